Source: an optimization exercise on an open RTL-to-GDS flow (aim: small area and a short achievable clock period). Production flows keep margins and buffers that such runs may drop. RTL that was checked went through simulation tests only; none was proved equivalent to the original. Runs are listed by start time; runs that overlapped did not see each other's results, and the first one shown may already differ from the original design. The series may have gaps, and a smaller design here may also do less where the tests do not look. Function not checked in runs 1 to 5, 8, 12 to 21, 23, 26 to 28, 31 and 41 to 44: the RTL went through the layout flow alone. Power is estimated from default activity; no workload was simulated.

## flow/constraint.sdc

```tcl
create_clock -name core_clock -period 8.0 [get_ports {clk}]
set_input_delay 1.6000 -clock core_clock [delete_from_list [all_inputs] [get_ports {clk}]]
set_output_delay 1.6000 -clock core_clock [all_outputs]
set_load 0.01 [all_outputs]
```

## flow/config.mk

```make
export PLATFORM = sky130hd
export DESIGN_NAME = neurona_capa_1
export DESIGN_NICKNAME = neurona_capa_1
export VERILOG_FILES = /design/flow/design.v
export SDC_FILE = /design/flow/constraint.sdc
export NUM_CORES = 4
export LEC_CHECK = 0
export CAP_MARGIN = 20
export CORE_MARGIN = 2
export CORE_UTILIZATION = 40
export SLEW_MARGIN = 20
```

## flow/run.sh

```bash
#!/bin/bash
# synth_recipe.tcl (not shown) runs the flow's synth.tcl, then flattens the netlist and writes it again
# the make line also repeats each setting of config.mk as NAME=value (left out here)
make -C /OpenROAD-flow-scripts/flow DESIGN_CONFIG=/design/flow/config.mk WORK_HOME=/design/flow/orfs CLKGATE_MAP_FILE= SYNTH_SCRIPT=/design/flow/synth_recipe.tcl finish
```

## flow/design.v

```verilog
module neurona_capa_1(
    weight_0, weight_1, weight_2, weight_3, weight_4, weight_5, weight_6, weight_7,
    weight_8, weight_9, weight_10, weight_11, weight_12, weight_13, weight_14, weight_15,
    weight_16, weight_17, weight_18, weight_19, weight_20, weight_21, weight_22, weight_23,
    weight_24, weight_25, weight_26, weight_27, weight_28, weight_29, weight_30, weight_31, weight_32,
    weight_33, weight_34, weight_35, weight_36, weight_37, weight_38, weight_39, weight_40, weight_41,
    weight_42, weight_43, weight_44, weight_45, weight_46, weight_47, weight_48,
    pixel_0, pixel_1, pixel_2, pixel_3, pixel_4, pixel_5, pixel_6, pixel_7,
    pixel_8, pixel_9, pixel_10, pixel_11, pixel_12, pixel_13, pixel_14, pixel_15,
    pixel_16, pixel_17, pixel_18, pixel_19, pixel_20, pixel_21, pixel_22, pixel_23,
    pixel_24, pixel_25, pixel_26, pixel_27, pixel_28, pixel_29, pixel_30, pixel_31,
    pixel_32, pixel_33, pixel_34, pixel_35, pixel_36, pixel_37, pixel_38, pixel_39,
    pixel_40, pixel_41, pixel_42, pixel_43, pixel_44, pixel_45, pixel_46, pixel_47,
    pixel_48, 
    clk, out
);
    input wire pixel_0;
    input wire pixel_1;
    input wire pixel_2;
    input wire pixel_3;
    input wire pixel_4;
    input wire pixel_5;
    input wire pixel_6;
    input wire pixel_7;
    input wire pixel_8;
    input wire pixel_9;
    input wire pixel_10;
    input wire pixel_11;
    input wire pixel_12;
    input wire pixel_13;
    input wire pixel_14;
    input wire pixel_15;
    input wire pixel_16;
    input wire pixel_17;
    input wire pixel_18;
    input wire pixel_19;
    input wire pixel_20;
    input wire pixel_21;
    input wire pixel_22;
    input wire pixel_23;
    input wire pixel_24;
    input wire pixel_25;
    input wire pixel_26;
    input wire pixel_27;
    input wire pixel_28;
    input wire pixel_29;
    input wire pixel_30;
    input wire pixel_31;
    input wire pixel_32;
    input wire pixel_33;
    input wire pixel_34;
    input wire pixel_35;
    input wire pixel_36;
    input wire pixel_37;
    input wire pixel_38;
    input wire pixel_39;
    input wire pixel_40;
    input wire pixel_41;
    input wire pixel_42;
    input wire pixel_43;
    input wire pixel_44;
    input wire pixel_45;
    input wire pixel_46;
    input wire pixel_47;
    input wire pixel_48;
    input wire clk;
    input wire signed [7:0] weight_0;
    input wire signed [7:0] weight_1;
    input wire signed [7:0] weight_2;
    input wire signed [7:0] weight_3;
    input wire signed [7:0] weight_4;
    input wire signed [7:0] weight_5;
    input wire signed [7:0] weight_6;
    input wire signed [7:0] weight_7;
    input wire signed [7:0] weight_8;
    input wire signed [7:0] weight_9;
    input wire signed [7:0] weight_10;
    input wire signed [7:0] weight_11;
    input wire signed [7:0] weight_12;
    input wire signed [7:0] weight_13;
    input wire signed [7:0] weight_14;
    input wire signed [7:0] weight_15;
    input wire signed [7:0] weight_16;
    input wire signed [7:0] weight_17;
    input wire signed [7:0] weight_18;
    input wire signed [7:0] weight_19;
    input wire signed [7:0] weight_20;
    input wire signed [7:0] weight_21;
    input wire signed [7:0] weight_22;
    input wire signed [7:0] weight_23;
    input wire signed [7:0] weight_24;
    input wire signed [7:0] weight_25;
    input wire signed [7:0] weight_26;
    input wire signed [7:0] weight_27;
    input wire signed [7:0] weight_28;
    input wire signed [7:0] weight_29;
    input wire signed [7:0] weight_30;
    input wire signed [7:0] weight_31;
    input wire signed [7:0] weight_32;
    input wire signed [7:0] weight_33;
    input wire signed [7:0] weight_34;
    input wire signed [7:0] weight_35;
    input wire signed [7:0] weight_36;
    input wire signed [7:0] weight_37;
    input wire signed [7:0] weight_38;
    input wire signed [7:0] weight_39;
    input wire signed [7:0] weight_40;
    input wire signed [7:0] weight_41;
    input wire signed [7:0] weight_42;
    input wire signed [7:0] weight_43;
    input wire signed [7:0] weight_44;
    input wire signed [7:0] weight_45;
    input wire signed [7:0] weight_46;
    input wire signed [7:0] weight_47;
    input wire signed [7:0] weight_48;
    output reg signed [7:0] out;
    reg signed [7:0] mul_0;
    reg signed [7:0] mul_1;
    reg signed [7:0] mul_2;
    reg signed [7:0] mul_3;
    reg signed [7:0] mul_4;
    reg signed [7:0] mul_5;
    reg signed [7:0] mul_6;
    reg signed [7:0] mul_7;
    reg signed [7:0] mul_8;
    reg signed [7:0] mul_9;
    reg signed [7:0] mul_10;
    reg signed [7:0] mul_11;
    reg signed [7:0] mul_12;
    reg signed [7:0] mul_13;
    reg signed [7:0] mul_14;
    reg signed [7:0] mul_15;
    reg signed [7:0] mul_16;
    reg signed [7:0] mul_17;
    reg signed [7:0] mul_18;
    reg signed [7:0] mul_19;
    reg signed [7:0] mul_20;
    reg signed [7:0] mul_21;
    reg signed [7:0] mul_22;
    reg signed [7:0] mul_23;
    reg signed [7:0] mul_24;
    reg signed [7:0] mul_25;
    reg signed [7:0] mul_26;
    reg signed [7:0] mul_27;
    reg signed [7:0] mul_28;
    reg signed [7:0] mul_29;
    reg signed [7:0] mul_30;
    reg signed [7:0] mul_31;
    reg signed [7:0] mul_32;
    reg signed [7:0] mul_33;
    reg signed [7:0] mul_34;
    reg signed [7:0] mul_35;
    reg signed [7:0] mul_36;
    reg signed [7:0] mul_37;
    reg signed [7:0] mul_38;
    reg signed [7:0] mul_39;
    reg signed [7:0] mul_40;
    reg signed [7:0] mul_41;
    reg signed [7:0] mul_42;
    reg signed [7:0] mul_43;
    reg signed [7:0] mul_44;
    reg signed [7:0] mul_45;
    reg signed [7:0] mul_46;
    reg signed [7:0] mul_47;
    reg signed [7:0] mul_48;
    always @(posedge clk) begin
        mul_0 <= pixel_0 * weight_0;
        mul_1 <= pixel_1 * weight_1;
        mul_2 <= pixel_2 * weight_2;
        mul_3 <= pixel_3 * weight_3;
        mul_4 <= pixel_4 * weight_4;
        mul_5 <= pixel_5 * weight_5;
        mul_6 <= pixel_6 * weight_6;
        mul_7 <= pixel_7 * weight_7;
        mul_8 <= pixel_8 * weight_8;
        mul_9 <= pixel_9 * weight_9;
        mul_10 <= pixel_10 * weight_10;
        mul_11 <= pixel_11 * weight_11;
        mul_12 <= pixel_12 * weight_12;
        mul_13 <= pixel_13 * weight_13;
        mul_14 <= pixel_14 * weight_14;
        mul_15 <= pixel_15 * weight_15;
        mul_16 <= pixel_16 * weight_16;
        mul_17 <= pixel_17 * weight_17;
        mul_18 <= pixel_18 * weight_18;
        mul_19 <= pixel_19 * weight_19;
        mul_20 <= pixel_20 * weight_20;
        mul_21 <= pixel_21 * weight_21;
        mul_22 <= pixel_22 * weight_22;
        mul_23 <= pixel_23 * weight_23;
        mul_24 <= pixel_24 * weight_24;
        mul_25 <= pixel_25 * weight_25;
        mul_26 <= pixel_26 * weight_26;
        mul_27 <= pixel_27 * weight_27;
        mul_28 <= pixel_28 * weight_28;
        mul_29 <= pixel_29 * weight_29;
        mul_30 <= pixel_30 * weight_30;
        mul_31 <= pixel_31 * weight_31;
        mul_32 <= pixel_32 * weight_32;
        mul_33 <= pixel_33 * weight_33;
        mul_34 <= pixel_34 * weight_34;
        mul_35 <= pixel_35 * weight_35;
        mul_36 <= pixel_36 * weight_36;
        mul_37 <= pixel_37 * weight_37;
        mul_38 <= pixel_38 * weight_38;
        mul_39 <= pixel_39 * weight_39;
        mul_40 <= pixel_40 * weight_40;
        mul_41 <= pixel_41 * weight_41;
        mul_42 <= pixel_42 * weight_42;
        mul_43 <= pixel_43 * weight_43;
        mul_44 <= pixel_44 * weight_44;
        mul_45 <= pixel_45 * weight_45;
        mul_46 <= pixel_46 * weight_46;
        mul_47 <= pixel_47 * weight_47;
        mul_48 <= pixel_48 * weight_48;
        out <= mul_0 + mul_1 + mul_2 + mul_3 + mul_4 + mul_5 + mul_6 + mul_7 + mul_8 + mul_9 + mul_10 + mul_11 + mul_12 + mul_13 + mul_14 + mul_15 + mul_16 + mul_17 + mul_18 + mul_19 + mul_20 + mul_21 + mul_22 + mul_23 + mul_24 + mul_25 + mul_26 + mul_27 + mul_28 + mul_29 + mul_30 + mul_31 + mul_32 + mul_33 + mul_34 + mul_35 + mul_36 + mul_37 + mul_38 + mul_39 + mul_40 + mul_41 + mul_42 + mul_43 + mul_44 + mul_45 + mul_46 + mul_47 + mul_48;
    end
endmodule
```

==> results of run 1 <==
==> worst min path at each step <==
stage	slack, ns	endpoint	startpoint	cells after the start
final	0.89	out[0]	mul_48[0]	4
after global routing	0.96	out[0]	mul_48[0]	4
after CTS	0.90	out[0]	mul_48[0]	4
after detailed placement	0.88	out[0]	mul_48[0]	4
after global placement	0.89	out[0]	mul_48[0]	4
after floorplan	0.76	out[0]	mul_48[0]	4
==> through the flow <==
stage	util (%)	setup slack, ns	hold slack (ns)
after floorplan	-	1.238	0.7632
after global placement	51.91	1.011	0.8902
after detailed placement	51.91	0.9343	0.8769
after CTS	54.86	0.9447	0.8958
after global routing	54.87	0.6738	0.9560
final	54.87	0.9896	0.8868
==> worst register-to-register path, cell delays in order, from the launching register on <==
cell and delay (ns):
dfxtp_1 0.31, inv_1 0.06, fa_1 0.53, inv_1 0.05, fa_1 0.48, fa_1 0.57, inv_1 0.06, fa_1 0.55
inv_1 0.06, fa_1 0.49, fa_1 0.47, fa_1 0.49, fa_1 0.49, inv_1 0.05, fa_1 0.47, inv_1 0.04
ha_1 0.20, fa_1 0.47, a21o_1 0.17, a21oi_1 0.16, xnor2_1 0.14, xnor3_1 0.42, xnor3_1 0.18
==> cell families (layout without fill, tap and decap cells) <==
group	Yosys count	after routing	share of synthesized area, %
xor gates and xnor gates	96	96	4.605
other	0	2	0
adders and majority gates	318	318	32.21
AOI/OAI and AO/OA	4	4	0.1316
and+or+nand+nor	392	392	12.89
buffers and inverters	408	934	8.053
DFF	400	400	42.11
==> cell type report <==
type | instances | area (um2) | share of cell area (%)
multi-input combinational | 810 | 9479 | 36.95
sequential | 400 | 8008 | 31.21
timing repair buffer | 449 | 4494 | 17.52
inverter | 408 | 1531 | 5.970
clock buffer | 69 | 1296 | 5.053
tap | 607 | 759.5 | 2.960
clock inverter | 8 | 81.33 | 0.3170
antenna | 2 | 5.005 | 0.01951
==> Yosys cell counts (all sizes together) <==
| cell type | instances |
|---|---|
| xnor3 | 2 |
| ha | 32 |
| xnor2 | 82 |
| xor2 | 12 |
| a21o | 2 |
| dfxtp | 400 |
| inv | 408 |
| a21oi | 2 |
| fa | 286 |
| and2 | 392 |
==> routing by layer <==
metal | global-route usage, % | up-vias | wire, um | share of wire (%)
li1 | - | 5525 | - | -
met2 | 35.68 | 266 | 24090 | 49
met1 | 26.57 | 5494 | 21780 | 45
met4 | 5.929 | 4 | 1201 | 2.5
met3 | 3.326 | 78 | 1808 | 3.7
met5 | 0 | - | 22 | 0.045
==> flow_results.org, run 1 <==
** Die
- 450 I/O pins were placed.
- For this configuration, the core starts out at a cell density of 40.68%.
- Rows :: 79
- The floorplan step set the die width to 222.1 um.
- The floorplan step defined a die boundary enclosing 49310 um2.
- Area of the placeable core :: 46750 um2
- Y dimension of the die :: 222.1 um

** Route
- TritonRoute pass-1 iters :: 4
- Dividing the detail-routed via count by the number of cells gives 4.129.
- Routed wire per std cell :: 17.76 um
- Number of vias in the routed layout :: 11367
- In this run the remaining antenna-violating nets after routing total 0.
- Remaining design rule violation count :: 0
- For this block, the routed nets add up to 48.90 mm of wire.
- After the first detailed-routing iteration, the DRC count stood at 279.

** CTS
- No sink is reached through more buffers than the 3 on the longest clock path.
- In this run, CTS created clock tree buffers numbering 44.
- Clock-pin slew was measured on the worst setup and hold paths at 0.06 ns.
- Setup repair bufs after CTS :: 0
- Number of resized instances in the post-cts repair step :: 0
- H-tree depth :: 2
- The clock net in this run drives a total of 400 sinks.
- For the worst-skew pair, the clock arrives at the later sink with an insertion delay of 0.56 ns.
- In this run the clock root is driven by a clkbuf_16.
- CTS tree :: built
- For this design, the CTS-stage hold fixing added 0 buffers.

** STA
- Setup repair after global routing left no endpoint under its margin.
- Period utilization :: 87.63%
- Final setup fails :: 0
- The final number of hold-violating endpoints came to 0.
- Setup tns final :: 0 ns
- Between clock sinks in the finished design, the worst skew comes to 0.01182 ns.
- Maximum clock rate :: 142.6 MHz
- After layout, the minimum clock period comes to 7.010 ns.
- The final max-slew violation count came to 0.
- Headroom to the max-slew limit :: 57.45%
- Transition time at the pin with the least slew margin :: 0.6337 ns

** Critical path
- Worst R2R Setup Slack :: 0.99 ns
- For the worst setup path, the data arrival time is 7.45 ns.
- Cell breakdown of the critical path :: inv_1 -> fa_1 -> inv_1 -> fa_1 -> fa_1 -> inv_1 -> fa_1 -> inv_1 -> fa_1 -> fa_1 -> fa_1 -> fa_1 -> inv_1 -> fa_1 -> inv_1 -> ha_1 -> fa_1 -> a21o_1 -> a21oi_1 -> xnor2_1 -> xnor3_1 -> xnor3_1
- Cell family with most CP delay :: adder cells
- Type of the worst setup path :: reg -> reg
- The worst setup path is captured at a flop.
- Worst-case reg-to-reg path depth :: 22
- Along the worst path, the maximum fanout reaches 2.
- Together, buffers and inverters on the worst path number 6.
- Data required, critical path :: 8.44 ns
- The critical path runs through a total of 22 cells.
- Reg-to-reg startpoint :: mul_33[2]
- The largest single stage delay on the critical path is 0.56 ns.
- Following the worst setup path forward leads to its endpoint at out[7].
- Beginning of the critical path :: mul_33[2]
- The most numerous cell type found on the critical path is fa_1.
- The largest individual stage delay along the critical path comes from the cell fa_1.
- Startpoint Class :: flop
- RR Endpoint :: out[7]

** Logic synthesis
- The biggest area contributor in the post-synthesis netlist is dfxtp_1.
- Part of the Yosys area used for sequential elements :: 42.11%
- In this run, distinct cell masters in the synthesized netlist total 11.
- Avg Synthesized Cell Area :: 11.75 um2
- In this run the cell area of the synthesized design comes to 19020 um2.
- Warnings, synthesis :: 1
- Post-Syn Instances :: 1618
- Register bit count reported by yosys :: 400
- Ranked by total cell area, the synthesized netlist is headed by dfxtp_1 42%, fa_1 30%, and2_1 13%.
- Synthesis produced a netlist with a net count of 2378.
- The share of synthesized area in the top cell type comes to 42.11%.

** Placed design
- DP Area :: 24270 um2
- Port-buffer cells :: 449
- Cells after DPL :: 2674
- HPWL after DPL :: 42.51 mm
- At the end of routability-driven placement, the weighted congestion stood at 0.8095.

** Layout
- Leading cell type in the layout, fill and taps excluded :: clkdlybuf4s50_1
- Fraction of layout cells with a size suffix above 1 :: 2.892%
- Layout Nets :: 2873
- After the flow finishes, the layout carries non-filler instances totaling 2753.
- Design Area, Final :: 25650 um2
- In the layout the commonest cells are 449 x clkdlybuf4s50_1, 408 x inv_1, 400 x dfxtp_1, 392 x and2_1, 286 x fa_1.
- Syn-to-layout area delta :: 34.89%
- Filler cells :: 4139

** Min path
- The path class of the tightest hold or removal check is reg -> reg.

** Global routing
- Entering global routing, the biggest net connects 13 pins.
- Number of antenna violations at the first check in global routing :: 3
- The via count of the first global-routing pass was 13347.
- Wire length of the first global-routing pass :: 75.14 mm
- Combined global-route utilization of all metal layers :: 20.58%
- Global routing finished with a remaining overflow of 0.

** Status
- Run status :: finished clean

** Job
- Max_cap viols :: 0
Power of run 1 is not shown: default switching activity piles up to over one toggle a cycle in this logic, so the estimate is an artifact.
--- run 2: outline of the changes from run 1 ---
flow/design.v: 218 -> 1518 lines; modules unchanged: 0
  neurona_capa_1: edited, 218 -> 1518 lines, shown in part
==> module neurona_capa_1 as of run 2, first 12 of 1518 lines <==
module neurona_capa_1(
    weight_0, weight_1, weight_2, weight_3, weight_4, weight_5, weight_6, weight_7, weight_8, weight_9, weight_10, weight_11, weight_12, weight_13, weight_14, weight_15, weight_16, weight_17, weight_18, weight_19, weight_20, weight_21, weight_22, weight_23, weight_24, weight_25, weight_26, weight_27, weight_28, weight_29, weight_30, weight_31, weight_32, weight_33, weight_34, weight_35, weight_36, weight_37, weight_38, weight_39, weight_40, weight_41, weight_42, weight_43, weight_44, weight_45, weight_46, weight_47, weight_48,
    pixel_0, pixel_1, pixel_2, pixel_3, pixel_4, pixel_5, pixel_6, pixel_7, pixel_8, pixel_9, pixel_10, pixel_11, pixel_12, pixel_13, pixel_14, pixel_15, pixel_16, pixel_17, pixel_18, pixel_19, pixel_20, pixel_21, pixel_22, pixel_23, pixel_24, pixel_25, pixel_26, pixel_27, pixel_28, pixel_29, pixel_30, pixel_31, pixel_32, pixel_33, pixel_34, pixel_35, pixel_36, pixel_37, pixel_38, pixel_39, pixel_40, pixel_41, pixel_42, pixel_43, pixel_44, pixel_45, pixel_46, pixel_47, pixel_48,
    clk, out
);
    input wire clk;
    input wire pixel_0;
    input wire pixel_1;
    input wire pixel_2;
    input wire pixel_3;
    input wire pixel_4;
    input wire pixel_5;
==> run 2 against run 1 <==
Utilization increased by 3.6 points. Critical path type unchanged. Still clean. Cell count fell by 27%. Synthesized cell count is 30% lower. Largest cell class unchanged. Global-route usage is 9.2 points higher. Final area fell by 33%. Register-to-register slack improved by 2.2 ns.
==> flow_results.org, run 2 <==
** Route
- The detailed-router iteration count before antenna repair is 4 (unchanged).
- The count of antenna-violating nets left after detailed routing was 0 (unchanged).
- Count of routing violations after the opening detailed-route iteration :: 356 (+28%)
- The wire length reported by the detailed router is 44.53 mm (-8.9%).
- Via-per-instance ratio :: 4.497 (+8.9%)
- The wire length per cell after detailed routing came to 22.27 um (+25%).
- The vias after detailed routing is 8993 (-21%).
- Remaining design rule violation count :: 0 (unchanged)

** STA
- Unrepaired setup endpoints after global routing :: no
- Fin. Hold Viols :: 0 (unchanged)
- Setup tns final :: 0 ns (unchanged)
- Post-layout min period :: 4.848 ns (-2.163 ns)
- WHS :: 0.6452 ns (-0.2415 ns)
- The final worst setup slack is 3.152 ns (+2.163 ns).
- Headroom to the max-slew limit :: 53.92% (-3.5 points)
- The pin slew with the least headroom to its limit came to 0.6890 ns (+0.05532 ns).
- The highest clock frequency the design can meet is 206.3 MHz (+45%).
- The period utilization was 60.60% (-27 points).
- The count of endpoints failing setup in the final report is 0 (unchanged).
- The final max-slew violation count was 0 (unchanged).
- Final clock skew :: 0.009010 ns (-0.002813 ns)

** Logic synthesis
- The number of distinct standard cells referenced by the synthesized netlist is 12 (+1).
- Netlist Area Pre-Place :: 11870 um2 (-38%)
- The share of the yosys chip area belonging to registers came to 17.88% (-24 points).
- Sorting the synthesized cells by area gives the leading types as fa_1 49%, dfxtp_1 18%, and2_1 13%.
- The mean cell area of the mapped netlist was 10.44 um2 (-11%).
- Post-Syn Instances :: 1137 (-30%)
- Post-synth top area share :: 48.58% (+6.5 points)
- Most instantiated library cell after synthesis :: fa_1
- The register bit count reported by yosys came to 106 (-74%).
- The number of enable flip-flop cells after synthesis was 0 (unchanged).
- Top FF cell, synth :: dfxtp_1
- fa_1 takes more of the synthesized area than any other cell.
- Most frequent cells after synthesis :: 288 x fa_1, 255 x and2_1, 254 x inv_1
- The count of warnings emitted by yosys was 1 (unchanged).
- The share of flip-flops with an asynchronous set or reset came to 0% (unchanged).
- The net count after synthesis was 1869 (-21%).

** CTS
- Setup repair bufs after CTS :: 0 (unchanged)
- The count of hold buffers inserted by post-cts repair was 0 (unchanged).
- The worst-case clock buffer depth was 2 (-1).
- Buffer type at the clock tree root :: clkbuf_16
- Number of resized instances in the post-cts repair step :: 0 (unchanged)
- H-tree depth :: 3 (+1)
- CTS tree :: built
- CTS clock-pin slew for the worst setup and hold paths :: 0.08 ns (+0.02 ns)
- Clock tree sinks :: 106 (-74%)
- Worst-skew pair later-pin latency :: 0.36 ns (-0.20 ns)
- The number of CTS-inserted buffers is 9 (-80%).

** Layout
- Leaving out fill and tap cells, the most frequent cell in the layout is clkdlybuf4s50_1.
- From synthesis to final layout, the design area changed by 44.79%.
- Final cell count without fillers :: 2000 (-27%)
- The library cells used most frequently in the layout, excluding fill and tap cells, are 449 x clkdlybuf4s50_1, 288 x fa_1, 255 x and2_1, 254 x inv_1, 129 x nand2_1.
- Biggest regs :: r1 x98, r2a x8
- The register with the most flip-flops in the layout has 98 of them.
- Filler cells :: 2601 (-37%)
- Register with the highest flop count :: r1
- The count of nets after finishing was 2329 (-19%).
- The share of post-route cells with drive strength above 1 was 1.685% (-1.2 points).
- The utilization of the core after routing came to 58.44% (+3.6 points).

** Critical path
- The critical path goes through fa_1 -> inv_1 -> fa_1 -> fa_1 -> fa_1 -> inv_1 -> fa_1 -> fa_1 -> inv_1 -> fa_1 -> inv_1 -> fa_1 -> xor2_1 -> xnor2_1 -> xnor2_1 -> xnor2_1 -> xnor2_1.
- The worst path buffer plus inverter count is 4 (-2).
- Critical Path Most Common Cell :: fa_1
- Arrival time of data at the critical path endpoint :: 5.14 ns (-2.31 ns)
- The worst setup path is captured at a flop.
- The path length in cells of the critical path was 17 (-23%).
- The endpoint required time on the critical path came to 8.29 ns (-0.15 ns).
- Type of the worst setup path :: reg -> reg
- The kind of cell with the highest combined delay along the critical path is adder cells.
- The highest cell delay on the worst timing path came to 0.54 ns (-0.02 ns).
- Crit path max fanout :: 1 (-1)
- Startpoint Class :: flop
- Worst-case reg-to-reg path depth :: 17 (-23%)
- The slowest stage of the critical path belongs to the cell fa_1.

** Die
- The die boundary height came to 176.2 um (-21%).
- The horizontal die dimension is 176.2 um (-21%).
- The effective utilization at floorplan was 40.36% (-0.31 points).
- The placeable core region came to 29400 um2 (-37%).
- Top-Level Pins :: 450 (unchanged)
- The number of core rows was 63 (-20%).
- Die ar. :: 31060 um2 (-37%)

** Placed design
- The count of port buffers added during placement came to 449 (unchanged).
- The setup slack after placement was 3.163 ns (+2.229 ns).
- The weighted congestion at the end of routability-driven global placement was 0.9236 (+14%).
- HPWL after DPL :: 40.29 mm (-5.2%)
- The post-placement cell count was 1976 (-26%).

** Min path
- Number of cells on the worst hold path :: 3 (-1)
- The min-delay analysis places its worst path in the category reg -> reg.

** Global routing
- Largest net degree at the start of global routing :: 18 (+5)
- Remaining global-route overflow :: 0 (unchanged)
- Global-route track usage on met3 :: 5.534% (+2.2 points)
- The first-pass GRT wire length was 64.44 mm (-14%).
- Routing layer with the top usage in global route :: met2
- Global-route met2 utilization :: 56.37% (+21 points)
- Vias in the first global route :: 10582 (-21%)
- The met1 global-route usage is 33.88% (+7.3 points).
- The initial antenna violation count is 10 (+7).
- The total global routing track utilization came to 29.81% (+9.2 points).

** Status
- The run finished with no timing, DRC or antenna violations.

** Job
- Max_cap viols :: 0 (unchanged)

** Pwr
- Maximum vdd ir drop :: 0.001136 V
- PD cells :: 399.5 nW/um2
- For this design the static power due to leakage is 7.336 nW.
## run 2: changes by cell type after synthesis, sizes merged, moves of 30 or more
cell / change
nand2: +134
ha: -30
dfxtp: -294
inv: -154
and2: -134
## run 2: metrics by stage
step / total power [W] / area (um2)
2_1_floorplan: 0.004662 / 11870
3_3_place_gp: 0.006371 / 16850
3_5_place_dp: 0.006499 / 16850
4_1_cts: 0.006960 / 17160
5_1_grt: 0.007621 / 17180
6_report: 0.006864 / 17180
## run 2: area by class of cell
cell class	count	area, um2	area share, %
Clock inverter	5	60.06	0.3495
Multi-Input combinational cell	777	8792	51.17
Timing Repair Buffer	449	4494	26.16
Inverter	254	953.4	5.549
Antenna cell	8	20.02	0.1165
Tap cell	390	488.0	2.840
Clock buffer	11	252.7	1.471
Sequential cell	106	2122	12.35
## run 2: worst paths after layout
check        endpoint  startpoint  slack, ns
max            r2a[7]       r1[5]       3.15
min            r2a[0]       r1[2]       0.65
max reg2reg    r2a[7]       r1[5]       3.15
min reg2reg    r2a[0]       r1[2]       0.65
## run 2: worst reg2reg max path, delay by kind of cell, from the launching register on
family	cells	cell delay [ns]
xor+xnor	5	0.83
fa+ha+maj	8	3.34
buf+inv	4	0.30
flops	1	0.32
## run 2: kinds of logic (layout without fill, tap and decap cells)
logic type	count (synthesis)	in the layout	share of synthesized area (%)
buffers and inverters	254	719	8.034
xor gates and xnor gates	95	95	7.317
DFF	106	106	17.88
and+or+nand+nor	392	392	17.98
other	0	8	0
adders and majority gates	290	290	48.79
## run 2: layer usage
layer | vias to the layer above | share of wire [%]
met1 | 4506 | 36
met4 | 4 | 2.9
met5 | - | 0.056
met3 | 60 | 6.8
li1 | 4101 | -
met2 | 322 | 55
## run 2: report_power, final
group	switching, W	leakage [nW]	internal, W
registers	0.000107	0.889	0.000856
logic	0.00279	6.29	0.00264
clock network	0.000213	0.153	0.000262
total	0.00311	7.34	0.00375
## Run 3: large edit since run 2, in outline
flow/design.v: 1518 -> 1518 lines; modules unchanged: 0
  neurona_capa_1: edited, 1518 -> 1518 lines, shown in part
==> module neurona_capa_1, changes in run 3, first 76 of 1661 lines <==
@@ -602,60 +602,60 @@
     wire c448;
     wire s449;
     wire c450;
-    wire x451;
-    wire x452;
-    wire x453;
-    wire x454;
-    wire x455;
-    wire x456;
-    wire x457;
-    wire x458;
-    wire x459;
-    wire x460;
-    wire x461;
-    wire x462;
-    wire x463;
-    wire x464;
-    wire x465;
-    wire x466;
-    wire x467;
-    wire x468;
-    wire x469;
-    wire x470;
-    wire x471;
-    wire x472;
-    wire x473;
-    wire x474;
-    wire x475;
-    wire x476;
-    wire x477;
-    wire x478;
-    wire x479;
-    wire x480;
-    wire x481;
-    wire x482;
-    wire x483;
-    wire x484;
-    wire x485;
-    wire x486;
-    wire x487;
-    wire x488;
-    wire x489;
-    wire x490;
-    wire x491;
-    wire x492;
-    wire x493;
-    wire x494;
-    wire x495;
-    wire x496;
-    wire x497;
-    wire x498;
-    wire x499;
-    wire x500;
-    wire x501;
-    wire x502;
-    wire x503;
-    wire x504;
+    wire s451;
+    wire c452;
+    wire s453;
+    wire c454;
+    wire s455;
+    wire c456;
+    wire s457;
+    wire c458;
+    wire s459;
+    wire c460;
+    wire s461;
+    wire c462;
+    wire s463;
+    wire c464;
+    wire s465;
+    wire c466;
+    wire s467;
+    wire c468;
==> run 3 against run 2 <==
Total power down 25%. Synthesized cell count down 5.3%. Utilization up 2.1 points. Final area down 4.5%. Combinational power down 26%. Die area down 6.3%. Via count down 0.20%. Sequential cell count down 36. Clock skew up 0.0010 ns. Cell count down 3.4%. Sequential share of layout area down 3.8 points. Critical path type is now in -> reg. Critical endpoint is now r1[54].
==> flow_results.org, run 3 <==
** Logic synthesis
- The most common cell in the synthesized netlist is fa_1.
- The biggest area contributor in the post-synthesis netlist is fa_1.
- Netlist Area Pre-Place :: 11100 um2 (-6.5%)
- Top FF cell, synth :: dfxtp_1
- The number of enable flip-flop cells after synthesis was 0 (unchanged).
- The mean cell area of the mapped netlist is 10.30 um2 (-1.3%).
- Post-synthesis async set-or-reset flop share :: 0% (unchanged)
- The cell count after synthesis came to 1077 (-5.3%).
- Part of the Yosys area used for sequential elements :: 12.63% (-5.3 points)
- Synthesized netlist net count :: 1809 (-3.2%)
- The register bit count reported by yosys came to 70 (-34%).
- The number of distinct standard cells referenced by the synthesized netlist was 9 (-3).
- Top post-synthesis cells by area :: fa_1 52%, and2_1 16%, dfxtp_1 13%
- Warnings, synthesis :: 1 (unchanged)
- Post-synth top area share :: 51.95% (+3.4 points)
- Most frequent cells after synthesis :: 288 x fa_1, 276 x and2_1, 234 x inv_1

** Die
- Y dimension of the die :: 170.6 um (-3.2%)
- The number of core rows came to 60 (-4.8%).
- The placeable core region was 27100 um2 (-7.8%).
- Starting Density :: 40.95% (+0.59 points)
- Top-Level Pins :: 450 (unchanged)
- The die outline area was 29090 um2 (-6.3%).
- Width of the die :: 170.6 um (-3.2%)

** Layout
- Syn-to-layout area delta :: 47.90%
- Final cell count without fillers :: 1932 (-3.4%)
- Biggest regs :: r1 x62, r2a x8
- In the layout the commonest cells are 449 x clkdlybuf4s50_1, 288 x fa_1, 276 x and2_1, 234 x inv_1, 116 x nand2_1.
- The count of nets after finishing is 2269 (-2.6%).
- Counting flops per register, the top entry is r1.
- Flip-flop count of the largest register, all copies and words added :: 62 (-37%)
- Fraction of layout cells with a size suffix above 1 :: 1.038% (-0.65 points)
- Leading cell type in the layout, fill and taps excluded :: clkdlybuf4s50_1

** CTS
- CTS hold repair buffers :: 0 (unchanged)
- The worst-case clock buffer depth came to 2 (unchanged).
- The cell sitting at the root of the clock tree is a clkbuf_16.
- CTS tree :: built
- The post-CTS resize count was 0 (unchanged).
- Worst-skew pair later-pin latency :: 0.35 ns (about the same)
- The number of H-tree levels was 3 (unchanged).
- Number of buffers added by the clock tree synthesis step :: 9 (unchanged)
- The post-CTS setup buffer count is 0 (unchanged).
- CTS clock-pin slew for the worst setup and hold paths :: 0.06 ns (-0.02 ns)
- Clock tree sinks :: 70 (-34%)

** Critical path
- Startpoint Class :: input port
- The data arrival time of the worst path was 5.44 ns (+0.30 ns).
- The critical path is of the in -> reg type.
- Reg-to-reg startpoint :: r1[33]
- Kind of capture point of the worst setup path :: flop
- The most critical setup path has its startpoint at pixel_21.
- Crit path max fanout :: 8 (+7)
- Worst-case reg-to-reg path depth :: 13 (-4)
- The endpoint required time on the critical path came to 8.22 ns (-0.07 ns).

** STA
- The setup TNS after final layout was 0 ns (unchanged).
- Period utilization :: 65.25% (+4.7 points)
- The final max-slew violation count came to 0 (unchanged).
- The pin slew with the least headroom to its limit came to 0.8131 ns (+0.1241 ns).
- Unrepaired setup endpoints after global routing :: no
- Final setup fails :: 0 (unchanged)
- Post-layout min period :: 5.220 ns (+0.3724 ns)
- Fin. Hold Viols :: 0 (unchanged)
- The highest clock frequency the design can meet was 191.6 MHz (-7.1%).
- The tightest slew margin relative to the limit came to 45.62% (-8.3 points).
- The maximum clock skew at final layout was 0.01001 ns (+0.0009952 ns).

** Min path
- Worst Min Path Start :: r1[0]
- Classification of the worst-slack hold path :: reg -> reg
- Number of cells on the worst hold path :: 0 (-3)

** Status
- The run finished with no timing, DRC or antenna violations.

** Placed design
- Final estimated routing congestion in global placement :: 0.9296 (+0.65%)
- The post-placement cell count was 1898 (-3.9%).
- The count of port buffers added during placement was 449 (unchanged).
- HPWL after DPL :: 42.15 mm (+4.6%)

** Global routing
- In this run the most used layer during global routing was met2.
- The pin count of the biggest net entering global routing came to 16 (-2).
- Combined global-route utilization of all metal layers :: 34.29% (+4.5 points)
- The first-pass GRT wire length was 66.89 mm (+3.8%).
- Remaining global-route overflow :: 0 (unchanged)
- The fraction of met3 tracks used by global routing came to 6.870% (+1.3 points).
- The initial antenna violation count came to 21 (+11).
- The met1 global-route usage was 39.01% (+5.1 points).
- Vias in the first global route :: 10237 (-3.3%)
- The met2 routing resource usage after global routing is 61.08% (+4.7 points).

** Pwr
- The power density normalized to cell area is 313.4 nW/um2 (-22%).
- The share of total power in combinational logic came to 78.3% (-0.8 points).
- Switching power :: 0.002350 W (-24%)
- Int Pwr :: 0.002794 W (-26%)
- Share of total power consumed by net switching :: 45.69% (+0.39 points)
- Leakage power summed over all cells :: 7.138 nW (-2.7%)
- The portion of total power attributed to sequential cells was 13.3% (-0.7 points).
- The highest ir drop seen on vdd came to 0.0006738 V (-41%).
- The proportion of power drawn by the clock network was 8.4% (+1.5 points).

** Route
- Routed wire per std cell :: 24.89 um (+12%)
- Number of vias in the routed layout :: 8975 (-0.20%)
- The detailed-router iteration count before antenna repair is 8 (+4).
- Antenna-violating nets left :: 0 (unchanged)
- The wire length reported by the detailed router was 48.09 mm (+8.0%).
- Remaining design rule violation count :: 0 (unchanged)
- Via-per-instance ratio :: 4.645 (+3.3%)
- The number of violations reported at the end of detailed-routing iteration 0 was 453 (+27%).

** Job
- The max-cap check violation count is 0 (unchanged).
==> run 3: changes by cell type after synthesis, sizes merged <==
cell | before | now
dfxtp | 106 | 70
inv | 254 | 234
and2 | 258 | 276
nand2 | 134 | 116
xnor2 | 79 | 70
xnor3 | 1 | 5
xor2 | 15 | 16
==> run 3: path summary, 6_finish.rpt <==
path | end | slack, ns
min reg2reg | r2a[0] | 0.34
min | r2a[0] | 0.34
max | r1[54] | 2.78
max reg2reg | r2a[7] | 3.54
==> run 3: stage by stage <==
step                      power [W]  hold slack [ns]  utilization (%)  setup WS, ns  cell area [um2]
final                      0.005144           0.3354            60.57         2.780            16410
after global routing       0.005669           0.3437            60.52         2.647            16400
after CTS                  0.005211           0.3392            60.40         2.734            16370
after detailed placement   0.004753           0.3252            59.25         2.407            16060
after global placement     0.004660           0.3127            59.25         2.528            16060
after floorplan            0.003295           0.3096                -         3.471            11100
==> run 3: final cells by class <==
type / instances / area (um2)
Tap cell: 372 / 465.4
Sequential cell: 70 / 1401
Clock inverter: 7 / 86.33
Inverter: 234 / 878.3
Fill cell: 2427 / 10690
Clock buffer: 9 / 225.2
Timing Repair Buffer: 449 / 4494
Antenna cell: 18 / 45.04
Multi-Input combinational cell: 773 / 8818
==> run 3: cell families after synthesis <==
kind of cell	synth area share [%]
AND/OR/NAND/NOR	19.48
buffers and inverters	7.914
adder cells (fa/ha/maj)	52.18
XOR/XNOR	7.802
flip-flops	12.63
==> run 3: power by group through the flow <==
stage,Combinational (W),Clock (W),Sequential (W)
after global placement,0.00397,0,0.000694
after global routing,0.00451,0.000451,0.000704
after CTS,0.00409,0.000435,0.000688
after floorplan,0.00262,0,0.000676
final,0.00403,0.000431,0.000686
after detailed placement,0.00406,0,0.000695
==> run 3: critical path, cell delays in order <==
cell and delay [ns]:
clkdlybuf4s50_1 0.64, and2_1 0.28, fa_1 0.45, fa_1 0.48, xor2_1 0.25, xnor3_1 0.37, xnor3_1 0.39, xnor3_1 0.22
xnor3_1 0.38, xnor3_1 0.38
==> run 3: routing by layer <==
layer / part of all wire (%) / vias to the layer above / routed length, um
met5: 0.048 / - / 23
met4: 5.1 / 4 / 2448
met3: 5.9 / 97 / 2834
met2: 52 / 403 / 24880
met1: 37 / 4512 / 17910
li1: - / 3959 / -
## Run 4: large edit since run 3, in outline
flow/design.v: 1518 -> 1266 lines; modules unchanged: 0
  neurona_capa_1: edited, 1518 -> 1255 lines, shown in part
  nfa: new, 4 lines
  nha: new, 4 lines
  nx2: new, 3 lines
==> module neurona_capa_1, changes in run 4, first 30 of 1191 lines <==
@@ -152,10 +152,10 @@
     wire [7:0] nb_46 = ~({8{pixel_46}} & weight_46);
     wire [7:0] nb_47 = ~({8{pixel_47}} & weight_47);
     wire [7:0] nb_48 = ~({8{pixel_48}} & weight_48);
-    wire s1;
-    wire c2;
-    wire s3;
-    wire c4;
+    wire k1;
+    wire k2;
+    wire k3;
+    wire k4;
     wire s5;
     wire c6;
     wire s7;
@@ -738,16 +738,16 @@
     wire x584;
     wire s585;
     wire c586;
-    wire s587;
-    wire c588;
+    wire h587;
+    wire hc588;
     wire s589;
     wire c590;
     wire s591;
     wire c592;
     wire s593;
     wire c594;
-    wire s595;
==> module nfa as of run 4 <==
module nfa(input wire a, input wire b, input wire ci, output wire s, output wire co);
    assign s = a ^ b ^ ci;
    assign co = (a & b) | (a & ci) | (b & ci);
endmodule
==> module nha as of run 4 <==
module nha(input wire a, input wire b, output wire s, output wire co);
    assign s = a ^ b;
    assign co = a & b;
endmodule
==> module nx2 as of run 4 <==
module nx2(input wire a, input wire b, output wire y);
    assign y = a ^ b;
endmodule
--- a/flow/config.mk
+++ b/flow/config.mk
@@ -9,3 +9,5 @@
 export CORE_MARGIN = 2
 export CORE_UTILIZATION = 40
 export SLEW_MARGIN = 20
+export SYNTH_HIERARCHICAL = 1
+export SYNTH_MINIMUM_KEEP_SIZE = 0
==> run 4 against run 3 <==
Hold slack worse by 0.0097 ns. Worst setup slack better by 0.72 ns. First-iteration DRC count down 8.2%. Total power down 23%. Fmax up 16%. Synthesized cell count down 12%. Critical path type unchanged.
==> flow_results.org, run 4 <==
** CTS
- The root buffer cell chosen for the clock tree is clkbuf_16.
- CTS tree :: built
- CTS hold repair buffers :: 0 (unchanged)
- H-tree depth :: 3 (unchanged)
- The post-CTS setup buffer count is 0 (unchanged).
- CTS clock-pin slew for the worst setup and hold paths :: 0.06 ns (about the same)
- Clock tree sinks :: 76 (+8.6%)
- The worst-case clock buffer depth came to 2 (unchanged).
- Worst-skew pair later-pin latency :: 0.34 ns (about the same)
- The post-CTS resize count is 0 (unchanged).
- The number of CTS-inserted buffers is 9 (unchanged).

** Logic synthesis
- The proportion of netlist area held by the largest area contributor is 56.06% (+4.1 points).
- Adder-Cell Fraction of Synth Area :: 57.79% (+5.6 points)
- The count of warnings emitted by yosys came to 7 (+6).
- After synthesis, the largest family of logic cells by area is adder cells.
- Avg Synthesized Cell Area :: 10.69 um2 (+3.8%)
- Netlist Area Pre-Place :: 10110 um2 (-8.9%)
- Most instantiated library cell after synthesis :: nand2_1
- Xor-xnor portion of the synthesized cell area :: 8.493% (+0.69 points)
- Synthesized netlist net count :: 1684 (-6.9%)
- Register bit count reported by yosys :: 76 (+8.6%)
- Top FF cell, synth :: dfxtp_1
- The share of the yosys chip area belonging to registers was 15.06% (+2.4 points).
- Post-synth EDFFs :: 0 (unchanged)
- Top post-synthesis cells by area :: fa_1 56%, dfxtp_1 15%, nand2_1 14%
- The synthesized design spends more area on one cell type than any other, namely fa_1.
- The portion of netlist area occupied by mux cells came to 0% (unchanged).
- The number of distinct standard cells referenced by the synthesized netlist was 28 (+19).
- The area share of and/or/nand/nor cells after synthesis was 15.60% (-3.9 points).
- Post-Syn Instances :: 945 (-12%)
- After synthesis, the most frequently instantiated cells are 390 x nand2_1, 283 x fa_1, 98 x xor2_1.
- Share of the synthesized area in compound gates (AO/OA/AOI/OAI) :: 0.9781% (+0.98 points)
- The share of flip-flops with an asynchronous set or reset was 0% (unchanged).

** Critical path
- The data arrival time of the worst path is 4.72 ns (-0.72 ns).
- The critical path is of the in -> reg type.
- The worst setup path is launched from an input port.
- Kind of capture point of the worst setup path :: flop
- Data required, critical path :: 8.21 ns (about the same)
- The peak fanout along the critical path was 8 (unchanged).

** STA
- The count of endpoints failing setup in the final report is 0 (unchanged).
- The highest clock frequency the design can meet was 222.2 MHz (+16%).
- Headroom to the max-slew limit :: 55.59% (+10 points)
- Final count of pins violating max slew :: 0 (unchanged)
- Post-layout min period :: 4.501 ns (-0.7193 ns)
- Setup tns final :: 0 ns (unchanged)
- The final number of hold-violating endpoints was 0 (unchanged).
- The pin slew with the least headroom to its limit came to 0.6641 ns (-0.1491 ns).
- Period utilization :: 56.26% (-9.0 points)
- Unrepaired setup endpoints after global routing :: no
- Final clock skew :: 0.007287 ns (-0.002718 ns)
- WHS :: 0.3257 ns (-0.009668 ns)

** Route
- The final routed DRC violation total was 0 (unchanged).
- The number of violations reported at the end of detailed-routing iteration 0 is 416 (-8.2%).
- The count of antenna-violating nets left after detailed routing came to 0 (unchanged).
- The vias after detailed routing came to 8176 (-8.9%).
- Routed wire per std cell :: 24.32 um (-2.3%)
- TritonRoute pass-1 iters :: 5 (-3)
- Detailed Route WL :: 41.26 mm (-14%)
- Via-per-instance ratio :: 4.818 (+3.7%)

** Layout
- The library cell used most frequently in the layout, excluding fill and tap cells, is clkdlybuf4s50_1.
- Layout Nets :: 2097 (-7.6%)
- Relative to the synthesized area, the layout overhead comes to 50.04%.
- The utilization of the core after routing is 60.74% (+0.17 points).
- The share of post-route cells with drive strength above 1 was 1.541% (+0.50 points).
- Most used cells in the layout excluding fill and tap cells :: 449 x clkdlybuf4s50_1, 390 x nand2_1, 283 x fa_1, 98 x xor2_1, 76 x dfxtp_1
- Filler cells :: 2186 (-9.9%)
- Ranked by flip-flop count, first place goes to r1.
- The flip-flop count of the largest register after layout was 62 (unchanged).

** Global routing
- The initial antenna violation count came to 5 (-76%).
- The pin count of the biggest net entering global routing came to 15 (-1).
- The via count of the first global-routing pass is 9412 (-8.1%).
- Combined global-route utilization of all metal layers :: 31.70% (-2.6 points)
- Remaining global-route overflow :: 0 (unchanged)
- Wire length of the first global-routing pass :: 58.25 mm (-13%)

** Pwr
- The highest ir drop seen on vdd is 0.0003698 V (-45%).
- The leakage power summed over all cells is 5.572 nW (-22%).
- The power density normalized to cell area came to 262.3 nW/um2 (-16%).

** Placed design
- Port-buffer cells :: 449 (unchanged)
- The detailed-placement wirelength estimate was 38.08 mm (-9.7%).
- Final estimated routing congestion in global placement :: 1.009 (+8.5%)

** Die
- The die boundary height was 163.0 um (-4.5%).
- Rows :: 58 (-3.3%)
- The effective utilization at floorplan was 40.48% (-0.47 points).
- Die ar. :: 26550 um2 (-8.7%)
- The placeable core region is 24960 um2 (-7.9%).
- The horizontal die dimension was 163.0 um (-4.5%).
- The I/O pin count came to 450 (unchanged).

** Min path
- The path class of the tightest hold or removal check is reg -> reg.

** Job
- The max-cap check violation count was 0 (unchanged).

** Status
- The flow ran to the end and the layout has no timing, DRC or antenna violations.
[run 4: changes by cell type after synthesis, sizes merged, moves of 3 or more]
cell / before / now
nand2: 116 / 390
and2: 276 / 4
inv: 234 / 9
xor2: 16 / 98
xnor2: 70 / 0
clkbuf: 0 / 47
ha: 2 / 14
dfxtp: 70 / 76
fa: 288 / 283
xnor3: 5 / 0
o21ai: 0 / 3
[run 4: worst paths after layout]
path | slack, ns | cells after the start | to | start
max | 3.50 | 6 | r1[53] | pixel_39
min | 0.33 | 0 | r2_0_0 | r1[0]
max reg2reg | 5.16 | 6 | r2_0_7 | r1[25]
min reg2reg | 0.33 | 0 | r2_0_0 | r1[0]
[run 4: cell families after synthesis]
logic type,Yosys count
compound gates,13
xor+xnor,98
fa+ha+maj,297
buf+inv,56
flops,76
simple gates,405
[run 4: routing by layer]
| layer | routed length (um) | global-route usage, % | vias up |
|---|---|---|---|
| met4 | 1264 | 10.30 | 2 |
| met2 | 21970 | 57.45 | 357 |
| met1 | 15320 | 37.56 | 4105 |
| li1 | - | - | 3657 |
| met5 | 13 | 0 | - |
| met3 | 2695 | 6.595 | 55 |
[run 4: layout make-up]
cell class / count / area (um2) / area share (%)
sequential: 76 / 1521 / 10.03
timing repair buffer: 449 / 4494 / 29.64
clock inverter: 5 / 63.81 / 0.4208
clock buffer: 11 / 252.7 / 1.667
tap: 330 / 412.9 / 2.723
multi-input combinational: 813 / 8374 / 55.23
inverter: 9 / 33.78 / 0.2228
antenna: 4 / 10.01 / 0.06601
[run 4: modules after synthesis, one instance, submodules excluded]
| module | flip-flops and latches | cells |
|---|---|---|
| neurona_capa_1 | 76 | 561 |
| nfa | 0 | 1 |
| nha | 0 | 1 |
| nx2 | 0 | 1 |
[run 4: critical path, cell delays in order]
cell             delay [ns]
clkdlybuf4s50_1        0.82
nand2_1                0.16
fa_1                   0.53
fa_1                   0.56
fa_1                   0.61
fa_1                   0.43
[run 4: power by group]
group	total, W	internal (W)	switching, W
sequential	0.000742	0.000636	0.000107
combinational	0.00281	0.00140	0.00140
clock	0.000430	0.000262	0.000168
[run 4: stage by stage]
step | instances | total power [W] | setup slack [ns] | area, um2
floorplan | 945 | 0.002508 | 3.991 | 10110
global placement | 1677 | 0.003552 | 3.178 | 14840
detailed placement | 1677 | 0.003604 | 3.152 | 14840
CTS | 1693 | 0.004051 | 3.503 | 15150
global route | 1695 | 0.004358 | 3.423 | 15160
finish | 1697 | 0.003977 | 3.499 | 15160
==> inputs of run 5 (changes only) <==
--- a/flow/config.mk
+++ b/flow/config.mk
@@ -8,6 +8,7 @@
 export CAP_MARGIN = 20
 export CORE_MARGIN = 2
 export CORE_UTILIZATION = 40
+export SETUP_SLACK_MARGIN = 4.5
 export SLEW_MARGIN = 20
 export SYNTH_HIERARCHICAL = 1
 export SYNTH_MINIMUM_KEEP_SIZE = 0
==> run 5 against run 4 <==
Hold slack improved by 0.0013 ns. Sequential share of layout area down 0.64 points. Non-clock buffer count increased by 29. Cell count up 1.7%. Largest power group unchanged. Highest routed layer is now met4.
==> flow_results.org, run 5 <==
** Logic synthesis
- Unique cell type count in the Yosys netlist :: 28 (unchanged)
- Register bit count reported by yosys :: 76 (unchanged)
- Post-synth EDFFs :: 0 (unchanged)
- The share of flip-flops with an asynchronous set or reset is 0% (unchanged).
- Post-synth top area share :: 56.06% (unchanged)
- The mean cell area of the mapped netlist came to 10.69 um2 (unchanged).
- Most frequent cells after synthesis :: 390 x nand2_1, 283 x fa_1, 98 x xor2_1
- In the post-synthesis netlist, the cell with the most instances is nand2_1.
- Top FF cell, synth :: dfxtp_1
- The mapped cell area was 10110 um2 (unchanged).
- Post-Syn Instances :: 945 (unchanged)
- Of all cell types, the one taking the most synthesized area is fa_1.
- The count of warnings emitted by yosys is 7 (unchanged).
- By area the synthesized netlist is led by fa_1 56%, dfxtp_1 15%, nand2_1 14%.
- The share of the yosys chip area belonging to registers is 15.06% (unchanged).
- The net count after synthesis is 1684 (unchanged).

** Layout
- The utilization of the core after routing came to 64.99% (+4.3 points).
- Fraction of layout cells with a size suffix above 1 :: 53.49% (+52 points)
- Most used cells in the layout excluding fill and tap cells :: 189 x fa_2, 179 x nand2_2, 164 x nand2_1, 145 x buf_2, 94 x fa_1
- The count of nets after finishing came to 2126 (+1.4%).
- Filler cells :: 2117 (-3.2%)
- The post-layout instance count excluding filler cells came to 1726 (+1.7%).
- Compared with the post-synthesis result, the final layout area differs by 60.54%.
- The flip-flop count of the largest register after layout came to 62 (unchanged).
- The library cell used most frequently in the layout, excluding fill and tap cells, is fa_2.
- Register with the highest flop count :: r1

** Die
- Starting Density :: 40.48% (unchanged)
- The number of core rows came to 58 (unchanged).
- The placeable core region is 24960 um2 (unchanged).
- The die outline area came to 26550 um2 (unchanged).
- The horizontal die dimension came to 163.0 um (unchanged).
- Top-Level Pins :: 450 (unchanged)
- The die boundary height came to 163.0 um (unchanged).

** Placed design
- Final estimated routing congestion in global placement :: 0.9210 (-8.7%)
- The count of port buffers added during placement is 449 (unchanged).
- HPWL after DPL :: 36.76 mm (-3.5%)
- The post-placement cell count came to 1677 (unchanged).
- Pre-CTS setup slack :: 3.050 ns (-0.1014 ns)

** Route
- Detailed Route WL :: 41.26 mm (about the same)
- Antenna-violating nets left :: 0 (unchanged)
- TritonRoute pass-1 iters :: 4 (-1)
- Routed wire per std cell :: 23.91 um (-1.7%)
- Remaining design rule violation count :: 0 (unchanged)
- Count of routing violations after the opening detailed-route iteration :: 415 (-0.24%)
- Via-per-instance ratio :: 4.863 (+0.94%)
- Number of vias in the routed layout :: 8394 (+2.7%)

** STA
- The final period demand of the worst path came to 3.643 ns (-0.8579 ns).
- Final clock skew :: 0.003339 ns (-0.003948 ns)
- Period utilization :: 45.54% (-11 points)
- The final worst setup slack was 4.357 ns (+0.8579 ns).
- The final max-slew violation count was 0 (unchanged).
- Fin. Hold Viols :: 0 (unchanged)
- The tightest slew margin relative to the limit was 75.21% (+20 points).
- Final setup fails :: 0 (unchanged)
- Transition time at the pin with the least slew margin :: 0.3715 ns (-0.2926 ns)
- Setup tns final :: 0 ns (unchanged)
- Maximum clock rate :: 274.5 MHz (+24%)
- Unrepaired setup endpoints after global routing :: yes

** Pwr
- Maximum vdd ir drop :: 0.0003518 V (-4.9%)
- The total power draw was 0.004180 W (+5.1%).
- The leakage power summed over all cells came to 6.488 nW (+16%).
- PD cells :: 257.6 nW/um2 (-1.8%)

** Critical path
- Beginning of the critical path :: pixel_30
- In this run the critical register-to-register path is captured at r2_0_7.
- Type of the worst setup path :: in -> reg
- On the critical path, the stage with the largest delay is an instance of fa_2.
- Data required, critical path :: 8.22 ns (about the same)
- Startpoint Class :: input port
- Cell family with most CP delay :: adder cells
- Crit path max fanout :: 8 (unchanged)
- The number of cell instances on the worst register-to-register path was 6 (unchanged).
- The setup slack of the most critical reg-to-reg path came to 5.11 ns (-0.05 ns).
- Count of buffer and inverter cells on the critical path :: 1 (unchanged)
- Kind of capture point of the worst setup path :: flop
- Arrival time of data at the critical path endpoint :: 3.87 ns (-0.85 ns)
- Highest cell delay on the worst timing path :: 0.61 ns (-0.21 ns)
- The startpoint identified for the worst register-to-register timing path is r1[33].
- Cell breakdown of the critical path :: buf_12 -> nand2_2 -> fa_2 -> fa_2 -> fa_2 -> fa_2
- Critical Path Most Common Cell :: fa_2

** Global routing
- Largest net degree at the start of global routing :: 13 (-2)
- The global-route congestion overflow total is 0 (unchanged).
- The via count of the first global-routing pass is 9915 (+5.3%).
- The initial antenna violation count came to 3 (-2).
- The first-pass GRT wire length is 58.85 mm (+1.0%).
- The total global routing track utilization came to 31.74% (+0.042 points).

** CTS
- H-tree depth :: 3 (unchanged)
- Worst-skew pair later-pin latency :: 0.34 ns (about the same)
- CTS placed an instance of clkbuf_16 at the clock tree root.
- Number of buffers between clock root and the deepest sink :: 2 (unchanged)
- TritonCTS built the clock tree.
- CTS clock-pin slew for the worst setup and hold paths :: 0.06 ns (about the same)
- The clock net sink count came to 76 (unchanged).
- CTS hold repair buffers :: 0 (unchanged)
- The number of CTS-inserted buffers is 9 (unchanged).

** Min path
- For hold timing, the worst endpoint is r2_0_0.
- Number of cells on the worst hold path :: 0 (unchanged)
- In this run the most critical hold path is launched from r1[0].
- Classification of the worst-slack hold path :: reg -> reg

** Status
- The run finished with no timing, DRC or antenna violations.

** Job
- The max-cap check violation count came to 0 (unchanged).
-- run 5: cell counts after synthesis --
Identical to the previous run, type by type.
-- run 5: timing repair --
| item | 4_1_cts | 5_1_grt |
|---|---|---|
| endpoints found under the setup margin | 68 | 30 |
| setup buffers | 17 | 12 |
| gates resized for setup | 1483 | 180 |
| pin swaps | 406 | 204 |
| endpoints found under the hold margin | 0 | 0 |
-- run 5: layer usage --
layer | vias to the layer above | part of all wire [%] | global-route usage, %
li1 | 3721 | - | -
met4 | 0 | 3.2 | 10.06
met3 | 59 | 5.9 | 5.882
met2 | 337 | 54 | 57.84
met5 | - | 0 | 0
met1 | 4277 | 37 | 37.95
-- run 5: layout make-up --
class / instances / area (um2) / area share, %
timing repair buffer: 478 / 4103 / 25.29
inverter: 9 / 33.78 / 0.2082
antenna: 5 / 12.51 / 0.07712
multi-input combinational: 813 / 9813 / 60.48
tap: 330 / 412.9 / 2.545
clock buffer: 11 / 252.7 / 1.558
sequential: 76 / 1524 / 9.393
clock inverter: 4 / 72.57 / 0.4473
-- run 5: cells by family (layout without fill, tap and decap cells) --
logic type      after synthesis  in the layout  synth area share [%]
compound gates               13             13                0.9781
xor+xnor                     98             98                 8.493
fa+ha+maj                   297            297                 57.79
buf+inv                      56            502                 2.080
flops                        76             76                 15.06
other cells                   0              5                     0
simple gates                405            405                 15.60
-- run 5: per-stage QoR --
stage	hold slack, ns	instance area, um2
floorplan	0.3096	11390
global placement	0.3104	15430
detailed placement	0.3154	15430
CTS	0.3292	16060
global route	0.3319	16220
finish	0.3270	16220
-- run 5: worst max path at each step --
stage | cells past startpoint | endpoint
global route | 11 | r1[55]
floorplan | 6 | r1[53]
detailed placement | 6 | r1[0]
CTS | 6 | r1[0]
finish | 6 | r1[0]
global placement | 6 | r1[0]
-- run 5: worst reg2reg max path, delay by kind of cell, from the launching register on --
family     cells  cell delay, ns
xor+xnor       1            0.18
fa+ha+maj      5            2.26
flops          1            0.32
-- run 5: power by group --
group | switching [W] | internal, W
Clock | 0.000159 | 0.000288
Combinational | 0.00154 | 0.00145
Sequential | 0.000109 | 0.000637
Total | 0.00181 | 0.00237
-- run 5: modules after synthesis, one instance, submodules excluded --
module / flip-flops and latches / cells inside / copies in the design / area [um2]
neurona_capa_1: 76 / 561 / 1 / 3545
nha: 0 / 1 / 6 / 12.51
nx2: 0 / 1 / 96 / 8.758
nfa: 0 / 1 / 282 / 20.02
--- run 6: outline of the changes from run 5 ---
flow/design.v: 1266 -> 1376 lines; modules unchanged: 3
  neurona_capa_1: edited, 1255 -> 1362 lines, shown in part
  nxn2: new, 3 lines
==> module neurona_capa_1, changes in run 6, first 62 of 1232 lines <==
@@ -152,10 +152,10 @@
     wire [7:0] nb_46 = ~({8{pixel_46}} & weight_46);
     wire [7:0] nb_47 = ~({8{pixel_47}} & weight_47);
     wire [7:0] nb_48 = ~({8{pixel_48}} & weight_48);
-    wire k1;
-    wire k2;
-    wire k3;
-    wire k4;
+    wire x1;
+    wire p2;
+    wire x3;
+    wire p4;
     wire s5;
     wire c6;
     wire s7;
@@ -604,58 +604,58 @@
     wire c450;
     wire s451;
     wire c452;
-    wire s453;
-    wire c454;
-    wire s455;
-    wire c456;
-    wire s457;
-    wire c458;
-    wire s459;
-    wire c460;
-    wire s461;
-    wire c462;
-    wire s463;
-    wire c464;
-    wire s465;
-    wire c466;
-    wire s467;
-    wire c468;
-    wire s469;
-    wire c470;
-    wire s471;
-    wire c472;
-    wire s473;
-    wire c474;
-    wire s475;
-    wire c476;
-    wire s477;
-    wire c478;
-    wire s479;
-    wire c480;
-    wire s481;
-    wire c482;
-    wire s483;
-    wire c484;
-    wire s485;
-    wire c486;
-    wire s487;
-    wire c488;
-    wire s489;
-    wire c490;
-    wire s491;
-    wire c492;
-    wire s493;
-    wire c494;
-    wire s495;
==> module nxn2 as of run 6 <==
module nxn2(input wire a, input wire b, output wire y);
    assign y = ~(a ^ b);
endmodule
==> run 6 against run 5 <==
Register-to-register slack worse by 0.51 ns. Clock power up 4%. Clock-buffer cell count is 1 lower. Critical endpoint is now r1[89].
==> flow_results.org, run 6 <==
** Status
- The run finished with no timing, DRC or antenna violations.

** Global routing
- The global-route congestion overflow total is 0 (unchanged).
- The initial antenna violation count is 8 (+5).
- The total global routing track utilization was 31.24% (-0.50 points).
- The pin count of the biggest net entering global routing came to 20 (+7).
- The via count of the first global-routing pass is 9795 (-1.2%).
- The first-pass GRT wire length came to 61.62 mm (+4.7%).

** Route
- The via-per-instance ratio came to 4.850 (-0.28%).
- Count of routing violations after the opening detailed-route iteration :: 394 (-5.1%)
- TritonRoute pass-1 iters :: 5 (+1)
- Remaining design rule violation count :: 0 (unchanged)
- Antenna-violating nets left :: 0 (unchanged)
- The wire length reported by the detailed router came to 43.93 mm (+6.5%).
- The wire length per cell after detailed routing was 25.23 um (+5.5%).
- Number of vias in the routed layout :: 8443 (+0.58%)

** STA
- Final setup fails :: 0 (unchanged)
- Maximum clock rate :: 285.0 MHz (+3.8%)
- Period utilization :: 43.86% (-1.7 points)
- The setup TNS after final layout was 0 ns (unchanged).
- The final max-slew violation count is 0 (unchanged).
- Fin. Hold Viols :: 0 (unchanged)
- Unrepaired setup endpoints after global routing :: yes
- Headroom to the max-slew limit :: 71.87% (-3.3 points)
- Final clock skew :: 0.009888 ns (+0.006549 ns)
- Post-layout min period :: 3.509 ns (-0.1339 ns)
- The pin slew with the least headroom to its limit was 0.4220 ns (+0.05046 ns).

** Logic synthesis
- Register bit count reported by yosys :: 112 (+47%)
- Netlist Area Pre-Place :: 10880 um2 (+7.7%)
- The share of flip-flops with an asynchronous set or reset was 0% (unchanged).
- Xor-xnor portion of the synthesized cell area :: 8.450% (-0.043 points)
- The cell count after synthesis came to 985 (+4.2%).
- The mean cell area of the mapped netlist came to 11.05 um2 (+3.3%).
- The portion of netlist area occupied by mux cells was 0% (unchanged).
- Share of the synthesized area in compound gates (AO/OA/AOI/OAI) :: 0.8048% (-0.17 points)
- Largest area contributor in the synthesized netlist :: fa_1
- After synthesis, the largest family of logic cells by area is adder cells.
- Post-synth EDFFs :: 0 (unchanged)
- Part of the Yosys area used for sequential elements :: 20.60% (+5.5 points)
- The commonest cells after synthesis are 395 x nand2_1, 281 x fa_1, 112 x dfxtp_1.
- Warnings, synthesis :: 7 (unchanged)
- The most common cell in the synthesized netlist is nand2_1.
- The most used flip-flop cell after synthesis is dfxtp_1.
- The post-synthesis adder-cell area fraction is 53.30% (-4.5 points).
- Post-synth top area share :: 51.69% (-4.4 points)
- The area share of and/or/nand/nor cells after synthesis is 13.97% (-1.6 points).
- Unique cell type count in the Yosys netlist :: 17 (-39%)
- Top post-synthesis cells by area :: fa_1 52%, dfxtp_1 21%, nand2_1 14%
- Synthesized netlist net count :: 1722 (+2.3%)

** Critical path
- RR Endpoint :: r2_p698
- Arrival time of data at the critical path endpoint :: 3.80 ns (-0.07 ns)
- Startpoint Class :: input port
- The worst setup path is of the in -> reg kind.
- The peak fanout along the critical path was 1 (-7).
- The setup slack of the most critical reg-to-reg path was 4.60 ns (-0.51 ns).
- Reg-to-reg startpoint :: r1[30]
- Worst-case reg-to-reg path depth :: 7 (+1)
- The endpoint required time on the critical path came to 8.29 ns (+0.07 ns).
- Kind of capture point of the worst setup path :: flop

** Die
- Rows :: 60 (+3.4%)
- Width of the die :: 168.9 um (+3.7%)
- Area of the placeable core :: 26800 um2 (+7.4%)
- The I/O pin count was 450 (unchanged).
- The die boundary height was 168.9 um (+3.7%).
- Die ar. :: 28540 um2 (+7.5%)
- Starting Density :: 40.61% (+0.12 points)

** Placed design
- Port-buffer cells :: 449 (unchanged)
- Final estimated routing congestion in global placement :: 0.9574 (+4.0%)
- The post-placement cell count was 1718 (+2.4%).
- HPWL after DPL :: 39.70 mm (+8.0%)

** Pwr
- Portion of total power attributed to the clock network :: 7.1% (-3.6 points)
- Portion of total power attributed to combinational logic :: 76.2% (+4.7 points)
- Share of total power consumed by net switching :: 44.59% (+1.4 points)
- Sequential fraction of design power :: 16.7% (-1.1 points)
- Maximum vdd ir drop :: 0.0008357 V (+140%)
- Leakage power summed over all cells :: 6.581 nW (+1.4%)
- Int Pwr :: 0.003629 W (+53%)
- Switching power :: 0.002920 W (+62%)
- The power density normalized to cell area was 408.4 nW/um2 (+59%).

** CTS
- The number of H-tree levels was 3 (unchanged).
- The count of hold buffers inserted by post-cts repair came to 0 (unchanged).
- Worst-skew pair later-pin latency :: 0.35 ns (about the same)
- Number of buffers between clock root and the deepest sink :: 2 (unchanged)
- The number of CTS-inserted buffers is 9 (unchanged).
- Clock tree sinks :: 112 (+47%)
- CTS tree :: built
- Buffer type at the clock tree root :: clkbuf_16
- The clock-pin slew reported for the worst setup and hold paths after clock tree synthesis was 0.08 ns (+0.02 ns).
- Setup repair bufs after CTS :: 0 (-17)

** Layout
- The post-layout instance count excluding filler cells came to 1741 (+0.87%).
- Layout Nets :: 2125 (-0.047%)
- From synthesis to final layout, the design area changed by 47.36%.
- The library cell used most frequently in the layout, excluding fill and tap cells, is nand2_1.
- The top cell types in the final layout, fill and taps aside, are 375 x nand2_1, 311 x clkdlybuf4s50_1, 247 x fa_1, 112 x dfxtp_1, 84 x xor2_1.
- The flip-flop count of the largest register after layout is 90 (+45%).
- Fraction of layout cells with a size suffix above 1 :: 9.261% (-44 points)
- Register with the highest flop count :: r1

** Min path
- Worst Hold End :: r2_p718
- In this run the worst hold path is classified as reg -> reg.
- The number of cells on the worst hold path is 2 (+2).
- In this run the most critical hold path is launched from r1[2].

** Job
- Max_cap viols :: 0 (unchanged)
-- run 6: changes by cell type after synthesis, moves of 5 or more --
| cell | before | now |
|---|---|---|
| xnor2_1 | 0 | 9 |
| buf_4 | 0 | 8 |
| buf_2 | 0 | 49 |
| inv_1 | 9 | 2 |
| dfxtp_1 | 76 | 112 |
| nand2_1 | 390 | 395 |
| a21o_1 | 1 | 8 |
| clkbuf_1 | 47 | 0 |
-- run 6: power groups by stage --
| stage | Clock (W) | Sequential [W] | Combinational, W |
|---|---|---|---|
| CTS | 0.000473 | 0.00110 | 0.00504 |
| finish | 0.000463 | 0.00110 | 0.00499 |
| global route | 0.000492 | 0.00112 | 0.00556 |
| floorplan | 0 | 0.00107 | 0.00347 |
| global placement | 0 | 0.00111 | 0.00501 |
| detailed placement | 0 | 0.00112 | 0.00502 |
-- run 6: kinds of logic after synthesis --
group	after synthesis
buffers and inverters	59
flip-flops	112
AO/OA/AOI/OAI	13
AND/OR/NAND/NOR	401
XOR/XNOR	105
adder cells (fa/ha/maj)	295
-- run 6: stage by stage --
stage / instance area (um2) / power, W / setup slack [ns] / hold slack [ns] / util (%)
6_report: 16040 / 0.006549 / 4.491 / 0.5044 / 59.84
4_1_cts: 15870 / 0.006615 / 4.381 / 0.5060 / 59.21
5_1_grt: 16030 / 0.007172 / 4.438 / 0.5396 / 59.82
3_3_place_gp: 15500 / 0.006121 / 3.403 / 0.4951 / 57.84
2_1_floorplan: 10890 / 0.004533 / 4.512 / 0.4827 / -
3_5_place_dp: 15500 / 0.006134 / 3.417 / 0.4983 / 57.84
-- run 6: repair_timing --
action                     CTS  global route
setup endpoints to repair   84            22
pin swaps                   31           113
gates resized for setup    177           192
-- run 6: final cells by class --
type | count | area, um2
Fill cell | 2315 | 10760
Multi-Input combinational cell | 814 | 8553
Timing Repair Buffer | 449 | 4484
Sequential cell | 112 | 2242
Tap cell | 341 | 426.7
Clock buffer | 10 | 229.0
Clock inverter | 6 | 76.32
Antenna cell | 7 | 17.52
Inverter | 2 | 7.507
-- run 6: how the worst max path moves through the flow --
stage / startpoint / to
floorplan: pixel_23 / r1[88]
global placement: pixel_0 / r1[89]
detailed placement: pixel_0 / r1[89]
CTS: weight_47[5] / r1[89]
global route: pixel_4 / r1[89]
finish: weight_44[5] / r1[89]
-- run 6: critical path: stages --
cell             delay [ns]
clkdlybuf4s50_1        0.46
nand2_1                0.08
fa_1                   0.49
fa_2                   0.38
xor2_2                 0.23
xor2_1                 0.20
xor2_1                 0.21
xor2_1                 0.15
-- run 6: metal layers --
layer,vias to the layer above,track usage [%],routed length [um],part of all wire (%)
li1,3746,-,-,-
met1,4274,36.78,16420,37
met2,360,58.21,23610,54
met3,63,6.173,2667,6.1
met4,0,8.058,1229,2.8
met5,-,0,0,0
-- run 6: per-module statistics from Yosys (local to each module, per instance) --
module          times used  cells
nx2                     96      1
nxn2                     9      1
nfa                    281      1
neurona_capa_1           1    585
nha                     14      1
==> inputs of run 7 (changes only) <==
==> flow/flow/run.sh (new file) <==
#!/bin/bash
# Own layout flow: the standard flow (standard.sh, unchanged synthesis),
# except that the port buffers buffer_ports inserts are buf_1 cells rather
# than the default it picks; timing repair resizes them where needed.
set -euo pipefail
export BUFFER_PORTS_ARGS="-buffer_cell sky130_fd_sc_hd__buf_1"
bash standard.sh > standard.log 2>&1
==> flow/standard.sh (new file) <==
#!/bin/bash
# synth_recipe.tcl (not shown) runs the flow's synth.tcl, then flattens the netlist and writes it again
# the make line also repeats each setting of config.mk as NAME=value (left out here)
make -C /OpenROAD-flow-scripts/flow DESIGN_CONFIG=/design/flow/config.mk WORK_HOME=/design/flow/orfs CLKGATE_MAP_FILE= SYNTH_SCRIPT=/design/flow/synth_recipe.tcl "${@:-finish}"
--- a/flow/config.mk
+++ b/flow/config.mk
@@ -8,7 +8,7 @@
 export CAP_MARGIN = 20
 export CORE_MARGIN = 2
 export CORE_UTILIZATION = 40
-export SETUP_SLACK_MARGIN = 4.5
+export SETUP_SLACK_MARGIN = 5.0
 export SLEW_MARGIN = 20
 export SYNTH_HIERARCHICAL = 1
 export SYNTH_MINIMUM_KEEP_SIZE = 0
removed: flow/run.sh
==> run 7 against run 6 <==
Clock skew rose by 0.0025 ns. Die area did not move. Critical path depth fell by 1. Clock-buffer cell count rose by 1. Synthesized cell count did not move. Largest cell class unchanged. Largest power group unchanged.
==> flow_results.org, run 7 <==
** Logic synthesis
- For this run, the leading register cell type out of synthesis is dfxtp_1.
- Post-synthesis async set-or-reset flop share :: 0% (unchanged)
- The mapped cell area is 10880 um2 (unchanged).
- The proportion of netlist area held by the largest area contributor came to 51.69% (unchanged).
- After synthesis, the cell types taking the most area are fa_1 52%, dfxtp_1 21%, nand2_1 14%.
- Most frequent cells after synthesis :: 395 x nand2_1, 281 x fa_1, 112 x dfxtp_1
- Synthesized netlist net count :: 1722 (unchanged)
- The share of the yosys chip area belonging to registers came to 20.60% (unchanged).
- The register bit count reported by yosys was 112 (unchanged).
- The number of enable flip-flop cells after synthesis came to 0 (unchanged).
- Unique cell type count in the Yosys netlist :: 17 (unchanged)
- Post-Syn Instances :: 985 (unchanged)
- Avg Synthesized Cell Area :: 11.05 um2 (unchanged)
- The count of warnings emitted by yosys was 7 (unchanged).
- Largest area contributor in the synthesized netlist :: fa_1
- Most instantiated library cell after synthesis :: nand2_1

** STA
- Fin. Hold Viols :: 0 (unchanged)
- Post-layout min period :: 3.247 ns (-0.2616 ns)
- The count of endpoints failing setup in the final report is 0 (unchanged).
- The final max-slew violation count came to 0 (unchanged).
- Setup repair after global routing could not meet its margin everywhere.
- The tightest slew margin relative to the limit was 77.15% (+5.3 points).
- Final clock skew :: 0.01234 ns (+0.002451 ns)
- Setup tns final :: 0 ns (unchanged)
- The highest clock frequency the design can meet was 307.9 MHz (+8.1%).
- Transition time at the pin with the least slew margin :: 0.3416 ns (-0.08040 ns)
- The final worst setup slack is 4.753 ns (+0.2616 ns).
- Period utilization :: 40.59% (-3.3 points)

** Placed design
- Pre-CTS setup slack :: 3.736 ns (+0.3189 ns)
- The weighted congestion at the end of routability-driven global placement came to 0.9451 (-1.3%).
- Port-buffer cells :: 449 (unchanged)
- The detailed-placement wirelength estimate was 37.29 mm (-6.1%).

** CTS
- CTS hold repair buffers :: 0 (unchanged)
- The tree is rooted in a clkbuf_16.
- Worst-skew pair later-pin latency :: 0.36 ns (about the same)
- H-tree depth :: 3 (unchanged)
- Number of buffers between clock root and the deepest sink :: 2 (unchanged)
- CTS clock-pin slew for the worst setup and hold paths :: 0.08 ns (about the same)
- CTS tree :: built
- Number of buffers added by the clock tree synthesis step :: 9 (unchanged)
- Clock tree sinks :: 112 (unchanged)

** Layout
- The library cell used most frequently in the layout, excluding fill and tap cells, is buf_1.
- Register with the highest flop count :: r1
- Syn-to-layout area delta :: 47.34% (about the same)
- The share of post-route cells with drive strength above 1 is 45.09% (+36 points).
- Layout Nets :: 2158 (+1.6%)
- In the layout the commonest cells are 346 x buf_1, 217 x fa_2, 172 x nand2_1, 136 x nand2_2, 94 x dfxtp_1.
- The flip-flop count of the largest register after layout is 90 (unchanged).

** Critical path
- STA classifies the critical path startpoint as a flop.
- The setup slack of the most critical reg-to-reg path was 4.75 ns (+0.15 ns).
- Type of the worst setup path :: reg -> reg
- STA classifies the critical path endpoint as a flop.
- Crit path max fanout :: 3 (+2)
- Arrival time of data at the critical path endpoint :: 3.50 ns (-0.30 ns)
- The endpoint required time on the critical path is 8.25 ns (-0.04 ns).

** Global routing
- The initial antenna violation count came to 3 (-5).
- Vias in the first global route :: 9886 (+0.93%)
- The total global routing track utilization came to 29.54% (-1.7 points).
- The global-route congestion overflow total was 0 (unchanged).
- The pin count of the biggest net entering global routing came to 20 (unchanged).
- Wire length of the first global-routing pass :: 58.96 mm (-4.3%)

** Die
- The die boundary height came to 168.9 um (unchanged).
- Top-Level Pins :: 450 (unchanged)
- The effective utilization at floorplan is 40.61% (unchanged).
- Rows :: 60 (unchanged)
- Area of the placeable core :: 26800 um2 (unchanged)
- Die ar. :: 28540 um2 (unchanged)
- Width of the die :: 168.9 um (unchanged)

** Pwr
- The power density normalized to cell area came to 463.5 nW/um2 (+13%).
- Sequential fraction of design power :: 15.2% (-1.5 points)
- The switching power total is 0.003216 W (+10%).
- Portion of total power attributed to the clock network :: 6.0% (-1.1 points)
- Leakage power summed over all cells :: 5.859 nW (-11%)
- The internal power came to 0.004216 W (+16%).
- The share of total power in combinational logic was 78.8% (+2.6 points).
- Share of total power consumed by net switching :: 43.27% (-1.3 points)
- Maximum vdd ir drop :: 0.0008907 V (+6.6%)

** Min path
- The path class of the tightest hold or removal check is reg -> reg.

** Status
- Run status :: finished clean

** Job
- The max-cap check violation count was 0 (unchanged).

** Route
- The wire length per cell after detailed routing was 23.46 um (-7.0%).
- Number of vias in the routed layout :: 8520 (+0.91%)
- The wire length reported by the detailed router was 41.50 mm (-5.5%).
- Antenna-violating nets left :: 0 (unchanged)
- The final routed DRC violation total is 0 (unchanged).
- Count of routing violations after the opening detailed-route iteration :: 326 (-17%)
- The via-per-instance ratio is 4.816 (-0.69%).
- TritonRoute pass-1 iters :: 5 (unchanged)
[run 7: cell counts after synthesis]
Identical to the previous run, type by type.
[run 7: through the flow]
step	std cells	utilization, %	hold WS (ns)	area, um2	power (W)
after floorplan	985	-	0.4827	12350	0.004820
after global routing	1769	59.83	0.5612	16040	0.008158
after CTS	1751	57.76	0.5271	15480	0.007237
final	1769	59.83	0.5173	16040	0.007432
after global placement	1718	51.17	0.5066	13710	0.006087
after detailed placement	1718	51.17	0.5158	13710	0.006164
[run 7: layout make-up]
class,count,area [um2]
fillers,2234,10770
multi-input cells,814,10120
repair buffers,482,2904
flip-flops and latches,112,2272
well taps,341,426.7
clock buffers,11,252.7
clock inverters,5,43.79
inverters,2,7.507
diodes,2,5.005
[run 7: metal layers]
metal,global-route usage [%],share of wire (%),vias up
li1,-,-,3801
met2,55.70,56,278
met4,8.021,2.5,2
met3,3.671,4.1,55
met1,35.49,37,4384
met5,0,0.031,-
[run 7: power groups by stage]
stage / Sequential, W / Clock (W) / Combinational [W]
6_report: 0.00113 / 0.000448 / 0.00585
5_1_grt: 0.00115 / 0.000480 / 0.00652
4_1_cts: 0.00113 / 0.000459 / 0.00565
3_5_place_dp: 0.00113 / 0 / 0.00503
3_3_place_gp: 0.00113 / 0 / 0.00496
2_1_floorplan: 0.00107 / 0 / 0.00375
[run 7: modules after synthesis, one instance, submodules excluded]
module / copies in the design / flip-flops and latches
neurona_capa_1: 1 / 112
nfa: 281 / 0
nha: 14 / 0
nx2: 96 / 0
nxn2: 9 / 0
[run 7: path summary, 6_finish.rpt]
kind                            startpoint       to  cells past startpoint
worst min register to register       r1[2]  r2_p718                      2
worst max-delay path                r1[41]  r2_p699                      7
worst min-delay path                 r1[2]  r2_p718                      2
worst max register to register      r1[41]  r2_p699                      7
[run 7: timing repair]
item | CTS | global route
gates cloned | 1 | 0
resized for setup | 416 | 112
setup buffers | 16 | 16
setup endpoints to repair | 98 | 57
pin swaps | 170 | 130
[run 7: cells by family (layout without fill, tap and decap cells)]
logic type                 Yosys count  after routing  share of synthesized area [%]
DFF                                112            112                          20.60
adders and majority gates          295            295                          53.30
and+or+nand+nor                    401            401                          13.97
xor gates and xnor gates           105            105                          8.450
AOI/OAI and AO/OA                   13             13                         0.8047
buffers and inverters               59            500                          2.874
other                                0              2                              0
[run 7: worst max-delay path, cell delays in order, from the launching register on]
cell and delay, ns:
dfxtp_2 0.35, fa_2 0.40, fa_1 0.48, fa_1 0.55
fa_1 0.45, fa_1 0.55, ha_4 0.22, and2_1 0.14
--- run 8: outline of the changes from run 7 ---
flow/design.v: 1376 -> 1361 lines; modules unchanged: 4
  neurona_capa_1: edited, 1362 -> 1347 lines, shown in part
==> module neurona_capa_1, changes in run 8, first 76 of 1297 lines <==
@@ -604,58 +604,58 @@
     wire c450;
     wire s451;
     wire c452;
-    wire x453;
-    wire x454;
-    wire x455;
-    wire x456;
-    wire x457;
-    wire x458;
-    wire x459;
-    wire x460;
-    wire x461;
-    wire x462;
-    wire x463;
-    wire x464;
-    wire x465;
-    wire x466;
-    wire x467;
-    wire x468;
-    wire x469;
-    wire x470;
-    wire x471;
-    wire x472;
-    wire x473;
-    wire x474;
-    wire x475;
-    wire x476;
-    wire x477;
-    wire x478;
-    wire x479;
-    wire x480;
-    wire x481;
-    wire x482;
-    wire x483;
-    wire x484;
-    wire x485;
-    wire x486;
-    wire x487;
-    wire x488;
-    wire x489;
-    wire x490;
-    wire x491;
-    wire x492;
-    wire x493;
-    wire x494;
-    wire x495;
-    wire x496;
-    wire x497;
-    wire x498;
-    wire x499;
-    wire x500;
-    wire x501;
-    wire x502;
-    wire x503;
-    wire x504;
+    wire s453;
+    wire c454;
+    wire s455;
+    wire c456;
+    wire s457;
+    wire c458;
+    wire s459;
+    wire c460;
+    wire s461;
+    wire c462;
+    wire s463;
+    wire c464;
+    wire s465;
+    wire c466;
+    wire s467;
+    wire c468;
+    wire s469;
+    wire c470;
+    wire s471;
+    wire c472;
==> run 8 against run 7 <==
Wire length fell by 4.8%. Critical path depth fell by 1. Cell count fell by 3.4%. Clock-buffer cell count fell by 2. Sequential power fell by 29%. Utilization fell by 0.12 points. Highest routed layer is now met4. Clock power fell by 1%.
==> flow_results.org, run 8 <==
** Status
- The run finished with no timing, DRC or antenna violations.

** Route
- The number of violations reported at the end of detailed-routing iteration 0 is 331 (+1.5%).
- Routed wire per std cell :: 23.14 um (-1.4%)
- The final routed DRC violation total was 0 (unchanged).
- TritonRoute pass-1 iters :: 4 (-1)
- The via-per-instance ratio came to 4.856 (+0.82%).
- The count of antenna-violating nets left after detailed routing came to 0 (unchanged).
- Detailed Route WL :: 39.52 mm (-4.8%)
- The vias after detailed routing is 8294 (-2.7%).

** STA
- Post-layout min period :: 3.647 ns (+0.3995 ns)
- WHS :: 0.3701 ns (-0.1472 ns)
- The maximum clock skew at final layout was 0.008609 ns (-0.003730 ns).
- The setup TNS after final layout is 0 ns (unchanged).
- The final number of hold-violating endpoints came to 0 (unchanged).
- The highest clock frequency the design can meet was 274.2 MHz (-11%).
- Final count of pins violating max slew :: 0 (unchanged)
- Final setup fails :: 0 (unchanged)
- Transition time at the pin with the least slew margin :: 0.3945 ns (+0.05290 ns)
- Headroom to the max-slew limit :: 73.61% (-3.5 points)
- Period utilization :: 45.59% (+5.0 points)
- Setup repair after global routing could not meet its margin everywhere.

** Placed design
- Port-buffer cells :: 449 (unchanged)
- Final estimated routing congestion in global placement :: 0.9754 (+3.2%)
- The instance area at placement came to 12740 um2 (-7.1%).
- The detailed-placement wirelength estimate is 35.29 mm (-5.3%).

** Critical path
- The peak fanout along the critical path came to 8 (+5).
- The worst setup path is of the in -> reg kind.
- The endpoint required time on the critical path came to 8.22 ns (-0.03 ns).
- STA classifies the critical path startpoint as an input port.
- The data arrival time of the worst path was 3.87 ns (+0.37 ns).
- STA classifies the critical path endpoint as a flop.

** Global routing
- The total global routing track utilization was 30.11% (+0.57 points).
- Number of antenna violations at the first check in global routing :: 4 (+1)
- Routing layer with the top usage in global route :: met2
- The via count of the first global-routing pass is 9318 (-5.7%).
- The met2 routing resource usage after global routing was 55.85% (+0.15 points).
- Remaining global-route overflow :: 0 (unchanged)
- The fraction of met3 tracks used by global routing was 6.094% (+2.4 points).
- The first-pass GRT wire length is 55.84 mm (-5.3%).
- Largest net degree at the start of global routing :: 15 (-25%)
- Met1 usage in global routing :: 36.15% (+0.66 points)

** Logic synthesis
- Most frequent cells after synthesis :: 395 x nand2_1, 282 x fa_1, 96 x xor2_1
- The count of warnings emitted by yosys was 7 (unchanged).
- The share of flip-flops with an asynchronous set or reset is 0% (unchanged).
- Netlist Area Pre-Place :: 10160 um2 (-6.7%)
- Register bit count reported by yosys :: 78 (-30%)
- Post-synth top area share :: 55.58% (+3.9 points)
- fa_1 takes more of the synthesized area than any other cell.
- The most used flip-flop cell after synthesis is dfxtp_1.
- The number of enable flip-flop cells after synthesis came to 0 (unchanged).
- Most instantiated library cell after synthesis :: nand2_1
- Unique cell type count in the Yosys netlist :: 16 (-1)
- Post-Syn Instances :: 945 (-4.1%)
- The net count after synthesis is 1681 (-2.4%).
- Sorting the synthesized cells by area gives the leading types as fa_1 56%, dfxtp_1 15%, nand2_1 15%.
- Avg Synthesized Cell Area :: 10.75 um2 (-2.7%)
- The share of the yosys chip area belonging to registers was 15.37% (-5.2 points).

** CTS
- The clock latency of the later-clocked register in the worst-skew pair came to 0.34 ns (-0.02 ns).
- CTS tree :: built
- The number of H-tree levels was 3 (unchanged).
- The count of hold buffers inserted by post-cts repair came to 0 (unchanged).
- The clock net sink count is 78 (-30%).
- The root buffer cell chosen for the clock tree is clkbuf_16.
- Number of buffers between clock root and the deepest sink :: 2 (unchanged)
- The number of CTS-inserted buffers came to 9 (unchanged).
- CTS clock-pin slew for the worst setup and hold paths :: 0.07 ns (about the same)

** Layout
- Most used cells in the layout excluding fill and tap cells :: 325 x buf_1, 208 x fa_2, 162 x nand2_1, 157 x nand2_2, 84 x xor2_1
- The number of inserted filler cells in the final layout came to 2100 (-6.0%).
- Design Area, Final :: 14950 um2 (-6.8%)
- Leaving out fill and tap cells, the most frequent cell in the layout is buf_1.
- The flip-flop count of the largest register after layout was 61 (-32%).
- Syn-to-layout area delta :: 47.19%
- Layout Nets :: 2105 (-2.5%)
- The register with the most flip-flops in the final layout is r1.
- Fraction of layout cells with a size suffix above 1 :: 44.91% (-0.19 points)

** Pwr
- Leakage power summed over all cells :: 5.438 nW (-7.2%)
- Maximum vdd ir drop :: 0.0007750 V (-13%)
- PD cells :: 355.5 nW/um2 (-23%)

** Die
- The I/O pin count was 450 (unchanged).
- Width of the die :: 163.4 um (-3.3%)
- Die ar. :: 26680 um2 (-6.5%)
- Area of the placeable core :: 25040 um2 (-6.6%)
- The die boundary height was 163.4 um (-3.3%).
- The number of core rows is 58 (-3.3%).
- Starting Density :: 40.57% (about the same)

** Min path
- The worst hold path belongs to the class reg -> reg.

** Job
- Max_cap viols :: 0 (unchanged)
-- run 8: cell types whose count changed after synthesis --
| cell | delta |
|---|---|
| ha_1 | -2 |
| o21ai_0 | +1 |
| a21o_1 | -4 |
| and2_1 | -2 |
| a21oi_1 | +1 |
| xnor2_1 | -1 |
| o21bai_1 | -1 |
| fa_1 | +1 |
| dfxtp_1 | -34 |
| and2_4 | +1 |
-- run 8: stage by stage --
stage          total power, W  utilization [%]  worst slack (ns)  std cells
2_1_floorplan        0.003622                -             4.165        945
3_3_place_gp         0.004527            50.87             3.521       1667
4_1_cts              0.005336            57.81             4.369       1691
5_1_grt              0.005869            59.72             4.305       1708
3_5_place_dp         0.004613            50.87             3.485       1667
6_report             0.005315            59.72             4.353       1708
-- run 8: final timing paths --
| check | start | end | slack [ns] | cells after the start |
|---|---|---|---|---|
| hold reg to reg | r1[0] | r2_p713 | 0.37 | 1 |
| setup reg to reg | r1[33] | r2_p704 | 5.06 | 7 |
| setup / recovery | pixel_2 | r1[0] | 4.35 | 6 |
| hold / removal | r1[0] | r2_p713 | 0.37 | 1 |
-- run 8: timing repair --
item,CTS,global route
endpoints found under the hold margin,0,0
setup endpoints to repair,62,65
gates resized for setup,451,118
cloned,1,0
pin swaps,197,135
buffers inserted,7,13
-- run 8: power by group --
part           total [W]  internal (W)  switching (W)
Combinational    0.00407       0.00203        0.00204
Clock           0.000443      0.000274       0.000169
Sequential      0.000801      0.000703      0.0000987
Total            0.00531       0.00301        0.00231
-- run 8: logic make-up after synthesis --
logic type / synth area share [%]
xor gates and xnor gates: 8.968
DFF: 15.37
AOI/OAI and AO/OA: 0.5913
and+or+nand+nor: 14.93
adders and majority gates: 57.06
buffers and inverters: 3.080
-- run 8: metal layers --
layer	vias to the layer above	part of all wire, %
met3	57	6.0
li1	3661	-
met1	4234	38
met2	342	54
met5	-	0
met4	0	2.1
-- run 8: worst max-delay path: stages --
cell and delay (ns):
buf_12 0.11, nand2_2 0.06, fa_2 0.58, fa_2 0.51
fa_2 0.58, fa_1 0.42
-- run 8: cell type report --
type	count	area, um2	share of cell area, %
Timing Repair Buffer	470	2758	18.45
Inverter	2	7.507	0.05021
Clock buffer	9	225.2	1.506
Sequential cell	78	1562	10.44
Tap cell	330	412.9	2.762
Antenna cell	4	10.01	0.06695
Clock inverter	7	97.59	0.6528
Multi-Input combinational cell	808	9878	66.07
-- run 8: modules after synthesis, one instance, submodules excluded --
module	cell area [um2]	flops+latches
nfa	20.02	0
nha	12.51	0
nxn2	8.758	0
nx2	8.758	0
neurona_capa_1	3451	78
==> inputs of run 9 (changes only) <==
==> flow/design.v: back to that of run 6 <==
--- a/flow/config.mk
+++ b/flow/config.mk
@@ -8,7 +8,7 @@
 export CAP_MARGIN = 20
 export CORE_MARGIN = 2
 export CORE_UTILIZATION = 40
-export SETUP_SLACK_MARGIN = 5.0
+export SETUP_SLACK_MARGIN = 4.5
 export SLEW_MARGIN = 20
 export SYNTH_HIERARCHICAL = 1
 export SYNTH_MINIMUM_KEEP_SIZE = 0
==> run 9 against run 8 <==
Still clean on timing, DRC and antenna. Sequential cell count increased by 34. Clock power about the same. Sequential power increased by 36%. First-iteration DRC count increased by 35%. Critical endpoint is now r1[88].
==> flow_results.org, run 9 <==
** Status
- Run status :: finished clean

** Global routing
- Combined global-route utilization of all metal layers :: 29.06% (-1.0 points)
- Global-route met2 utilization :: 53.81% (-2.0 points)
- The pin count of the biggest net entering global routing was 22 (+7).
- The first-pass GRT wire length came to 57.59 mm (+3.1%).
- The initial antenna violation count is 6 (+2).
- Remaining global-route overflow :: 0 (unchanged)
- The fraction of met3 tracks used by global routing is 6.102% (+0.0079 points).
- Met1 usage in global routing :: 33.08% (-3.1 points)
- Routing layer with the top usage in global route :: met2
- The via count of the first global-routing pass came to 9569 (+2.7%).

** Logic synthesis
- The number of enable flip-flop cells after synthesis is 0 (unchanged).
- Post-synth top area share :: 51.69% (-3.9 points)
- Most frequent cells after synthesis :: 395 x nand2_1, 281 x fa_1, 112 x dfxtp_1
- Post-synthesis async set-or-reset flop share :: 0% (unchanged)
- The net count after synthesis came to 1722 (+2.4%).
- The cell count after synthesis is 985 (+4.2%).
- By area, the combinational part of the netlist is dominated by adder cells.
- By area the synthesized netlist is led by fa_1 52%, dfxtp_1 21%, nand2_1 14%.
- The area share of and/or/nand/nor cells after synthesis is 13.97% (-0.96 points).
- Xor-xnor portion of the synthesized cell area :: 8.450% (-0.52 points)
- Avg Synthesized Cell Area :: 11.05 um2 (+2.8%)
- Fraction of synthesized area in multiplexers :: 0% (unchanged)
- Most instantiated library cell after synthesis :: nand2_1
- Share of the synthesized area in compound gates (AO/OA/AOI/OAI) :: 0.8048% (+0.21 points)
- Part of the Yosys area used for sequential elements :: 20.60% (+5.2 points)
- Largest area contributor in the synthesized netlist :: fa_1
- The register bit count reported by yosys was 112 (+44%).
- Top FF cell, synth :: dfxtp_1
- The mapped cell area came to 10880 um2 (+7.1%).
- Warnings, synthesis :: 7 (unchanged)
- The post-synthesis adder-cell area fraction is 53.30% (-3.8 points).
- The number of distinct standard cells referenced by the synthesized netlist was 17 (+1).

** CTS
- Number of buffers between clock root and the deepest sink :: 2 (unchanged)
- The tree is rooted in a clkbuf_16.
- The clock latency of the later-clocked register in the worst-skew pair came to 0.35 ns (about the same).
- The clock-pin slew reported for the worst setup and hold paths after clock tree synthesis came to 0.08 ns (about the same).
- Number of buffers added by the clock tree synthesis step :: 9 (unchanged)
- The post-CTS setup buffer count came to 0 (-7).
- CTS hold repair buffers :: 0 (unchanged)
- CTS tree :: built
- Clock tree sinks :: 112 (+44%)
- H-tree depth :: 3 (unchanged)
- The post-CTS resize count came to 39 (-91%).

** Pwr
- The leakage power summed over all cells was 4.773 nW (-12%).
- PD cells :: 467.5 nW/um2 (+31%)
- The highest ir drop seen on vdd is 0.0007025 V (-9.4%).

** Die
- The number of core rows came to 60 (+3.4%).
- Die ar. :: 28540 um2 (+7.0%)
- The effective utilization at floorplan came to 40.61% (about the same).
- Area of the placeable core :: 26800 um2 (+7.0%)
- Y dimension of the die :: 168.9 um (+3.4%)
- Width of the die :: 168.9 um (+3.4%)
- The I/O pin count was 450 (unchanged).

** Route
- The count of antenna-violating nets left after detailed routing was 0 (unchanged).
- The vias after detailed routing was 8537 (+2.9%).
- The final routed DRC violation total is 0 (unchanged).
- Routed wire per std cell :: 23.41 um (+1.2%)
- The wire length reported by the detailed router is 40.73 mm (+3.0%).
- TritonRoute pass-1 iters :: 6 (+2)
- The via-per-instance ratio is 4.906 (+1.0%).
- The number of violations reported at the end of detailed-routing iteration 0 was 446 (+35%).

** Critical path
- The data arrival time of the worst path was 3.72 ns (-0.15 ns).
- Crit path max fanout :: 8 (unchanged)
- The endpoint required time on the critical path was 8.24 ns (+0.02 ns).
- The worst setup path is of the in -> reg kind.
- Startpoint Class :: input port
- Kind of capture point of the worst setup path :: flop

** STA
- Period utilization :: 43.47% (-2.1 points)
- The final number of hold-violating endpoints came to 0 (unchanged).
- The maximum clock skew at final layout is 0.01145 ns (+0.002837 ns).
- Maximum clock rate :: 287.5 MHz (+4.9%)
- The setup TNS after final layout is 0 ns (unchanged).
- The tightest slew margin relative to the limit is 67.04% (-6.6 points).
- The pin slew with the least headroom to its limit was 0.4944 ns (+0.09999 ns).
- Unrepaired setup endpoints after global routing :: no
- The final period demand of the worst path is 3.478 ns (-0.1690 ns).
- The count of endpoints failing setup in the final report is 0 (unchanged).
- The final max-slew violation count came to 0 (unchanged).

** Placed design
- The instance area at placement was 12690 um2 (-0.34%).
- The count of port buffers added during placement was 449 (unchanged).
- HPWL after DPL :: 37.16 mm (+5.3%)
- Final estimated routing congestion in global placement :: 0.9618 (-1.4%)
- The post-placement cell count is 1718 (+3.1%).

** Layout
- Filler cells :: 2557 (+22%)
- The library cell used most frequently in the layout, excluding fill and tap cells, is buf_1.
- In the layout the commonest cells are 401 x buf_1, 395 x nand2_1, 280 x fa_1, 112 x dfxtp_1, 94 x xor2_1.
- The flip-flop count of the largest register after layout is 90 (+48%).
- Fraction of layout cells with a size suffix above 1 :: 4.882% (-40 points)
- Syn-to-layout area delta :: 20.25%
- The final instance area is 13090 um2 (-12%).
- The post-layout instance count excluding filler cells was 1740 (+1.9%).
- The count of nets after finishing came to 2125 (+0.95%).
- Ranked by flip-flop count, first place goes to r1.
- Utilization after layout :: 48.83% (-11 points)

** Job
- Max_cap viols :: 0 (unchanged)

** Min path
- Classification of the worst-slack hold path :: reg -> reg
## run 9: kinds of logic after synthesis
family	after synthesis
AOI/OAI and AO/OA	13
xor gates and xnor gates	105
adders and majority gates	295
buffers and inverters	59
DFF	112
and+or+nand+nor	401
## run 9: worst paths after layout
path / cells after the start / start / slack, ns / endpoint
hold / removal: 2 / r1[2] / 0.52 / r2_p718
setup reg to reg: 7 / r1[40] / 4.66 / r2_p699
hold reg to reg: 2 / r1[2] / 0.52 / r2_p718
setup / recovery: 6 / pixel_28 / 4.52 / r1[88]
## run 9: layer usage
layer	part of all wire, %	wire, um
met1	35	14380
met2	55	22210
met3	6.7	2740
met4	3.4	1398
met5	0	0
## run 9: Yosys stat by module (local to each module, per instance)
module          copies in the design  cell area [um2]
neurona_capa_1                     1             4163
nfa                              281            20.02
nha                               14            12.51
nx2                               96            8.758
nxn2                               9            8.758
## run 9: stage by stage
step           hold WS [ns]  setup WS, ns  power, W
2_1_floorplan        0.4827         4.512  0.004533
3_3_place_gp         0.4969         3.774  0.005650
3_5_place_dp         0.4962         3.738  0.005692
4_1_cts              0.5109         4.386  0.006185
5_1_grt              0.5618         4.508  0.006746
6_report             0.5200         4.522  0.006118
## run 9: critical path, cell delays in order
cell,delay [ns]
buf_2,0.22
nand2_1,0.12
fa_1,0.56
fa_1,0.63
fa_2,0.42
xor2_1,0.16
## run 9: final cells by class
cell class	count	area [um2]	area share (%)
Antenna cell	6	15.01	0.1147
Clock inverter	7	71.32	0.5450
Timing Repair Buffer	449	1753	13.40
Clock buffer	9	225.2	1.721
Sequential cell	112	2242	17.13
Tap cell	341	426.7	3.260
Inverter	2	7.507	0.05737
Multi-Input combinational cell	814	8346	63.77
## run 9: where the power goes
group	switching (W)	internal, W
combinational	0.00239	0.00219
sequential	0.000128	0.000964
clock	0.000221	0.000222
total	0.00274	0.00338
==> inputs of run 10 (changes only) <==
--- a/flow/config.mk
+++ b/flow/config.mk
@@ -8,7 +8,7 @@
 export CAP_MARGIN = 20
 export CORE_MARGIN = 2
 export CORE_UTILIZATION = 40
-export SETUP_SLACK_MARGIN = 4.5
+export SETUP_SLACK_MARGIN = 4.7
 export SLEW_MARGIN = 20
 export SYNTH_HIERARCHICAL = 1
 export SYNTH_MINIMUM_KEEP_SIZE = 0
==> run 10 against run 9 <==
Fmax is 5.5% higher. First-iteration DRC count is 22% lower. Clock power is 16% higher. Sequential power hardly changed. Sequential cell count stayed put. Worst setup slack better by 0.18 ns. Wire length is 3.6% lower. Hold slack hardly changed. Clock-buffer cell count is 2 higher. Total power is 8.9% higher. Largest power group unchanged.
==> flow_results.org, run 10 <==
** Placed design
- Final estimated routing congestion in global placement :: 0.9307 (-3.2%)
- The setup slack after placement came to 3.780 ns (+0.04137 ns).
- The post-placement cell count was 1718 (unchanged).
- Port-buffer cells :: 449 (unchanged)
- The instance area at placement was 13000 um2 (+2.4%).
- The detailed-placement wirelength estimate was 35.58 mm (-4.3%).

** Route
- Antenna-violating nets left :: 0 (unchanged)
- The number of violations reported at the end of detailed-routing iteration 0 is 347 (-22%).
- TritonRoute pass-1 iters :: 4 (-2)
- Number of vias in the routed layout :: 8384 (-1.8%)
- Routed wire per std cell :: 22.61 um (-3.4%)
- The wire length reported by the detailed router was 39.26 mm (-3.6%).
- Via-per-instance ratio :: 4.829 (-1.6%)
- Total met3 wirelength after detailed routing :: 2.047 mm (-25%)
- The met2 layer wire length in the routed design came to 21.81 mm (-1.8%).
- The routed metal-1 wirelength was 14.52 mm (+0.97%).
- Remaining design rule violation count :: 0 (unchanged)
- Highest metal layer used by the detailed router :: met4

** Logic synthesis
- Yosys instantiated no cell more often than nand2_1.
- Avg Synthesized Cell Area :: 11.05 um2 (unchanged)
- Post-synth EDFFs :: 0 (unchanged)
- Netlist Area Pre-Place :: 10880 um2 (unchanged)
- The count of warnings emitted by yosys is 7 (unchanged).
- Counting instances in the post-synthesis netlist gives the leading cell types as 395 x nand2_1, 281 x fa_1, 112 x dfxtp_1.
- The cell count after synthesis was 985 (unchanged).
- After synthesis, the cell types taking the most area are fa_1 52%, dfxtp_1 21%, nand2_1 14%.
- The net count after synthesis was 1722 (unchanged).
- The register bit count reported by yosys was 112 (unchanged).
- Top FF cell, synth :: dfxtp_1
- The share of the yosys chip area belonging to registers was 20.60% (unchanged).
- Unique cell type count in the Yosys netlist :: 17 (unchanged)
- Post-synthesis async set-or-reset flop share :: 0% (unchanged)
- The largest total area in the synthesized netlist belongs to fa_1.
- Post-synth top area share :: 51.69% (unchanged)

** Critical path
- The endpoint required time on the critical path came to 8.28 ns (+0.04 ns).
- Cell depth of the worst setup path :: 10 (+4)
- Kind of capture point of the worst setup path :: flop
- In this design, the critical path's most frequently occurring cell is xor2_1.
- The data arrival time of the worst path was 3.58 ns (-0.14 ns).
- On the critical path, the stage with the largest delay is an instance of xor2_1.
- The number of cell instances on the worst register-to-register path came to 7 (unchanged).
- Cell family with most CP delay :: XOR/XNOR gates
- The worst path buffer plus inverter count is 1 (unchanged).
- Startpoint Class :: input port
- The critical path goes through buf_2 -> nand2_1 -> xor2_1 -> xor2_1 -> xor2_1 -> xor2_1 -> xor2_1 -> xor2_1 -> xor2_1 -> xor2_1.
- The peak fanout along the critical path came to 8 (unchanged).
- Type of the worst setup path :: in -> reg
- The highest cell delay on the worst timing path is 0.26 ns (-0.37 ns).

** CTS
- CTS tree :: built
- The worst-case clock buffer depth is 2 (unchanged).
- The clock latency of the later-clocked register in the worst-skew pair came to 0.34 ns (about the same).
- The clock-pin slew reported for the worst setup and hold paths after clock tree synthesis is 0.07 ns (about the same).
- The number of CTS-inserted buffers came to 9 (unchanged).
- The post-CTS setup buffer count was 0 (unchanged).
- H-tree depth :: 3 (unchanged)
- The count of hold buffers inserted by post-cts repair is 0 (unchanged).
- Clock tree sinks :: 112 (unchanged)
- The cell sitting at the root of the clock tree is a clkbuf_16.

** Die
- The die outline area came to 28540 um2 (unchanged).
- Top-Level Pins :: 450 (unchanged)
- The number of core rows is 60 (unchanged).
- The effective utilization at floorplan came to 40.61% (unchanged).
- Width of the die :: 168.9 um (unchanged)
- The die boundary height was 168.9 um (unchanged).
- Area of the placeable core :: 26800 um2 (unchanged)

** Layout
- Leading cell type in the layout, fill and taps excluded :: buf_1
- The final instance area is 13570 um2 (+3.7%).
- Final cell count without fillers :: 1736 (-0.23%)
- r1 holds more flip-flops than any other register.
- From synthesis to final layout, the design area changed by 24.67%.
- Filler cells :: 2527 (-1.2%)
- Most used cells in the layout excluding fill and tap cells :: 399 x buf_1, 329 x nand2_1, 225 x fa_1, 111 x dfxtp_1, 95 x xor2_1
- The flip-flop count of the largest register after layout was 90 (unchanged).
- Fraction of layout cells with a size suffix above 1 :: 13.78% (+8.9 points)
- The utilization of the core after routing came to 50.63% (+1.8 points).
- Layout Nets :: 2125 (unchanged)

** Global routing
- The pin count of the biggest net entering global routing came to 18 (-18%).
- The initial antenna violation count came to 2 (-4).
- The total global routing track utilization was 28.25% (-0.82 points).
- Wire length of the first global-routing pass :: 56.46 mm (-2.0%)
- Remaining global-route overflow :: 0 (unchanged)
- The via count of the first global-routing pass came to 9574 (+0.052%).

** STA
- Unrepaired setup endpoints after global routing :: yes
- The highest clock frequency the design can meet is 303.3 MHz (+5.5%).
- The tightest slew margin relative to the limit was 79.72% (+13 points).
- The final max-slew violation count came to 0 (unchanged).
- The maximum clock skew at final layout was 0.007787 ns (-0.003660 ns).
- The count of endpoints failing setup in the final report came to 0 (unchanged).
- The pin slew with the least headroom to its limit was 0.3032 ns (-0.1912 ns).
- Worst path setup slack after routing :: 4.702 ns (+0.1804 ns)
- Fin. Hold Viols :: 0 (unchanged)
- The final period demand of the worst path is 3.298 ns (-0.1804 ns).
- The period utilization is 41.22% (-2.3 points).
- Setup tns final :: 0 ns (unchanged)

** Min path
- In this run the worst hold path is classified as reg -> reg.
- The number of cells on the worst hold path came to 2 (unchanged).

** Pwr
- PD cells :: 491.1 nW/um2 (+5.0%)
- The highest ir drop seen on vdd was 0.0008744 V (+24%).
- The leakage power summed over all cells came to 4.864 nW (+1.9%).

** Status
- The run finished with no timing, DRC or antenna violations.

** Job
- The max-cap check violation count was 0 (unchanged).
run 10: worst register-to-register path: cells and delay by family, from the launching register on:
kind	cells	cell delay, ns
fa+ha+maj	6	2.67
flops	1	0.33
simple gates	1	0.15
run 10: where the power goes:
group	leakage, nW	internal, W	switching [W]	total (W)
Clock	0.170	0.000315	0.000199	0.000514
Combinational	3.76	0.00251	0.00254	0.00505
Sequential	0.939	0.000965	0.000135	0.00110
Total	4.86	0.00379	0.00287	0.00666
run 10: final cells by class:
cell class / count / area [um2] / share of cell area [%]
tap: 341 / 426.7 / 3.145
inverter: 2 / 7.507 / 0.05533
antenna: 2 / 5.005 / 0.03689
sequential: 112 / 2243 / 16.53
clock inverter: 5 / 103.9 / 0.7654
clock buffer: 11 / 242.7 / 1.789
timing repair buffer: 449 / 1838 / 13.55
multi-input combinational: 814 / 8701 / 64.13
run 10: through the flow:
step	hold slack (ns)	total power [W]
finish	0.5200	0.006663
floorplan	0.4827	0.004569
CTS	0.5270	0.006298
global placement	0.5093	0.005665
detailed placement	0.5166	0.005731
global route	0.5597	0.007389
run 10: path summary, 6_finish.rpt:
path	from	endpoint	slack, ns
max	pixel_47	r1[89]	4.70
min	r1[2]	r2_p718	0.52
max reg2reg	r1[41]	r2_p699	4.75
min reg2reg	r1[2]	r2_p718	0.52
run 10: Yosys stat by module (local to each module, per instance):
module / cells / cell area [um2] / flip-flops and latches / copies in the design
neurona_capa_1: 585 / 4163 / 112 / 1
nfa: 1 / 20.02 / 0 / 281
nha: 1 / 12.51 / 0 / 14
nx2: 1 / 8.758 / 0 / 96
nxn2: 1 / 8.758 / 0 / 9
run 10: logic make-up after synthesis:
family,synth area share [%]
flip-flops,20.60
AO/OA/AOI/OAI,0.8047
XOR/XNOR,8.450
buffers and inverters,2.874
AND/OR/NAND/NOR,13.97
adder cells (fa/ha/maj),53.30
run 10: repair_timing:
action	CTS	global route
cloned	0	0
hold endpoints to repair	0	0
resized for setup	83	27
endpoints found under the setup margin	85	22
pin swaps	4	12
run 10: per-layer routing:
metal  vias up  GRT usage, %
li1       3744             -
met1      4303         33.05
met2       295         53.30
met3        42         5.027
met4         0         7.196
met5         -             0
==> inputs of run 11 (changes only) <==
--- a/flow/config.mk
+++ b/flow/config.mk
@@ -7,7 +7,7 @@
 export LEC_CHECK = 0
 export CAP_MARGIN = 20
 export CORE_MARGIN = 2
-export CORE_UTILIZATION = 40
+export CORE_UTILIZATION = 60
 export SETUP_SLACK_MARGIN = 4.7
 export SLEW_MARGIN = 20
 export SYNTH_HIERARCHICAL = 1
==> run 11 against run 10 <==
Clock skew about the same. Wire length decreased by 2.8%. Cell count down 6.4%. Clock-buffer cell count unchanged. Non-clock buffer count is 2 higher. Sequential share of layout area about the same. Sequential power is essentially flat. Combinational power grew 9.9%. Hold slack improved by 0.012 ns. Via count rose by 5.2%. Highest routed layer is now met5.
==> flow_results.org, run 11 <==
** Status
- Run status :: finished clean

** Critical path
- Highest cell delay on the worst timing path :: 0.29 ns (+0.03 ns)
- STA classifies the critical path startpoint as an input port.
- Kind of capture point of the worst setup path :: flop
- The most numerous cell type found on the critical path is xor2_1.
- Worst R2R Setup Slack :: 4.74 ns (about the same)
- Cell family with most CP delay :: XOR/XNOR gates
- Count of buffer and inverter cells on the critical path :: 1 (unchanged)
- The signal on the critical path passes through buf_2 -> nand2_1 -> xor2_1 -> xor2_1 -> xor2_1 -> xor2_1 -> xor2_1 -> xor2_1 -> xor2_1 -> xor2_1.
- The worst setup path is of the in -> reg kind.
- Data required, critical path :: 8.29 ns (about the same)
- Crit path max fanout :: 8 (unchanged)
- Arrival time of data at the critical path endpoint :: 3.64 ns (+0.06 ns)
- Standard cell with the maximum stage delay on the critical path :: xor2_1

** CTS
- CTS hold repair buffers :: 0 (unchanged)
- The clock-pin slew reported for the worst setup and hold paths after clock tree synthesis is 0.07 ns (about the same).
- TritonCTS built the clock tree.
- Number of buffers added by the clock tree synthesis step :: 9 (unchanged)
- H-tree depth :: 3 (unchanged)
- The clock net sink count is 112 (unchanged).
- Worst-skew pair later-pin latency :: 0.36 ns (+0.02 ns)
- Buffer type at the clock tree root :: clkbuf_16
- Number of buffers between clock root and the deepest sink :: 2 (unchanged)

** Logic synthesis
- The mean cell area of the mapped netlist was 11.05 um2 (unchanged).
- Warnings, synthesis :: 7 (unchanged)
- Post-synthesis async set-or-reset flop share :: 0% (unchanged)
- Register bit count reported by yosys :: 112 (unchanged)
- Most instantiated library cell after synthesis :: nand2_1
- Netlist Area Pre-Place :: 10880 um2 (unchanged)
- The cell count after synthesis is 985 (unchanged).
- The number of distinct standard cells referenced by the synthesized netlist is 17 (unchanged).
- Largest area contributor in the synthesized netlist :: fa_1
- Sorting the synthesized cells by how often they occur yields 395 x nand2_1, 281 x fa_1, 112 x dfxtp_1.
- Top post-synthesis cells by area :: fa_1 52%, dfxtp_1 21%, nand2_1 14%
- Synthesized netlist net count :: 1722 (unchanged)
- Post-synth top area share :: 51.69% (unchanged)
- The number of enable flip-flop cells after synthesis is 0 (unchanged).
- Part of the Yosys area used for sequential elements :: 20.60% (unchanged)
- Top FF cell, synth :: dfxtp_1

** Global routing
- The global-route congestion overflow total was 0 (unchanged).
- The total global routing track utilization was 40.17% (+12 points).
- The pin count of the biggest net entering global routing came to 19 (+1).
- Vias in the first global route :: 9907 (+3.5%)
- The first-pass GRT wire length came to 55.42 mm (-1.8%).
- Number of antenna violations at the first check in global routing :: 2 (unchanged)

** Die
- The number of core rows was 49 (-18%).
- The die outline area was 19230 um2 (-33%).
- Y dimension of the die :: 138.7 um (-18%)
- Area of the placeable core :: 17900 um2 (-33%)
- Starting Density :: 60.79% (+20 points)
- Width of the die :: 138.7 um (-18%)
- The I/O pin count is 450 (unchanged).

** Layout
- Leaving out fill and tap cells, the most frequent cell in the layout is buf_1.
- Most used cells in the layout excluding fill and tap cells :: 399 x buf_1, 319 x nand2_1, 220 x fa_1, 105 x dfxtp_1, 85 x xor2_1
- Register with the highest flop count :: r1
- Flip-flop count of the largest register, all copies and words added :: 90 (unchanged)
- The final instance area came to 13650 um2 (+0.64%).
- Layout Nets :: 2127 (+0.094%)
- From synthesis to final layout, the design area changed by 25.47%.
- The share of post-route cells with drive strength above 1 was 16.20% (+2.4 points).
- Filler cells :: 1252 (-50%)

** STA
- Final setup fails :: 0 (unchanged)
- Final clock skew :: 0.007737 ns (-0.00004954 ns)
- The final number of hold-violating endpoints was 0 (unchanged).
- The highest clock frequency the design can meet came to 299.3 MHz (-1.3%).
- Period utilization :: 41.76% (+0.54 points)
- Setup tns final :: 0 ns (unchanged)
- Final count of pins violating max slew :: 0 (unchanged)
- The final period demand of the worst path is 3.341 ns (+0.04320 ns).
- Unrepaired setup endpoints after global routing :: yes
- The tightest slew margin relative to the limit was 74.31% (-5.4 points).
- Transition time at the pin with the least slew margin :: 0.3850 ns (+0.08180 ns)

** Placed design
- Port-buffer cells :: 449 (unchanged)
- DP Area :: 12860 um2 (-1.1%)
- The detailed-placement wirelength estimate was 32.75 mm (-8.0%).
- Final estimated routing congestion in global placement :: 1.009 (+8.5%)

** Route
- Number of vias in the routed layout :: 8817 (+5.2%)
- The wire length per cell after detailed routing is 23.47 um (+3.8%).
- Remaining design rule violation count :: 0 (unchanged)
- Count of routing violations after the opening detailed-route iteration :: 496 (+43%)
- The wire length reported by the detailed router came to 38.14 mm (-2.8%).
- TritonRoute pass-1 iters :: 5 (+1)
- Antenna-violating nets left :: 0 (unchanged)
- The via-per-instance ratio is 5.426 (+12%).

** Pwr
- Leakage power summed over all cells :: 4.919 nW (+1.1%)
- PD cells :: 519.8 nW/um2 (+5.8%)
- The highest ir drop seen on vdd was 0.001794 V (+110%).

** Min path
- Classification of the worst-slack hold path :: reg -> reg

** Job
- Max_cap viols :: 0 (unchanged)
[run 11: cell counts after synthesis]
No cell type changed its count.
[run 11: where the power goes]
part	internal (W)	total, W	leakage [nW]	switching, W
Sequential	0.000968	0.00111	0.939	0.000140
Clock	0.000230	0.000442	0.138	0.000212
Combinational	0.00264	0.00555	3.84	0.00291
[run 11: metal layers]
| metal | vias up | routed length, um | share of wire (%) | GRT usage (%) |
|---|---|---|---|---|
| met5 | - | 11 | 0.029 | 0 |
| met4 | 2 | 1878 | 4.9 | 15.79 |
| met3 | 109 | 2837 | 7.4 | 6.975 |
| met2 | 487 | 19960 | 52 | 71.44 |
| met1 | 4480 | 13450 | 35 | 49.36 |
| li1 | 3739 | - | - | - |
[run 11: final timing paths]
check             startpoint       to  cells after the start
setup / recovery    pixel_12   r1[89]                     10
hold / removal         r1[2]  r2_p718                      2
hold reg to reg        r1[2]  r2_p718                      2
setup reg to reg      r1[27]  r2_p698                      7
[run 11: through the flow]
step | hold WS (ns) | cells | util (%) | total power [W] | setup slack [ns]
3_3_place_gp | 0.5165 | 1606 | 71.85 | 0.005711 | 3.713
6_report | 0.5320 | 1625 | 76.27 | 0.007097 | 4.659
5_1_grt | 0.5571 | 1624 | 76.26 | 0.007581 | 4.581
2_1_floorplan | 0.4827 | 985 | - | 0.004569 | 4.610
4_1_cts | 0.5377 | 1622 | 74.34 | 0.006716 | 4.571
3_5_place_dp | 0.5273 | 1606 | 71.85 | 0.005871 | 3.693
[run 11: what timing repair did]
| item | in CTS | in global routing |
|---|---|---|
| gates resized for setup | 77 | 100 |
| pin swaps | 11 | 34 |
| setup endpoints to repair | 84 | 20 |
| hold endpoints to repair | 0 | 0 |
| buffers inserted | 0 | 2 |
[run 11: layout make-up]
cell class              count  area (um2)  area share (%)
diodes                      1       2.502         0.01833
inverters                   2       7.507         0.05498
clock buffers              11       252.7           1.851
clock inverters             5       41.29          0.3024
repair buffers            451        1984           14.53
multi-input cells         814        8828           64.66
flip-flops and latches    112        2251           16.48
well taps                 229       286.5           2.098
[run 11: cell families (layout without fill, tap and decap cells)]
kind of cell / count (synthesis) / count (layout) / share of synthesized area [%]
AOI/OAI and AO/OA: 13 / 13 / 0.8047
xor gates and xnor gates: 105 / 105 / 8.450
adders and majority gates: 295 / 295 / 53.30
buffers and inverters: 59 / 469 / 2.874
DFF: 112 / 112 / 20.60
other: 0 / 1 / 0
and+or+nand+nor: 401 / 401 / 13.97
[run 11: modules after synthesis (local to each module, per instance)]
module	cell area, um2	times used
nxn2	8.758	9
nx2	8.758	96
nfa	20.02	281
neurona_capa_1	4163	1
nha	12.51	14
[run 11: tightest hold or removal path, delay by kind of cell (launching register included)]
kind	cells	cell delay, ns
fa+ha+maj	1	0.14
flops	1	0.32
buf+inv	1	0.03
==> inputs of run 12 (changes only) <==
==> flow/design.v: back to that of run 8 <==
--- a/flow/config.mk
+++ b/flow/config.mk
@@ -7,8 +7,8 @@
 export LEC_CHECK = 0
 export CAP_MARGIN = 20
 export CORE_MARGIN = 2
-export CORE_UTILIZATION = 60
-export SETUP_SLACK_MARGIN = 4.7
+export CORE_UTILIZATION = 40
+export SETUP_SLACK_MARGIN = 4.5
 export SLEW_MARGIN = 20
 export SYNTH_HIERARCHICAL = 1
 export SYNTH_MINIMUM_KEEP_SIZE = 0
==> run 12 against run 11 <==
Clock-buffer cell count down 1. Utilization shrank 20 points. Critical path depth down 4. Via count fell by 7.3%. Sequential power decreased by 28%. Total power is 29% lower. Non-clock buffer count rose by 7. First-iteration DRC count shrank 26%. Fmax is 8.5% lower. Sequential share of layout area shrank 5.5 points. Largest cell class unchanged.
==> flow_results.org, run 12 <==
** Status
- Run status :: finished clean

** Pwr
- The proportion of power drawn by the clock network was 8.2% (+2.0 points).
- Share of total power consumed by net switching :: 44.15% (-1.8 points)
- The portion of total power attributed to sequential cells is 16.0% (+0.4 points).
- Power Total :: 0.005031 W (-29%)
- Leakage power summed over all cells :: 5.035 nW (+2.4%)
- Maximum vdd ir drop :: 0.0005607 V (-69%)
- The power density normalized to cell area was 355.2 nW/um2 (-32%).
- The internal power came to 0.002810 W (-27%).
- The share of total power in combinational logic came to 75.9% (-2.3 points).
- The switching power total was 0.002221 W (-32%).

** Logic synthesis
- Largest area contributor in the synthesized netlist :: fa_1
- The share of the yosys chip area belonging to registers came to 15.37% (-5.2 points).
- Post-Syn Instances :: 945 (-4.1%)
- The number of distinct standard cells referenced by the synthesized netlist came to 16 (-1).
- Post-synth top area share :: 55.58% (+3.9 points)
- For this run, the leading register cell type out of synthesis is dfxtp_1.
- Among all cell types in the netlist, the one instantiated most often is nand2_1.
- The mapped cell area came to 10160 um2 (-6.7%).
- Register bit count reported by yosys :: 78 (-30%)
- Most frequent cells after synthesis :: 395 x nand2_1, 282 x fa_1, 96 x xor2_1
- Post-synth EDFFs :: 0 (unchanged)
- The share of flip-flops with an asynchronous set or reset is 0% (unchanged).
- Synthesized netlist net count :: 1681 (-2.4%)
- Warnings, synthesis :: 7 (unchanged)
- By area the synthesized netlist is led by fa_1 56%, dfxtp_1 15%, nand2_1 15%.
- The mean cell area of the mapped netlist was 10.75 um2 (-2.7%).

** Die
- The I/O pin count came to 450 (unchanged).
- The effective utilization at floorplan is 40.57% (-20 points).
- Y dimension of the die :: 163.4 um (+18%)
- Rows :: 58 (+18%)
- The placeable core region came to 25040 um2 (+40%).
- The die outline area was 26680 um2 (+39%).
- The horizontal die dimension was 163.4 um (+18%).

** Layout
- Filler cells :: 2250 (+80%)
- Fraction of layout cells with a size suffix above 1 :: 33.99% (+18 points)
- Syn-to-layout area delta :: 39.47%
- Leading cell type in the layout, fill and taps excluded :: buf_1
- In the layout the commonest cells are 363 x buf_1, 220 x nand2_1, 173 x fa_2, 137 x nand2_2, 109 x fa_1.
- Layout Nets :: 2093 (-1.6%)
- The flip-flop count of the largest register after layout came to 61 (-32%).
- r1 holds more flip-flops than any other register.

** Placed design
- The setup slack after placement came to 3.346 ns (-0.3474 ns).
- HPWL after DPL :: 34.95 mm (+6.7%)
- Port-buffer cells :: 449 (unchanged)
- The weighted congestion at the end of routability-driven global placement was 0.9670 (-4.2%).

** Route
- The via-per-instance ratio is 4.826 (-11%).
- The wire length per cell after detailed routing was 22.78 um (-2.9%).
- Remaining design rule violation count :: 0 (unchanged)
- The number of violations reported at the end of detailed-routing iteration 0 came to 366 (-26%).
- TritonRoute pass-1 iters :: 5 (unchanged)
- The count of antenna-violating nets left after detailed routing was 0 (unchanged).
- Detailed Route WL :: 38.57 mm (+1.1%)
- The vias after detailed routing came to 8171 (-7.3%).

** CTS
- The clock latency of the later-clocked register in the worst-skew pair was 0.34 ns (-0.02 ns).
- The clock-pin slew reported for the worst setup and hold paths after clock tree synthesis came to 0.06 ns (about the same).
- CTS tree :: built
- Buffer type at the clock tree root :: clkbuf_16
- The clock net sink count was 78 (-30%).
- The number of H-tree levels is 3 (unchanged).
- Number of buffers between clock root and the deepest sink :: 2 (unchanged)
- The number of CTS-inserted buffers came to 9 (unchanged).

** STA
- Setup repair after global routing could not meet its margin everywhere.
- Period utilization :: 45.64% (+3.9 points)
- Fin. Hold Viols :: 0 (unchanged)
- The final max-slew violation count was 0 (unchanged).
- The count of endpoints failing setup in the final report is 0 (unchanged).
- The tightest slew margin relative to the limit is 77.58% (+3.3 points).
- Final clock skew :: 0.005074 ns (-0.002663 ns)
- The smallest hold slack came to 0.3607 ns (-0.1713 ns).
- Transition time at the pin with the least slew margin :: 0.3351 ns (-0.04992 ns)
- Maximum clock rate :: 273.9 MHz (-8.5%)
- The setup TNS after final layout came to 0 ns (unchanged).
- Worst path setup slack after routing :: 4.349 ns (-0.3101 ns)
- The final period demand of the worst path was 3.651 ns (+0.3101 ns).

** Global routing
- The global-route congestion overflow total was 0 (unchanged).
- The first-pass GRT wire length was 55.70 mm (+0.50%).
- Number of antenna violations at the first check in global routing :: 0 (-2)
- The pin count of the biggest net entering global routing was 14 (-5).
- The via count of the first global-routing pass is 9492 (-4.2%).
- Combined global-route utilization of all metal layers :: 29.93% (-10 points)

** Critical path
- STA classifies the critical path endpoint as a flop.
- The peak fanout along the critical path is 8 (unchanged).
- Arrival time of data at the critical path endpoint :: 3.87 ns (+0.23 ns)
- The worst setup path is of the in -> reg kind.
- Startpoint Class :: input port
- Data required, critical path :: 8.21 ns (-0.08 ns)

** Job
- Max_cap viols :: 0 (unchanged)

** Min path
- Classification of the worst-slack hold path :: reg -> reg
[run 12: cells by family (layout without fill, tap and decap cells)]
kind of cell,after synthesis,count (layout),share of synthesized area (%)
compound gates,10,10,0.5913
xor+xnor,104,104,8.968
fa+ha+maj,294,294,57.06
buf+inv,59,476,3.080
flops,78,78,15.37
other cells,0,1,0
simple gates,400,400,14.93
[run 12: through the flow]
step	util (%)	std cells	area (um2)
after floorplan	-	945	11230
after global placement	50.59	1667	12670
after detailed placement	50.59	1667	12670
after CTS	55.02	1685	13780
after global routing	56.57	1692	14160
final	56.58	1693	14170
[run 12: routing by layer]
| metal | part of all wire [%] | track usage (%) |
|---|---|---|
| met5 | 0 | 0 |
| met2 | 55 | 55.54 |
| met1 | 37 | 35.22 |
| met3 | 4.2 | 4.241 |
| met4 | 4.0 | 10.62 |
[run 12: critical path: stages]
cell and delay (ns):
buf_12 0.11, nand2_4 0.05, fa_2 0.58, fa_2 0.50, fa_2 0.59, fa_2 0.43
[run 12: power groups by stage]
| stage | Combinational, W | Sequential (W) | Clock (W) |
|---|---|---|---|
| after floorplan | 0.00283 | 0.000783 | 0 |
| after global placement | 0.00368 | 0.000813 | 0 |
| after detailed placement | 0.00373 | 0.000817 | 0 |
| after CTS | 0.00383 | 0.000808 | 0.000419 |
| after global routing | 0.00430 | 0.000825 | 0.000440 |
| final | 0.00382 | 0.000803 | 0.000412 |
[run 12: timing repair]
| action | CTS | global route |
|---|---|---|
| resized for setup | 287 | 113 |
| setup endpoints to repair | 61 | 22 |
| cloned | 0 | 0 |
| hold buffers | 0 | 0 |
| pin swaps | 89 | 112 |
| buffers inserted | 2 | 7 |
| hold endpoints to repair | 0 | 0 |
[run 12: area by class of cell]
cell class	instances	area, um2	area share [%]
clock buffer	10	239.0	1.687
timing repair buffer	458	2522	17.81
multi-input combinational	808	9359	66.07
inverter	2	7.507	0.05299
antenna	1	2.502	0.01766
sequential	78	1562	11.02
tap	330	412.9	2.915
clock inverter	6	61.31	0.4328
[run 12: worst paths after layout]
check / depth (start not counted) / end / start / slack (ns)
worst max-delay path: 6 / r1[21] / pixel_13 / 4.35
worst min register to register: 1 / r2_p713 / r1[0] / 0.36
worst min-delay path: 1 / r2_p713 / r1[0] / 0.36
worst max register to register: 7 / r2_p704 / r1[33] / 4.96
[run 12: modules after synthesis, one instance, submodules excluded]
module	cells inside	flip-flops and latches
nx2	1	0
nfa	1	0
nxn2	1	0
nha	1	0
neurona_capa_1	547	78
--- run 13: outline of the changes from run 12 ---
flow/design.v: 1361 -> 1519 lines; modules unchanged: 4
  neurona_capa_1: edited, 1347 -> 1502 lines, shown in part
  nmx: new, 3 lines
==> module neurona_capa_1, changes in run 13, first 50 of 1515 lines <==
@@ -604,58 +604,58 @@
     wire c450;
     wire s451;
     wire c452;
-    wire s453;
-    wire c454;
-    wire s455;
-    wire c456;
-    wire s457;
-    wire c458;
-    wire s459;
-    wire c460;
-    wire s461;
-    wire c462;
-    wire s463;
-    wire c464;
-    wire s465;
-    wire c466;
-    wire s467;
-    wire c468;
-    wire s469;
-    wire c470;
-    wire s471;
-    wire c472;
-    wire s473;
-    wire c474;
-    wire s475;
-    wire c476;
-    wire s477;
-    wire c478;
-    wire s479;
-    wire c480;
-    wire s481;
-    wire c482;
-    wire s483;
-    wire c484;
-    wire s485;
-    wire c486;
-    wire s487;
-    wire c488;
-    wire s489;
-    wire c490;
-    wire s491;
-    wire c492;
-    wire s493;
-    wire c494;
-    wire s495;
-    wire c496;
-    wire s497;
-    wire c498;
==> module nmx as of run 13 <==
module nmx(input wire s, input wire a, input wire b, output wire y);
    assign y = s ? b : a;
endmodule
--- a/flow/config.mk
+++ b/flow/config.mk
@@ -8,7 +8,7 @@
 export CAP_MARGIN = 20
 export CORE_MARGIN = 2
 export CORE_UTILIZATION = 40
-export SETUP_SLACK_MARGIN = 4.5
+export SETUP_SLACK_MARGIN = 4.7
 export SLEW_MARGIN = 20
 export SYNTH_HIERARCHICAL = 1
 export SYNTH_MINIMUM_KEEP_SIZE = 0
==> run 13 against run 12 <==
Critical endpoint is now r1[85]. Via count is 13% higher. Wire length is 16% higher. Still clean on timing, DRC and antenna. Non-clock buffer count is 8 higher. Fmax is 11% higher. Clock skew is 0.0087 ns higher. Highest routed layer unchanged. Global-route usage is 0.093 points higher. Critical path type unchanged. Register-to-register slack worse by 0.25 ns.
==> flow_results.org, run 13 <==
** Global routing
- Wire length of the first global-routing pass :: 61.02 mm (+9.6%)
- The initial antenna violation count came to 0 (unchanged).
- The pin count of the biggest net entering global routing came to 19 (+5).
- The global-route congestion overflow total was 0 (unchanged).
- Combined global-route utilization of all metal layers :: 30.03% (+0.093 points)
- Vias in the first global route :: 9936 (+4.7%)

** STA
- The final number of hold-violating endpoints came to 0 (unchanged).
- The final worst setup slack came to 4.706 ns (+0.3568 ns).
- Unrepaired setup endpoints after global routing :: yes
- Setup tns final :: 0 ns (unchanged)
- The maximum clock skew at final layout came to 0.01381 ns (+0.008735 ns).
- The final max-slew violation count came to 0 (unchanged).
- The pin slew with the least headroom to its limit is 0.3578 ns (+0.02272 ns).
- Post-layout min period :: 3.294 ns (-0.3568 ns)
- The count of endpoints failing setup in the final report was 0 (unchanged).
- Maximum clock rate :: 303.6 MHz (+11%)
- The period utilization is 41.18% (-4.5 points).
- The tightest slew margin relative to the limit was 76.06% (-1.5 points).

** Logic synthesis
- The cell count after synthesis was 1072 (+13%).
- The proportion of netlist area held by the largest area contributor came to 41.34% (-14 points).
- Register bit count reported by yosys :: 106 (+36%)
- The share of flip-flops with an asynchronous set or reset was 0% (unchanged).
- The number of distinct standard cells referenced by the synthesized netlist was 17 (+1).
- Part of the Yosys area used for sequential elements :: 18.81% (+3.4 points)
- The number of enable flip-flop cells after synthesis was 0 (unchanged).
- Among all cell types in the netlist, the one instantiated most often is nand2_1.
- The count of warnings emitted by yosys is 7 (unchanged).
- Avg Synthesized Cell Area :: 10.52 um2 (-2.1%)
- The synthesized design spends more area on one cell type than any other, namely fa_1.
- Most frequent cells after synthesis :: 394 x nand2_1, 233 x fa_1, 192 x xor2_1
- The net count after synthesis came to 1761 (+4.8%).
- Top post-synthesis cells by area :: fa_1 41%, dfxtp_1 19%, xor2_1 15%
- Netlist Area Pre-Place :: 11280 um2 (+11%)
- In the synthesized netlist the dominant register cell turns out to be dfxtp_1.

** Min path
- Worst Min Path Start :: r1[2]
- Classification of the worst-slack hold path :: reg -> reg

** Layout
- Most used cells in the layout excluding fill and tap cells :: 398 x buf_1, 343 x nand2_1, 167 x fa_1, 147 x xor2_1, 92 x dfxtp_1
- The area growth from synthesis to layout is 31.45%.
- Flip-flop count of the largest register, all copies and words added :: 90 (+48%)
- The register with the most flip-flops in the final layout is r1.
- The utilization of the core after routing was 53.38% (-3.2 points).
- The number of antenna repair diodes is 0 (-1).
- Leaving out fill and tap cells, the most frequent cell in the layout is buf_1.
- The count of nets after finishing was 2181 (+4.2%).
- The post-layout instance count excluding filler cells was 1875 (+11%).
- The number of inserted filler cells in the final layout came to 2623 (+17%).
- The share of post-route cells with drive strength above 1 came to 20.77% (-13 points).

** Route
- The final routed DRC violation total was 0 (unchanged).
- The vias after detailed routing was 9235 (+13%).
- The met2 layer wire length in the routed design is 24.09 mm (+14%).
- Met1 Routed Length :: 16.53 mm (+16%)
- Total met3 wirelength after detailed routing :: 2.746 mm (+68%)
- The highest layer touched by signal routing is met4.
- The via-per-instance ratio was 4.925 (+2.1%).
- TritonRoute pass-1 iters :: 5 (unchanged)
- Detailed Route WL :: 44.76 mm (+16%)
- Count of routing violations after the opening detailed-route iteration :: 492 (+34%)
- Routed wire per std cell :: 23.87 um (+4.8%)
- Antenna-violating nets left :: 0 (unchanged)

** Critical path
- The worst path buffer plus inverter count was 1 (unchanged).
- Broken down by cell family, the worst path's largest delay share belongs to adder cells.
- Crit path max fanout :: 8 (unchanged)
- Highest cell delay on the worst timing path :: 0.57 ns (-0.02 ns)
- Standard cell with the maximum stage delay on the critical path :: fa_1
- The data arrival time of the worst path came to 3.59 ns (-0.28 ns).
- Cell breakdown of the critical path :: buf_4 -> nand2_1 -> fa_1 -> fa_1 -> xor2_1 -> xor2_1 -> xor2_1
- Beginning of the critical path :: pixel_20
- The worst register-to-register path begins at r1[40].
- Critical Path Most Common Cell :: xor2_1
- Startpoint Class :: input port
- The setup slack of the most critical reg-to-reg path was 4.71 ns (-0.25 ns).
- The critical path is of the in -> reg type.
- STA classifies the critical path endpoint as a flop.
- Data required, critical path :: 8.29 ns (+0.08 ns)

** Die
- The horizontal die dimension came to 171.9 um (+5.3%).
- Starting Density :: 40.61% (about the same)
- Rows :: 61 (+5.2%)
- Area of the placeable core :: 27780 um2 (+11%)
- The die outline area is 29570 um2 (+11%).
- Y dimension of the die :: 171.9 um (+5.3%)
- The I/O pin count came to 450 (unchanged).

** CTS
- Worst-skew pair later-pin latency :: 0.36 ns (+0.02 ns)
- The worst-case clock buffer depth was 2 (unchanged).
- Clock tree sinks :: 106 (+36%)
- The number of CTS-inserted buffers was 9 (unchanged).
- CTS clock-pin slew for the worst setup and hold paths :: 0.07 ns (about the same)
- H-tree depth :: 3 (unchanged)
- TritonCTS built the clock tree.
- The tree is rooted in a clkbuf_16.

** Job
- Max_cap viols :: 0 (unchanged)

** Placed design
- The setup slack after placement came to 3.678 ns (+0.3320 ns).
- HPWL after DPL :: 38.55 mm (+10%)
- Final estimated routing congestion in global placement :: 0.9445 (-2.3%)
- The count of port buffers added during placement was 449 (unchanged).
- Cells after DPL :: 1842 (+10%)

** Status
- The flow ran to the end and the layout has no timing, DRC or antenna violations.
==> run 13: cell count changes in the layout (fill, tap and decap cells not counted), sizes merged, moves of 3 or more <==
cell,change
xor2,+96
fa,-49
mux2,+48
dfxtp,+28
buf,+24
clkbuf,-16
a21o,+3
==> run 13: path summary, 6_finish.rpt <==
| check | endpoint | depth (start not counted) |
|---|---|---|
| setup / recovery | r1[85] | 7 |
| hold / removal | r2_p766 | 2 |
| setup reg to reg | r2_p748 | 10 |
| hold reg to reg | r2_p766 | 2 |
==> run 13: per-layer routing <==
| layer | up-vias | global-route usage (%) |
|---|---|---|
| met2 | 406 | 55.54 |
| met1 | 4709 | 35.47 |
| met3 | 74 | 4.692 |
| li1 | 4046 | - |
| met4 | 0 | 10.05 |
| met5 | - | 0 |
==> run 13: modules after synthesis (local to each module, per instance) <==
module          flip-flops and latches  copies in the design  cells inside
nxn2                                 0                     9             1
nmx                                  0                    48             1
nfa                                  0                   233             1
neurona_capa_1                     106                     1           576
nx2                                  0                   192             1
nha                                  0                    14             1
==> run 13: worst min-delay path, cell delays in order (launching register included) <==
cell and delay (ns):
dfxtp_1 0.32, ha_1 0.13, inv_1 0.04
==> run 13: logic make-up (layout without fill, tap and decap cells) <==
kind of cell / Yosys count / in the layout / share of synthesized area [%]
fa+ha+maj: 247 / 247 / 42.90
flops: 106 / 106 / 18.81
xor+xnor: 201 / 201 / 15.60
compound gates: 11 / 11 / 0.6431
buf+inv: 59 / 484 / 2.229
simple gates: 400 / 400 / 13.43
mux: 48 / 48 / 6.388
==> run 13: repair_timing <==
item / CTS / global route
pin swaps: 25 / 56
gates resized for setup: 167 / 87
setup endpoints to repair: 91 / 16
cloned: 0 / 0
setup buffers: 10 / 7
hold buffers: 0 / 0
==> run 13: cell type report <==
class / instances / area [um2] / area share, %
Sequential cell: 106 / 2152 / 14.51
Clock inverter: 6 / 73.82 / 0.4978
Multi-Input combinational cell: 907 / 9806 / 66.12
Tap cell: 378 / 473.0 / 3.189
Clock buffer: 10 / 229.0 / 1.544
Inverter: 2 / 7.507 / 0.05062
Timing Repair Buffer: 466 / 2090 / 14.09
==> run 13: stage by stage <==
step | hold WS [ns] | cell area (um2)
after floorplan | 0.4827 | 12270
after global placement | 0.5137 | 13590
after detailed placement | 0.5129 | 13590
after CTS | 0.5280 | 14350
after global routing | 0.5305 | 14830
final | 0.5214 | 14830
Power of run 13 is not shown: the default activity estimate is doubtful for this run.
--- run 14: outline of the changes from run 13 ---
flow/design.v: 1519 -> 1405 lines; modules unchanged: 5
  neurona_capa_1: edited, 1502 -> 1388 lines, shown in part
==> module neurona_capa_1, changes in run 14, first 75 of 871 lines <==
@@ -684,93 +684,93 @@
     wire x530;
     wire h531;
     wire g532;
-    wire fp533;
-    wire s534;
-    wire c535;
-    wire fp536;
-    wire s537;
-    wire c538;
-    wire fp539;
-    wire s540;
-    wire c541;
-    wire h542;
-    wire g543;
-    wire fp544;
-    wire s545;
-    wire c546;
-    wire fp547;
+    wire s533;
+    wire c534;
+    wire s535;
+    wire c536;
+    wire fp537;
+    wire s538;
+    wire c539;
+    wire h540;
+    wire g541;
+    wire s542;
+    wire c543;
+    wire s544;
+    wire c545;
+    wire s546;
+    wire c547;
     wire s548;
     wire c549;
-    wire fp550;
-    wire s551;
-    wire c552;
-    wire fp553;
-    wire s554;
-    wire c555;
-    wire s556;
-    wire c557;
-    wire fp558;
+    wire s550;
+    wire c551;
+    wire s552;
+    wire c553;
+    wire fp554;
+    wire s555;
+    wire c556;
+    wire h557;
+    wire g558;
     wire s559;
     wire c560;
-    wire fp561;
-    wire s562;
-    wire c563;
-    wire h564;
-    wire g565;
-    wire fp566;
+    wire s561;
+    wire c562;
+    wire s563;
+    wire c564;
+    wire s565;
+    wire c566;
     wire s567;
     wire c568;
-    wire fp569;
-    wire s570;
-    wire c571;
-    wire fp572;
+    wire s569;
==> run 14 against run 13 <==
Sequential share of layout area grew 0.96 points. Worst setup slack gained 0.015 ns. Hold slack lost 0.013 ns. Die area shrank 3.9%. Clock skew shrank 0.0060 ns. Cell count shrank 6.6%. Area after synthesis shrank 4.0%. Critical endpoint is now r1[68]. Synthesized cell count shrank 7.0%. Fmax grew 0.46%. Clock-buffer cell count is the same.
==> flow_results.org, run 14 <==
** Logic synthesis
- The net count after synthesis came to 1724 (-2.1%).
- The share of flip-flops with an asynchronous set or reset is 0% (unchanged).
- Warnings, synthesis :: 7 (unchanged)
- The mapped cell area was 10830 um2 (-4.0%).
- Unique cell type count in the Yosys netlist :: 17 (unchanged)
- The mean cell area of the mapped netlist was 10.86 um2 (+3.2%).
- Post-Syn Instances :: 997 (-7.0%)
- Most instantiated library cell after synthesis :: nand2_1
- Among all flip-flop cells after synthesis, the most frequent one is dfxtp_1.
- Of all cell types, the one taking the most synthesized area is fa_1.
- Top post-synthesis cells by area :: fa_1 50%, dfxtp_1 20%, nand2_1 14%
- Most frequent cells after synthesis :: 394 x nand2_1, 271 x fa_1, 116 x xor2_1
- The number of enable flip-flop cells after synthesis is 0 (unchanged).
- The proportion of netlist area held by the largest area contributor came to 50.11% (+8.8 points).
- Part of the Yosys area used for sequential elements :: 19.79% (+0.98 points)
- The register bit count reported by yosys was 107 (+0.94%).

** Die
- The number of core rows is 60 (-1.6%).
- The die outline area was 28400 um2 (-3.9%).
- The die boundary height came to 168.5 um (-2.0%).
- The effective utilization at floorplan is 40.40% (-0.21 points).
- Area of the placeable core :: 26800 um2 (-3.5%)
- Top-Level Pins :: 450 (unchanged)
- The horizontal die dimension came to 168.5 um (-2.0%).

** STA
- The final max-slew violation count came to 0 (unchanged).
- Transition time at the pin with the least slew margin :: 0.3696 ns (+0.01178 ns)
- The highest clock frequency the design can meet is 305.0 MHz (+0.46%).
- The maximum clock skew at final layout is 0.007772 ns (-0.006038 ns).
- The tightest slew margin relative to the limit was 75.28% (-0.79 points).
- The count of endpoints failing setup in the final report was 0 (unchanged).
- Setup tns final :: 0 ns (unchanged)
- Post-layout min period :: 3.279 ns (-0.01523 ns)
- Setup repair after global routing could not meet its margin everywhere.
- Period utilization :: 40.99% (-0.19 points)
- The final number of hold-violating endpoints came to 0 (unchanged).

** Global routing
- Combined global-route utilization of all metal layers :: 28.76% (-1.3 points)
- The first-pass GRT wire length came to 57.33 mm (-6.0%).
- Largest net degree at the start of global routing :: 18 (-1)
- The via count of the first global-routing pass was 9803 (-1.3%).
- Number of antenna violations at the first check in global routing :: 1 (+1)
- Remaining global-route overflow :: 0 (unchanged)

** Route
- Number of vias in the routed layout :: 8534 (-7.6%)
- Via-per-instance ratio :: 4.871 (-1.1%)
- Remaining design rule violation count :: 0 (unchanged)
- Detailed Route WL :: 40.09 mm (-10%)
- The detailed-router iteration count before antenna repair was 5 (unchanged).
- The count of antenna-violating nets left after detailed routing is 0 (unchanged).
- Count of routing violations after the opening detailed-route iteration :: 418 (-15%)
- Routed wire per std cell :: 22.88 um (-4.1%)

** CTS
- The number of CTS-inserted buffers came to 9 (unchanged).
- The worst-case clock buffer depth is 2 (unchanged).
- Buffer type at the clock tree root :: clkbuf_16
- H-tree depth :: 3 (unchanged)
- Worst-skew pair later-pin latency :: 0.35 ns (about the same)
- CTS hold repair buffers :: 0 (unchanged)
- The clock-pin slew reported for the worst setup and hold paths after clock tree synthesis came to 0.07 ns (about the same).
- Clock tree sinks :: 107 (+0.94%)
- CTS tree :: built

** Placed design
- Final estimated routing congestion in global placement :: 0.9590 (+1.5%)
- HPWL after DPL :: 36.09 mm (-6.4%)
- The count of port buffers added during placement is 449 (unchanged).

** Critical path
- Arrival time of data at the critical path endpoint :: 3.50 ns (-0.09 ns)
- Type of the worst setup path :: in -> reg
- Crit path max fanout :: 8 (unchanged)
- Data required, critical path :: 8.23 ns (-0.06 ns)
- Kind of capture point of the worst setup path :: flop
- STA classifies the critical path startpoint as an input port.

** Layout
- Filler cells :: 2485 (-5.3%)
- Sequential cell area :: 2147 um2 (-0.23%)
- Layout Nets :: 2131 (-2.3%)
- Combined area of the multi-input logic cells :: 8982 um2 (-8.4%)
- In the layout the commonest cells are 399 x buf_1, 343 x nand2_1, 199 x fa_1, 103 x dfxtp_1, 102 x xor2_1.
- r1 holds more flip-flops than any other register.
- Flip-flop count of the largest register, all copies and words added :: 90 (unchanged)
- Syn-to-layout area delta :: 28.19%
- Leaving out fill and tap cells, the most frequent cell in the layout is buf_1.
- Fraction of layout cells with a size suffix above 1 :: 16.04% (-4.7 points)

** Min path
- In this run the worst hold path is classified as reg -> reg.

** Status
- The run finished with no timing, DRC or antenna violations.

** Job
- The max-cap check violation count came to 0 (unchanged).
==> run 14: cell types whose count changed after synthesis, sizes merged <==
cell	before	now
fa	233	271
mux2	48	10
dfxtp	106	107
xor2	192	116
==> run 14: area by class of cell <==
type                       count  share of cell area [%]
multi-input combinational    831                   64.72
sequential                   107                   15.47
timing repair buffer         453                   14.34
tap                          341                   3.074
clock buffer                  10                   1.650
clock inverter                 6                  0.6491
inverter                       2                 0.05409
antenna                        2                 0.03606
==> run 14: through the flow <==
step	worst slack, ns	util (%)	cell area [um2]	hold WS (ns)	std cells
after floorplan	4.586	-	11760	0.4827	997
after global placement	3.789	48.65	13040	0.5071	1730
after detailed placement	3.775	48.65	13040	0.5074	1730
after CTS	4.673	50.88	13640	0.5173	1749
after global routing	4.655	51.77	13880	0.5304	1751
final	4.721	51.78	13880	0.5085	1752
==> run 14: cell families (layout without fill, tap and decap cells) <==
logic type,count (synthesis),after routing,share of synthesized area (%)
and+or+nand+nor,400,400,14.00
buffers and inverters,59,471,2.323
AOI/OAI and AO/OA,11,11,0.6702
adders and majority gates,285,285,51.73
other,0,2,0
xor gates and xnor gates,125,125,10.11
DFF,107,107,19.79
muxes,10,10,1.387
==> run 14: worst max-delay path, stage by stage <==
cell and delay [ns]:
clkbuf_4 0.22, nand2_1 0.10, fa_1 0.49, fa_1 0.64
fa_2 0.45
==> run 14: metal layers <==
metal | track usage (%) | vias to the layer above | wire (um)
met5 | 0 | - | 0
met2 | 53.55 | 360 | 21780
li1 | - | 3785 | -
met4 | 11.06 | 0 | 1599
met3 | 5.027 | 77 | 2370
met1 | 32.90 | 4312 | 14340
==> run 14: worst paths after layout <==
check               start      end  slack, ns  cells after the start
hold / removal      r1[2]  r2_p728       0.51                      2
setup reg to reg   r1[55]  r2_p710       4.79                      8
hold reg to reg     r1[2]  r2_p728       0.51                      2
setup / recovery  pixel_9   r1[68]       4.72                      5
==> run 14: modules after synthesis, one instance, submodules excluded <==
| module | flip-flops and latches | cells | area [um2] | times used |
|---|---|---|---|---|
| nxn2 | 0 | 1 | 8.758 | 9 |
| nmx | 0 | 1 | 15.01 | 10 |
| neurona_capa_1 | 107 | 577 | 3981 | 1 |
| nfa | 0 | 1 | 20.02 | 271 |
| nx2 | 0 | 1 | 8.758 | 116 |
| nha | 0 | 1 | 12.51 | 14 |
==> run 14: timing repair <==
item,4_1_cts,5_1_grt
endpoints found under the setup margin,88,14
buffers inserted,3,1
pin swaps,13,22
resized for setup,118,59
Power of run 14 is not shown: the default activity estimate is doubtful for this run.
==> inputs of run 15 (changes only) <==
--- a/flow/config.mk
+++ b/flow/config.mk
@@ -8,7 +8,7 @@
 export CAP_MARGIN = 20
 export CORE_MARGIN = 2
 export CORE_UTILIZATION = 40
-export SETUP_SLACK_MARGIN = 4.7
+export SETUP_SLACK_MARGIN = 4.5
 export SLEW_MARGIN = 20
 export SYNTH_HIERARCHICAL = 1
 export SYNTH_MINIMUM_KEEP_SIZE = 0
==> run 15 against run 14 <==
Hold slack got worse by 0.0051 ns. Register-to-register slack lost 0.21 ns. Cell count about the same. Sequential cell count is the same.
==> flow_results.org, run 15 <==
** Global routing
- The first-pass GRT wire length is 58.47 mm (+2.0%).
- Remaining global-route overflow :: 0 (unchanged)
- Number of antenna violations at the first check in global routing :: 4 (+3)
- The via count of the first global-routing pass is 9635 (-1.7%).
- Largest net degree at the start of global routing :: 19 (+1)
- The total global routing track utilization was 29.54% (+0.79 points).

** Die
- The die outline area is 28400 um2 (unchanged).
- Rows :: 60 (unchanged)
- Area of the placeable core :: 26800 um2 (unchanged)
- Starting Density :: 40.40% (unchanged)
- Width of the die :: 168.5 um (unchanged)
- The I/O pin count was 450 (unchanged).
- The die boundary height came to 168.5 um (unchanged).

** Logic synthesis
- The share of the yosys chip area belonging to registers was 19.79% (unchanged).
- The register bit count reported by yosys was 107 (unchanged).
- The share of flip-flops with an asynchronous set or reset was 0% (unchanged).
- The mapped cell area was 10830 um2 (unchanged).
- The mean cell area of the mapped netlist was 10.86 um2 (unchanged).
- The number of enable flip-flop cells after synthesis is 0 (unchanged).
- The commonest cells after synthesis are 394 x nand2_1, 271 x fa_1, 116 x xor2_1.
- Most instantiated library cell after synthesis :: nand2_1
- The count of warnings emitted by yosys was 7 (unchanged).
- Of all cell types, the one taking the most synthesized area is fa_1.
- Top post-synthesis cells by area :: fa_1 50%, dfxtp_1 20%, nand2_1 14%
- Post-synth top area share :: 50.11% (unchanged)
- Unique cell type count in the Yosys netlist :: 17 (unchanged)
- The cell count after synthesis came to 997 (unchanged).
- The net count after synthesis was 1724 (unchanged).
- Top FF cell, synth :: dfxtp_1

** Critical path
- The worst setup path is captured at a flop.
- Type of the worst setup path :: in -> reg
- Arrival time of data at the critical path endpoint :: 3.71 ns (+0.21 ns)
- Crit path max fanout :: 8 (unchanged)
- The worst setup path is launched from an input port.
- The endpoint required time on the critical path is 8.28 ns (+0.05 ns).

** Layout
- The number of inserted filler cells in the final layout was 2605 (+4.8%).
- Final cell count without fillers :: 1751 (-0.057%)
- Layout Nets :: 2127 (-0.19%)
- Leading cell type in the layout, fill and taps excluded :: buf_1
- Syn-to-layout area delta :: 21.32%
- Most used cells in the layout excluding fill and tap cells :: 401 x buf_1, 394 x nand2_1, 270 x fa_1, 109 x xor2_1, 105 x dfxtp_1
- Register with the highest flop count :: r1
- The flip-flop count of the largest register after layout came to 90 (unchanged).
- The share of post-route cells with drive strength above 1 was 5.979% (-10 points).

** STA
- Headroom to the max-slew limit :: 69.75% (-5.5 points)
- The final max-slew violation count is 0 (unchanged).
- Maximum clock rate :: 291.1 MHz (-4.5%)
- The final period demand of the worst path was 3.435 ns (+0.1559 ns).
- The period utilization came to 42.93% (+1.9 points).
- Unrepaired setup endpoints after global routing :: no
- Fin. Hold Viols :: 0 (unchanged)
- The setup TNS after final layout was 0 ns (unchanged).
- Transition time at the pin with the least slew margin :: 0.4538 ns (+0.08422 ns)
- The maximum clock skew at final layout is 0.01021 ns (+0.002442 ns).
- The count of endpoints failing setup in the final report came to 0 (unchanged).

** Status
- Run status :: finished clean

** Route
- Count of routing violations after the opening detailed-route iteration :: 415 (-0.72%)
- Detailed Route WL :: 41.39 mm (+3.2%)
- The count of antenna-violating nets left after detailed routing came to 0 (unchanged).
- Via-per-instance ratio :: 4.898 (+0.55%)
- Routed wire per std cell :: 23.64 um (+3.3%)
- The detailed-router iteration count before antenna repair is 4 (-1).
- The vias after detailed routing was 8576 (+0.49%).
- Remaining design rule violation count :: 0 (unchanged)

** CTS
- CTS clock-pin slew for the worst setup and hold paths :: 0.08 ns (about the same)
- The worst-case clock buffer depth is 2 (unchanged).
- Clock tree sinks :: 107 (unchanged)
- Worst-skew pair later-pin latency :: 0.35 ns (about the same)
- TritonCTS built the clock tree.
- H-tree depth :: 3 (unchanged)
- Buffer type at the clock tree root :: clkbuf_16
- Setup repair bufs after CTS :: 0 (-3)
- Number of buffers added by the clock tree synthesis step :: 9 (unchanged)

** Placed design
- The detailed-placement wirelength estimate came to 37.22 mm (+3.1%).
- The post-placement cell count was 1730 (unchanged).
- The count of port buffers added during placement was 449 (unchanged).
- Final estimated routing congestion in global placement :: 0.9921 (+3.5%)

** Min path
- Classification of the worst-slack hold path :: reg -> reg

** Job
- Max_cap viols :: 0 (unchanged)
[run 15: layout make-up]
| type | count | area, um2 | area share, % |
|---|---|---|---|
| Timing Repair Buffer | 449 | 1780 | 13.55 |
| Antenna cell | 5 | 12.51 | 0.09526 |
| Clock buffer | 9 | 225.2 | 1.715 |
| Sequential cell | 107 | 2145 | 16.33 |
| Inverter | 2 | 7.507 | 0.05715 |
| Multi-Input combinational cell | 831 | 8488 | 64.62 |
| Tap cell | 341 | 426.7 | 3.248 |
| Clock inverter | 7 | 50.05 | 0.3810 |
[run 15: through the flow]
stage / hold WS (ns) / util, % / cell area (um2) / worst slack [ns]
after global placement: 0.4954 / 47.38 / 12700 / 3.777
after CTS: 0.5097 / 48.66 / 13040 / 4.482
after floorplan: 0.4827 / - / 10910 / 4.498
final: 0.5034 / 49.01 / 13140 / 4.565
after detailed placement: 0.4983 / 47.38 / 12700 / 3.748
after global routing: 0.5325 / 49.00 / 13130 / 4.490
[run 15: worst paths after layout]
path / end / slack [ns] / start / cells after the start
worst max-delay path: r1[89] / 4.57 / pixel_30 / 8
worst min-delay path: r2_p728 / 0.50 / r1[2] / 2
worst max register to register: r2_p710 / 4.58 / r1[61] / 9
worst min register to register: r2_p728 / 0.50 / r1[2] / 2
[run 15: critical path, stage by stage]
cell and delay, ns:
buf_2 0.22, nand2_1 0.11, fa_1 0.48, fa_1 0.44, xor2_1 0.31, xor2_1 0.20, xor2_1 0.18, xor2_1 0.15
[run 15: per-module statistics from Yosys, one instance, submodules excluded]
module / cell area [um2] / cells / flip-flops and latches / times used
neurona_capa_1: 3981 / 577 / 107 / 1
nxn2: 8.758 / 1 / 0 / 9
nfa: 20.02 / 1 / 0 / 271
nmx: 15.01 / 1 / 0 / 10
nha: 12.51 / 1 / 0 / 14
nx2: 8.758 / 1 / 0 / 116
[run 15: cells by family (layout without fill, tap and decap cells)]
| family | after synthesis | in the layout | synth area share, % |
|---|---|---|---|
| adders and majority gates | 285 | 285 | 51.73 |
| AOI/OAI and AO/OA | 11 | 11 | 0.6702 |
| xor gates and xnor gates | 125 | 125 | 10.11 |
| other | 0 | 5 | 0 |
| buffers and inverters | 59 | 467 | 2.323 |
| DFF | 107 | 107 | 19.79 |
| muxes | 10 | 10 | 1.387 |
| and+or+nand+nor | 400 | 400 | 14.00 |
[run 15: metal layers]
metal | wire (um) | track usage (%) | share of wire [%]
met2 | 22000 | 53.91 | 53
met5 | 0 | 0 | 0
met3 | 2268 | 5.307 | 5.5
met4 | 1493 | 11.06 | 3.6
met1 | 15640 | 34.76 | 38
[run 15: what timing repair did]
item                                    4_1_cts  5_1_grt
endpoints found under the setup margin       79       11
gates resized for setup                      55       29
hold buffers                                  0        0
pin swaps                                     0        6
Power of run 15 is not shown: the default activity estimate is doubtful for this run.
==> inputs of run 16 (changes only) <==
--- a/flow/config.mk
+++ b/flow/config.mk
@@ -8,7 +8,8 @@
 export CAP_MARGIN = 20
 export CORE_MARGIN = 2
 export CORE_UTILIZATION = 40
-export SETUP_SLACK_MARGIN = 4.5
+export CTS_BUF_LIST = sky130_fd_sc_hd__clkbuf_4 sky130_fd_sc_hd__clkbuf_8
+export SETUP_SLACK_MARGIN = 4.7
 export SLEW_MARGIN = 20
 export SYNTH_HIERARCHICAL = 1
 export SYNTH_MINIMUM_KEEP_SIZE = 0
==> run 16 against run 15 <==
Still clean on timing, DRC and antenna. Non-clock buffer count up 5. Fmax up 4.8%. Area after synthesis unchanged. Synthesized cell count unchanged. Clock skew up 0.0052 ns. Largest cell class unchanged. Highest routed layer unchanged.
==> flow_results.org, run 16 <==
** Critical path
- STA classifies the critical path endpoint as a flop.
- The data arrival time of the worst path was 3.61 ns (-0.10 ns).
- Standard cell with the maximum stage delay on the critical path :: fa_2
- The number of cell instances on the worst register-to-register path was 8 (-1).
- Critical Path Most Common Cell :: fa_2
- The endpoint required time on the critical path was 8.33 ns (+0.05 ns).
- Walking the worst path, the cells encountered are buf_2 -> nand2_2 -> fa_2 -> fa_2 -> fa_2.
- STA classifies the critical path startpoint as an input port.
- Reg-to-reg startpoint :: r1[55]
- The peak fanout along the critical path was 8 (unchanged).
- The highest cell delay on the worst timing path came to 0.65 ns (+0.17 ns).
- The critical path starts at pixel_47.
- The critical path in this run is classified as in -> reg.

** Route
- Remaining design rule violation count :: 0 (unchanged)
- The wire length reported by the detailed router is 39.93 mm (-3.5%).
- Antenna-violating nets left :: 0 (unchanged)
- The vias after detailed routing came to 8528 (-0.56%).
- Count of routing violations after the opening detailed-route iteration :: 357 (-14%)
- Routed wire per std cell :: 22.78 um (-3.6%)
- The via-per-instance ratio was 4.865 (-0.67%).
- TritonRoute pass-1 iters :: 5 (+1)

** STA
- Transition time at the pin with the least slew margin :: 0.3328 ns (-0.1210 ns)
- The count of endpoints failing setup in the final report was 0 (unchanged).
- The highest clock frequency the design can meet is 305.1 MHz (+4.8%).
- The final number of hold-violating endpoints came to 0 (unchanged).
- Final clock skew :: 0.01539 ns (+0.005174 ns)
- Post-layout min period :: 3.278 ns (-0.1572 ns)
- The setup TNS after final layout is 0 ns (unchanged).
- The period utilization was 40.97% (-2.0 points).
- The final max-slew violation count came to 0 (unchanged).
- Unrepaired setup endpoints after global routing :: yes
- The tightest slew margin relative to the limit came to 77.74% (+8.0 points).

** CTS
- The number of CTS-inserted buffers was 9 (unchanged).
- The worst-case clock buffer depth is 2 (unchanged).
- The clock net sink count was 107 (unchanged).
- TritonCTS built the clock tree.
- Worst-skew pair later-pin latency :: 0.39 ns (+0.04 ns)
- The number of H-tree levels came to 3 (unchanged).
- Buffer type at the clock tree root :: clkbuf_8
- The clock-pin slew reported for the worst setup and hold paths after clock tree synthesis came to 0.10 ns (+0.02 ns).

** Logic synthesis
- Unique cell type count in the Yosys netlist :: 17 (unchanged)
- Most instantiated library cell after synthesis :: nand2_1
- By count the netlist is led by 394 x nand2_1, 271 x fa_1, 116 x xor2_1.
- The cell count after synthesis was 997 (unchanged).
- Warnings, synthesis :: 7 (unchanged)
- Top post-synthesis cells by area :: fa_1 50%, dfxtp_1 20%, nand2_1 14%
- The share of the yosys chip area belonging to registers came to 19.79% (unchanged).
- Top FF cell, synth :: dfxtp_1
- The share of flip-flops with an asynchronous set or reset was 0% (unchanged).
- Netlist Area Pre-Place :: 10830 um2 (unchanged)
- The mean cell area of the mapped netlist is 10.86 um2 (unchanged).
- fa_1 takes more of the synthesized area than any other cell.
- Synthesized netlist net count :: 1724 (unchanged)
- The register bit count reported by yosys was 107 (unchanged).
- The number of enable flip-flop cells after synthesis was 0 (unchanged).
- The proportion of netlist area held by the largest area contributor came to 50.11% (unchanged).

** Layout
- Most used cells in the layout excluding fill and tap cells :: 400 x buf_1, 344 x nand2_1, 202 x fa_1, 104 x xor2_1, 100 x dfxtp_1
- Layout Nets :: 2132 (+0.24%)
- Flip-flop count of the largest register, all copies and words added :: 90 (unchanged)
- From synthesis to final layout, the design area changed by 26.27%.
- Leading cell type in the layout, fill and taps excluded :: buf_1
- Filler cells :: 2522 (-3.2%)
- Fraction of layout cells with a size suffix above 1 :: 15.89% (+9.9 points)
- More flip-flops sit in one register than any other, and that register is r1.

** Min path
- Classification of the worst-slack hold path :: reg -> reg
- Number of cells on the worst hold path :: 2 (unchanged)
- In this run the most critical hold path is launched from r1[2].

** Die
- Rows :: 60 (unchanged)
- The effective utilization at floorplan came to 40.40% (unchanged).
- Width of the die :: 168.5 um (unchanged)
- Area of the placeable core :: 26800 um2 (unchanged)
- Y dimension of the die :: 168.5 um (unchanged)
- The I/O pin count came to 450 (unchanged).
- The die outline area came to 28400 um2 (unchanged).

** Global routing
- The total global routing track utilization is 28.68% (-0.86 points).
- The initial antenna violation count is 1 (-3).
- The pin count of the biggest net entering global routing was 18 (-1).
- Remaining global-route overflow :: 0 (unchanged)
- The first-pass GRT wire length is 57.26 mm (-2.1%).
- Vias in the first global route :: 9672 (+0.38%)

** Status
- Run status :: finished clean

** Placed design
- Port-buffer cells :: 449 (unchanged)
- The weighted congestion at the end of routability-driven global placement is 0.9590 (-3.3%).
- HPWL after DPL :: 36.09 mm (-3.0%)

** Job
- Max_cap viols :: 0 (unchanged)
-- run 16: cell counts after synthesis --
No cell type changed its count.
-- run 16: area by class of cell --
| class | instances | area (um2) | share of cell area [%] |
|---|---|---|---|
| diodes | 2 | 5.005 | 0.03661 |
| clock buffers | 10 | 131.4 | 0.9610 |
| clock inverters | 6 | 90.09 | 0.6590 |
| inverters | 2 | 7.507 | 0.05491 |
| multi-input cells | 831 | 8949 | 65.46 |
| flip-flops and latches | 107 | 2151 | 15.73 |
| well taps | 341 | 426.7 | 3.121 |
| repair buffers | 454 | 1911 | 13.98 |
-- run 16: timing repair --
item                       4_1_cts  5_1_grt
buffers inserted                 2        3
setup endpoints to repair       87       14
resized for setup              101       55
pin swaps                       12       20
hold buffers                     0        0
-- run 16: Yosys stat by module (local to each module, per instance) --
module / times used / flip-flops and latches / cell area (um2)
nmx: 10 / 0 / 15.01
nxn2: 9 / 0 / 8.758
nx2: 116 / 0 / 8.758
neurona_capa_1: 1 / 107 / 3981
nha: 14 / 0 / 12.51
nfa: 271 / 0 / 20.02
-- run 16: path summary, 6_finish.rpt --
| kind | endpoint | slack, ns |
|---|---|---|
| setup / recovery | r1[2] | 4.72 |
| hold / removal | r2_p728 | 0.51 |
| setup reg to reg | r2_p710 | 4.78 |
| hold reg to reg | r2_p728 | 0.51 |
-- run 16: through the flow --
step	std cells	instance area [um2]	hold WS (ns)	setup slack, ns	utilization (%)
floorplan	997	11760	0.4827	4.586	-
global placement	1730	13040	0.5071	3.789	48.65
detailed placement	1730	13040	0.5074	3.775	48.65
CTS	1748	13480	0.5218	4.659	50.29
global route	1752	13670	0.5352	4.648	51.00
finish	1753	13670	0.5127	4.722	51.01
-- run 16: worst max-delay path, delay by kind of cell --
family | cells | cell delay, ns
AND/OR/NAND/NOR | 1 | 0.09
adder cells (fa/ha/maj) | 3 | 1.69
buffers and inverters | 1 | 0.23
-- run 16: cells by family (layout without fill, tap and decap cells) --
logic type | count (synthesis) | count (layout) | share of synthesized area (%)
AND/OR/NAND/NOR | 400 | 400 | 14.00
adder cells (fa/ha/maj) | 285 | 285 | 51.73
XOR/XNOR | 125 | 125 | 10.11
flip-flops | 107 | 107 | 19.79
buffers and inverters | 59 | 472 | 2.323
AO/OA/AOI/OAI | 11 | 11 | 0.6702
multiplexers | 10 | 10 | 1.387
other | 0 | 2 | 0
-- run 16: per-layer routing --
metal	routed length, um	part of all wire [%]	global-route usage (%)	vias up
li1	-	-	-	3788
met1	14720	37	33.69	4341
met2	22230	56	55.07	348
met3	1928	4.8	3.647	51
met4	1049	2.6	7.609	0
met5	0	0	0	-
Power of run 16 is not shown: the default activity estimate is doubtful for this run.
--- run 17: outline of the changes from run 16 ---
flow/design.v: 1405 -> 1550 lines; modules unchanged: 5
  neurona_capa_1: edited, 1388 -> 1530 lines, shown in part
  nmj: new, 3 lines
==> module neurona_capa_1, changes in run 17, first 48 of 1152 lines <==
@@ -602,8 +602,8 @@
     wire c448;
     wire s449;
     wire c450;
-    wire s451;
-    wire c452;
+    wire x451;
+    wire x452;
     wire x453;
     wire x454;
     wire x455;
@@ -674,35 +674,35 @@
     wire x520;
     wire x521;
     wire x522;
-    wire x523;
-    wire x524;
-    wire x525;
-    wire x526;
-    wire x527;
-    wire x528;
-    wire x529;
-    wire x530;
-    wire h531;
-    wire g532;
-    wire s533;
-    wire c534;
-    wire s535;
-    wire c536;
-    wire fp537;
-    wire s538;
-    wire c539;
-    wire h540;
-    wire g541;
-    wire s542;
-    wire c543;
-    wire s544;
-    wire c545;
+    wire h523;
+    wire g524;
+    wire fp525;
+    wire s526;
+    wire c527;
+    wire fp528;
+    wire s529;
+    wire c530;
+    wire fp531;
+    wire s532;
==> module nmj as of run 17 <==
module nmj(input wire a, input wire b, input wire c, output wire y);
    assign y = (a & b) | (a & c) | (b & c);
endmodule
--- a/flow/config.mk
+++ b/flow/config.mk
@@ -8,7 +8,6 @@
 export CAP_MARGIN = 20
 export CORE_MARGIN = 2
 export CORE_UTILIZATION = 40
-export CTS_BUF_LIST = sky130_fd_sc_hd__clkbuf_4 sky130_fd_sc_hd__clkbuf_8
 export SETUP_SLACK_MARGIN = 4.7
 export SLEW_MARGIN = 20
 export SYNTH_HIERARCHICAL = 1
==> run 17 against run 16 <==
Still clean on timing, DRC and antenna. Die area up 4.9%. Clock-buffer cell count up 7. Fmax down 2.0%. Via count up 11%. Synthesized cell count up 10%. Critical path depth unchanged. Register-to-register slack better by 0.10 ns. Non-clock buffer count down 4. Wire length up 13%. Area after synthesis up 5.0%. Critical path type unchanged.
==> flow_results.org, run 17 <==
** Status
- The flow ran to the end and the layout has no timing, DRC or antenna violations.

** Critical path
- On the critical path the largest part of the delay comes from adder cells.
- Highest cell delay on the worst timing path :: 0.65 ns (about the same)
- The data arrival time of the worst path came to 3.63 ns (+0.02 ns).
- Standard cell with the maximum stage delay on the critical path :: fa_1
- Startpoint Class :: input port
- Data required, critical path :: 8.29 ns (-0.04 ns)
- By instance count, the cell type seen most on the critical path is fa_1.
- Type of the worst setup path :: in -> reg
- The peak fanout along the critical path came to 8 (unchanged).
- Kind of capture point of the worst setup path :: flop
- The worst path buffer plus inverter count came to 1 (unchanged).
- Cell breakdown of the critical path :: buf_4 -> nand2_2 -> fa_1 -> fa_1 -> fa_1

** CTS
- The count of hold buffers inserted by post-cts repair is 0 (unchanged).
- CTS tree :: built
- Number of buffers between clock root and the deepest sink :: 2 (unchanged)
- Worst-skew pair later-pin latency :: 0.42 ns (+0.03 ns)
- The number of CTS-inserted buffers is 17 (+8).
- H-tree depth :: 4 (+1)
- CTS clock-pin slew for the worst setup and hold paths :: 0.06 ns (-0.04 ns)
- The clock net sink count was 114 (+6.5%).
- Buffer type at the clock tree root :: clkbuf_16

** Route
- Routed wire per std cell :: 23.64 um (+3.8%)
- Antenna-violating nets left :: 0 (unchanged)
- Total met3 wirelength after detailed routing :: 3.077 mm (+60%)
- Detailed Route WL :: 45.03 mm (+13%)
- The met2 layer wire length in the routed design is 23.15 mm (+4.1%).
- Remaining design rule violation count :: 0 (unchanged)
- The highest layer touched by signal routing is met4.
- The detailed-router iteration count before antenna repair came to 5 (unchanged).
- Via-per-instance ratio :: 4.973 (+2.2%)
- The vias after detailed routing was 9474 (+11%).
- Met1 Routed Length :: 16.78 mm (+14%)
- Count of routing violations after the opening detailed-route iteration :: 657 (+84%)

** Layout
- Most used cells in the layout excluding fill and tap cells :: 401 x buf_1, 357 x nand2_1, 208 x xor2_1, 198 x fa_1, 114 x dfxtp_1
- The area taken by multi-input logic gates came to 9059 um2 (+1.2%).
- The number of inserted filler cells in the final layout came to 2606 (+3.3%).
- Layout Nets :: 2191 (+2.8%)
- The library cell used most frequently in the layout, excluding fill and tap cells, is buf_1.
- Sequential cell area :: 2282 um2 (+6.1%)
- Flip-flop count of the largest register, all copies and words added :: 97 (+7.8%)
- Register with the highest flop count :: r1
- Relative to the synthesized area, the layout overhead comes to 25.10%.
- Fraction of layout cells with a size suffix above 1 :: 13.51% (-2.4 points)

** Die
- The die outline area is 29790 um2 (+4.9%).
- Area of the placeable core :: 27860 um2 (+3.9%)
- Y dimension of the die :: 172.6 um (+2.4%)
- The I/O pin count came to 450 (unchanged).
- Starting Density :: 40.81% (+0.42 points)
- The horizontal die dimension was 172.6 um (+2.4%).
- The number of core rows is 61 (+1.7%).

** Logic synthesis
- Netlist Area Pre-Place :: 11370 um2 (+5.0%)
- Largest area contributor in the synthesized netlist :: fa_1
- Top FF cell, synth :: dfxtp_1
- The cell count after synthesis came to 1100 (+10%).
- The proportion of netlist area held by the largest area contributor is 39.26% (-11 points).
- The register bit count reported by yosys came to 114 (+6.5%).
- Unique cell type count in the Yosys netlist :: 18 (+1)
- Most instantiated library cell after synthesis :: nand2_1
- Synthesized netlist net count :: 1779 (+3.2%)
- Warnings, synthesis :: 7 (unchanged)
- The share of the yosys chip area belonging to registers came to 20.07% (+0.29 points).
- Top post-synthesis cells by area :: fa_1 39%, dfxtp_1 20%, xor2_1 16%
- In the synthesized netlist, the cells that appear most often are 395 x nand2_1, 223 x fa_1, 212 x xor2_1.
- The number of enable flip-flop cells after synthesis is 0 (unchanged).
- Avg Synthesized Cell Area :: 10.34 um2 (-4.8%)
- Post-synthesis async set-or-reset flop share :: 0% (unchanged)

** Placed design
- HPWL after DPL :: 38.99 mm (+8.0%)
- Final estimated routing congestion in global placement :: 0.9479 (-1.2%)
- Pre-CTS setup slack :: 3.691 ns (-0.08411 ns)
- Port-buffer cells :: 449 (unchanged)

** Pwr
- Leakage power summed over all cells :: 5.212 nW
- IR analysis of the VDD net gives a maximum drop of 0.0006405 V.
- For this design the ratio of total power to cell area is 563.6 nW/um2.

** STA
- Unrepaired setup endpoints after global routing :: yes
- Transition time at the pin with the least slew margin :: 0.7337 ns (+0.4009 ns)
- Post-layout min period :: 3.344 ns (+0.06604 ns)
- The count of endpoints failing setup in the final report is 0 (unchanged).
- The setup TNS after final layout is 0 ns (unchanged).
- The highest clock frequency the design can meet was 299.1 MHz (-2.0%).
- Period utilization :: 41.79% (+0.83 points)
- The final max-slew violation count is 0 (unchanged).
- The tightest slew margin relative to the limit came to 51.09% (-27 points).
- Worst path setup slack after routing :: 4.656 ns (-0.06604 ns)
- Final clock skew :: 0.009443 ns (-0.005945 ns)
- Fin. Hold Viols :: 0 (unchanged)

** Global routing
- Remaining global-route overflow :: 0 (unchanged)
- The pin count of the biggest net entering global routing is 17 (-1).
- The total global routing track utilization came to 30.24% (+1.6 points).
- The via count of the first global-routing pass is 10291 (+6.4%).
- The first-pass GRT wire length is 63.58 mm (+11%).
- The initial antenna violation count was 1 (unchanged).

** Min path
- Classification of the worst-slack hold path :: reg -> reg

** Job
- Max_cap viols :: 0 (unchanged)
-- run 17: cell types whose count changed in the layout (fill, tap and decap cells not counted), sizes merged, moves of 2 or more --
cell    change
a21o        -3
a21oi       +2
buf         -6
clkbuf      +9
clkinv      +7
dfxtp       +7
fa         -48
inv         +3
maj3       +50
mux2        -2
xor2       +96
-- run 17: power breakdown --
| part | internal [W] | switching, W | total (W) |
|---|---|---|---|
| clock network | 0.000460 | 0.000287 | 0.000747 |
| logic | 0.00289 | 0.00325 | 0.00613 |
| registers | 0.000976 | 0.000161 | 0.00114 |
-- run 17: area by class of cell --
class	count	share of cell area, %
multi-input combinational	927	63.69
antenna	2	0.03519
clock buffer	17	2.991
tap	378	3.325
clock inverter	15	1.117
timing repair buffer	450	12.75
inverter	2	0.05278
sequential	114	16.05
-- run 17: per-layer routing --
layer	vias up	track usage (%)
met2	505	53.92
li1	4183	-
met3	93	5.321
met1	4693	35.95
met5	-	0
met4	0	12.71
-- run 17: stage by stage --
stage | utilization, % | hold WS (ns) | instances | power [W] | cell area, um2
CTS | 50.88 | 0.5238 | 1902 | 0.008037 | 14170
global placement | 48.37 | 0.5065 | 1870 | 0.007140 | 13470
floorplan | - | 0.4827 | 1100 | 0.006002 | 12090
global route | 51.04 | 0.5466 | 1903 | 0.008889 | 14220
finish | 51.06 | 0.5128 | 1905 | 0.008017 | 14220
detailed placement | 48.37 | 0.5142 | 1870 | 0.007230 | 13470
-- run 17: tightest hold or removal path, stage by stage (launching register included) --
cell and delay [ns]:
dfxtp_1 0.31, ha_1 0.13, inv_1 0.04
-- run 17: final timing paths --
kind	to	start	depth (start not counted)	slack, ns
setup / recovery	r1[37]	pixel_1	5	4.66
hold / removal	r2_p776	r1[2]	2	0.51
setup reg to reg	r2_h747	r1[42]	10	4.88
hold reg to reg	r2_p776	r1[2]	2	0.51
-- run 17: cells by family after synthesis --
group	share of synthesized area, %
AOI/OAI and AO/OA	0.5722
muxes	1.056
adders and majority gates	45.76
xor gates and xnor gates	17.02
DFF	20.07
and+or+nand+nor	13.30
buffers and inverters	2.212
-- run 17: Yosys stat by module, one instance, submodules excluded --
module | cells | flip-flops and latches
neurona_capa_1 | 584 | 114
nfa | 1 | 0
nmx | 1 | 0
nha | 1 | 0
nmj | 1 | 0
nx2 | 1 | 0
nxn2 | 1 | 0
-- run 17: timing repair --
| item | in CTS | in global routing |
|---|---|---|
| setup endpoints to repair | 86 | 11 |
| pin swaps | 0 | 2 |
| gates resized for setup | 108 | 11 |
| buffers inserted | 0 | 1 |
==> inputs of run 18 (changes only) <==
--- a/flow/design.v
+++ b/flow/design.v
@@ -1458,6 +1458,10 @@
     assign p755 = h743 & h741;
     assign p756 = g746 | (h745 & g744);
     assign p757 = h745 & h743;
+    assign p758 = g748 | (h747 & g746);
+    assign p759 = h747 & h745;
+    assign p760 = x734 & g748;
+    assign p761 = x734 & h747;
     assign p762 = p750 | (p751 & g736);
     assign p763 = p752 | (p753 & p749);
     assign p764 = p754 | (p755 & p750);
@@ -1465,68 +1469,62 @@
     assign p766 = p756 | (p757 & p752);
     assign p767 = p757 & p753;
     assign p772 = p764 | (p765 & g736);
+    assign p773 = p766 | (p767 & p749);
     assign p776 = ~h735;
     nxn2 u_x777 (.a(h737), .b(g736), .y(x777));
     nxn2 u_x778 (.a(h739), .b(p749), .y(x778));
     nxn2 u_x779 (.a(h741), .b(p762), .y(x779));
     nxn2 u_x780 (.a(h743), .b(p763), .y(x780));
-    reg r2_g748;
-    reg r2_h747;
-    reg r2_g746;
-    reg r2_h745;
-    reg r2_x734;
+    nxn2 u_x781 (.a(h745), .b(p772), .y(x781));
+    reg r2_p758;
+    reg r2_p759;
     reg r2_p754;
     reg r2_p755;
+    reg r2_p760;
+    reg r2_p761;
     reg r2_p756;
     reg r2_p757;
-    reg r2_p766;
-    reg r2_p767;
-    reg r2_p749;
     reg r2_p762;
     reg r2_p763;
-    reg r2_p772;
+    reg r2_h747;
+    reg r2_p773;
+    reg r2_x734;
     reg r2_p776;
     reg r2_x777;
     reg r2_x778;
     reg r2_x779;
     reg r2_x780;
+    reg r2_x781;
     always @(posedge clk) begin
-        r2_g748 <= g748;
-        r2_h747 <= h747;
-        r2_g746 <= g746;
-        r2_h745 <= h745;
-        r2_x734 <= x734;
+        r2_p758 <= p758;
+        r2_p759 <= p759;
         r2_p754 <= p754;
         r2_p755 <= p755;
+        r2_p760 <= p760;
+        r2_p761 <= p761;
         r2_p756 <= p756;
         r2_p757 <= p757;
-        r2_p766 <= p766;
-        r2_p767 <= p767;
-        r2_p749 <= p749;
         r2_p762 <= p762;
         r2_p763 <= p763;
-        r2_p772 <= p772;
+        r2_h747 <= h747;
+        r2_p773 <= p773;
+        r2_x734 <= x734;
         r2_p776 <= p776;
         r2_x777 <= x777;
         r2_x778 <= x778;
         r2_x779 <= x779;
         r2_x780 <= x780;
+        r2_x781 <= x781;
     end
-    assign p758 = r2_g748 | (r2_h747 & r2_g746);
-    assign p759 = r2_h747 & r2_h745;
-    assign p760 = r2_x734 & r2_g748;
-    assign p761 = r2_x734 & r2_h747;
-    assign p768 = p758 | (p759 & r2_p754);
-    assign p769 = p759 & r2_p755;
-    assign p770 = p760 | (p761 & r2_p756);
-    assign p771 = p761 & r2_p757;
-    assign p773 = r2_p766 | (r2_p767 & r2_p749);
+    assign p768 = r2_p758 | (r2_p759 & r2_p754);
+    assign p769 = r2_p759 & r2_p755;
+    assign p770 = r2_p760 | (r2_p761 & r2_p756);
+    assign p771 = r2_p761 & r2_p757;
     assign p774 = p768 | (p769 & r2_p762);
     assign p775 = p770 | (p771 & r2_p763);
-    nxn2 u_x781 (.a(r2_h745), .b(r2_p772), .y(x781));
-    nxn2 u_x782 (.a(r2_h747), .b(p773), .y(x782));
+    nxn2 u_x782 (.a(r2_h747), .b(r2_p773), .y(x782));
     nxn2 u_x783 (.a(r2_x734), .b(p774), .y(x783));
-    assign out = {x783, x782, x781, r2_x780, r2_x779, r2_x778, r2_x777, r2_p776};
+    assign out = {x783, x782, r2_x781, r2_x780, r2_x779, r2_x778, r2_x777, r2_p776};
 endmodule
 module nfa(input wire a, input wire b, input wire ci, output wire s, output wire co);
     assign s = a ^ b ^ ci;
==> run 18 against run 17 <==
Still clean on timing, DRC and antenna. Cell count is 1.0% lower. First-iteration DRC count decreased by 19%. Critical path depth is the same. Synthesized cell count fell by 0.45%. Utilization decreased by 0.77 points. Clock skew decreased by 0.0015 ns. Area after synthesis shrank 0.50%. Final area fell by 1.8%. Non-clock buffer count did not move. Global-route usage decreased by 0.16 points. Via count decreased by 1.3%.
==> flow_results.org, run 18 <==
** Global routing
- Routing layer with the top usage in global route :: met2
- The first-pass GRT wire length was 61.18 mm (-3.8%).
- Vias in the first global route :: 9885 (-3.9%)
- Largest net degree at the start of global routing :: 20 (+3)
- Combined global-route utilization of all metal layers :: 30.08% (-0.16 points)
- Global-route track usage on met3 :: 4.669% (-0.65 points)
- The met2 routing resource usage after global routing was 54.25% (+0.34 points).
- The met1 global-route usage is 35.51% (-0.44 points).
- The initial antenna violation count is 4 (+3).
- Remaining global-route overflow :: 0 (unchanged)

** Critical path
- The worst path buffer plus inverter count was 1 (unchanged).
- The data arrival time of the worst path was 3.53 ns (-0.10 ns).
- The worst setup path is launched from an input port.
- The largest individual stage delay along the critical path comes from the cell fa_1.
- The peak fanout along the critical path is 8 (unchanged).
- Walking the worst path, the cells encountered are buf_2 -> nand2_1 -> fa_1 -> fa_1 -> fa_1.
- Critical Path Most Common Cell :: fa_1
- Worst R2R Setup Slack :: 4.77 ns (-0.11 ns)
- RR Endpoint :: r2_p758
- Beginning of the critical path :: pixel_33
- The critical path in this run is classified as in -> reg.
- Data required, critical path :: 8.23 ns (-0.06 ns)
- Reg-to-reg startpoint :: r1[56]
- Cell family with most CP delay :: adder cells
- Highest cell delay on the worst timing path :: 0.54 ns (-0.11 ns)
- Kind of capture point of the worst setup path :: flop
- Worst-case reg-to-reg path depth :: 11 (+1)

** Logic synthesis
- Post-Syn Instances :: 1095 (-0.45%)
- Unique cell type count in the Yosys netlist :: 17 (-1)
- The mapped cell area came to 11310 um2 (-0.50%).
- The share of the yosys chip area belonging to registers came to 19.64% (-0.43 points).
- Warnings, synthesis :: 7 (unchanged)
- Register bit count reported by yosys :: 111 (-2.6%)
- By instance count, the leading cell after synthesis is nand2_1.
- Among all flip-flop cells after synthesis, the most frequent one is dfxtp_1.
- The share of flip-flops with an asynchronous set or reset was 0% (unchanged).
- Largest area contributor in the synthesized netlist :: fa_1
- Post-synth top area share :: 39.46% (+0.20 points)
- Top post-synthesis cells by area :: fa_1 39%, dfxtp_1 20%, xor2_1 16%
- Avg Synthesized Cell Area :: 10.33 um2 (about the same)
- The net count after synthesis came to 1774 (-0.28%).
- The number of enable flip-flop cells after synthesis was 0 (unchanged).
- By count the netlist is led by 393 x nand2_1, 223 x fa_1, 212 x xor2_1.

** CTS
- The clock net sink count came to 111 (-2.6%).
- Number of buffers added by the clock tree synthesis step :: 9 (-8)
- The number of H-tree levels came to 3 (-1).
- The worst-case clock buffer depth is 2 (unchanged).
- CTS clock-pin slew for the worst setup and hold paths :: 0.08 ns (+0.02 ns)
- TritonCTS built the clock tree.
- The clock latency of the later-clocked register in the worst-skew pair came to 0.36 ns (-0.06 ns).
- Buffer type at the clock tree root :: clkbuf_16

** Route
- The detailed-router iteration count before antenna repair is 5 (unchanged).
- The number of violations reported at the end of detailed-routing iteration 0 was 530 (-19%).
- Remaining design rule violation count :: 0 (unchanged)
- The vias after detailed routing was 9348 (-1.3%).
- The count of antenna-violating nets left after detailed routing was 0 (unchanged).
- Detailed Route WL :: 44.37 mm (-1.5%)
- The wire length per cell after detailed routing was 23.52 um (-0.49%).
- The via-per-instance ratio is 4.957 (-0.34%).

** Layout
- The flip-flop count of the largest register after layout is 97 (unchanged).
- Register with the highest flop count :: r1
- Layout Nets :: 2178 (-0.59%)
- The share of post-route cells with drive strength above 1 is 13.43% (-0.077 points).
- Compared with the post-synthesis result, the final layout area differs by 23.49%.
- The library cells used most frequently in the layout, excluding fill and tap cells, are 400 x buf_1, 355 x nand2_1, 204 x xor2_1, 195 x fa_1, 107 x dfxtp_1.
- Leading cell type in the layout, fill and taps excluded :: buf_1
- The post-layout instance count excluding filler cells was 1886 (-1.0%).

** STA
- The maximum clock skew at final layout came to 0.007982 ns (-0.001461 ns).
- Setup tns final :: 0 ns (unchanged)
- The period utilization came to 41.16% (-0.64 points).
- The tightest slew margin relative to the limit was 67.89% (+17 points).
- Final count of pins violating max slew :: 0 (unchanged)
- The final number of hold-violating endpoints came to 0 (unchanged).
- Transition time at the pin with the least slew margin :: 0.4800 ns (-0.2536 ns)
- The highest clock frequency the design can meet was 303.7 MHz (+1.5%).
- The count of endpoints failing setup in the final report was 0 (unchanged).
- Setup repair after global routing could not meet its margin everywhere.
- The final period demand of the worst path came to 3.293 ns (-0.05088 ns).

** Placed design
- Final estimated routing congestion in global placement :: 0.9517 (+0.40%)
- The post-placement cell count is 1865 (-0.27%).
- HPWL after DPL :: 38.98 mm (about the same)
- The count of port buffers added during placement was 449 (unchanged).

** Die
- The placeable core region was 27780 um2 (-0.27%).
- Top-Level Pins :: 450 (unchanged)
- Starting Density :: 40.72% (-0.091 points)
- Die ar. :: 29640 um2 (-0.49%)
- The horizontal die dimension is 172.2 um (-0.24%).
- The die boundary height was 172.2 um (-0.24%).
- The number of core rows was 61 (unchanged).

** Job
- Max_cap viols :: 0 (unchanged)

** Status
- Run status :: finished clean

** Min path
- The worst hold path begins at r1[2].
- The tightest min-delay check is of the reg -> reg type.
- The path with the worst hold slack has its endpoint at r2_p776.
- Number of cells on the worst hold path :: 2 (unchanged)
run 18: cell count changes after synthesis:
cell,before,now
a21boi_0,0,1
a21o_1,4,7
a21oi_1,5,2
and2_1,1,3
and3_1,1,0
dfxtp_1,114,111
nand2_1,395,393
nand3_1,1,0
o21ai_0,0,1
o21ai_1,2,0
run 18: per-module statistics from Yosys, one instance, submodules excluded:
module | cells inside | area (um2)
nx2 | 1 | 8.758
neurona_capa_1 | 579 | 4055
nfa | 1 | 20.02
nmj | 1 | 11.26
nxn2 | 1 | 8.758
nmx | 1 | 15.01
nha | 1 | 12.51
run 18: worst max-delay path by stage:
stage	end	slack, ns	cells past startpoint
finish	r1[38]	4.71	5
global route	r2_p758	4.67	11
CTS	r1[23]	4.67	5
detailed placement	r1[23]	3.74	5
global placement	r1[23]	3.80	5
floorplan	r1[23]	4.63	5
run 18: metrics by stage:
step                hold slack (ns)  area, um2  setup WS [ns]  utilization (%)
floorplan                    0.4827      12030          4.629                -
global placement             0.4972      13420          3.800            48.30
detailed placement           0.5091      13420          3.742            48.30
CTS                          0.5216      13840          4.675            49.82
global route                 0.5513      13970          4.670            50.29
finish                       0.5089      13970          4.707            50.29
run 18: cell type report:
type | instances | area [um2]
Inverter | 2 | 7.507
Sequential cell | 111 | 2227
Clock inverter | 6 | 51.30
Timing Repair Buffer | 450 | 1852
Multi-Input combinational cell | 925 | 9111
Antenna cell | 4 | 10.01
Fill cell | 2700 | 13810
Clock buffer | 10 | 239.0
Tap cell | 378 | 473.0
run 18: layer usage:
| metal | vias up | part of all wire [%] |
|---|---|---|
| li1 | 4146 | - |
| met1 | 4709 | 38 |
| met2 | 417 | 53 |
| met3 | 76 | 5.6 |
| met4 | 0 | 3.8 |
| met5 | - | 0 |
run 18: repair_timing:
item | CTS | global route
hold endpoints to repair | 0 | 0
gates resized for setup | 104 | 30
setup endpoints to repair | 92 | 21
pin swaps | 0 | 9
setup buffers | 0 | 1
hold buffers | 0 | 0
run 18: worst reg2reg max path, cell delays in order, from the launching register on:
cell and delay [ns]:
dfxtp_1 0.39, xor2_2 0.20, xor2_2 0.23, xor2_1 0.19, xor2_1 0.29, xor2_2 0.25
xor2_2 0.33, xor2_4 0.20, mux2_4 0.31, ha_1 0.27, ha_1 0.30, a21o_1 0.16
run 18: logic make-up (layout without fill, tap and decap cells):
family,count (synthesis),after routing,synth area share (%)
muxes,8,8,1.062
buffers and inverters,59,468,2.223
adders and majority gates,287,287,45.99
and+or+nand+nor,398,398,13.32
other,0,4,0
AOI/OAI and AO/OA,11,11,0.6636
xor gates and xnor gates,221,221,17.11
DFF,111,111,19.64
Power of run 18 is not shown: the default activity estimate is doubtful for this run.
## Run 19: large edit since run 18, in outline
flow/design.v: 1548 -> 1382 lines; modules unchanged: 6
  neurona_capa_1: edited, 1528 -> 1362 lines, shown in part
==> module neurona_capa_1, changes in run 19, first 61 of 1127 lines <==
@@ -602,8 +602,8 @@
     wire c448;
     wire s449;
     wire c450;
-    wire x451;
-    wire x452;
+    wire s451;
+    wire c452;
     wire x453;
     wire x454;
     wire x455;
@@ -674,202 +674,202 @@
     wire x520;
     wire x521;
     wire x522;
-    wire h523;
-    wire g524;
-    wire fp525;
-    wire s526;
-    wire c527;
-    wire fp528;
-    wire s529;
-    wire c530;
-    wire fp531;
-    wire s532;
-    wire c533;
-    wire h534;
-    wire g535;
-    wire fp536;
+    wire x523;
+    wire x524;
+    wire x525;
+    wire x526;
+    wire x527;
+    wire x528;
+    wire x529;
+    wire x530;
+    wire h531;
+    wire g532;
+    wire s533;
+    wire c534;
+    wire s535;
+    wire c536;
     wire s537;
     wire c538;
-    wire fp539;
-    wire s540;
-    wire c541;
-    wire fp542;
+    wire h539;
+    wire g540;
+    wire s541;
+    wire c542;
     wire s543;
     wire c544;
-    wire fp545;
-    wire s546;
-    wire c547;
-    wire fp548;
+    wire s545;
+    wire c546;
--- a/flow/config.mk
+++ b/flow/config.mk
@@ -5,6 +5,7 @@
 export SDC_FILE = /design/flow/constraint.sdc
 export NUM_CORES = 4
 export LEC_CHECK = 0
+export ABC_AREA = 1
 export CAP_MARGIN = 20
 export CORE_MARGIN = 2
 export CORE_UTILIZATION = 40
==> run 19 against run 18 <==
Still clean. Critical path depth is the same. Via count grew 12%. Clock-buffer cell count shrank 1. Wire length grew 1.4%. Sequential cell count grew 1. Non-clock buffer count shrank 1. Cell count grew 18%. Area after synthesis grew 5.8%. First-iteration DRC count shrank 6.0%. Critical endpoint is now r1[32].
==> flow_results.org, run 19 <==
** Status
- The flow ran to the end and the layout has no timing, DRC or antenna violations.

** Layout
- The share of post-route cells with drive strength above 1 was 9.623% (-3.8 points).
- The footprint of the flip-flops and latches is 2245 um2 (+0.79%).
- Filler cells :: 2928 (+8.4%)
- Syn-to-layout area delta :: 22.34%
- Leaving out fill and tap cells, the most frequent cell in the layout is nand2_1.
- The flip-flop count of the largest register after layout was 90 (-7.2%).
- Layout Nets :: 2561 (+18%)
- Counting flops per register, the top entry is r1.
- The library cells used most frequently in the layout, excluding fill and tap cells, are 656 x nand2_1, 400 x buf_1, 246 x fa_1, 218 x inv_1, 110 x dfxtp_1.
- The area taken by multi-input logic gates came to 8897 um2 (-2.3%).

** Logic synthesis
- The number of enable flip-flop cells after synthesis is 0 (unchanged).
- Largest area contributor in the synthesized netlist :: fa_1
- Yosys attributes the largest share of cell area to fa_1 47%, nand2_1 23%, dfxtp_1 19%.
- Most instantiated library cell after synthesis :: nand2_1
- Post-Syn Instances :: 1421 (+30%)
- The number of distinct standard cells referenced by the synthesized netlist is 14 (-3).
- Warnings, synthesis :: 7 (unchanged)
- Most frequent cells after synthesis :: 724 x nand2_1, 281 x fa_1, 218 x inv_1
- The share of the yosys chip area belonging to registers was 18.74% (-0.90 points).
- Avg Synthesized Cell Area :: 8.419 um2 (-19%)
- Top FF cell, synth :: dfxtp_1
- Synthesized netlist net count :: 2158 (+22%)
- The register bit count reported by yosys was 112 (+0.90%).
- Netlist Area Pre-Place :: 11960 um2 (+5.8%)
- The proportion of netlist area held by the largest area contributor came to 47.02% (+7.6 points).
- Post-synthesis async set-or-reset flop share :: 0% (unchanged)

** Pwr
- Dividing total power by cell area gives a power density of 456.3 nW/um2.
- In this run the power spent charging and discharging nets is 0.003273 W.
- Sequential fraction of design power :: 16.3%
- Portion of total power attributed to combinational logic :: 76.6%
- Of the total power, the share spent switching nets is 49.01%.
- Total power for the finished layout comes to 0.006679 W.
- Maximum vdd ir drop :: 0.0007233 V
- The clock network accounts for 7.1% of the total power.
- For this design the static power due to leakage is 6.638 nW.
- Int Pwr :: 0.003406 W

** Global routing
- Largest net degree at the start of global routing :: 21 (+5.0%)
- Wire length of the first global-routing pass :: 65.03 mm (+6.3%)
- The via count of the first global-routing pass is 11213 (+13%).
- The initial antenna violation count came to 5 (+1).
- The global-route congestion overflow total is 0 (unchanged).
- Combined global-route utilization of all metal layers :: 29.68% (-0.41 points)

** STA
- Final clock skew :: 0.008162 ns (+0.0001808 ns)
- Period utilization :: 41.69% (+0.53 points)
- The count of endpoints failing setup in the final report is 0 (unchanged).
- Setup tns final :: 0 ns (unchanged)
- The final period demand of the worst path came to 3.335 ns (+0.04223 ns).
- Unrepaired setup endpoints after global routing :: yes
- The pin slew with the least headroom to its limit came to 0.3265 ns (-0.1535 ns).
- Maximum clock rate :: 299.9 MHz (-1.3%)
- Fin. Hold Viols :: 0 (unchanged)
- The tightest slew margin relative to the limit was 78.23% (+10 points).
- The final max-slew violation count was 0 (unchanged).

** Route
- TritonRoute pass-1 iters :: 7 (+2)
- The number of violations reported at the end of detailed-routing iteration 0 came to 498 (-6.0%).
- Via-per-instance ratio :: 4.700 (-5.2%)
- The routed metal-1 wirelength was 16.41 mm (-1.8%).
- The wire length per cell after detailed routing was 20.23 um (-14%).
- The detailed router used layers up to and including met4.
- Remaining design rule violation count :: 0 (unchanged)
- Number of vias in the routed layout :: 10457 (+12%)
- Total met3 wirelength after detailed routing :: 2.986 mm (+19%)
- The wire length reported by the detailed router was 45.01 mm (+1.4%).
- Antenna-violating nets left :: 0 (unchanged)
- The met2 layer wire length in the routed design was 23.82 mm (+1.5%).

** Critical path
- Arrival time of data at the critical path endpoint :: 3.56 ns (+0.03 ns)
- Critical Path Most Common Cell :: fa_2
- Data required, critical path :: 8.23 ns (about the same)
- Kind of capture point of the worst setup path :: flop
- Highest cell delay on the worst timing path :: 0.67 ns (+0.13 ns)
- STA classifies the critical path startpoint as an input port.
- Crit path max fanout :: 8 (unchanged)
- Type of the worst setup path :: in -> reg
- For this design, the slowest cell found on the critical path is fa_2.
- Cell depth of the worst setup path :: 5 (unchanged)
- Cell family with most CP delay :: adder cells
- Count of buffer and inverter cells on the critical path :: 1 (unchanged)
- The critical path goes through buf_4 -> nand2_1 -> fa_2 -> fa_2 -> fa_1.
- The number of cell instances on the worst register-to-register path came to 7 (-4).

** CTS
- CTS tree :: built
- The clock latency of the later-clocked register in the worst-skew pair is 0.36 ns (about the same).
- CTS clock-pin slew for the worst setup and hold paths :: 0.08 ns (about the same)
- Number of buffers between clock root and the deepest sink :: 2 (unchanged)
- H-tree depth :: 3 (unchanged)
- Clock tree synthesis selected as its root buffer the cell clkbuf_16.
- The number of CTS-inserted buffers was 9 (unchanged).
- Setup repair bufs after CTS :: 0 (unchanged)
- The clock net sink count was 112 (+0.90%).

** Job
- The max-cap check violation count was 0 (unchanged).

** Die
- Width of the die :: 176.9 um (+2.8%)
- The die outline area is 31310 um2 (+5.6%).
- The placeable core region came to 29560 um2 (+6.4%).
- Top-Level Pins :: 450 (unchanged)
- The effective utilization at floorplan is 40.47% (-0.25 points).
- Y dimension of the die :: 176.9 um (+2.8%)
- Rows :: 63 (+3.3%)

** Min path
- The number of cells on the worst hold path came to 2 (unchanged).
- The tightest min-delay check is of the reg -> reg type.

** Placed design
- The count of port buffers added during placement came to 449 (unchanged).
- The detailed-placement wirelength estimate was 40.69 mm (+4.4%).
- Final estimated routing congestion in global placement :: 0.9626 (+1.1%)
## run 19: layer usage
metal | up-vias | track usage [%]
li1 | 4846 | -
met5 | - | 0
met4 | 0 | 11.43
met1 | 5134 | 33.87
met3 | 88 | 6.229
met2 | 389 | 54.13
## run 19: layout make-up
cell class	instances	share of cell area [%]
diodes	6	0.1026
clock buffers	9	1.539
clock inverters	7	0.5984
inverters	220	5.642
multi-input cells	1032	60.79
flip-flops and latches	112	15.34
well taps	390	3.334
repair buffers	449	12.66
## run 19: modules after synthesis (local to each module, per instance)
module          copies in the design  flip-flops and latches  cells
neurona_capa_1                     1                     112    601
nfa                              281                       0      1
nx2                               96                       0      5
nxn2                               9                       0      5
nha                               14                       0      1
## run 19: cells by family (layout without fill, tap and decap cells)
kind of cell | Yosys count | in the layout | share of synthesized area (%)
simple gates | 731 | 731 | 23.03
fa+ha+maj | 295 | 295 | 48.48
compound gates | 6 | 6 | 0.2928
other cells | 0 | 6 | 0
buf+inv | 277 | 685 | 9.454
flops | 112 | 112 | 18.74
## run 19: what timing repair did
action | 4_1_cts | 5_1_grt
pin swaps | 5 | 5
setup endpoints to repair | 85 | 25
gates resized for setup | 88 | 29
hold buffers | 0 | 0
## run 19: power groups by stage
stage / clock network (W) / logic, W / registers [W]
6_report: 0.000475 / 0.00512 / 0.00109
5_1_grt: 0.000506 / 0.00596 / 0.00111
4_1_cts: 0.000486 / 0.00506 / 0.00109
3_5_place_dp: 0 / 0.00482 / 0.00110
3_3_place_gp: 0 / 0.00467 / 0.00110
2_1_floorplan: 0 / 0.00361 / 0.00105
## run 19: final timing paths
kind,startpoint,endpoint,slack [ns]
max reg2reg,r1[44],r2_p698,4.74
min,r1[2],r2_p718,0.52
max,pixel_37,r1[32],4.67
min reg2reg,r1[2],r2_p718,0.52
## run 19: through the flow
stage	std cells	hold slack [ns]	area (um2)	setup slack [ns]	utilization, %
after floorplan	1421	0.4827	12500	4.635	-
after global placement	2203	0.5212	14100	3.755	47.70
after detailed placement	2203	0.5243	14100	3.686	47.70
after CTS	2219	0.5364	14540	4.691	49.20
after global routing	2224	0.5458	14630	4.601	49.51
final	2225	0.5249	14640	4.665	49.52
## run 19: worst register-to-register path: stages (launching register included)
cell     delay [ns]
dfxtp_2        0.33
fa_1           0.50
fa_2           0.41
fa_1           0.57
fa_1           0.44
fa_1           0.54
ha_4           0.21
a21o_1         0.15
==> inputs of run 20 (changes only) <==
==> flow/design.v: back to that of run 18 <==
==> run 20 against run 19 <==
First-iteration DRC count is 86% higher. Global-route usage is 0.48 points higher. Clock-buffer cell count is 1 higher. Area after synthesis is 18% higher. Cell count is 36% higher. Still clean. Critical path depth stayed put. Sequential share of layout area is 2.1 points lower.
==> flow_results.org, run 20 <==
** Status
- The run finished with no timing, DRC or antenna violations.

** Layout
- Leading cell type in the layout, fill and taps excluded :: nand2_1
- Most used cells in the layout excluding fill and tap cells :: 1169 x nand2_1, 459 x inv_1, 400 x buf_1, 210 x fa_1, 111 x dfxtp_1
- From synthesis to final layout, the design area changed by 19.04%.
- The area taken by multi-input logic gates was 10150 um2 (+14%).
- The footprint of the flip-flops and latches came to 2222 um2 (-1.0%).
- The share of post-route cells with drive strength above 1 is 7.946% (-1.7 points).
- Filler cells :: 3562 (+22%)
- The count of nets after finishing came to 3254 (+27%).
- The number of antenna repair diodes was 0 (-6).
- Register with the highest flop count :: r1
- The flip-flop count of the largest register after layout was 97 (+7.8%).

** CTS
- The clock-pin slew reported for the worst setup and hold paths after clock tree synthesis was 0.08 ns (about the same).
- Buffer type at the clock tree root :: clkbuf_16
- The clock latency of the later-clocked register in the worst-skew pair is 0.35 ns (about the same).
- Clock tree sinks :: 111 (-0.89%)
- The number of CTS-inserted buffers came to 9 (unchanged).
- H-tree depth :: 3 (unchanged)
- The post-CTS setup buffer count came to 0 (unchanged).
- The worst-case clock buffer depth is 2 (unchanged).
- TritonCTS built the clock tree.

** Logic synthesis
- The number of enable flip-flop cells after synthesis came to 0 (unchanged).
- Post-Syn Instances :: 2172 (+53%)
- The number of distinct standard cells referenced by the synthesized netlist is 16 (+2).
- Most frequent cells after synthesis :: 1243 x nand2_1, 459 x inv_1, 223 x fa_1
- Top FF cell, synth :: dfxtp_1
- The share of flip-flops with an asynchronous set or reset was 0% (unchanged).
- The register bit count reported by yosys was 111 (-0.89%).
- The net count after synthesis is 2851 (+32%).
- Post-synth top area share :: 33.00% (-14 points)
- Avg Synthesized Cell Area :: 6.510 um2 (-23%)
- nand2_1 is the most common cell in the netlist.
- The mapped cell area came to 14140 um2 (+18%).
- Largest area contributor in the synthesized netlist :: nand2_1
- Yosys attributes the largest share of cell area to nand2_1 33%, fa_1 32%, dfxtp_1 16%.
- The count of warnings emitted by yosys is 7 (unchanged).
- Part of the Yosys area used for sequential elements :: 15.72% (-3.0 points)

** Critical path
- By startpoint and endpoint, the worst setup path is classified as in -> reg.
- Worst-case reg-to-reg path depth :: 23 (+16)
- The endpoint identified for the worst register-to-register timing path is r2_p758.
- In this run the critical register-to-register path is launched from r1[40].
- Startpoint Class :: input port
- Kind of capture point of the worst setup path :: flop
- Data required, critical path :: 8.22 ns (about the same)
- The setup slack of the most critical reg-to-reg path was 5.18 ns (+0.44 ns).
- The data arrival time of the worst path is 3.52 ns (-0.04 ns).
- Following the worst setup path forward leads to its endpoint at r1[23].
- The peak fanout along the critical path was 8 (unchanged).
- Tracing the worst setup path back leads to its startpoint at pixel_28.

** Route
- Routed wire per std cell :: 18.24 um (-9.8%)
- The number of violations reported at the end of detailed-routing iteration 0 came to 924 (+86%).
- The detailed-router iteration count before antenna repair came to 5 (-2).
- The vias after detailed routing came to 14126 (+35%).
- The final routed DRC violation total was 0 (unchanged).
- Via-per-instance ratio :: 4.654 (-0.97%)
- Detailed Route WL :: 55.35 mm (+23%)
- Antenna-violating nets left :: 0 (unchanged)

** Placed design
- HPWL after DPL :: 48.46 mm (+19%)
- Final estimated routing congestion in global placement :: 0.9849 (+2.3%)
- Pre-CTS setup slack :: 3.647 ns (-0.03856 ns)
- Port-buffer cells :: 449 (unchanged)

** Pwr
- Maximum vdd ir drop :: 0.0006187 V (-14%)
- The leakage power summed over all cells was 9.421 nW (+42%).
- The power density normalized to cell area was 379.1 nW/um2 (-17%).

** STA
- Setup repair after global routing could not meet its margin everywhere.
- Post-layout min period :: 3.298 ns (-0.03664 ns)
- The setup TNS after final layout was 0 ns (unchanged).
- Final count of pins violating max slew :: 0 (unchanged)
- Period utilization :: 41.23% (-0.46 points)
- Transition time at the pin with the least slew margin :: 0.4751 ns (+0.1486 ns)
- Final setup fails :: 0 (unchanged)
- Headroom to the max-slew limit :: 68.32% (-9.9 points)
- The final number of hold-violating endpoints was 0 (unchanged).
- Final clock skew :: 0.01395 ns (+0.005785 ns)
- Maximum clock rate :: 303.2 MHz (+1.1%)
- Worst path setup slack after routing :: 4.702 ns (+0.03664 ns)

** Job
- Max_cap viols :: 0 (unchanged)

** Die
- The die boundary height was 192.0 um (+8.5%).
- Starting Density :: 40.73% (+0.26 points)
- Rows :: 68 (+7.9%)
- The placeable core region is 34710 um2 (+17%).
- The horizontal die dimension was 192.0 um (+8.5%).
- Die ar. :: 36870 um2 (+18%)
- Top-Level Pins :: 450 (unchanged)

** Global routing
- The first-pass GRT wire length was 78.80 mm (+21%).
- The initial antenna violation count came to 2 (-3).
- Combined global-route utilization of all metal layers :: 30.15% (+0.48 points)
- Vias in the first global route :: 13815 (+23%)
- The global-route congestion overflow total came to 0 (unchanged).
- Largest net degree at the start of global routing :: 21 (unchanged)

** Min path
- Classification of the worst-slack hold path :: reg -> reg
-- run 20: Yosys stat by module, one instance, submodules excluded --
module          times used  flops+latches
nha                     14              0
neurona_capa_1           1            111
nfa                    223              0
nmx                      8              0
nx2                    212              0
nmj                     50              0
nxn2                     9              0
-- run 20: power by group --
group	internal, W	total (W)	switching [W]
Sequential	0.000836	0.00105	0.000212
Clock	0.000228	0.000459	0.000231
Combinational	0.00177	0.00487	0.00310
Total	0.00283	0.00638	0.00355
-- run 20: cell type report --
| class | instances | share of cell area, % |
|---|---|---|
| Multi-Input combinational cell | 1544 | 60.32 |
| Sequential cell | 111 | 13.20 |
| Timing Repair Buffer | 449 | 11.05 |
| Inverter | 460 | 10.26 |
| Tap cell | 455 | 3.382 |
| Clock buffer | 10 | 1.420 |
| Clock inverter | 6 | 0.3642 |
-- run 20: repair_timing --
action	CTS	global route
hold buffers	0	0
cloned	0	0
endpoints found under the setup margin	92	19
gates resized for setup	118	22
-- run 20: per-layer routing --
layer  wire length, um  GRT usage (%)  vias up
met4              2479          12.18        4
met3              4000          4.751      122
met5                30              0        -
li1                  -              -     6907
met1             21700          36.94     6498
met2             27140          52.90      595
-- run 20: stage by stage --
step                area [um2]  std cells  util (%)  total power (W)  hold WS [ns]
floorplan                14680       2172         -         0.004822        0.4827
global placement         16340       3019     47.08         0.005751        0.5131
detailed placement       16340       3019     47.08         0.005942        0.5160
CTS                      16780       3035     48.35         0.006427        0.5284
global route             16830       3035     48.49         0.007304        0.5596
finish                   16830       3035     48.49         0.006381        0.5315
-- run 20: how the worst min path moves through the flow --
stage,from,to,slack (ns),depth (start not counted)
after global routing,r1[2],r2_p776,0.56,2
after global placement,r1[2],r2_p776,0.51,2
final,r1[2],r2_p776,0.53,2
after detailed placement,r1[2],r2_p776,0.52,2
after CTS,r1[2],r2_p776,0.53,2
after floorplan,r1[2],r2_p776,0.48,2
-- run 20: cells by family after synthesis --
kind of cell    share of synthesized area [%]
compound gates                         0.1593
buf+inv                                 14.37
fa+ha+maj                               32.81
flops                                   15.72
simple gates                            36.94
-- run 20: worst max-delay path: stages --
cell	delay (ns)
buf_4	0.21
nand2_2	0.09
fa_1	0.51
fa_1	0.67
fa_1	0.44
==> inputs of run 21 (changes only) <==
==> flow/design.v: back to that of run 14 <==
--- a/flow/config.mk
+++ b/flow/config.mk
@@ -5,11 +5,11 @@
 export SDC_FILE = /design/flow/constraint.sdc
 export NUM_CORES = 4
 export LEC_CHECK = 0
-export ABC_AREA = 1
 export CAP_MARGIN = 20
 export CORE_MARGIN = 2
 export CORE_UTILIZATION = 40
-export SETUP_SLACK_MARGIN = 4.7
+export CTS_BUF_LIST = sky130_fd_sc_hd__clkbuf_4 sky130_fd_sc_hd__clkbuf_8
+export SETUP_SLACK_MARGIN = 4.8
 export SLEW_MARGIN = 20
 export SYNTH_HIERARCHICAL = 1
 export SYNTH_MINIMUM_KEEP_SIZE = 0
==> run 21 against run 20 <==
Fmax is 2.5% higher. Non-clock buffer count grew 5. Global-route usage fell by 1.5 points. Utilization grew 5.5 points. Via count is 40% lower. Still clean on timing, DRC and antenna. Critical endpoint is now r2_p710.
==> flow_results.org, run 21 <==
** Die
- Die ar. :: 28400 um2 (-23%)
- The effective utilization at floorplan was 40.40% (-0.34 points).
- The placeable core region came to 26800 um2 (-23%).
- The horizontal die dimension came to 168.5 um (-12%).
- The die boundary height came to 168.5 um (-12%).
- The number of core rows came to 60 (-12%).
- The I/O pin count is 450 (unchanged).

** Logic synthesis
- Part of the Yosys area used for sequential elements :: 19.79% (+4.1 points)
- By instance count, the leading cell after synthesis is nand2_1.
- Netlist Area Pre-Place :: 10830 um2 (-23%)
- By area the synthesized netlist is led by fa_1 50%, dfxtp_1 20%, nand2_1 14%.
- The number of enable flip-flop cells after synthesis is 0 (unchanged).
- The mean cell area of the mapped netlist was 10.86 um2 (+67%).
- The proportion of netlist area held by the largest area contributor is 50.11% (+17 points).
- The number of distinct standard cells referenced by the synthesized netlist is 17 (+1).
- The net count after synthesis was 1724 (-40%).
- The register bit count reported by yosys was 107 (-3.6%).
- By count the netlist is led by 394 x nand2_1, 271 x fa_1, 116 x xor2_1.
- Post-synthesis async set-or-reset flop share :: 0% (unchanged)
- Among all flip-flop cells after synthesis, the most frequent one is dfxtp_1.
- Of all cell types, the one taking the most synthesized area is fa_1.
- The cell count after synthesis is 997 (-54%).
- The count of warnings emitted by yosys is 7 (unchanged).

** Route
- The count of antenna-violating nets left after detailed routing was 0 (unchanged).
- The wire length reported by the detailed router is 40.15 mm (-27%).
- The final routed DRC violation total is 0 (unchanged).
- The wire length per cell after detailed routing came to 22.86 um (+25%).
- The number of violations reported at the end of detailed-routing iteration 0 was 443 (-52%).
- Via-per-instance ratio :: 4.834 (+3.9%)
- The vias after detailed routing was 8489 (-40%).
- TritonRoute pass-1 iters :: 5 (unchanged)

** STA
- Maximum clock rate :: 310.8 MHz (+2.5%)
- The count of endpoints failing setup in the final report is 0 (unchanged).
- Transition time at the pin with the least slew margin :: 0.3112 ns (-0.1639 ns)
- The final period demand of the worst path came to 3.218 ns (-0.08075 ns).
- Unrepaired setup endpoints after global routing :: yes
- Final count of pins violating max slew :: 0 (unchanged)
- The maximum clock skew at final layout came to 0.01808 ns (+0.004131 ns).
- The final number of hold-violating endpoints was 0 (unchanged).
- Setup tns final :: 0 ns (unchanged)
- The period utilization came to 40.22% (-1.0 points).
- Headroom to the max-slew limit :: 79.18% (+11 points)

** Global routing
- Global-route track usage on met3 :: 4.138% (-0.61 points)
- The met1 global-route usage is 33.00% (-3.9 points).
- Largest net degree at the start of global routing :: 19 (-9.5%)
- The global-route congestion overflow total came to 0 (unchanged).
- Global-route met2 utilization :: 55.48% (+2.6 points)
- Vias in the first global route :: 9779 (-29%)
- Number of antenna violations at the first check in global routing :: 4 (+2)
- The first-pass GRT wire length came to 57.13 mm (-27%).
- Routing layer with the top usage in global route :: met2
- Combined global-route utilization of all metal layers :: 28.65% (-1.5 points)

** Min path
- The path class of the tightest hold or removal check is reg -> reg.
- Number of cells on the worst hold path :: 2 (unchanged)

** Layout
- The library cells used most frequently in the layout, excluding fill and tap cells, are 400 x buf_1, 273 x nand2_1, 145 x fa_2, 126 x fa_1, 100 x dfxtp_1.
- Layout Nets :: 2132 (-34%)
- The library cell used most frequently in the layout, excluding fill and tap cells, is buf_1.
- The register with the most flip-flops in the final layout is r1.
- Flip-flop count of the largest register, all copies and words added :: 90 (-7.2%)
- Fraction of layout cells with a size suffix above 1 :: 26.88% (+19 points)
- The area growth from synthesis to layout is 33.69%.

** Job
- The max-cap check violation count is 0 (unchanged).

** Critical path
- The number of cell instances on the worst register-to-register path came to 10 (-57%).
- Arrival time of data at the critical path endpoint :: 3.49 ns (-0.03 ns)
- Crit path max fanout :: 3 (-5)
- The worst setup path is of the reg -> reg kind.
- Kind of capture point of the worst setup path :: flop
- The worst setup path is launched from a flop.
- Data required, critical path :: 8.27 ns (+0.05 ns)

** CTS
- TritonCTS built the clock tree.
- The clock-pin slew reported for the worst setup and hold paths after clock tree synthesis is 0.11 ns (+0.03 ns).
- Worst-skew pair later-pin latency :: 0.38 ns (+0.03 ns)
- The clock net sink count is 107 (-3.6%).
- Buffer type at the clock tree root :: clkbuf_8
- Number of buffers between clock root and the deepest sink :: 2 (unchanged)
- The number of H-tree levels was 3 (unchanged).
- Number of buffers added by the clock tree synthesis step :: 9 (unchanged)
- The count of hold buffers inserted by post-cts repair came to 0 (unchanged).

** Status
- Run status :: finished clean

** Placed design
- HPWL after DPL :: 35.97 mm (-26%)
- Final estimated routing congestion in global placement :: 0.9638 (-2.1%)
- Port-buffer cells :: 449 (unchanged)
==> run 21: cell count changes after synthesis, sizes merged, moves of 10 or more <==
cell    delta
nand2    -850
inv      -458
xor2     +116
nand3     -53
buf       -49
clkbuf    +49
fa        +48
mux2      +10
==> run 21: per-module statistics from Yosys, one instance, submodules excluded <==
| module | times used | flops+latches | area (um2) | cells inside |
|---|---|---|---|---|
| neurona_capa_1 | 1 | 107 | 3981 | 577 |
| nfa | 271 | 0 | 20.02 | 1 |
| nmx | 10 | 0 | 15.01 | 1 |
| nha | 14 | 0 | 12.51 | 1 |
| nx2 | 116 | 0 | 8.758 | 1 |
| nxn2 | 9 | 0 | 8.758 | 1 |
==> run 21: layout make-up <==
class / count / area, um2
antenna: 5 / 12.51
clock buffer: 9 / 123.9
clock inverter: 7 / 98.84
fill: 2438 / 12330
inverter: 2 / 7.507
multi-input combinational: 831 / 9538
sequential: 107 / 2151
tap: 341 / 426.7
timing repair buffer: 454 / 2116
==> run 21: per-stage QoR <==
step	area, um2	util [%]	hold slack, ns	cells	worst slack [ns]
after floorplan	12330	-	0.4827	997	4.586
after global placement	13480	50.29	0.5042	1730	3.812
after detailed placement	13480	50.29	0.5170	1730	3.789
after CTS	14080	52.55	0.5341	1750	4.783
after global routing	14470	54.00	0.5547	1755	4.689
final	14470	54.01	0.5278	1756	4.782
==> run 21: kinds of logic (layout without fill, tap and decap cells) <==
family          Yosys count  count (layout)  synth area share, %
compound gates           11              11               0.6702
xor+xnor                125             125                10.11
fa+ha+maj               285             285                51.73
buf+inv                  59             472                2.323
flops                   107             107                19.79
mux                      10              10                1.387
other cells               0               5                    0
simple gates            400             400                14.00
==> run 21: metal layers <==
layer | up-vias | routed length (um)
met5 | - | 0
met1 | 4372 | 14620
met3 | 43 | 1946
met4 | 0 | 967
li1 | 3785 | -
met2 | 289 | 22610
==> run 21: repair_timing <==
action	4_1_cts	5_1_grt
hold endpoints to repair	0	0
endpoints found under the setup margin	91	14
resized for setup	162	95
setup buffers	4	1
pin swaps	25	53
==> run 21: final timing paths <==
path	from	slack (ns)	to
setup / recovery	r1[8]	4.78	r2_p710
hold reg to reg	r1[2]	0.53	r2_p728
hold / removal	r1[2]	0.53	r2_p728
setup reg to reg	r1[8]	4.78	r2_p710
==> run 21: worst max-delay path: stages (launching register included) <==
cell     delay, ns
dfxtp_2       0.38
xor2_2        0.18
mux2_4        0.33
fa_2          0.40
fa_1          0.46
ha_1          0.20
ha_1          0.22
mux2_4        0.28
ha_4          0.25
ha_4          0.24
a21o_1        0.15
Power of run 21 is not shown: the default activity estimate is doubtful for this run.
==> inputs of run 22 (changes only) <==
==> flow/design.v: back to that of run 6 <==
--- a/flow/config.mk
+++ b/flow/config.mk
@@ -9,7 +9,8 @@
 export CORE_MARGIN = 2
 export CORE_UTILIZATION = 40
 export CTS_BUF_LIST = sky130_fd_sc_hd__clkbuf_4 sky130_fd_sc_hd__clkbuf_8
-export SETUP_SLACK_MARGIN = 4.8
+export PLACE_DENSITY = 0.8
+export SETUP_SLACK_MARGIN = 4.7
 export SLEW_MARGIN = 20
 export SYNTH_HIERARCHICAL = 1
 export SYNTH_MINIMUM_KEEP_SIZE = 0
==> run 22 against run 21 <==
Hold slack lost 0.00084 ns. Clock skew fell by 0.0092 ns. Wire length increased by 2.5%. Critical path depth stayed put. Non-clock buffer count down 5. Utilization shrank 3.1 points. Area after synthesis increased by 0.52%. Register-to-register slack worse by 0.07 ns. Synthesized cell count fell by 1.2%.
==> flow_results.org, run 22 <==
** Logic synthesis
- The share of the yosys chip area belonging to registers was 20.60% (+0.82 points).
- Synthesized netlist net count :: 1722 (-0.12%)
- After synthesis, the cell types taking the most area are fa_1 52%, dfxtp_1 21%, nand2_1 14%.
- Most instantiated library cell after synthesis :: nand2_1
- The mean cell area of the mapped netlist came to 11.05 um2 (+1.7%).
- The mapped cell area was 10880 um2 (+0.52%).
- Counting instances in the post-synthesis netlist gives the leading cell types as 395 x nand2_1, 281 x fa_1, 112 x dfxtp_1.
- Register bit count reported by yosys :: 112 (+4.7%)
- The share of flip-flops with an asynchronous set or reset is 0% (unchanged).
- The proportion of netlist area held by the largest area contributor was 51.69% (+1.6 points).
- Warnings, synthesis :: 7 (unchanged)
- Among all flip-flop cells after synthesis, the most frequent one is dfxtp_1.
- Largest area contributor in the synthesized netlist :: fa_1
- Unique cell type count in the Yosys netlist :: 17 (unchanged)
- The cell count after synthesis came to 985 (-1.2%).
- Post-synth EDFFs :: 0 (unchanged)

** Route
- The final routed DRC violation total was 0 (unchanged).
- The via-per-instance ratio came to 5.042 (+4.3%).
- The detailed-router iteration count before antenna repair was 5 (unchanged).
- The wire length reported by the detailed router came to 41.16 mm (+2.5%).
- Number of vias in the routed layout :: 8738 (+2.9%)
- Antenna-violating nets left :: 0 (unchanged)
- Count of routing violations after the opening detailed-route iteration :: 419 (-5.4%)
- The wire length per cell after detailed routing is 23.75 um (+3.9%).

** Placed design
- The detailed-placement wirelength estimate came to 36.62 mm (+1.8%).
- Port-buffer cells :: 449 (unchanged)
- The weighted congestion at the end of routability-driven global placement is 0.9793 (+1.6%).

** STA
- The final max-slew violation count was 0 (unchanged).
- Transition time at the pin with the least slew margin :: 0.3370 ns (+0.02582 ns)
- Unrepaired setup endpoints after global routing :: yes
- Final clock skew :: 0.008839 ns (-0.009239 ns)
- Setup tns final :: 0 ns (unchanged)
- The period utilization is 41.29% (+1.1 points).
- Maximum clock rate :: 302.7 MHz (-2.6%)
- The final period demand of the worst path was 3.303 ns (+0.08554 ns).
- Final setup fails :: 0 (unchanged)
- The final number of hold-violating endpoints came to 0 (unchanged).
- Headroom to the max-slew limit :: 77.45% (-1.7 points)

** CTS
- The number of H-tree levels was 3 (unchanged).
- CTS tree :: built
- CTS clock-pin slew for the worst setup and hold paths :: 0.10 ns (about the same)
- The clock latency of the later-clocked register in the worst-skew pair came to 0.38 ns (about the same).
- The worst-case clock buffer depth came to 2 (unchanged).
- Clock tree synthesis selected as its root buffer the cell clkbuf_8.
- CTS hold repair buffers :: 0 (unchanged)
- The post-CTS setup buffer count was 0 (-4).
- The clock net sink count came to 112 (+4.7%).
- The number of CTS-inserted buffers was 9 (unchanged).

** Min path
- Worst Min Path Start :: r1[2]
- Classification of the worst-slack hold path :: reg -> reg

** Layout
- Layout Nets :: 2125 (-0.33%)
- Leaving out fill and tap cells, the most frequent cell in the layout is buf_1.
- Leaving out fill and tap cells, the most frequent cells in the layout are 399 x buf_1, 321 x nand2_1, 225 x fa_1, 110 x dfxtp_1, 84 x xor2_1.
- Utilization after layout :: 50.94% (-3.1 points)
- The share of post-route cells with drive strength above 1 was 15.38% (-11 points).
- Syn-to-layout area delta :: 25.45%
- Flip-flop count of the largest register, all copies and words added :: 90 (unchanged)
- Register with the highest flop count :: r1

** Status
- The run finished with no timing, DRC or antenna violations.

** Critical path
- Data required, critical path :: 8.30 ns (+0.03 ns)
- STA classifies the critical path startpoint as an input port.
- Reg-to-reg startpoint :: r1[39]
- Kind of capture point of the worst setup path :: flop
- Type of the worst setup path :: in -> reg
- Crit path max fanout :: 8 (+5)
- The most critical setup path has its startpoint at pixel_46.
- The data arrival time of the worst path is 3.61 ns (+0.12 ns).

** Pwr
- In this run the power density over the cells is 497.7 nW/um2.
- Leakage power summed over all cells :: 4.863 nW
- VDD sags by at most 0.0008338 V.

** Die
- Area of the placeable core :: 26800 um2 (unchanged)
- Die ar. :: 28540 um2 (+0.50%)
- Rows :: 60 (unchanged)
- Starting Density :: 40.61% (+0.21 points)
- Y dimension of the die :: 168.9 um (+0.25%)
- Width of the die :: 168.9 um (+0.25%)
- Top-Level Pins :: 450 (unchanged)

** Global routing
- Remaining global-route overflow :: 0 (unchanged)
- The initial antenna violation count was 1 (-3).
- Largest net degree at the start of global routing :: 17 (-2)
- Wire length of the first global-routing pass :: 58.28 mm (+2.0%)
- Combined global-route utilization of all metal layers :: 29.27% (+0.62 points)
- The via count of the first global-routing pass came to 9793 (+0.14%).

** Job
- Max_cap viols :: 0 (unchanged)
run 22: modules after synthesis (local to each module, per instance):
module | cell area [um2] | flip-flops and latches | cells inside | copies in the design
nxn2 | 8.758 | 0 | 1 | 9
nha | 12.51 | 0 | 1 | 14
neurona_capa_1 | 4163 | 112 | 585 | 1
nx2 | 8.758 | 0 | 1 | 96
nfa | 20.02 | 0 | 1 | 281
run 22: stage by stage:
step	cells	power (W)	hold slack [ns]	instance area (um2)	setup WS, ns
floorplan	985	0.004569	0.4827	11470	4.610
global placement	1718	0.005522	0.5117	13000	3.704
detailed placement	1718	0.005774	0.5166	13000	3.659
CTS	1732	0.006604	0.5311	13380	4.630
global route	1733	0.007463	0.5535	13650	4.622
finish	1733	0.006795	0.5270	13650	4.697
run 22: path summary, 6_finish.rpt:
path                                end  slack (ns)  cells after the start
worst min-delay path            r2_p718        0.53                      2
worst max-delay path             r1[89]        4.70                     10
worst min register to register  r2_p718        0.53                      2
worst max register to register  r2_p698        4.71                      7
run 22: layout make-up:
cell class	instances	area [um2]
clock inverters	3	67.56
diodes	1	2.502
fillers	2404	13150
inverters	2	7.507
well taps	341	426.7
repair buffers	449	1932
multi-input cells	814	8827
flip-flops and latches	112	2245
clock buffers	11	145.1
run 22: report_power, final:
| part | internal (W) | leakage (nW) | total [W] | switching [W] |
|---|---|---|---|---|
| sequential | 0.000965 | 0.940 | 0.00111 | 0.000142 |
| combinational | 0.00267 | 3.82 | 0.00532 | 0.00264 |
| clock | 0.000185 | 0.105 | 0.000372 | 0.000186 |
run 22: critical path, stage by stage:
cell     delay (ns)
buf_4          0.17
nand2_2        0.09
xor2_2         0.18
xor2_1         0.25
xor2_1         0.20
xor2_1         0.32
xor2_1         0.21
xor2_1         0.20
xor2_1         0.20
xor2_1         0.18
run 22: kinds of logic (layout without fill, tap and decap cells):
| logic type | count (synthesis) | after routing | synth area share (%) |
|---|---|---|---|
| simple gates | 401 | 401 | 13.97 |
| compound gates | 13 | 13 | 0.8047 |
| fa+ha+maj | 295 | 295 | 53.30 |
| buf+inv | 59 | 465 | 2.874 |
| flops | 112 | 112 | 20.60 |
| other cells | 0 | 1 | 0 |
| xor+xnor | 105 | 105 | 8.450 |
run 22: routing by layer:
layer	track usage, %	routed length, um	vias up
met5	0	0	-
met4	13.08	2007	0
met3	5.775	3002	100
met2	52.78	21970	452
met1	33.68	14170	4457
li1	-	-	3729
run 22: timing repair:
action                                 CTS  global route
setup endpoints to repair               86            13
endpoints found under the hold margin    0             0
pin swaps                                2            35
resized for setup                       98            89
==> run 23: too many edits to list; what changed since run 22 <==
flow/design.v: 1376 -> 1376 lines; modules unchanged: 4
  neurona_capa_1: edited, 1362 -> 1362 lines, shown in part
==> module neurona_capa_1, changes in run 23, first 56 of 569 lines <==
@@ -602,8 +602,8 @@
     wire c448;
     wire s449;
     wire c450;
-    wire s451;
-    wire c452;
+    wire x451;
+    wire x452;
     wire x453;
     wire x454;
     wire x455;
@@ -678,20 +678,20 @@
     wire x524;
     wire x525;
     wire x526;
-    wire x527;
-    wire x528;
-    wire x529;
-    wire x530;
-    wire h531;
-    wire g532;
+    wire h527;
+    wire g528;
+    wire s529;
+    wire c530;
+    wire s531;
+    wire c532;
     wire s533;
     wire c534;
-    wire s535;
-    wire c536;
+    wire h535;
+    wire g536;
     wire s537;
     wire c538;
-    wire h539;
-    wire g540;
+    wire s539;
+    wire c540;
     wire s541;
     wire c542;
     wire s543;
@@ -702,12 +702,12 @@
     wire c548;
     wire s549;
     wire c550;
-    wire s551;
-    wire c552;
+    wire h551;
+    wire g552;
     wire s553;
     wire c554;
-    wire h555;
-    wire g556;
+    wire s555;
+    wire c556;
--- a/flow/config.mk
+++ b/flow/config.mk
@@ -9,7 +9,6 @@
 export CORE_MARGIN = 2
 export CORE_UTILIZATION = 40
 export CTS_BUF_LIST = sky130_fd_sc_hd__clkbuf_4 sky130_fd_sc_hd__clkbuf_8
-export PLACE_DENSITY = 0.8
 export SETUP_SLACK_MARGIN = 4.7
 export SLEW_MARGIN = 20
 export SYNTH_HIERARCHICAL = 1
==> run 23 against run 22 <==
Largest cell class unchanged. Non-clock buffer count unchanged. Fmax about the same. Highest routed layer unchanged. Global-route usage down 0.67 points. Wire length fell by 2.7%. Sequential share of layout area up 0.41 points.
==> flow_results.org, run 23 <==
** Logic synthesis
- The count of warnings emitted by yosys was 7 (unchanged).
- The mean cell area of the mapped netlist is 11.08 um2 (+0.25%).
- Synthesized netlist net count :: 1725 (+0.17%)
- Top FF cell, synth :: dfxtp_1
- Unique cell type count in the Yosys netlist :: 17 (unchanged)
- Part of the Yosys area used for sequential elements :: 21.04% (+0.44 points)
- The mapped cell area came to 10940 um2 (+0.55%).
- The proportion of netlist area held by the largest area contributor is 51.41% (-0.28 points).
- Top post-synthesis cells by area :: fa_1 51%, dfxtp_1 21%, nand2_1 14%
- Post-synthesis async set-or-reset flop share :: 0% (unchanged)
- Most instantiated library cell after synthesis :: nand2_1
- The register bit count reported by yosys came to 115 (+2.7%).
- Post-synth EDFFs :: 0 (unchanged)
- Largest area contributor in the synthesized netlist :: fa_1
- By count the netlist is led by 395 x nand2_1, 281 x fa_1, 115 x dfxtp_1.
- The cell count after synthesis is 988 (+0.30%).

** Pwr
- The leakage power summed over all cells came to 4.959 nW (+2.0%).
- PD cells :: 520.8 nW/um2 (+4.6%)
- Maximum vdd ir drop :: 0.001010 V (+21%)

** Die
- Rows :: 60 (unchanged)
- The horizontal die dimension is 169.4 um (+0.27%).
- The effective utilization at floorplan came to 40.72% (+0.11 points).
- Top-Level Pins :: 450 (unchanged)
- The placeable core region was 26880 um2 (+0.28%).
- Die ar. :: 28700 um2 (+0.54%)
- The die boundary height was 169.4 um (+0.27%).

** CTS
- The number of H-tree levels came to 4 (+1).
- The worst-case clock buffer depth is 2 (unchanged).
- The clock-pin slew reported for the worst setup and hold paths after clock tree synthesis came to 0.07 ns (-0.03 ns).
- The count of hold buffers inserted by post-cts repair was 0 (unchanged).
- The cell sitting at the root of the clock tree is a clkbuf_8.
- The clock latency of the later-clocked register in the worst-skew pair came to 0.43 ns (+0.05 ns).
- The number of CTS-inserted buffers is 17 (+8).
- TritonCTS built the clock tree.
- The post-CTS setup buffer count came to 0 (unchanged).
- The clock net sink count is 115 (+2.7%).

** Route
- The wire length reported by the detailed router came to 40.04 mm (-2.7%).
- The vias after detailed routing was 8492 (-2.8%).
- Routed wire per std cell :: 22.81 um (-3.9%)
- Remaining design rule violation count :: 0 (unchanged)
- The detailed-router iteration count before antenna repair is 4 (-1).
- The number of violations reported at the end of detailed-routing iteration 0 came to 391 (-6.7%).
- The count of antenna-violating nets left after detailed routing came to 0 (unchanged).
- The via-per-instance ratio was 4.839 (-4.0%).

** Layout
- The flip-flop count of the largest register after layout was 93 (+3.3%).
- Leading cell type in the layout, fill and taps excluded :: buf_1
- From synthesis to final layout, the design area changed by 25.03%.
- Layout Nets :: 2136 (+0.52%)
- Most used cells in the layout excluding fill and tap cells :: 400 x buf_1, 316 x nand2_1, 247 x fa_1, 112 x dfxtp_1, 95 x xor2_1
- Fraction of layout cells with a size suffix above 1 :: 14.38% (-1.0 points)
- Register with the highest flop count :: r1
- The final instance area was 13680 um2 (+0.21%).

** Global routing
- Vias in the first global route :: 9534 (-2.6%)
- Largest net degree at the start of global routing :: 17 (unchanged)
- The first-pass GRT wire length came to 56.79 mm (-2.6%).
- The total global routing track utilization was 28.60% (-0.67 points).
- The initial antenna violation count is 1 (unchanged).
- The global-route congestion overflow total came to 0 (unchanged).

** STA
- The final number of hold-violating endpoints is 0 (unchanged).
- Setup repair after global routing could not meet its margin everywhere.
- Period utilization :: 41.32% (about the same)
- Transition time at the pin with the least slew margin :: 0.6702 ns (+0.3332 ns)
- The highest clock frequency the design can meet came to 302.5 MHz (about the same).
- Final setup fails :: 0 (unchanged)
- The maximum clock skew at final layout was 0.008478 ns (-0.0003616 ns).
- The final max-slew violation count was 0 (unchanged).
- The final period demand of the worst path was 3.306 ns (+0.002760 ns).
- Setup tns final :: 0 ns (unchanged)
- Headroom to the max-slew limit :: 55.32% (-22 points)

** Critical path
- The peak fanout along the critical path was 3 (-5).
- Worst-case reg-to-reg path depth :: 7 (unchanged)
- The worst setup path is launched from a flop.
- The critical path in this run is classified as reg -> reg.
- Beginning of the critical path :: r1[41]
- The worst register-to-register path ends at r2_p698.
- The data arrival time of the worst path is 3.63 ns (+0.02 ns).
- Reg-to-reg startpoint :: r1[41]
- The endpoint required time on the critical path is 8.32 ns (+0.02 ns).
- The worst setup path is captured at a flop.
- Worst R2R Setup Slack :: 4.69 ns (-0.02 ns)

** Placed design
- Port-buffer cells :: 449 (unchanged)
- HPWL after DPL :: 35.77 mm (-2.3%)
- Final estimated routing congestion in global placement :: 0.9760 (-0.34%)
- The instance area at placement came to 13060 um2 (+0.44%).

** Min path
- Worst Min Path Start :: r1[2]
- The worst hold path belongs to the class reg -> reg.
- Worst Hold End :: r2_p718
- Number of cells on the worst hold path :: 2 (unchanged)

** Job
- The max-cap check violation count was 0 (unchanged).

** Status
- The run finished with no timing, DRC or antenna violations.
## run 23: cell count changes after synthesis, sizes merged
cell and delta:
dfxtp +3
## run 23: worst max path at each step
stage	end	slack, ns	cells after the start
global placement	r1[2]	3.81	5
global route	r2_p698	4.63	7
floorplan	r1[23]	4.66	5
finish	r2_p698	4.69	7
detailed placement	r1[2]	3.78	5
CTS	r2_p699	4.70	7
## run 23: modules after synthesis, one instance, submodules excluded
module	cells	copies in the design	cell area [um2]	flops+latches
neurona_capa_1	588	1	4223	115
nfa	1	281	20.02	0
nx2	1	96	8.758	0
nha	1	14	12.51	0
nxn2	1	9	8.758	0
## run 23: final cells by class
cell class | instances | area, um2
Inverter | 2 | 7.507
Clock inverter | 10 | 153.9
Sequential cell | 115 | 2306
Fill cell | 2551 | 13190
Antenna cell | 2 | 5.005
Tap cell | 341 | 426.7
Multi-Input combinational cell | 814 | 8713
Timing Repair Buffer | 449 | 1779
Clock buffer | 22 | 290.3
## run 23: cells by family (layout without fill, tap and decap cells)
logic type,after synthesis,after routing,synth area share (%)
flip-flops,115,115,21.04
AO/OA/AOI/OAI,13,13,0.8003
other,0,2,0
AND/OR/NAND/NOR,401,401,13.89
XOR/XNOR,105,105,8.404
buffers and inverters,59,483,2.859
adder cells (fa/ha/maj),295,295,53.01
## run 23: repair_timing
item                                    in CTS  in global routing
gates resized for setup                     69                 27
endpoints found under the setup margin      83                 18
pin swaps                                    4                 10
## run 23: where the power goes
| group | internal, W | switching [W] |
|---|---|---|
| combinational | 0.00270 | 0.00269 |
| sequential | 0.000990 | 0.000146 |
| clock | 0.000369 | 0.000231 |
| total | 0.00406 | 0.00306 |
## run 23: per-stage QoR
step                std cells  utilization [%]  worst slack, ns  total power, W  hold WS [ns]
floorplan                 988                -            4.655        0.004657        0.4827
global placement         1721            48.59            3.815        0.005803        0.4977
detailed placement       1721            48.59            3.781        0.005856        0.5031
CTS                      1753            50.57            4.701        0.006714        0.5131
global route             1754            50.90            4.632        0.007838        0.5581
finish                   1755            50.91            4.694        0.007125        0.5086
## run 23: critical path, cell delays in order (launching register included)
cell	delay, ns
dfxtp_2	0.33
fa_2	0.39
fa_1	0.55
fa_1	0.44
fa_1	0.50
fa_1	0.63
ha_4	0.23
a21o_1	0.15
## run 23: routing by layer
layer / global-route usage, % / wire [um] / vias up
met1: 33.01 / 14680 / 4300
met2: 53.35 / 21800 / 347
met5: 0 / 0 / -
li1: - / - / 3777
met4: 10.22 / 1484 / 0
met3: 4.781 / 2074 / 68
==> inputs of run 24 (changes only) <==
==> flow/design.v: back to that of run 6 <==
==> run 24 against run 23 <==
Total power fell by 7.8%. Clock-buffer cell count fell by 11. Largest power group unchanged. Global-route usage fell by 0.46 points. Via count fell by 2.2%. Area after synthesis fell by 0.55%. Fmax barely moved. Clock power fell by 33%. Utilization fell by 0.72 points. Sequential share of layout area fell by 0.17 points. Sequential power fell by 4%. Critical path type is now in -> reg. Die area fell by 0.54%. First-iteration DRC count fell by 4.9%.
==> flow_results.org, run 24 <==
** STA
- Period utilization :: 41.31% (about the same)
- Final clock skew :: 0.01169 ns (+0.003212 ns)
- Setup tns final :: 0 ns (unchanged)
- Maximum clock rate :: 302.6 MHz (about the same)
- The final max-slew violation count came to 0 (unchanged).
- The pin slew with the least headroom to its limit was 0.3030 ns (-0.3672 ns).
- The final worst setup slack was 4.695 ns (+0.001140 ns).
- Unrepaired setup endpoints after global routing :: yes
- The count of endpoints failing setup in the final report came to 0 (unchanged).
- The tightest slew margin relative to the limit came to 79.73% (+24 points).
- The final number of hold-violating endpoints was 0 (unchanged).
- Post-layout min period :: 3.305 ns (-0.001140 ns)

** Logic synthesis
- The register bit count reported by yosys is 112 (-2.6%).
- Most instantiated library cell after synthesis :: nand2_1
- Synthesized netlist net count :: 1722 (-0.17%)
- The share of the yosys chip area belonging to registers came to 20.60% (-0.44 points).
- The share of flip-flops with an asynchronous set or reset came to 0% (unchanged).
- Post-Syn Instances :: 985 (-0.30%)
- For this run, the leading register cell type out of synthesis is dfxtp_1.
- The number of enable flip-flop cells after synthesis is 0 (unchanged).
- The count of warnings emitted by yosys is 7 (unchanged).
- Most frequent cells after synthesis :: 395 x nand2_1, 281 x fa_1, 112 x dfxtp_1
- Unique cell type count in the Yosys netlist :: 17 (unchanged)
- The mean cell area of the mapped netlist came to 11.05 um2 (-0.25%).
- The biggest area contributor in the post-synthesis netlist is fa_1.
- Ranked by total cell area, the synthesized netlist is headed by fa_1 52%, dfxtp_1 21%, nand2_1 14%.
- Post-synth top area share :: 51.69% (+0.28 points)
- Netlist Area Pre-Place :: 10880 um2 (-0.55%)

** Layout
- Leading cell type in the layout, fill and taps excluded :: buf_1
- Flip-flop count of the largest register, all copies and words added :: 90 (-3.2%)
- The utilization of the core after routing came to 50.19% (-0.72 points).
- The count of nets after finishing came to 2125 (-0.51%).
- Compared with the post-synthesis result, the final layout area differs by 23.60%.
- Most used cells in the layout excluding fill and tap cells :: 399 x buf_1, 328 x nand2_1, 227 x fa_1, 110 x dfxtp_1, 96 x xor2_1
- More flip-flops sit in one register than any other, and that register is r1.
- The share of post-route cells with drive strength above 1 is 13.85% (-0.52 points).

** CTS
- Number of buffers between clock root and the deepest sink :: 2 (unchanged)
- Clock tree sinks :: 112 (-2.6%)
- The count of hold buffers inserted by post-cts repair was 0 (unchanged).
- CTS clock-pin slew for the worst setup and hold paths :: 0.10 ns (+0.03 ns)
- The clock latency of the later-clocked register in the worst-skew pair came to 0.38 ns (-0.05 ns).
- The number of H-tree levels came to 3 (-1).
- TritonCTS built the clock tree.
- Number of buffers added by the clock tree synthesis step :: 9 (-8)
- Clock tree synthesis selected as its root buffer the cell clkbuf_8.

** Job
- Max_cap viols :: 0 (unchanged)

** Pwr
- The leakage power summed over all cells was 4.812 nW (-3.0%).
- Power Total :: 0.006569 W (-7.8%)
- The power density normalized to cell area was 488.3 nW/um2 (-6.2%).
- The highest ir drop seen on vdd came to 0.0009009 V (-11%).

** Status
- Run status :: finished clean

** Critical path
- Worst-case reg-to-reg path depth :: 7 (unchanged)
- Crit path max fanout :: 10 (+7)
- STA classifies the critical path endpoint as a flop.
- Reg-to-reg startpoint :: r1[40]
- The data arrival time of the worst path is 3.62 ns (about the same).
- In this run the critical register-to-register path is captured at r2_p699.
- Worst R2R Setup Slack :: 4.72 ns (+0.03 ns)
- Type of the worst setup path :: in -> reg
- Data required, critical path :: 8.31 ns (about the same)
- STA classifies the critical path startpoint as an input port.

** Global routing
- The pin count of the biggest net entering global routing came to 18 (+1).
- The via count of the first global-routing pass is 9550 (+0.17%).
- The global-route congestion overflow total came to 0 (unchanged).
- Wire length of the first global-routing pass :: 56.21 mm (-1.0%)
- The total global routing track utilization was 28.14% (-0.46 points).
- Number of antenna violations at the first check in global routing :: 2 (+1)

** Placed design
- The setup slack after placement came to 3.780 ns (-0.001890 ns).
- Final estimated routing congestion in global placement :: 0.9307 (-4.6%)
- The count of port buffers added during placement was 449 (unchanged).
- The detailed-placement wirelength estimate is 35.58 mm (-0.53%).

** Min path
- For hold timing, the worst endpoint is r2_p718.
- Worst Min Path Start :: r1[2]
- Classification of the worst-slack hold path :: reg -> reg
- Number of cells on the worst hold path :: 2 (unchanged)

** Route
- Count of routing violations after the opening detailed-route iteration :: 372 (-4.9%)
- TritonRoute pass-1 iters :: 4 (unchanged)
- Detailed Route WL :: 39.09 mm (-2.4%)
- The wire length per cell after detailed routing is 22.52 um (-1.3%).
- The via-per-instance ratio came to 4.786 (-1.1%).
- Number of vias in the routed layout :: 8308 (-2.2%)
- The final routed DRC violation total came to 0 (unchanged).
- The count of antenna-violating nets left after detailed routing is 0 (unchanged).

** Die
- Die ar. :: 28540 um2 (-0.54%)
- Area of the placeable core :: 26800 um2 (-0.28%)
- Top-Level Pins :: 450 (unchanged)
- Starting Density :: 40.61% (-0.11 points)
- Rows :: 60 (unchanged)
- The die boundary height is 168.9 um (-0.27%).
- The horizontal die dimension is 168.9 um (-0.27%).
==> run 24: cell types whose count changed in the layout (fill, tap and decap cells not counted), moves of 2 or more <==
cell,delta
fa_1,-20
fa_2,+20
nand2_1,+12
buf_2,-11
clkbuf_4,+11
clkbuf_8,-10
nand2_2,-8
clkinv_2,-4
nand2_4,-4
buf_4,+2
clkbuf_2,-2
dfxtp_1,-2
==> run 24: worst max-delay path by stage <==
stage / slack (ns) / depth (start not counted) / from / to
3_5_place_dp: 3.78 / 8 / pixel_44 / r1[89]
2_1_floorplan: 4.61 / 6 / pixel_44 / r1[88]
4_1_cts: 4.68 / 8 / pixel_41 / r1[89]
3_3_place_gp: 3.77 / 8 / pixel_44 / r1[89]
6_report: 4.70 / 8 / pixel_10 / r1[89]
5_1_grt: 4.62 / 10 / pixel_36 / r1[89]
==> run 24: layout make-up <==
type / count / area, um2
fillers: 2540 / 13350
clock buffers: 11 / 145.1
clock inverters: 5 / 103.9
diodes: 2 / 5.005
well taps: 341 / 426.7
inverters: 2 / 7.507
multi-input cells: 814 / 8703
flip-flops and latches: 112 / 2245
repair buffers: 449 / 1815
==> run 24: cells by family after synthesis <==
group / after synthesis / synth area share [%]
flops: 112 / 20.60
buf+inv: 59 / 2.874
compound gates: 13 / 0.8047
simple gates: 401 / 13.97
xor+xnor: 105 / 8.450
fa+ha+maj: 295 / 53.30
==> run 24: routing by layer <==
metal  track usage (%)  part of all wire [%]  vias up
met5                 0                     0        -
li1                  -                     -     3747
met3             4.980                   5.9       46
met4             7.534                   2.4        0
met1             32.93                    36     4228
met2             52.92                    55      287
==> run 24: worst max-delay path, stage by stage <==
cell and delay [ns]:
buf_2 0.25, nand2_2 0.10, fa_1 0.51, fa_2 0.41, xor2_1 0.23, xor2_1 0.20
xor2_1 0.18, xor2_1 0.14
==> run 24: stage by stage <==
stage / hold slack [ns] / instance area [um2] / cells
finish: 0.5239 / 13450 / 1736
global placement: 0.5093 / 13000 / 1718
floorplan: 0.4827 / 11470 / 985
global route: 0.5650 / 13450 / 1736
CTS: 0.5319 / 13330 / 1734
detailed placement: 0.5166 / 13000 / 1718
==> run 24: power by group <==
part           leakage (nW)  total, W  switching, W  internal [W]
combinational          3.75   0.00506       0.00255       0.00252
sequential            0.940   0.00110      0.000137      0.000965
clock                 0.127  0.000405      0.000185      0.000220
total                  4.81   0.00657       0.00287       0.00370
==> run 24: repair_timing <==
item / 4_1_cts / 5_1_grt
pin swaps: 2 / 8
buffers inserted: 0 / 0
endpoints found under the setup margin: 83 / 21
hold endpoints to repair: 0 / 0
resized for setup: 67 / 34
==> run 24: per-module statistics from Yosys, one instance, submodules excluded <==
module          flops+latches  cells
nha                         0      1
neurona_capa_1            112    585
nxn2                        0      1
nx2                         0      1
nfa                         0      1
==> inputs of run 25 (changes only) <==
==> flow/flow/run.sh (replaced) <==
#!/bin/bash
# Own layout flow: the standard flow (standard.sh, unchanged synthesis),
# except that the port buffers buffer_ports inserts are buf_1 cells rather
# than the default it picks, and power recovery (downsizing gates off the
# critical paths) runs after global routing.
set -euo pipefail
export BUFFER_PORTS_ARGS="-buffer_cell sky130_fd_sc_hd__buf_1"
export RECOVER_POWER=100
bash standard.sh > standard.log 2>&1
==> run 25 against run 24 <==
Still clean. Area after synthesis stayed put. Register-to-register slack worse by 0.08 ns. Clock power barely moved. Utilization down 0.30 points. Final area fell by 0.61%.
==> flow_results.org, run 25 <==
** STA
- Maximum clock rate :: 266.1 MHz (-12%)
- The tightest slew margin relative to the limit came to 45.10% (-35 points).
- Setup repair after global routing could not meet its margin everywhere.
- The maximum clock skew at final layout came to 0.01249 ns (+0.0008049 ns).
- The final number of hold-violating endpoints came to 0 (unchanged).
- Transition time at the pin with the least slew margin :: 0.8235 ns (+0.5204 ns)
- Period utilization :: 46.97% (+5.7 points)
- Final count of pins violating max slew :: 0 (unchanged)
- Post-layout min period :: 3.758 ns (+0.4532 ns)
- The setup TNS after final layout was 0 ns (unchanged).
- The smallest hold slack was 0.5240 ns (+0.0001040 ns).
- Final setup fails :: 0 (unchanged)

** CTS
- The number of CTS-inserted buffers is 9 (unchanged).
- TritonCTS built the clock tree.
- The number of H-tree levels is 3 (unchanged).
- The worst-case clock buffer depth was 2 (unchanged).
- The post-CTS setup buffer count came to 0 (unchanged).
- CTS hold repair buffers :: 0 (unchanged)
- The clock latency of the later-clocked register in the worst-skew pair is 0.38 ns (about the same).
- Buffer type at the clock tree root :: clkbuf_8
- Clock tree sinks :: 112 (unchanged)
- CTS clock-pin slew for the worst setup and hold paths :: 0.10 ns (about the same)

** Logic synthesis
- Register bit count reported by yosys :: 112 (unchanged)
- Counting instances in the post-synthesis netlist gives the leading cell types as 395 x nand2_1, 281 x fa_1, 112 x dfxtp_1.
- nand2_1 is the most common cell in the netlist.
- Post-synth EDFFs :: 0 (unchanged)
- The share of the yosys chip area belonging to registers is 20.60% (unchanged).
- Post-synthesis async set-or-reset flop share :: 0% (unchanged)
- The proportion of netlist area held by the largest area contributor came to 51.69% (unchanged).
- The cell count after synthesis came to 985 (unchanged).
- The mapped cell area is 10880 um2 (unchanged).
- Synthesized netlist net count :: 1722 (unchanged)
- The count of warnings emitted by yosys was 7 (unchanged).
- The most used flip-flop cell after synthesis is dfxtp_1.
- Of all cell types, the one taking the most synthesized area is fa_1.
- The number of distinct standard cells referenced by the synthesized netlist came to 17 (unchanged).
- Sorting the synthesized cells by area gives the leading types as fa_1 52%, dfxtp_1 21%, nand2_1 14%.
- Avg Synthesized Cell Area :: 11.05 um2 (unchanged)

** Layout
- Leaving out fill and tap cells, the most frequent cell in the layout is buf_1.
- The flip-flop count of the largest register after layout was 90 (unchanged).
- The register with the most flip-flops in the final layout is r1.
- The library cells used most frequently in the layout, excluding fill and tap cells, are 399 x buf_1, 331 x nand2_1, 239 x fa_1, 111 x dfxtp_1, 96 x xor2_1.
- Relative to the synthesized area, the layout overhead comes to 22.86%.
- The count of nets after finishing came to 2125 (unchanged).
- The share of post-route cells with drive strength above 1 was 11.99% (-1.9 points).

** Route
- Via-per-instance ratio :: 4.822 (+0.76%)
- Detailed Route WL :: 39.23 mm (+0.37%)
- Number of vias in the routed layout :: 8371 (+0.76%)
- Remaining design rule violation count :: 0 (unchanged)
- Routed wire per std cell :: 22.60 um (+0.37%)
- The routed metal-1 wirelength is 14.37 mm (+1.1%).
- Highest metal layer used by the detailed router :: met4
- TritonRoute pass-1 iters :: 6 (+2)
- The met2 layer wire length in the routed design is 21.63 mm (-0.11%).
- Count of routing violations after the opening detailed-route iteration :: 322 (-13%)
- Antenna-violating nets left :: 0 (unchanged)
- The routed length on met3 is 2.249 mm (-2.1%).

** Die
- Rows :: 60 (unchanged)
- Top-Level Pins :: 450 (unchanged)
- The horizontal die dimension is 168.9 um (unchanged).
- Area of the placeable core :: 26800 um2 (unchanged)
- Starting Density :: 40.61% (unchanged)
- Die ar. :: 28540 um2 (unchanged)
- Y dimension of the die :: 168.9 um (unchanged)

** Global routing
- Remaining global-route overflow :: 0 (unchanged)
- Combined global-route utilization of all metal layers :: 28.14% (unchanged)
- The pin count of the biggest net entering global routing was 18 (unchanged).
- The first-pass GRT wire length was 56.21 mm (unchanged).
- Vias in the first global route :: 9550 (unchanged)
- The initial antenna violation count is 2 (unchanged).

** Critical path
- The worst register-to-register path begins at r1[40].
- The critical path is of the in -> reg type.
- Crit path max fanout :: 8 (-2)
- The most critical setup path has its startpoint at pixel_41.
- Worst-case reg-to-reg path depth :: 7 (unchanged)
- The endpoint required time on the critical path was 8.32 ns (about the same).
- Startpoint Class :: input port
- The data arrival time of the worst path is 4.07 ns (+0.45 ns).
- In this run the critical register-to-register path is captured at r2_p699.
- STA classifies the critical path endpoint as a flop.
- The most critical setup path has its endpoint at r1[89].
- The setup slack of the most critical reg-to-reg path was 4.64 ns (-0.08 ns).

** Min path
- Classification of the worst-slack hold path :: reg -> reg

** Placed design
- The count of port buffers added during placement came to 449 (unchanged).
- HPWL after DPL :: 35.58 mm (unchanged)
- The weighted congestion at the end of routability-driven global placement came to 0.9307 (unchanged).

** Pwr
- The power density normalized to cell area is 460.1 nW/um2 (-5.8%).
- Switching power :: 0.002771 W (-3.4%)
- The internal power was 0.003382 W (-8.6%).
- Leakage power summed over all cells :: 4.791 nW (-0.43%)
- The share of total power in combinational logic was 75.5% (-1.6 points).
- Sequential fraction of design power :: 17.9% (+1.1 points)
- Portion of total power attributed to the clock network :: 6.6% (+0.4 points)
- Share of total power consumed by net switching :: 45.04% (+1.4 points)
- Maximum vdd ir drop :: 0.0006904 V (-23%)

** Job
- Max_cap viols :: 0 (unchanged)

** Status
- The flow ran to the end and the layout has no timing, DRC or antenna violations.
## run 25: cell counts after synthesis
Identical to the previous run, type by type.
## run 25: timing repair
item | in CTS | in global routing
pin swaps | 2 | 8
endpoints found under the setup margin | 83 | 21
resized for setup | 67 | 34
## run 25: cell families after synthesis
| family | Yosys count | share of synthesized area, % |
|---|---|---|
| and+or+nand+nor | 401 | 13.97 |
| adders and majority gates | 295 | 53.30 |
| DFF | 112 | 20.60 |
| xor gates and xnor gates | 105 | 8.450 |
| buffers and inverters | 59 | 2.874 |
| AOI/OAI and AO/OA | 13 | 0.8047 |
## run 25: metal layers
layer / up-vias / track usage, %
met2: 301 / 52.92
met3: 50 / 4.980
met5: - / 0
li1: 3747 / -
met4: 0 / 7.534
met1: 4273 / 32.93
## run 25: per-module statistics from Yosys (local to each module, per instance)
module	times used	cell area, um2
nfa	281	20.02
neurona_capa_1	1	4163
nx2	96	8.758
nha	14	12.51
nxn2	9	8.758
## run 25: how the worst min path moves through the flow
stage,start,end,slack (ns),cells after the start
after floorplan,r1[2],r2_p718,0.48,2
after global placement,r1[2],r2_p718,0.51,2
after detailed placement,r1[2],r2_p718,0.52,2
after CTS,r1[2],r2_p718,0.53,2
after global routing,r1[2],r2_p718,0.56,2
final,r1[2],r2_p718,0.52,2
## run 25: power by group through the flow
stage | logic (W) | registers [W] | clock network [W]
floorplan | 0.00350 | 0.00107 | 0
CTS | 0.00466 | 0.00111 | 0.000414
global route | 0.00526 | 0.00112 | 0.000434
detailed placement | 0.00461 | 0.00112 | 0
global placement | 0.00455 | 0.00112 | 0
finish | 0.00464 | 0.00110 | 0.000406
## run 25: through the flow
stage	cells	util [%]	setup WS, ns	area, um2	total power, W
3_3_place_gp	1718	48.52	3.767	13000	0.005665
2_1_floorplan	985	-	4.610	11470	0.004569
5_1_grt	1736	49.89	4.173	13370	0.006823
6_report	1736	49.89	4.242	13370	0.006152
3_5_place_dp	1718	48.52	3.780	13000	0.005731
4_1_cts	1734	49.75	4.680	13330	0.006179
## run 25: worst max-delay path, stage by stage
cell,delay [ns]
clkbuf_1,0.60
nand2_1,0.18
fa_1,0.48
fa_1,0.41
xor2_1,0.27
xor2_1,0.20
xor2_1,0.18
xor2_1,0.14
## run 25: layout make-up
type / instances / area, um2
fillers: 2561 / 13430
clock buffers: 11 / 145.1
well taps: 341 / 426.7
diodes: 2 / 5.005
repair buffers: 449 / 1798
flip-flops and latches: 112 / 2243
inverters: 2 / 7.507
clock inverters: 5 / 103.9
multi-input cells: 814 / 8641
==> inputs of run 26 (changes only) <==
--- a/flow/design.v
+++ b/flow/design.v
@@ -838,10 +838,10 @@
     wire g684;
     wire h685;
     wire g686;
-    wire h687;
-    wire g688;
-    wire h689;
-    wire g690;
+    wire p687;
+    wire p688;
+    wire p689;
+    wire p690;
     wire p691;
     wire p692;
     wire p693;
@@ -853,14 +853,14 @@
     wire p699;
     wire p700;
     wire p701;
-    wire p702;
-    wire p703;
-    wire p704;
-    wire p705;
-    wire p706;
-    wire p707;
-    wire p708;
-    wire p709;
+    wire x702;
+    wire x703;
+    wire x704;
+    wire x705;
+    wire h706;
+    wire g707;
+    wire h708;
+    wire g709;
     wire p710;
     wire p711;
     wire p712;
@@ -868,15 +868,9 @@
     wire p714;
     wire p715;
     wire p716;
-    wire p717;
-    wire p718;
+    wire x717;
+    wire x718;
     wire x719;
-    wire x720;
-    wire x721;
-    wire x722;
-    wire x723;
-    wire x724;
-    wire x725;
     nxn2 u_x1 (.a(nb_0[4]), .b(nb_10[4]), .y(x1));
     assign p2 = nb_0[4] | nb_10[4];
     nxn2 u_x3 (.a(nb_0[5]), .b(nb_10[5]), .y(x3));
@@ -1267,98 +1261,68 @@
     nx2 u_x673 (.a(c652), .b(x672), .y(x673));
     nx2 u_x674 (.a(x673), .b(c654), .y(x674));
     nx2 u_x675 (.a(x674), .b(g658), .y(x675));
+    nx2 u_x676 (.a(c656), .b(x675), .y(x676));
     nha u_h677 (.a(r1[2]), .b(h531), .s(h677), .co(g678));
     nha u_h679 (.a(s537), .b(h539), .s(h679), .co(g680));
     nha u_h681 (.a(s553), .b(h555), .s(h681), .co(g682));
     nha u_h683 (.a(s575), .b(h577), .s(h683), .co(g684));
     nha u_h685 (.a(s601), .b(h603), .s(h685), .co(g686));
-    nha u_h687 (.a(h629), .b(s627), .s(h687), .co(g688));
-    assign p691 = g680 | (h679 & g678);
-    assign p692 = g682 | (h681 & g680);
-    assign p693 = h681 & h679;
-    assign p694 = g684 | (h683 & g682);
-    assign p695 = h683 & h681;
-    assign p696 = g686 | (h685 & g684);
-    assign p697 = h685 & h683;
-    assign p698 = g688 | (h687 & g686);
-    assign p699 = h687 & h685;
-    assign p704 = p692 | (p693 & g678);
-    assign p705 = p694 | (p695 & p691);
-    assign p706 = p696 | (p697 & p692);
-    assign p707 = p697 & p693;
-    assign p718 = ~h677;
-    nxn2 u_x719 (.a(h679), .b(g678), .y(x719));
-    nxn2 u_x720 (.a(h681), .b(p691), .y(x720));
-    nxn2 u_x721 (.a(h683), .b(p704), .y(x721));
-    nxn2 u_x722 (.a(h685), .b(p705), .y(x722));
-    reg r2_c656;
-    reg r2_x675;
+    assign p687 = g680 | (h679 & g678);
+    assign p688 = h679 & h677;
+    assign p689 = g682 | (h681 & g680);
+    assign p690 = h681 & h679;
+    assign p691 = g684 | (h683 & g682);
+    assign p692 = h683 & h681;
+    assign p693 = g686 | (h685 & g684);
+    assign p694 = h685 & h683;
+    assign p695 = p689 | (p690 & g678);
+    assign p696 = p691 | (p692 & p687);
+    assign p697 = p692 & p688;
+    assign p698 = p693 | (p694 & p689);
+    assign p699 = p694 & p690;
+    assign p700 = p698 | (p699 & g678);
+    assign p701 = ~h677;
+    nxn2 u_x702 (.a(h679), .b(g678), .y(x702));
+    nxn2 u_x703 (.a(h681), .b(p687), .y(x703));
+    nxn2 u_x704 (.a(h683), .b(p695), .y(x704));
+    nxn2 u_x705 (.a(h685), .b(p696), .y(x705));
+    reg r2_h629;
+    reg r2_s627;
     reg r2_h657;
     reg r2_s655;
-    reg r2_g688;
-    reg r2_h687;
-    reg r2_p698;
-    reg r2_p699;
-    reg r2_p694;
-    reg r2_p695;
-    reg r2_p696;
-    reg r2_p697;
-    reg r2_p706;
-    reg r2_p707;
-    reg r2_g678;
-    reg r2_p691;
-    reg r2_p704;
-    reg r2_p705;
-    reg r2_p718;
-    reg r2_x719;
-    reg r2_x720;
-    reg r2_x721;
-    reg r2_x722;
+    reg r2_p700;
+    reg r2_x676;
+    reg r2_p701;
+    reg r2_x702;
+    reg r2_x703;
+    reg r2_x704;
+    reg r2_x705;
     always @(posedge clk) begin
-        r2_c656 <= c656;
-        r2_x675 <= x675;
+        r2_h629 <= h629;
+        r2_s627 <= s627;
         r2_h657 <= h657;
         r2_s655 <= s655;
-        r2_g688 <= g688;
-        r2_h687 <= h687;
-        r2_p698 <= p698;
-        r2_p699 <= p699;
-        r2_p694 <= p694;
-        r2_p695 <= p695;
-        r2_p696 <= p696;
-        r2_p697 <= p697;
-        r2_p706 <= p706;
-        r2_p707 <= p707;
-        r2_g678 <= g678;
-        r2_p691 <= p691;
-        r2_p704 <= p704;
-        r2_p705 <= p705;
-        r2_p718 <= p718;
-        r2_x719 <= x719;
-        r2_x720 <= x720;
-        r2_x721 <= x721;
-        r2_x722 <= x722;
+        r2_p700 <= p700;
+        r2_x676 <= x676;
+        r2_p701 <= p701;
+        r2_x702 <= x702;
+        r2_x703 <= x703;
+        r2_x704 <= x704;
+        r2_x705 <= x705;
     end
-    nx2 u_x676 (.a(r2_c656), .b(r2_x675), .y(x676));
-    nha u_h689 (.a(r2_h657), .b(r2_s655), .s(h689), .co(g690));
-    assign p700 = g690 | (h689 & r2_g688);
-    assign p701 = h689 & r2_h687;
-    assign p702 = x676 & g690;
-    assign p703 = x676 & h689;
-    assign p708 = r2_p698 | (r2_p699 & r2_p694);
-    assign p709 = r2_p699 & r2_p695;
-    assign p710 = p700 | (p701 & r2_p696);
-    assign p711 = p701 & r2_p697;
-    assign p712 = p702 | (p703 & r2_p698);
-    assign p713 = p703 & r2_p699;
-    assign p714 = r2_p706 | (r2_p707 & r2_g678);
-    assign p715 = p708 | (p709 & r2_p691);
-    assign p716 = p710 | (p711 & r2_p704);
-    assign p717 = p712 | (p713 & r2_p705);
-    nxn2 u_x723 (.a(r2_h687), .b(p714), .y(x723));
-    nxn2 u_x724 (.a(h689), .b(p715), .y(x724));
-    nxn2 u_x725 (.a(x676), .b(p716), .y(x725));
-    assign out = {x725, x724, x723, r2_x722, r2_x721, r2_x720, r2_x719, r2_p718};
+    nha u_h706 (.a(r2_h629), .b(r2_s627), .s(h706), .co(g707));
+    nha u_h708 (.a(r2_h657), .b(r2_s655), .s(h708), .co(g709));
+    assign p710 = g707 | (h706 & r2_p700);
+    assign p711 = g709 | (h708 & g707);
+    assign p712 = h708 & h706;
+    assign p713 = r2_x676 & g709;
+    assign p714 = r2_x676 & h708;
+    assign p715 = p711 | (p712 & r2_p700);
+    assign p716 = p713 | (p714 & p710);
+    nxn2 u_x717 (.a(h706), .b(r2_p700), .y(x717));
+    nxn2 u_x718 (.a(h708), .b(p710), .y(x718));
+    nxn2 u_x719 (.a(r2_x676), .b(p715), .y(x719));
+    assign out = {x719, x718, x717, r2_x705, r2_x704, r2_x703, r2_x702, r2_p701};
 endmodule
 module nfa(input wire a, input wire b, input wire ci, output wire s, output wire co);
     assign s = a ^ b ^ ci;
@@ -1371,6 +1335,12 @@
 module nx2(input wire a, input wire b, output wire y);
     assign y = a ^ b;
 endmodule
+module nmx(input wire s, input wire a, input wire b, output wire y);
+    assign y = s ? b : a;
+endmodule
+module nmj(input wire a, input wire b, input wire c, output wire y);
+    assign y = (a & b) | (a & c) | (b & c);
+endmodule
 module nxn2(input wire a, input wire b, output wire y);
     assign y = ~(a ^ b);
 endmodule
==> flow/flow/run.sh (replaced) <==
#!/bin/bash
# Own layout flow: the standard flow (standard.sh, unchanged synthesis),
# except that the port buffers buffer_ports inserts are buf_1 cells rather
# than the default it picks; timing repair resizes them where needed.
set -euo pipefail
export BUFFER_PORTS_ARGS="-buffer_cell sky130_fd_sc_hd__buf_1"
bash standard.sh > standard.log 2>&1
==> run 26 against run 25 <==
First-iteration DRC count up 25%. Hold slack better by 0.0044 ns. Utilization up 0.93 points. Largest cell class unchanged. Largest power group unchanged.
==> flow_results.org, run 26 <==
** CTS
- TritonCTS built the clock tree.
- CTS hold repair buffers :: 0 (unchanged)
- The clock latency of the later-clocked register in the worst-skew pair is 0.39 ns (about the same).
- Number of buffers added by the clock tree synthesis step :: 9 (unchanged)
- H-tree depth :: 3 (unchanged)
- CTS placed an instance of clkbuf_8 at the clock tree root.
- Clock tree sinks :: 101 (-9.8%)
- The worst-case clock buffer depth came to 2 (unchanged).
- CTS clock-pin slew for the worst setup and hold paths :: 0.11 ns (about the same)

** STA
- The period utilization is 41.54% (-5.4 points).
- The count of endpoints failing setup in the final report was 0 (unchanged).
- Maximum clock rate :: 300.9 MHz (+13%)
- Headroom to the max-slew limit :: 80.43% (+35 points)
- Transition time at the pin with the least slew margin :: 0.2936 ns (-0.5299 ns)
- Final count of pins violating max slew :: 0 (unchanged)
- The final period demand of the worst path is 3.323 ns (-0.4347 ns).
- The final number of hold-violating endpoints was 0 (unchanged).
- Final clock skew :: 0.01394 ns (+0.001447 ns)
- Setup repair after global routing could not meet its margin everywhere.
- Setup tns final :: 0 ns (unchanged)

** Layout
- Most used cells in the layout excluding fill and tap cells :: 400 x buf_1, 341 x nand2_1, 211 x fa_1, 96 x dfxtp_1, 92 x xor2_1
- The post-layout instance count excluding filler cells came to 1707 (-1.7%).
- Ranked by flip-flop count, first place goes to r1.
- Flip-flop count of the largest register, all copies and words added :: 90 (unchanged)
- Leaving out fill and tap cells, the most frequent cell in the layout is buf_1.
- Relative to the synthesized area, the layout overhead comes to 25.42%.
- Fraction of layout cells with a size suffix above 1 :: 14.66% (+2.7 points)
- Layout Nets :: 2103 (-1.0%)

** Route
- The count of antenna-violating nets left after detailed routing is 0 (unchanged).
- The vias after detailed routing is 8307 (-0.76%).
- Via-per-instance ratio :: 4.866 (+0.92%)
- The detailed-router iteration count before antenna repair is 5 (-1).
- Remaining design rule violation count :: 0 (unchanged)
- Detailed Route WL :: 38.49 mm (-1.9%)
- Count of routing violations after the opening detailed-route iteration :: 403 (+25%)
- Routed wire per std cell :: 22.55 um (-0.22%)

** Critical path
- In this run the critical register-to-register path is launched from r1[41].
- The data arrival time of the worst path came to 3.61 ns (-0.46 ns).
- The number of cell instances on the worst register-to-register path is 8 (+1).
- The slowest stage of the critical path belongs to the cell fa_2.
- Among cell families on the critical path, the largest total delay comes from adder cells.
- The endpoint required time on the critical path is 8.29 ns (-0.03 ns).
- The highest cell delay on the worst timing path is 0.61 ns (about the same).
- Cell breakdown of the critical path :: buf_1 -> buf_6 -> buf_4 -> nand2_4 -> fa_1 -> fa_2 -> fa_2
- STA classifies the critical path startpoint as an input port.
- The peak fanout along the critical path came to 8 (unchanged).
- Count of buffer and inverter cells on the critical path :: 3 (+2)
- The setup slack of the most critical reg-to-reg path was 4.76 ns (+0.12 ns).
- The worst setup path is of the in -> reg kind.
- By instance count, the cell type seen most on the critical path is fa_2.
- RR Endpoint :: r2_x676
- Beginning of the critical path :: pixel_41
- STA classifies the critical path endpoint as a flop.

** Die
- The effective utilization at floorplan was 40.51% (-0.093 points).
- The I/O pin count came to 450 (unchanged).
- Area of the placeable core :: 25980 um2 (-3.0%)
- Width of the die :: 166.2 um (-1.6%)
- The die outline area came to 27630 um2 (-3.2%).
- The die boundary height came to 166.2 um (-1.6%).
- The number of core rows came to 59 (-1.7%).

** Logic synthesis
- Top post-synthesis cells by area :: fa_1 53%, dfxtp_1 19%, nand2_1 14%
- Post-Syn Instances :: 960 (-2.5%)
- Part of the Yosys area used for sequential elements :: 19.21% (-1.4 points)
- Synthesized netlist net count :: 1697 (-1.5%)
- fa_1 takes more of the synthesized area than any other cell.
- Top FF cell, synth :: dfxtp_1
- Most instantiated library cell after synthesis :: nand2_1
- The count of warnings emitted by yosys was 7 (unchanged).
- The register bit count reported by yosys came to 101 (-9.8%).
- Avg Synthesized Cell Area :: 10.97 um2 (-0.75%)
- Sorting the synthesized cells by how often they occur yields 392 x nand2_1, 281 x fa_1, 101 x dfxtp_1.
- Unique cell type count in the Yosys netlist :: 12 (-5)
- The proportion of netlist area held by the largest area contributor came to 53.43% (+1.7 points).
- The share of flip-flops with an asynchronous set or reset is 0% (unchanged).
- Netlist Area Pre-Place :: 10530 um2 (-3.3%)
- Post-synth EDFFs :: 0 (unchanged)

** Placed design
- Cells after DPL :: 1688 (-1.7%)
- The detailed-placement wirelength estimate is 34.67 mm (-2.5%).
- The count of port buffers added during placement came to 449 (unchanged).
- The weighted congestion at the end of routability-driven global placement was 0.9233 (-0.80%).

** Global routing
- The pin count of the biggest net entering global routing came to 18 (unchanged).
- Number of antenna violations at the first check in global routing :: 1 (-1)
- The global-route congestion overflow total was 0 (unchanged).
- Wire length of the first global-routing pass :: 55.37 mm (-1.5%)
- The via count of the first global-routing pass is 9408 (-1.5%).
- The total global routing track utilization was 27.98% (-0.16 points).

** Pwr
- The power density normalized to cell area was 403.4 nW/um2 (-12%).
- The highest ir drop seen on vdd came to 0.0007924 V (+15%).
- Leakage power summed over all cells :: 4.689 nW (-2.1%)

** Min path
- The number of cells on the worst hold path came to 2 (unchanged).
- The worst hold path begins at r1[2].
- Classification of the worst-slack hold path :: reg -> reg
- Worst Hold End :: r2_p701

** Job
- Max_cap viols :: 0 (unchanged)

** Status
- Run status :: finished clean
run 26: cell types whose count changed after synthesis, moves of 2 or more:
| cell | previous run | this run |
|---|---|---|
| clkbuf_1 | 0 | 49 |
| dfxtp_1 | 112 | 101 |
| and2_1 | 2 | 0 |
| a21oi_1 | 3 | 0 |
| nand2_1 | 395 | 392 |
| buf_2 | 49 | 0 |
| a21o_1 | 8 | 6 |
run 26: layer usage:
| layer | vias up | global-route usage [%] | share of wire [%] |
|---|---|---|---|
| met3 | 41 | 3.932 | 4.7 |
| li1 | 3666 | - | - |
| met5 | - | 0 | 0 |
| met1 | 4284 | 34.08 | 38 |
| met4 | 0 | 7.384 | 2.7 |
| met2 | 316 | 52.03 | 54 |
run 26: layout make-up:
type,instances,area (um2)
diodes,1,2.502
clock buffers,9,123.9
clock inverters,7,76.32
fillers,2499,12780
inverters,1,3.754
multi-input cells,801,8693
flip-flops and latches,101,2028
well taps,335,419.2
repair buffers,452,1857
run 26: stage by stage:
stage	power [W]	utilization (%)	instance area, um2	hold slack (ns)	setup WS [ns]
2_1_floorplan	0.003966	-	11460	0.4827	4.586
3_3_place_gp	0.004777	49.02	12740	0.5064	3.847
3_5_place_dp	0.004930	49.02	12740	0.5068	3.792
4_1_cts	0.005352	50.38	13090	0.5267	4.678
5_1_grt	0.005913	50.81	13200	0.5554	4.641
6_report	0.005326	50.81	13200	0.5284	4.677
run 26: worst max path at each step:
stage,cells after the start,slack [ns],to
finish,7,4.68,r1[2]
global route,10,4.64,r1[89]
CTS,9,4.68,r1[89]
detailed placement,9,3.79,r1[89]
global placement,8,3.85,r1[89]
floorplan,6,4.59,r1[88]
run 26: where the power goes:
| part | switching (W) | internal [W] |
|---|---|---|
| sequential | 0.000137 | 0.000820 |
| clock | 0.000187 | 0.000145 |
| combinational | 0.00201 | 0.00203 |
run 26: timing repair:
| action | CTS | global route |
|---|---|---|
| hold endpoints to repair | 0 | 0 |
| pin swaps | 7 | 10 |
| buffers inserted | 1 | 1 |
| resized for setup | 86 | 31 |
| endpoints found under the setup margin | 84 | 16 |
run 26: tightest hold or removal path, stage by stage (launching register included):
cell	delay, ns
dfxtp_1	0.34
ha_1	0.13
inv_1	0.03
run 26: logic make-up (layout without fill, tap and decap cells):
| logic type | after synthesis | after routing | synth area share [%] |
|---|---|---|---|
| simple gates | 394 | 394 | 14.10 |
| flops | 101 | 101 | 19.21 |
| buf+inv | 58 | 469 | 2.353 |
| xor+xnor | 105 | 105 | 8.736 |
| other cells | 0 | 1 | 0 |
| fa+ha+maj | 295 | 295 | 55.10 |
| compound gates | 7 | 7 | 0.5110 |
run 26: per-module statistics from Yosys, one instance, submodules excluded:
module	cells inside	area [um2]	times used
nxn2	1	8.758	9
nha	1	12.51	14
neurona_capa_1	560	3807	1
nfa	1	20.02	281
nx2	1	8.758	96
==> run 27: too many edits to list; what changed since run 26 <==
flow/design.v: 1346 -> 1520 lines; modules unchanged: 6
  neurona_capa_1: edited, 1326 -> 1500 lines, shown in part
==> module neurona_capa_1, changes in run 27, first 75 of 1067 lines <==
@@ -602,8 +602,8 @@
     wire c448;
     wire s449;
     wire c450;
-    wire s451;
-    wire c452;
+    wire x451;
+    wire x452;
     wire x453;
     wire x454;
     wire x455;
@@ -674,203 +674,261 @@
     wire x520;
     wire x521;
     wire x522;
-    wire x523;
-    wire x524;
-    wire x525;
-    wire x526;
-    wire x527;
-    wire x528;
-    wire x529;
-    wire x530;
-    wire h531;
-    wire g532;
-    wire s533;
-    wire c534;
-    wire s535;
-    wire c536;
+    wire h523;
+    wire g524;
+    wire fp525;
+    wire s526;
+    wire c527;
+    wire fp528;
+    wire s529;
+    wire c530;
+    wire fp531;
+    wire s532;
+    wire c533;
+    wire h534;
+    wire g535;
+    wire fp536;
     wire s537;
     wire c538;
-    wire h539;
-    wire g540;
-    wire s541;
-    wire c542;
+    wire fp539;
+    wire s540;
+    wire c541;
+    wire fp542;
     wire s543;
     wire c544;
-    wire s545;
-    wire c546;
-    wire s547;
-    wire c548;
+    wire fp545;
+    wire s546;
+    wire c547;
+    wire fp548;
     wire s549;
     wire c550;
-    wire s551;
-    wire c552;
-    wire s553;
-    wire c554;
-    wire h555;
-    wire g556;
-    wire s557;
-    wire c558;
-    wire s559;
-    wire c560;
==> run 27 against run 26 <==
Sequential power increased by 9%. Largest cell class unchanged. Total power increased by 29%. Largest power group unchanged. Clock-buffer cell count increased by 2. Hold slack got worse by 0.012 ns. First-iteration DRC count increased by 8.2%. Cell count increased by 9.6%. Combinational power increased by 37%.
==> flow_results.org, run 27 <==
** Status
- The run finished with no timing, DRC or antenna violations.

** CTS
- The number of H-tree levels was 3 (unchanged).
- The count of hold buffers inserted by post-cts repair came to 0 (unchanged).
- The number of CTS-inserted buffers came to 9 (unchanged).
- Buffer type at the clock tree root :: clkbuf_8
- The clock net sink count is 108 (+6.9%).
- The clock-pin slew reported for the worst setup and hold paths after clock tree synthesis came to 0.11 ns (about the same).
- Number of buffers between clock root and the deepest sink :: 2 (unchanged)
- Worst-skew pair later-pin latency :: 0.39 ns (about the same)
- CTS tree :: built

** Global routing
- The initial antenna violation count was 0 (-1).
- The total global routing track utilization came to 29.45% (+1.5 points).
- The via count of the first global-routing pass came to 9652 (+2.6%).
- Remaining global-route overflow :: 0 (unchanged)
- Wire length of the first global-routing pass :: 59.44 mm (+7.4%)
- The pin count of the biggest net entering global routing was 19 (+1).

** Logic synthesis
- Synthesized netlist net count :: 1762 (+3.8%)
- The number of enable flip-flop cells after synthesis came to 0 (unchanged).
- Most instantiated library cell after synthesis :: nand2_1
- The mean cell area of the mapped netlist came to 10.35 um2 (-5.6%).
- The mapped cell area was 11210 um2 (+6.4%).
- Most frequent cells after synthesis :: 392 x nand2_1, 223 x fa_1, 212 x xor2_1
- Post-synthesis async set-or-reset flop share :: 0% (unchanged)
- Warnings, synthesis :: 7 (unchanged)
- Unique cell type count in the Yosys netlist :: 14 (+2)
- The proportion of netlist area held by the largest area contributor came to 39.84% (-14 points).
- Top FF cell, synth :: dfxtp_1
- Post-Syn Instances :: 1083 (+13%)
- Top post-synthesis cells by area :: fa_1 40%, dfxtp_1 19%, xor2_1 17%
- The share of the yosys chip area belonging to registers was 19.29% (+0.088 points).
- Register bit count reported by yosys :: 108 (+6.9%)
- Summed over all instances, the cell type with the most area after synthesis is fa_1.

** Route
- Routed wire per std cell :: 23.07 um (+2.3%)
- The via-per-instance ratio is 4.891 (+0.50%).
- TritonRoute pass-1 iters :: 5 (unchanged)
- Number of vias in the routed layout :: 9151 (+10%)
- Count of routing violations after the opening detailed-route iteration :: 436 (+8.2%)
- Antenna-violating nets left :: 0 (unchanged)
- The wire length reported by the detailed router is 43.16 mm (+12%).
- Remaining design rule violation count :: 0 (unchanged)

** STA
- Setup repair after global routing could not meet its margin everywhere.
- WHS :: 0.5167 ns (-0.01175 ns)
- The final number of hold-violating endpoints was 0 (unchanged).
- The setup TNS after final layout was 0 ns (unchanged).
- Post-layout min period :: 3.333 ns (+0.009550 ns)
- Maximum clock rate :: 300.1 MHz (-0.29%)
- Final count of pins violating max slew :: 0 (unchanged)
- The tightest slew margin relative to the limit was 69.27% (-11 points).
- The pin slew with the least headroom to its limit is 0.4594 ns (+0.1658 ns).
- Final clock skew :: 0.01174 ns (-0.002197 ns)
- Final setup fails :: 0 (unchanged)
- Period utilization :: 41.66% (+0.12 points)

** Placed design
- The detailed-placement wirelength estimate was 37.88 mm (+9.3%).
- Final estimated routing congestion in global placement :: 0.9504 (+2.9%)
- Cells after DPL :: 1853 (+9.8%)
- The count of port buffers added during placement was 449 (unchanged).

** Layout
- The library cell used most frequently in the layout, excluding fill and tap cells, is buf_1.
- Register with the highest flop count :: r1
- Syn-to-layout area delta :: 22.02%
- The number of antenna repair diodes was 0 (-1).
- The share of post-route cells with drive strength above 1 was 12.93% (-1.7 points).
- Flip-flop count of the largest register, all copies and words added :: 97 (+7.8%)
- The library cells used most frequently in the layout, excluding fill and tap cells, are 400 x buf_1, 354 x nand2_1, 210 x xor2_1, 195 x fa_1, 108 x dfxtp_1.
- Final cell count without fillers :: 1871 (+9.6%)
- The count of nets after finishing came to 2167 (+3.0%).

** Critical path
- Startpoint Class :: input port
- The peak fanout along the critical path is 8 (unchanged).
- Kind of capture point of the worst setup path :: flop
- The endpoint required time on the critical path is 8.27 ns (-0.02 ns).
- The data arrival time of the worst path came to 3.60 ns (about the same).
- Reg-to-reg startpoint :: r1[56]
- Beginning of the critical path :: pixel_27
- The setup path with the least slack is of type in -> reg.

** Pwr
- Leakage power summed over all cells :: 4.969 nW (+6.0%)
- PD cells :: 504.0 nW/um2 (+25%)
- Int Pwr :: 0.003700 W (+24%)
- Portion of total power attributed to combinational logic :: 80.2% (+4.4 points)
- The switching part of the total was 46.31% (+2.5 points).
- Portion of total power attributed to the clock network :: 4.7% (-1.5 points)
- Maximum vdd ir drop :: 0.0006140 V (-23%)
- Sequential fraction of design power :: 15.1% (-2.9 points)
- Switching power :: 0.003192 W (+37%)

** Die
- Top-Level Pins :: 450 (unchanged)
- The effective utilization at floorplan came to 40.45% (-0.068 points).
- Die ar. :: 29370 um2 (+6.3%)
- The horizontal die dimension came to 171.4 um (+3.1%).
- Area of the placeable core :: 27710 um2 (+6.6%)
- Y dimension of the die :: 171.4 um (+3.1%)
- Rows :: 61 (+3.4%)

** Min path
- Worst Min Path Start :: r1[2]
- Classification of the worst-slack hold path :: reg -> reg

** Job
- Max_cap viols :: 0 (unchanged)
==> run 27: cell count changes in the layout (fill, tap and decap cells not counted), sizes merged, moves of 2 or more <==
cell    previous run  this run
xor2              96       212
fa               281       223
maj3               0        50
mux2               0         8
dfxtp            101       108
clkbuf            29        31
clkinv             4         2
inv                1         3
==> run 27: cells by family (layout without fill, tap and decap cells) <==
logic type      count (synthesis)  count (layout)  synth area share [%]
simple gates                  394             394                 13.24
fa+ha+maj                     287             287                 46.43
xor+xnor                      221             221                 17.27
flops                         108             108                 19.29
buf+inv                        58             468                 2.211
mux                             8               8                 1.072
compound gates                  7               7                0.4801
==> run 27: metrics by stage <==
stage	total power [W]	util (%)	instance area (um2)	worst slack (ns)
floorplan	0.005418	-	11930	4.629
global placement	0.006376	48.04	13310	3.783
detailed placement	0.006492	48.04	13310	3.761
CTS	0.006860	49.09	13600	4.648
global route	0.007584	49.35	13670	4.683
finish	0.006891	49.35	13670	4.667
==> run 27: final timing paths <==
path                  end  slack, ns  depth (start not counted)
setup / recovery   r1[23]       4.67                          5
hold / removal    r2_p759       0.52                          2
setup reg to reg  r2_h766       4.86                         10
hold reg to reg   r2_p759       0.52                          2
==> run 27: critical path, stage by stage <==
cell     delay [ns]
buf_2          0.23
nand2_1        0.11
fa_1           0.53
fa_2           0.68
fa_1           0.43
==> run 27: final cells by class <==
cell class | instances | area [um2]
Clock buffer | 11 | 138.9
Clock inverter | 5 | 45.04
Fill cell | 2686 | 14030
Inverter | 1 | 3.754
Multi-Input combinational cell | 917 | 9011
Sequential cell | 108 | 2162
Tap cell | 378 | 473.0
Timing Repair Buffer | 451 | 1839
==> run 27: power by group through the flow <==
| stage | Clock, W | Combinational [W] | Sequential [W] |
|---|---|---|---|
| 5_1_grt | 0.000350 | 0.00617 | 0.00106 |
| 6_report | 0.000323 | 0.00553 | 0.00104 |
| 3_5_place_dp | 0 | 0.00543 | 0.00106 |
| 2_1_floorplan | 0 | 0.00440 | 0.00101 |
| 3_3_place_gp | 0 | 0.00532 | 0.00105 |
| 4_1_cts | 0.000332 | 0.00549 | 0.00104 |
==> run 27: repair_timing <==
action / CTS / global route
endpoints found under the setup margin: 87 / 14
pin swaps: 0 / 4
buffers inserted: 0 / 2
gates cloned: 0 / 0
resized for setup: 98 / 21
==> run 27: routing by layer <==
metal  wire length, um  global-route usage, %
met5                 0                      0
met4              1548                  10.35
met3              2403                  4.004
met2             22970                  54.05
met1             16240                  35.28
==> run 27: modules after synthesis (local to each module, per instance) <==
module | cell area, um2 | flops+latches | copies in the design | cells inside
nha | 12.51 | 0 | 14 | 1
nmx | 15.01 | 0 | 8 | 1
neurona_capa_1 | 3948 | 108 | 1 | 567
nx2 | 8.758 | 0 | 212 | 1
nfa | 20.02 | 0 | 223 | 1
nmj | 11.26 | 0 | 50 | 1
nxn2 | 8.758 | 0 | 9 | 1
==> run 28: too many edits to list; what changed since run 27 <==
flow/design.v: 1520 -> 1348 lines; modules unchanged: 6
  neurona_capa_1: edited, 1500 -> 1328 lines, shown in part
==> module neurona_capa_1, changes in run 28, first 75 of 1067 lines <==
@@ -602,8 +602,8 @@
     wire c448;
     wire s449;
     wire c450;
-    wire x451;
-    wire x452;
+    wire s451;
+    wire c452;
     wire x453;
     wire x454;
     wire x455;
@@ -674,261 +674,205 @@
     wire x520;
     wire x521;
     wire x522;
-    wire h523;
-    wire g524;
-    wire fp525;
-    wire s526;
-    wire c527;
-    wire fp528;
-    wire s529;
-    wire c530;
-    wire fp531;
-    wire s532;
-    wire c533;
-    wire h534;
-    wire g535;
-    wire fp536;
+    wire x523;
+    wire x524;
+    wire x525;
+    wire x526;
+    wire x527;
+    wire x528;
+    wire x529;
+    wire x530;
+    wire h531;
+    wire g532;
+    wire s533;
+    wire c534;
+    wire s535;
+    wire c536;
     wire s537;
     wire c538;
-    wire fp539;
-    wire s540;
-    wire c541;
-    wire fp542;
+    wire h539;
+    wire g540;
+    wire s541;
+    wire c542;
     wire s543;
     wire c544;
-    wire fp545;
-    wire s546;
-    wire c547;
-    wire fp548;
+    wire s545;
+    wire c546;
+    wire s547;
+    wire c548;
     wire s549;
     wire c550;
-    wire fp551;
-    wire s552;
-    wire c553;
-    wire fp554;
-    wire s555;
-    wire c556;
-    wire h557;
-    wire g558;
-    wire fp559;
-    wire s560;
==> run 28 against run 27 <==
Still clean on timing, DRC and antenna. Utilization increased by 2.8 points. First-iteration DRC count fell by 12%. Combinational power rose by 3%. Synthesized cell count shrank 11%. Via count shrank 9.2%. Clock skew grew 0.0050 ns. Sequential power decreased by 8%. Sequential share of layout area is 1.0 points lower. Clock-buffer cell count is 2 lower. Critical path type is now reg -> reg. Largest power group unchanged.
==> flow_results.org, run 28 <==
** Pwr
- The highest ir drop seen on vdd was 0.001562 V (+150%).
- The power density normalized to cell area came to 516.4 nW/um2 (+2.5%).
- The leakage power summed over all cells was 4.790 nW (-3.6%).

** Logic synthesis
- The register bit count reported by yosys came to 100 (-7.4%).
- Post-synthesis async set-or-reset flop share :: 0% (unchanged)
- Warnings, synthesis :: 7 (unchanged)
- Largest area contributor in the synthesized netlist :: fa_1
- Main combinational cell family by area after synthesis :: adder cells
- Post-Syn Instances :: 965 (-11%)
- The proportion of netlist area held by the largest area contributor is 53.31% (+13 points).
- Fraction of synthesized area in multiplexers :: 0% (-1.1 points)
- The mapped cell area came to 10550 um2 (-5.8%).
- Top FF cell, synth :: dfxtp_1
- By count the netlist is led by 393 x nand2_1, 281 x fa_1, 100 x dfxtp_1.
- Post-synthesis share of cell area spent on and, or, nand and nor gates :: 14.31% (+1.1 points)
- Synthesized netlist net count :: 1702 (-3.4%)
- Top post-synthesis cells by area :: fa_1 53%, dfxtp_1 19%, nand2_1 14%
- The compound-gate portion of the synthesized area is 0.6166% (+0.14 points).
- The number of distinct standard cells referenced by the synthesized netlist was 20 (+6).
- Part of the Yosys area used for sequential elements :: 18.97% (-0.32 points)
- Most instantiated library cell after synthesis :: nand2_1
- The post-synthesis adder-cell area fraction came to 54.97% (+8.5 points).
- Xor-xnor portion of the synthesized cell area :: 8.716% (-8.6 points)
- The number of enable flip-flop cells after synthesis was 0 (unchanged).
- The mean cell area of the mapped netlist was 10.93 um2 (+5.7%).

** STA
- Transition time at the pin with the least slew margin :: 0.3139 ns (-0.1455 ns)
- Post-layout min period :: 3.441 ns (+0.1085 ns)
- The setup TNS after final layout came to 0 ns (unchanged).
- The count of endpoints failing setup in the final report is 0 (unchanged).
- The highest clock frequency the design can meet came to 290.6 MHz (-3.2%).
- The period utilization came to 43.02% (+1.4 points).
- Unrepaired setup endpoints after global routing :: yes
- The smallest hold slack is 0.5089 ns (-0.007743 ns).
- The final max-slew violation count came to 0 (unchanged).
- Final clock skew :: 0.01670 ns (+0.004959 ns)
- Fin. Hold Viols :: 0 (unchanged)
- Worst path setup slack after routing :: 4.559 ns (-0.1085 ns)
- Headroom to the max-slew limit :: 79.07% (+9.8 points)

** Critical path
- The peak fanout along the critical path was 2 (-6).
- The endpoint required time on the critical path came to 8.29 ns (+0.02 ns).
- Worst-case reg-to-reg path depth :: 8 (-2)
- STA classifies the critical path startpoint as a flop.
- Kind of capture point of the worst setup path :: flop
- Arrival time of data at the critical path endpoint :: 3.73 ns (+0.13 ns)
- Type of the worst setup path :: reg -> reg

** Die
- The horizontal die dimension came to 166.4 um (-2.9%).
- The I/O pin count came to 450 (unchanged).
- The number of core rows came to 59 (-3.3%).
- Y dimension of the die :: 166.4 um (-2.9%)
- The placeable core region was 25980 um2 (-6.2%).
- The die outline area is 27690 um2 (-5.7%).
- Starting Density :: 40.61% (+0.16 points)

** Route
- Via-per-instance ratio :: 4.862 (-0.58%)
- Antenna-violating nets left :: 0 (unchanged)
- The wire length reported by the detailed router was 39.33 mm (-8.9%).
- Number of vias in the routed layout :: 8310 (-9.2%)
- The number of violations reported at the end of detailed-routing iteration 0 is 382 (-12%).
- TritonRoute pass-1 iters :: 5 (unchanged)
- Routed wire per std cell :: 23.01 um (-0.24%)
- Remaining design rule violation count :: 0 (unchanged)

** Layout
- Leaving out fill and tap cells, the most frequent cell in the layout is buf_1.
- The count of nets after finishing was 2106 (-2.8%).
- The utilization of the core after routing came to 52.16% (+2.8 points).
- Syn-to-layout area delta :: 28.45%
- Final cell count without fillers :: 1709 (-8.7%)
- Filler cells :: 2461 (-8.4%)
- The footprint of the flip-flops and latches was 2004 um2 (-7.3%).
- The area taken by multi-input logic gates came to 8846 um2 (-1.8%).
- The top cell types in the final layout, fill and taps aside, are 398 x buf_1, 320 x nand2_1, 212 x fa_1, 98 x dfxtp_1, 84 x xor2_1.
- Register with the highest flop count :: r1
- The number of antenna repair diodes came to 0 (unchanged).
- Fraction of layout cells with a size suffix above 1 :: 16.96% (+4.0 points)
- Flip-flop count of the largest register, all copies and words added :: 90 (-7.2%)

** CTS
- The number of H-tree levels is 3 (unchanged).
- CTS tree :: built
- The cell sitting at the root of the clock tree is a clkbuf_8.
- Clock tree sinks :: 100 (-7.4%)
- Number of buffers between clock root and the deepest sink :: 2 (unchanged)
- Worst-skew pair later-pin latency :: 0.39 ns (about the same)
- The clock-pin slew reported for the worst setup and hold paths after clock tree synthesis is 0.11 ns (about the same).
- Number of buffers added by the clock tree synthesis step :: 9 (unchanged)

** Placed design
- The detailed-placement wirelength estimate came to 35.41 mm (-6.5%).
- Cells after DPL :: 1692 (-8.7%)
- Final estimated routing congestion in global placement :: 0.9792 (+3.0%)
- The setup slack after placement was 3.770 ns (+0.008770 ns).
- Port-buffer cells :: 449 (unchanged)

** Global routing
- The first-pass GRT wire length is 56.53 mm (-4.9%).
- Number of antenna violations at the first check in global routing :: 0 (unchanged)
- Vias in the first global route :: 9526 (-1.3%)
- The total global routing track utilization is 28.52% (-0.94 points).
- The global-route congestion overflow total is 0 (unchanged).
- Largest net degree at the start of global routing :: 19 (unchanged)

** Job
- The max-cap check violation count came to 0 (unchanged).

** Status
- The run finished with no timing, DRC or antenna violations.

** Min path
- Number of cells on the worst hold path :: 2 (unchanged)
- The tightest min-delay check is of the reg -> reg type.
## run 28: metrics by stage
stage | power (W) | area, um2
2_1_floorplan | 0.004860 | 11450
3_3_place_gp | 0.005957 | 12750
3_5_place_dp | 0.006064 | 12750
4_1_cts | 0.006745 | 13150
5_1_grt | 0.007636 | 13550
6_report | 0.006999 | 13550
## run 28: report_power, final
part | internal, W | switching [W] | total, W
Sequential | 0.000826 | 0.000128 | 0.000954
Clock | 0.000150 | 0.000191 | 0.000341
Combinational | 0.00281 | 0.00289 | 0.00570
## run 28: kinds of logic after synthesis
logic type / after synthesis
AO/OA/AOI/OAI: 7
buffers and inverters: 59
XOR/XNOR: 105
flip-flops: 100
AND/OR/NAND/NOR: 399
adder cells (fa/ha/maj): 295
## run 28: layer usage
layer	GRT usage [%]	part of all wire (%)	up-vias
met1	33.91	38	4279
li1	-	-	3673
met4	7.309	2.9	0
met5	0	0	-
met3	3.755	4.5	49
met2	54.22	55	309
## run 28: path summary, 6_finish.rpt
path	from	endpoint	slack [ns]
worst min register to register	r1[2]	r2_p708	0.51
worst min-delay path	r1[2]	r2_p708	0.51
worst max-delay path	r1[41]	r2_p707	4.56
worst max register to register	r1[41]	r2_p707	4.56
## run 28: repair_timing
item,CTS,global route
gates cloned,0,0
gates resized for setup,111,108
setup endpoints to repair,84,11
pin swaps,13,40
hold endpoints to repair,0,0
hold buffers,0,0
setup buffers,0,1
## run 28: cell type report
cell class	count	area share, %
Multi-Input combinational cell	806	65.27
Clock inverter	7	0.5816
Timing Repair Buffer	450	15.30
Tap cell	335	3.093
Sequential cell	100	14.79
Clock buffer	9	0.9140
Inverter	2	0.05539
## run 28: worst max-delay path, stage by stage, from the launching register on
cell and delay (ns):
dfxtp_2 0.34, fa_1 0.51, fa_2 0.41, fa_1 0.48, fa_1 0.54, fa_2 0.47
ha_4 0.29, nor2_1 0.05, a311oi_2 0.24
## run 28: Yosys stat by module, one instance, submodules excluded
module	cells	copies in the design
nx2	1	96
nfa	1	281
neurona_capa_1	565	1
nxn2	1	9
nha	1	14
--- run 29: outline of the changes from run 28 ---
flow/design.v: 1348 -> 1346 lines; modules unchanged: 6
  neurona_capa_1: edited, 1328 -> 1326 lines, shown in part
==> module neurona_capa_1, changes in run 29, first 75 of 691 lines <==
@@ -602,8 +602,8 @@
     wire c448;
     wire s449;
     wire c450;
-    wire s451;
-    wire c452;
+    wire x451;
+    wire x452;
     wire x453;
     wire x454;
     wire x455;
@@ -678,20 +678,20 @@
     wire x524;
     wire x525;
     wire x526;
-    wire x527;
-    wire x528;
-    wire x529;
-    wire x530;
-    wire h531;
-    wire g532;
+    wire h527;
+    wire g528;
+    wire s529;
+    wire c530;
+    wire s531;
+    wire c532;
     wire s533;
     wire c534;
-    wire s535;
-    wire c536;
+    wire h535;
+    wire g536;
     wire s537;
     wire c538;
-    wire h539;
-    wire g540;
+    wire s539;
+    wire c540;
     wire s541;
     wire c542;
     wire s543;
@@ -702,12 +702,12 @@
     wire c548;
     wire s549;
     wire c550;
-    wire s551;
-    wire c552;
+    wire h551;
+    wire g552;
     wire s553;
     wire c554;
-    wire h555;
-    wire g556;
+    wire s555;
+    wire c556;
     wire s557;
     wire c558;
     wire s559;
@@ -724,12 +724,12 @@
     wire c570;
     wire s571;
     wire c572;
-    wire s573;
-    wire c574;
+    wire h573;
+    wire g574;
     wire s575;
     wire c576;
-    wire h577;
-    wire g578;
+    wire s577;
+    wire c578;
     wire s579;
     wire c580;
==> run 29 against run 28 <==
Still clean on timing, DRC and antenna. Worst setup slack improved by 0.17 ns. Total power decreased by 20%. Global-route usage down 0.37 points. Hold slack better by 0.016 ns. Clock skew grew 0.0023 ns. Via count shrank 0.57%. Synthesized cell count fell by 0.21%. Cell count is 0.29% higher. Final area down 3.4%. Clock power fell by 6.7%. Wire length shrank 2.3%. Sequential cell count up 4. Critical path type is now reg -> out. Largest cell class unchanged. Largest power group unchanged.
==> flow_results.org, run 29 <==
** Status
- Run status :: finished clean

** Route
- Detailed Route WL :: 38.43 mm (-2.3%)
- Remaining design rule violation count :: 0 (unchanged)
- The met2 layer wire length in the routed design is 20.72 mm (-4.3%).
- Via-per-instance ratio :: 4.821 (-0.86%)
- Antenna-violating nets left :: 0 (unchanged)
- Number of vias in the routed layout :: 8263 (-0.57%)
- The routed metal-1 wirelength was 14.53 mm (-1.6%).
- Signal routing reaches up to met4.
- TritonRoute pass-1 iters :: 5 (unchanged)
- The wire length per cell after detailed routing is 22.42 um (-2.6%).
- The routed length on met3 was 1.868 mm (+5.4%).
- The number of violations reported at the end of detailed-routing iteration 0 was 357 (-6.5%).

** Die
- Rows :: 59 (unchanged)
- The placeable core region was 26060 um2 (+0.28%).
- The die outline area is 27790 um2 (+0.34%).
- The effective utilization at floorplan came to 40.63% (about the same).
- The I/O pin count is 450 (unchanged).
- Y dimension of the die :: 166.7 um (+0.17%)
- Width of the die :: 166.7 um (+0.17%)

** STA
- The final period demand of the worst path was 3.273 ns (-0.1687 ns).
- The highest clock frequency the design can meet is 305.6 MHz (+5.2%).
- The final worst setup slack is 4.727 ns (+0.1687 ns).
- Final count of pins violating max slew :: 0 (unchanged)
- Final clock skew :: 0.01902 ns (+0.002314 ns)
- Period utilization :: 40.91% (-2.1 points)
- Unrepaired setup endpoints after global routing :: yes
- Setup tns final :: 0 ns (unchanged)
- Headroom to the max-slew limit :: 53.85% (-25 points)
- The count of endpoints failing setup in the final report was 0 (unchanged).
- The pin slew with the least headroom to its limit came to 0.6922 ns (+0.3783 ns).
- Fin. Hold Viols :: 0 (unchanged)

** Layout
- Layout Nets :: 2105 (-0.047%)
- Leading cell type in the layout, fill and taps excluded :: buf_1
- Register with the highest flop count :: r1
- Utilization after layout :: 50.24% (-1.9 points)
- Fraction of layout cells with a size suffix above 1 :: 11.36% (-5.6 points)
- Syn-to-layout area delta :: 23.65%
- The flip-flop count of the largest register after layout was 93 (+3.3%).
- The library cells used most frequently in the layout, excluding fill and tap cells, are 400 x buf_1, 349 x nand2_1, 241 x fa_1, 100 x dfxtp_1, 96 x xor2_1.
- Design Area, Final :: 13090 um2 (-3.4%)

** CTS
- The clock latency of the later-clocked register in the worst-skew pair came to 0.38 ns (about the same).
- The root buffer cell chosen for the clock tree is clkbuf_8.
- CTS tree :: built
- The number of H-tree levels came to 3 (unchanged).
- The number of CTS-inserted buffers came to 9 (unchanged).
- CTS clock-pin slew for the worst setup and hold paths :: 0.11 ns (about the same)
- The worst-case clock buffer depth was 2 (unchanged).
- The clock net sink count is 104 (+4.0%).
- CTS hold repair buffers :: 0 (unchanged)

** Global routing
- The initial antenna violation count was 3 (+3).
- Largest net degree at the start of global routing :: 19 (unchanged)
- The total global routing track utilization came to 28.15% (-0.37 points).
- Remaining global-route overflow :: 0 (unchanged)
- The via count of the first global-routing pass was 9471 (-0.58%).
- Wire length of the first global-routing pass :: 55.49 mm (-1.8%)

** Logic synthesis
- Part of the Yosys area used for sequential elements :: 19.66% (+0.69 points)
- Post-synthesis async set-or-reset flop share :: 0% (unchanged)
- Ranked by total cell area, the synthesized netlist is headed by fa_1 53%, dfxtp_1 20%, nand2_1 14%.
- Avg Synthesized Cell Area :: 10.99 um2 (+0.55%)
- The count of warnings emitted by yosys is 7 (unchanged).
- Post-synth top area share :: 53.13% (-0.18 points)
- Top FF cell, synth :: dfxtp_1
- The mapped cell area was 10590 um2 (+0.34%).
- Unique cell type count in the Yosys netlist :: 12 (-40%)
- nand2_1 is the most common cell in the netlist.
- By count the netlist is led by 392 x nand2_1, 281 x fa_1, 104 x dfxtp_1.
- Post-Syn Instances :: 963 (-0.21%)
- Largest area contributor in the synthesized netlist :: fa_1
- The number of enable flip-flop cells after synthesis is 0 (unchanged).
- Register bit count reported by yosys :: 104 (+4.0%)
- The net count after synthesis came to 1700 (-0.12%).

** Critical path
- The data arrival time of the worst path came to 1.67 ns (-2.06 ns).
- Worst-case reg-to-reg path depth :: 8 (unchanged)
- The setup path with the least slack is of type reg -> out.
- The worst path buffer plus inverter count was 1 (+1).
- Cell depth of the worst setup path :: 5 (-3)
- Kind of capture point of the worst setup path :: output pin
- The endpoint required time on the critical path came to 6.40 ns (-1.89 ns).
- Critical Path Most Common Cell :: a21o_1
- Among cell families on the critical path, the largest total delay comes from compound AO/OA/AOI/OAI gates.
- RR Endpoint :: r2_x676
- The signal on the critical path passes through ha_4 -> a21o_1 -> a21o_1 -> xnor2_1 -> buf_2.
- The highest cell delay on the worst timing path is 0.34 ns (-0.20 ns).
- Critical path destination :: out[7]
- STA classifies the critical path startpoint as a flop.
- The peak fanout along the critical path is 2 (unchanged).
- The slowest stage of the critical path belongs to the cell dfxtp_2.
- The startpoint identified for the worst register-to-register timing path is r1[41].
- The setup slack of the most critical reg-to-reg path was 4.77 ns (+0.21 ns).
- Beginning of the critical path :: r2_h627

** Placed design
- The instance area at placement came to 12710 um2 (-0.34%).
- HPWL after DPL :: 34.80 mm (-1.7%)
- The setup slack after placement was 3.858 ns (+0.08812 ns).
- The weighted congestion at the end of routability-driven global placement is 0.9425 (-3.7%).
- The count of port buffers added during placement came to 449 (unchanged).

** Min path
- Classification of the worst-slack hold path :: reg -> reg

** Job
- Max_cap viols :: 0 (unchanged)

** Pwr
- The highest ir drop seen on vdd was 0.001184 V (-24%).
- The leakage power summed over all cells came to 4.694 nW (-2.0%).
- The power density normalized to cell area came to 426.9 nW/um2 (-17%).
==> run 29: per-module statistics from Yosys (local to each module, per instance) <==
module,flops+latches,times used
neurona_capa_1,104,1
nfa,0,281
nha,0,14
nx2,0,96
nxn2,0,9
==> run 29: area by class of cell <==
cell class | instances | area [um2]
multi-input combinational | 801 | 8561
clock buffer | 10 | 137.6
antenna | 6 | 15.01
inverter | 1 | 3.754
clock inverter | 6 | 51.30
fill | 2529 | 12970
sequential | 104 | 2087
tap | 335 | 419.2
timing repair buffer | 451 | 1817
==> run 29: report_power, final <==
group | internal, W | switching [W]
registers | 0.000843 | 0.000144
logic | 0.00217 | 0.00211
clock network | 0.000126 | 0.000192
total | 0.00314 | 0.00245
==> run 29: worst min path at each step <==
stage	start	end	slack (ns)	cells after the start
detailed placement	r1[2]	r2_p701	0.52	2
finish	r1[2]	r2_p701	0.52	2
global route	r1[2]	r2_p701	0.56	2
floorplan	r1[2]	r2_p701	0.48	2
CTS	r1[2]	r2_p701	0.53	2
global placement	r1[2]	r2_p701	0.51	2
==> run 29: what timing repair did <==
action                     CTS  global route
hold endpoints to repair     0             0
setup buffers                1             1
setup endpoints to repair   84            21
pin swaps                    4             5
resized for setup           69            26
==> run 29: kinds of logic after synthesis <==
kind of cell / count (synthesis) / share of synthesized area, %
AND/OR/NAND/NOR: 394 / 14.02
adder cells (fa/ha/maj): 295 / 54.79
XOR/XNOR: 105 / 8.686
flip-flops: 104 / 19.66
buffers and inverters: 58 / 2.340
AO/OA/AOI/OAI: 7 / 0.5081
==> run 29: worst min-delay path: cells and delay by family (launching register included) <==
| family | cells | cell delay [ns] |
|---|---|---|
| DFF | 1 | 0.34 |
| adders and majority gates | 1 | 0.12 |
| buffers and inverters | 1 | 0.03 |
==> run 29: routing by layer <==
layer,vias up,GRT usage (%)
li1,3683,-
met1,4219,33.41
met2,307,51.99
met3,54,4.206
met4,0,9.708
met5,-,0
==> run 29: stage by stage <==
step	hold slack, ns	std cells	power [W]
after CTS	0.5327	1707	0.005435
final	0.5249	1714	0.005588
after detailed placement	0.5157	1690	0.005059
after floorplan	0.4827	963	0.004042
after global routing	0.5642	1711	0.006250
after global placement	0.5070	1690	0.004976
==> inputs of run 30 (changes only) <==
--- a/flow/config.mk
+++ b/flow/config.mk
@@ -9,7 +9,7 @@
 export CORE_MARGIN = 2
 export CORE_UTILIZATION = 40
 export CTS_BUF_LIST = sky130_fd_sc_hd__clkbuf_4 sky130_fd_sc_hd__clkbuf_8
-export SETUP_SLACK_MARGIN = 4.7
+export SETUP_SLACK_MARGIN = 4.8
 export SLEW_MARGIN = 20
 export SYNTH_HIERARCHICAL = 1
 export SYNTH_MINIMUM_KEEP_SIZE = 0
==> run 30 against run 29 <==
Still clean on timing, DRC and antenna. Fmax fell by 2.9%. Utilization increased by 1.4 points. Sequential power decreased by 1%. Sequential share of layout area decreased by 0.40 points. Combinational power rose by 4%. Register-to-register slack got worse by 0.14 ns. Area after synthesis did not move. Via count increased by 0.77%. Clock skew shrank 0.0017 ns. Non-clock buffer count unchanged. Sequential cell count stayed put. Largest power group unchanged.
==> flow_results.org, run 30 <==
** Status
- The flow ran to the end and the layout has no timing, DRC or antenna violations.

** STA
- Final clock skew :: 0.01736 ns (-0.001656 ns)
- WHS :: 0.5199 ns (-0.005013 ns)
- The final number of hold-violating endpoints is 0 (unchanged).
- Period utilization :: 42.15% (+1.2 points)
- The setup TNS after final layout was 0 ns (unchanged).
- Headroom to the max-slew limit :: 77.29% (+23 points)
- Unrepaired setup endpoints after global routing :: yes
- The highest clock frequency the design can meet was 296.6 MHz (-2.9%).
- The final max-slew violation count was 0 (unchanged).
- Final setup fails :: 0 (unchanged)
- Transition time at the pin with the least slew margin :: 0.3406 ns (-0.3516 ns)
- The final worst setup slack came to 4.628 ns (-0.09924 ns).
- The final period demand of the worst path came to 3.372 ns (+0.09924 ns).

** Global routing
- The first-pass GRT wire length was 54.57 mm (-1.7%).
- Vias in the first global route :: 9355 (-1.2%)
- Remaining global-route overflow :: 0 (unchanged)
- The pin count of the biggest net entering global routing came to 18 (-1).
- Combined global-route utilization of all metal layers :: 27.75% (-0.40 points)
- Number of antenna violations at the first check in global routing :: 3 (unchanged)

** Logic synthesis
- The mean cell area of the mapped netlist was 10.99 um2 (unchanged).
- Netlist Area Pre-Place :: 10590 um2 (unchanged)
- Post-synth top area share :: 53.13% (unchanged)
- The net count after synthesis was 1700 (unchanged).
- The share of the yosys chip area belonging to registers was 19.66% (unchanged).
- Top FF cell, synth :: dfxtp_1
- Post-synth EDFFs :: 0 (unchanged)
- The cell count after synthesis was 963 (unchanged).
- Register bit count reported by yosys :: 104 (unchanged)
- Among all cell types in the netlist, the one instantiated most often is nand2_1.
- Unique cell type count in the Yosys netlist :: 12 (unchanged)
- Post-synthesis async set-or-reset flop share :: 0% (unchanged)
- Top post-synthesis cells by area :: fa_1 53%, dfxtp_1 20%, nand2_1 14%
- Warnings, synthesis :: 7 (unchanged)
- Largest area contributor in the synthesized netlist :: fa_1
- Most frequent cells after synthesis :: 392 x nand2_1, 281 x fa_1, 104 x dfxtp_1

** Placed design
- The count of port buffers added during placement came to 449 (unchanged).
- Pre-CTS setup slack :: 3.834 ns (-0.02389 ns)
- Final estimated routing congestion in global placement :: 0.9546 (+1.3%)
- DP Area :: 12890 um2 (+1.4%)
- The detailed-placement wirelength estimate came to 34.36 mm (-1.3%).

** Critical path
- Count of buffer and inverter cells on the critical path :: 0 (-1)
- For this design, the slowest cell found on the critical path is fa_1.
- STA classifies the critical path startpoint as a flop.
- Arrival time of data at the critical path endpoint :: 3.65 ns (+1.98 ns)
- Kind of capture point of the worst setup path :: flop
- RR Endpoint :: r2_x676
- By instance count, the cell type seen most on the critical path is fa_2.
- Cell breakdown of the critical path :: fa_2 -> fa_2 -> fa_1 -> fa_1 -> fa_2 -> ha_4 -> xor2_1 -> xor2_1
- Type of the worst setup path :: reg -> reg
- Highest cell delay on the worst timing path :: 0.56 ns (+0.22 ns)
- The peak fanout along the critical path came to 1 (-1).
- The worst register-to-register path begins at r1[40].
- Worst R2R Setup Slack :: 4.63 ns (-0.14 ns)
- The endpoint required time on the critical path was 8.28 ns (+1.88 ns).
- Cell family with most CP delay :: adder cells
- Worst-case reg-to-reg path depth :: 8 (unchanged)

** Job
- The max-cap check violation count is 0 (unchanged).

** Route
- The final routed DRC violation total was 0 (unchanged).
- The detailed-router iteration count before antenna repair is 4 (-1).
- The count of antenna-violating nets left after detailed routing was 0 (unchanged).
- Detailed Route WL :: 38.22 mm (-0.55%)
- The vias after detailed routing was 8327 (+0.77%).
- Routed wire per std cell :: 22.34 um (-0.38%)
- Via-per-instance ratio :: 4.867 (+0.95%)
- Count of routing violations after the opening detailed-route iteration :: 345 (-3.4%)

** Layout
- Most used cells in the layout excluding fill and tap cells :: 398 x buf_1, 326 x nand2_1, 186 x fa_1, 97 x dfxtp_1, 95 x fa_2
- Design Area, Final :: 13460 um2 (+2.8%)
- The share of post-route cells with drive strength above 1 was 17.77% (+6.4 points).
- Leading cell type in the layout, fill and taps excluded :: buf_1
- Syn-to-layout area delta :: 27.09%
- Counting flops per register, the top entry is r1.
- Flip-flop count of the largest register, all copies and words added :: 93 (unchanged)
- Layout Nets :: 2105 (unchanged)
- Filler cells :: 2495 (-1.3%)

** CTS
- Buffer type at the clock tree root :: clkbuf_8
- The number of H-tree levels was 3 (unchanged).
- Clock tree sinks :: 104 (unchanged)
- CTS clock-pin slew for the worst setup and hold paths :: 0.11 ns (about the same)
- Number of buffers between clock root and the deepest sink :: 2 (unchanged)
- Worst-skew pair later-pin latency :: 0.39 ns (about the same)
- The number of CTS-inserted buffers was 9 (unchanged).
- TritonCTS built the clock tree.

** Die
- Die ar. :: 27790 um2 (unchanged)
- The I/O pin count is 450 (unchanged).
- Rows :: 59 (unchanged)
- Width of the die :: 166.7 um (unchanged)
- The effective utilization at floorplan was 40.63% (unchanged).
- The placeable core region came to 26060 um2 (unchanged).
- Y dimension of the die :: 166.7 um (unchanged)

** Pwr
- Power Total :: 0.005818 W (+4.1%)
- PD cells :: 432.4 nW/um2 (+1.3%)
- The highest ir drop seen on vdd is 0.001368 V (+16%).
- The leakage power summed over all cells was 4.767 nW (+1.6%).

** Min path
- The number of cells on the worst hold path was 2 (unchanged).
- In this run the most critical hold path is launched from r1[2].
- Classification of the worst-slack hold path :: reg -> reg
- Worst Hold End :: r2_p701
==> run 30: cell counts after synthesis <==
Identical to the previous run, type by type.
==> run 30: layout make-up <==
| cell class | count | area (um2) | area share [%] |
|---|---|---|---|
| diodes | 3 | 7.507 | 0.05579 |
| clock buffers | 9 | 123.9 | 0.9206 |
| clock inverters | 7 | 96.34 | 0.7160 |
| inverters | 1 | 3.754 | 0.02790 |
| multi-input cells | 801 | 8818 | 65.54 |
| flip-flops and latches | 104 | 2091 | 15.54 |
| well taps | 335 | 419.2 | 3.115 |
| repair buffers | 451 | 1896 | 14.09 |
==> run 30: worst max-delay path by stage <==
| stage | start | endpoint | slack [ns] | cells after the start |
|---|---|---|---|---|
| after detailed placement | pixel_44 | r1[23] | 3.83 | 5 |
| after CTS | r1[42] | r2_x676 | 4.63 | 8 |
| after global routing | r1[40] | r2_x676 | 4.59 | 8 |
| after global placement | pixel_44 | r1[23] | 3.82 | 5 |
| after floorplan | pixel_44 | r1[23] | 4.63 | 5 |
| final | r1[40] | r2_x676 | 4.63 | 8 |
==> run 30: cells by family (layout without fill, tap and decap cells) <==
family                   count (synthesis)  count (layout)  share of synthesized area [%]
XOR/XNOR                               105             105                          8.686
buffers and inverters                   58             468                          2.340
AO/OA/AOI/OAI                            7               7                         0.5081
flip-flops                             104             104                          19.66
adder cells (fa/ha/maj)                295             295                          54.79
AND/OR/NAND/NOR                        394             394                          14.02
other                                    0               3                              0
==> run 30: worst reg2reg max path, cell delays in order (launching register included) <==
cell     delay [ns]
dfxtp_2        0.36
fa_2           0.46
fa_2           0.41
fa_1           0.56
fa_1           0.47
fa_2           0.39
ha_4           0.19
xor2_1         0.17
xor2_1         0.27
==> run 30: repair_timing <==
item,in CTS,in global routing
hold buffers,0,0
gates resized for setup,111,46
setup buffers,2,0
endpoints found under the setup margin,89,29
pin swaps,10,15
==> run 30: Yosys stat by module (local to each module, per instance) <==
module	times used	area, um2
nfa	281	20.02
nha	14	12.51
neurona_capa_1	1	3867
nxn2	9	8.758
nx2	96	8.758
==> run 30: per-stage QoR <==
step,cells,utilization [%]
after floorplan,963,-
after global placement,1690,49.47
after detailed placement,1690,49.47
after CTS,1708,51.10
after global routing,1711,51.63
final,1711,51.63
==> run 30: per-layer routing <==
| metal | routed length, um | part of all wire [%] | track usage (%) | up-vias |
|---|---|---|---|---|
| met4 | 1522 | 4.0 | 10.83 | 0 |
| met2 | 20270 | 53 | 50.00 | 357 |
| li1 | - | - | - | 3676 |
| met5 | 0 | 0 | 0 | - |
| met3 | 2025 | 5.3 | 3.683 | 76 |
| met1 | 14400 | 38 | 33.81 | 4218 |
==> run 30: where the power goes <==
group	internal (W)	switching (W)	leakage, nW	total [W]
combinational	0.00223	0.00225	3.79	0.00447
sequential	0.000842	0.000134	0.873	0.000976
clock	0.000176	0.000192	0.101	0.000368
==> inputs of run 31 (changes only) <==
--- a/flow/design.v
+++ b/flow/design.v
@@ -674,20 +674,20 @@
     wire x520;
     wire x521;
     wire x522;
-    wire x523;
-    wire x524;
-    wire x525;
-    wire x526;
-    wire h527;
-    wire g528;
+    wire h523;
+    wire g524;
+    wire s525;
+    wire c526;
+    wire s527;
+    wire c528;
     wire s529;
     wire c530;
-    wire s531;
-    wire c532;
+    wire h531;
+    wire g532;
     wire s533;
     wire c534;
-    wire h535;
-    wire g536;
+    wire s535;
+    wire c536;
     wire s537;
     wire c538;
     wire s539;
@@ -698,12 +698,12 @@
     wire c544;
     wire s545;
     wire c546;
-    wire s547;
-    wire c548;
+    wire h547;
+    wire g548;
     wire s549;
     wire c550;
-    wire h551;
-    wire g552;
+    wire s551;
+    wire c552;
     wire s553;
     wire c554;
     wire s555;
@@ -718,70 +718,70 @@
     wire c564;
     wire s565;
     wire c566;
-    wire s567;
-    wire c568;
-    wire s569;
-    wire c570;
-    wire s571;
-    wire c572;
-    wire h573;
-    wire g574;
-    wire s575;
-    wire c576;
-    wire s577;
-    wire c578;
-    wire s579;
-    wire c580;
-    wire s581;
-    wire c582;
-    wire s583;
-    wire c584;
-    wire s585;
-    wire c586;
-    wire s587;
-    wire c588;
-    wire s589;
-    wire c590;
-    wire s591;
-    wire c592;
+    wire fp567;
+    wire s568;
+    wire c569;
+    wire h570;
+    wire g571;
+    wire s572;
+    wire c573;
+    wire s574;
+    wire c575;
+    wire s576;
+    wire c577;
+    wire s578;
+    wire c579;
+    wire s580;
+    wire c581;
+    wire s582;
+    wire c583;
+    wire s584;
+    wire c585;
+    wire s586;
+    wire c587;
+    wire s588;
+    wire c589;
+    wire s590;
+    wire c591;
+    wire fp592;
     wire s593;
     wire c594;
-    wire s595;
-    wire c596;
-    wire s597;
-    wire c598;
-    wire h599;
-    wire g600;
-    wire s601;
-    wire c602;
-    wire s603;
-    wire c604;
-    wire s605;
-    wire c606;
-    wire s607;
-    wire c608;
-    wire s609;
-    wire c610;
-    wire s611;
-    wire c612;
-    wire s613;
-    wire c614;
-    wire s615;
-    wire c616;
-    wire s617;
-    wire c618;
-    wire s619;
-    wire c620;
+    wire fp595;
+    wire s596;
+    wire c597;
+    wire h598;
+    wire g599;
+    wire s600;
+    wire c601;
+    wire s602;
+    wire c603;
+    wire s604;
+    wire c605;
+    wire s606;
+    wire c607;
+    wire s608;
+    wire c609;
+    wire s610;
+    wire c611;
+    wire s612;
+    wire c613;
+    wire s614;
+    wire c615;
+    wire s616;
+    wire c617;
+    wire s618;
+    wire c619;
+    wire fp620;
     wire s621;
     wire c622;
-    wire s623;
-    wire c624;
-    wire s625;
-    wire c626;
-    wire h627;
-    wire g628;
-    wire s629;
-    wire c630;
+    wire fp623;
+    wire s624;
+    wire c625;
+    wire fp626;
+    wire s627;
+    wire c628;
+    wire h629;
+    wire g630;
     wire s631;
     wire c632;
     wire s633;
@@ -800,20 +800,20 @@
     wire c646;
     wire s647;
     wire c648;
-    wire s649;
-    wire c650;
-    wire s651;
-    wire c652;
+    wire fp649;
+    wire s650;
+    wire c651;
+    wire fp652;
     wire s653;
     wire c654;
-    wire h655;
-    wire g656;
-    wire x657;
-    wire x658;
-    wire x659;
-    wire x660;
-    wire x661;
-    wire x662;
+    wire fp655;
+    wire s656;
+    wire c657;
+    wire fp658;
+    wire s659;
+    wire c660;
+    wire h661;
+    wire g662;
     wire x663;
     wire x664;
     wire x665;
@@ -828,49 +828,59 @@
     wire x674;
     wire x675;
     wire x676;
-    wire h677;
-    wire g678;
-    wire h679;
-    wire g680;
-    wire h681;
-    wire g682;
-    wire h683;
-    wire g684;
-    wire h685;
-    wire g686;
-    wire p687;
-    wire p688;
-    wire p689;
-    wire p690;
-    wire p691;
-    wire p692;
-    wire p693;
-    wire p694;
-    wire p695;
-    wire p696;
+    wire x677;
+    wire x678;
+    wire x679;
+    wire x680;
+    wire x681;
+    wire x682;
+    wire x683;
+    wire x684;
+    wire x685;
+    wire x686;
+    wire h687;
+    wire g688;
+    wire h689;
+    wire g690;
+    wire h691;
+    wire g692;
+    wire h693;
+    wire g694;
+    wire h695;
+    wire g696;
     wire p697;
     wire p698;
     wire p699;
     wire p700;
     wire p701;
-    wire x702;
-    wire x703;
-    wire x704;
-    wire x705;
-    wire h706;
-    wire g707;
-    wire h708;
-    wire g709;
+    wire p702;
+    wire p703;
+    wire p704;
+    wire p705;
+    wire p706;
+    wire p707;
+    wire p708;
+    wire p709;
     wire p710;
     wire p711;
-    wire p712;
-    wire p713;
-    wire p714;
-    wire p715;
-    wire p716;
-    wire x717;
-    wire x718;
-    wire x719;
+    wire x712;
+    wire x713;
+    wire x714;
+    wire x715;
+    wire h716;
+    wire g717;
+    wire h718;
+    wire g719;
+    wire p720;
+    wire p721;
+    wire p722;
+    wire p723;
+    wire p724;
+    wire p725;
+    wire p726;
+    wire x727;
+    wire x728;
+    wire x729;
     nxn2 u_x1 (.a(nb_0[4]), .b(nb_10[4]), .y(x1));
     assign p2 = nb_0[4] | nb_10[4];
     nxn2 u_x3 (.a(nb_0[5]), .b(nb_10[5]), .y(x3));
@@ -1170,159 +1180,179 @@
     nx2 u_x520 (.a(x513), .b(x514), .y(x520));
     nx2 u_x521 (.a(x515), .b(x516), .y(x521));
     nx2 u_x522 (.a(x517), .b(x518), .y(x522));
-    nx2 u_x523 (.a(x519), .b(x520), .y(x523));
-    nx2 u_x524 (.a(x521), .b(c438), .y(x524));
-    nx2 u_x525 (.a(c440), .b(c442), .y(x525));
-    nx2 u_x526 (.a(c444), .b(c446), .y(x526));
-    reg [92:0] r1;
+    reg [96:0] r1;
     always @(posedge clk)
-        r1 <= {x526, x525, x524, x523, x522, c450, c448, s449, s447, s445, s443, s441, c382, s439, s437, c380, c378, c376, c374, c372, c370, s435, s381, s379, s377, s375, s373, c316, s371, c314, c312, c310, c308, c306, c304, s369, s367, s365, s315, s313, s311, s309, s307, c250, c248, s305, s303, c246, c244, c242, c240, c238, s301, s299, s249, s247, s245, s243, s241, s239, c182, c180, s237, c178, c176, c174, c172, c170, s235, s181, s179, s177, s175, s173, s171, c114, c112, s169, c110, c108, c106, s167, s113, s111, s109, s107, s105, c50, c48, s99, s49, s47, s45};
-    nha u_h527 (.a(r1[0]), .b(r1[1]), .s(h527), .co(g528));
-    nfa u_s529 (.a(r1[10]), .b(r1[3]), .ci(r1[4]), .s(s529), .co(c530));
-    nfa u_s531 (.a(r1[5]), .b(r1[6]), .ci(r1[7]), .s(s531), .co(c532));
-    nfa u_s533 (.a(r1[8]), .b(r1[9]), .ci(g528), .s(s533), .co(c534));
-    nha u_h535 (.a(s529), .b(s531), .s(h535), .co(g536));
-    nfa u_s537 (.a(r1[11]), .b(r1[12]), .ci(r1[13]), .s(s537), .co(c538));
-    nfa u_s539 (.a(r1[14]), .b(r1[15]), .ci(r1[16]), .s(s539), .co(c540));
-    nfa u_s541 (.a(r1[17]), .b(r1[18]), .ci(r1[19]), .s(s541), .co(c542));
-    nfa u_s543 (.a(r1[20]), .b(r1[21]), .ci(r1[22]), .s(s543), .co(c544));
-    nfa u_s545 (.a(r1[23]), .b(c530), .ci(c532), .s(s545), .co(c546));
-    nfa u_s547 (.a(s537), .b(s539), .ci(s541), .s(s547), .co(c548));
-    nfa u_s549 (.a(s543), .b(c534), .ci(g536), .s(s549), .co(c550));
-    nha u_h551 (.a(s545), .b(s547), .s(h551), .co(g552));
-    nfa u_s553 (.a(r1[24]), .b(r1[25]), .ci(r1[26]), .s(s553), .co(c554));
-    nfa u_s555 (.a(r1[27]), .b(r1[28]), .ci(r1[29]), .s(s555), .co(c556));
-    nfa u_s557 (.a(r1[30]), .b(r1[31]), .ci(r1[32]), .s(s557), .co(c558));
-    nfa u_s559 (.a(r1[33]), .b(r1[34]), .ci(r1[35]), .s(s559), .co(c560));
-    nfa u_s561 (.a(r1[36]), .b(r1[37]), .ci(r1[38]), .s(s561), .co(c562));
-    nfa u_s563 (.a(c538), .b(c540), .ci(c542), .s(s563), .co(c564));
-    nfa u_s565 (.a(c544), .b(s553), .ci(s555), .s(s565), .co(c566));
-    nfa u_s567 (.a(s557), .b(s559), .ci(s561), .s(s567), .co(c568));
-    nfa u_s569 (.a(c546), .b(c548), .ci(s563), .s(s569), .co(c570));
-    nfa u_s571 (.a(s565), .b(s567), .ci(c550), .s(s571), .co(c572));
-    nha u_h573 (.a(g552), .b(s569), .s(h573), .co(g574));
-    nfa u_s575 (.a(r1[39]), .b(r1[40]), .ci(r1[41]), .s(s575), .co(c576));
-    nfa u_s577 (.a(r1[42]), .b(r1[43]), .ci(r1[44]), .s(s577), .co(c578));
-    nfa u_s579 (.a(r1[45]), .b(r1[46]), .ci(r1[47]), .s(s579), .co(c580));
-    nfa u_s581 (.a(r1[48]), .b(r1[49]), .ci(r1[50]), .s(s581), .co(c582));
-    nfa u_s583 (.a(r1[51]), .b(r1[52]), .ci(r1[53]), .s(s583), .co(c584));
-    nfa u_s585 (.a(r1[54]), .b(c554), .ci(c556), .s(s585), .co(c586));
-    nfa u_s587 (.a(c558), .b(c560), .ci(c562), .s(s587), .co(c588));
-    nfa u_s589 (.a(s575), .b(s577), .ci(s579), .s(s589), .co(c590));
-    nfa u_s591 (.a(s581), .b(s583), .ci(c564), .s(s591), .co(c592));
-    nfa u_s593 (.a(c566), .b(c568), .ci(s585), .s(s593), .co(c594));
-    nfa u_s595 (.a(s587), .b(s589), .ci(c570), .s(s595), .co(c596));
-    nfa u_s597 (.a(s591), .b(s593), .ci(c572), .s(s597), .co(c598));
-    nha u_h599 (.a(g574), .b(s595), .s(h599), .co(g600));
-    nfa u_s601 (.a(r1[55]), .b(r1[56]), .ci(r1[57]), .s(s601), .co(c602));
-    nfa u_s603 (.a(r1[58]), .b(r1[59]), .ci(r1[60]), .s(s603), .co(c604));
-    nfa u_s605 (.a(r1[61]), .b(r1[62]), .ci(r1[63]), .s(s605), .co(c606));
-    nfa u_s607 (.a(r1[64]), .b(r1[65]), .ci(r1[66]), .s(s607), .co(c608));
-    nfa u_s609 (.a(r1[67]), .b(r1[68]), .ci(r1[69]), .s(s609), .co(c610));
-    nfa u_s611 (.a(r1[70]), .b(c576), .ci(c578), .s(s611), .co(c612));
-    nfa u_s613 (.a(c580), .b(c582), .ci(c584), .s(s613), .co(c614));
-    nfa u_s615 (.a(s601), .b(s603), .ci(s605), .s(s615), .co(c616));
-    nfa u_s617 (.a(s607), .b(s609), .ci(c586), .s(s617), .co(c618));
-    nfa u_s619 (.a(c588), .b(c590), .ci(s611), .s(s619), .co(c620));
-    nfa u_s621 (.a(s613), .b(s615), .ci(c592), .s(s621), .co(c622));
-    nfa u_s623 (.a(c594), .b(s617), .ci(s619), .s(s623), .co(c624));
-    nfa u_s625 (.a(c596), .b(s621), .ci(s623), .s(s625), .co(c626));
-    nha u_h627 (.a(c598), .b(g600), .s(h627), .co(g628));
-    nfa u_s629 (.a(r1[71]), .b(r1[72]), .ci(r1[73]), .s(s629), .co(c630));
-    nfa u_s631 (.a(r1[74]), .b(r1[75]), .ci(r1[76]), .s(s631), .co(c632));
-    nfa u_s633 (.a(r1[77]), .b(r1[78]), .ci(r1[79]), .s(s633), .co(c634));
-    nfa u_s635 (.a(r1[80]), .b(r1[81]), .ci(r1[82]), .s(s635), .co(c636));
-    nfa u_s637 (.a(r1[83]), .b(r1[84]), .ci(r1[85]), .s(s637), .co(c638));
-    nfa u_s639 (.a(c602), .b(c604), .ci(c606), .s(s639), .co(c640));
-    nfa u_s641 (.a(c608), .b(c610), .ci(s629), .s(s641), .co(c642));
-    nfa u_s643 (.a(s631), .b(s633), .ci(s635), .s(s643), .co(c644));
-    nfa u_s645 (.a(s637), .b(c612), .ci(c614), .s(s645), .co(c646));
-    nfa u_s647 (.a(c616), .b(s639), .ci(s641), .s(s647), .co(c648));
-    nfa u_s649 (.a(s643), .b(c618), .ci(c620), .s(s649), .co(c650));
-    nfa u_s651 (.a(s645), .b(s647), .ci(c622), .s(s651), .co(c652));
-    nfa u_s653 (.a(c624), .b(s649), .ci(s651), .s(s653), .co(c654));
-    nha u_h655 (.a(g628), .b(c626), .s(h655), .co(g656));
-    nx2 u_x657 (.a(r1[86]), .b(r1[87]), .y(x657));
-    nx2 u_x658 (.a(r1[88]), .b(r1[89]), .y(x658));
-    nx2 u_x659 (.a(r1[90]), .b(r1[91]), .y(x659));
-    nx2 u_x660 (.a(r1[92]), .b(x657), .y(x660));
-    nx2 u_x661 (.a(x658), .b(x659), .y(x661));
-    nx2 u_x662 (.a(x660), .b(x661), .y(x662));
-    nx2 u_x663 (.a(c630), .b(c632), .y(x663));
-    nx2 u_x664 (.a(c634), .b(c636), .y(x664));
-    nx2 u_x665 (.a(c638), .b(x662), .y(x665));
-    nx2 u_x666 (.a(x663), .b(x664), .y(x666));
-    nx2 u_x667 (.a(x665), .b(x666), .y(x667));
-    nx2 u_x668 (.a(c640), .b(c642), .y(x668));
-    nx2 u_x669 (.a(c644), .b(x667), .y(x669));
-    nx2 u_x670 (.a(x668), .b(x669), .y(x670));
-    nx2 u_x671 (.a(c646), .b(c648), .y(x671));
-    nx2 u_x672 (.a(x670), .b(x671), .y(x672));
-    nx2 u_x673 (.a(c650), .b(x672), .y(x673));
-    nx2 u_x674 (.a(x673), .b(c652), .y(x674));
-    nx2 u_x675 (.a(x674), .b(g656), .y(x675));
-    nx2 u_x676 (.a(c654), .b(x675), .y(x676));
-    nha u_h677 (.a(r1[2]), .b(h527), .s(h677), .co(g678));
-    nha u_h679 (.a(s533), .b(h535), .s(h679), .co(g680));
-    nha u_h681 (.a(s549), .b(h551), .s(h681), .co(g682));
-    nha u_h683 (.a(s571), .b(h573), .s(h683), .co(g684));
-    nha u_h685 (.a(s597), .b(h599), .s(h685), .co(g686));
-    assign p687 = g680 | (h679 & g678);
-    assign p688 = h679 & h677;
-    assign p689 = g682 | (h681 & g680);
-    assign p690 = h681 & h679;
-    assign p691 = g684 | (h683 & g682);
-    assign p692 = h683 & h681;
-    assign p693 = g686 | (h685 & g684);
-    assign p694 = h685 & h683;
-    assign p695 = p689 | (p690 & g678);
-    assign p696 = p691 | (p692 & p687);
-    assign p697 = p692 & p688;
-    assign p698 = p693 | (p694 & p689);
-    assign p699 = p694 & p690;
-    assign p700 = p698 | (p699 & g678);
-    assign p701 = ~h677;
-    nxn2 u_x702 (.a(h679), .b(g678), .y(x702));
-    nxn2 u_x703 (.a(h681), .b(p687), .y(x703));
-    nxn2 u_x704 (.a(h683), .b(p695), .y(x704));
-    nxn2 u_x705 (.a(h685), .b(p696), .y(x705));
-    reg r2_h627;
-    reg r2_s625;
-    reg r2_h655;
-    reg r2_s653;
-    reg r2_p700;
-    reg r2_x676;
-    reg r2_p701;
-    reg r2_x702;
-    reg r2_x703;
-    reg r2_x704;
-    reg r2_x705;
+        r1 <= {x522, c450, c448, c446, c444, c442, c440, c438, x521, x520, x519, s449, s447, s445, s443, s441, c382, s439, s437, c380, c378, c376, c374, c372, c370, s435, s381, s379, s377, s375, s373, c316, s371, c314, c312, c310, c308, c306, c304, s369, s367, s365, s315, s313, s311, s309, s307, c250, c248, s305, s303, c246, c244, c242, c240, c238, s301, s299, s249, s247, s245, s243, s241, s239, c182, c180, s237, c178, c176, c174, c172, c170, s235, s181, s179, s177, s175, s173, s171, c114, c112, s169, c110, c108, c106, s167, s113, s111, s109, s107, s105, c50, c48, s99, s49, s47, s45};
+    nha u_h523 (.a(r1[0]), .b(r1[1]), .s(h523), .co(g524));
+    nfa u_s525 (.a(r1[10]), .b(r1[3]), .ci(r1[4]), .s(s525), .co(c526));
+    nfa u_s527 (.a(r1[5]), .b(r1[6]), .ci(r1[7]), .s(s527), .co(c528));
+    nfa u_s529 (.a(r1[8]), .b(r1[9]), .ci(g524), .s(s529), .co(c530));
+    nha u_h531 (.a(s525), .b(s527), .s(h531), .co(g532));
+    nfa u_s533 (.a(r1[11]), .b(r1[12]), .ci(r1[13]), .s(s533), .co(c534));
+    nfa u_s535 (.a(r1[14]), .b(r1[15]), .ci(r1[16]), .s(s535), .co(c536));
+    nfa u_s537 (.a(r1[17]), .b(r1[18]), .ci(r1[19]), .s(s537), .co(c538));
+    nfa u_s539 (.a(r1[20]), .b(r1[21]), .ci(r1[22]), .s(s539), .co(c540));
+    nfa u_s541 (.a(r1[23]), .b(c526), .ci(c528), .s(s541), .co(c542));
+    nfa u_s543 (.a(s533), .b(s535), .ci(s537), .s(s543), .co(c544));
+    nfa u_s545 (.a(s539), .b(c530), .ci(g532), .s(s545), .co(c546));
+    nha u_h547 (.a(s541), .b(s543), .s(h547), .co(g548));
+    nfa u_s549 (.a(r1[24]), .b(r1[25]), .ci(r1[26]), .s(s549), .co(c550));
+    nfa u_s551 (.a(r1[27]), .b(r1[28]), .ci(r1[29]), .s(s551), .co(c552));
+    nfa u_s553 (.a(r1[30]), .b(r1[31]), .ci(r1[32]), .s(s553), .co(c554));
+    nfa u_s555 (.a(r1[33]), .b(r1[34]), .ci(r1[35]), .s(s555), .co(c556));
+    nfa u_s557 (.a(r1[36]), .b(r1[37]), .ci(r1[38]), .s(s557), .co(c558));
+    nfa u_s559 (.a(c534), .b(c536), .ci(c538), .s(s559), .co(c560));
+    nfa u_s561 (.a(c540), .b(s549), .ci(s551), .s(s561), .co(c562));
+    nfa u_s563 (.a(s553), .b(s555), .ci(s557), .s(s563), .co(c564));
+    nfa u_s565 (.a(c542), .b(c544), .ci(s559), .s(s565), .co(c566));
+    nx2 u_fp567 (.a(s561), .b(s563), .y(fp567));
+    nx2 u_s568 (.a(fp567), .b(c546), .y(s568));
+    nmj u_c569 (.a(s561), .b(s563), .c(c546), .y(c569));
+    nha u_h570 (.a(g548), .b(s568), .s(h570), .co(g571));
+    nfa u_s572 (.a(r1[39]), .b(r1[40]), .ci(r1[41]), .s(s572), .co(c573));
+    nfa u_s574 (.a(r1[42]), .b(r1[43]), .ci(r1[44]), .s(s574), .co(c575));
+    nfa u_s576 (.a(r1[45]), .b(r1[46]), .ci(r1[47]), .s(s576), .co(c577));
+    nfa u_s578 (.a(r1[48]), .b(r1[49]), .ci(r1[50]), .s(s578), .co(c579));
+    nfa u_s580 (.a(r1[51]), .b(r1[52]), .ci(r1[53]), .s(s580), .co(c581));
+    nfa u_s582 (.a(r1[54]), .b(c550), .ci(c552), .s(s582), .co(c583));
+    nfa u_s584 (.a(c554), .b(c556), .ci(c558), .s(s584), .co(c585));
+    nfa u_s586 (.a(s572), .b(s574), .ci(s576), .s(s586), .co(c587));
+    nfa u_s588 (.a(s578), .b(s580), .ci(c560), .s(s588), .co(c589));
+    nfa u_s590 (.a(c562), .b(c564), .ci(s582), .s(s590), .co(c591));
+    nx2 u_fp592 (.a(s584), .b(s586), .y(fp592));
+    nx2 u_s593 (.a(fp592), .b(c566), .y(s593));
+    nmx u_c594 (.s(fp592), .a(s584), .b(c566), .y(c594));
+    nx2 u_fp595 (.a(s588), .b(s590), .y(fp595));
+    nx2 u_s596 (.a(fp595), .b(c569), .y(s596));
+    nmj u_c597 (.a(s588), .b(s590), .c(c569), .y(c597));
+    nha u_h598 (.a(g571), .b(s593), .s(h598), .co(g599));
+    nfa u_s600 (.a(r1[55]), .b(r1[56]), .ci(r1[57]), .s(s600), .co(c601));
+    nfa u_s602 (.a(r1[58]), .b(r1[59]), .ci(r1[60]), .s(s602), .co(c603));
+    nfa u_s604 (.a(r1[61]), .b(r1[62]), .ci(r1[63]), .s(s604), .co(c605));
+    nfa u_s606 (.a(r1[64]), .b(r1[65]), .ci(r1[66]), .s(s606), .co(c607));
+    nfa u_s608 (.a(r1[67]), .b(r1[68]), .ci(r1[69]), .s(s608), .co(c609));
+    nfa u_s610 (.a(r1[70]), .b(c573), .ci(c575), .s(s610), .co(c611));
+    nfa u_s612 (.a(c577), .b(c579), .ci(c581), .s(s612), .co(c613));
+    nfa u_s614 (.a(s600), .b(s602), .ci(s604), .s(s614), .co(c615));
+    nfa u_s616 (.a(s606), .b(s608), .ci(c583), .s(s616), .co(c617));
+    nfa u_s618 (.a(c585), .b(c587), .ci(s610), .s(s618), .co(c619));
+    nx2 u_fp620 (.a(s612), .b(s614), .y(fp620));
+    nx2 u_s621 (.a(fp620), .b(c589), .y(s621));
+    nmx u_c622 (.s(fp620), .a(s612), .b(c589), .y(c622));
+    nx2 u_fp623 (.a(c591), .b(s616), .y(fp623));
+    nx2 u_s624 (.a(fp623), .b(s618), .y(s624));
+    nmj u_c625 (.a(c591), .b(s616), .c(s618), .y(c625));
+    nx2 u_fp626 (.a(s621), .b(c594), .y(fp626));
+    nx2 u_s627 (.a(fp626), .b(g599), .y(s627));
+    nmj u_c628 (.a(s621), .b(c594), .c(g599), .y(c628));
+    nha u_h629 (.a(s624), .b(c597), .s(h629), .co(g630));
+    nfa u_s631 (.a(r1[71]), .b(r1[72]), .ci(r1[73]), .s(s631), .co(c632));
+    nfa u_s633 (.a(r1[74]), .b(r1[75]), .ci(r1[76]), .s(s633), .co(c634));
+    nfa u_s635 (.a(r1[77]), .b(r1[78]), .ci(r1[79]), .s(s635), .co(c636));
+    nfa u_s637 (.a(r1[80]), .b(r1[81]), .ci(r1[82]), .s(s637), .co(c638));
+    nfa u_s639 (.a(r1[83]), .b(r1[84]), .ci(r1[85]), .s(s639), .co(c640));
+    nfa u_s641 (.a(c601), .b(c603), .ci(c605), .s(s641), .co(c642));
+    nfa u_s643 (.a(c607), .b(c609), .ci(s631), .s(s643), .co(c644));
+    nfa u_s645 (.a(s633), .b(s635), .ci(s637), .s(s645), .co(c646));
+    nfa u_s647 (.a(s639), .b(c611), .ci(c613), .s(s647), .co(c648));
+    nx2 u_fp649 (.a(c615), .b(s641), .y(fp649));
+    nx2 u_s650 (.a(fp649), .b(s643), .y(s650));
+    nmj u_c651 (.a(c615), .b(s641), .c(s643), .y(c651));
+    nx2 u_fp652 (.a(s645), .b(s650), .y(fp652));
+    nx2 u_s653 (.a(fp652), .b(c617), .y(s653));
+    nmj u_c654 (.a(s645), .b(s650), .c(c617), .y(c654));
+    nx2 u_fp655 (.a(c619), .b(s647), .y(fp655));
+    nx2 u_s656 (.a(fp655), .b(c622), .y(s656));
+    nmx u_c657 (.s(fp655), .a(c619), .b(c622), .y(c657));
+    nx2 u_fp658 (.a(s653), .b(c625), .y(fp658));
+    nx2 u_s659 (.a(fp658), .b(s656), .y(s659));
+    nmj u_c660 (.a(s653), .b(c625), .c(s656), .y(c660));
+    nha u_h661 (.a(g630), .b(c628), .s(h661), .co(g662));
+    nx2 u_x663 (.a(r1[86]), .b(r1[87]), .y(x663));
+    nx2 u_x664 (.a(r1[88]), .b(r1[89]), .y(x664));
+    nx2 u_x665 (.a(r1[90]), .b(r1[91]), .y(x665));
+    nx2 u_x666 (.a(r1[92]), .b(r1[93]), .y(x666));
+    nx2 u_x667 (.a(r1[94]), .b(r1[95]), .y(x667));
+    nx2 u_x668 (.a(r1[96]), .b(x663), .y(x668));
+    nx2 u_x669 (.a(x664), .b(x665), .y(x669));
+    nx2 u_x670 (.a(x666), .b(x667), .y(x670));
+    nx2 u_x671 (.a(x668), .b(x669), .y(x671));
+    nx2 u_x672 (.a(x670), .b(c632), .y(x672));
+    nx2 u_x673 (.a(c634), .b(c636), .y(x673));
+    nx2 u_x674 (.a(c638), .b(c640), .y(x674));
+    nx2 u_x675 (.a(x671), .b(x672), .y(x675));
+    nx2 u_x676 (.a(x673), .b(x674), .y(x676));
+    nx2 u_x677 (.a(x675), .b(x676), .y(x677));
+    nx2 u_x678 (.a(c642), .b(c644), .y(x678));
+    nx2 u_x679 (.a(c646), .b(x677), .y(x679));
+    nx2 u_x680 (.a(x678), .b(x679), .y(x680));
+    nx2 u_x681 (.a(c648), .b(c651), .y(x681));
+    nx2 u_x682 (.a(x680), .b(x681), .y(x682));
+    nx2 u_x683 (.a(c654), .b(x682), .y(x683));
+    nx2 u_x684 (.a(x683), .b(c657), .y(x684));
+    nx2 u_x685 (.a(x684), .b(c660), .y(x685));
+    nx2 u_x686 (.a(g662), .b(x685), .y(x686));
+    nha u_h687 (.a(r1[2]), .b(h523), .s(h687), .co(g688));
+    nha u_h689 (.a(s529), .b(h531), .s(h689), .co(g690));
+    nha u_h691 (.a(s545), .b(h547), .s(h691), .co(g692));
+    nha u_h693 (.a(s565), .b(h570), .s(h693), .co(g694));
+    nha u_h695 (.a(h598), .b(s596), .s(h695), .co(g696));
+    assign p697 = g690 | (h689 & g688);
+    assign p698 = h689 & h687;
+    assign p699 = g692 | (h691 & g690);
+    assign p700 = h691 & h689;
+    assign p701 = g694 | (h693 & g692);
+    assign p702 = h693 & h691;
+    assign p703 = g696 | (h695 & g694);
+    assign p704 = h695 & h693;
+    assign p705 = p699 | (p700 & g688);
+    assign p706 = p701 | (p702 & p697);
+    assign p707 = p702 & p698;
+    assign p708 = p703 | (p704 & p699);
+    assign p709 = p704 & p700;
+    assign p710 = p708 | (p709 & g688);
+    assign p711 = ~h687;
+    nxn2 u_x712 (.a(h689), .b(g688), .y(x712));
+    nxn2 u_x713 (.a(h691), .b(p697), .y(x713));
+    nxn2 u_x714 (.a(h693), .b(p705), .y(x714));
+    nxn2 u_x715 (.a(h695), .b(p706), .y(x715));
+    nha u_h716 (.a(s627), .b(h629), .s(h716), .co(g717));
+    nha u_h718 (.a(s659), .b(h661), .s(h718), .co(g719));
+    reg r2_g717;
+    reg r2_h716;
+    reg r2_p710;
+    reg r2_g719;
+    reg r2_h718;
+    reg r2_x686;
+    reg r2_p711;
+    reg r2_x712;
+    reg r2_x713;
+    reg r2_x714;
+    reg r2_x715;
     always @(posedge clk) begin
-        r2_h627 <= h627;
-        r2_s625 <= s625;
-        r2_h655 <= h655;
-        r2_s653 <= s653;
-        r2_p700 <= p700;
-        r2_x676 <= x676;
-        r2_p701 <= p701;
-        r2_x702 <= x702;
-        r2_x703 <= x703;
-        r2_x704 <= x704;
-        r2_x705 <= x705;
+        r2_g717 <= g717;
+        r2_h716 <= h716;
+        r2_p710 <= p710;
+        r2_g719 <= g719;
+        r2_h718 <= h718;
+        r2_x686 <= x686;
+        r2_p711 <= p711;
+        r2_x712 <= x712;
+        r2_x713 <= x713;
+        r2_x714 <= x714;
+        r2_x715 <= x715;
     end
-    nha u_h706 (.a(r2_h627), .b(r2_s625), .s(h706), .co(g707));
-    nha u_h708 (.a(r2_h655), .b(r2_s653), .s(h708), .co(g709));
-    assign p710 = g707 | (h706 & r2_p700);
-    assign p711 = g709 | (h708 & g707);
-    assign p712 = h708 & h706;
-    assign p713 = r2_x676 & g709;
-    assign p714 = r2_x676 & h708;
-    assign p715 = p711 | (p712 & r2_p700);
-    assign p716 = p713 | (p714 & p710);
-    nxn2 u_x717 (.a(h706), .b(r2_p700), .y(x717));
-    nxn2 u_x718 (.a(h708), .b(p710), .y(x718));
-    nxn2 u_x719 (.a(r2_x676), .b(p715), .y(x719));
-    assign out = {x719, x718, x717, r2_x705, r2_x704, r2_x703, r2_x702, r2_p701};
+    assign p720 = r2_g717 | (r2_h716 & r2_p710);
+    assign p721 = r2_g719 | (r2_h718 & r2_g717);
+    assign p722 = r2_h718 & r2_h716;
+    assign p723 = r2_x686 & r2_g719;
+    assign p724 = r2_x686 & r2_h718;
+    assign p725 = p721 | (p722 & r2_p710);
+    assign p726 = p723 | (p724 & p720);
+    nxn2 u_x727 (.a(r2_h716), .b(r2_p710), .y(x727));
+    nxn2 u_x728 (.a(r2_h718), .b(p720), .y(x728));
+    nxn2 u_x729 (.a(r2_x686), .b(p725), .y(x729));
+    assign out = {x729, x728, x727, r2_x715, r2_x714, r2_x713, r2_x712, r2_p711};
 endmodule
 module nfa(input wire a, input wire b, input wire ci, output wire s, output wire co);
     assign s = a ^ b ^ ci;
--- a/flow/config.mk
+++ b/flow/config.mk
@@ -9,7 +9,7 @@
 export CORE_MARGIN = 2
 export CORE_UTILIZATION = 40
 export CTS_BUF_LIST = sky130_fd_sc_hd__clkbuf_4 sky130_fd_sc_hd__clkbuf_8
-export SETUP_SLACK_MARGIN = 4.8
+export SETUP_SLACK_MARGIN = 4.7
 export SLEW_MARGIN = 20
 export SYNTH_HIERARCHICAL = 1
 export SYNTH_MINIMUM_KEEP_SIZE = 0
==> run 31 against run 30 <==
Cell count increased by 1.6%. Sequential cell count increased by 4. Via count increased by 1.2%. Non-clock buffer count decreased by 1. Largest cell class unchanged. Critical endpoint is now r1[10].
==> flow_results.org, run 31 <==
** Layout
- Most used cells in the layout excluding fill and tap cells :: 401 x buf_1, 354 x nand2_1, 242 x fa_1, 116 x xor2_1, 108 x dfxtp_1
- The area growth from synthesis to layout is 21.98%.
- Fraction of layout cells with a size suffix above 1 :: 10.17% (-7.6 points)
- The library cell used most frequently in the layout, excluding fill and tap cells, is buf_1.
- The flip-flop count of the largest register after layout was 97 (+4.3%).
- Design Area, Final :: 13130 um2 (-2.4%)
- Register with the highest flop count :: r1
- The count of nets after finishing is 2118 (+0.62%).

** CTS
- The root buffer cell chosen for the clock tree is clkbuf_8.
- The clock net sink count was 108 (+3.8%).
- CTS clock-pin slew for the worst setup and hold paths :: 0.11 ns (about the same)
- Number of buffers added by the clock tree synthesis step :: 9 (unchanged)
- Number of buffers between clock root and the deepest sink :: 2 (unchanged)
- CTS hold repair buffers :: 0 (unchanged)
- The clock latency of the later-clocked register in the worst-skew pair was 0.38 ns (about the same).
- TritonCTS built the clock tree.
- The number of H-tree levels came to 3 (unchanged).

** Job
- The max-cap check violation count is 0 (unchanged).

** Logic synthesis
- The cell count after synthesis was 987 (+2.5%).
- Post-synth EDFFs :: 0 (unchanged)
- Fraction of synthesized area in multiplexers :: 0.4184% (+0.42 points)
- Post-synth top area share :: 50.39% (-2.7 points)
- The post-synthesis adder-cell area fraction was 52.75% (-2.0 points).
- Netlist Area Pre-Place :: 10770 um2 (+1.7%)
- The compound-gate portion of the synthesized area was 0.4997% (-0.0084 points).
- The number of distinct standard cells referenced by the synthesized netlist is 14 (+2).
- The area share of and/or/nand/nor cells after synthesis was 13.78% (-0.23 points).
- The mean cell area of the mapped netlist is 10.91 um2 (-0.78%).
- Sorting the synthesized cells by area gives the leading types as fa_1 50%, dfxtp_1 20%, nand2_1 14%.
- Register bit count reported by yosys :: 108 (+3.8%)
- Of all cell types, the one taking the most synthesized area is fa_1.
- Main combinational cell family by area after synthesis :: adder cells
- Part of the Yosys area used for sequential elements :: 20.08% (+0.42 points)
- The share of flip-flops with an asynchronous set or reset was 0% (unchanged).
- The net count after synthesis is 1714 (+0.82%).
- Among all flip-flop cells after synthesis, the most frequent one is dfxtp_1.
- Most instantiated library cell after synthesis :: nand2_1
- The count of warnings emitted by yosys was 7 (unchanged).
- By count the netlist is led by 392 x nand2_1, 271 x fa_1, 116 x xor2_1.
- Xor-xnor portion of the synthesized cell area :: 10.17% (+1.5 points)

** Critical path
- Crit path max fanout :: 8 (+7)
- Type of the worst setup path :: in -> reg
- The worst setup path is launched from an input port.
- Kind of capture point of the worst setup path :: flop
- The number of cell instances on the worst register-to-register path is 9 (+1).
- The data arrival time of the worst path was 3.54 ns (-0.11 ns).
- The endpoint required time on the critical path was 8.27 ns (about the same).

** STA
- Unrepaired setup endpoints after global routing :: yes
- The setup TNS after final layout was 0 ns (unchanged).
- The final period demand of the worst path came to 3.275 ns (-0.09691 ns).
- The count of endpoints failing setup in the final report is 0 (unchanged).
- Fin. Hold Viols :: 0 (unchanged)
- Final count of pins violating max slew :: 0 (unchanged)
- Final clock skew :: 0.008185 ns (-0.009177 ns)
- Headroom to the max-slew limit :: 54.09% (-23 points)
- The period utilization was 40.94% (-1.2 points).
- The highest clock frequency the design can meet came to 305.3 MHz (+3.0%).
- Transition time at the pin with the least slew margin :: 0.6887 ns (+0.3481 ns)

** Pwr
- Power Total :: 0.006302 W (+8.3%)
- The leakage power summed over all cells is 4.746 nW (-0.44%).
- PD cells :: 479.8 nW/um2 (+11%)
- Maximum vdd ir drop :: 0.0005914 V (-57%)

** Min path
- The worst hold path belongs to the class reg -> reg.
- The number of cells on the worst hold path came to 2 (unchanged).

** Route
- The detailed-router iteration count before antenna repair came to 5 (+1).
- Number of vias in the routed layout :: 8427 (+1.2%)
- Routed wire per std cell :: 22.63 um (+1.3%)
- The wire length reported by the detailed router is 39.35 mm (+3.0%).
- The number of violations reported at the end of detailed-routing iteration 0 is 314 (-9.0%).
- The count of antenna-violating nets left after detailed routing was 0 (unchanged).
- The final routed DRC violation total came to 0 (unchanged).
- The via-per-instance ratio came to 4.846 (-0.43%).

** Global routing
- The pin count of the biggest net entering global routing was 19 (+1).
- Vias in the first global route :: 9441 (+0.92%)
- Remaining global-route overflow :: 0 (unchanged)
- Wire length of the first global-routing pass :: 55.79 mm (+2.2%)
- Number of antenna violations at the first check in global routing :: 2 (-1)
- The total global routing track utilization was 28.25% (+0.50 points).

** Die
- Die ar. :: 28240 um2 (+1.6%)
- Starting Density :: 40.29% (-0.34 points)
- The die boundary height was 168.1 um (+0.82%).
- Rows :: 60 (+1.7%)
- The horizontal die dimension came to 168.1 um (+0.82%).
- The I/O pin count was 450 (unchanged).
- The placeable core region came to 26730 um2 (+2.6%).

** Placed design
- Port-buffer cells :: 449 (unchanged)
- The instance area at placement came to 12820 um2 (-0.51%).
- HPWL after DPL :: 35.50 mm (+3.3%)
- The weighted congestion at the end of routability-driven global placement is 0.9461 (-0.89%).

** Status
- Run status :: finished clean
==> run 31: cell types whose count changed in the layout (fill, tap and decap cells not counted), moves of 7 or more <==
cell | before | now
fa_2 | 95 | 29
fa_1 | 186 | 242
nand2_1 | 326 | 354
buf_2 | 8 | 33
xor2_1 | 94 | 116
buf_4 | 23 | 5
nand2_2 | 48 | 31
dfxtp_1 | 97 | 108
nand2_4 | 18 | 7
buf_6 | 7 | 0
dfxtp_2 | 7 | 0
maj3_2 | 0 | 7
==> run 31: power breakdown <==
| group | total, W | switching [W] | internal (W) |
|---|---|---|---|
| Clock | 0.000319 | 0.000195 | 0.000125 |
| Sequential | 0.00102 | 0.000140 | 0.000879 |
| Combinational | 0.00496 | 0.00257 | 0.00239 |
==> run 31: per-layer routing <==
| metal | share of wire, % | GRT usage [%] | vias up |
|---|---|---|---|
| met3 | 4.8 | 3.855 | 58 |
| met1 | 38 | 33.87 | 4289 |
| li1 | - | - | 3765 |
| met4 | 3.0 | 8.283 | 0 |
| met2 | 54 | 52.86 | 315 |
| met5 | 0 | 0 | - |
==> run 31: critical path, cell delays in order <==
cell,delay [ns]
buf_2,0.25
nand2_1,0.14
fa_2,0.47
fa_1,0.63
fa_1,0.45
==> run 31: cells by family after synthesis <==
| family | Yosys count |
|---|---|
| XOR/XNOR | 125 |
| buffers and inverters | 58 |
| AO/OA/AOI/OAI | 7 |
| flip-flops | 108 |
| adder cells (fa/ha/maj) | 292 |
| multiplexers | 3 |
| AND/OR/NAND/NOR | 394 |
==> run 31: timing repair <==
| action | CTS | global route |
|---|---|---|
| hold endpoints to repair | 0 | 0 |
| pin swaps | 0 | 9 |
| gates resized for setup | 66 | 14 |
| setup buffers | 0 | 1 |
| setup endpoints to repair | 85 | 14 |
==> run 31: per-module statistics from Yosys, one instance, submodules excluded <==
module / cells / flops+latches / copies in the design
nmx: 1 / 0 / 3
nha: 1 / 0 / 14
nx2: 1 / 0 / 116
nfa: 1 / 0 / 271
nxn2: 1 / 0 / 9
nmj: 1 / 0 / 7
neurona_capa_1: 567 / 108 / 1
==> run 31: path summary, 6_finish.rpt <==
path,from,to,slack [ns]
max reg2reg,r1[30],r2_h718,4.84
min reg2reg,r1[2],r2_p711,0.52
max,pixel_21,r1[10],4.73
min,r1[2],r2_p711,0.52
==> run 31: area by class of cell <==
class	instances	area [um2]
clock inverter	6	47.55
sequential	108	2162
fill	2619	13590
inverter	1	3.754
timing repair buffer	450	1790
multi-input combinational	821	8559
tap	341	426.7
clock buffer	10	137.6
antenna	2	5.005
==> run 31: stage by stage <==
stage	util (%)	cells	worst slack [ns]	hold slack [ns]
detailed placement	47.99	1720	3.842	0.5051
global route	49.14	1739	4.695	0.5657
global placement	47.99	1720	3.857	0.5051
floorplan	-	987	4.629	0.4827
finish	49.14	1739	4.725	0.5172
CTS	48.96	1736	4.701	0.5211
==> inputs of run 32 (changes only) <==
==> flow/design.v: back to that of run 29 <==
--- a/flow/config.mk
+++ b/flow/config.mk
@@ -7,7 +7,7 @@
 export LEC_CHECK = 0
 export CAP_MARGIN = 20
 export CORE_MARGIN = 2
-export CORE_UTILIZATION = 40
+export CORE_UTILIZATION = 50
 export CTS_BUF_LIST = sky130_fd_sc_hd__clkbuf_4 sky130_fd_sc_hd__clkbuf_8
 export SETUP_SLACK_MARGIN = 4.7
 export SLEW_MARGIN = 20
==> run 32 against run 31 <==
Final area is 1.2% lower. Wire length is 6.5% lower. Worst setup slack worse by 0.096 ns. Combinational power is 16% lower. Critical path depth is 3 higher. Clock skew is 0.00092 ns higher. Largest cell class unchanged. Global-route usage is 5.8 points higher. Sequential share of layout area is 0.40 points lower. Critical path type is now reg -> reg. Die area is 21% lower. Sequential cell count is 4 lower. Fmax is 2.8% lower. Area after synthesis is 1.7% lower.
==> flow_results.org, run 32 <==
** Status
- Run status :: finished clean

** Min path
- The startpoint identified for the worst hold timing path is r1[2].
- The worst hold path belongs to the class reg -> reg.

** CTS
- CTS clock-pin slew for the worst setup and hold paths :: 0.10 ns (about the same)
- The post-CTS setup buffer count is 0 (unchanged).
- The number of CTS-inserted buffers came to 9 (unchanged).
- Buffer type at the clock tree root :: clkbuf_8
- Number of buffers between clock root and the deepest sink :: 2 (unchanged)
- Worst-skew pair later-pin latency :: 0.38 ns (about the same)
- CTS tree :: built
- The clock net sink count was 104 (-3.7%).
- The number of H-tree levels is 3 (unchanged).
- The count of hold buffers inserted by post-cts repair was 0 (unchanged).

** STA
- The count of endpoints failing setup in the final report came to 0 (unchanged).
- The setup TNS after final layout was 0 ns (unchanged).
- Maximum clock rate :: 296.7 MHz (-2.8%)
- The final worst setup slack is 4.629 ns (-0.09578 ns).
- The pin slew with the least headroom to its limit was 0.6373 ns (-0.05141 ns).
- Post-layout min period :: 3.371 ns (+0.09578 ns)
- The final number of hold-violating endpoints is 0 (unchanged).
- Final count of pins violating max slew :: 0 (unchanged)
- Unrepaired setup endpoints after global routing :: yes
- The tightest slew margin relative to the limit was 57.51% (+3.4 points).
- The maximum clock skew at final layout came to 0.009106 ns (+0.0009208 ns).
- Period utilization :: 42.13% (+1.2 points)

** Logic synthesis
- The share of flip-flops with an asynchronous set or reset came to 0% (unchanged).
- The count of warnings emitted by yosys came to 7 (unchanged).
- For this run, the leading register cell type out of synthesis is dfxtp_1.
- Post-Syn Instances :: 963 (-2.4%)
- Yosys attributes the largest share of cell area to fa_1 53%, dfxtp_1 20%, nand2_1 14%.
- Post-synth EDFFs :: 0 (unchanged)
- Register bit count reported by yosys :: 104 (-3.7%)
- By count the netlist is led by 392 x nand2_1, 281 x fa_1, 104 x dfxtp_1.
- Most instantiated library cell after synthesis :: nand2_1
- Largest area contributor in the synthesized netlist :: fa_1
- The mean cell area of the mapped netlist came to 10.99 um2 (+0.79%).
- Synthesized netlist net count :: 1700 (-0.82%)
- Netlist Area Pre-Place :: 10590 um2 (-1.7%)
- The share of the yosys chip area belonging to registers is 19.66% (-0.42 points).
- The number of distinct standard cells referenced by the synthesized netlist is 12 (-2).
- The proportion of netlist area held by the largest area contributor was 53.13% (+2.7 points).

** Job
- Max_cap viols :: 0 (unchanged)

** Layout
- Leading cell type in the layout, fill and taps excluded :: buf_1
- From synthesis to final layout, the design area changed by 22.58%.
- Final cell count without fillers :: 1649 (-5.2%)
- The share of post-route cells with drive strength above 1 came to 11.52% (+1.4 points).
- The count of nets after finishing was 2103 (-0.71%).
- Register with the highest flop count :: r1
- Most used cells in the layout excluding fill and tap cells :: 400 x buf_1, 348 x nand2_1, 237 x fa_1, 102 x dfxtp_1, 95 x xor2_1
- The flip-flop count of the largest register after layout is 93 (-4.1%).
- Filler cells :: 1865 (-29%)
- Utilization after layout :: 62.13% (+13 points)

** Route
- Remaining design rule violation count :: 0 (unchanged)
- Highest metal layer used by the detailed router :: met4
- The detailed-router iteration count before antenna repair came to 4 (-1).
- Detailed Route WL :: 36.77 mm (-6.5%)
- The routed length on met3 is 2.431 mm (+30%).
- Number of vias in the routed layout :: 8349 (-0.93%)
- The via-per-instance ratio is 5.063 (+4.5%).
- Met1 Routed Length :: 13.65 mm (-9.2%)
- Routed wire per std cell :: 22.30 um (-1.4%)
- Antenna-violating nets left :: 0 (unchanged)
- The met2 layer wire length in the routed design came to 19.33 mm (-9.2%).
- The number of violations reported at the end of detailed-routing iteration 0 came to 369 (+18%).

** Die
- The die outline area came to 22350 um2 (-21%).
- The placeable core region was 20890 um2 (-22%).
- The I/O pin count came to 450 (unchanged).
- Rows :: 53 (-12%)
- The effective utilization at floorplan came to 50.69% (+10 points).
- Width of the die :: 149.5 um (-11%)
- Y dimension of the die :: 149.5 um (-11%)

** Pwr
- The share of total power in combinational logic came to 76.5% (-2.3 points).
- Sequential fraction of design power :: 17.8% (+1.6 points)
- Maximum vdd ir drop :: 0.0005719 V (-3.3%)
- Share of total power consumed by net switching :: 45.14% (-0.98 points)
- Power Total :: 0.005477 W (-13%)
- Leakage power summed over all cells :: 4.673 nW (-1.5%)
- The power density normalized to cell area is 422.0 nW/um2 (-12%).
- The switching power total is 0.002472 W (-15%).
- Portion of total power attributed to the clock network :: 5.7% (+0.6 points)
- The internal power came to 0.003005 W (-12%).

** Critical path
- Kind of capture point of the worst setup path :: flop
- The critical path is of the reg -> reg type.
- The peak fanout along the critical path was 1 (-7).
- The endpoint required time on the critical path was 8.28 ns (about the same).
- Beginning of the critical path :: r1[39]
- The data arrival time of the worst path was 3.65 ns (+0.11 ns).
- The worst register-to-register path begins at r1[39].
- Startpoint Class :: flop

** Global routing
- The total global routing track utilization came to 34.00% (+5.8 points).
- The global-route congestion overflow total was 0 (unchanged).
- The pin count of the biggest net entering global routing came to 18 (-1).
- Number of antenna violations at the first check in global routing :: 3 (+1)
- Vias in the first global route :: 9311 (-1.4%)
- Wire length of the first global-routing pass :: 52.66 mm (-5.6%)

** Placed design
- The count of port buffers added during placement was 449 (unchanged).
- HPWL after DPL :: 33.11 mm (-6.7%)
- Pre-CTS setup slack :: 3.831 ns (-0.01068 ns)
- The post-placement cell count came to 1630 (-5.2%).
- The weighted congestion at the end of routability-driven global placement came to 0.9671 (+2.2%).
[run 32: cells by family (layout without fill, tap and decap cells)]
| family | count (synthesis) | after routing | share of synthesized area [%] |
|---|---|---|---|
| simple gates | 394 | 394 | 14.02 |
| fa+ha+maj | 295 | 295 | 54.79 |
| xor+xnor | 105 | 105 | 8.686 |
| flops | 104 | 104 | 19.66 |
| buf+inv | 58 | 466 | 2.340 |
| compound gates | 7 | 7 | 0.5081 |
| other cells | 0 | 3 | 0 |
[run 32: path summary, 6_finish.rpt]
check	cells past startpoint	endpoint	slack [ns]
worst min register to register	2	r2_p701	0.52
worst max register to register	8	r2_x676	4.63
worst min-delay path	2	r2_p701	0.52
worst max-delay path	8	r2_x676	4.63
[run 32: what timing repair did]
action	in CTS	in global routing
gates resized for setup	72	17
pin swaps	4	4
setup endpoints to repair	87	16
cloned	0	0
[run 32: cell type report]
cell class,count,area (um2),area share (%)
Antenna cell,3,7.507,0.05784
Clock buffer,11,145.1,1.118
Clock inverter,5,41.29,0.3181
Inverter,1,3.754,0.02892
Multi-Input combinational cell,801,8571,66.04
Sequential cell,104,2085,16.06
Tap cell,275,344.1,2.651
Timing Repair Buffer,449,1782,13.73
[run 32: power groups by stage]
stage | Clock, W | Sequential [W] | Combinational (W)
after global placement | 0 | 0.000992 | 0.00405
after CTS | 0.000320 | 0.000982 | 0.00421
after global routing | 0.000340 | 0.00100 | 0.00468
after floorplan | 0 | 0.000940 | 0.00310
after detailed placement | 0 | 0.000993 | 0.00412
final | 0.000312 | 0.000977 | 0.00419
[run 32: metal layers]
layer	global-route usage, %	up-vias
met5	0	-
met4	12.05	0
met3	6.738	67
met2	60.55	358
met1	41.16	4251
li1	-	3673
[run 32: modules after synthesis (local to each module, per instance)]
module | times used | cells
nfa | 281 | 1
nxn2 | 9 | 1
nha | 14 | 1
nx2 | 96 | 1
neurona_capa_1 | 1 | 563
[run 32: metrics by stage]
step,cell area [um2],hold slack [ns]
floorplan,11420,0.4827
finish,12980,0.5154
global route,12970,0.5330
detailed placement,12640,0.5062
CTS,12920,0.5207
global placement,12640,0.4907
[run 32: critical path, cell delays in order, from the launching register on]
cell and delay (ns):
dfxtp_1 0.34, fa_1 0.51, fa_2 0.41, fa_1 0.53, fa_1 0.46, fa_2 0.36
ha_2 0.21, xor2_1 0.18, xor2_1 0.28
==> inputs of run 33 (changes only) <==
--- a/flow/design.v
+++ b/flow/design.v
@@ -722,70 +722,70 @@
     wire c568;
     wire s569;
     wire c570;
-    wire s571;
-    wire c572;
-    wire h573;
-    wire g574;
-    wire s575;
-    wire c576;
-    wire s577;
-    wire c578;
-    wire s579;
-    wire c580;
-    wire s581;
-    wire c582;
-    wire s583;
-    wire c584;
-    wire s585;
-    wire c586;
-    wire s587;
-    wire c588;
-    wire s589;
-    wire c590;
-    wire s591;
-    wire c592;
-    wire s593;
-    wire c594;
-    wire s595;
-    wire c596;
+    wire fp571;
+    wire s572;
+    wire c573;
+    wire h574;
+    wire g575;
+    wire s576;
+    wire c577;
+    wire s578;
+    wire c579;
+    wire s580;
+    wire c581;
+    wire s582;
+    wire c583;
+    wire s584;
+    wire c585;
+    wire s586;
+    wire c587;
+    wire s588;
+    wire c589;
+    wire s590;
+    wire c591;
+    wire s592;
+    wire c593;
+    wire s594;
+    wire c595;
+    wire fp596;
     wire s597;
     wire c598;
-    wire h599;
-    wire g600;
-    wire s601;
-    wire c602;
-    wire s603;
-    wire c604;
-    wire s605;
-    wire c606;
-    wire s607;
-    wire c608;
-    wire s609;
-    wire c610;
-    wire s611;
-    wire c612;
-    wire s613;
-    wire c614;
-    wire s615;
-    wire c616;
-    wire s617;
-    wire c618;
-    wire s619;
-    wire c620;
-    wire s621;
-    wire c622;
-    wire s623;
-    wire c624;
+    wire fp599;
+    wire s600;
+    wire c601;
+    wire h602;
+    wire g603;
+    wire s604;
+    wire c605;
+    wire s606;
+    wire c607;
+    wire s608;
+    wire c609;
+    wire s610;
+    wire c611;
+    wire s612;
+    wire c613;
+    wire s614;
+    wire c615;
+    wire s616;
+    wire c617;
+    wire s618;
+    wire c619;
+    wire s620;
+    wire c621;
+    wire s622;
+    wire c623;
+    wire fp624;
     wire s625;
     wire c626;
-    wire h627;
-    wire g628;
-    wire s629;
-    wire c630;
+    wire fp627;
+    wire s628;
+    wire c629;
+    wire fp630;
     wire s631;
     wire c632;
-    wire s633;
-    wire c634;
+    wire h633;
+    wire g634;
     wire s635;
     wire c636;
     wire s637;
@@ -804,20 +804,20 @@
     wire c650;
     wire s651;
     wire c652;
-    wire s653;
-    wire c654;
-    wire h655;
-    wire g656;
-    wire x657;
-    wire x658;
-    wire x659;
-    wire x660;
-    wire x661;
-    wire x662;
-    wire x663;
-    wire x664;
-    wire x665;
-    wire x666;
+    wire fp653;
+    wire s654;
+    wire c655;
+    wire fp656;
+    wire s657;
+    wire c658;
+    wire fp659;
+    wire s660;
+    wire c661;
+    wire fp662;
+    wire s663;
+    wire c664;
+    wire h665;
+    wire g666;
     wire x667;
     wire x668;
     wire x669;
@@ -828,49 +828,59 @@
     wire x674;
     wire x675;
     wire x676;
-    wire h677;
-    wire g678;
-    wire h679;
-    wire g680;
-    wire h681;
-    wire g682;
-    wire h683;
-    wire g684;
-    wire h685;
-    wire g686;
-    wire p687;
-    wire p688;
-    wire p689;
-    wire p690;
-    wire p691;
-    wire p692;
-    wire p693;
-    wire p694;
-    wire p695;
-    wire p696;
+    wire x677;
+    wire x678;
+    wire x679;
+    wire x680;
+    wire x681;
+    wire x682;
+    wire x683;
+    wire x684;
+    wire x685;
+    wire x686;
+    wire h687;
+    wire g688;
+    wire h689;
+    wire g690;
+    wire h691;
+    wire g692;
+    wire h693;
+    wire g694;
+    wire h695;
+    wire g696;
     wire p697;
     wire p698;
     wire p699;
     wire p700;
     wire p701;
-    wire x702;
-    wire x703;
-    wire x704;
-    wire x705;
-    wire h706;
-    wire g707;
-    wire h708;
-    wire g709;
+    wire p702;
+    wire p703;
+    wire p704;
+    wire p705;
+    wire p706;
+    wire p707;
+    wire p708;
+    wire p709;
     wire p710;
     wire p711;
-    wire p712;
-    wire p713;
-    wire p714;
-    wire p715;
-    wire p716;
-    wire x717;
-    wire x718;
-    wire x719;
+    wire x712;
+    wire x713;
+    wire x714;
+    wire x715;
+    wire h716;
+    wire g717;
+    wire h718;
+    wire g719;
+    wire p720;
+    wire p721;
+    wire p722;
+    wire p723;
+    wire p724;
+    wire p725;
+    wire p726;
+    wire x727;
+    wire x728;
+    wire x729;
     nxn2 u_x1 (.a(nb_0[4]), .b(nb_10[4]), .y(x1));
     assign p2 = nb_0[4] | nb_10[4];
     nxn2 u_x3 (.a(nb_0[5]), .b(nb_10[5]), .y(x3));
@@ -1199,130 +1209,150 @@
     nfa u_s565 (.a(c544), .b(s553), .ci(s555), .s(s565), .co(c566));
     nfa u_s567 (.a(s557), .b(s559), .ci(s561), .s(s567), .co(c568));
     nfa u_s569 (.a(c546), .b(c548), .ci(s563), .s(s569), .co(c570));
-    nfa u_s571 (.a(s565), .b(s567), .ci(c550), .s(s571), .co(c572));
-    nha u_h573 (.a(g552), .b(s569), .s(h573), .co(g574));
-    nfa u_s575 (.a(r1[39]), .b(r1[40]), .ci(r1[41]), .s(s575), .co(c576));
-    nfa u_s577 (.a(r1[42]), .b(r1[43]), .ci(r1[44]), .s(s577), .co(c578));
-    nfa u_s579 (.a(r1[45]), .b(r1[46]), .ci(r1[47]), .s(s579), .co(c580));
-    nfa u_s581 (.a(r1[48]), .b(r1[49]), .ci(r1[50]), .s(s581), .co(c582));
-    nfa u_s583 (.a(r1[51]), .b(r1[52]), .ci(r1[53]), .s(s583), .co(c584));
-    nfa u_s585 (.a(r1[54]), .b(c554), .ci(c556), .s(s585), .co(c586));
-    nfa u_s587 (.a(c558), .b(c560), .ci(c562), .s(s587), .co(c588));
-    nfa u_s589 (.a(s575), .b(s577), .ci(s579), .s(s589), .co(c590));
-    nfa u_s591 (.a(s581), .b(s583), .ci(c564), .s(s591), .co(c592));
-    nfa u_s593 (.a(c566), .b(c568), .ci(s585), .s(s593), .co(c594));
-    nfa u_s595 (.a(s587), .b(s589), .ci(c570), .s(s595), .co(c596));
-    nfa u_s597 (.a(s591), .b(s593), .ci(c572), .s(s597), .co(c598));
-    nha u_h599 (.a(g574), .b(s595), .s(h599), .co(g600));
-    nfa u_s601 (.a(r1[55]), .b(r1[56]), .ci(r1[57]), .s(s601), .co(c602));
-    nfa u_s603 (.a(r1[58]), .b(r1[59]), .ci(r1[60]), .s(s603), .co(c604));
-    nfa u_s605 (.a(r1[61]), .b(r1[62]), .ci(r1[63]), .s(s605), .co(c606));
-    nfa u_s607 (.a(r1[64]), .b(r1[65]), .ci(r1[66]), .s(s607), .co(c608));
-    nfa u_s609 (.a(r1[67]), .b(r1[68]), .ci(r1[69]), .s(s609), .co(c610));
-    nfa u_s611 (.a(r1[70]), .b(c576), .ci(c578), .s(s611), .co(c612));
-    nfa u_s613 (.a(c580), .b(c582), .ci(c584), .s(s613), .co(c614));
-    nfa u_s615 (.a(s601), .b(s603), .ci(s605), .s(s615), .co(c616));
-    nfa u_s617 (.a(s607), .b(s609), .ci(c586), .s(s617), .co(c618));
-    nfa u_s619 (.a(c588), .b(c590), .ci(s611), .s(s619), .co(c620));
-    nfa u_s621 (.a(s613), .b(s615), .ci(c592), .s(s621), .co(c622));
-    nfa u_s623 (.a(c594), .b(s617), .ci(s619), .s(s623), .co(c624));
-    nfa u_s625 (.a(c596), .b(s621), .ci(s623), .s(s625), .co(c626));
-    nha u_h627 (.a(c598), .b(g600), .s(h627), .co(g628));
-    nfa u_s629 (.a(r1[71]), .b(r1[72]), .ci(r1[73]), .s(s629), .co(c630));
-    nfa u_s631 (.a(r1[74]), .b(r1[75]), .ci(r1[76]), .s(s631), .co(c632));
-    nfa u_s633 (.a(r1[77]), .b(r1[78]), .ci(r1[79]), .s(s633), .co(c634));
-    nfa u_s635 (.a(r1[80]), .b(r1[81]), .ci(r1[82]), .s(s635), .co(c636));
-    nfa u_s637 (.a(r1[83]), .b(r1[84]), .ci(r1[85]), .s(s637), .co(c638));
-    nfa u_s639 (.a(c602), .b(c604), .ci(c606), .s(s639), .co(c640));
-    nfa u_s641 (.a(c608), .b(c610), .ci(s629), .s(s641), .co(c642));
-    nfa u_s643 (.a(s631), .b(s633), .ci(s635), .s(s643), .co(c644));
-    nfa u_s645 (.a(s637), .b(c612), .ci(c614), .s(s645), .co(c646));
-    nfa u_s647 (.a(c616), .b(s639), .ci(s641), .s(s647), .co(c648));
-    nfa u_s649 (.a(s643), .b(c618), .ci(c620), .s(s649), .co(c650));
-    nfa u_s651 (.a(s645), .b(s647), .ci(c622), .s(s651), .co(c652));
-    nfa u_s653 (.a(c624), .b(s649), .ci(s651), .s(s653), .co(c654));
-    nha u_h655 (.a(g628), .b(c626), .s(h655), .co(g656));
-    nx2 u_x657 (.a(r1[86]), .b(r1[87]), .y(x657));
-    nx2 u_x658 (.a(r1[88]), .b(r1[89]), .y(x658));
-    nx2 u_x659 (.a(r1[90]), .b(r1[91]), .y(x659));
-    nx2 u_x660 (.a(r1[92]), .b(x657), .y(x660));
-    nx2 u_x661 (.a(x658), .b(x659), .y(x661));
-    nx2 u_x662 (.a(x660), .b(x661), .y(x662));
-    nx2 u_x663 (.a(c630), .b(c632), .y(x663));
-    nx2 u_x664 (.a(c634), .b(c636), .y(x664));
-    nx2 u_x665 (.a(c638), .b(x662), .y(x665));
-    nx2 u_x666 (.a(x663), .b(x664), .y(x666));
-    nx2 u_x667 (.a(x665), .b(x666), .y(x667));
-    nx2 u_x668 (.a(c640), .b(c642), .y(x668));
-    nx2 u_x669 (.a(c644), .b(x667), .y(x669));
-    nx2 u_x670 (.a(x668), .b(x669), .y(x670));
-    nx2 u_x671 (.a(c646), .b(c648), .y(x671));
+    nx2 u_fp571 (.a(s565), .b(s567), .y(fp571));
+    nx2 u_s572 (.a(fp571), .b(c550), .y(s572));
+    nmj u_c573 (.a(s565), .b(s567), .c(c550), .y(c573));
+    nha u_h574 (.a(g552), .b(s572), .s(h574), .co(g575));
+    nfa u_s576 (.a(r1[39]), .b(r1[40]), .ci(r1[41]), .s(s576), .co(c577));
+    nfa u_s578 (.a(r1[42]), .b(r1[43]), .ci(r1[44]), .s(s578), .co(c579));
+    nfa u_s580 (.a(r1[45]), .b(r1[46]), .ci(r1[47]), .s(s580), .co(c581));
+    nfa u_s582 (.a(r1[48]), .b(r1[49]), .ci(r1[50]), .s(s582), .co(c583));
+    nfa u_s584 (.a(r1[51]), .b(r1[52]), .ci(r1[53]), .s(s584), .co(c585));
+    nfa u_s586 (.a(r1[54]), .b(c554), .ci(c556), .s(s586), .co(c587));
+    nfa u_s588 (.a(c558), .b(c560), .ci(c562), .s(s588), .co(c589));
+    nfa u_s590 (.a(s576), .b(s578), .ci(s580), .s(s590), .co(c591));
+    nfa u_s592 (.a(s582), .b(s584), .ci(c564), .s(s592), .co(c593));
+    nfa u_s594 (.a(c566), .b(c568), .ci(s586), .s(s594), .co(c595));
+    nx2 u_fp596 (.a(s588), .b(s590), .y(fp596));
+    nx2 u_s597 (.a(fp596), .b(c570), .y(s597));
+    nmx u_c598 (.s(fp596), .a(s588), .b(c570), .y(c598));
+    nx2 u_fp599 (.a(s592), .b(s594), .y(fp599));
+    nx2 u_s600 (.a(fp599), .b(c573), .y(s600));
+    nmj u_c601 (.a(s592), .b(s594), .c(c573), .y(c601));
+    nha u_h602 (.a(g575), .b(s597), .s(h602), .co(g603));
+    nfa u_s604 (.a(r1[55]), .b(r1[56]), .ci(r1[57]), .s(s604), .co(c605));
+    nfa u_s606 (.a(r1[58]), .b(r1[59]), .ci(r1[60]), .s(s606), .co(c607));
+    nfa u_s608 (.a(r1[61]), .b(r1[62]), .ci(r1[63]), .s(s608), .co(c609));
+    nfa u_s610 (.a(r1[64]), .b(r1[65]), .ci(r1[66]), .s(s610), .co(c611));
+    nfa u_s612 (.a(r1[67]), .b(r1[68]), .ci(r1[69]), .s(s612), .co(c613));
+    nfa u_s614 (.a(r1[70]), .b(c577), .ci(c579), .s(s614), .co(c615));
+    nfa u_s616 (.a(c581), .b(c583), .ci(c585), .s(s616), .co(c617));
+    nfa u_s618 (.a(s604), .b(s606), .ci(s608), .s(s618), .co(c619));
+    nfa u_s620 (.a(s610), .b(s612), .ci(c587), .s(s620), .co(c621));
+    nfa u_s622 (.a(c589), .b(c591), .ci(s614), .s(s622), .co(c623));
+    nx2 u_fp624 (.a(s616), .b(s618), .y(fp624));
+    nx2 u_s625 (.a(fp624), .b(c593), .y(s625));
+    nmx u_c626 (.s(fp624), .a(s616), .b(c593), .y(c626));
+    nx2 u_fp627 (.a(c595), .b(s620), .y(fp627));
+    nx2 u_s628 (.a(fp627), .b(s622), .y(s628));
+    nmj u_c629 (.a(c595), .b(s620), .c(s622), .y(c629));
+    nx2 u_fp630 (.a(s625), .b(c598), .y(fp630));
+    nx2 u_s631 (.a(fp630), .b(g603), .y(s631));
+    nmj u_c632 (.a(s625), .b(c598), .c(g603), .y(c632));
+    nha u_h633 (.a(s628), .b(c601), .s(h633), .co(g634));
+    nfa u_s635 (.a(r1[71]), .b(r1[72]), .ci(r1[73]), .s(s635), .co(c636));
+    nfa u_s637 (.a(r1[74]), .b(r1[75]), .ci(r1[76]), .s(s637), .co(c638));
+    nfa u_s639 (.a(r1[77]), .b(r1[78]), .ci(r1[79]), .s(s639), .co(c640));
+    nfa u_s641 (.a(r1[80]), .b(r1[81]), .ci(r1[82]), .s(s641), .co(c642));
+    nfa u_s643 (.a(r1[83]), .b(r1[84]), .ci(r1[85]), .s(s643), .co(c644));
+    nfa u_s645 (.a(c605), .b(c607), .ci(c609), .s(s645), .co(c646));
+    nfa u_s647 (.a(c611), .b(c613), .ci(s635), .s(s647), .co(c648));
+    nfa u_s649 (.a(s637), .b(s639), .ci(s641), .s(s649), .co(c650));
+    nfa u_s651 (.a(s643), .b(c615), .ci(c617), .s(s651), .co(c652));
+    nx2 u_fp653 (.a(c619), .b(s645), .y(fp653));
+    nx2 u_s654 (.a(fp653), .b(s647), .y(s654));
+    nmj u_c655 (.a(c619), .b(s645), .c(s647), .y(c655));
+    nx2 u_fp656 (.a(s649), .b(s654), .y(fp656));
+    nx2 u_s657 (.a(fp656), .b(c621), .y(s657));
+    nmj u_c658 (.a(s649), .b(s654), .c(c621), .y(c658));
+    nx2 u_fp659 (.a(c623), .b(s651), .y(fp659));
+    nx2 u_s660 (.a(fp659), .b(c626), .y(s660));
+    nmx u_c661 (.s(fp659), .a(c623), .b(c626), .y(c661));
+    nx2 u_fp662 (.a(s657), .b(c629), .y(fp662));
+    nx2 u_s663 (.a(fp662), .b(s660), .y(s663));
+    nmj u_c664 (.a(s657), .b(c629), .c(s660), .y(c664));
+    nha u_h665 (.a(g634), .b(c632), .s(h665), .co(g666));
+    nx2 u_x667 (.a(r1[86]), .b(r1[87]), .y(x667));
+    nx2 u_x668 (.a(r1[88]), .b(r1[89]), .y(x668));
+    nx2 u_x669 (.a(r1[90]), .b(r1[91]), .y(x669));
+    nx2 u_x670 (.a(r1[92]), .b(x667), .y(x670));
+    nx2 u_x671 (.a(x668), .b(x669), .y(x671));
     nx2 u_x672 (.a(x670), .b(x671), .y(x672));
-    nx2 u_x673 (.a(c650), .b(x672), .y(x673));
-    nx2 u_x674 (.a(x673), .b(c652), .y(x674));
-    nx2 u_x675 (.a(x674), .b(g656), .y(x675));
-    nx2 u_x676 (.a(c654), .b(x675), .y(x676));
-    nha u_h677 (.a(r1[2]), .b(h527), .s(h677), .co(g678));
-    nha u_h679 (.a(s533), .b(h535), .s(h679), .co(g680));
-    nha u_h681 (.a(s549), .b(h551), .s(h681), .co(g682));
-    nha u_h683 (.a(s571), .b(h573), .s(h683), .co(g684));
-    nha u_h685 (.a(s597), .b(h599), .s(h685), .co(g686));
-    assign p687 = g680 | (h679 & g678);
-    assign p688 = h679 & h677;
-    assign p689 = g682 | (h681 & g680);
-    assign p690 = h681 & h679;
-    assign p691 = g684 | (h683 & g682);
-    assign p692 = h683 & h681;
-    assign p693 = g686 | (h685 & g684);
-    assign p694 = h685 & h683;
-    assign p695 = p689 | (p690 & g678);
-    assign p696 = p691 | (p692 & p687);
-    assign p697 = p692 & p688;
-    assign p698 = p693 | (p694 & p689);
-    assign p699 = p694 & p690;
-    assign p700 = p698 | (p699 & g678);
-    assign p701 = ~h677;
-    nxn2 u_x702 (.a(h679), .b(g678), .y(x702));
-    nxn2 u_x703 (.a(h681), .b(p687), .y(x703));
-    nxn2 u_x704 (.a(h683), .b(p695), .y(x704));
-    nxn2 u_x705 (.a(h685), .b(p696), .y(x705));
-    reg r2_h627;
-    reg r2_s625;
-    reg r2_h655;
-    reg r2_s653;
-    reg r2_p700;
-    reg r2_x676;
-    reg r2_p701;
-    reg r2_x702;
-    reg r2_x703;
-    reg r2_x704;
-    reg r2_x705;
+    nx2 u_x673 (.a(c636), .b(c638), .y(x673));
+    nx2 u_x674 (.a(c640), .b(c642), .y(x674));
+    nx2 u_x675 (.a(c644), .b(x672), .y(x675));
+    nx2 u_x676 (.a(x673), .b(x674), .y(x676));
+    nx2 u_x677 (.a(x675), .b(x676), .y(x677));
+    nx2 u_x678 (.a(c646), .b(c648), .y(x678));
+    nx2 u_x679 (.a(c650), .b(x677), .y(x679));
+    nx2 u_x680 (.a(x678), .b(x679), .y(x680));
+    nx2 u_x681 (.a(c652), .b(c655), .y(x681));
+    nx2 u_x682 (.a(x680), .b(x681), .y(x682));
+    nx2 u_x683 (.a(c658), .b(x682), .y(x683));
+    nx2 u_x684 (.a(x683), .b(c661), .y(x684));
+    nx2 u_x685 (.a(x684), .b(c664), .y(x685));
+    nx2 u_x686 (.a(g666), .b(x685), .y(x686));
+    nha u_h687 (.a(r1[2]), .b(h527), .s(h687), .co(g688));
+    nha u_h689 (.a(s533), .b(h535), .s(h689), .co(g690));
+    nha u_h691 (.a(s549), .b(h551), .s(h691), .co(g692));
+    nha u_h693 (.a(s569), .b(h574), .s(h693), .co(g694));
+    nha u_h695 (.a(h602), .b(s600), .s(h695), .co(g696));
+    assign p697 = g690 | (h689 & g688);
+    assign p698 = h689 & h687;
+    assign p699 = g692 | (h691 & g690);
+    assign p700 = h691 & h689;
+    assign p701 = g694 | (h693 & g692);
+    assign p702 = h693 & h691;
+    assign p703 = g696 | (h695 & g694);
+    assign p704 = h695 & h693;
+    assign p705 = p699 | (p700 & g688);
+    assign p706 = p701 | (p702 & p697);
+    assign p707 = p702 & p698;
+    assign p708 = p703 | (p704 & p699);
+    assign p709 = p704 & p700;
+    assign p710 = p708 | (p709 & g688);
+    assign p711 = ~h687;
+    nxn2 u_x712 (.a(h689), .b(g688), .y(x712));
+    nxn2 u_x713 (.a(h691), .b(p697), .y(x713));
+    nxn2 u_x714 (.a(h693), .b(p705), .y(x714));
+    nxn2 u_x715 (.a(h695), .b(p706), .y(x715));
+    nha u_h716 (.a(s631), .b(h633), .s(h716), .co(g717));
+    nha u_h718 (.a(s663), .b(h665), .s(h718), .co(g719));
+    reg r2_g717;
+    reg r2_h716;
+    reg r2_p710;
+    reg r2_g719;
+    reg r2_h718;
+    reg r2_x686;
+    reg r2_p711;
+    reg r2_x712;
+    reg r2_x713;
+    reg r2_x714;
+    reg r2_x715;
     always @(posedge clk) begin
-        r2_h627 <= h627;
-        r2_s625 <= s625;
-        r2_h655 <= h655;
-        r2_s653 <= s653;
-        r2_p700 <= p700;
-        r2_x676 <= x676;
-        r2_p701 <= p701;
-        r2_x702 <= x702;
-        r2_x703 <= x703;
-        r2_x704 <= x704;
-        r2_x705 <= x705;
+        r2_g717 <= g717;
+        r2_h716 <= h716;
+        r2_p710 <= p710;
+        r2_g719 <= g719;
+        r2_h718 <= h718;
+        r2_x686 <= x686;
+        r2_p711 <= p711;
+        r2_x712 <= x712;
+        r2_x713 <= x713;
+        r2_x714 <= x714;
+        r2_x715 <= x715;
     end
-    nha u_h706 (.a(r2_h627), .b(r2_s625), .s(h706), .co(g707));
-    nha u_h708 (.a(r2_h655), .b(r2_s653), .s(h708), .co(g709));
-    assign p710 = g707 | (h706 & r2_p700);
-    assign p711 = g709 | (h708 & g707);
-    assign p712 = h708 & h706;
-    assign p713 = r2_x676 & g709;
-    assign p714 = r2_x676 & h708;
-    assign p715 = p711 | (p712 & r2_p700);
-    assign p716 = p713 | (p714 & p710);
-    nxn2 u_x717 (.a(h706), .b(r2_p700), .y(x717));
-    nxn2 u_x718 (.a(h708), .b(p710), .y(x718));
-    nxn2 u_x719 (.a(r2_x676), .b(p715), .y(x719));
-    assign out = {x719, x718, x717, r2_x705, r2_x704, r2_x703, r2_x702, r2_p701};
+    assign p720 = r2_g717 | (r2_h716 & r2_p710);
+    assign p721 = r2_g719 | (r2_h718 & r2_g717);
+    assign p722 = r2_h718 & r2_h716;
+    assign p723 = r2_x686 & r2_g719;
+    assign p724 = r2_x686 & r2_h718;
+    assign p725 = p721 | (p722 & r2_p710);
+    assign p726 = p723 | (p724 & p720);
+    nxn2 u_x727 (.a(r2_h716), .b(r2_p710), .y(x727));
+    nxn2 u_x728 (.a(r2_h718), .b(p720), .y(x728));
+    nxn2 u_x729 (.a(r2_x686), .b(p725), .y(x729));
+    assign out = {x729, x728, x727, r2_x715, r2_x714, r2_x713, r2_x712, r2_p711};
 endmodule
 module nfa(input wire a, input wire b, input wire ci, output wire s, output wire co);
     assign s = a ^ b ^ ci;
--- a/flow/config.mk
+++ b/flow/config.mk
@@ -7,7 +7,7 @@
 export LEC_CHECK = 0
 export CAP_MARGIN = 20
 export CORE_MARGIN = 2
-export CORE_UTILIZATION = 50
+export CORE_UTILIZATION = 41
 export CTS_BUF_LIST = sky130_fd_sc_hd__clkbuf_4 sky130_fd_sc_hd__clkbuf_8
 export SETUP_SLACK_MARGIN = 4.7
 export SLEW_MARGIN = 20
==> run 33 against run 32 <==
Still clean on timing, DRC and antenna. Global-route usage shrank 4.8 points. Non-clock buffer count unchanged. Sequential cell count stayed put. Final area grew 1.6%. Total power is 15% higher. Wire length is 6.6% higher. Combinational power grew 17%. Critical path type is now in -> reg.
==> flow_results.org, run 33 <==
** STA
- Final setup fails :: 0 (unchanged)
- Setup repair after global routing could not meet its margin everywhere.
- The pin slew with the least headroom to its limit was 0.6166 ns (-0.02067 ns).
- The setup TNS after final layout is 0 ns (unchanged).
- The period utilization is 41.35% (-0.79 points).
- The final number of hold-violating endpoints came to 0 (unchanged).
- The final max-slew violation count is 0 (unchanged).
- The maximum clock skew at final layout came to 0.007065 ns (-0.002041 ns).
- The final period demand of the worst path came to 3.308 ns (-0.06303 ns).
- The tightest slew margin relative to the limit is 58.89% (+1.4 points).
- The highest clock frequency the design can meet is 302.3 MHz (+1.9%).

** Die
- The effective utilization at floorplan came to 41.36% (-9.3 points).
- Area of the placeable core :: 25840 um2 (+24%)
- Y dimension of the die :: 165.4 um (+11%)
- Die ar. :: 27370 um2 (+22%)
- The number of core rows was 59 (+11%).
- Width of the die :: 165.4 um (+11%)
- Top-Level Pins :: 450 (unchanged)

** Layout
- The flip-flop count of the largest register after layout was 93 (unchanged).
- The register with the most flip-flops in the final layout is r1.
- The share of post-route cells with drive strength above 1 came to 11.21% (-0.31 points).
- The count of nets after finishing is 2113 (+0.48%).
- Syn-to-layout area delta :: 23.33%
- Final cell count without fillers :: 1729 (+4.9%)
- Leading cell type in the layout, fill and taps excluded :: buf_1
- In the layout the commonest cells are 401 x buf_1, 349 x nand2_1, 235 x fa_1, 113 x xor2_1, 104 x dfxtp_1.

** Route
- The detailed-router iteration count before antenna repair is 5 (+1).
- Remaining design rule violation count :: 0 (unchanged)
- Antenna-violating nets left :: 0 (unchanged)
- Detailed Route WL :: 39.21 mm (+6.6%)
- The number of violations reported at the end of detailed-routing iteration 0 was 450 (+22%).
- Routed wire per std cell :: 22.67 um (+1.7%)
- The via-per-instance ratio came to 4.942 (-2.4%).
- The vias after detailed routing was 8544 (+2.3%).

** Logic synthesis
- Among all flip-flop cells after synthesis, the most frequent one is dfxtp_1.
- The number of distinct standard cells referenced by the synthesized netlist is 14 (+2).
- The cell count after synthesis was 983 (+2.1%).
- Most frequent cells after synthesis :: 392 x nand2_1, 271 x fa_1, 116 x xor2_1
- Post-synth top area share :: 50.77% (-2.4 points)
- The mean cell area of the mapped netlist was 10.87 um2 (-1.1%).
- The register bit count reported by yosys came to 104 (unchanged).
- The share of flip-flops with an asynchronous set or reset is 0% (unchanged).
- The count of warnings emitted by yosys came to 7 (unchanged).
- Synthesized netlist net count :: 1710 (+0.59%)
- Sorting the synthesized cells by area gives the leading types as fa_1 51%, dfxtp_1 19%, nand2_1 14%.
- The biggest area contributor in the post-synthesis netlist is fa_1.
- Post-synth EDFFs :: 0 (unchanged)
- By instance count, the leading cell after synthesis is nand2_1.
- Netlist Area Pre-Place :: 10690 um2 (+0.93%)
- Part of the Yosys area used for sequential elements :: 19.48% (-0.18 points)

** Placed design
- Port-buffer cells :: 449 (unchanged)
- HPWL after DPL :: 35.33 mm (+6.7%)
- Final estimated routing congestion in global placement :: 0.9380 (-3.0%)
- The post-placement cell count is 1710 (+4.9%).

** CTS
- The number of CTS-inserted buffers was 9 (unchanged).
- The tree is rooted in a clkbuf_8.
- TritonCTS built the clock tree.
- Setup repair bufs after CTS :: 0 (unchanged)
- The count of hold buffers inserted by post-cts repair was 0 (unchanged).
- H-tree depth :: 3 (unchanged)
- The clock net sink count came to 104 (unchanged).
- The clock-pin slew reported for the worst setup and hold paths after clock tree synthesis is 0.10 ns (about the same).
- Number of buffers between clock root and the deepest sink :: 2 (unchanged)
- Worst-skew pair later-pin latency :: 0.37 ns (about the same)

** Global routing
- Largest net degree at the start of global routing :: 18 (unchanged)
- The via count of the first global-routing pass is 9527 (+2.3%).
- Combined global-route utilization of all metal layers :: 29.24% (-4.8 points)
- Remaining global-route overflow :: 0 (unchanged)
- Number of antenna violations at the first check in global routing :: 3 (unchanged)
- The first-pass GRT wire length was 55.08 mm (+4.6%).

** Pwr
- The highest ir drop seen on vdd came to 0.001251 V (+120%).
- Leakage power summed over all cells :: 4.764 nW (+1.9%)
- The total power draw came to 0.006273 W (+15%).
- PD cells :: 475.9 nW/um2 (+13%)

** Critical path
- Cell family with most CP delay :: adder cells
- Traced cell by cell, the critical path runs through clkbuf_4 -> nand2_2 -> fa_1 -> fa_1 -> xor2_2 -> xor2_1 -> xor2_1.
- The peak fanout along the critical path was 8 (+7).
- Type of the worst setup path :: in -> reg
- The worst setup path is launched from an input port.
- Count of buffer and inverter cells on the critical path :: 1 (+1)
- The data arrival time of the worst path came to 3.58 ns (-0.07 ns).
- Standard cell with the maximum stage delay on the critical path :: fa_1
- STA classifies the critical path endpoint as a flop.
- Data required, critical path :: 8.27 ns (about the same)
- Highest cell delay on the worst timing path :: 0.50 ns (-0.03 ns)

** Job
- Max_cap viols :: 0 (unchanged)

** Status
- Run status :: finished clean

** Min path
- In this run the worst hold path is classified as reg -> reg.
-- run 33: cell types whose count changed after synthesis, sizes merged --
cell  delta
fa      -10
xor2    +20
maj3     +7
mux2     +3
-- run 33: logic make-up after synthesis --
kind of cell | Yosys count | share of synthesized area, %
AND/OR/NAND/NOR | 394 | 13.89
flip-flops | 104 | 19.48
buffers and inverters | 58 | 2.318
adder cells (fa/ha/maj) | 292 | 53.14
AO/OA/AOI/OAI | 7 | 0.5034
multiplexers | 3 | 0.4215
XOR/XNOR | 125 | 10.24
-- run 33: final timing paths --
| path | startpoint | end | slack, ns | cells after the start |
|---|---|---|---|---|
| hold / removal | r1[2] | r2_p711 | 0.50 | 2 |
| setup reg to reg | r1[11] | r2_h718 | 4.86 | 8 |
| setup / recovery | pixel_11 | r1[89] | 4.69 | 7 |
| hold reg to reg | r1[2] | r2_p711 | 0.50 | 2 |
-- run 33: per-module statistics from Yosys (local to each module, per instance) --
module          cells inside  flops+latches  times used
nmj                        1              0           7
nha                        1              0          14
nx2                        1              0         116
nmx                        1              0           3
nfa                        1              0         271
neurona_capa_1           563            104           1
nxn2                       1              0           9
-- run 33: final cells by class --
| class | count | area, um2 |
|---|---|---|
| antenna | 3 | 7.507 |
| clock buffer | 9 | 123.9 |
| clock inverter | 7 | 93.84 |
| fill | 2512 | 12660 |
| inverter | 1 | 3.754 |
| multi-input combinational | 821 | 8647 |
| sequential | 104 | 2082 |
| tap | 335 | 419.2 |
| timing repair buffer | 449 | 1803 |
-- run 33: routing by layer --
metal / track usage, % / part of all wire [%]
met2: 55.32 / 55
met4: 8.582 / 3.0
met5: 0 / 0
met1: 33.84 / 35
met3: 4.770 / 6.5
-- run 33: through the flow --
stage	worst slack (ns)	instance area (um2)	util, %	hold slack [ns]
global placement	3.749	12810	49.58	0.5007
finish	4.692	13180	51.01	0.5027
floorplan	4.632	11520	-	0.4827
global route	4.695	13180	51.01	0.5354
CTS	4.615	13110	50.74	0.5087
detailed placement	3.706	12810	49.58	0.4923
-- run 33: timing repair --
action                     CTS  global route
setup endpoints to repair   83            10
resized for setup           69            19
pin swaps                    0             2
-- run 33: power breakdown --
group | total, W | internal, W | switching (W) | leakage, nW
Combinational | 0.00492 | 0.00236 | 0.00256 | 3.79
Sequential | 0.000994 | 0.000857 | 0.000137 | 0.873
Clock | 0.000360 | 0.000176 | 0.000183 | 0.106
Total | 0.00627 | 0.00339 | 0.00288 | 4.76
-- run 33: worst reg2reg max path, stage by stage (launching register included) --
cell and delay, ns:
dfxtp_1 0.36, fa_1 0.51, fa_1 0.46, fa_1 0.44, xor2_1 0.19, ha_1 0.24
maj3_2 0.32, ha_1 0.27, ha_1 0.26
==> inputs of run 34 (changes only) <==
==> flow/design.v: back to that of run 29 <==
--- a/flow/config.mk
+++ b/flow/config.mk
@@ -5,9 +5,10 @@
 export SDC_FILE = /design/flow/constraint.sdc
 export NUM_CORES = 4
 export LEC_CHECK = 0
+export ABC_CLOCK_PERIOD_IN_PS = 1500
 export CAP_MARGIN = 20
 export CORE_MARGIN = 2
-export CORE_UTILIZATION = 41
+export CORE_UTILIZATION = 40
 export CTS_BUF_LIST = sky130_fd_sc_hd__clkbuf_4 sky130_fd_sc_hd__clkbuf_8
 export SETUP_SLACK_MARGIN = 4.7
 export SLEW_MARGIN = 20
==> run 34 against run 33 <==
Critical endpoint is now out[7]. Still clean. Wire length is 2.0% lower. Area after synthesis is 0.92% lower. Clock power is 12% lower. Total power is 11% lower. Largest cell class unchanged. Synthesized cell count is 2.0% lower. Highest routed layer unchanged.
==> flow_results.org, run 34 <==
** Placed design
- The instance area at placement was 12710 um2 (-0.77%).
- The post-placement cell count is 1690 (-1.2%).
- Final estimated routing congestion in global placement :: 0.9425 (+0.48%)
- HPWL after DPL :: 34.80 mm (-1.5%)
- The count of port buffers added during placement is 449 (unchanged).

** Pwr
- The switching power total was 0.002447 W (-15%).
- Power Total :: 0.005588 W (-11%)
- The switching part of the total came to 43.78% (-2.2 points).
- The share of total power in combinational logic is 76.7% (-1.7 points).
- Maximum vdd ir drop :: 0.001184 V (-5.4%)
- The proportion of power drawn by the clock network came to 5.7% (about the same).
- Sequential fraction of design power :: 17.7% (+1.9 points)
- Leakage power summed over all cells :: 4.694 nW (-1.5%)
- The internal power was 0.003142 W (-7.3%).
- PD cells :: 426.9 nW/um2 (-10%)

** Layout
- The top cell types in the final layout, fill and taps aside, are 400 x buf_1, 349 x nand2_1, 241 x fa_1, 100 x dfxtp_1, 96 x xor2_1.
- Layout Nets :: 2105 (-0.38%)
- Flip-flop count of the largest register, all copies and words added :: 93 (unchanged)
- Filler cells :: 2529 (+0.68%)
- Final cell count without fillers :: 1714 (-0.87%)
- Combined area of the multi-input logic cells :: 8561 um2 (-1.0%)
- The final instance area is 13090 um2 (-0.67%).
- Leaving out fill and tap cells, the most frequent cell in the layout is buf_1.
- Syn-to-layout area delta :: 23.65%
- The footprint of the flip-flops and latches is 2087 um2 (+0.24%).
- The share of post-route cells with drive strength above 1 is 11.36% (+0.15 points).
- r1 holds more flip-flops than any other register.
- The utilization of the core after routing came to 50.24% (-0.77 points).

** Logic synthesis
- Most frequent cells after synthesis :: 392 x nand2_1, 281 x fa_1, 104 x dfxtp_1
- The proportion of netlist area held by the largest area contributor is 53.13% (+2.4 points).
- Unique cell type count in the Yosys netlist :: 12 (-2)
- Post-synthesis async set-or-reset flop share :: 0% (unchanged)
- Netlist Area Pre-Place :: 10590 um2 (-0.92%)
- Among all cell types in the netlist, the one instantiated most often is nand2_1.
- The count of warnings emitted by yosys is 7 (unchanged).
- Top FF cell, synth :: dfxtp_1
- The net count after synthesis came to 1700 (-0.58%).
- The register bit count reported by yosys came to 104 (unchanged).
- Of all cell types, the one taking the most synthesized area is fa_1.
- The mean cell area of the mapped netlist was 10.99 um2 (+1.1%).
- The share of the yosys chip area belonging to registers is 19.66% (+0.18 points).
- The number of enable flip-flop cells after synthesis is 0 (unchanged).
- After synthesis, the cell types taking the most area are fa_1 53%, dfxtp_1 20%, nand2_1 14%.
- The cell count after synthesis was 963 (-2.0%).

** STA
- Post-layout min period :: 3.273 ns (-0.03508 ns)
- Period utilization :: 40.91% (-0.44 points)
- The count of endpoints failing setup in the final report was 0 (unchanged).
- Final count of pins violating max slew :: 0 (unchanged)
- Setup repair after global routing could not meet its margin everywhere.
- Transition time at the pin with the least slew margin :: 0.6922 ns (+0.07557 ns)
- Fin. Hold Viols :: 0 (unchanged)
- Final clock skew :: 0.01902 ns (+0.01195 ns)
- Setup tns final :: 0 ns (unchanged)
- The highest clock frequency the design can meet is 305.6 MHz (+1.1%).
- Headroom to the max-slew limit :: 53.85% (-5.0 points)

** Route
- Number of vias in the routed layout :: 8263 (-3.3%)
- Remaining design rule violation count :: 0 (unchanged)
- The number of violations reported at the end of detailed-routing iteration 0 is 357 (-21%).
- Met1 Routed Length :: 14.53 mm (+4.7%)
- The via-per-instance ratio was 4.821 (-2.4%).
- The wire length per cell after detailed routing came to 22.42 um (-1.1%).
- TritonRoute pass-1 iters :: 5 (unchanged)
- Highest metal layer used by the detailed router :: met4
- The wire length reported by the detailed router came to 38.43 mm (-2.0%).
- The routed length on met3 was 1.868 mm (-27%).
- Met2 WL post-DR :: 20.72 mm (-4.0%)
- The count of antenna-violating nets left after detailed routing is 0 (unchanged).

** Global routing
- The first-pass GRT wire length came to 55.49 mm (+0.74%).
- The pin count of the biggest net entering global routing is 19 (+1).
- Vias in the first global route :: 9471 (-0.59%)
- Combined global-route utilization of all metal layers :: 28.15% (-1.1 points)
- The global-route congestion overflow total is 0 (unchanged).
- Number of antenna violations at the first check in global routing :: 3 (unchanged)

** Die
- Rows :: 59 (unchanged)
- Y dimension of the die :: 166.7 um (+0.76%)
- The horizontal die dimension is 166.7 um (+0.76%).
- The die outline area came to 27790 um2 (+1.5%).
- The placeable core region is 26060 um2 (+0.86%).
- The I/O pin count came to 450 (unchanged).
- Starting Density :: 40.63% (-0.73 points)

** Critical path
- The critical path is of the reg -> out type.
- Arrival time of data at the critical path endpoint :: 1.67 ns (-1.91 ns)
- The worst setup path is launched from a flop.
- The highest cell delay on the worst timing path came to 0.34 ns (-0.16 ns).
- Walking the worst path, the cells encountered are ha_4 -> a21o_1 -> a21o_1 -> xnor2_1 -> buf_2.
- Data required, critical path :: 6.40 ns (-1.87 ns)
- Among the stages of the critical path, the cell type that occurs most often is a21o_1.
- Standard cell with the maximum stage delay on the critical path :: dfxtp_2
- Crit path max fanout :: 2 (-6)
- Count of buffer and inverter cells on the critical path :: 1 (unchanged)
- On the critical path the largest part of the delay comes from compound AO/OA/AOI/OAI gates.
- The worst setup path is captured at an output pin.

** Job
- The max-cap check violation count was 0 (unchanged).

** CTS
- The number of H-tree levels came to 3 (unchanged).
- The number of CTS-inserted buffers came to 9 (unchanged).
- CTS clock-pin slew for the worst setup and hold paths :: 0.11 ns (about the same)
- The clock latency of the later-clocked register in the worst-skew pair is 0.38 ns (about the same).
- TritonCTS built the clock tree.
- CTS placed an instance of clkbuf_8 at the clock tree root.
- Clock tree sinks :: 104 (unchanged)
- The worst-case clock buffer depth is 2 (unchanged).
- CTS hold repair buffers :: 0 (unchanged)

** Status
- Run status :: finished clean

** Min path
- Classification of the worst-slack hold path :: reg -> reg
==> run 34: cell types whose count changed after synthesis <==
cell	change
maj3_2	-7
fa_1	+10
xor2_1	-20
mux2_4	-3
==> run 34: worst paths after layout <==
kind / start / endpoint / slack [ns] / depth (start not counted)
worst min-delay path: r1[2] / r2_p701 / 0.52 / 2
worst max-delay path: r2_h627 / out[7] / 4.73 / 5
worst min register to register: r1[2] / r2_p701 / 0.52 / 2
worst max register to register: r1[41] / r2_x676 / 4.77 / 8
==> run 34: cell type report <==
| cell class | count | share of cell area (%) |
|---|---|---|
| multi-input cells | 801 | 65.39 |
| well taps | 335 | 3.202 |
| clock buffers | 10 | 1.051 |
| clock inverters | 6 | 0.3919 |
| repair buffers | 451 | 13.88 |
| diodes | 6 | 0.1147 |
| flip-flops and latches | 104 | 15.94 |
| inverters | 1 | 0.02867 |
==> run 34: stage by stage <==
| stage | worst slack [ns] | hold WS [ns] |
|---|---|---|
| after floorplan | 4.632 | 0.4827 |
| after global placement | 3.854 | 0.5070 |
| after detailed placement | 3.858 | 0.5157 |
| after CTS | 4.682 | 0.5327 |
| after global routing | 4.648 | 0.5642 |
| final | 4.727 | 0.5249 |
==> run 34: power groups by stage <==
stage | clock network [W] | registers, W | logic [W]
after floorplan | 0 | 0.000940 | 0.00310
after global placement | 0 | 0.00100 | 0.00398
after detailed placement | 0 | 0.00100 | 0.00406
after CTS | 0.000324 | 0.000988 | 0.00412
after global routing | 0.000348 | 0.00101 | 0.00489
final | 0.000318 | 0.000986 | 0.00428
==> run 34: Yosys stat by module (local to each module, per instance) <==
| module | copies in the design | cells inside | flip-flops and latches |
|---|---|---|---|
| nx2 | 96 | 1 | 0 |
| nxn2 | 9 | 1 | 0 |
| nha | 14 | 1 | 0 |
| neurona_capa_1 | 1 | 563 | 104 |
| nfa | 281 | 1 | 0 |
==> run 34: routing by layer <==
layer  vias to the layer above  global-route usage (%)
met5                         -                       0
met4                         0                   9.708
met3                        54                   4.206
met2                       307                   51.99
met1                      4219                   33.41
li1                       3683                       -
==> run 34: repair_timing <==
action	in CTS	in global routing
pin swaps	4	5
resized for setup	69	26
setup endpoints to repair	84	21
hold endpoints to repair	0	0
buffers inserted	1	1
==> run 34: worst register-to-register path, cell delays in order (launching register included) <==
cell and delay, ns:
dfxtp_1 0.33, fa_1 0.52, fa_2 0.41, fa_1 0.53
fa_1 0.43, fa_1 0.38, ha_1 0.21, xor2_1 0.17
xor2_1 0.16
==> run 34: cells by family after synthesis <==
| family | synth area share (%) |
|---|---|
| xor+xnor | 8.686 |
| compound gates | 0.5081 |
| fa+ha+maj | 54.79 |
| simple gates | 14.02 |
| flops | 19.66 |
| buf+inv | 2.340 |
==> inputs of run 35 (changes only) <==
--- a/flow/config.mk
+++ b/flow/config.mk
@@ -5,12 +5,11 @@
 export SDC_FILE = /design/flow/constraint.sdc
 export NUM_CORES = 4
 export LEC_CHECK = 0
-export ABC_CLOCK_PERIOD_IN_PS = 1500
 export CAP_MARGIN = 20
 export CORE_MARGIN = 2
 export CORE_UTILIZATION = 40
 export CTS_BUF_LIST = sky130_fd_sc_hd__clkbuf_4 sky130_fd_sc_hd__clkbuf_8
-export SETUP_SLACK_MARGIN = 4.7
+export SETUP_SLACK_MARGIN = 4.6
 export SLEW_MARGIN = 20
 export SYNTH_HIERARCHICAL = 1
 export SYNTH_MINIMUM_KEEP_SIZE = 0
==> run 35 against run 34 <==
Still clean on timing, DRC and antenna. Critical path depth stayed put. Utilization is 1.2 points lower. Cell count is 0.23% lower. Worst setup slack worse by 0.093 ns. Non-clock buffer count is 2 lower. Hold slack better by 0.011 ns. Global-route usage is 0.86 points higher. Wire length is 3.2% higher. Register-to-register slack worse by 0.13 ns. Critical path type is now in -> reg.
==> flow_results.org, run 35 <==
** Die
- Rows :: 59 (unchanged)
- The placeable core region was 26060 um2 (unchanged).
- The effective utilization at floorplan is 40.63% (unchanged).
- The die outline area is 27790 um2 (unchanged).
- The horizontal die dimension is 166.7 um (unchanged).
- Top-Level Pins :: 450 (unchanged)
- Y dimension of the die :: 166.7 um (unchanged)

** Placed design
- The post-placement cell count is 1690 (unchanged).
- The detailed-placement wirelength estimate came to 35.88 mm (+3.1%).
- The weighted congestion at the end of routability-driven global placement is 0.9862 (+4.6%).
- Port-buffer cells :: 449 (unchanged)

** Logic synthesis
- The share of the yosys chip area belonging to registers came to 19.66% (unchanged).
- Unique cell type count in the Yosys netlist :: 12 (unchanged)
- The count of warnings emitted by yosys came to 7 (unchanged).
- In the synthesized netlist the dominant register cell turns out to be dfxtp_1.
- Synthesized netlist net count :: 1700 (unchanged)
- Post-Syn Instances :: 963 (unchanged)
- The mapped cell area was 10590 um2 (unchanged).
- Most frequent cells after synthesis :: 392 x nand2_1, 281 x fa_1, 104 x dfxtp_1
- The share of flip-flops with an asynchronous set or reset is 0% (unchanged).
- Post-synth top area share :: 53.13% (unchanged)
- fa_1 takes more of the synthesized area than any other cell.
- Top post-synthesis cells by area :: fa_1 53%, dfxtp_1 20%, nand2_1 14%
- Avg Synthesized Cell Area :: 10.99 um2 (unchanged)
- Post-synth EDFFs :: 0 (unchanged)
- The most common cell in the synthesized netlist is nand2_1.
- Register bit count reported by yosys :: 104 (unchanged)

** Route
- The final routed DRC violation total was 0 (unchanged).
- Via-per-instance ratio :: 4.916 (+2.0%)
- Detailed Route WL :: 39.64 mm (+3.2%)
- Antenna-violating nets left :: 0 (unchanged)
- Number of vias in the routed layout :: 8407 (+1.7%)
- The number of violations reported at the end of detailed-routing iteration 0 came to 367 (+2.8%).
- TritonRoute pass-1 iters :: 5 (unchanged)
- Routed wire per std cell :: 23.18 um (+3.4%)

** STA
- Period utilization :: 42.07% (+1.2 points)
- Final setup fails :: 0 (unchanged)
- Setup tns final :: 0 ns (unchanged)
- Post-layout min period :: 3.366 ns (+0.09328 ns)
- Fin. Hold Viols :: 0 (unchanged)
- The final max-slew violation count was 0 (unchanged).
- The pin slew with the least headroom to its limit was 0.6632 ns (-0.02899 ns).
- The tightest slew margin relative to the limit is 55.79% (+1.9 points).
- The smallest hold slack is 0.5356 ns (+0.01070 ns).
- Setup repair after global routing could not meet its margin everywhere.
- Final clock skew :: 0.009813 ns (-0.009205 ns)
- The highest clock frequency the design can meet came to 297.1 MHz (-2.8%).

** Layout
- Flip-flop count of the largest register, all copies and words added :: 93 (unchanged)
- The post-layout instance count excluding filler cells was 1710 (-0.23%).
- Layout Nets :: 2103 (-0.095%)
- The footprint of the flip-flops and latches is 2083 um2 (-0.18%).
- Fraction of layout cells with a size suffix above 1 :: 5.981% (-5.4 points)
- Leading cell type in the layout, fill and taps excluded :: buf_1
- Ranked by flip-flop count, first place goes to r1.
- The area taken by multi-input logic gates is 8308 um2 (-3.0%).
- Most used cells in the layout excluding fill and tap cells :: 402 x buf_1, 392 x nand2_1, 265 x fa_1, 103 x dfxtp_1, 96 x xor2_1
- Compared with the post-synthesis result, the final layout area differs by 20.61%.
- The number of inserted filler cells in the final layout is 2577 (+1.9%).

** Pwr
- The total power draw came to 0.005386 W (-3.6%).
- Maximum vdd ir drop :: 0.001102 V (-6.9%)
- PD cells :: 421.7 nW/um2 (-1.2%)
- Leakage power summed over all cells :: 4.605 nW (-1.9%)

** Global routing
- Remaining global-route overflow :: 0 (unchanged)
- Largest net degree at the start of global routing :: 17 (-2)
- Wire length of the first global-routing pass :: 57.13 mm (+2.9%)
- The initial antenna violation count came to 4 (+1).
- The via count of the first global-routing pass came to 9646 (+1.8%).
- Combined global-route utilization of all metal layers :: 29.01% (+0.86 points)

** CTS
- The cell sitting at the root of the clock tree is a clkbuf_8.
- The post-CTS setup buffer count is 0 (-1).
- The worst-case clock buffer depth is 2 (unchanged).
- The clock net sink count came to 104 (unchanged).
- The number of CTS-inserted buffers came to 9 (unchanged).
- TritonCTS built the clock tree.
- The number of H-tree levels is 3 (unchanged).
- Worst-skew pair later-pin latency :: 0.38 ns (about the same)
- CTS clock-pin slew for the worst setup and hold paths :: 0.10 ns (about the same)

** Critical path
- Data required, critical path :: 8.32 ns (+1.92 ns)
- The data arrival time of the worst path came to 3.69 ns (+2.02 ns).
- Kind of capture point of the worst setup path :: flop
- The critical path is of the in -> reg type.
- Cell breakdown of the critical path :: buf_2 -> nand2_1 -> fa_1 -> fa_1 -> fa_1
- Crit path max fanout :: 8 (+6)
- The highest cell delay on the worst timing path came to 0.59 ns (+0.25 ns).
- The worst setup path is launched from an input port.
- For this design, the slowest cell found on the critical path is fa_1.
- Critical Path Most Common Cell :: fa_1

** Status
- Run status :: finished clean

** Job
- Max_cap viols :: 0 (unchanged)

** Min path
- The min-delay analysis places its worst path in the category reg -> reg.
[run 35: repair_timing]
item / CTS / global route
resized for setup: 56 / 13
setup endpoints to repair: 78 / 18
hold buffers: 0 / 0
pin swaps: 3 / 5
cloned: 0 / 0
endpoints found under the hold margin: 0 / 0
[run 35: worst max-delay path: cells and delay by family]
family	cells	cell delay, ns
buf+inv	1	0.31
fa+ha+maj	3	1.65
simple gates	1	0.13
[run 35: power by group]
group          internal [W]  total [W]  switching (W)
clock network      0.000152   0.000335       0.000183
registers          0.000842   0.000979       0.000138
logic               0.00199    0.00407        0.00209
[run 35: area by class of cell]
type	count	share of cell area [%]
Inverter	1	0.02939
Tap cell	335	3.282
Multi-Input combinational cell	801	65.06
Timing Repair Buffer	449	13.70
Antenna cell	4	0.07839
Clock inverter	5	0.4507
Clock buffer	11	1.088
Sequential cell	104	16.31
[run 35: metal layers]
metal  GRT usage [%]  share of wire [%]  vias to the layer above
met2           52.52                 53                      371
met3           5.632                5.9                       80
li1                -                  -                     3675
met4           11.09                4.0                        0
met1           34.05                 37                     4281
met5               0                  0                        -
[run 35: final timing paths]
path                   to  slack (ns)  cells past startpoint     start
setup reg to reg  r2_x676        4.64                      8    r1[40]
setup / recovery   r1[35]        4.63                      5  pixel_40
hold / removal    r2_p701        0.54                      2     r1[2]
hold reg to reg   r2_p701        0.54                      2     r1[2]
[run 35: logic make-up after synthesis]
| family | after synthesis | share of synthesized area (%) |
|---|---|---|
| adder cells (fa/ha/maj) | 295 | 54.79 |
| flip-flops | 104 | 19.66 |
| AND/OR/NAND/NOR | 394 | 14.02 |
| AO/OA/AOI/OAI | 7 | 0.5081 |
| XOR/XNOR | 105 | 8.686 |
| buffers and inverters | 58 | 2.340 |
[run 35: per-stage QoR]
stage,area [um2],setup WS [ns],util [%]
finish,12770,4.634,49.00
global route,12770,4.555,49.00
CTS,12730,4.605,48.86
detailed placement,12470,3.761,47.86
global placement,12470,3.760,47.86
floorplan,10840,4.594,-
[run 35: per-module statistics from Yosys, one instance, submodules excluded]
module	cell area, um2	copies in the design	cells
neurona_capa_1	3867	1	563
nxn2	8.758	9	1
nfa	20.02	281	1
nha	12.51	14	1
nx2	8.758	96	1
==> inputs of run 36 (changes only) <==
--- a/flow/config.mk
+++ b/flow/config.mk
@@ -9,7 +9,7 @@
 export CORE_MARGIN = 2
 export CORE_UTILIZATION = 40
 export CTS_BUF_LIST = sky130_fd_sc_hd__clkbuf_4 sky130_fd_sc_hd__clkbuf_8
-export SETUP_SLACK_MARGIN = 4.6
+export SETUP_SLACK_MARGIN = 4.75
 export SLEW_MARGIN = 20
 export SYNTH_HIERARCHICAL = 1
 export SYNTH_MINIMUM_KEEP_SIZE = 0
==> run 36 against run 35 <==
Final area rose by 3.3%. Non-clock buffer count rose by 1. Worst setup slack improved by 0.064 ns. Area after synthesis did not move. Total power rose by 4.1%. Register-to-register slack improved by 0.06 ns. Sequential power barely moved. Synthesized cell count did not move.
==> flow_results.org, run 36 <==
** Status
- Run status :: finished clean

** Critical path
- Arrival time of data at the critical path endpoint :: 3.58 ns (-0.11 ns)
- STA classifies the critical path startpoint as a flop.
- Crit path max fanout :: 1 (-7)
- Type of the worst setup path :: reg -> reg
- The worst path buffer plus inverter count came to 0 (-1).
- The most numerous cell type found on the critical path is fa_2.
- For this design, the slowest cell found on the critical path is fa_1.
- Cell family with most CP delay :: adder cells
- The highest cell delay on the worst timing path came to 0.53 ns (-0.06 ns).
- Cell breakdown of the critical path :: fa_2 -> fa_2 -> fa_1 -> fa_1 -> fa_2 -> ha_2 -> xor2_1 -> xor2_1
- The worst setup path is captured at a flop.
- Data required, critical path :: 8.28 ns (-0.04 ns)

** Die
- The number of core rows is 59 (unchanged).
- Width of the die :: 166.7 um (unchanged)
- Top-Level Pins :: 450 (unchanged)
- Y dimension of the die :: 166.7 um (unchanged)
- Die ar. :: 27790 um2 (unchanged)
- Area of the placeable core :: 26060 um2 (unchanged)
- Starting Density :: 40.63% (unchanged)

** CTS
- TritonCTS built the clock tree.
- Worst-skew pair later-pin latency :: 0.38 ns (about the same)
- The number of CTS-inserted buffers is 9 (unchanged).
- The cell sitting at the root of the clock tree is a clkbuf_8.
- CTS clock-pin slew for the worst setup and hold paths :: 0.10 ns (about the same)
- H-tree depth :: 3 (unchanged)
- Number of buffers between clock root and the deepest sink :: 2 (unchanged)
- The clock net sink count came to 104 (unchanged).

** Logic synthesis
- The number of enable flip-flop cells after synthesis is 0 (unchanged).
- The register bit count reported by yosys is 104 (unchanged).
- Synthesized netlist net count :: 1700 (unchanged)
- The commonest cells after synthesis are 392 x nand2_1, 281 x fa_1, 104 x dfxtp_1.
- Unique cell type count in the Yosys netlist :: 12 (unchanged)
- Post-synth top area share :: 53.13% (unchanged)
- The cell count after synthesis was 963 (unchanged).
- For this run, the leading register cell type out of synthesis is dfxtp_1.
- The mapped cell area is 10590 um2 (unchanged).
- In the post-synthesis netlist, the cell with the most instances is nand2_1.
- The mean cell area of the mapped netlist came to 10.99 um2 (unchanged).
- The share of flip-flops with an asynchronous set or reset is 0% (unchanged).
- Largest area contributor in the synthesized netlist :: fa_1
- Part of the Yosys area used for sequential elements :: 19.66% (unchanged)
- By area the synthesized netlist is led by fa_1 53%, dfxtp_1 20%, nand2_1 14%.
- The count of warnings emitted by yosys was 7 (unchanged).

** Route
- The detailed-router iteration count before antenna repair was 4 (-1).
- The wire length reported by the detailed router was 38.06 mm (-4.0%).
- Antenna-violating nets left :: 0 (unchanged)
- Number of vias in the routed layout :: 8126 (-3.3%)
- Routed wire per std cell :: 22.27 um (-3.9%)
- Met1 Routed Length :: 13.89 mm (-4.6%)
- The routed length on met3 came to 2.421 mm (+3.6%).
- The final routed DRC violation total is 0 (unchanged).
- The via-per-instance ratio came to 4.755 (-3.3%).
- Met2 WL post-DR :: 21.01 mm (-0.73%)
- Count of routing violations after the opening detailed-route iteration :: 294 (-20%)
- In this run the top signal layer used is met4.

** Layout
- The top cell types in the final layout, fill and taps aside, are 400 x buf_1, 336 x nand2_1, 211 x fa_1, 100 x dfxtp_1, 96 x xor2_1.
- Design Area, Final :: 13190 um2 (+3.3%)
- Ranked by flip-flop count, first place goes to r1.
- The count of nets after finishing was 2104 (+0.048%).
- The area growth from synthesis to layout is 24.56%.
- The share of post-route cells with drive strength above 1 came to 14.37% (+8.4 points).
- Flip-flop count of the largest register, all copies and words added :: 93 (unchanged)
- Leading cell type in the layout, fill and taps excluded :: buf_1

** Global routing
- Vias in the first global route :: 9557 (-0.92%)
- Largest net degree at the start of global routing :: 17 (unchanged)
- The total global routing track utilization came to 28.28% (-0.73 points).
- Remaining global-route overflow :: 0 (unchanged)
- Number of antenna violations at the first check in global routing :: 2 (-2)
- Wire length of the first global-routing pass :: 55.90 mm (-2.1%)

** Placed design
- The weighted congestion at the end of routability-driven global placement was 0.9681 (-1.8%).
- The detailed-placement wirelength estimate was 34.63 mm (-3.5%).
- DP Area :: 12800 um2 (+2.7%)
- The count of port buffers added during placement was 449 (unchanged).

** STA
- Headroom to the max-slew limit :: 53.37% (-2.4 points)
- The pin slew with the least headroom to its limit came to 0.6994 ns (+0.03618 ns).
- The maximum clock skew at final layout came to 0.006685 ns (-0.003127 ns).
- Setup repair after global routing could not meet its margin everywhere.
- Final setup fails :: 0 (unchanged)
- The final number of hold-violating endpoints came to 0 (unchanged).
- The final period demand of the worst path is 3.302 ns (-0.06423 ns).
- Final count of pins violating max slew :: 0 (unchanged)
- Setup tns final :: 0 ns (unchanged)
- The highest clock frequency the design can meet is 302.9 MHz (+1.9%).
- Period utilization :: 41.27% (-0.80 points)

** Min path
- The path class of the tightest hold or removal check is reg -> reg.

** Pwr
- PD cells :: 425.0 nW/um2 (+0.78%)
- The highest ir drop seen on vdd is 0.001192 V (+8.1%).
- The leakage power summed over all cells was 4.694 nW (+1.9%).

** Job
- Max_cap viols :: 0 (unchanged)
==> run 36: cell counts after synthesis <==
Identical to the previous run, type by type.
==> run 36: metal layers <==
metal  global-route usage, %  vias up
li1                        -     3673
met1                   33.82     4108
met2                   53.40      308
met3                   4.396       37
met4                   6.484        0
met5                       0        -
==> run 36: area by class of cell <==
type | instances | area [um2]
fill | 2466 | 12870
tap | 335 | 419.2
sequential | 104 | 2087
clock buffer | 10 | 137.6
timing repair buffer | 450 | 1836
multi-input combinational | 801 | 8663
clock inverter | 5 | 33.78
antenna | 3 | 7.507
inverter | 1 | 3.754
==> run 36: final timing paths <==
kind / start / end / slack [ns] / cells after the start
min reg2reg: r1[2] / r2_p701 / 0.51 / 2
min: r1[2] / r2_p701 / 0.51 / 2
max: r1[40] / r2_x676 / 4.70 / 8
max reg2reg: r1[40] / r2_x676 / 4.70 / 8
==> run 36: worst reg2reg max path: stages, from the launching register on <==
cell and delay [ns]:
dfxtp_2 0.36, fa_2 0.46, fa_2 0.41, fa_1 0.53
fa_1 0.46, fa_2 0.36, ha_2 0.20, xor2_1 0.16
xor2_1 0.27
==> run 36: repair_timing <==
action	in CTS	in global routing
pin swaps	11	5
setup buffers	1	0
gates resized for setup	99	17
setup endpoints to repair	87	16
hold buffers	0	0
==> run 36: modules after synthesis (local to each module, per instance) <==
module / cell area (um2) / cells / copies in the design
nfa: 20.02 / 1 / 281
nx2: 8.758 / 1 / 96
neurona_capa_1: 3867 / 563 / 1
nha: 12.51 / 1 / 14
nxn2: 8.758 / 1 / 9
==> run 36: through the flow <==
step	power (W)	utilization (%)	hold WS [ns]	cells	worst slack, ns
6_report	0.005605	50.61	0.5114	1709	4.698
5_1_grt	0.006202	50.60	0.5471	1708	4.595
4_1_cts	0.005476	50.37	0.5143	1706	4.652
3_5_place_dp	0.005087	49.13	0.5000	1690	3.777
3_3_place_gp	0.005011	49.13	0.4978	1690	3.799
2_1_floorplan	0.004049	-	0.4827	963	4.632
==> run 36: kinds of logic after synthesis <==
family,count (synthesis),share of synthesized area (%)
buffers and inverters,58,2.340
XOR/XNOR,105,8.686
adder cells (fa/ha/maj),295,54.79
AND/OR/NAND/NOR,394,14.02
flip-flops,104,19.66
AO/OA/AOI/OAI,7,0.5081
==> run 36: where the power goes <==
| part | internal [W] | switching, W | total (W) | leakage [nW] |
|---|---|---|---|---|
| clock | 0.000120 | 0.000185 | 0.000305 | 0.0842 |
| sequential | 0.000840 | 0.000137 | 0.000977 | 0.873 |
| combinational | 0.00215 | 0.00217 | 0.00432 | 3.74 |
==> inputs of run 37 (changes only) <==
==> flow/flow/run.sh (replaced) <==
#!/bin/bash
# Own layout flow: the standard flow (standard.sh, unchanged synthesis),
# with two changes: the port buffers buffer_ports inserts are buf_1 cells
# (timing repair resizes them where needed), and the setup repair margin is
# 4.4 ns for the pre-placement repair in floorplan and 4.7 ns for the
# repairs after clock-tree synthesis and global routing, so that gates are
# upsized from placed timing rather than from the wire-less estimate.
set -euo pipefail
export BUFFER_PORTS_ARGS="-buffer_cell sky130_fd_sc_hd__buf_1"
SETUP_SLACK_MARGIN=4.4 bash standard.sh synth floorplan > standard_floorplan.log 2>&1
SETUP_SLACK_MARGIN=4.7 bash standard.sh > standard.log 2>&1
--- a/flow/config.mk
+++ b/flow/config.mk
@@ -9,7 +9,6 @@
 export CORE_MARGIN = 2
 export CORE_UTILIZATION = 40
 export CTS_BUF_LIST = sky130_fd_sc_hd__clkbuf_4 sky130_fd_sc_hd__clkbuf_8
-export SETUP_SLACK_MARGIN = 4.75
 export SLEW_MARGIN = 20
 export SYNTH_HIERARCHICAL = 1
 export SYNTH_MINIMUM_KEEP_SIZE = 0
==> run 37 against run 36 <==
Sequential share of layout area up 0.37 points. Fmax up 0.81%. Wire length up 4.3%. Via count up 1.8%. Critical path depth down 3. Non-clock buffer count down 1. Combinational power up 0.9%. Clock skew up 0.0031 ns. Area after synthesis unchanged. Utilization down 1.2 points. Clock-buffer cell count up 1. Register-to-register slack better by 0.04 ns. Still clean on timing, DRC and antenna.
==> flow_results.org, run 37 <==
** Status
- Run status :: finished clean

** Die
- Width of the die :: 166.7 um (unchanged)
- The die boundary height came to 166.7 um (unchanged).
- Rows :: 59 (unchanged)
- The effective utilization at floorplan was 40.63% (unchanged).
- Die ar. :: 27790 um2 (unchanged)
- Area of the placeable core :: 26060 um2 (unchanged)
- The I/O pin count was 450 (unchanged).

** Critical path
- In this design, the critical path's most frequently occurring cell is fa_1.
- The setup slack of the most critical reg-to-reg path was 4.74 ns (+0.04 ns).
- The worst path buffer plus inverter count is 1 (+1).
- Highest cell delay on the worst timing path :: 0.65 ns (+0.12 ns)
- Kind of capture point of the worst setup path :: flop
- Data required, critical path :: 8.26 ns (-0.02 ns)
- Reg-to-reg startpoint :: r1[11]
- Critical path destination :: r1[38]
- In this run the worst setup path begins at pixel_37.
- RR Endpoint :: r2_x676
- The path length in cells of the critical path is 5 (-3).
- The data arrival time of the worst path is 3.53 ns (-0.05 ns).
- Cell family with most CP delay :: adder cells
- The peak fanout along the critical path came to 9 (+8).
- STA classifies the critical path startpoint as an input port.
- Standard cell with the maximum stage delay on the critical path :: fa_1
- Worst-case reg-to-reg path depth :: 7 (-1)
- The signal on the critical path passes through buf_4 -> nand2_1 -> fa_1 -> fa_1 -> fa_1.
- The worst setup path is of the in -> reg kind.

** Pwr
- Switching power :: 0.002510 W (+0.75%)
- The leakage power summed over all cells came to 4.624 nW (-1.5%).
- Portion of total power attributed to combinational logic :: 76.8% (-0.3 points)
- The power density normalized to cell area is 440.6 nW/um2 (+3.7%).
- The portion of total power attributed to sequential cells was 17.3% (about the same).
- Int Pwr :: 0.003163 W (+1.6%)
- The proportion of power drawn by the clock network is 5.9% (+0.5 points).
- Maximum vdd ir drop :: 0.001340 V (+12%)
- The switching part of the total is 44.25% (-0.21 points).

** Route
- TritonRoute pass-1 iters :: 6 (+2)
- Routed wire per std cell :: 23.21 um (+4.2%)
- The via-per-instance ratio is 4.837 (+1.7%).
- The wire length reported by the detailed router was 39.69 mm (+4.3%).
- Antenna-violating nets left :: 0 (unchanged)
- Remaining design rule violation count :: 0 (unchanged)
- Count of routing violations after the opening detailed-route iteration :: 408 (+39%)
- Number of vias in the routed layout :: 8272 (+1.8%)

** Global routing
- The fraction of met3 tracks used by global routing was 4.325% (-0.071 points).
- After global routing, the most crowded layer is met2.
- Global-route met2 utilization :: 54.89% (+1.5 points)
- The met1 global-route usage is 34.49% (+0.68 points).
- Wire length of the first global-routing pass :: 56.86 mm (+1.7%)
- Number of antenna violations at the first check in global routing :: 1 (-1)
- The pin count of the biggest net entering global routing is 17 (unchanged).
- Remaining global-route overflow :: 0 (unchanged)
- Combined global-route utilization of all metal layers :: 29.02% (+0.74 points)
- Vias in the first global route :: 9376 (-1.9%)

** Logic synthesis
- The cell count after synthesis came to 963 (unchanged).
- Most instantiated library cell after synthesis :: nand2_1
- Most frequent cells after synthesis :: 392 x nand2_1, 281 x fa_1, 104 x dfxtp_1
- Post-synth top area share :: 53.13% (unchanged)
- The count of warnings emitted by yosys is 7 (unchanged).
- Yosys attributes the largest share of cell area to fa_1 53%, dfxtp_1 20%, nand2_1 14%.
- Post-synthesis async set-or-reset flop share :: 0% (unchanged)
- Post-synth EDFFs :: 0 (unchanged)
- Unique cell type count in the Yosys netlist :: 12 (unchanged)
- The share of the yosys chip area belonging to registers was 19.66% (unchanged).
- The register bit count reported by yosys was 104 (unchanged).
- Of all cell types, the one taking the most synthesized area is fa_1.
- Top FF cell, synth :: dfxtp_1
- Synthesized netlist net count :: 1700 (unchanged)
- Avg Synthesized Cell Area :: 10.99 um2 (unchanged)
- Netlist Area Pre-Place :: 10590 um2 (unchanged)

** CTS
- The count of hold buffers inserted by post-cts repair is 0 (unchanged).
- CTS tree :: built
- Number of buffers between clock root and the deepest sink :: 2 (unchanged)
- The number of CTS-inserted buffers came to 9 (unchanged).
- Buffer type at the clock tree root :: clkbuf_8
- H-tree depth :: 3 (unchanged)
- The clock-pin slew reported for the worst setup and hold paths after clock tree synthesis came to 0.10 ns (about the same).
- Setup repair bufs after CTS :: 0 (-1)
- The clock net sink count came to 104 (unchanged).
- The clock latency of the later-clocked register in the worst-skew pair is 0.37 ns (about the same).

** STA
- The final max-slew violation count is 0 (unchanged).
- The count of endpoints failing setup in the final report was 0 (unchanged).
- Unrepaired setup endpoints after global routing :: yes
- The final number of hold-violating endpoints was 0 (unchanged).
- Period utilization :: 40.94% (-0.33 points)
- Headroom to the max-slew limit :: 76.99% (+24 points)
- The final period demand of the worst path is 3.275 ns (-0.02651 ns).
- The final worst setup slack came to 4.725 ns (+0.02651 ns).
- Maximum clock rate :: 305.3 MHz (+0.81%)
- Transition time at the pin with the least slew margin :: 0.3440 ns (-0.3554 ns)
- The setup TNS after final layout was 0 ns (unchanged).
- Final clock skew :: 0.009748 ns (+0.003062 ns)

** Placed design
- The setup slack after placement was 3.857 ns (+0.07983 ns).
- The count of port buffers added during placement was 449 (unchanged).
- The instance area at placement is 12450 um2 (-2.8%).
- HPWL after DPL :: 36.39 mm (+5.1%)
- The weighted congestion at the end of routability-driven global placement came to 1.035 (+6.9%).

** Layout
- Layout Nets :: 2103 (-0.048%)
- The share of post-route cells with drive strength above 1 is 6.200% (-8.2 points).
- Syn-to-layout area delta :: 21.61%
- Flip-flop count of the largest register, all copies and words added :: 93 (unchanged)
- More flip-flops sit in one register than any other, and that register is r1.
- Design Area, Final :: 12880 um2 (-2.4%)
- Leaving out fill and tap cells, the most frequent cell in the layout is buf_1.
- Most used cells in the layout excluding fill and tap cells :: 399 x buf_1, 392 x nand2_1, 269 x fa_1, 101 x dfxtp_1, 94 x xor2_1

** Min path
- Classification of the worst-slack hold path :: reg -> reg

** Job
- Max_cap viols :: 0 (unchanged)
[run 37: cell counts after synthesis]
Identical to the previous run, type by type.
[run 37: how the worst min path moves through the flow]
stage          cells past startpoint      end  slack, ns  start
4_1_cts                            2  r2_p701       0.54  r1[2]
3_3_place_gp                       2  r2_p701       0.50  r1[2]
2_1_floorplan                      2  r2_p701       0.48  r1[2]
5_1_grt                            2  r2_p701       0.56  r1[2]
6_report                           2  r2_p701       0.53  r1[2]
3_5_place_dp                       2  r2_p701       0.53  r1[2]
[run 37: what timing repair did]
action                                 in CTS  in global routing
gates resized for setup                    66                 41
cloned                                      0                  0
endpoints found under the hold margin       0                  0
setup endpoints to repair                  85                 18
pin swaps                                   1                 12
[run 37: worst min-delay path, cell delays in order, from the launching register on]
cell and delay (ns):
dfxtp_1 0.34, ha_1 0.13, inv_1 0.03
[run 37: layer usage]
metal,vias to the layer above,wire length (um)
met5,-,0
met4,0,999
met3,52,2068
met2,290,21890
met1,4255,14730
li1,3675,-
[run 37: cell families (layout without fill, tap and decap cells)]
family | count (synthesis) | count (layout) | synth area share, %
AO/OA/AOI/OAI | 7 | 7 | 0.5081
adder cells (fa/ha/maj) | 295 | 295 | 54.79
buffers and inverters | 58 | 466 | 2.340
flip-flops | 104 | 104 | 19.66
other | 0 | 4 | 0
XOR/XNOR | 105 | 105 | 8.686
AND/OR/NAND/NOR | 394 | 394 | 14.02
[run 37: layout make-up]
| cell class | instances | area (um2) |
|---|---|---|
| diodes | 4 | 10.01 |
| clock buffers | 11 | 138.9 |
| clock inverters | 5 | 57.56 |
| fillers | 2556 | 13180 |
| inverters | 1 | 3.754 |
| multi-input cells | 801 | 8328 |
| flip-flops and latches | 104 | 2086 |
| well taps | 335 | 419.2 |
| repair buffers | 449 | 1833 |
[run 37: per-module statistics from Yosys (local to each module, per instance)]
module          flip-flops and latches  copies in the design  area [um2]  cells inside
neurona_capa_1                     104                     1        3867           563
nfa                                  0                   281       20.02             1
nxn2                                 0                     9       8.758             1
nx2                                  0                    96       8.758             1
nha                                  0                    14       12.51             1
[run 37: power by group through the flow]
stage | combinational, W | clock (W) | sequential, W
floorplan | 0.00306 | 0 | 0.000940
global placement | 0.00411 | 0 | 0.000990
detailed placement | 0.00412 | 0 | 0.000994
CTS | 0.00418 | 0.000344 | 0.000981
global route | 0.00498 | 0.000364 | 0.00100
finish | 0.00436 | 0.000337 | 0.000979
[run 37: through the flow]
stage | instances | total power (W) | util [%] | hold WS (ns)
floorplan | 963 | 0.003998 | - | 0.4827
global placement | 1690 | 0.005101 | 47.77 | 0.5037
detailed placement | 1690 | 0.005117 | 47.77 | 0.5253
CTS | 1706 | 0.005507 | 48.92 | 0.5399
global route | 1707 | 0.006349 | 49.38 | 0.5609
finish | 1710 | 0.005673 | 49.41 | 0.5308
==> inputs of run 38 (changes only) <==
==> flow/flow/run.sh (replaced) <==
#!/bin/bash
# Own layout flow: the standard flow (standard.sh, unchanged synthesis),
# with two changes: the port buffers buffer_ports inserts are buf_1 cells
# (timing repair resizes them where needed), and the setup repair margin is
# 0 ns for the pre-placement repair in floorplan and 4.85 ns for the
# repairs after clock-tree synthesis and global routing, so that gates are
# upsized from placed timing rather than from the wire-less estimate.
set -euo pipefail
export BUFFER_PORTS_ARGS="-buffer_cell sky130_fd_sc_hd__buf_1"
SETUP_SLACK_MARGIN=0 bash standard.sh synth floorplan > standard_floorplan.log 2>&1
SETUP_SLACK_MARGIN=4.85 bash standard.sh > standard.log 2>&1
==> run 38 against run 37 <==
Still clean on timing, DRC and antenna. Fmax rose by 2.6%. Combinational power is 4% higher. Sequential power rose by 0.5%. Hold slack gained 0.0016 ns. Worst setup slack improved by 0.083 ns. Global-route usage grew 0.088 points.
==> flow_results.org, run 38 <==
** Logic synthesis
- Unique cell type count in the Yosys netlist :: 12 (unchanged)
- The mapped cell area is 10590 um2 (unchanged).
- Warnings, synthesis :: 7 (unchanged)
- Avg Synthesized Cell Area :: 10.99 um2 (unchanged)
- The net count after synthesis was 1700 (unchanged).
- Part of the Yosys area used for sequential elements :: 19.66% (unchanged)
- Most instantiated library cell after synthesis :: nand2_1
- The cell count after synthesis is 963 (unchanged).
- Top post-synthesis cells by area :: fa_1 53%, dfxtp_1 20%, nand2_1 14%
- Post-synth top area share :: 53.13% (unchanged)
- Largest area contributor in the synthesized netlist :: fa_1
- The share of flip-flops with an asynchronous set or reset came to 0% (unchanged).
- The register bit count reported by yosys is 104 (unchanged).
- Post-synth EDFFs :: 0 (unchanged)
- Most frequent cells after synthesis :: 392 x nand2_1, 281 x fa_1, 104 x dfxtp_1
- Top FF cell, synth :: dfxtp_1

** Layout
- Ranked by flip-flop count, first place goes to r1.
- The area growth from synthesis to layout is 26.55%.
- Design Area, Final :: 13400 um2 (+4.1%)
- The library cell used most frequently in the layout, excluding fill and tap cells, is buf_1.
- The share of post-route cells with drive strength above 1 was 12.53% (+6.3 points).
- Flip-flop count of the largest register, all copies and words added :: 93 (unchanged)
- The utilization of the core after routing is 51.42% (+2.0 points).
- Layout Nets :: 2105 (+0.095%)
- Leaving out fill and tap cells, the most frequent cells in the layout are 388 x buf_1, 367 x nand2_1, 235 x fa_1, 95 x dfxtp_1, 88 x xor2_1.

** STA
- The final period demand of the worst path was 3.192 ns (-0.08324 ns).
- Transition time at the pin with the least slew margin :: 0.3268 ns (-0.01725 ns)
- Headroom to the max-slew limit :: 78.14% (+1.2 points)
- Final count of pins violating max slew :: 0 (unchanged)
- Final setup fails :: 0 (unchanged)
- The final number of hold-violating endpoints is 0 (unchanged).
- The highest clock frequency the design can meet is 313.3 MHz (+2.6%).
- Setup repair after global routing could not meet its margin everywhere.
- The setup TNS after final layout is 0 ns (unchanged).
- Period utilization :: 39.90% (-1.0 points)
- The maximum clock skew at final layout came to 0.009045 ns (-0.0007023 ns).

** CTS
- The clock-pin slew reported for the worst setup and hold paths after clock tree synthesis was 0.10 ns (about the same).
- H-tree depth :: 3 (unchanged)
- The clock latency of the later-clocked register in the worst-skew pair came to 0.37 ns (about the same).
- The clock net sink count was 104 (unchanged).
- CTS tree :: built
- The number of CTS-inserted buffers is 9 (unchanged).
- In this run the clock root is driven by a clkbuf_8.
- The worst-case clock buffer depth is 2 (unchanged).

** Global routing
- Largest net degree at the start of global routing :: 17 (unchanged)
- The first-pass GRT wire length is 57.10 mm (+0.41%).
- The initial antenna violation count is 0 (-1).
- Combined global-route utilization of all metal layers :: 29.11% (+0.088 points)
- The global-route congestion overflow total came to 0 (unchanged).
- Vias in the first global route :: 9423 (+0.50%)

** Critical path
- The number of cell instances on the worst register-to-register path is 8 (+1).
- The critical path is of the reg -> reg type.
- Worst R2R Setup Slack :: 4.81 ns (+0.07 ns)
- Reg-to-reg startpoint :: r1[47]
- Beginning of the critical path :: r1[47]
- Crit path max fanout :: 1 (-8)
- The data arrival time of the worst path came to 3.49 ns (-0.04 ns).
- The worst setup path is captured at a flop.
- The endpoint required time on the critical path was 8.29 ns (+0.03 ns).
- RR Endpoint :: r2_x676
- STA classifies the critical path startpoint as a flop.
- Critical path destination :: r2_x676

** Min path
- Worst Min Path Start :: r1[2]
- Classification of the worst-slack hold path :: reg -> reg

** Die
- Die ar. :: 27790 um2 (unchanged)
- The die boundary height is 166.7 um (unchanged).
- The number of core rows was 59 (unchanged).
- Starting Density :: 40.63% (unchanged)
- Top-Level Pins :: 450 (unchanged)
- Area of the placeable core :: 26060 um2 (unchanged)
- Width of the die :: 166.7 um (unchanged)

** Pwr
- Maximum vdd ir drop :: 0.001348 V (+0.58%)
- The leakage power summed over all cells came to 4.784 nW (+3.5%).
- The power density normalized to cell area came to 437.9 nW/um2 (-0.61%).

** Route
- Remaining design rule violation count :: 0 (unchanged)
- The wire length per cell after detailed routing came to 23.44 um (+0.99%).
- The vias after detailed routing came to 8269 (-0.036%).
- Count of routing violations after the opening detailed-route iteration :: 320 (-22%)
- The via-per-instance ratio came to 4.839 (about the same).
- The detailed-router iteration count before antenna repair is 5 (-1).
- The wire length reported by the detailed router is 40.06 mm (+0.93%).
- Antenna-violating nets left :: 0 (unchanged)

** Placed design
- The detailed-placement wirelength estimate was 36.39 mm (unchanged).
- Port-buffer cells :: 449 (unchanged)
- The weighted congestion at the end of routability-driven global placement came to 1.035 (unchanged).
- The instance area at placement was 12450 um2 (unchanged).

** Job
- The max-cap check violation count is 0 (unchanged).

** Status
- Run status :: finished clean
==> run 38: worst min path at each step <==
stage | endpoint | slack (ns) | depth (start not counted)
global placement | r2_p701 | 0.50 | 2
floorplan | r2_p701 | 0.48 | 2
detailed placement | r2_p701 | 0.53 | 2
finish | r2_p701 | 0.53 | 2
global route | r2_p701 | 0.56 | 2
CTS | r2_p701 | 0.54 | 2
==> run 38: final cells by class <==
class / count / area (um2)
multi-input cells: 801 / 8574
clock buffers: 11 / 138.9
diodes: 1 / 2.502
repair buffers: 451 / 2110
clock inverters: 5 / 57.56
well taps: 335 / 419.2
inverters: 1 / 3.754
fillers: 2492 / 12660
flip-flops and latches: 104 / 2093
==> run 38: per-layer routing <==
| metal | vias to the layer above | GRT usage (%) | share of wire, % |
|---|---|---|---|
| met3 | 51 | 3.992 | 4.4 |
| met1 | 4250 | 34.67 | 38 |
| met2 | 296 | 55.46 | 55 |
| li1 | 3672 | - | - |
| met5 | - | 0 | 0 |
| met4 | 0 | 6.784 | 2.4 |
==> run 38: cells by family after synthesis <==
| kind of cell | synth area share, % |
|---|---|
| AO/OA/AOI/OAI | 0.5081 |
| XOR/XNOR | 8.686 |
| adder cells (fa/ha/maj) | 54.79 |
| buffers and inverters | 2.340 |
| flip-flops | 19.66 |
| AND/OR/NAND/NOR | 14.02 |
==> run 38: Yosys stat by module, one instance, submodules excluded <==
module | cell area (um2) | flops+latches | cells inside | copies in the design
neurona_capa_1 | 3867 | 104 | 563 | 1
nfa | 20.02 | 0 | 1 | 281
nha | 12.51 | 0 | 1 | 14
nx2 | 8.758 | 0 | 1 | 96
nxn2 | 8.758 | 0 | 1 | 9
==> run 38: critical path: stages (launching register included) <==
cell	delay, ns
dfxtp_2	0.34
fa_1	0.51
fa_2	0.40
fa_1	0.53
fa_1	0.44
fa_2	0.35
ha_2	0.18
xor2_1	0.16
xor2_1	0.20
==> run 38: stage by stage <==
stage / total power, W / setup WS (ns) / cells / hold slack, ns
2_1_floorplan: 0.003998 / 4.418 / 963 / 0.4827
5_1_grt: 0.006526 / 4.682 / 1708 / 0.5631
3_3_place_gp: 0.005101 / 3.859 / 1690 / 0.5037
3_5_place_dp: 0.005117 / 3.857 / 1690 / 0.5253
4_1_cts: 0.005759 / 4.796 / 1708 / 0.5399
6_report: 0.005868 / 4.808 / 1709 / 0.5323
==> run 38: power breakdown <==
part           switching, W  internal, W  total [W]
Clock              0.000186     0.000151   0.000337
Combinational       0.00225      0.00230    0.00455
Sequential         0.000139     0.000845   0.000984
==> run 38: repair_timing <==
action | 4_1_cts | 5_1_grt
setup endpoints to repair | 88 | 31
gates resized for setup | 157 | 105
hold buffers | 0 | 0
pin swaps | 32 | 77
buffers inserted | 2 | 0
==> inputs of run 39 (changes only) <==
==> flow/flow/run.sh (replaced) <==
#!/bin/bash
# Own layout flow: the standard flow (standard.sh, unchanged synthesis),
# with two changes: the port buffers buffer_ports inserts are buf_1 cells
# (timing repair resizes them where needed), and the setup repair margin is
# 0 ns for the pre-placement repair in floorplan and 5.0 ns for the
# repairs after clock-tree synthesis and global routing, so that gates are
# upsized from placed timing rather than from the wire-less estimate.
set -euo pipefail
export BUFFER_PORTS_ARGS="-buffer_cell sky130_fd_sc_hd__buf_1"
SETUP_SLACK_MARGIN=0 bash standard.sh synth floorplan > standard_floorplan.log 2>&1
SETUP_SLACK_MARGIN=5.0 bash standard.sh > standard.log 2>&1
==> run 39 against run 38 <==
Clock-buffer cell count unchanged. Utilization increased by 4.7 points. Register-to-register slack about the same. Sequential cell count unchanged. Die area unchanged. Synthesized cell count unchanged. Clock power about the same. Fmax decreased by 0.30%. Worst setup slack got worse by 0.0096 ns. Critical path type unchanged. Largest power group unchanged.
==> flow_results.org, run 39 <==
** Placed design
- The count of port buffers added during placement was 449 (unchanged).
- The weighted congestion at the end of routability-driven global placement came to 1.035 (unchanged).
- HPWL after DPL :: 36.39 mm (unchanged)
- The instance area at placement is 12450 um2 (unchanged).

** Logic synthesis
- The number of enable flip-flop cells after synthesis came to 0 (unchanged).
- Most frequent cells after synthesis :: 392 x nand2_1, 281 x fa_1, 104 x dfxtp_1
- The register bit count reported by yosys was 104 (unchanged).
- The largest total area in the synthesized netlist belongs to fa_1.
- Synthesized netlist net count :: 1700 (unchanged)
- The mapped cell area came to 10590 um2 (unchanged).
- Post-synth top area share :: 53.13% (unchanged)
- The cell count after synthesis came to 963 (unchanged).
- Avg Synthesized Cell Area :: 10.99 um2 (unchanged)
- The share of flip-flops with an asynchronous set or reset was 0% (unchanged).
- Top post-synthesis cells by area :: fa_1 53%, dfxtp_1 20%, nand2_1 14%
- The count of warnings emitted by yosys was 7 (unchanged).
- Most instantiated library cell after synthesis :: nand2_1
- Top FF cell, synth :: dfxtp_1
- The share of the yosys chip area belonging to registers is 19.66% (unchanged).
- The number of distinct standard cells referenced by the synthesized netlist came to 12 (unchanged).

** CTS
- TritonCTS built the clock tree.
- Buffer type at the clock tree root :: clkbuf_8
- H-tree depth :: 3 (unchanged)
- The clock latency of the later-clocked register in the worst-skew pair was 0.37 ns (about the same).
- The worst-case clock buffer depth was 2 (unchanged).
- CTS hold repair buffers :: 0 (unchanged)
- The number of CTS-inserted buffers was 9 (unchanged).
- Clock tree sinks :: 104 (unchanged)
- The clock-pin slew reported for the worst setup and hold paths after clock tree synthesis is 0.10 ns (about the same).

** Job
- Max_cap viols :: 0 (unchanged)

** STA
- Setup tns final :: 0 ns (unchanged)
- Transition time at the pin with the least slew margin :: 0.2886 ns (-0.03818 ns)
- Period utilization :: 40.02% (+0.12 points)
- Unrepaired setup endpoints after global routing :: yes
- The tightest slew margin relative to the limit was 80.70% (+2.6 points).
- The maximum clock skew at final layout is 0.009596 ns (+0.0005505 ns).
- The final max-slew violation count was 0 (unchanged).
- The final period demand of the worst path is 3.201 ns (+0.009570 ns).
- Final setup fails :: 0 (unchanged)
- Maximum clock rate :: 312.4 MHz (-0.30%)
- Fin. Hold Viols :: 0 (unchanged)

** Layout
- Syn-to-layout area delta :: 38.04%
- The number of inserted filler cells in the final layout is 2354 (-5.5%).
- Leading cell type in the layout, fill and taps excluded :: buf_1
- The footprint of the flip-flops and latches came to 2097 um2 (+0.18%).
- Flip-flop count of the largest register, all copies and words added :: 93 (unchanged)
- Most used cells in the layout excluding fill and tap cells :: 333 x buf_1, 244 x nand2_1, 156 x fa_1, 125 x fa_2, 104 x nand2_2
- Layout Nets :: 2113 (+0.38%)
- Utilization after layout :: 56.09% (+4.7 points)
- The area taken by multi-input logic gates is 9284 um2 (+8.3%).
- Fraction of layout cells with a size suffix above 1 :: 32.01% (+19 points)
- Register with the highest flop count :: r1
- The final instance area is 14620 um2 (+9.1%).

** Route
- Via-per-instance ratio :: 4.888 (+1.0%)
- The vias after detailed routing was 8397 (+1.5%).
- The number of violations reported at the end of detailed-routing iteration 0 is 303 (-5.3%).
- TritonRoute pass-1 iters :: 6 (+1)
- The count of antenna-violating nets left after detailed routing came to 0 (unchanged).
- Routed wire per std cell :: 23.60 um (+0.71%)
- Detailed Route WL :: 40.55 mm (+1.2%)
- The final routed DRC violation total is 0 (unchanged).

** Global routing
- Wire length of the first global-routing pass :: 57.61 mm (+0.89%)
- The global-route congestion overflow total came to 0 (unchanged).
- The initial antenna violation count came to 2 (+2).
- Vias in the first global route :: 9597 (+1.8%)
- The total global routing track utilization came to 29.43% (+0.32 points).
- Largest net degree at the start of global routing :: 17 (unchanged)

** Die
- Top-Level Pins :: 450 (unchanged)
- Rows :: 59 (unchanged)
- The die boundary height is 166.7 um (unchanged).
- Die ar. :: 27790 um2 (unchanged)
- Area of the placeable core :: 26060 um2 (unchanged)
- Width of the die :: 166.7 um (unchanged)
- The effective utilization at floorplan is 40.63% (unchanged).

** Pwr
- PD cells :: 431.8 nW/um2 (-1.4%)
- The leakage power summed over all cells came to 5.336 nW (+12%).
- The total power draw came to 0.006311 W (+7.5%).
- The highest ir drop seen on vdd was 0.001600 V (+19%).

** Critical path
- Startpoint Class :: flop
- Crit path max fanout :: 1 (unchanged)
- Data required, critical path :: 8.29 ns (about the same)
- Worst-case reg-to-reg path depth :: 8 (unchanged)
- The data arrival time of the worst path is 3.49 ns (about the same).
- The critical path is of the reg -> reg type.
- STA classifies the critical path endpoint as a flop.

** Min path
- Classification of the worst-slack hold path :: reg -> reg
- The number of cells on the worst hold path came to 2 (unchanged).

** Status
- The run finished with no timing, DRC or antenna violations.
==> run 39: cell type report <==
| type | instances | share of cell area (%) |
|---|---|---|
| Timing Repair Buffer | 459 | 17.86 |
| Tap cell | 335 | 2.868 |
| Multi-Input combinational cell | 801 | 63.52 |
| Inverter | 1 | 0.02568 |
| Clock buffer | 11 | 0.9503 |
| Sequential cell | 104 | 14.35 |
| Antenna cell | 2 | 0.03424 |
| Clock inverter | 5 | 0.3938 |
==> run 39: what timing repair did <==
action | CTS | global route
setup buffers | 4 | 6
setup endpoints to repair | 96 | 51
gates resized for setup | 487 | 163
hold endpoints to repair | 0 | 0
pin swaps | 165 | 125
==> run 39: final timing paths <==
check | start | end | slack, ns
max | r1[46] | r2_x676 | 4.80
min | r1[2] | r2_p701 | 0.53
max reg2reg | r1[46] | r2_x676 | 4.80
min reg2reg | r1[2] | r2_p701 | 0.53
==> run 39: through the flow <==
step	hold slack [ns]	std cells	worst slack, ns
after global routing	0.5631	1718	4.682
final	0.5315	1718	4.799
after detailed placement	0.5253	1690	3.857
after global placement	0.5037	1690	3.859
after CTS	0.5399	1710	4.796
after floorplan	0.4827	963	4.418
==> run 39: power breakdown <==
part           total [W]  internal (W)  switching, W
combinational    0.00499       0.00262       0.00237
sequential      0.000985      0.000846      0.000140
clock           0.000336      0.000151      0.000185
total            0.00631       0.00362       0.00270
==> run 39: per-module statistics from Yosys (local to each module, per instance) <==
module,flip-flops and latches,times used,cell area [um2]
nha,0,14,12.51
nxn2,0,9,8.758
neurona_capa_1,104,1,3867
nx2,0,96,8.758
nfa,0,281,20.02
==> run 39: critical path, cell delays in order (launching register included) <==
cell and delay [ns]:
dfxtp_2 0.35, fa_1 0.49, fa_2 0.41, fa_1 0.53, fa_1 0.44, fa_2 0.35
ha_2 0.18, xor2_1 0.16, xor2_1 0.21
==> run 39: kinds of logic after synthesis <==
| family | share of synthesized area, % |
|---|---|
| simple gates | 14.02 |
| compound gates | 0.5081 |
| xor+xnor | 8.686 |
| buf+inv | 2.340 |
| flops | 19.66 |
| fa+ha+maj | 54.79 |
==> run 39: per-layer routing <==
metal,global-route usage (%),vias to the layer above,part of all wire [%]
met5,0,-,0
met4,7.646,0,2.8
met3,4.515,64,5.0
met2,56.11,318,56
met1,34.36,4326,36
li1,-,3689,-
==> inputs of run 40 (changes only) <==
==> flow/flow/run.sh (replaced) <==
#!/bin/bash
# Own layout flow: the standard flow (standard.sh, unchanged synthesis),
# with two changes: the port buffers buffer_ports inserts are buf_1 cells
# (timing repair resizes them where needed), and the setup repair margin is
# 0 ns for the pre-placement repair in floorplan and 4.7 ns for the
# repairs after clock-tree synthesis and global routing, so that gates are
# upsized from placed timing rather than from the wire-less estimate.
set -euo pipefail
export BUFFER_PORTS_ARGS="-buffer_cell sky130_fd_sc_hd__buf_1"
SETUP_SLACK_MARGIN=0 bash standard.sh synth floorplan > standard_floorplan.log 2>&1
SETUP_SLACK_MARGIN=4.7 bash standard.sh > standard.log 2>&1
==> run 40 against run 39 <==
Critical endpoint is now r1[38]. Total power shrank 10%. Synthesized cell count is the same. Highest routed layer unchanged. Largest cell class unchanged. Largest power group unchanged. Still clean. Clock power is essentially flat. Sequential power decreased by 0.6%. Critical path type is now in -> reg.
==> flow_results.org, run 40 <==
** Status
- The flow ran to the end and the layout has no timing, DRC or antenna violations.

** Global routing
- Combined global-route utilization of all metal layers :: 29.02% (-0.41 points)
- Remaining global-route overflow :: 0 (unchanged)
- Wire length of the first global-routing pass :: 56.86 mm (-1.3%)
- Largest net degree at the start of global routing :: 17 (unchanged)
- Number of antenna violations at the first check in global routing :: 1 (-1)
- The via count of the first global-routing pass was 9376 (-2.3%).

** Pwr
- The switching part of the total is 44.25% (+1.5 points).
- Power Total :: 0.005673 W (-10%)
- PD cells :: 440.6 nW/um2 (+2.0%)
- Leakage power summed over all cells :: 4.624 nW (-13%)
- The switching power total was 0.002510 W (-6.9%).
- The proportion of power drawn by the clock network was 5.9% (+0.6 points).
- The internal power was 0.003163 W (-13%).
- The portion of total power attributed to sequential cells came to 17.3% (+1.7 points).
- Portion of total power attributed to combinational logic :: 76.8% (-2.3 points)
- Maximum vdd ir drop :: 0.001340 V (-16%)

** Layout
- Layout Nets :: 2103 (-0.47%)
- Design Area, Final :: 12880 um2 (-12%)
- Fraction of layout cells with a size suffix above 1 :: 6.200% (-26 points)
- The top cell types in the final layout, fill and taps aside, are 399 x buf_1, 392 x nand2_1, 269 x fa_1, 101 x dfxtp_1, 94 x xor2_1.
- Register with the highest flop count :: r1
- The flip-flop count of the largest register after layout was 93 (unchanged).
- Leaving out fill and tap cells, the most frequent cell in the layout is buf_1.
- From synthesis to final layout, the design area changed by 21.61%.

** Critical path
- Data required, critical path :: 8.26 ns (-0.03 ns)
- The peak fanout along the critical path is 9 (+8).
- The worst setup path is of the in -> reg kind.
- Kind of capture point of the worst setup path :: flop
- Startpoint Class :: input port
- The data arrival time of the worst path came to 3.53 ns (+0.04 ns).

** Logic synthesis
- The number of distinct standard cells referenced by the synthesized netlist came to 12 (unchanged).
- Top post-synthesis cells by area :: fa_1 53%, dfxtp_1 20%, nand2_1 14%
- Summed over all instances, the cell type with the most area after synthesis is fa_1.
- The proportion of netlist area held by the largest area contributor came to 53.13% (unchanged).
- The mean cell area of the mapped netlist came to 10.99 um2 (unchanged).
- The cell count after synthesis is 963 (unchanged).
- The count of warnings emitted by yosys was 7 (unchanged).
- The most common cell in the synthesized netlist is nand2_1.
- Most frequent cells after synthesis :: 392 x nand2_1, 281 x fa_1, 104 x dfxtp_1
- Top FF cell, synth :: dfxtp_1
- Post-synthesis async set-or-reset flop share :: 0% (unchanged)
- Netlist Area Pre-Place :: 10590 um2 (unchanged)
- Register bit count reported by yosys :: 104 (unchanged)
- Synthesized netlist net count :: 1700 (unchanged)
- The number of enable flip-flop cells after synthesis was 0 (unchanged).
- The share of the yosys chip area belonging to registers came to 19.66% (unchanged).

** STA
- The setup TNS after final layout is 0 ns (unchanged).
- Maximum clock rate :: 305.3 MHz (-2.2%)
- Setup repair after global routing could not meet its margin everywhere.
- The final max-slew violation count was 0 (unchanged).
- Fin. Hold Viols :: 0 (unchanged)
- The pin slew with the least headroom to its limit came to 0.3440 ns (+0.05543 ns).
- Period utilization :: 40.94% (+0.92 points)
- The count of endpoints failing setup in the final report was 0 (unchanged).
- Final clock skew :: 0.009748 ns (+0.0001518 ns)
- The tightest slew margin relative to the limit came to 76.99% (-3.7 points).
- Worst path setup slack after routing :: 4.725 ns (-0.07367 ns)
- Post-layout min period :: 3.275 ns (+0.07367 ns)

** Route
- The detailed-router iteration count before antenna repair came to 6 (unchanged).
- The via-per-instance ratio was 4.837 (-1.0%).
- The wire length reported by the detailed router came to 39.69 mm (-2.1%).
- The number of violations reported at the end of detailed-routing iteration 0 came to 408 (+35%).
- The count of antenna-violating nets left after detailed routing is 0 (unchanged).
- Routed wire per std cell :: 23.21 um (-1.7%)
- Remaining design rule violation count :: 0 (unchanged)
- Number of vias in the routed layout :: 8272 (-1.5%)

** Die
- Top-Level Pins :: 450 (unchanged)
- The number of core rows is 59 (unchanged).
- The die boundary height came to 166.7 um (unchanged).
- Width of the die :: 166.7 um (unchanged)
- The effective utilization at floorplan is 40.63% (unchanged).
- The placeable core region is 26060 um2 (unchanged).
- Die ar. :: 27790 um2 (unchanged)

** Placed design
- HPWL after DPL :: 36.39 mm (unchanged)
- The count of port buffers added during placement is 449 (unchanged).
- Final estimated routing congestion in global placement :: 1.035 (unchanged)
- Pre-CTS setup slack :: 3.857 ns (unchanged)
- The instance area at placement was 12450 um2 (unchanged).

** Job
- Max_cap viols :: 0 (unchanged)

** CTS
- Number of buffers between clock root and the deepest sink :: 2 (unchanged)
- CTS clock-pin slew for the worst setup and hold paths :: 0.10 ns (about the same)
- The number of CTS-inserted buffers is 9 (unchanged).
- Buffer type at the clock tree root :: clkbuf_8
- The clock latency of the later-clocked register in the worst-skew pair was 0.37 ns (about the same).
- The count of hold buffers inserted by post-cts repair came to 0 (unchanged).
- Clock tree sinks :: 104 (unchanged)
- CTS tree :: built
- H-tree depth :: 3 (unchanged)
- The post-CTS setup buffer count was 0 (-4).

** Min path
- In this run the worst hold path is classified as reg -> reg.
==> run 40: final timing paths <==
| path | to | slack [ns] | cells after the start | start |
|---|---|---|---|---|
| max reg2reg | r2_x676 | 4.74 | 7 | r1[11] |
| min reg2reg | r2_p701 | 0.53 | 2 | r1[2] |
| min | r2_p701 | 0.53 | 2 | r1[2] |
| max | r1[38] | 4.72 | 5 | pixel_37 |
==> run 40: layout make-up <==
class,count,area [um2]
inverter,1,3.754
sequential,104,2086
tap,335,419.2
antenna,4,10.01
multi-input combinational,801,8328
fill,2556,13180
clock inverter,5,57.56
clock buffer,11,138.9
timing repair buffer,449,1833
==> run 40: critical path, stage by stage <==
cell and delay [ns]:
buf_4 0.18, nand2_1 0.10, fa_1 0.56, fa_1 0.65, fa_1 0.43
==> run 40: repair_timing <==
item,4_1_cts,5_1_grt
setup endpoints to repair,85,18
resized for setup,66,41
pin swaps,1,12
==> run 40: kinds of logic (layout without fill, tap and decap cells) <==
family	count (synthesis)	after routing	share of synthesized area [%]
AO/OA/AOI/OAI	7	7	0.5081
XOR/XNOR	105	105	8.686
adder cells (fa/ha/maj)	295	295	54.79
buffers and inverters	58	466	2.340
flip-flops	104	104	19.66
other	0	4	0
AND/OR/NAND/NOR	394	394	14.02
==> run 40: power groups by stage <==
stage          Clock [W]  Combinational (W)  Sequential, W
4_1_cts         0.000344            0.00418       0.000981
3_5_place_dp           0            0.00412       0.000994
5_1_grt         0.000364            0.00498        0.00100
6_report        0.000337            0.00436       0.000979
2_1_floorplan          0            0.00306       0.000940
3_3_place_gp           0            0.00411       0.000990
==> run 40: routing by layer <==
layer  GRT usage (%)  wire length (um)  up-vias
li1                -                 -     3675
met1           34.49             14730     4255
met2           54.89             21890      290
met3           4.325              2068       52
met4           7.234               999        0
met5               0                 0        -
==> run 40: through the flow <==
step / hold slack [ns] / std cells / utilization [%]
after global placement: 0.5037 / 1690 / 47.77
after detailed placement: 0.5253 / 1690 / 47.77
after floorplan: 0.4827 / 963 / -
after global routing: 0.5609 / 1707 / 49.38
after CTS: 0.5399 / 1706 / 48.92
final: 0.5308 / 1710 / 49.41
==> run 40: modules after synthesis (local to each module, per instance) <==
module          times used  flops+latches  cells inside  area [um2]
nfa                    281              0             1       20.02
neurona_capa_1           1            104           563        3867
nxn2                     9              0             1       8.758
nha                     14              0             1       12.51
nx2                     96              0             1       8.758
==> inputs of run 41 (changes only) <==
==> flow/design.v: back to that of run 31 <==
==> run 41 against run 40 <==
Largest cell class unchanged. Wire length rose by 1.3%. Highest routed layer is now met5. Still clean. Sequential cell count rose by 4. Via count rose by 3.3%. Hold slack got worse by 0.011 ns.
==> flow_results.org, run 41 <==
** Status
- Run status :: finished clean

** Logic synthesis
- The post-synthesis adder-cell area fraction is 52.75% (-2.0 points).
- The mean cell area of the mapped netlist was 10.91 um2 (-0.78%).
- The share of flip-flops with an asynchronous set or reset came to 0% (unchanged).
- The mapped cell area came to 10770 um2 (+1.7%).
- The proportion of netlist area held by the largest area contributor came to 50.39% (-2.7 points).
- The XOR/XNOR share of the synthesized area was 10.17% (+1.5 points).
- Part of the Yosys area used for sequential elements :: 20.08% (+0.42 points)
- Synthesized netlist net count :: 1714 (+0.82%)
- The portion of netlist area occupied by mux cells is 0.4184% (+0.42 points).
- Summed over all instances, the cell type with the most area after synthesis is fa_1.
- The number of distinct standard cells referenced by the synthesized netlist is 14 (+2).
- The number of enable flip-flop cells after synthesis was 0 (unchanged).
- Most frequent cells after synthesis :: 392 x nand2_1, 271 x fa_1, 116 x xor2_1
- In the synthesized netlist the dominant register cell turns out to be dfxtp_1.
- The count of warnings emitted by yosys is 7 (unchanged).
- The area share of and/or/nand/nor cells after synthesis is 13.78% (-0.23 points).
- The cell count after synthesis is 987 (+2.5%).
- Main combinational cell family by area after synthesis :: adder cells
- By area the synthesized netlist is led by fa_1 50%, dfxtp_1 20%, nand2_1 14%.
- Register bit count reported by yosys :: 108 (+3.8%)
- By instance count, the leading cell after synthesis is nand2_1.
- The compound-gate portion of the synthesized area came to 0.4997% (-0.0084 points).

** CTS
- The worst-case clock buffer depth came to 2 (unchanged).
- Clock tree sinks :: 108 (+3.8%)
- CTS tree :: built
- CTS clock-pin slew for the worst setup and hold paths :: 0.12 ns (+0.02 ns)
- CTS hold repair buffers :: 0 (unchanged)
- The number of CTS-inserted buffers came to 9 (unchanged).
- The number of H-tree levels is 3 (unchanged).
- The clock latency of the later-clocked register in the worst-skew pair came to 0.38 ns (about the same).
- Buffer type at the clock tree root :: clkbuf_8

** Critical path
- Type of the worst setup path :: in -> reg
- The peak fanout along the critical path was 8 (-1).
- Beginning of the critical path :: pixel_22
- Worst-case reg-to-reg path depth :: 9 (+2)
- The worst setup path is captured at a flop.
- Reg-to-reg startpoint :: r1[59]
- Worst R2R Setup Slack :: 4.84 ns (+0.10 ns)
- Startpoint Class :: input port
- The endpoint required time on the critical path came to 8.25 ns (about the same).
- Arrival time of data at the critical path endpoint :: 3.54 ns (about the same)

** Global routing
- Remaining global-route overflow :: 0 (unchanged)
- The pin count of the biggest net entering global routing came to 20 (+3).
- The first-pass GRT wire length came to 58.04 mm (+2.1%).
- Number of antenna violations at the first check in global routing :: 2 (+1)
- Vias in the first global route :: 9449 (+0.78%)
- Combined global-route utilization of all metal layers :: 29.30% (+0.28 points)

** STA
- Setup tns final :: 0 ns (unchanged)
- The final number of hold-violating endpoints was 0 (unchanged).
- The final max-slew violation count is 0 (unchanged).
- Worst path setup slack after routing :: 4.705 ns (-0.02021 ns)
- Setup repair after global routing left no endpoint under its margin.
- The smallest hold slack came to 0.5193 ns (-0.01150 ns).
- Transition time at the pin with the least slew margin :: 0.3815 ns (+0.03753 ns)
- Final setup fails :: 0 (unchanged)
- The maximum clock skew at final layout was 0.01673 ns (+0.006984 ns).
- Maximum clock rate :: 303.5 MHz (-0.61%)
- The period utilization came to 41.19% (+0.25 points).
- The tightest slew margin relative to the limit came to 74.48% (-2.5 points).
- Post-layout min period :: 3.295 ns (+0.02021 ns)

** Min path
- The worst hold path begins at r1[2].
- Classification of the worst-slack hold path :: reg -> reg
- The number of cells on the worst hold path was 2 (unchanged).

** Layout
- The library cell used most frequently in the layout, excluding fill and tap cells, is buf_1.
- Most used cells in the layout excluding fill and tap cells :: 400 x buf_1, 391 x nand2_1, 268 x fa_1, 114 x xor2_1, 108 x dfxtp_1
- Layout Nets :: 2118 (+0.71%)
- Register with the highest flop count :: r1
- Fraction of layout cells with a size suffix above 1 :: 5.874% (-0.33 points)
- The flip-flop count of the largest register after layout was 97 (+4.3%).
- The area growth from synthesis to layout is 20.46%.
- The utilization of the core after routing was 48.53% (-0.88 points).

** Die
- The placeable core region was 26730 um2 (+2.6%).
- The die boundary height is 168.1 um (+0.82%).
- Top-Level Pins :: 450 (unchanged)
- The die outline area came to 28240 um2 (+1.6%).
- The number of core rows was 60 (+1.7%).
- The effective utilization at floorplan was 40.29% (-0.34 points).
- The horizontal die dimension came to 168.1 um (+0.82%).

** Placed design
- Final estimated routing congestion in global placement :: 0.9852 (-4.8%)
- HPWL after DPL :: 36.64 mm (+0.68%)
- The count of port buffers added during placement is 449 (unchanged).
- Pre-CTS setup slack :: 3.722 ns (-0.1351 ns)

** Route
- The wire length reported by the detailed router is 40.18 mm (+1.3%).
- Via-per-instance ratio :: 4.918 (+1.7%)
- Remaining design rule violation count :: 0 (unchanged)
- The vias after detailed routing came to 8548 (+3.3%).
- Antenna-violating nets left :: 0 (unchanged)
- Routed wire per std cell :: 23.12 um (-0.37%)
- The number of violations reported at the end of detailed-routing iteration 0 came to 359 (-12%).
- TritonRoute pass-1 iters :: 5 (-1)

** Pwr
- The leakage power summed over all cells was 4.715 nW (+2.0%).
- PD cells :: 483.0 nW/um2 (+9.6%)
- The highest ir drop seen on vdd was 0.0008222 V (-39%).
- The total power draw was 0.006264 W (+10%).

** Job
- Max_cap viols :: 0 (unchanged)
## run 41: cell types whose count changed after synthesis
cell     before  now
xor2_1       96  116
fa_1        281  271
maj3_2        0    7
dfxtp_1     104  108
mux2_4        0    3
## run 41: where the power goes
| group | leakage, nW | switching (W) | internal, W |
|---|---|---|---|
| Clock | 0.0954 | 0.000198 | 0.000127 |
| Sequential | 0.906 | 0.000139 | 0.000879 |
| Combinational | 3.71 | 0.00255 | 0.00237 |
| Total | 4.71 | 0.00289 | 0.00337 |
## run 41: worst paths after layout
kind | endpoint
worst max register to register | r2_h718
worst min-delay path | r2_p711
worst min register to register | r2_p711
worst max-delay path | r1[70]
## run 41: Yosys stat by module (local to each module, per instance)
module          cells inside  times used  flip-flops and latches  area (um2)
nxn2                       1           9                       0       8.758
nmj                        1           7                       0       11.26
nmx                        1           3                       0       15.01
nx2                        1         116                       0       8.758
neurona_capa_1           567           1                     108        3948
nha                        1          14                       0       12.51
nfa                        1         271                       0       20.02
## run 41: timing repair
action / CTS / global route
setup endpoints to repair: 86 / 13
gates resized for setup: 55 / 19
setup buffers: 0 / 1
pin swaps: 0 / 9
## run 41: logic make-up after synthesis
family	Yosys count
and+or+nand+nor	394
AOI/OAI and AO/OA	7
adders and majority gates	292
xor gates and xnor gates	125
DFF	108
buffers and inverters	58
muxes	3
## run 41: cell type report
type,count,area (um2)
repair buffers,450,1802
flip-flops and latches,108,2162
fillers,2631,13760
diodes,1,2.502
inverters,1,3.754
well taps,341,426.7
clock buffers,10,137.6
multi-input cells,821,8382
clock inverters,6,53.80
## run 41: worst max-delay path, stage by stage
cell and delay (ns):
buf_2 0.23, nand2_1 0.12, fa_1 0.62, fa_1 0.47, fa_1 0.50
## run 41: metrics by stage
stage	cells	instance area, um2
after global placement	1720	12630
after detailed placement	1720	12630
after global routing	1738	12970
after floorplan	987	10770
after CTS	1736	12900
final	1738	12970
## run 41: routing by layer
| metal | GRT usage (%) | part of all wire, % | wire, um | up-vias |
|---|---|---|---|---|
| li1 | - | - | - | 3755 |
| met1 | 35.38 | 39 | 15510 | 4417 |
| met2 | 54.80 | 54 | 21770 | 323 |
| met3 | 4.984 | 4.9 | 1950 | 51 |
| met4 | 6.522 | 2.3 | 941 | 2 |
| met5 | 0 | 0.040 | 16 | - |
==> inputs of run 42 (changes only) <==
==> flow/design.v: back to that of run 26 <==
==> run 42 against run 41 <==
Still clean. Utilization up 1.0 points. Worst setup slack better by 0.027 ns. Sequential cell count down 7. Largest power group unchanged. Highest routed layer is now met4.
==> flow_results.org, run 42 <==
** Logic synthesis
- The mean cell area of the mapped netlist is 10.97 um2 (+0.53%).
- The register bit count reported by yosys is 101 (-6.5%).
- Part of the Yosys area used for sequential elements :: 19.21% (-0.88 points)
- fa_1 takes more of the synthesized area than any other cell.
- Netlist Area Pre-Place :: 10530 um2 (-2.2%)
- The count of warnings emitted by yosys was 7 (unchanged).
- Post-Syn Instances :: 960 (-2.7%)
- Top FF cell, synth :: dfxtp_1
- Ranked by instance count, the synthesized netlist is headed by 392 x nand2_1, 281 x fa_1, 101 x dfxtp_1.
- Synthesized netlist net count :: 1697 (-0.99%)
- The number of distinct standard cells referenced by the synthesized netlist came to 12 (-2).
- nand2_1 is the most common cell in the netlist.
- The number of enable flip-flop cells after synthesis was 0 (unchanged).
- The share of flip-flops with an asynchronous set or reset came to 0% (unchanged).
- Sorting the synthesized cells by area gives the leading types as fa_1 53%, dfxtp_1 19%, nand2_1 14%.
- The proportion of netlist area held by the largest area contributor was 53.43% (+3.0 points).

** Layout
- The share of post-route cells with drive strength above 1 is 7.018% (+1.1 points).
- The utilization of the core after routing was 49.53% (+1.0 points).
- In the layout the commonest cells are 399 x buf_1, 390 x nand2_1, 264 x fa_1, 96 x dfxtp_1, 92 x xor2_1.
- Flip-flop count of the largest register, all copies and words added :: 90 (-7.2%)
- More flip-flops sit in one register than any other, and that register is r1.
- The count of nets after finishing is 2100 (-0.85%).
- Leading cell type in the layout, fill and taps excluded :: buf_1
- Compared with the post-synthesis result, the final layout area differs by 22.25%.

** Die
- The die boundary height was 166.2 um (-1.1%).
- The die outline area came to 27630 um2 (-2.2%).
- Starting Density :: 40.51% (+0.23 points)
- The horizontal die dimension came to 166.2 um (-1.1%).
- Area of the placeable core :: 25980 um2 (-2.8%)
- The I/O pin count is 450 (unchanged).
- Rows :: 59 (-1.7%)

** Placed design
- Port-buffer cells :: 449 (unchanged)
- HPWL after DPL :: 35.72 mm (-2.5%)
- The weighted congestion at the end of routability-driven global placement came to 1.014 (+2.9%).

** Route
- The wire length reported by the detailed router is 39.24 mm (-2.3%).
- Remaining design rule violation count :: 0 (unchanged)
- Count of routing violations after the opening detailed-route iteration :: 385 (+7.2%)
- The via-per-instance ratio came to 4.849 (-1.4%).
- Number of vias in the routed layout :: 8272 (-3.2%)
- TritonRoute pass-1 iters :: 5 (unchanged)
- The count of antenna-violating nets left after detailed routing was 0 (unchanged).
- Routed wire per std cell :: 23.00 um (-0.51%)

** Critical path
- Critical Path Most Common Cell :: xor2_1
- Count of buffer and inverter cells on the critical path :: 1 (unchanged)
- The endpoint required time on the critical path was 8.26 ns (about the same).
- The worst setup path is captured at a flop.
- The highest cell delay on the worst timing path is 0.48 ns (-0.14 ns).
- Among all stages on the critical path, the largest delay is contributed by fa_1.
- The data arrival time of the worst path came to 3.53 ns (about the same).
- STA classifies the critical path startpoint as an input port.
- The peak fanout along the critical path was 8 (unchanged).
- By startpoint and endpoint, the worst setup path is classified as in -> reg.
- The signal on the critical path passes through clkbuf_4 -> nand2_1 -> fa_1 -> fa_1 -> xor2_1 -> xor2_1 -> xor2_1 -> xor2_1.
- Cell family with most CP delay :: adder cells

** CTS
- CTS tree :: built
- CTS clock-pin slew for the worst setup and hold paths :: 0.10 ns (-0.02 ns)
- The clock latency of the later-clocked register in the worst-skew pair is 0.37 ns (about the same).
- CTS hold repair buffers :: 0 (unchanged)
- Number of buffers between clock root and the deepest sink :: 2 (unchanged)
- The clock net sink count came to 101 (-6.5%).
- The number of H-tree levels was 3 (unchanged).
- Buffer type at the clock tree root :: clkbuf_8
- Number of buffers added by the clock tree synthesis step :: 9 (unchanged)

** STA
- The final number of hold-violating endpoints is 0 (unchanged).
- The pin slew with the least headroom to its limit was 0.3276 ns (-0.05396 ns).
- The final period demand of the worst path was 3.268 ns (-0.02711 ns).
- Headroom to the max-slew limit :: 78.16% (+3.7 points)
- The maximum clock skew at final layout came to 0.01327 ns (-0.003457 ns).
- The setup TNS after final layout was 0 ns (unchanged).
- The period utilization came to 40.85% (-0.34 points).
- The count of endpoints failing setup in the final report is 0 (unchanged).
- The final max-slew violation count came to 0 (unchanged).
- Maximum clock rate :: 306.0 MHz (+0.83%)
- Unrepaired setup endpoints after global routing :: yes

** Pwr
- Maximum vdd ir drop :: 0.001283 V (+56%)
- The power density normalized to cell area was 408.4 nW/um2 (-15%).
- The leakage power summed over all cells is 4.612 nW (-2.2%).

** Global routing
- Number of antenna violations at the first check in global routing :: 2 (unchanged)
- The via count of the first global-routing pass was 9369 (-0.85%).
- Remaining global-route overflow :: 0 (unchanged)
- The pin count of the biggest net entering global routing came to 17 (-15%).
- The total global routing track utilization came to 28.88% (-0.42 points).
- The first-pass GRT wire length was 56.63 mm (-2.4%).

** Min path
- The tightest min-delay check is of the reg -> reg type.

** Status
- Run status :: finished clean

** Job
- Max_cap viols :: 0 (unchanged)
## run 42: cell count changes in the layout (fill, tap and decap cells not counted), sizes merged
| cell | change |
|---|---|
| buf | -3 |
| clkbuf | +4 |
| clkinvlp | +1 |
| dfxtp | -7 |
| diode | +2 |
| fa | +10 |
| inv | -3 |
| maj3 | -7 |
| mux2 | -3 |
| xor2 | -20 |
## run 42: report_power, final
group | internal (W) | total (W) | switching, W
registers | 0.000820 | 0.000947 | 0.000127
clock network | 0.000135 | 0.000310 | 0.000175
logic | 0.00198 | 0.00400 | 0.00202
total | 0.00293 | 0.00526 | 0.00232
## run 42: worst paths after layout
kind | from | to | slack (ns) | cells after the start
worst min-delay path | r1[2] | r2_p701 | 0.52 | 2
worst max-delay path | pixel_30 | r1[89] | 4.73 | 8
worst max register to register | r1[12] | r2_x676 | 4.79 | 7
worst min register to register | r1[2] | r2_p701 | 0.52 | 2
## run 42: final cells by class
| cell class | count | area [um2] |
|---|---|---|
| repair buffers | 449 | 1869 |
| fillers | 2557 | 13120 |
| clock buffers | 12 | 158.9 |
| diodes | 3 | 7.507 |
| clock inverters | 4 | 32.53 |
| well taps | 335 | 419.2 |
| multi-input cells | 801 | 8351 |
| inverters | 1 | 3.754 |
| flip-flops and latches | 101 | 2028 |
## run 42: layer usage
layer  vias to the layer above  track usage [%]  part of all wire [%]  routed length, um
li1                       3664                -                     -                  -
met1                      4186            34.81                    38              14810
met2                       353            52.53                    53              20810
met3                        69            5.195                   5.9               2314
met4                         0            9.108                   3.3               1309
met5                         -                0                     0                  0
## run 42: what timing repair did
action | CTS | global route
buffers inserted | 0 | 0
resized for setup | 84 | 47
cloned | 0 | 0
endpoints found under the setup margin | 84 | 11
pin swaps | 4 | 29
## run 42: cells by family (layout without fill, tap and decap cells)
family | Yosys count | count (layout) | synth area share [%]
other | 0 | 3 | 0
adder cells (fa/ha/maj) | 295 | 295 | 55.10
AO/OA/AOI/OAI | 7 | 7 | 0.5110
flip-flops | 101 | 101 | 19.21
AND/OR/NAND/NOR | 394 | 394 | 14.10
XOR/XNOR | 105 | 105 | 8.736
buffers and inverters | 58 | 466 | 2.353
## run 42: worst reg2reg max path: cells and delay by family (launching register included)
family | cells | cell delay, ns
adder cells (fa/ha/maj) | 6 | 2.60
flip-flops | 1 | 0.34
XOR/XNOR | 1 | 0.15
## run 42: modules after synthesis, one instance, submodules excluded
module,cells,flops+latches
neurona_capa_1,560,101
nfa,1,0
nha,1,0
nx2,1,0
nxn2,1,0
## run 42: stage by stage
stage / hold slack, ns / cells / cell area, um2 / setup WS, ns / total power [W]
2_1_floorplan: 0.4827 / 960 / 10530 / 4.361 / 0.003908
3_3_place_gp: 0.5006 / 1687 / 12390 / 3.845 / 0.004866
3_5_place_dp: 0.5155 / 1687 / 12390 / 3.863 / 0.004895
4_1_cts: 0.5348 / 1703 / 12740 / 4.687 / 0.005293
5_1_grt: 0.5646 / 1704 / 12860 / 4.662 / 0.005868
6_report: 0.5246 / 1706 / 12870 / 4.732 / 0.005256
==> run 43: too many edits to list; what changed since run 42 <==
flow/design.v: 1346 -> 1337 lines; modules unchanged: 6
  neurona_capa_1: edited, 1326 -> 1317 lines, shown in part
==> module neurona_capa_1, changes in run 43, first 76 of 1277 lines <==
@@ -604,58 +604,58 @@
     wire c450;
     wire s451;
     wire c452;
-    wire x453;
-    wire x454;
-    wire x455;
-    wire x456;
-    wire x457;
-    wire x458;
-    wire x459;
-    wire x460;
-    wire x461;
-    wire x462;
-    wire x463;
-    wire x464;
-    wire x465;
-    wire x466;
-    wire x467;
-    wire x468;
-    wire x469;
-    wire x470;
-    wire x471;
-    wire x472;
-    wire x473;
-    wire x474;
-    wire x475;
-    wire x476;
-    wire x477;
-    wire x478;
-    wire x479;
-    wire x480;
-    wire x481;
-    wire x482;
-    wire x483;
-    wire x484;
-    wire x485;
-    wire x486;
-    wire x487;
-    wire x488;
-    wire x489;
-    wire x490;
-    wire x491;
-    wire x492;
-    wire x493;
-    wire x494;
-    wire x495;
-    wire x496;
-    wire x497;
-    wire x498;
-    wire x499;
-    wire x500;
-    wire x501;
-    wire x502;
-    wire x503;
-    wire x504;
+    wire s453;
+    wire c454;
+    wire s455;
+    wire c456;
+    wire s457;
+    wire c458;
+    wire s459;
+    wire c460;
+    wire s461;
+    wire c462;
+    wire s463;
+    wire c464;
+    wire s465;
+    wire c466;
+    wire s467;
+    wire c468;
+    wire s469;
+    wire c470;
+    wire s471;
+    wire c472;
==> run 43 against run 42 <==
Sequential share of layout area fell by 5.4 points. Register-to-register slack improved by 0.41 ns. Clock power rose by 12%. Clock-buffer cell count did not move. Die area fell by 5.0%. Critical path depth fell by 2. Sequential cell count fell by 29. Clock skew fell by 0.0055 ns. Utilization rose by 7.8 points. Combinational power fell by 22%. Critical path type unchanged. Critical endpoint is now r1[0].
==> flow_results.org, run 43 <==
** Logic synthesis
- Unique cell type count in the Yosys netlist :: 12 (unchanged)
- Largest area contributor in the synthesized netlist :: fa_1
- Netlist Area Pre-Place :: 9991 um2 (-5.1%)
- The proportion of netlist area held by the largest area contributor came to 56.51% (+3.1 points).
- Post-Syn Instances :: 929 (-3.2%)
- Post-synthesis async set-or-reset flop share :: 0% (unchanged)
- Counting instances in the post-synthesis netlist gives the leading cell types as 392 x nand2_1, 282 x fa_1, 96 x xor2_1.
- Register bit count reported by yosys :: 72 (-29%)
- Most instantiated library cell after synthesis :: nand2_1
- Post-synth EDFFs :: 0 (unchanged)
- The net count after synthesis was 1665 (-1.9%).
- Top post-synthesis cells by area :: fa_1 57%, nand2_1 15%, dfxtp_1 14%
- Top FF cell, synth :: dfxtp_1
- Avg Synthesized Cell Area :: 10.75 um2 (-1.9%)
- Warnings, synthesis :: 7 (unchanged)
- Part of the Yosys area used for sequential elements :: 14.43% (-4.8 points)

** CTS
- The clock net sink count is 72 (-29%).
- CTS tree :: built
- The clock latency of the later-clocked register in the worst-skew pair was 0.37 ns (about the same).
- H-tree depth :: 3 (unchanged)
- The worst-case clock buffer depth is 2 (unchanged).
- The cell sitting at the root of the clock tree is a clkbuf_8.
- The clock-pin slew reported for the worst setup and hold paths after clock tree synthesis was 0.08 ns (-0.02 ns).
- Number of buffers added by the clock tree synthesis step :: 9 (unchanged)

** Global routing
- The first-pass GRT wire length is 57.04 mm (+0.72%).
- The pin count of the biggest net entering global routing was 13 (-4).
- The total global routing track utilization came to 31.29% (+2.4 points).
- The initial antenna violation count was 2 (unchanged).
- The via count of the first global-routing pass was 9584 (+2.3%).
- The global-route congestion overflow total came to 0 (unchanged).

** Die
- Area of the placeable core :: 24390 um2 (-6.1%)
- The die boundary height is 162.0 um (-2.5%).
- The die outline area came to 26260 um2 (-5.0%).
- Rows :: 57 (-3.4%)
- The horizontal die dimension is 162.0 um (-2.5%).
- Top-Level Pins :: 450 (unchanged)
- Starting Density :: 40.96% (+0.45 points)

** Critical path
- Startpoint Class :: input port
- Worst-case reg-to-reg path depth :: 7 (unchanged)
- Kind of capture point of the worst setup path :: flop
- The endpoint required time on the critical path was 8.25 ns (about the same).
- RR Endpoint :: r2_p694
- The startpoint identified for the worst register-to-register timing path is r1[13].
- The setup slack of the most critical reg-to-reg path is 5.20 ns (+0.41 ns).
- Type of the worst setup path :: in -> reg
- Crit path max fanout :: 8 (unchanged)
- Arrival time of data at the critical path endpoint :: 3.85 ns (+0.32 ns)

** Pwr
- Portion of total power attributed to combinational logic :: 74.5% (-1.6 points)
- Switching power :: 0.001831 W (-21%)
- The switching part of the total is 43.59% (-0.57 points).
- Sequential fraction of design power :: 17.2% (-0.8 points)
- Portion of total power attributed to the clock network :: 8.3% (+2.4 points)
- The highest ir drop seen on vdd is 0.0004204 V (-67%).
- PD cells :: 300.4 nW/um2 (-26%)
- The internal power was 0.002369 W (-19%).
- The leakage power summed over all cells came to 5.018 nW (+8.8%).

** Min path
- The number of cells on the worst hold path came to 1 (-1).
- Classification of the worst-slack hold path :: reg -> reg
- The worst hold path terminates at r2_p696.
- Worst Min Path Start :: r1[0]

** Layout
- Design Area, Final :: 13980 um2 (+8.7%)
- Relative to the synthesized area, the layout overhead comes to 39.98%.
- Fraction of layout cells with a size suffix above 1 :: 33.46% (+26 points)
- Register with the highest flop count :: r1
- Layout Nets :: 2079 (-1.0%)
- Most used cells in the layout excluding fill and tap cells :: 345 x buf_1, 253 x nand2_1, 174 x fa_2, 108 x fa_1, 101 x nand2_2
- Leading cell type in the layout, fill and taps excluded :: buf_1
- Flip-flop count of the largest register, all copies and words added :: 61 (-32%)
- The number of inserted filler cells in the final layout was 2187 (-14%).

** STA
- Final setup fails :: 0 (unchanged)
- Post-layout min period :: 3.599 ns (+0.3310 ns)
- WHS :: 0.3770 ns (-0.1476 ns)
- Final clock skew :: 0.007727 ns (-0.005547 ns)
- The highest clock frequency the design can meet came to 277.8 MHz (-9.2%).
- Setup repair after global routing could not meet its margin everywhere.
- The setup TNS after final layout was 0 ns (unchanged).
- Final count of pins violating max slew :: 0 (unchanged)
- Transition time at the pin with the least slew margin :: 0.3028 ns (-0.02479 ns)
- The period utilization came to 44.99% (+4.1 points).
- The final number of hold-violating endpoints was 0 (unchanged).
- Headroom to the max-slew limit :: 79.75% (+1.6 points)

** Route
- The final routed DRC violation total was 0 (unchanged).
- Via-per-instance ratio :: 5.019 (+3.5%)
- The wire length reported by the detailed router was 40.87 mm (+4.2%).
- The number of violations reported at the end of detailed-routing iteration 0 is 539 (+40%).
- Antenna-violating nets left :: 0 (unchanged)
- Routed wire per std cell :: 24.42 um (+6.1%)
- TritonRoute pass-1 iters :: 5 (unchanged)
- Number of vias in the routed layout :: 8401 (+1.6%)

** Job
- The max-cap check violation count came to 0 (unchanged).

** Status
- Run status :: finished clean

** Placed design
- Port-buffer cells :: 449 (unchanged)
- The instance area at placement came to 11780 um2 (-4.9%).
- HPWL after DPL :: 36.47 mm (+2.1%)
- Final estimated routing congestion in global placement :: 0.9528 (-6.0%)
-- run 43: cell families after synthesis --
kind of cell / synth area share [%]
buffers and inverters: 3.131
DFF: 14.43
adders and majority gates: 58.01
and+or+nand+nor: 14.85
AOI/OAI and AO/OA: 0.4634
xor gates and xnor gates: 9.117
-- run 43: worst max path at each step --
stage	slack, ns	cells after the start	end	from
4_1_cts	4.42	6	r1[53]	weight_36[6]
5_1_grt	4.40	6	r1[53]	pixel_1
3_3_place_gp	3.42	6	r1[53]	pixel_44
6_report	4.40	6	r1[0]	pixel_24
2_1_floorplan	4.09	6	r1[53]	pixel_20
3_5_place_dp	3.40	6	r1[53]	pixel_44
-- run 43: layout make-up --
cell class	count	area [um2]	share of cell area [%]
Clock buffer	12	165.2	1.181
Antenna cell	2	5.005	0.03579
Inverter	2	7.507	0.05368
Tap cell	324	405.4	2.899
Clock inverter	4	75.07	0.5368
Timing Repair Buffer	460	2630	18.81
Multi-Input combinational cell	798	9253	66.16
Sequential cell	72	1444	10.32
-- run 43: modules after synthesis (local to each module, per instance) --
| module | area [um2] | cells | flip-flops and latches | copies in the design |
|---|---|---|---|---|
| nxn2 | 8.758 | 1 | 0 | 8 |
| nha | 12.51 | 1 | 0 | 12 |
| neurona_capa_1 | 3284 | 531 | 72 | 1 |
| nfa | 20.02 | 1 | 0 | 282 |
| nx2 | 8.758 | 1 | 0 | 96 |
-- run 43: repair_timing --
action                     CTS  global route
pin swaps                  149           148
setup buffers                8             2
cloned                       0             1
hold buffers                 0             0
setup endpoints to repair   62            50
gates resized for setup    516           135
-- run 43: routing by layer --
metal,track usage (%),vias to the layer above,wire length (um)
met5,0,-,0
met4,10.14,0,1476
met3,6.282,80,2883
met2,57.54,450,21820
met1,36.58,4277,14690
li1,-,3594,-
-- run 43: metrics by stage --
step	util [%]	total power [W]	setup WS [ns]	instances
finish	57.34	0.004201	4.401	1674
global route	57.34	0.004598	4.401	1674
CTS	55.49	0.004224	4.419	1669
detailed placement	48.28	0.003696	3.402	1645
global placement	48.28	0.003636	3.420	1645
floorplan	-	0.002904	4.090	929
-- run 43: critical path: stages --
cell and delay (ns):
buf_12 0.11, nand2_2 0.07, fa_2 0.58, fa_2 0.47, fa_2 0.59, fa_2 0.42
-- run 43: power by group through the flow --
stage | registers, W | logic, W | clock network (W)
floorplan | 0.000696 | 0.00221 | 0
global placement | 0.000729 | 0.00291 | 0
detailed placement | 0.000729 | 0.00297 | 0
CTS | 0.000722 | 0.00315 | 0.000357
global route | 0.000740 | 0.00348 | 0.000374
finish | 0.000723 | 0.00313 | 0.000348
## Run 44: large edit since run 43, in outline
flow/design.v: 1337 -> 1412 lines; modules unchanged: 6
  neurona_capa_1: edited, 1317 -> 1392 lines, shown in part
==> module neurona_capa_1, changes in run 44, first 75 of 1498 lines <==
@@ -198,10 +198,10 @@
     wire c44;
     wire s45;
     wire c46;
-    wire s47;
-    wire c48;
-    wire s49;
-    wire c50;
+    wire fp47;
+    wire s48;
+    wire c49;
+    wire fp50;
     wire s51;
     wire c52;
     wire s53;
@@ -264,10 +264,10 @@
     wire c110;
     wire s111;
     wire c112;
-    wire s113;
-    wire c114;
-    wire s115;
-    wire c116;
+    wire fp113;
+    wire s114;
+    wire c115;
+    wire fp116;
     wire s117;
     wire c118;
     wire s119;
@@ -334,10 +334,10 @@
     wire c180;
     wire s181;
     wire c182;
-    wire s183;
-    wire c184;
-    wire s185;
-    wire c186;
+    wire fp183;
+    wire s184;
+    wire c185;
+    wire fp186;
     wire s187;
     wire c188;
     wire s189;
@@ -404,10 +404,10 @@
     wire c250;
     wire s251;
     wire c252;
-    wire s253;
-    wire c254;
-    wire s255;
-    wire c256;
+    wire fp253;
+    wire s254;
+    wire c255;
+    wire fp256;
     wire s257;
     wire c258;
     wire s259;
@@ -474,74 +474,74 @@
     wire c320;
     wire s321;
     wire c322;
-    wire s323;
-    wire c324;
-    wire s325;
-    wire c326;
-    wire s327;
-    wire c328;
-    wire s329;
-    wire c330;
-    wire s331;
-    wire c332;
-    wire s333;
==> run 44 against run 43 <==
Still clean on timing, DRC and antenna. Global-route usage shrank 0.99 points. Non-clock buffer count fell by 11. Sequential share of layout area up 5.5 points. Fmax up 9.5%. Total power up 54%. Sequential cell count is 31 higher. Area after synthesis is 7.9% higher. Critical path type unchanged.
==> flow_results.org, run 44 <==
** Global routing
- Combined global-route utilization of all metal layers :: 30.30% (-0.99 points)
- The pin count of the biggest net entering global routing is 17 (+4).
- The first-pass GRT wire length was 59.77 mm (+4.8%).
- The via count of the first global-routing pass is 9768 (+1.9%).
- Remaining global-route overflow :: 0 (unchanged)
- The initial antenna violation count came to 5 (+3).

** STA
- Setup repair after global routing could not meet its margin everywhere.
- Period utilization :: 41.09% (-3.9 points)
- Headroom to the max-slew limit :: 76.12% (-3.6 points)
- Setup tns final :: 0 ns (unchanged)
- The final period demand of the worst path was 3.287 ns (-0.3124 ns).
- Final count of pins violating max slew :: 0 (unchanged)
- Final clock skew :: 0.01077 ns (+0.003041 ns)
- The highest clock frequency the design can meet was 304.2 MHz (+9.5%).
- The final number of hold-violating endpoints was 0 (unchanged).
- The pin slew with the least headroom to its limit is 0.3570 ns (+0.05420 ns).
- The count of endpoints failing setup in the final report was 0 (unchanged).

** Logic synthesis
- Post-synth top area share :: 48.12% (-8.4 points)
- Most instantiated library cell after synthesis :: nand2_1
- Sorting the synthesized cells by how often they occur yields 392 x nand2_1, 259 x fa_1, 140 x xor2_1.
- Post-Syn Instances :: 1006 (+8.3%)
- Top post-synthesis cells by area :: fa_1 48%, dfxtp_1 19%, nand2_1 14%
- Netlist Area Pre-Place :: 10780 um2 (+7.9%)
- Part of the Yosys area used for sequential elements :: 19.14% (+4.7 points)
- For this run, the leading register cell type out of synthesis is dfxtp_1.
- Of all cell types, the one taking the most synthesized area is fa_1.
- Synthesized netlist net count :: 1721 (+3.4%)
- The count of warnings emitted by yosys was 7 (unchanged).
- Register bit count reported by yosys :: 103 (+43%)
- Unique cell type count in the Yosys netlist :: 14 (+2)
- Avg Synthesized Cell Area :: 10.71 um2 (-0.40%)
- The number of enable flip-flop cells after synthesis is 0 (unchanged).
- Post-synthesis async set-or-reset flop share :: 0% (unchanged)

** Route
- Number of vias in the routed layout :: 8702 (+3.6%)
- TritonRoute pass-1 iters :: 5 (unchanged)
- The via-per-instance ratio is 4.950 (-1.4%).
- Antenna-violating nets left :: 0 (unchanged)
- The wire length per cell after detailed routing came to 23.75 um (-2.7%).
- The wire length reported by the detailed router is 41.74 mm (+2.1%).
- Count of routing violations after the opening detailed-route iteration :: 507 (-5.9%)
- Remaining design rule violation count :: 0 (unchanged)

** Critical path
- The setup slack of the most critical reg-to-reg path was 4.83 ns (-0.37 ns).
- The peak fanout along the critical path came to 8 (unchanged).
- Startpoint Class :: input port
- The endpoint required time on the critical path came to 8.27 ns (+0.02 ns).
- The worst setup path is captured at a flop.
- The data arrival time of the worst path came to 3.56 ns (-0.29 ns).
- The number of cell instances on the worst register-to-register path was 9 (+2).
- RR Endpoint :: r2_h730
- In this run the critical register-to-register path is launched from r1[30].
- The critical path is of the in -> reg type.

** Min path
- The number of cells on the worst hold path was 2 (+1).
- The worst hold path begins at r1[2].
- Classification of the worst-slack hold path :: reg -> reg
- For hold timing, the worst endpoint is r2_p723.

** Placed design
- DP Area :: 12640 um2 (+7.4%)
- The detailed-placement wirelength estimate was 37.86 mm (+3.8%).
- Port-buffer cells :: 449 (unchanged)
- Final estimated routing congestion in global placement :: 1.029 (+8.0%)

** CTS
- CTS tree :: built
- The clock-pin slew reported for the worst setup and hold paths after clock tree synthesis was 0.10 ns (+0.02 ns).
- Worst-skew pair later-pin latency :: 0.37 ns (about the same)
- H-tree depth :: 3 (unchanged)
- In this run the clock root is driven by a clkbuf_8.
- Number of buffers added by the clock tree synthesis step :: 9 (unchanged)
- Number of buffers between clock root and the deepest sink :: 2 (unchanged)
- CTS hold repair buffers :: 0 (unchanged)
- The clock net sink count came to 103 (+43%).
- The post-CTS setup buffer count was 0 (-8).

** Die
- Starting Density :: 40.32% (-0.64 points)
- The die boundary height is 168.1 um (+3.8%).
- The die outline area is 28270 um2 (+7.7%).
- Rows :: 60 (+5.3%)
- Width of the die :: 168.1 um (+3.8%)
- The I/O pin count came to 450 (unchanged).
- The placeable core region was 26730 um2 (+9.6%).

** Layout
- The count of nets after finishing is 2124 (+2.2%).
- The library cell used most frequently in the layout, excluding fill and tap cells, is buf_1.
- Most used cells in the layout excluding fill and tap cells :: 400 x buf_1, 392 x nand2_1, 258 x fa_1, 137 x xor2_1, 103 x dfxtp_1
- Fraction of layout cells with a size suffix above 1 :: 6.369% (-27 points)
- More flip-flops sit in one register than any other, and that register is r1.
- Syn-to-layout area delta :: 20.67%
- The flip-flop count of the largest register after layout came to 92 (+51%).
- The final instance area was 13000 um2 (-7.0%).

** Pwr
- The power density normalized to cell area came to 496.9 nW/um2 (+65%).
- Leakage power summed over all cells :: 4.746 nW (-5.4%)
- The highest ir drop seen on vdd was 0.0007519 V (+79%).

** Status
- The run finished with no timing, DRC or antenna violations.

** Job
- The max-cap check violation count was 0 (unchanged).
==> run 44: cell types whose count changed after synthesis, moves of 2 or more <==
| cell | previous run | this run |
|---|---|---|
| fa_1 | 282 | 259 |
| maj3_2 | 0 | 18 |
| clkbuf_1 | 0 | 49 |
| buf_2 | 49 | 0 |
| mux2_4 | 0 | 4 |
| ha_1 | 12 | 14 |
| xor2_1 | 96 | 140 |
| dfxtp_1 | 72 | 103 |
==> run 44: critical path: stages <==
cell and delay [ns]:
buf_2 0.26, nand2_1 0.12, fa_1 0.50, fa_1 0.49, fa_1 0.43, xor2_1 0.15
==> run 44: layout make-up <==
type | count | area (um2)
Sequential cell | 103 | 2062
Fill cell | 2625 | 13720
Clock inverter | 6 | 83.83
Antenna cell | 4 | 10.01
Timing Repair Buffer | 449 | 1802
Multi-Input combinational cell | 845 | 8491
Clock buffer | 9 | 123.9
Inverter | 1 | 3.754
Tap cell | 341 | 426.7
==> run 44: per-stage QoR <==
step | utilization [%] | cells | worst slack, ns | total power, W | hold slack, ns
final | 48.65 | 1758 | 4.713 | 0.006460 | 0.5187
after global routing | 48.63 | 1756 | 4.656 | 0.007096 | 0.5389
after CTS | 48.37 | 1754 | 4.676 | 0.006486 | 0.5270
after detailed placement | 47.31 | 1739 | 3.871 | 0.006084 | 0.5129
after global placement | 47.31 | 1739 | 3.893 | 0.005971 | 0.5009
after floorplan | - | 1006 | 4.418 | 0.004921 | 0.4827
==> run 44: worst max path at each step <==
stage          startpoint      to  slack (ns)  depth (start not counted)
6_report         pixel_42  r1[91]        4.71                          6
3_3_place_gp     pixel_11  r1[90]        3.89                          6
2_1_floorplan    pixel_14  r1[91]        4.42                          6
3_5_place_dp     pixel_11  r1[90]        3.87                          6
5_1_grt          pixel_14  r1[91]        4.66                          6
4_1_cts          pixel_17  r1[90]        4.68                          6
==> run 44: metal layers <==
| metal | part of all wire, % | vias up | global-route usage (%) |
|---|---|---|---|
| li1 | - | 3828 | - |
| met1 | 38 | 4411 | 36.34 |
| met2 | 52 | 384 | 54.20 |
| met3 | 7.0 | 75 | 6.417 |
| met4 | 3.5 | 4 | 10.42 |
| met5 | 0.046 | - | 0 |
==> run 44: power by group <==
part           total [W]  internal, W  switching [W]
combinational    0.00513      0.00245        0.00267
clock           0.000353     0.000174       0.000179
sequential      0.000982     0.000854       0.000128
total            0.00646      0.00348        0.00298
==> run 44: timing repair <==
action / CTS / global route
gates cloned: 0 / 0
pin swaps: 0 / 1
resized for setup: 54 / 21
hold endpoints to repair: 0 / 0
setup endpoints to repair: 78 / 17
==> run 44: kinds of logic (layout without fill, tap and decap cells) <==
family	count (synthesis)	in the layout	share of synthesized area [%]
and+or+nand+nor	394	394	13.77
AOI/OAI and AO/OA	7	7	0.4993
other	0	4	0
xor gates and xnor gates	149	149	12.11
DFF	103	103	19.14
muxes	4	4	0.5574
buffers and inverters	58	465	2.299
adders and majority gates	291	291	51.63
==> run 44: per-module statistics from Yosys (local to each module, per instance) <==
| module | flip-flops and latches | cell area (um2) | times used | cells |
|---|---|---|---|---|
| nxn2 | 0 | 8.758 | 9 | 1 |
| nfa | 0 | 20.02 | 259 | 1 |
| nha | 0 | 12.51 | 14 | 1 |
| nmx | 0 | 15.01 | 4 | 1 |
| nx2 | 0 | 8.758 | 140 | 1 |
| neurona_capa_1 | 103 | 3847 | 1 | 562 |
| nmj | 0 | 11.26 | 18 | 1 |
==> inputs of run 45 (changes only) <==
==> flow/design.v: back to that of run 33 <==
--- a/flow/config.mk
+++ b/flow/config.mk
@@ -7,7 +7,7 @@
 export LEC_CHECK = 0
 export CAP_MARGIN = 20
 export CORE_MARGIN = 2
-export CORE_UTILIZATION = 40
+export CORE_UTILIZATION = 41
 export CTS_BUF_LIST = sky130_fd_sc_hd__clkbuf_4 sky130_fd_sc_hd__clkbuf_8
 export SLEW_MARGIN = 20
 export SYNTH_HIERARCHICAL = 1
==> run 45 against run 44 <==
Global-route usage up 0.14 points. Fmax increased by 0.74%. Register-to-register slack about the same. First-iteration DRC count unchanged. Critical path depth is 1 lower. Final area is 1.0% lower. Via count shrank 2.9%. Non-clock buffer count is the same. Critical path type unchanged. Highest routed layer unchanged.
==> flow_results.org, run 45 <==
** Route
- The final routed DRC violation total is 0 (unchanged).
- Antenna-violating nets left :: 0 (unchanged)
- Routed wire per std cell :: 23.34 um (-1.7%)
- The vias after detailed routing came to 8449 (-2.9%).
- Count of routing violations after the opening detailed-route iteration :: 507 (unchanged)
- The detailed-router iteration count before antenna repair is 5 (unchanged).
- The wire length reported by the detailed router was 40.34 mm (-3.4%).
- The via-per-instance ratio is 4.889 (-1.2%).

** CTS
- H-tree depth :: 3 (unchanged)
- CTS placed an instance of clkbuf_8 at the clock tree root.
- CTS tree :: built
- The clock-pin slew reported for the worst setup and hold paths after clock tree synthesis came to 0.11 ns (about the same).
- The number of CTS-inserted buffers is 9 (unchanged).
- The clock net sink count came to 104 (+0.97%).
- Setup repair bufs after CTS :: 0 (unchanged)
- The count of hold buffers inserted by post-cts repair came to 0 (unchanged).
- The clock latency of the later-clocked register in the worst-skew pair came to 0.38 ns (about the same).
- Number of buffers between clock root and the deepest sink :: 2 (unchanged)

** Logic synthesis
- Of all cell types, the one taking the most synthesized area is fa_1.
- Fraction of synthesized area in multiplexers :: 0.4215% (-0.14 points)
- Post-Syn Instances :: 983 (-2.3%)
- Netlist Area Pre-Place :: 10690 um2 (-0.82%)
- Post-synth top area share :: 50.77% (+2.6 points)
- The net count after synthesis is 1710 (-0.64%).
- The XOR/XNOR share of the synthesized area came to 10.24% (-1.9 points).
- Share of the synthesized area in compound gates (AO/OA/AOI/OAI) :: 0.5035% (+0.0042 points)
- For this run, the leading register cell type out of synthesis is dfxtp_1.
- The share of flip-flops with an asynchronous set or reset came to 0% (unchanged).
- Top post-synthesis cells by area :: fa_1 51%, dfxtp_1 19%, nand2_1 14%
- The count of warnings emitted by yosys is 7 (unchanged).
- The number of distinct standard cells referenced by the synthesized netlist was 14 (unchanged).
- The mean cell area of the mapped netlist came to 10.87 um2 (+1.5%).
- Adder-Cell Fraction of Synth Area :: 53.14% (+1.5 points)
- The number of enable flip-flop cells after synthesis is 0 (unchanged).
- After synthesis, the most frequently instantiated cells are 392 x nand2_1, 271 x fa_1, 116 x xor2_1.
- The register bit count reported by yosys was 104 (+0.97%).
- The share of the yosys chip area belonging to registers came to 19.48% (+0.35 points).
- nand2_1 is the most common cell in the netlist.
- The area share of and/or/nand/nor cells after synthesis came to 13.89% (+0.11 points).
- Main combinational cell family by area after synthesis :: adder cells

** Die
- Area of the placeable core :: 25840 um2 (-3.3%)
- Top-Level Pins :: 450 (unchanged)
- The number of core rows came to 59 (-1.7%).
- Width of the die :: 165.4 um (-1.6%)
- The effective utilization at floorplan is 41.36% (+1.0 points).
- The die outline area came to 27370 um2 (-3.2%).
- Y dimension of the die :: 165.4 um (-1.6%)

** STA
- The setup TNS after final layout is 0 ns (unchanged).
- Headroom to the max-slew limit :: 47.28% (-29 points)
- The period utilization is 40.78% (-0.30 points).
- Setup repair after global routing could not meet its margin everywhere.
- Final setup fails :: 0 (unchanged)
- The final max-slew violation count is 0 (unchanged).
- Post-layout min period :: 3.263 ns (-0.02408 ns)
- The highest clock frequency the design can meet was 306.5 MHz (+0.74%).
- Final clock skew :: 0.01466 ns (+0.003892 ns)
- The final number of hold-violating endpoints came to 0 (unchanged).
- Transition time at the pin with the least slew margin :: 0.7908 ns (+0.4338 ns)

** Status
- The flow ran to the end and the layout has no timing, DRC or antenna violations.

** Critical path
- The most critical setup path has its startpoint at pixel_21.
- Worst-case reg-to-reg path depth :: 9 (unchanged)
- Cell family with most CP delay :: adder cells
- The highest cell delay on the worst timing path was 0.54 ns (+0.04 ns).
- Startpoint Class :: input port
- Crit path max fanout :: 8 (unchanged)
- Kind of capture point of the worst setup path :: flop
- The most critical setup path has its endpoint at r1[85].
- Count of buffer and inverter cells on the critical path :: 1 (unchanged)
- Critical Path Most Common Cell :: fa_1
- The signal on the critical path passes through buf_2 -> nand2_1 -> fa_1 -> fa_1 -> fa_1.
- The worst setup path is of the in -> reg kind.
- Data required, critical path :: 8.26 ns (about the same)
- Standard cell with the maximum stage delay on the critical path :: fa_1
- The data arrival time of the worst path is 3.52 ns (-0.04 ns).
- Worst R2R Setup Slack :: 4.84 ns (about the same)
- RR Endpoint :: r2_h718
- Cell depth of the worst setup path :: 5 (-1)
- The worst register-to-register path begins at r1[55].

** Global routing
- The via count of the first global-routing pass came to 9395 (-3.8%).
- Wire length of the first global-routing pass :: 56.93 mm (-4.7%)
- Combined global-route utilization of all metal layers :: 30.45% (+0.14 points)
- Number of antenna violations at the first check in global routing :: 3 (-2)
- Remaining global-route overflow :: 0 (unchanged)
- Largest net degree at the start of global routing :: 19 (+2)

** Min path
- Classification of the worst-slack hold path :: reg -> reg
- The number of cells on the worst hold path was 2 (unchanged).

** Placed design
- The weighted congestion at the end of routability-driven global placement came to 1.024 (-0.52%).
- HPWL after DPL :: 36.84 mm (-2.7%)
- Port-buffer cells :: 449 (unchanged)
- DP Area :: 12550 um2 (-0.76%)

** Layout
- The library cell used most frequently in the layout, excluding fill and tap cells, is buf_1.
- The count of nets after finishing was 2113 (-0.52%).
- The share of post-route cells with drive strength above 1 is 5.464% (-0.91 points).
- Most used cells in the layout excluding fill and tap cells :: 401 x buf_1, 392 x nand2_1, 269 x fa_1, 116 x xor2_1, 104 x dfxtp_1
- The final instance area was 12870 um2 (-1.0%).
- From synthesis to final layout, the design area changed by 20.43%.
- The number of inserted filler cells in the final layout was 2512 (-4.3%).
- Register with the highest flop count :: r1
- The flip-flop count of the largest register after layout came to 93 (+1.1%).

** Pwr
- The power density normalized to cell area came to 476.6 nW/um2 (-4.1%).
- The leakage power summed over all cells was 4.668 nW (-1.6%).
- Maximum vdd ir drop :: 0.001512 V (+100%)

** Job
- The max-cap check violation count was 0 (unchanged).
run 45: cell types whose count changed in the layout (fill, tap and decap cells not counted), sizes merged:
| cell | change |
|---|---|
| xor2 | -24 |
| fa | +12 |
| maj3 | -11 |
| buf | -9 |
| clkbuf | +9 |
| clkinvlp | +3 |
| bufinv | -2 |
| clkinv | -2 |
| diode | -2 |
| inv | +2 |
| dfxtp | +1 |
| mux2 | -1 |
run 45: worst min path at each step:
stage / startpoint / endpoint / slack, ns
2_1_floorplan: r1[2] / r2_p711 / 0.48
3_3_place_gp: r1[2] / r2_p711 / 0.50
3_5_place_dp: r1[2] / r2_p711 / 0.52
4_1_cts: r1[2] / r2_p711 / 0.53
5_1_grt: r1[2] / r2_p711 / 0.55
6_report: r1[2] / r2_p711 / 0.53
run 45: through the flow:
step	hold slack [ns]	cells	utilization [%]	power, W	worst slack, ns
finish	0.5278	1728	49.81	0.006133	4.737
global route	0.5517	1728	49.81	0.006800	4.669
CTS	0.5316	1726	49.53	0.006205	4.698
detailed placement	0.5154	1710	48.56	0.005855	3.905
global placement	0.5045	1710	48.56	0.005785	3.912
floorplan	0.4827	983	-	0.004813	4.418
run 45: worst register-to-register path: cells and delay by family (launching register included):
| kind | cells | cell delay [ns] |
|---|---|---|
| xor+xnor | 6 | 1.39 |
| flops | 1 | 0.35 |
| fa+ha+maj | 3 | 1.33 |
run 45: logic make-up (layout without fill, tap and decap cells):
family	Yosys count	after routing
xor+xnor	125	125
fa+ha+maj	292	292
other cells	0	2
buf+inv	58	466
mux	3	3
flops	104	104
simple gates	394	394
compound gates	7	7
run 45: what timing repair did:
item                                    4_1_cts  5_1_grt
hold endpoints to repair                      0        0
endpoints found under the setup margin       82       16
gates resized for setup                      52       28
pin swaps                                     0        2
cloned                                        0        0
run 45: per-module statistics from Yosys (local to each module, per instance):
module | cell area [um2] | copies in the design
nmj | 11.26 | 7
nmx | 15.01 | 3
nfa | 20.02 | 271
neurona_capa_1 | 3867 | 1
nx2 | 8.758 | 116
nha | 12.51 | 14
nxn2 | 8.758 | 9
run 45: final cells by class:
cell class	count	area [um2]	area share (%)
inverter	1	3.754	0.02917
sequential	104	2082	16.18
multi-input combinational	821	8362	64.97
timing repair buffer	449	1821	14.15
antenna	2	5.005	0.03889
tap	335	419.2	3.257
clock inverter	7	53.80	0.4180
clock buffer	9	123.9	0.9625
run 45: per-layer routing:
metal  GRT usage (%)  up-vias  share of wire (%)
met5               0        -              0.027
met4           9.208        2                3.1
met3           5.544       69                6.4
met2           55.75      343                 54
met1           36.34     4291                 37
li1                -     3744                  -
run 45: power breakdown:
part	total, W	switching, W	internal, W
clock	0.000309	0.000193	0.000116
sequential	0.000988	0.000129	0.000858
combinational	0.00484	0.00248	0.00236
total	0.00613	0.00280	0.00333

## re-timing with driven ports
The results above use ideal ports. As a check the final layouts listed here were re-extracted and re-timed, cells and wires unchanged. Step 1, drivers: a clkbuf_16 drives clk and a buf_2 each remaining input, both assumed. Step 2 adds t to the input delays and takes it off the output delays; t is the mean of the earliest and latest rising clock arrival at the registers after step 1. Input paths then give back, and output paths get back, about the clock's delay inside the block. Slacks: ideal / step 1 / step 2; pairs: ideal / step 1.
run | shift t [ns] | setup slack, ns | latest minus earliest clock arrival (ns) | worst data-port slew with drivers (ns)
run 1 | 0.608 | 0.990 / 0.990 / 0.990 | 0.017 / 0.016 | 0.08
run 2 | 0.399 | 3.152 / 3.152 / 3.152 | 0.009 / 0.010 | 0.11
run 3 | 0.379 | 2.780 / 2.798 / 2.419 | 0.011 / 0.010 | 0.14
run 4 | 0.381 | 3.499 / 3.489 / 3.108 | 0.008 / 0.008 | 0.13
run 5 | 0.380 | 4.357 / 4.325 / 3.946 | 0.004 / 0.005 | 0.10
run 6 | 0.391 | 4.491 / 4.473 / 4.082 | 0.011 / 0.012 | 0.14
run 7 | 0.394 | 4.753 / 4.753 / 4.367 | 0.012 / 0.012 | 0.15
run 8 | 0.370 | 4.353 / 4.304 / 3.933 | 0.009 / 0.009 | 0.17
run 9 | 0.391 | 4.522 / 4.538 / 4.147 | 0.012 / 0.012 | 0.13
run 10 | 0.382 | 4.702 / 4.718 / 4.336 | 0.009 / 0.010 | 0.08
run 11 | 0.401 | 4.659 / 4.641 / 4.240 | 0.008 / 0.008 | 0.11
run 12 | 0.374 | 4.349 / 4.321 / 3.946 | 0.006 / 0.005 | 0.09
run 13 | 0.403 | 4.706 / 4.714 / 4.326 | 0.016 / 0.016 | 0.09
run 14 | 0.384 | 4.721 / 4.731 / 4.348 | 0.008 / 0.009 | 0.10
run 15 | 0.389 | 4.565 / 4.584 / 4.198 | 0.013 / 0.013 | 0.11
run 16 | 0.421 | 4.722 / 4.741 / 4.320 | 0.015 / 0.015 | 0.09
run 17 | 0.458 | 4.656 / 4.680 / 4.222 | 0.009 / 0.010 | 0.13
run 18 | 0.403 | 4.707 / 4.723 / 4.320 | 0.012 / 0.012 | 0.12
run 19 | 0.401 | 4.665 / 4.684 / 4.283 | 0.008 / 0.008 | 0.10
run 20 | 0.399 | 4.702 / 4.726 / 4.327 | 0.016 / 0.016 | 0.09
run 21 | 0.410 | 4.782 / 4.782 / 4.417 | 0.021 / 0.021 | 0.10
run 22 | 0.413 | 4.697 / 4.668 / 4.255 | 0.009 / 0.010 | 0.10
run 23 | 0.466 | 4.694 / 4.694 / 4.251 | 0.009 / 0.009 | 0.13
run 24 | 0.408 | 4.695 / 4.707 / 4.299 | 0.014 / 0.013 | 0.08
run 25 | 0.410 | 4.242 / 4.226 / 3.816 | 0.014 / 0.014 | 0.09
run 26 | 0.428 | 4.677 / 4.665 / 4.261 | 0.014 / 0.014 | 0.08
run 27 | 0.424 | 4.667 / 4.689 / 4.265 | 0.013 / 0.013 | 0.08
run 28 | 0.421 | 4.559 / 4.559 / 4.353 | 0.018 / 0.017 | 0.09
run 29 | 0.412 | 4.727 / 4.684 / 4.330 | 0.020 / 0.020 | 0.09
run 30 | 0.428 | 4.628 / 4.628 / 4.420 | 0.018 / 0.018 | 0.11
run 31 | 0.422 | 4.725 / 4.745 / 4.322 | 0.011 / 0.011 | 0.08
run 32 | 0.413 | 4.629 / 4.629 / 4.311 | 0.010 / 0.010 | 0.09
run 33 | 0.408 | 4.692 / 4.704 / 4.296 | 0.008 / 0.008 | 0.12
run 34 | 0.412 | 4.727 / 4.684 / 4.330 | 0.020 / 0.020 | 0.09
run 35 | 0.414 | 4.634 / 4.642 / 4.239 | 0.011 / 0.010 | 0.10
run 36 | 0.417 | 4.698 / 4.698 / 4.369 | 0.010 / 0.010 | 0.08
run 37 | 0.407 | 4.725 / 4.736 / 4.329 | 0.012 / 0.013 | 0.12
run 38 | 0.410 | 4.808 / 4.800 / 4.441 | 0.012 / 0.013 | 0.10
run 39 | 0.406 | 4.799 / 4.799 / 4.434 | 0.013 / 0.013 | 0.12
run 40 | 0.407 | 4.725 / 4.736 / 4.329 | 0.012 / 0.013 | 0.12
run 41 | 0.416 | 4.705 / 4.725 / 4.308 | 0.017 / 0.017 | 0.11
run 42 | 0.402 | 4.732 / 4.746 / 4.343 | 0.015 / 0.015 | 0.11
run 43 | 0.402 | 4.401 / 4.338 / 3.936 | 0.009 / 0.009 | 0.12
run 44 | 0.409 | 4.713 / 4.724 / 4.314 | 0.013 / 0.013 | 0.11
run 45 | 0.410 | 4.737 / 4.752 / 4.342 | 0.015 / 0.014 | 0.12
After both steps setup and hold are still met in every run listed. The setup slack of run 43, which loses most, moves by -0.063 ns with the drivers and by -0.465 ns with both steps.
